Context: an optimization exercise on an open-source flow, tuned for small area. The choices shown serve that exercise and are no tape-out recipe. RTL that was checked went through simulation tests only; none was proved equivalent to the original. The runs stand in the order in which they began. Some may have run side by side, so a run need not build on the results above it, and the first need not be the original design. Not every run is shown, and edits may drop behaviour that the tests do not exercise. No functional check of the RTL was part of runs 6, 7, 10, 11, 13, 18, 21 and 22.

===== design/flow/config.mk =====
export PLATFORM = sky130hd
export DESIGN_NAME = math_sqrtf32
export DESIGN_NICKNAME = math_sqrtf32
export VERILOG_FILES = /design/flow/design.v
export SDC_FILE = /design/flow/constraint.sdc
export NUM_CORES = 4
export LEC_CHECK = 0
export CAP_MARGIN = 20
export CORE_MARGIN = 2
export CORE_UTILIZATION = 40
export SLEW_MARGIN = 20
export SYNTH_MEMORY_MAX_BITS = 65536

===== design/flow/constraint.sdc =====
create_clock -name core_clock -period 16.0 [get_ports {clk}]
set_input_delay 3.2000 -clock core_clock [delete_from_list [all_inputs] [get_ports {clk}]]
set_output_delay 3.2000 -clock core_clock [all_outputs]
set_load 0.01 [all_outputs]

===== design/flow/design.v =====
module LutZ
(
	input  logic [7:0]  index,
	output logic [24:0] lut_value
);
always_comb begin
    case (index)
		8'b00000000:	lut_value = 25'b0010110100010100001111110;
		8'b00000001:	lut_value = 25'b0010110011100111110001101;
		8'b00000010:	lut_value = 25'b0010110010111011110100001;
		8'b00000011:	lut_value = 25'b0010110010010000010110101;
		8'b00000100:	lut_value = 25'b0010110001100101011000100;
		8'b00000101:	lut_value = 25'b0010110000111010111001011;
		8'b00000110:	lut_value = 25'b0010110000010000111000100;
		8'b00000111:	lut_value = 25'b0010101111100111010101010;
		8'b00001000:	lut_value = 25'b0010101110111110001111001;
		8'b00001001:	lut_value = 25'b0010101110010101100101110;
		8'b00001010:	lut_value = 25'b0010101101101101011000100;
		8'b00001011:	lut_value = 25'b0010101101000101100110110;
		8'b00001100:	lut_value = 25'b0010101100011110010000010;
		8'b00001101:	lut_value = 25'b0010101011110111010100011;
		8'b00001110:	lut_value = 25'b0010101011010000110010101;
		8'b00001111:	lut_value = 25'b0010101010101010101010110;
		8'b00010000:	lut_value = 25'b0010101010000100111100000;
		8'b00010001:	lut_value = 25'b0010101001011111100110001;
		8'b00010010:	lut_value = 25'b0010101000111010101000110;
		8'b00010011:	lut_value = 25'b0010101000010110000011011;
		8'b00010100:	lut_value = 25'b0010100111110001110101100;
		8'b00010101:	lut_value = 25'b0010100111001101111111000;
		8'b00010110:	lut_value = 25'b0010100110101010011111010;
		8'b00010111:	lut_value = 25'b0010100110000111010101111;
		8'b00011000:	lut_value = 25'b0010100101100100100010110;
		8'b00011001:	lut_value = 25'b0010100101000010000101011;
		8'b00011010:	lut_value = 25'b0010100100011111111101010;
		8'b00011011:	lut_value = 25'b0010100011111110001010001;
		8'b00011100:	lut_value = 25'b0010100011011100101011110;
		8'b00011101:	lut_value = 25'b0010100010111011100001111;
		8'b00011110:	lut_value = 25'b0010100010011010101011111;
		8'b00011111:	lut_value = 25'b0010100001111010001001110;
		8'b00100000:	lut_value = 25'b0010100001011001111011000;
		8'b00100001:	lut_value = 25'b0010100000111001111111010;
		8'b00100010:	lut_value = 25'b0010100000011010010110100;
		8'b00100011:	lut_value = 25'b0010011111111011000000010;
		8'b00100100:	lut_value = 25'b0010011111011011111100010;
		8'b00100101:	lut_value = 25'b0010011110111101001010010;
		8'b00100110:	lut_value = 25'b0010011110011110101010000;
		8'b00100111:	lut_value = 25'b0010011110000000011011001;
		8'b00101000:	lut_value = 25'b0010011101100010011101100;
		8'b00101001:	lut_value = 25'b0010011101000100110000111;
		8'b00101010:	lut_value = 25'b0010011100100111010100111;
		8'b00101011:	lut_value = 25'b0010011100001010001001011;
		8'b00101100:	lut_value = 25'b0010011011101101001110001;
		8'b00101101:	lut_value = 25'b0010011011010000100010110;
		8'b00101110:	lut_value = 25'b0010011010110100000111001;
		8'b00101111:	lut_value = 25'b0010011010010111111011001;
		8'b00110000:	lut_value = 25'b0010011001111011111110011;
		8'b00110001:	lut_value = 25'b0010011001100000010000110;
		8'b00110010:	lut_value = 25'b0010011001000100110010000;
		8'b00110011:	lut_value = 25'b0010011000101001100001111;
		8'b00110100:	lut_value = 25'b0010011000001110100000010;
		8'b00110101:	lut_value = 25'b0010010111110011101101000;
		8'b00110110:	lut_value = 25'b0010010111011001000111110;
		8'b00110111:	lut_value = 25'b0010010110111110110000011;
		8'b00111000:	lut_value = 25'b0010010110100100100110110;
		8'b00111001:	lut_value = 25'b0010010110001010101010101;
		8'b00111010:	lut_value = 25'b0010010101110000111011110;
		8'b00111011:	lut_value = 25'b0010010101010111011010001;
		8'b00111100:	lut_value = 25'b0010010100111110000101100;
		8'b00111101:	lut_value = 25'b0010010100100100111101101;
		8'b00111110:	lut_value = 25'b0010010100001100000010011;
		8'b00111111:	lut_value = 25'b0010010011110011010011101;
		8'b01000000:	lut_value = 25'b0010010011011010110001010;
		8'b01000001:	lut_value = 25'b0010010011000010011011000;
		8'b01000010:	lut_value = 25'b0010010010101010010000110;
		8'b01000011:	lut_value = 25'b0010010010010010010010010;
		8'b01000100:	lut_value = 25'b0010010001111010011111100;
		8'b01000101:	lut_value = 25'b0010010001100010111000011;
		8'b01000110:	lut_value = 25'b0010010001001011011100101;
		8'b01000111:	lut_value = 25'b0010010000110100001100001;
		8'b01001000:	lut_value = 25'b0010010000011101000110110;
		8'b01001001:	lut_value = 25'b0010010000000110001100011;
		8'b01001010:	lut_value = 25'b0010001111101111011100111;
		8'b01001011:	lut_value = 25'b0010001111011000111000000;
		8'b01001100:	lut_value = 25'b0010001111000010011101110;
		8'b01001101:	lut_value = 25'b0010001110101100001110000;
		8'b01001110:	lut_value = 25'b0010001110010110001000100;
		8'b01001111:	lut_value = 25'b0010001110000000001101010;
		8'b01010000:	lut_value = 25'b0010001101101010011100001;
		8'b01010001:	lut_value = 25'b0010001101010100110101000;
		8'b01010010:	lut_value = 25'b0010001100111111010111101;
		8'b01010011:	lut_value = 25'b0010001100101010000100000;
		8'b01010100:	lut_value = 25'b0010001100010100111010000;
		8'b01010101:	lut_value = 25'b0010001011111111111001011;
		8'b01010110:	lut_value = 25'b0010001011101011000010010;
		8'b01010111:	lut_value = 25'b0010001011010110010100100;
		8'b01011000:	lut_value = 25'b0010001011000001101111111;
		8'b01011001:	lut_value = 25'b0010001010101101010100010;
		8'b01011010:	lut_value = 25'b0010001010011001000001101;
		8'b01011011:	lut_value = 25'b0010001010000100110111111;
		8'b01011100:	lut_value = 25'b0010001001110000110110111;
		8'b01011101:	lut_value = 25'b0010001001011100111110100;
		8'b01011110:	lut_value = 25'b0010001001001001001110110;
		8'b01011111:	lut_value = 25'b0010001000110101100111011;
		8'b01100000:	lut_value = 25'b0010001000100010001000100;
		8'b01100001:	lut_value = 25'b0010001000001110110001111;
		8'b01100010:	lut_value = 25'b0010000111111011100011100;
		8'b01100011:	lut_value = 25'b0010000111101000011101001;
		8'b01100100:	lut_value = 25'b0010000111010101011110110;
		8'b01100101:	lut_value = 25'b0010000111000010101000011;
		8'b01100110:	lut_value = 25'b0010000110101111111001111;
		8'b01100111:	lut_value = 25'b0010000110011101010011001;
		8'b01101000:	lut_value = 25'b0010000110001010110100000;
		8'b01101001:	lut_value = 25'b0010000101111000011100100;
		8'b01101010:	lut_value = 25'b0010000101100110001100100;
		8'b01101011:	lut_value = 25'b0010000101010100000011111;
		8'b01101100:	lut_value = 25'b0010000101000010000010101;
		8'b01101101:	lut_value = 25'b0010000100110000001000101;
		8'b01101110:	lut_value = 25'b0010000100011110010101111;
		8'b01101111:	lut_value = 25'b0010000100001100101010010;
		8'b01110000:	lut_value = 25'b0010000011111011000101110;
		8'b01110001:	lut_value = 25'b0010000011101001101000001;
		8'b01110010:	lut_value = 25'b0010000011011000010001011;
		8'b01110011:	lut_value = 25'b0010000011000111000001101;
		8'b01110100:	lut_value = 25'b0010000010110101111000100;
		8'b01110101:	lut_value = 25'b0010000010100100110110001;
		8'b01110110:	lut_value = 25'b0010000010010011111010011;
		8'b01110111:	lut_value = 25'b0010000010000011000101001;
		8'b01111000:	lut_value = 25'b0010000001110010010110011;
		8'b01111001:	lut_value = 25'b0010000001100001101110001;
		8'b01111010:	lut_value = 25'b0010000001010001001100010;
		8'b01111011:	lut_value = 25'b0010000001000000110000101;
		8'b01111100:	lut_value = 25'b0010000000110000011011010;
		8'b01111101:	lut_value = 25'b0010000000100000001100001;
		8'b01111110:	lut_value = 25'b0010000000010000000011000;
		8'b01111111:	lut_value = 25'b0010000000000000000000000;
		8'b10000000:	lut_value = 25'b0011111110000001011110111;
		8'b10000001:	lut_value = 25'b0011111110000001011110111;
		8'b10000010:	lut_value = 25'b0011111100000101110110011;
		8'b10000011:	lut_value = 25'b0011111100000101110110011;
		8'b10000100:	lut_value = 25'b0011111010001100111111101;
		8'b10000101:	lut_value = 25'b0011111010001100111111101;
		8'b10000110:	lut_value = 25'b0011111000010110110100001;
		8'b10000111:	lut_value = 25'b0011111000010110110100001;
		8'b10001000:	lut_value = 25'b0011110110100011001101110;
		8'b10001001:	lut_value = 25'b0011110110100011001101110;
		8'b10001010:	lut_value = 25'b0011110100110010000110011;
		8'b10001011:	lut_value = 25'b0011110100110010000110011;
		8'b10001100:	lut_value = 25'b0011110011000011011000101;
		8'b10001101:	lut_value = 25'b0011110011000011011000101;
		8'b10001110:	lut_value = 25'b0011110001010110111111000;
		8'b10001111:	lut_value = 25'b0011110001010110111111000;
		8'b10010000:	lut_value = 25'b0011101111101100110100010;
		8'b10010001:	lut_value = 25'b0011101111101100110100010;
		8'b10010010:	lut_value = 25'b0011101110000100110011111;
		8'b10010011:	lut_value = 25'b0011101110000100110011111;
		8'b10010100:	lut_value = 25'b0011101100011110111001000;
		8'b10010101:	lut_value = 25'b0011101100011110111001000;
		8'b10010110:	lut_value = 25'b0011101010111010111111011;
		8'b10010111:	lut_value = 25'b0011101010111010111111011;
		8'b10011000:	lut_value = 25'b0011101001011001000010101;
		8'b10011001:	lut_value = 25'b0011101001011001000010101;
		8'b10011010:	lut_value = 25'b0011100111111000111110111;
		8'b10011011:	lut_value = 25'b0011100111111000111110111;
		8'b10011100:	lut_value = 25'b0011100110011010110000001;
		8'b10011101:	lut_value = 25'b0011100110011010110000001;
		8'b10011110:	lut_value = 25'b0011100100111110010011000;
		8'b10011111:	lut_value = 25'b0011100100111110010011000;
		8'b10100000:	lut_value = 25'b0011100011100011100011100;
		8'b10100001:	lut_value = 25'b0011100011100011100011100;
		8'b10100010:	lut_value = 25'b0011100010001010011110110;
		8'b10100011:	lut_value = 25'b0011100010001010011110110;
		8'b10100100:	lut_value = 25'b0011100000110011000001011;
		8'b10100101:	lut_value = 25'b0011100000110011000001011;
		8'b10100110:	lut_value = 25'b0011011111011101001000010;
		8'b10100111:	lut_value = 25'b0011011111011101001000010;
		8'b10101000:	lut_value = 25'b0011011110001000110000010;
		8'b10101001:	lut_value = 25'b0011011110001000110000010;
		8'b10101010:	lut_value = 25'b0011011100110101110110111;
		8'b10101011:	lut_value = 25'b0011011100110101110110111;
		8'b10101100:	lut_value = 25'b0011011011100100011001010;
		8'b10101101:	lut_value = 25'b0011011011100100011001010;
		8'b10101110:	lut_value = 25'b0011011010010100010100101;
		8'b10101111:	lut_value = 25'b0011011010010100010100101;
		8'b10110000:	lut_value = 25'b0011011001000101100110101;
		8'b10110001:	lut_value = 25'b0011011001000101100110101;
		8'b10110010:	lut_value = 25'b0011010111111000001100111;
		8'b10110011:	lut_value = 25'b0011010111111000001100111;
		8'b10110100:	lut_value = 25'b0011010110101100000101001;
		8'b10110101:	lut_value = 25'b0011010110101100000101001;
		8'b10110110:	lut_value = 25'b0011010101100001001100111;
		8'b10110111:	lut_value = 25'b0011010101100001001100111;
		8'b10111000:	lut_value = 25'b0011010100010111100010001;
		8'b10111001:	lut_value = 25'b0011010100010111100010001;
		8'b10111010:	lut_value = 25'b0011010011001111000010111;
		8'b10111011:	lut_value = 25'b0011010011001111000010111;
		8'b10111100:	lut_value = 25'b0011010010000111101101000;
		8'b10111101:	lut_value = 25'b0011010010000111101101000;
		8'b10111110:	lut_value = 25'b0011010001000001011110110;
		8'b10111111:	lut_value = 25'b0011010001000001011110110;
		8'b11000000:	lut_value = 25'b0011001111111100010110000;
		8'b11000001:	lut_value = 25'b0011001111111100010110000;
		8'b11000010:	lut_value = 25'b0011001110111000010001011;
		8'b11000011:	lut_value = 25'b0011001110111000010001011;
		8'b11000100:	lut_value = 25'b0011001101110101001110111;
		8'b11000101:	lut_value = 25'b0011001101110101001110111;
		8'b11000110:	lut_value = 25'b0011001100110011001100110;
		8'b11000111:	lut_value = 25'b0011001100110011001100110;
		8'b11001000:	lut_value = 25'b0011001011110010001001110;
		8'b11001001:	lut_value = 25'b0011001011110010001001110;
		8'b11001010:	lut_value = 25'b0011001010110010000100000;
		8'b11001011:	lut_value = 25'b0011001010110010000100000;
		8'b11001100:	lut_value = 25'b0011001001110010111010001;
		8'b11001101:	lut_value = 25'b0011001001110010111010001;
		8'b11001110:	lut_value = 25'b0011001000110100101010101;
		8'b11001111:	lut_value = 25'b0011001000110100101010101;
		8'b11010000:	lut_value = 25'b0011000111110111010100011;
		8'b11010001:	lut_value = 25'b0011000111110111010100011;
		8'b11010010:	lut_value = 25'b0011000110111010110101101;
		8'b11010011:	lut_value = 25'b0011000110111010110101101;
		8'b11010100:	lut_value = 25'b0011000101111111001101011;
		8'b11010101:	lut_value = 25'b0011000101111111001101011;
		8'b11010110:	lut_value = 25'b0011000101000100011010001;
		8'b11010111:	lut_value = 25'b0011000101000100011010001;
		8'b11011000:	lut_value = 25'b0011000100001010011011000;
		8'b11011001:	lut_value = 25'b0011000100001010011011000;
		8'b11011010:	lut_value = 25'b0011000011010001001110011;
		8'b11011011:	lut_value = 25'b0011000011010001001110011;
		8'b11011100:	lut_value = 25'b0011000010011000110011100;
		8'b11011101:	lut_value = 25'b0011000010011000110011100;
		8'b11011110:	lut_value = 25'b0011000001100001001001000;
		8'b11011111:	lut_value = 25'b0011000001100001001001000;
		8'b11100000:	lut_value = 25'b0011000000101010001101111;
		8'b11100001:	lut_value = 25'b0011000000101010001101111;
		8'b11100010:	lut_value = 25'b0010111111110100000001001;
		8'b11100011:	lut_value = 25'b0010111111110100000001001;
		8'b11100100:	lut_value = 25'b0010111110111110100001110;
		8'b11100101:	lut_value = 25'b0010111110111110100001110;
		8'b11100110:	lut_value = 25'b0010111110001001101110101;
		8'b11100111:	lut_value = 25'b0010111110001001101110101;
		8'b11101000:	lut_value = 25'b0010111101010101100111001;
		8'b11101001:	lut_value = 25'b0010111101010101100111001;
		8'b11101010:	lut_value = 25'b0010111100100010001001111;
		8'b11101011:	lut_value = 25'b0010111100100010001001111;
		8'b11101100:	lut_value = 25'b0010111011101111010110100;
		8'b11101101:	lut_value = 25'b0010111011101111010110100;
		8'b11101110:	lut_value = 25'b0010111010111101001011101;
		8'b11101111:	lut_value = 25'b0010111010111101001011101;
		8'b11110000:	lut_value = 25'b0010111010001011101000110;
		8'b11110001:	lut_value = 25'b0010111010001011101000110;
		8'b11110010:	lut_value = 25'b0010111001011010101100111;
		8'b11110011:	lut_value = 25'b0010111001011010101100111;
		8'b11110100:	lut_value = 25'b0010111000101010010111010;
		8'b11110101:	lut_value = 25'b0010111000101010010111010;
		8'b11110110:	lut_value = 25'b0010110111111010100111010;
		8'b11110111:	lut_value = 25'b0010110111111010100111010;
		8'b11111000:	lut_value = 25'b0010110111001011011011111;
		8'b11111001:	lut_value = 25'b0010110111001011011011111;
		8'b11111010:	lut_value = 25'b0010110110011100110100101;
		8'b11111011:	lut_value = 25'b0010110110011100110100101;
		8'b11111100:	lut_value = 25'b0010110101101110110000101;
		8'b11111101:	lut_value = 25'b0010110101101110110000101;
		8'b11111110:	lut_value = 25'b0010110101000001001111001;
		8'b11111111:	lut_value = 25'b0010110101000001001111001;
	endcase
end
endmodule
module LutZ3
(
	input  logic [7:0]  index,
	output logic [24:0] lut_value
);
always_comb begin
    case (index)
		8'b00000000:	lut_value = 25'b0001011001011101011001000;
		8'b00000001:	lut_value = 25'b0001011000011011011101010;
		8'b00000010:	lut_value = 25'b0001010111011010110001110;
		8'b00000011:	lut_value = 25'b0001010110011011010100101;
		8'b00000100:	lut_value = 25'b0001010101011101000011011;
		8'b00000101:	lut_value = 25'b0001010100011111111100110;
		8'b00000110:	lut_value = 25'b0001010011100011111110011;
		8'b00000111:	lut_value = 25'b0001010010101001000110001;
		8'b00001000:	lut_value = 25'b0001010001101111010010101;
		8'b00001001:	lut_value = 25'b0001010000110110100010001;
		8'b00001010:	lut_value = 25'b0001001111111110110010111;
		8'b00001011:	lut_value = 25'b0001001111001000000010111;
		8'b00001100:	lut_value = 25'b0001001110010010010001010;
		8'b00001101:	lut_value = 25'b0001001101011101011100000;
		8'b00001110:	lut_value = 25'b0001001100101001100001110;
		8'b00001111:	lut_value = 25'b0001001011110110100001010;
		8'b00010000:	lut_value = 25'b0001001011000100011000101;
		8'b00010001:	lut_value = 25'b0001001010010011000110111;
		8'b00010010:	lut_value = 25'b0001001001100010101010111;
		8'b00010011:	lut_value = 25'b0001001000110011000011001;
		8'b00010100:	lut_value = 25'b0001001000000100001110010;
		8'b00010101:	lut_value = 25'b0001000111010110001011011;
		8'b00010110:	lut_value = 25'b0001000110101000111001010;
		8'b00010111:	lut_value = 25'b0001000101111100010110100;
		8'b00011000:	lut_value = 25'b0001000101010000100010100;
		8'b00011001:	lut_value = 25'b0001000100100101011100000;
		8'b00011010:	lut_value = 25'b0001000011111011000001101;
		8'b00011011:	lut_value = 25'b0001000011010001010010110;
		8'b00011100:	lut_value = 25'b0001000010101000001110011;
		8'b00011101:	lut_value = 25'b0001000001111111110011110;
		8'b00011110:	lut_value = 25'b0001000001011000000001100;
		8'b00011111:	lut_value = 25'b0001000000110000110111000;
		8'b00100000:	lut_value = 25'b0001000000001010010011011;
		8'b00100001:	lut_value = 25'b0000111111100100010101110;
		8'b00100010:	lut_value = 25'b0000111110111110111101011;
		8'b00100011:	lut_value = 25'b0000111110011010001001011;
		8'b00100100:	lut_value = 25'b0000111101110101111001000;
		8'b00100101:	lut_value = 25'b0000111101010010001011101;
		8'b00100110:	lut_value = 25'b0000111100101111000000011;
		8'b00100111:	lut_value = 25'b0000111100001100010110011;
		8'b00101000:	lut_value = 25'b0000111011101010001101010;
		8'b00101001:	lut_value = 25'b0000111011001000100100011;
		8'b00101010:	lut_value = 25'b0000111010100111011010110;
		8'b00101011:	lut_value = 25'b0000111010000110110000000;
		8'b00101100:	lut_value = 25'b0000111001100110100011100;
		8'b00101101:	lut_value = 25'b0000111001000110110100100;
		8'b00101110:	lut_value = 25'b0000111000100111100010010;
		8'b00101111:	lut_value = 25'b0000111000001000101100101;
		8'b00110000:	lut_value = 25'b0000110111101010010010110;
		8'b00110001:	lut_value = 25'b0000110111001100010100010;
		8'b00110010:	lut_value = 25'b0000110110101110110000100;
		8'b00110011:	lut_value = 25'b0000110110010001100110111;
		8'b00110100:	lut_value = 25'b0000110101110100110111001;
		8'b00110101:	lut_value = 25'b0000110101011000100000101;
		8'b00110110:	lut_value = 25'b0000110100111100100010110;
		8'b00110111:	lut_value = 25'b0000110100100000111101010;
		8'b00111000:	lut_value = 25'b0000110100000101101111101;
		8'b00111001:	lut_value = 25'b0000110011101010111001010;
		8'b00111010:	lut_value = 25'b0000110011010000011001111;
		8'b00111011:	lut_value = 25'b0000110010110110010001000;
		8'b00111100:	lut_value = 25'b0000110010011100011110010;
		8'b00111101:	lut_value = 25'b0000110010000011000001001;
		8'b00111110:	lut_value = 25'b0000110001101001111001011;
		8'b00111111:	lut_value = 25'b0000110001010001000110011;
		8'b01000000:	lut_value = 25'b0000110000111000101000001;
		8'b01000001:	lut_value = 25'b0000110000100000011110000;
		8'b01000010:	lut_value = 25'b0000110000001000100111100;
		8'b01000011:	lut_value = 25'b0000101111110001000100100;
		8'b01000100:	lut_value = 25'b0000101111011001110100101;
		8'b01000101:	lut_value = 25'b0000101111000010110111101;
		8'b01000110:	lut_value = 25'b0000101110101100001101000;
		8'b01000111:	lut_value = 25'b0000101110010101110100011;
		8'b01001000:	lut_value = 25'b0000101101111111101101101;
		8'b01001001:	lut_value = 25'b0000101101101001111000011;
		8'b01001010:	lut_value = 25'b0000101101010100010100011;
		8'b01001011:	lut_value = 25'b0000101100111111000001001;
		8'b01001100:	lut_value = 25'b0000101100101001111110101;
		8'b01001101:	lut_value = 25'b0000101100010101001100011;
		8'b01001110:	lut_value = 25'b0000101100000000101010000;
		8'b01001111:	lut_value = 25'b0000101011101100010111101;
		8'b01010000:	lut_value = 25'b0000101011011000010100110;
		8'b01010001:	lut_value = 25'b0000101011000100100001001;
		8'b01010010:	lut_value = 25'b0000101010110000111100100;
		8'b01010011:	lut_value = 25'b0000101010011101100110101;
		8'b01010100:	lut_value = 25'b0000101010001010011111010;
		8'b01010101:	lut_value = 25'b0000101001110111100110000;
		8'b01010110:	lut_value = 25'b0000101001100100111010111;
		8'b01010111:	lut_value = 25'b0000101001010010011101101;
		8'b01011000:	lut_value = 25'b0000101001000000001110001;
		8'b01011001:	lut_value = 25'b0000101000101110001011110;
		8'b01011010:	lut_value = 25'b0000101000011100010110101;
		8'b01011011:	lut_value = 25'b0000101000001010101110011;
		8'b01011100:	lut_value = 25'b0000100111111001010011000;
		8'b01011101:	lut_value = 25'b0000100111101000000100001;
		8'b01011110:	lut_value = 25'b0000100111010111000001100;
		8'b01011111:	lut_value = 25'b0000100111000110001011001;
		8'b01100000:	lut_value = 25'b0000100110110101100000110;
		8'b01100001:	lut_value = 25'b0000100110100101000010001;
		8'b01100010:	lut_value = 25'b0000100110010100101111001;
		8'b01100011:	lut_value = 25'b0000100110000100100111100;
		8'b01100100:	lut_value = 25'b0000100101110100101011001;
		8'b01100101:	lut_value = 25'b0000100101100100111001111;
		8'b01100110:	lut_value = 25'b0000100101010101010011100;
		8'b01100111:	lut_value = 25'b0000100101000101110111111;
		8'b01101000:	lut_value = 25'b0000100100110110100111000;
		8'b01101001:	lut_value = 25'b0000100100100111100000011;
		8'b01101010:	lut_value = 25'b0000100100011000100100000;
		8'b01101011:	lut_value = 25'b0000100100001001110001110;
		8'b01101100:	lut_value = 25'b0000100011111011001001100;
		8'b01101101:	lut_value = 25'b0000100011101100101011000;
		8'b01101110:	lut_value = 25'b0000100011011110010110011;
		8'b01101111:	lut_value = 25'b0000100011010000001011001;
		8'b01110000:	lut_value = 25'b0000100011000010001001011;
		8'b01110001:	lut_value = 25'b0000100010110100010000111;
		8'b01110010:	lut_value = 25'b0000100010100110100001011;
		8'b01110011:	lut_value = 25'b0000100010011000111011001;
		8'b01110100:	lut_value = 25'b0000100010001011011101100;
		8'b01110101:	lut_value = 25'b0000100001111110001000110;
		8'b01110110:	lut_value = 25'b0000100001110000111100101;
		8'b01110111:	lut_value = 25'b0000100001100011111000111;
		8'b01111000:	lut_value = 25'b0000100001010110111101101;
		8'b01111001:	lut_value = 25'b0000100001001010001010101;
		8'b01111010:	lut_value = 25'b0000100000111101011111111;
		8'b01111011:	lut_value = 25'b0000100000110000111101000;
		8'b01111100:	lut_value = 25'b0000100000100100100010001;
		8'b01111101:	lut_value = 25'b0000100000011000001111001;
		8'b01111110:	lut_value = 25'b0000100000001100000011110;
		8'b01111111:	lut_value = 25'b0000100000000000000000000;
		8'b10000000:	lut_value = 25'b0011111010000111010111101;
		8'b10000001:	lut_value = 25'b0011111010000111010111101;
		8'b10000010:	lut_value = 25'b0011110100011100111100101;
		8'b10000011:	lut_value = 25'b0011110100011100111100101;
		8'b10000100:	lut_value = 25'b0011101110111111111111101;
		8'b10000101:	lut_value = 25'b0011101110111111111111101;
		8'b10000110:	lut_value = 25'b0011101001101111110100110;
		8'b10000111:	lut_value = 25'b0011101001101111110100110;
		8'b10001000:	lut_value = 25'b0011100100101011110010110;
		8'b10001001:	lut_value = 25'b0011100100101011110010110;
		8'b10001010:	lut_value = 25'b0011011111110011010010011;
		8'b10001011:	lut_value = 25'b0011011111110011010010011;
		8'b10001100:	lut_value = 25'b0011011011000101110000010;
		8'b10001101:	lut_value = 25'b0011011011000101110000010;
		8'b10001110:	lut_value = 25'b0011010110100010101001110;
		8'b10001111:	lut_value = 25'b0011010110100010101001110;
		8'b10010000:	lut_value = 25'b0011010010001001011110110;
		8'b10010001:	lut_value = 25'b0011010010001001011110110;
		8'b10010010:	lut_value = 25'b0011001101111001110010000;
		8'b10010011:	lut_value = 25'b0011001101111001110010000;
		8'b10010100:	lut_value = 25'b0011001001110011000110101;
		8'b10010101:	lut_value = 25'b0011001001110011000110101;
		8'b10010110:	lut_value = 25'b0011000101110101000010110;
		8'b10010111:	lut_value = 25'b0011000101110101000010110;
		8'b10011000:	lut_value = 25'b0011000001111111001100111;
		8'b10011001:	lut_value = 25'b0011000001111111001100111;
		8'b10011010:	lut_value = 25'b0010111110010001001101111;
		8'b10011011:	lut_value = 25'b0010111110010001001101111;
		8'b10011100:	lut_value = 25'b0010111010101010101111000;
		8'b10011101:	lut_value = 25'b0010111010101010101111000;
		8'b10011110:	lut_value = 25'b0010110111001011011100001;
		8'b10011111:	lut_value = 25'b0010110111001011011100001;
		8'b10100000:	lut_value = 25'b0010110011110011000000010;
		8'b10100001:	lut_value = 25'b0010110011110011000000010;
		8'b10100010:	lut_value = 25'b0010110000100001001001110;
		8'b10100011:	lut_value = 25'b0010110000100001001001110;
		8'b10100100:	lut_value = 25'b0010101101010101100110110;
		8'b10100101:	lut_value = 25'b0010101101010101100110110;
		8'b10100110:	lut_value = 25'b0010101010010000000110010;
		8'b10100111:	lut_value = 25'b0010101010010000000110010;
		8'b10101000:	lut_value = 25'b0010100111010000011000001;
		8'b10101001:	lut_value = 25'b0010100111010000011000001;
		8'b10101010:	lut_value = 25'b0010100100010110001110000;
		8'b10101011:	lut_value = 25'b0010100100010110001110000;
		8'b10101100:	lut_value = 25'b0010100001100001011001010;
		8'b10101101:	lut_value = 25'b0010100001100001011001010;
		8'b10101110:	lut_value = 25'b0010011110110001101100000;
		8'b10101111:	lut_value = 25'b0010011110110001101100000;
		8'b10110000:	lut_value = 25'b0010011100000110111001110;
		8'b10110001:	lut_value = 25'b0010011100000110111001110;
		8'b10110010:	lut_value = 25'b0010011001100000110110100;
		8'b10110011:	lut_value = 25'b0010011001100000110110100;
		8'b10110100:	lut_value = 25'b0010010110111111010110101;
		8'b10110101:	lut_value = 25'b0010010110111111010110101;
		8'b10110110:	lut_value = 25'b0010010100100010001110011;
		8'b10110111:	lut_value = 25'b0010010100100010001110011;
		8'b10111000:	lut_value = 25'b0010010010001001010011111;
		8'b10111001:	lut_value = 25'b0010010010001001010011111;
		8'b10111010:	lut_value = 25'b0010001111110100011101000;
		8'b10111011:	lut_value = 25'b0010001111110100011101000;
		8'b10111100:	lut_value = 25'b0010001101100011100000010;
		8'b10111101:	lut_value = 25'b0010001101100011100000010;
		8'b10111110:	lut_value = 25'b0010001011010110010100011;
		8'b10111111:	lut_value = 25'b0010001011010110010100011;
		8'b11000000:	lut_value = 25'b0010001001001100110000101;
		8'b11000001:	lut_value = 25'b0010001001001100110000101;
		8'b11000010:	lut_value = 25'b0010000111000110101101001;
		8'b11000011:	lut_value = 25'b0010000111000110101101001;
		8'b11000100:	lut_value = 25'b0010000101000100000001111;
		8'b11000101:	lut_value = 25'b0010000101000100000001111;
		8'b11000110:	lut_value = 25'b0010000011000100100110110;
		8'b11000111:	lut_value = 25'b0010000011000100100110110;
		8'b11001000:	lut_value = 25'b0010000001001000010101011;
		8'b11001001:	lut_value = 25'b0010000001001000010101011;
		8'b11001010:	lut_value = 25'b0001111111001111000110001;
		8'b11001011:	lut_value = 25'b0001111111001111000110001;
		8'b11001100:	lut_value = 25'b0001111101011000110011000;
		8'b11001101:	lut_value = 25'b0001111101011000110011000;
		8'b11001110:	lut_value = 25'b0001111011100101010101001;
		8'b11001111:	lut_value = 25'b0001111011100101010101001;
		8'b11010000:	lut_value = 25'b0001111001110100100111010;
		8'b11010001:	lut_value = 25'b0001111001110100100111010;
		8'b11010010:	lut_value = 25'b0001111000000110100010101;
		8'b11010011:	lut_value = 25'b0001111000000110100010101;
		8'b11010100:	lut_value = 25'b0001110110011011000010100;
		8'b11010101:	lut_value = 25'b0001110110011011000010100;
		8'b11010110:	lut_value = 25'b0001110100110010000001001;
		8'b11010111:	lut_value = 25'b0001110100110010000001001;
		8'b11011000:	lut_value = 25'b0001110011001011011001111;
		8'b11011001:	lut_value = 25'b0001110011001011011001111;
		8'b11011010:	lut_value = 25'b0001110001100111000111001;
		8'b11011011:	lut_value = 25'b0001110001100111000111001;
		8'b11011100:	lut_value = 25'b0001110000000101000100111;
		8'b11011101:	lut_value = 25'b0001110000000101000100111;
		8'b11011110:	lut_value = 25'b0001101110100101001110010;
		8'b11011111:	lut_value = 25'b0001101110100101001110010;
		8'b11100000:	lut_value = 25'b0001101101000111011111000;
		8'b11100001:	lut_value = 25'b0001101101000111011111000;
		8'b11100010:	lut_value = 25'b0001101011101011110011000;
		8'b11100011:	lut_value = 25'b0001101011101011110011000;
		8'b11100100:	lut_value = 25'b0001101010010010000110011;
		8'b11100101:	lut_value = 25'b0001101010010010000110011;
		8'b11100110:	lut_value = 25'b0001101000111010010101001;
		8'b11100111:	lut_value = 25'b0001101000111010010101001;
		8'b11101000:	lut_value = 25'b0001100111100100011011111;
		8'b11101001:	lut_value = 25'b0001100111100100011011111;
		8'b11101010:	lut_value = 25'b0001100110010000010110100;
		8'b11101011:	lut_value = 25'b0001100110010000010110100;
		8'b11101100:	lut_value = 25'b0001100100111110000010011;
		8'b11101101:	lut_value = 25'b0001100100111110000010011;
		8'b11101110:	lut_value = 25'b0001100011101101011011100;
		8'b11101111:	lut_value = 25'b0001100011101101011011100;
		8'b11110000:	lut_value = 25'b0001100010011110011111000;
		8'b11110001:	lut_value = 25'b0001100010011110011111000;
		8'b11110010:	lut_value = 25'b0001100001010001001001111;
		8'b11110011:	lut_value = 25'b0001100001010001001001111;
		8'b11110100:	lut_value = 25'b0001100000000101011001000;
		8'b11110101:	lut_value = 25'b0001100000000101011001000;
		8'b11110110:	lut_value = 25'b0001011110111011001001111;
		8'b11110111:	lut_value = 25'b0001011110111011001001111;
		8'b11111000:	lut_value = 25'b0001011101110010011001011;
		8'b11111001:	lut_value = 25'b0001011101110010011001011;
		8'b11111010:	lut_value = 25'b0001011100101011000101010;
		8'b11111011:	lut_value = 25'b0001011100101011000101010;
		8'b11111100:	lut_value = 25'b0001011011100101001010111;
		8'b11111101:	lut_value = 25'b0001011011100101001010111;
		8'b11111110:	lut_value = 25'b0001011010100000100111011;
		8'b11111111:	lut_value = 25'b0001011010100000100111011;
	endcase
end
endmodule
module math_sqrtf32
(
	input logic 		clk,
	input logic 		rst_n,
	input logic 		sqrt_op_en,
	input logic [31:0] 	sqrt_rb,
	output logic 		sqrt_ra_en,
	output logic [31:0] sqrt_ra,
	output logic 		sqrt_lvf_flag
);
logic [4:0] shift_reg_sqrt;
always_ff @(posedge clk or negedge rst_n)
begin
	if (~rst_n)
		shift_reg_sqrt <= 5'b0;
	else
		shift_reg_sqrt <= {shift_reg_sqrt[3:0], sqrt_op_en};
end
logic [7:0] exp;
assign exp = sqrt_rb[23] ? sqrt_rb[30:24] + 8'd64 : sqrt_rb[30:24] + 8'd63;
logic [31:0] enabled_sqrt_rb;
logic [7:0] index;
logic [24:0] B;
logic [24:0] Z;
logic [24:0] Z3;
logic [55:0] BZ3;
logic [27:0] temp_x;
logic [27:0] temp_x1;
logic minus_flag;
logic inf_flag;
logic zero_flag;
assign enabled_sqrt_rb = sqrt_op_en ? sqrt_rb : 32'h00000000;
assign minus_flag 	= enabled_sqrt_rb[31];
assign inf_flag 	= (enabled_sqrt_rb[30:23] == 8'hff) ? 1'b1 : 1'b0;
assign zero_flag 	= (enabled_sqrt_rb[30:23] == 8'h00) ? 1'b1 : 1'b0;
assign index = enabled_sqrt_rb[23:16];
assign B = enabled_sqrt_rb[23] ? {2'b01, enabled_sqrt_rb[22:0]} : {1'b1, enabled_sqrt_rb[22:0], 1'b0};
LutZ u_LutZ
(
	.index		(	index		),
	.lut_value	(	Z			)
);
LutZ3 u_LutZ3
(
	.index		(	index		),
	.lut_value	(	Z3			)
);
assign BZ3 		= {B, 3'b0} * {Z3, 3'b0};
assign temp_x 	= {Z, 3'b0} + {Z[23:0], 4'b0} - BZ3[53:26];
assign temp_x1 	= {1'b0, temp_x[27:1]};
logic [27:0] reg_X1_L1;
logic [24:0] reg_B_L1;
logic [7:0] reg_exp_L1;
logic reg_minus_flag_L1; 
logic reg_inf_flag_L1;
logic reg_zero_flag_L1;
always_ff @(posedge clk or negedge rst_n)
begin
	if (~rst_n) begin
		reg_X1_L1	<=	28'h0;
		reg_B_L1	<=	25'h0;	
		reg_exp_L1	<=	8'h0;
		reg_minus_flag_L1	<=	1'h0; 
		reg_inf_flag_L1		<=	1'h0;
		reg_zero_flag_L1	<=	1'h0;
	end
	else begin
		reg_X1_L1	<=	temp_x1;
		reg_B_L1	<=	B;
		reg_exp_L1	<=	exp;
		reg_minus_flag_L1	<=	minus_flag; 
		reg_inf_flag_L1		<=	inf_flag;
		reg_zero_flag_L1	<=	zero_flag;
	end
end	
logic [55:0] temp_y1;
logic [27:0] reg_X1_L2;
logic [24:0] reg_B_L2;
logic [27:0] reg_Y1_L2;
logic [7:0] reg_exp_L2;
logic reg_minus_flag_L2; 
logic reg_inf_flag_L2;
logic reg_zero_flag_L2;
assign temp_y1 = reg_X1_L1 * {reg_B_L1, 3'b0};
always_ff @(posedge clk or negedge rst_n)
begin
	if (~rst_n) begin
		reg_X1_L2	<=	28'h0;
		reg_B_L2	<=	25'h0;
		reg_Y1_L2	<=	28'h0;
		reg_exp_L2	<=	8'h0;
		reg_minus_flag_L2	<= 1'h0; 
		reg_inf_flag_L2		<= 1'h0;
		reg_zero_flag_L2	<= 1'h0;
	end
	else begin
		reg_X1_L2	<=	reg_X1_L1;
		reg_B_L2	<=	reg_B_L1;
		reg_Y1_L2	<=	temp_y1[53:26];
		reg_exp_L2	<=	reg_exp_L1;
		reg_minus_flag_L2	<= reg_minus_flag_L1; 
		reg_inf_flag_L2		<= reg_inf_flag_L1;
		reg_zero_flag_L2	<= reg_zero_flag_L1;
	end
end	
logic [55:0] temp_xy;
logic [27:0] temp_sub;
logic [27:0] reg_T0_L3;
logic [27:0] reg_Y1_L3;
logic [24:0] reg_B_L3;
logic [7:0]  reg_exp_L3;
logic reg_minus_flag_L3; 
logic reg_inf_flag_L3;
logic reg_zero_flag_L3;
parameter THREE = 28'b1100000000000000000000000000;
assign temp_xy = reg_X1_L2 * reg_Y1_L2;
assign temp_sub = THREE - temp_xy[53:26];
always_ff @(posedge clk or negedge rst_n)
begin
	if (~rst_n) begin
		reg_T0_L3	<= 28'h0;
		reg_Y1_L3	<= 28'h0;
		reg_B_L3	<= 25'h0;
		reg_exp_L3	<= 8'h0;
		reg_minus_flag_L3	<= 1'h0; 
		reg_inf_flag_L3		<= 1'h0;
		reg_zero_flag_L3	<= 1'h0;
	end 
	else begin 
		reg_T0_L3	<= temp_sub;
		reg_Y1_L3	<= reg_Y1_L2;
		reg_B_L3	<= reg_B_L2;
		reg_exp_L3	<= reg_exp_L2;	
		reg_minus_flag_L3	<= reg_minus_flag_L2; 
		reg_inf_flag_L3		<= reg_inf_flag_L2;
		reg_zero_flag_L3	<= reg_zero_flag_L2;
	end
end
logic [55:0] temp_yt;
logic [27:0] temp_t;
logic [27:0] reg_T_L4;
logic [24:0] reg_B_L4;
logic [7:0]  reg_exp_L4;
logic reg_minus_flag_L4; 
logic reg_inf_flag_L4;
logic reg_zero_flag_L4;
logic temp_overflow_flag;
logic overflow_flag;
assign temp_yt = reg_T0_L3 * reg_Y1_L3;
assign temp_t = {1'b0, temp_yt[53:27]};
assign temp_overflow_flag = (reg_minus_flag_L3 | reg_inf_flag_L3) & ~reg_zero_flag_L3;
always_ff @(posedge clk or negedge rst_n)
begin
	if (~rst_n)
		overflow_flag <= 1'b0;
	else
		overflow_flag <= temp_overflow_flag;
end
always_ff @(posedge clk or negedge rst_n)
begin
	if (~rst_n) begin
		reg_T_L4	<= 28'h0;
		reg_B_L4	<= 25'h0;
		reg_exp_L4	<= 8'h0;
		reg_minus_flag_L4	<= 1'h0; 
		reg_inf_flag_L4		<= 1'h0;
		reg_zero_flag_L4	<= 1'h0;
	end 
	else begin 
		reg_T_L4	<= temp_t;
		reg_B_L4	<= reg_B_L3;
		reg_exp_L4	<= reg_exp_L3;	
		reg_minus_flag_L4	<= reg_minus_flag_L3; 
		reg_inf_flag_L4		<= reg_inf_flag_L3;
		reg_zero_flag_L4	<= reg_zero_flag_L3;
	end
end
logic [24:0] R;
logic [49:0] R_square;
logic [50:0] D1, D2;
logic [24:0] R_plus_1;
logic [24:0] R_minus_1;
logic bor1, bor2;
logic [24:0] R_new;
logic [7:0] ra_exp;
logic [22:0] ra_tail;
logic [31:0] output_value;
assign R 		 = reg_T_L4[27:3];
assign R_square  = R * R;
assign R_plus_1  = R + 1'b1;
assign R_minus_1 = R - 1'b1;
assign D1		 = {reg_B_L4, 23'b0} + R - R_square;
assign D2		 = R_square + R - {reg_B_L4, 23'b0};
assign bor1		 = D1[50];
assign bor2		 = D2[50];
always_comb begin
	case({bor1, bor2})
		2'b00:		R_new = R;
		2'b01:		R_new = R_plus_1;
		2'b10:		R_new = R_minus_1;
		2'b11:		R_new = R;
		default:	R_new = R;
	endcase	
end
always_comb begin
	if (reg_zero_flag_L4)
		ra_exp = 8'h00;
	else if (reg_minus_flag_L4)
		ra_exp = 8'h00;
	else if (reg_inf_flag_L4)
		ra_exp = 8'hff;
	else
		ra_exp = reg_exp_L4;
end
always_comb begin
	if (reg_zero_flag_L4)
		ra_tail = 23'h0;
	else if (reg_minus_flag_L4)
		ra_tail = 23'h0;
	else if (reg_inf_flag_L4)
		ra_tail = 23'h0;
	else
		ra_tail = R_new;
end		
always_ff @(posedge clk or negedge rst_n)
begin
	if (~rst_n)
		output_value <= 32'h0;
	else if (shift_reg_sqrt[3])
		output_value <= {1'b0, ra_exp, ra_tail};
	else
		output_value <= output_value;
end
assign sqrt_ra 		 = 	output_value;
assign sqrt_ra_en	 =	shift_reg_sqrt[4];
assign sqrt_lvf_flag =	overflow_flag;
endmodule

===== design/flow/run.sh =====
#!/bin/bash
# synth_recipe.tcl (not shown) runs the flow's synth.tcl, then flattens the netlist and writes it again
# the make line also repeats each setting of config.mk as NAME=value (left out here)
make -C /OpenROAD-flow-scripts/flow DESIGN_CONFIG=/design/flow/config.mk WORK_HOME=/design/flow/orfs CLKGATE_MAP_FILE= SYNTH_SCRIPT=/design/flow/synth_recipe.tcl finish

==> results of run 1 <==
cell type report:
type | count | share of cell area
antenna | 6 | 0.000109
clock buffer | 49 | 0.00800
timing repair buffer | 983 | 0.0588
clock inverter | 25 | 0.00252
inverter | 3290 | 0.0893
multi-input combinational | 10043 | 0.741
sequential | 343 | 0.0623
tap | 4160 | 0.0377
flip-flops by register name (all words and copies together), names as in the netlist, 5 cells and up:
| register | flops |
|---|---|
| reg_B_L4 | 25 |
| shift_reg_sqrt | 5 |
| reg_exp_L4 | 8 |
| reg_exp_L1 | 8 |
| reg_B_L1 | 25 |
| reg_B_L3 | 25 |
| reg_exp_L2 | 8 |
| reg_Y1_L3 | 28 |
| reg_X1_L2 | 27 |
| output_value | 31 |
| reg_T_L4 | 24 |
| reg_T0_L3 | 28 |
| reg_B_L2 | 25 |
| reg_X1_L1 | 27 |
| reg_Y1_L2 | 28 |
| reg_exp_L3 | 8 |
metal layers:
| metal | vias up | wire length (um) |
|---|---|---|
| li1 | 43970 | - |
| met1 | 51984 | 187000 |
| met2 | 4125 | 200000 |
| met3 | 885 | 35900 |
| met4 | 6 | 20600 |
| met5 | - | 136 |
synth_stat cells, types with 38 or more instances:
| cell type | count | area [um^2] |
|---|---|---|
| nand2_1 | 2510 | 9420 |
| and2_1 | 627 | 3920 |
| ha_1 | 1182 | 14800 |
| nor2b_1 | 56 | 350 |
| inv_1 | 3263 | 12200 |
| xor2_1 | 86 | 753 |
| o22ai_1 | 39 | 244 |
| a221oi_1 | 39 | 342 |
| xnor2_1 | 151 | 1320 |
| nor3_1 | 135 | 676 |
| o21a_1 | 44 | 330 |
| o21bai_1 | 39 | 293 |
| fa_1 | 2817 | 56400 |
| buf_1 | 110 | 413 |
| clkbuf_1 | 703 | 2640 |
| a211oi_1 | 53 | 398 |
| nand4_1 | 38 | 238 |
| a31oi_1 | 69 | 432 |
| o211ai_1 | 38 | 285 |
| a21oi_1 | 418 | 2090 |
| nor2_1 | 556 | 2090 |
| a21o_1 | 129 | 968 |
| dfrtp_1 | 343 | 8580 |
| nand3_1 | 95 | 475 |
| nand2b_1 | 66 | 413 |
| o21ai_0 | 337 | 1690 |
per-stage QoR:
step / area, um^2 / TNS [ns] / util
2_1_floorplan: 126000 / 0 / -
5_1_grt: 138000 / 0 / 0.439
3_5_place_dp: 137000 / -0.0366 / 0.434
3_3_place_gp: 137000 / -0.0977 / 0.434
6_report: 138000 / 0 / 0.439
4_1_cts: 138000 / 0 / 0.439
worst reg2reg max path: cells and delay by family, from the launching register on:
family | cells | cell delay, ns
flip-flops | 1 | 0.32
buffers and inverters | 10 | 1.28
adder cells (fa/ha/maj) | 14 | 6.01
AND/OR/NAND/NOR | 12 | 2.88
AO/OA/AOI/OAI | 18 | 4.04
XOR/XNOR | 2 | 0.26
timing repair:
item                                    in CTS  in global routing
hold buffers                                 0                  0
endpoints found under the setup margin       0                  1
resized for setup                            0                  2
final timing paths:
kind                       slack, ns               end         start
max                             0.65     reg_X1_L1[26]   sqrt_rb[17]
min                             0.33       reg_B_L3[5]   reg_B_L2[5]
max reg2reg                     1.10  output_value[22]  reg_T_L4[24]
min reg2reg                     0.33       reg_B_L3[5]   reg_B_L2[5]
max in group asynchronous      11.50      reg_Y1_L2[3]         rst_n
min in group asynchronous       2.45   output_value[1]         rst_n
cell families (layout without fill, tap and decap cells):
| family | Yosys count | count (layout) | synth area share |
|---|---|---|---|
| xor gates and xnor gates | 239 | 239 | 0.0168 |
| DFF | 343 | 343 | 0.0679 |
| other | 2 | 8 | 0.0000594 |
| buffers and inverters | 4117 | 4347 | 0.122 |
| adders and majority gates | 4003 | 4003 | 0.563 |
| and+or+nand+nor | 4245 | 4245 | 0.148 |
| AOI/OAI and AO/OA | 1520 | 1520 | 0.0782 |
| muxes | 34 | 34 | 0.00290 |
==> flow_summary.ini, run 1 <==
[setup_path]
worst_path_max_delay_cell = fa_1
crit_path_end_kind = flip-flop
crit_buf_inv = 13
r2r_cells = 56
cpLargestDelayFamily = compound AO/OA/AOI/OAI gates
crit_type = in2reg
critPathRequiredTime_ns = 16.52
cp_slowest_stage_delay_ns = 0.54
worst_setup_path_start_kind = input pin
worstPathMaxFanout = 8
cp.depth = 58
crit_arrival_ns = 15.88

[logic_synthesis]
ys_types = 102
ys_warn_count = 3
async_flop_share = 1.00
syn_avg_cell_area_um2 = 8.72
synth-seq-cells = 343
synth_edf_count = 0
synth.cell_area_mm2 = 0.126
synth-main-ff-cell = dfrtp_1
synth_cells = 14503
syn-num-nets = 18537
seq_area_frac_synth = 0.0679

[finish]
num-fill-cells = 31232
layout_commonest_cell = inv_1
register_area_mm2 = 0.00861
finalNonFillerCells = 18899
synthToLayoutAreaGrowth_pct = 9.33
fin_nets = 18736
final_cell_mix = inv_1, fa_1, nand2_1, ha_1, buf_4
multiInputGateArea_mm2 = 0.102
drive_gt1_frac = 0.0755

[sta]
fin_worst_skew_ns = 0.0646
hold_viol = 0
setup_viol = 0
holdWs_ns = 0.333
fin_crit_ns = 15.35
drv_slew = 0
fin_crit_sh = 0.960
max_slew_margin = 0.160
rsz0062_at_grt = no
fmax_mhz = 65.1
setup_ws_ns = 0.646
worst_pin_slew_ns = 1.26

[grt]
met1_usage = 0.380
busiest_layer = met2
track_usage = 0.280
grt_pass1_vias = 107238
use_met3 = 0.0499
grt_max_degree = 71
overflow = 0
grt_pass1_wl_mm = 681
antenna_found_initial = 19
grtUsageMet2 = 0.445

[place]
hpwl_mm = 349
dp_slack_ns = -0.0366
dp_cells = 18818
port_buffers = 67
place_congestion = 1.03

[detailed_routing]
first_iter_violations = 8545
vias = 100970
firstDrtPassIters = 7
drc = 0
routedWlPerCell_um = 23.5
ant_nets = 0
vias_per_cell = 5.34
routed_wl_mm = 444

[cts]
clkLatencyLatePin_ns = 0.67
h-tree-depth = 2
path_clk_slew_ns = 0.07
clock_sinks = 343
numCtsBuffers = 41
cts_tree = yes
clockBufferDepth = 3
cts_setup_buffers = 0
root_buffer = clkbuf_16

[floorplanning]
core-area_mm2 = 0.315
initial_core_util = 0.402
ioPinCount = 69
fp.dieW_um = 566
fp-row-count = 206
die_h_um = 566
die_area_mm2 = 0.321

[flow_run]
cap_violations = 0

[status]
status = no timing/DRC/antenna violations

[worst_hold_path]
holdPathStages = 0
holdCritPathClass = reg2reg
Power of run 1 is left out: the tool's default activity adds up to more than one toggle a clock period on the data nets, which glitch-free logic cannot reach.
==> run 2, diff against run 1 <==
==> design/flow/design.v (replaced) <==
module math_sqrtf32
(
	input logic 		clk,
	input logic 		rst_n,
	input logic 		sqrt_op_en,
	input logic [31:0] 	sqrt_rb,
	output logic 		sqrt_ra_en,
	output logic [31:0] sqrt_ra,
	output logic 		sqrt_lvf_flag
);
logic [4:0] vld;
always_ff @(posedge clk or negedge rst_n)
begin
	if (~rst_n)
		vld <= 5'b0;
	else
		vld <= {vld[3:0], sqrt_op_en};
end
logic [1:0] rem24;
assign rem24 = sqrt_rb[23] ? 2'b00 : {sqrt_rb[22], ~sqrt_rb[22]};
logic [3:0] T23, S23, D23;
logic ge23;
assign T23 = {rem24, (sqrt_rb[23] ? sqrt_rb[22] : sqrt_rb[21]), (sqrt_rb[23] ? sqrt_rb[21] : sqrt_rb[20])};
assign S23 = {1'b0, 1'b1, 1'b0, 1'b1};
assign {ge23, D23} = {1'b1, T23} - {1'b0, S23};
logic [2:0] rem23;
assign rem23 = ge23 ? D23[2:0] : T23[2:0];
logic [4:0] T22, S22, D22;
logic ge22;
assign T22 = {rem23, (sqrt_rb[23] ? sqrt_rb[20] : sqrt_rb[19]), (sqrt_rb[23] ? sqrt_rb[19] : sqrt_rb[18])};
assign S22 = {1'b0, 1'b1, ge23, 1'b0, 1'b1};
assign {ge22, D22} = {1'b1, T22} - {1'b0, S22};
logic [3:0] rem22;
assign rem22 = ge22 ? D22[3:0] : T22[3:0];
logic [5:0] T21, S21, D21;
logic ge21;
assign T21 = {rem22, (sqrt_rb[23] ? sqrt_rb[18] : sqrt_rb[17]), (sqrt_rb[23] ? sqrt_rb[17] : sqrt_rb[16])};
assign S21 = {1'b0, 1'b1, ge23, ge22, 1'b0, 1'b1};
assign {ge21, D21} = {1'b1, T21} - {1'b0, S21};
logic [4:0] rem21;
assign rem21 = ge21 ? D21[4:0] : T21[4:0];
logic [6:0] T20, S20, D20;
logic ge20;
assign T20 = {rem21, (sqrt_rb[23] ? sqrt_rb[16] : sqrt_rb[15]), (sqrt_rb[23] ? sqrt_rb[15] : sqrt_rb[14])};
assign S20 = {1'b0, 1'b1, ge23, ge22, ge21, 1'b0, 1'b1};
assign {ge20, D20} = {1'b1, T20} - {1'b0, S20};
logic [5:0] rem20;
assign rem20 = ge20 ? D20[5:0] : T20[5:0];
logic [7:0] T19, S19, D19;
logic ge19;
assign T19 = {rem20, (sqrt_rb[23] ? sqrt_rb[14] : sqrt_rb[13]), (sqrt_rb[23] ? sqrt_rb[13] : sqrt_rb[12])};
assign S19 = {1'b0, 1'b1, ge23, ge22, ge21, ge20, 1'b0, 1'b1};
assign {ge19, D19} = {1'b1, T19} - {1'b0, S19};
logic [6:0] rem19;
assign rem19 = ge19 ? D19[6:0] : T19[6:0];
logic [8:0] T18, S18, D18;
logic ge18;
assign T18 = {rem19, (sqrt_rb[23] ? sqrt_rb[12] : sqrt_rb[11]), (sqrt_rb[23] ? sqrt_rb[11] : sqrt_rb[10])};
assign S18 = {1'b0, 1'b1, ge23, ge22, ge21, ge20, ge19, 1'b0, 1'b1};
assign {ge18, D18} = {1'b1, T18} - {1'b0, S18};
logic [7:0] rem18;
assign rem18 = ge18 ? D18[7:0] : T18[7:0];
logic [9:0] T17, S17, D17;
logic ge17;
assign T17 = {rem18, (sqrt_rb[23] ? sqrt_rb[10] : sqrt_rb[9]), (sqrt_rb[23] ? sqrt_rb[9] : sqrt_rb[8])};
assign S17 = {1'b0, 1'b1, ge23, ge22, ge21, ge20, ge19, ge18, 1'b0, 1'b1};
assign {ge17, D17} = {1'b1, T17} - {1'b0, S17};
logic [8:0] rem17;
assign rem17 = ge17 ? D17[8:0] : T17[8:0];
logic [10:0] T16, S16, D16;
logic ge16;
assign T16 = {rem17, (sqrt_rb[23] ? sqrt_rb[8] : sqrt_rb[7]), (sqrt_rb[23] ? sqrt_rb[7] : sqrt_rb[6])};
assign S16 = {1'b0, 1'b1, ge23, ge22, ge21, ge20, ge19, ge18, ge17, 1'b0, 1'b1};
assign {ge16, D16} = {1'b1, T16} - {1'b0, S16};
logic [9:0] rem16;
assign rem16 = ge16 ? D16[9:0] : T16[9:0];
logic [7:0] q_r1;
logic [9:0] rem_r1;
logic [31:0] n_r1;
logic [6:0] k_r1;
logic par_r1, sgn_r1;
always_ff @(posedge clk)
begin
	q_r1 <= {ge23, ge22, ge21, ge20, ge19, ge18, ge17, ge16};
	rem_r1 <= rem16;
	n_r1[25] <= (sqrt_rb[23] & sqrt_rb[0]);
	n_r1[26] <= (sqrt_rb[23] ? sqrt_rb[1] : sqrt_rb[0]);
	n_r1[27] <= (sqrt_rb[23] ? sqrt_rb[2] : sqrt_rb[1]);
	n_r1[28] <= (sqrt_rb[23] ? sqrt_rb[3] : sqrt_rb[2]);
	n_r1[29] <= (sqrt_rb[23] ? sqrt_rb[4] : sqrt_rb[3]);
	n_r1[30] <= (sqrt_rb[23] ? sqrt_rb[5] : sqrt_rb[4]);
	n_r1[31] <= (sqrt_rb[23] ? sqrt_rb[6] : sqrt_rb[5]);
	k_r1 <= sqrt_rb[30:24];
	par_r1 <= sqrt_rb[23];
	sgn_r1 <= sqrt_rb[31];
end
logic [11:0] T15, S15, D15;
logic ge15;
assign T15 = {rem_r1, n_r1[31], n_r1[30]};
assign S15 = {1'b0, 1'b1, q_r1[7], q_r1[6], q_r1[5], q_r1[4], q_r1[3], q_r1[2], q_r1[1], q_r1[0], 1'b0, 1'b1};
assign {ge15, D15} = {1'b1, T15} - {1'b0, S15};
logic [10:0] rem15;
assign rem15 = ge15 ? D15[10:0] : T15[10:0];
logic [12:0] T14, S14, D14;
logic ge14;
assign T14 = {rem15, n_r1[29], n_r1[28]};
assign S14 = {1'b0, 1'b1, q_r1[7], q_r1[6], q_r1[5], q_r1[4], q_r1[3], q_r1[2], q_r1[1], q_r1[0], ge15, 1'b0, 1'b1};
assign {ge14, D14} = {1'b1, T14} - {1'b0, S14};
logic [11:0] rem14;
assign rem14 = ge14 ? D14[11:0] : T14[11:0];
logic [13:0] T13, S13, D13;
logic ge13;
assign T13 = {rem14, n_r1[27], n_r1[26]};
assign S13 = {1'b0, 1'b1, q_r1[7], q_r1[6], q_r1[5], q_r1[4], q_r1[3], q_r1[2], q_r1[1], q_r1[0], ge15, ge14, 1'b0, 1'b1};
assign {ge13, D13} = {1'b1, T13} - {1'b0, S13};
logic [12:0] rem13;
assign rem13 = ge13 ? D13[12:0] : T13[12:0];
logic [14:0] T12, S12, D12;
logic ge12;
assign T12 = {rem13, n_r1[25], 1'b0};
assign S12 = {1'b0, 1'b1, q_r1[7], q_r1[6], q_r1[5], q_r1[4], q_r1[3], q_r1[2], q_r1[1], q_r1[0], ge15, ge14, ge13, 1'b0, 1'b1};
assign {ge12, D12} = {1'b1, T12} - {1'b0, S12};
logic [13:0] rem12;
assign rem12 = ge12 ? D12[13:0] : T12[13:0];
logic [15:0] T11, S11, D11;
logic ge11;
assign T11 = {rem12, 1'b0, 1'b0};
assign S11 = {1'b0, 1'b1, q_r1[7], q_r1[6], q_r1[5], q_r1[4], q_r1[3], q_r1[2], q_r1[1], q_r1[0], ge15, ge14, ge13, ge12, 1'b0, 1'b1};
assign {ge11, D11} = {1'b1, T11} - {1'b0, S11};
logic [14:0] rem11;
assign rem11 = ge11 ? D11[14:0] : T11[14:0];
logic [12:0] q_r2;
logic [14:0] rem_r2;
logic [6:0] k_r2;
logic par_r2, sgn_r2;
always_ff @(posedge clk)
begin
	q_r2 <= {q_r1[7], q_r1[6], q_r1[5], q_r1[4], q_r1[3], q_r1[2], q_r1[1], q_r1[0], ge15, ge14, ge13, ge12, ge11};
	rem_r2 <= rem11;
	k_r2 <= k_r1;
	par_r2 <= par_r1;
	sgn_r2 <= sgn_r1;
end
logic [16:0] T10, S10, D10;
logic ge10;
assign T10 = {rem_r2, 1'b0, 1'b0};
assign S10 = {1'b0, 1'b1, q_r2[12], q_r2[11], q_r2[10], q_r2[9], q_r2[8], q_r2[7], q_r2[6], q_r2[5], q_r2[4], q_r2[3], q_r2[2], q_r2[1], q_r2[0], 1'b0, 1'b1};
assign {ge10, D10} = {1'b1, T10} - {1'b0, S10};
logic [15:0] rem10;
assign rem10 = ge10 ? D10[15:0] : T10[15:0];
logic [17:0] T9, S9, D9;
logic ge9;
assign T9 = {rem10, 1'b0, 1'b0};
assign S9 = {1'b0, 1'b1, q_r2[12], q_r2[11], q_r2[10], q_r2[9], q_r2[8], q_r2[7], q_r2[6], q_r2[5], q_r2[4], q_r2[3], q_r2[2], q_r2[1], q_r2[0], ge10, 1'b0, 1'b1};
assign {ge9, D9} = {1'b1, T9} - {1'b0, S9};
logic [16:0] rem9;
assign rem9 = ge9 ? D9[16:0] : T9[16:0];
logic [18:0] T8, S8, D8;
logic ge8;
assign T8 = {rem9, 1'b0, 1'b0};
assign S8 = {1'b0, 1'b1, q_r2[12], q_r2[11], q_r2[10], q_r2[9], q_r2[8], q_r2[7], q_r2[6], q_r2[5], q_r2[4], q_r2[3], q_r2[2], q_r2[1], q_r2[0], ge10, ge9, 1'b0, 1'b1};
assign {ge8, D8} = {1'b1, T8} - {1'b0, S8};
logic [17:0] rem8;
assign rem8 = ge8 ? D8[17:0] : T8[17:0];
logic [19:0] T7, S7, D7;
logic ge7;
assign T7 = {rem8, 1'b0, 1'b0};
assign S7 = {1'b0, 1'b1, q_r2[12], q_r2[11], q_r2[10], q_r2[9], q_r2[8], q_r2[7], q_r2[6], q_r2[5], q_r2[4], q_r2[3], q_r2[2], q_r2[1], q_r2[0], ge10, ge9, ge8, 1'b0, 1'b1};
assign {ge7, D7} = {1'b1, T7} - {1'b0, S7};
logic [18:0] rem7;
assign rem7 = ge7 ? D7[18:0] : T7[18:0];
logic [16:0] q_r3;
logic [18:0] rem_r3;
logic [6:0] k_r3;
logic par_r3, sgn_r3;
always_ff @(posedge clk)
begin
	q_r3 <= {q_r2[12], q_r2[11], q_r2[10], q_r2[9], q_r2[8], q_r2[7], q_r2[6], q_r2[5], q_r2[4], q_r2[3], q_r2[2], q_r2[1], q_r2[0], ge10, ge9, ge8, ge7};
	rem_r3 <= rem7;
	k_r3 <= k_r2;
	par_r3 <= par_r2;
	sgn_r3 <= sgn_r2;
end
logic [20:0] T6, S6, D6;
logic ge6;
assign T6 = {rem_r3, 1'b0, 1'b0};
assign S6 = {1'b0, 1'b1, q_r3[16], q_r3[15], q_r3[14], q_r3[13], q_r3[12], q_r3[11], q_r3[10], q_r3[9], q_r3[8], q_r3[7], q_r3[6], q_r3[5], q_r3[4], q_r3[3], q_r3[2], q_r3[1], q_r3[0], 1'b0, 1'b1};
assign {ge6, D6} = {1'b1, T6} - {1'b0, S6};
logic [19:0] rem6;
assign rem6 = ge6 ? D6[19:0] : T6[19:0];
logic [21:0] T5, S5, D5;
logic ge5;
assign T5 = {rem6, 1'b0, 1'b0};
assign S5 = {1'b0, 1'b1, q_r3[16], q_r3[15], q_r3[14], q_r3[13], q_r3[12], q_r3[11], q_r3[10], q_r3[9], q_r3[8], q_r3[7], q_r3[6], q_r3[5], q_r3[4], q_r3[3], q_r3[2], q_r3[1], q_r3[0], ge6, 1'b0, 1'b1};
assign {ge5, D5} = {1'b1, T5} - {1'b0, S5};
logic [20:0] rem5;
assign rem5 = ge5 ? D5[20:0] : T5[20:0];
logic [22:0] T4, S4, D4;
logic ge4;
assign T4 = {rem5, 1'b0, 1'b0};
assign S4 = {1'b0, 1'b1, q_r3[16], q_r3[15], q_r3[14], q_r3[13], q_r3[12], q_r3[11], q_r3[10], q_r3[9], q_r3[8], q_r3[7], q_r3[6], q_r3[5], q_r3[4], q_r3[3], q_r3[2], q_r3[1], q_r3[0], ge6, ge5, 1'b0, 1'b1};
assign {ge4, D4} = {1'b1, T4} - {1'b0, S4};
logic [21:0] rem4;
assign rem4 = ge4 ? D4[21:0] : T4[21:0];
logic [23:0] T3, S3, D3;
logic ge3;
assign T3 = {rem4, 1'b0, 1'b0};
assign S3 = {1'b0, 1'b1, q_r3[16], q_r3[15], q_r3[14], q_r3[13], q_r3[12], q_r3[11], q_r3[10], q_r3[9], q_r3[8], q_r3[7], q_r3[6], q_r3[5], q_r3[4], q_r3[3], q_r3[2], q_r3[1], q_r3[0], ge6, ge5, ge4, 1'b0, 1'b1};
assign {ge3, D3} = {1'b1, T3} - {1'b0, S3};
logic [22:0] rem3;
assign rem3 = ge3 ? D3[22:0] : T3[22:0];
logic [20:0] q_r4;
logic [22:0] rem_r4;
logic [6:0] k_r4;
logic par_r4, sgn_r4;
always_ff @(posedge clk)
begin
	q_r4 <= {q_r3[16], q_r3[15], q_r3[14], q_r3[13], q_r3[12], q_r3[11], q_r3[10], q_r3[9], q_r3[8], q_r3[7], q_r3[6], q_r3[5], q_r3[4], q_r3[3], q_r3[2], q_r3[1], q_r3[0], ge6, ge5, ge4, ge3};
	rem_r4 <= rem3;
	k_r4 <= k_r3;
	par_r4 <= par_r3;
	sgn_r4 <= sgn_r3;
end
logic [24:0] T2, S2, D2;
logic ge2;
assign T2 = {rem_r4, 1'b0, 1'b0};
assign S2 = {1'b0, 1'b1, q_r4[20], q_r4[19], q_r4[18], q_r4[17], q_r4[16], q_r4[15], q_r4[14], q_r4[13], q_r4[12], q_r4[11], q_r4[10], q_r4[9], q_r4[8], q_r4[7], q_r4[6], q_r4[5], q_r4[4], q_r4[3], q_r4[2], q_r4[1], q_r4[0], 1'b0, 1'b1};
assign {ge2, D2} = {1'b1, T2} - {1'b0, S2};
logic [23:0] rem2;
assign rem2 = ge2 ? D2[23:0] : T2[23:0];
logic [25:0] T1, S1, D1;
logic ge1;
assign T1 = {rem2, 1'b0, 1'b0};
assign S1 = {1'b0, 1'b1, q_r4[20], q_r4[19], q_r4[18], q_r4[17], q_r4[16], q_r4[15], q_r4[14], q_r4[13], q_r4[12], q_r4[11], q_r4[10], q_r4[9], q_r4[8], q_r4[7], q_r4[6], q_r4[5], q_r4[4], q_r4[3], q_r4[2], q_r4[1], q_r4[0], ge2, 1'b0, 1'b1};
assign {ge1, D1} = {1'b1, T1} - {1'b0, S1};
logic [24:0] rem1;
assign rem1 = ge1 ? D1[24:0] : T1[24:0];
logic [26:0] T0, S0, D0;
logic ge0;
assign T0 = {rem1, 1'b0, 1'b0};
assign S0 = {1'b0, 1'b1, q_r4[20], q_r4[19], q_r4[18], q_r4[17], q_r4[16], q_r4[15], q_r4[14], q_r4[13], q_r4[12], q_r4[11], q_r4[10], q_r4[9], q_r4[8], q_r4[7], q_r4[6], q_r4[5], q_r4[4], q_r4[3], q_r4[2], q_r4[1], q_r4[0], ge2, ge1, 1'b0, 1'b1};
assign {ge0, D0} = {1'b1, T0} - {1'b0, S0};
logic [23:0] q_r5;
logic [6:0] k_r5;
logic par_r5, sgn_r5;
always_ff @(posedge clk)
begin
	q_r5 <= {q_r4[20], q_r4[19], q_r4[18], q_r4[17], q_r4[16], q_r4[15], q_r4[14], q_r4[13], q_r4[12], q_r4[11], q_r4[10], q_r4[9], q_r4[8], q_r4[7], q_r4[6], q_r4[5], q_r4[4], q_r4[3], q_r4[2], q_r4[1], q_r4[0], ge2, ge1, ge0};
	k_r5 <= k_r4;
	par_r5 <= par_r4;
	sgn_r5 <= sgn_r4;
end
logic zero4, inf4;
assign zero4 = (k_r4 == 7'd0) & ~par_r4;
assign inf4  = (k_r4 == 7'h7f) & par_r4;
assign sqrt_lvf_flag = vld[3] & ~zero4 & (sgn_r4 | inf4);
logic zero5, inf5;
logic [22:0] mant;
logic [7:0] expo;
assign zero5 = (k_r5 == 7'd0) & ~par_r5;
assign inf5  = (k_r5 == 7'h7f) & par_r5;
assign mant = q_r5[23:1] + q_r5[0];
assign expo = {1'b0, k_r5} + 8'd63 + par_r5;
assign sqrt_ra = (zero5 | sgn_r5) ? 32'h0 : inf5 ? 32'h7f800000 : {1'b0, expo, mant};
assign sqrt_ra_en = vld[4];
endmodule
==> run 2 against run 1 <==
  * Still clean on timing, DRC and antenna
  * Sequential share of layout area grew 12 points
  * Sequential cell count shrank 139
  * Routed wire length shrank 88%
  * Maximum frequency grew 3.1%
  * Synthesized cell count shrank 83%
  * First-iteration DRC count shrank 87%
  * Register-to-register slack gained 0.35 ns
  * Worst hold slack lost 0.014 ns
  * Design area shrank 84%
  * Global-route usage shrank 7.9 points
  * Synthesized area shrank 84%
  * Setup slack gained 0.46 ns
  * Highest routed layer is now met4
==> flow_summary.ini, run 2 <==
[place]
placed_cell_area_mm2 = 0.0218
hpwl_mm = 43.7
port_buffers = 67
place_congestion = 0.856

[logic_synthesis]
yosysMostFrequentCell = ha_1
synth_edf_count = 0
synth-main-ff-cell = dfxtp_1
synth_area_leader_cell = dfxtp_1
ys_warn_count = 1
seq_area_frac_synth = 0.202
ys_types = 100
syn_avg_cell_area_um2 = 8.11
synth.top_cell.area_share = 0.196
synth_cells = 2510
async_flop_share = 0.0245
synth.cell_area_mm2 = 0.0204
netlist_top_cells_count = ha_1, a21oi_1, nor2_1
syn-num-nets = 2833
synth-seq-cells = 204
synthTopCellsByArea = dfxtp_1, ha_1, a21oi_1

[grt]
busiest_layer = met2
overflow = 0
grt_max_degree = 37
track_usage = 0.201
grt_pass1_vias = 17433
grt_pass1_wl_mm = 88.0
antenna_found_initial = 0
use_met3 = 0.0203
met1_usage = 0.269
grtUsageMet2 = 0.342

[detailed_routing]
vias = 18030
drc = 0
firstDrtPassIters = 6
routedWlPerCell_um = 16.5
routed_wl_mm = 54.0
first_iter_violations = 1123
ant_nets = 0
vias_per_cell = 5.52

[sta]
worst_pin_slew_ns = 1.01
rsz0062_at_grt = no
drv_slew = 0
fin_crit_sh = 0.931
setup_viol = 0
fin_crit_ns = 14.90
max_slew_margin = 0.330
fin_worst_skew_ns = 0.0369
hold_viol = 0
fmax_mhz = 67.1

[status]
status = no timing/DRC/antenna violations

[finish]
drive_gt1_frac = 0.0924
final_area_mm2 = 0.0226
reg_top3 = q_r5: 24 flops, rem_r4: 22 flops, q_r4: 21 flops
num-fill-cells = 4953
antennaDiodeCount = 0
synthToLayoutAreaGrowth_pct = 11.2
largest_register = q_r5
layout_commonest_cell = ha_1
largest_reg_flops = 24
fin_nets = 2903
final_cell_mix = ha_1, a21oi_1, nor2_1, dfxtp_1, inv_1

[floorplanning]
fp.dieW_um = 230
initial_core_util = 0.406
fp-row-count = 82
ioPinCount = 69
die_area_mm2 = 0.0527
die_h_um = 230
core-area_mm2 = 0.0502

[setup_path]
worstReg2RegStart = q_r1[3]
timing.rr.end = rem_r2[10]
worst_setup_path_start_kind = input pin
r2r_slack_ns = 1.45
worstPathMaxFanout = 12
critPathRequiredTime_ns = 16.44
cp_slowest_stage_delay_ns = 0.52
worst_path_max_delay_cell = clkdlybuf4s50_1
r2r_cells = 57
crit_top_cell = ha_1
crit_arrival_ns = 15.33
crit_path_end_kind = flip-flop
crit_type = in2reg

[worst_hold_path]
min_from = sgn_r3
timing.hold.worst_endpoint = sgn_r4
holdCritPathClass = reg2reg
holdPathStages = 0

[flow_run]
cap_violations = 0

[cts]
cts_tree = yes
numCtsBuffers = 23
clock_sinks = 204
path_clk_slew_ns = 0.07
clkLatencyLatePin_ns = 0.57
h-tree-depth = 1
clockBufferDepth = 3
cts-hold-fix-buffers = 0
root_buffer = clkbuf_16
==> run 2: per-stage QoR <==
stage | util | TNS (ns) | worst slack [ns] | instances | hold WS [ns]
after floorplan | - | 0 | 1.03 | 2510 | 0.310
after global placement | 0.435 | 0 | 0.272 | 3226 | 0.312
after detailed placement | 0.435 | -1.21 | -0.214 | 3226 | 0.312
after CTS | 0.450 | 0 | 0.319 | 3267 | 0.321
after global routing | 0.451 | 0 | 0.0764 | 3268 | 0.330
final | 0.451 | 0 | 1.10 | 3268 | 0.319
==> run 2: cells by family (layout without fill, tap and decap cells) <==
kind of cell | after synthesis | after routing | synth area share
buf+inv | 237 | 323 | 0.0460
simple gates | 671 | 671 | 0.158
flops | 204 | 204 | 0.202
compound gates | 731 | 731 | 0.233
other cells | 1 | 1 | 0.000184
mux | 158 | 158 | 0.0869
xor+xnor | 219 | 219 | 0.0943
fa+ha+maj | 289 | 289 | 0.179
==> run 2: worst max path at each step <==
| stage | end | startpoint | cells after the start |
|---|---|---|---|
| floorplan | rem_r1[3] | sqrt_rb[23] | 65 |
| global placement | rem_r1[3] | sqrt_rb[23] | 59 |
| detailed placement | rem_r1[5] | sqrt_rb[23] | 62 |
| CTS | rem_r1[5] | sqrt_rb[23] | 62 |
| global route | rem_r1[8] | sqrt_rb[23] | 64 |
| finish | rem_r1[5] | sqrt_rb[23] | 61 |
==> run 2: layout make-up <==
class	count	area (um^2)	area share
clock buffer	29	618	0.0273
sequential	204	4110	0.182
tap	672	841	0.0371
inverter	189	712	0.0314
clock inverter	12	133	0.00586
timing repair buffer	93	878	0.0388
multi-input combinational	2069	15300	0.678
==> run 2: worst max-delay path, delay by kind of cell <==
kind | cells | cell delay (ns)
buf+inv | 9 | 1.54
fa+ha+maj | 8 | 2.27
compound gates | 26 | 4.85
mux | 8 | 2.18
simple gates | 10 | 1.29
==> run 2: what timing repair did <==
item	4_1_cts	5_1_grt
setup endpoints to repair	0	11
buffers inserted	0	1
gates resized for setup	0	6
==> run 2: per-layer routing <==
layer  vias up  share of wire
li1       9179              -
met2       352           0.46
met4         0          0.026
met3        74          0.036
met1      8425           0.48
met5         -              0
Power of run 2 is left out for the same reason.
==> run 3, diff against run 2 <==
==> design/flow/design.v (replaced) <==
module math_sqrtf32
(
	input logic 		clk,
	input logic 		rst_n,
	input logic 		sqrt_op_en,
	input logic [31:0] 	sqrt_rb,
	output logic 		sqrt_ra_en,
	output logic [31:0] sqrt_ra,
	output logic 		sqrt_lvf_flag
);
logic [4:0] vld;
always_ff @(posedge clk or negedge rst_n)
begin
	if (~rst_n)
		vld <= 5'b0;
	else
		vld <= {vld[3:0], sqrt_op_en};
end
logic       in_zero, in_inf;
logic [7:0] in_exp, code_r0;
assign in_zero = (sqrt_rb[30:23] == 8'h00);
assign in_inf  = (sqrt_rb[30:23] == 8'hff);
assign in_exp  = {1'b0, sqrt_rb[30:24]} + 8'd63 + {7'd0, sqrt_rb[23]};
assign code_r0 = in_zero ? 8'd0 : sqrt_rb[31] ? 8'd1 : in_inf ? 8'd255 : in_exp;
logic [2:0] R24;
assign R24 = sqrt_rb[23] ? 3'b000 : {1'b0, sqrt_rb[22], ~sqrt_rb[22]};
logic [3:0] A23, B23, R23;
logic s23;
assign s23 = 1'b1;
assign A23 = {R24[1:0], (sqrt_rb[23] ? sqrt_rb[22] : sqrt_rb[21]), (sqrt_rb[23] ? sqrt_rb[21] : sqrt_rb[20])};
assign B23 = {s23, 1'b0, 1'b1, 1'b1};
logic [3:0] c23;
assign c23[0] = 1'b0;
assign R23[0] = A23[0] ^ B23[0] ^ c23[0];
assign c23[1] = (A23[0] & B23[0]) | (A23[0] & c23[0]) | (B23[0] & c23[0]);
assign R23[1] = A23[1] ^ B23[1] ^ c23[1];
assign c23[2] = (A23[1] & B23[1]) | (A23[1] & c23[1]) | (B23[1] & c23[1]);
assign R23[2] = A23[2] ^ B23[2] ^ c23[2];
assign c23[3] = (A23[2] & B23[2]) | (A23[2] & c23[2]) | (B23[2] & c23[2]);
assign R23[3] = A23[3] ^ B23[3] ^ c23[3];
logic [4:0] A22, B22, R22;
logic s22;
assign s22 = ~R23[3];
assign A22 = {R23[2:0], (sqrt_rb[23] ? sqrt_rb[20] : sqrt_rb[19]), (sqrt_rb[23] ? sqrt_rb[19] : sqrt_rb[18])};
assign B22 = {s22, (1'b1 ^ s22), 1'b0, 1'b1, 1'b1};
logic [4:0] c22;
assign c22[0] = 1'b0;
assign R22[0] = A22[0] ^ B22[0] ^ c22[0];
assign c22[1] = (A22[0] & B22[0]) | (A22[0] & c22[0]) | (B22[0] & c22[0]);
assign R22[1] = A22[1] ^ B22[1] ^ c22[1];
assign c22[2] = (A22[1] & B22[1]) | (A22[1] & c22[1]) | (B22[1] & c22[1]);
assign R22[2] = A22[2] ^ B22[2] ^ c22[2];
assign c22[3] = (A22[2] & B22[2]) | (A22[2] & c22[2]) | (B22[2] & c22[2]);
assign R22[3] = A22[3] ^ B22[3] ^ c22[3];
assign c22[4] = (A22[3] & B22[3]) | (A22[3] & c22[3]) | (B22[3] & c22[3]);
assign R22[4] = A22[4] ^ B22[4] ^ c22[4];
logic [5:0] A21, B21, R21;
logic s21;
assign s21 = ~R22[4];
assign A21 = {R22[3:0], (sqrt_rb[23] ? sqrt_rb[18] : sqrt_rb[17]), (sqrt_rb[23] ? sqrt_rb[17] : sqrt_rb[16])};
assign B21 = {s21, (1'b1 ^ s21), (~R23[3] ^ s21), 1'b0, 1'b1, 1'b1};
logic [5:0] c21;
assign c21[0] = 1'b0;
assign R21[0] = A21[0] ^ B21[0] ^ c21[0];
assign c21[1] = (A21[0] & B21[0]) | (A21[0] & c21[0]) | (B21[0] & c21[0]);
assign R21[1] = A21[1] ^ B21[1] ^ c21[1];
assign c21[2] = (A21[1] & B21[1]) | (A21[1] & c21[1]) | (B21[1] & c21[1]);
assign R21[2] = A21[2] ^ B21[2] ^ c21[2];
assign c21[3] = (A21[2] & B21[2]) | (A21[2] & c21[2]) | (B21[2] & c21[2]);
assign R21[3] = A21[3] ^ B21[3] ^ c21[3];
assign c21[4] = (A21[3] & B21[3]) | (A21[3] & c21[3]) | (B21[3] & c21[3]);
assign R21[4] = A21[4] ^ B21[4] ^ c21[4];
assign c21[5] = (A21[4] & B21[4]) | (A21[4] & c21[4]) | (B21[4] & c21[4]);
assign R21[5] = A21[5] ^ B21[5] ^ c21[5];
logic [6:0] A20, B20, R20;
logic s20;
assign s20 = ~R21[5];
assign A20 = {R21[4:0], (sqrt_rb[23] ? sqrt_rb[16] : sqrt_rb[15]), (sqrt_rb[23] ? sqrt_rb[15] : sqrt_rb[14])};
assign B20 = {s20, (1'b1 ^ s20), (~R23[3] ^ s20), (~R22[4] ^ s20), 1'b0, 1'b1, 1'b1};
logic [6:0] c20;
assign c20[0] = 1'b0;
assign R20[0] = A20[0] ^ B20[0] ^ c20[0];
assign c20[1] = (A20[0] & B20[0]) | (A20[0] & c20[0]) | (B20[0] & c20[0]);
assign R20[1] = A20[1] ^ B20[1] ^ c20[1];
assign c20[2] = (A20[1] & B20[1]) | (A20[1] & c20[1]) | (B20[1] & c20[1]);
assign R20[2] = A20[2] ^ B20[2] ^ c20[2];
assign c20[3] = (A20[2] & B20[2]) | (A20[2] & c20[2]) | (B20[2] & c20[2]);
assign R20[3] = A20[3] ^ B20[3] ^ c20[3];
assign c20[4] = (A20[3] & B20[3]) | (A20[3] & c20[3]) | (B20[3] & c20[3]);
assign R20[4] = A20[4] ^ B20[4] ^ c20[4];
assign c20[5] = (A20[4] & B20[4]) | (A20[4] & c20[4]) | (B20[4] & c20[4]);
assign R20[5] = A20[5] ^ B20[5] ^ c20[5];
assign c20[6] = (A20[5] & B20[5]) | (A20[5] & c20[5]) | (B20[5] & c20[5]);
assign R20[6] = A20[6] ^ B20[6] ^ c20[6];
logic [7:0] A19, B19, R19;
logic s19;
assign s19 = ~R20[6];
assign A19 = {R20[5:0], (sqrt_rb[23] ? sqrt_rb[14] : sqrt_rb[13]), (sqrt_rb[23] ? sqrt_rb[13] : sqrt_rb[12])};
assign B19 = {s19, (1'b1 ^ s19), (~R23[3] ^ s19), (~R22[4] ^ s19), (~R21[5] ^ s19), 1'b0, 1'b1, 1'b1};
logic [7:0] c19;
assign c19[0] = 1'b0;
assign R19[0] = A19[0] ^ B19[0] ^ c19[0];
assign c19[1] = (A19[0] & B19[0]) | (A19[0] & c19[0]) | (B19[0] & c19[0]);
assign R19[1] = A19[1] ^ B19[1] ^ c19[1];
assign c19[2] = (A19[1] & B19[1]) | (A19[1] & c19[1]) | (B19[1] & c19[1]);
assign R19[2] = A19[2] ^ B19[2] ^ c19[2];
assign c19[3] = (A19[2] & B19[2]) | (A19[2] & c19[2]) | (B19[2] & c19[2]);
assign R19[3] = A19[3] ^ B19[3] ^ c19[3];
assign c19[4] = (A19[3] & B19[3]) | (A19[3] & c19[3]) | (B19[3] & c19[3]);
assign R19[4] = A19[4] ^ B19[4] ^ c19[4];
assign c19[5] = (A19[4] & B19[4]) | (A19[4] & c19[4]) | (B19[4] & c19[4]);
assign R19[5] = A19[5] ^ B19[5] ^ c19[5];
assign c19[6] = (A19[5] & B19[5]) | (A19[5] & c19[5]) | (B19[5] & c19[5]);
assign R19[6] = A19[6] ^ B19[6] ^ c19[6];
assign c19[7] = (A19[6] & B19[6]) | (A19[6] & c19[6]) | (B19[6] & c19[6]);
assign R19[7] = A19[7] ^ B19[7] ^ c19[7];
logic [8:0] A18, B18, R18;
logic s18;
assign s18 = ~R19[7];
assign A18 = {R19[6:0], (sqrt_rb[23] ? sqrt_rb[12] : sqrt_rb[11]), (sqrt_rb[23] ? sqrt_rb[11] : sqrt_rb[10])};
assign B18 = {s18, (1'b1 ^ s18), (~R23[3] ^ s18), (~R22[4] ^ s18), (~R21[5] ^ s18), (~R20[6] ^ s18), 1'b0, 1'b1, 1'b1};
logic [8:0] c18;
assign c18[0] = 1'b0;
assign R18[0] = A18[0] ^ B18[0] ^ c18[0];
assign c18[1] = (A18[0] & B18[0]) | (A18[0] & c18[0]) | (B18[0] & c18[0]);
assign R18[1] = A18[1] ^ B18[1] ^ c18[1];
assign c18[2] = (A18[1] & B18[1]) | (A18[1] & c18[1]) | (B18[1] & c18[1]);
assign R18[2] = A18[2] ^ B18[2] ^ c18[2];
assign c18[3] = (A18[2] & B18[2]) | (A18[2] & c18[2]) | (B18[2] & c18[2]);
assign R18[3] = A18[3] ^ B18[3] ^ c18[3];
assign c18[4] = (A18[3] & B18[3]) | (A18[3] & c18[3]) | (B18[3] & c18[3]);
assign R18[4] = A18[4] ^ B18[4] ^ c18[4];
assign c18[5] = (A18[4] & B18[4]) | (A18[4] & c18[4]) | (B18[4] & c18[4]);
assign R18[5] = A18[5] ^ B18[5] ^ c18[5];
assign c18[6] = (A18[5] & B18[5]) | (A18[5] & c18[5]) | (B18[5] & c18[5]);
assign R18[6] = A18[6] ^ B18[6] ^ c18[6];
assign c18[7] = (A18[6] & B18[6]) | (A18[6] & c18[6]) | (B18[6] & c18[6]);
assign R18[7] = A18[7] ^ B18[7] ^ c18[7];
assign c18[8] = (A18[7] & B18[7]) | (A18[7] & c18[7]) | (B18[7] & c18[7]);
assign R18[8] = A18[8] ^ B18[8] ^ c18[8];
logic [9:0] A17, B17, R17;
logic s17;
assign s17 = ~R18[8];
assign A17 = {R18[7:0], (sqrt_rb[23] ? sqrt_rb[10] : sqrt_rb[9]), (sqrt_rb[23] ? sqrt_rb[9] : sqrt_rb[8])};
assign B17 = {s17, (1'b1 ^ s17), (~R23[3] ^ s17), (~R22[4] ^ s17), (~R21[5] ^ s17), (~R20[6] ^ s17), (~R19[7] ^ s17), 1'b0, 1'b1, 1'b1};
logic [9:0] c17;
assign c17[0] = 1'b0;
assign R17[0] = A17[0] ^ B17[0] ^ c17[0];
assign c17[1] = (A17[0] & B17[0]) | (A17[0] & c17[0]) | (B17[0] & c17[0]);
assign R17[1] = A17[1] ^ B17[1] ^ c17[1];
assign c17[2] = (A17[1] & B17[1]) | (A17[1] & c17[1]) | (B17[1] & c17[1]);
assign R17[2] = A17[2] ^ B17[2] ^ c17[2];
assign c17[3] = (A17[2] & B17[2]) | (A17[2] & c17[2]) | (B17[2] & c17[2]);
assign R17[3] = A17[3] ^ B17[3] ^ c17[3];
assign c17[4] = (A17[3] & B17[3]) | (A17[3] & c17[3]) | (B17[3] & c17[3]);
assign R17[4] = A17[4] ^ B17[4] ^ c17[4];
assign c17[5] = (A17[4] & B17[4]) | (A17[4] & c17[4]) | (B17[4] & c17[4]);
assign R17[5] = A17[5] ^ B17[5] ^ c17[5];
assign c17[6] = (A17[5] & B17[5]) | (A17[5] & c17[5]) | (B17[5] & c17[5]);
assign R17[6] = A17[6] ^ B17[6] ^ c17[6];
assign c17[7] = (A17[6] & B17[6]) | (A17[6] & c17[6]) | (B17[6] & c17[6]);
assign R17[7] = A17[7] ^ B17[7] ^ c17[7];
assign c17[8] = (A17[7] & B17[7]) | (A17[7] & c17[7]) | (B17[7] & c17[7]);
assign R17[8] = A17[8] ^ B17[8] ^ c17[8];
assign c17[9] = (A17[8] & B17[8]) | (A17[8] & c17[8]) | (B17[8] & c17[8]);
assign R17[9] = A17[9] ^ B17[9] ^ c17[9];
logic [6:0] q_r1;
logic [9:0] rm_r1;
logic [33:25] n_r1;
logic [7:0] code_r1;
always_ff @(posedge clk)
begin
	q_r1 <= {~R23[3], ~R22[4], ~R21[5], ~R20[6], ~R19[7], ~R18[8], ~R17[9]};
	rm_r1 <= R17;
	n_r1[25] <= (sqrt_rb[23] & sqrt_rb[0]);
	n_r1[26] <= (sqrt_rb[23] ? sqrt_rb[1] : sqrt_rb[0]);
	n_r1[27] <= (sqrt_rb[23] ? sqrt_rb[2] : sqrt_rb[1]);
	n_r1[28] <= (sqrt_rb[23] ? sqrt_rb[3] : sqrt_rb[2]);
	n_r1[29] <= (sqrt_rb[23] ? sqrt_rb[4] : sqrt_rb[3]);
	n_r1[30] <= (sqrt_rb[23] ? sqrt_rb[5] : sqrt_rb[4]);
	n_r1[31] <= (sqrt_rb[23] ? sqrt_rb[6] : sqrt_rb[5]);
	n_r1[32] <= (sqrt_rb[23] ? sqrt_rb[7] : sqrt_rb[6]);
	n_r1[33] <= (sqrt_rb[23] ? sqrt_rb[8] : sqrt_rb[7]);
	code_r1 <= code_r0;
end
logic [10:0] A16, B16, R16;
logic s16;
assign s16 = q_r1[0];
assign A16 = {rm_r1[8:0], n_r1[33], n_r1[32]};
assign B16 = {s16, (1'b1 ^ s16), (q_r1[6] ^ s16), (q_r1[5] ^ s16), (q_r1[4] ^ s16), (q_r1[3] ^ s16), (q_r1[2] ^ s16), (q_r1[1] ^ s16), 1'b0, 1'b1, 1'b1};
logic [10:0] c16;
assign c16[0] = 1'b0;
assign R16[0] = A16[0] ^ B16[0] ^ c16[0];
assign c16[1] = (A16[0] & B16[0]) | (A16[0] & c16[0]) | (B16[0] & c16[0]);
assign R16[1] = A16[1] ^ B16[1] ^ c16[1];
assign c16[2] = (A16[1] & B16[1]) | (A16[1] & c16[1]) | (B16[1] & c16[1]);
assign R16[2] = A16[2] ^ B16[2] ^ c16[2];
assign c16[3] = (A16[2] & B16[2]) | (A16[2] & c16[2]) | (B16[2] & c16[2]);
assign R16[3] = A16[3] ^ B16[3] ^ c16[3];
assign c16[4] = (A16[3] & B16[3]) | (A16[3] & c16[3]) | (B16[3] & c16[3]);
assign R16[4] = A16[4] ^ B16[4] ^ c16[4];
assign c16[5] = (A16[4] & B16[4]) | (A16[4] & c16[4]) | (B16[4] & c16[4]);
assign R16[5] = A16[5] ^ B16[5] ^ c16[5];
assign c16[6] = (A16[5] & B16[5]) | (A16[5] & c16[5]) | (B16[5] & c16[5]);
assign R16[6] = A16[6] ^ B16[6] ^ c16[6];
assign c16[7] = (A16[6] & B16[6]) | (A16[6] & c16[6]) | (B16[6] & c16[6]);
assign R16[7] = A16[7] ^ B16[7] ^ c16[7];
assign c16[8] = (A16[7] & B16[7]) | (A16[7] & c16[7]) | (B16[7] & c16[7]);
assign R16[8] = A16[8] ^ B16[8] ^ c16[8];
assign c16[9] = (A16[8] & B16[8]) | (A16[8] & c16[8]) | (B16[8] & c16[8]);
assign R16[9] = A16[9] ^ B16[9] ^ c16[9];
assign c16[10] = (A16[9] & B16[9]) | (A16[9] & c16[9]) | (B16[9] & c16[9]);
assign R16[10] = A16[10] ^ B16[10] ^ c16[10];
logic [11:0] A15, B15, R15;
logic s15;
assign s15 = ~R16[10];
assign A15 = {R16[9:0], n_r1[31], n_r1[30]};
assign B15 = {s15, (1'b1 ^ s15), (q_r1[6] ^ s15), (q_r1[5] ^ s15), (q_r1[4] ^ s15), (q_r1[3] ^ s15), (q_r1[2] ^ s15), (q_r1[1] ^ s15), (q_r1[0] ^ s15), 1'b0, 1'b1, 1'b1};
logic [11:0] c15;
assign c15[0] = 1'b0;
assign R15[0] = A15[0] ^ B15[0] ^ c15[0];
assign c15[1] = (A15[0] & B15[0]) | (A15[0] & c15[0]) | (B15[0] & c15[0]);
assign R15[1] = A15[1] ^ B15[1] ^ c15[1];
assign c15[2] = (A15[1] & B15[1]) | (A15[1] & c15[1]) | (B15[1] & c15[1]);
assign R15[2] = A15[2] ^ B15[2] ^ c15[2];
assign c15[3] = (A15[2] & B15[2]) | (A15[2] & c15[2]) | (B15[2] & c15[2]);
assign R15[3] = A15[3] ^ B15[3] ^ c15[3];
assign c15[4] = (A15[3] & B15[3]) | (A15[3] & c15[3]) | (B15[3] & c15[3]);
assign R15[4] = A15[4] ^ B15[4] ^ c15[4];
assign c15[5] = (A15[4] & B15[4]) | (A15[4] & c15[4]) | (B15[4] & c15[4]);
assign R15[5] = A15[5] ^ B15[5] ^ c15[5];
assign c15[6] = (A15[5] & B15[5]) | (A15[5] & c15[5]) | (B15[5] & c15[5]);
assign R15[6] = A15[6] ^ B15[6] ^ c15[6];
assign c15[7] = (A15[6] & B15[6]) | (A15[6] & c15[6]) | (B15[6] & c15[6]);
assign R15[7] = A15[7] ^ B15[7] ^ c15[7];
assign c15[8] = (A15[7] & B15[7]) | (A15[7] & c15[7]) | (B15[7] & c15[7]);
assign R15[8] = A15[8] ^ B15[8] ^ c15[8];
assign c15[9] = (A15[8] & B15[8]) | (A15[8] & c15[8]) | (B15[8] & c15[8]);
assign R15[9] = A15[9] ^ B15[9] ^ c15[9];
assign c15[10] = (A15[9] & B15[9]) | (A15[9] & c15[9]) | (B15[9] & c15[9]);
assign R15[10] = A15[10] ^ B15[10] ^ c15[10];
assign c15[11] = (A15[10] & B15[10]) | (A15[10] & c15[10]) | (B15[10] & c15[10]);
assign R15[11] = A15[11] ^ B15[11] ^ c15[11];
logic [12:0] A14, B14, R14;
logic s14;
assign s14 = ~R15[11];
assign A14 = {R15[10:0], n_r1[29], n_r1[28]};
assign B14 = {s14, (1'b1 ^ s14), (q_r1[6] ^ s14), (q_r1[5] ^ s14), (q_r1[4] ^ s14), (q_r1[3] ^ s14), (q_r1[2] ^ s14), (q_r1[1] ^ s14), (q_r1[0] ^ s14), (~R16[10] ^ s14), 1'b0, 1'b1, 1'b1};
logic [12:0] c14;
assign c14[0] = 1'b0;
assign R14[0] = A14[0] ^ B14[0] ^ c14[0];
assign c14[1] = (A14[0] & B14[0]) | (A14[0] & c14[0]) | (B14[0] & c14[0]);
assign R14[1] = A14[1] ^ B14[1] ^ c14[1];
assign c14[2] = (A14[1] & B14[1]) | (A14[1] & c14[1]) | (B14[1] & c14[1]);
assign R14[2] = A14[2] ^ B14[2] ^ c14[2];
assign c14[3] = (A14[2] & B14[2]) | (A14[2] & c14[2]) | (B14[2] & c14[2]);
assign R14[3] = A14[3] ^ B14[3] ^ c14[3];
assign c14[4] = (A14[3] & B14[3]) | (A14[3] & c14[3]) | (B14[3] & c14[3]);
assign R14[4] = A14[4] ^ B14[4] ^ c14[4];
assign c14[5] = (A14[4] & B14[4]) | (A14[4] & c14[4]) | (B14[4] & c14[4]);
assign R14[5] = A14[5] ^ B14[5] ^ c14[5];
assign c14[6] = (A14[5] & B14[5]) | (A14[5] & c14[5]) | (B14[5] & c14[5]);
assign R14[6] = A14[6] ^ B14[6] ^ c14[6];
assign c14[7] = (A14[6] & B14[6]) | (A14[6] & c14[6]) | (B14[6] & c14[6]);
assign R14[7] = A14[7] ^ B14[7] ^ c14[7];
assign c14[8] = (A14[7] & B14[7]) | (A14[7] & c14[7]) | (B14[7] & c14[7]);
assign R14[8] = A14[8] ^ B14[8] ^ c14[8];
assign c14[9] = (A14[8] & B14[8]) | (A14[8] & c14[8]) | (B14[8] & c14[8]);
assign R14[9] = A14[9] ^ B14[9] ^ c14[9];
assign c14[10] = (A14[9] & B14[9]) | (A14[9] & c14[9]) | (B14[9] & c14[9]);
assign R14[10] = A14[10] ^ B14[10] ^ c14[10];
assign c14[11] = (A14[10] & B14[10]) | (A14[10] & c14[10]) | (B14[10] & c14[10]);
assign R14[11] = A14[11] ^ B14[11] ^ c14[11];
assign c14[12] = (A14[11] & B14[11]) | (A14[11] & c14[11]) | (B14[11] & c14[11]);
assign R14[12] = A14[12] ^ B14[12] ^ c14[12];
logic [13:0] A13, B13, R13;
logic s13;
assign s13 = ~R14[12];
assign A13 = {R14[11:0], n_r1[27], n_r1[26]};
assign B13 = {s13, (1'b1 ^ s13), (q_r1[6] ^ s13), (q_r1[5] ^ s13), (q_r1[4] ^ s13), (q_r1[3] ^ s13), (q_r1[2] ^ s13), (q_r1[1] ^ s13), (q_r1[0] ^ s13), (~R16[10] ^ s13), (~R15[11] ^ s13), 1'b0, 1'b1, 1'b1};
logic [13:0] c13;
assign c13[0] = 1'b0;
assign R13[0] = A13[0] ^ B13[0] ^ c13[0];
assign c13[1] = (A13[0] & B13[0]) | (A13[0] & c13[0]) | (B13[0] & c13[0]);
assign R13[1] = A13[1] ^ B13[1] ^ c13[1];
assign c13[2] = (A13[1] & B13[1]) | (A13[1] & c13[1]) | (B13[1] & c13[1]);
assign R13[2] = A13[2] ^ B13[2] ^ c13[2];
assign c13[3] = (A13[2] & B13[2]) | (A13[2] & c13[2]) | (B13[2] & c13[2]);
assign R13[3] = A13[3] ^ B13[3] ^ c13[3];
assign c13[4] = (A13[3] & B13[3]) | (A13[3] & c13[3]) | (B13[3] & c13[3]);
assign R13[4] = A13[4] ^ B13[4] ^ c13[4];
assign c13[5] = (A13[4] & B13[4]) | (A13[4] & c13[4]) | (B13[4] & c13[4]);
assign R13[5] = A13[5] ^ B13[5] ^ c13[5];
assign c13[6] = (A13[5] & B13[5]) | (A13[5] & c13[5]) | (B13[5] & c13[5]);
assign R13[6] = A13[6] ^ B13[6] ^ c13[6];
assign c13[7] = (A13[6] & B13[6]) | (A13[6] & c13[6]) | (B13[6] & c13[6]);
assign R13[7] = A13[7] ^ B13[7] ^ c13[7];
assign c13[8] = (A13[7] & B13[7]) | (A13[7] & c13[7]) | (B13[7] & c13[7]);
assign R13[8] = A13[8] ^ B13[8] ^ c13[8];
assign c13[9] = (A13[8] & B13[8]) | (A13[8] & c13[8]) | (B13[8] & c13[8]);
assign R13[9] = A13[9] ^ B13[9] ^ c13[9];
assign c13[10] = (A13[9] & B13[9]) | (A13[9] & c13[9]) | (B13[9] & c13[9]);
assign R13[10] = A13[10] ^ B13[10] ^ c13[10];
assign c13[11] = (A13[10] & B13[10]) | (A13[10] & c13[10]) | (B13[10] & c13[10]);
assign R13[11] = A13[11] ^ B13[11] ^ c13[11];
assign c13[12] = (A13[11] & B13[11]) | (A13[11] & c13[11]) | (B13[11] & c13[11]);
assign R13[12] = A13[12] ^ B13[12] ^ c13[12];
assign c13[13] = (A13[12] & B13[12]) | (A13[12] & c13[12]) | (B13[12] & c13[12]);
assign R13[13] = A13[13] ^ B13[13] ^ c13[13];
logic [10:0] q_r2;
logic [13:0] rm_r2;
logic [25:25] n_r2;
logic [7:0] code_r2;
always_ff @(posedge clk)
begin
	q_r2 <= {q_r1[6], q_r1[5], q_r1[4], q_r1[3], q_r1[2], q_r1[1], q_r1[0], ~R16[10], ~R15[11], ~R14[12], ~R13[13]};
	rm_r2 <= R13;
	n_r2[25] <= n_r1[25];
	code_r2 <= code_r1;
end
logic [14:0] A12, B12, R12;
logic s12;
assign s12 = q_r2[0];
assign A12 = {rm_r2[12:0], n_r2[25], 1'b0};
assign B12 = {s12, (1'b1 ^ s12), (q_r2[10] ^ s12), (q_r2[9] ^ s12), (q_r2[8] ^ s12), (q_r2[7] ^ s12), (q_r2[6] ^ s12), (q_r2[5] ^ s12), (q_r2[4] ^ s12), (q_r2[3] ^ s12), (q_r2[2] ^ s12), (q_r2[1] ^ s12), 1'b0, 1'b1, 1'b1};
logic [14:0] c12;
assign c12[0] = 1'b0;
assign R12[0] = A12[0] ^ B12[0] ^ c12[0];
assign c12[1] = (A12[0] & B12[0]) | (A12[0] & c12[0]) | (B12[0] & c12[0]);
assign R12[1] = A12[1] ^ B12[1] ^ c12[1];
assign c12[2] = (A12[1] & B12[1]) | (A12[1] & c12[1]) | (B12[1] & c12[1]);
assign R12[2] = A12[2] ^ B12[2] ^ c12[2];
assign c12[3] = (A12[2] & B12[2]) | (A12[2] & c12[2]) | (B12[2] & c12[2]);
assign R12[3] = A12[3] ^ B12[3] ^ c12[3];
assign c12[4] = (A12[3] & B12[3]) | (A12[3] & c12[3]) | (B12[3] & c12[3]);
assign R12[4] = A12[4] ^ B12[4] ^ c12[4];
assign c12[5] = (A12[4] & B12[4]) | (A12[4] & c12[4]) | (B12[4] & c12[4]);
assign R12[5] = A12[5] ^ B12[5] ^ c12[5];
assign c12[6] = (A12[5] & B12[5]) | (A12[5] & c12[5]) | (B12[5] & c12[5]);
assign R12[6] = A12[6] ^ B12[6] ^ c12[6];
assign c12[7] = (A12[6] & B12[6]) | (A12[6] & c12[6]) | (B12[6] & c12[6]);
assign R12[7] = A12[7] ^ B12[7] ^ c12[7];
assign c12[8] = (A12[7] & B12[7]) | (A12[7] & c12[7]) | (B12[7] & c12[7]);
assign R12[8] = A12[8] ^ B12[8] ^ c12[8];
assign c12[9] = (A12[8] & B12[8]) | (A12[8] & c12[8]) | (B12[8] & c12[8]);
assign R12[9] = A12[9] ^ B12[9] ^ c12[9];
assign c12[10] = (A12[9] & B12[9]) | (A12[9] & c12[9]) | (B12[9] & c12[9]);
assign R12[10] = A12[10] ^ B12[10] ^ c12[10];
assign c12[11] = (A12[10] & B12[10]) | (A12[10] & c12[10]) | (B12[10] & c12[10]);
assign R12[11] = A12[11] ^ B12[11] ^ c12[11];
assign c12[12] = (A12[11] & B12[11]) | (A12[11] & c12[11]) | (B12[11] & c12[11]);
assign R12[12] = A12[12] ^ B12[12] ^ c12[12];
assign c12[13] = (A12[12] & B12[12]) | (A12[12] & c12[12]) | (B12[12] & c12[12]);
assign R12[13] = A12[13] ^ B12[13] ^ c12[13];
assign c12[14] = (A12[13] & B12[13]) | (A12[13] & c12[13]) | (B12[13] & c12[13]);
assign R12[14] = A12[14] ^ B12[14] ^ c12[14];
logic [15:0] A11, B11, R11;
logic s11;
assign s11 = ~R12[14];
assign A11 = {R12[13:0], 1'b0, 1'b0};
assign B11 = {s11, (1'b1 ^ s11), (q_r2[10] ^ s11), (q_r2[9] ^ s11), (q_r2[8] ^ s11), (q_r2[7] ^ s11), (q_r2[6] ^ s11), (q_r2[5] ^ s11), (q_r2[4] ^ s11), (q_r2[3] ^ s11), (q_r2[2] ^ s11), (q_r2[1] ^ s11), (q_r2[0] ^ s11), 1'b0, 1'b1, 1'b1};
logic [15:0] c11;
assign c11[0] = 1'b0;
assign R11[0] = A11[0] ^ B11[0] ^ c11[0];
assign c11[1] = (A11[0] & B11[0]) | (A11[0] & c11[0]) | (B11[0] & c11[0]);
assign R11[1] = A11[1] ^ B11[1] ^ c11[1];
assign c11[2] = (A11[1] & B11[1]) | (A11[1] & c11[1]) | (B11[1] & c11[1]);
assign R11[2] = A11[2] ^ B11[2] ^ c11[2];
assign c11[3] = (A11[2] & B11[2]) | (A11[2] & c11[2]) | (B11[2] & c11[2]);
assign R11[3] = A11[3] ^ B11[3] ^ c11[3];
assign c11[4] = (A11[3] & B11[3]) | (A11[3] & c11[3]) | (B11[3] & c11[3]);
assign R11[4] = A11[4] ^ B11[4] ^ c11[4];
assign c11[5] = (A11[4] & B11[4]) | (A11[4] & c11[4]) | (B11[4] & c11[4]);
assign R11[5] = A11[5] ^ B11[5] ^ c11[5];
assign c11[6] = (A11[5] & B11[5]) | (A11[5] & c11[5]) | (B11[5] & c11[5]);
assign R11[6] = A11[6] ^ B11[6] ^ c11[6];
assign c11[7] = (A11[6] & B11[6]) | (A11[6] & c11[6]) | (B11[6] & c11[6]);
assign R11[7] = A11[7] ^ B11[7] ^ c11[7];
assign c11[8] = (A11[7] & B11[7]) | (A11[7] & c11[7]) | (B11[7] & c11[7]);
assign R11[8] = A11[8] ^ B11[8] ^ c11[8];
assign c11[9] = (A11[8] & B11[8]) | (A11[8] & c11[8]) | (B11[8] & c11[8]);
assign R11[9] = A11[9] ^ B11[9] ^ c11[9];
assign c11[10] = (A11[9] & B11[9]) | (A11[9] & c11[9]) | (B11[9] & c11[9]);
assign R11[10] = A11[10] ^ B11[10] ^ c11[10];
assign c11[11] = (A11[10] & B11[10]) | (A11[10] & c11[10]) | (B11[10] & c11[10]);
assign R11[11] = A11[11] ^ B11[11] ^ c11[11];
assign c11[12] = (A11[11] & B11[11]) | (A11[11] & c11[11]) | (B11[11] & c11[11]);
assign R11[12] = A11[12] ^ B11[12] ^ c11[12];
assign c11[13] = (A11[12] & B11[12]) | (A11[12] & c11[12]) | (B11[12] & c11[12]);
assign R11[13] = A11[13] ^ B11[13] ^ c11[13];
assign c11[14] = (A11[13] & B11[13]) | (A11[13] & c11[13]) | (B11[13] & c11[13]);
assign R11[14] = A11[14] ^ B11[14] ^ c11[14];
assign c11[15] = (A11[14] & B11[14]) | (A11[14] & c11[14]) | (B11[14] & c11[14]);
assign R11[15] = A11[15] ^ B11[15] ^ c11[15];
logic [16:0] A10, B10, R10;
logic s10;
assign s10 = ~R11[15];
assign A10 = {R11[14:0], 1'b0, 1'b0};
assign B10 = {s10, (1'b1 ^ s10), (q_r2[10] ^ s10), (q_r2[9] ^ s10), (q_r2[8] ^ s10), (q_r2[7] ^ s10), (q_r2[6] ^ s10), (q_r2[5] ^ s10), (q_r2[4] ^ s10), (q_r2[3] ^ s10), (q_r2[2] ^ s10), (q_r2[1] ^ s10), (q_r2[0] ^ s10), (~R12[14] ^ s10), 1'b0, 1'b1, 1'b1};
logic [16:0] c10;
assign c10[0] = 1'b0;
assign R10[0] = A10[0] ^ B10[0] ^ c10[0];
assign c10[1] = (A10[0] & B10[0]) | (A10[0] & c10[0]) | (B10[0] & c10[0]);
assign R10[1] = A10[1] ^ B10[1] ^ c10[1];
assign c10[2] = (A10[1] & B10[1]) | (A10[1] & c10[1]) | (B10[1] & c10[1]);
assign R10[2] = A10[2] ^ B10[2] ^ c10[2];
assign c10[3] = (A10[2] & B10[2]) | (A10[2] & c10[2]) | (B10[2] & c10[2]);
assign R10[3] = A10[3] ^ B10[3] ^ c10[3];
assign c10[4] = (A10[3] & B10[3]) | (A10[3] & c10[3]) | (B10[3] & c10[3]);
assign R10[4] = A10[4] ^ B10[4] ^ c10[4];
assign c10[5] = (A10[4] & B10[4]) | (A10[4] & c10[4]) | (B10[4] & c10[4]);
assign R10[5] = A10[5] ^ B10[5] ^ c10[5];
assign c10[6] = (A10[5] & B10[5]) | (A10[5] & c10[5]) | (B10[5] & c10[5]);
assign R10[6] = A10[6] ^ B10[6] ^ c10[6];
assign c10[7] = (A10[6] & B10[6]) | (A10[6] & c10[6]) | (B10[6] & c10[6]);
assign R10[7] = A10[7] ^ B10[7] ^ c10[7];
assign c10[8] = (A10[7] & B10[7]) | (A10[7] & c10[7]) | (B10[7] & c10[7]);
assign R10[8] = A10[8] ^ B10[8] ^ c10[8];
assign c10[9] = (A10[8] & B10[8]) | (A10[8] & c10[8]) | (B10[8] & c10[8]);
assign R10[9] = A10[9] ^ B10[9] ^ c10[9];
assign c10[10] = (A10[9] & B10[9]) | (A10[9] & c10[9]) | (B10[9] & c10[9]);
assign R10[10] = A10[10] ^ B10[10] ^ c10[10];
assign c10[11] = (A10[10] & B10[10]) | (A10[10] & c10[10]) | (B10[10] & c10[10]);
assign R10[11] = A10[11] ^ B10[11] ^ c10[11];
assign c10[12] = (A10[11] & B10[11]) | (A10[11] & c10[11]) | (B10[11] & c10[11]);
assign R10[12] = A10[12] ^ B10[12] ^ c10[12];
assign c10[13] = (A10[12] & B10[12]) | (A10[12] & c10[12]) | (B10[12] & c10[12]);
assign R10[13] = A10[13] ^ B10[13] ^ c10[13];
assign c10[14] = (A10[13] & B10[13]) | (A10[13] & c10[13]) | (B10[13] & c10[13]);
assign R10[14] = A10[14] ^ B10[14] ^ c10[14];
assign c10[15] = (A10[14] & B10[14]) | (A10[14] & c10[14]) | (B10[14] & c10[14]);
assign R10[15] = A10[15] ^ B10[15] ^ c10[15];
assign c10[16] = (A10[15] & B10[15]) | (A10[15] & c10[15]) | (B10[15] & c10[15]);
assign R10[16] = A10[16] ^ B10[16] ^ c10[16];
logic [13:0] q_r3;
logic [16:0] rm_r3;
logic [7:0] code_r3;
always_ff @(posedge clk)
begin
	q_r3 <= {q_r2[10], q_r2[9], q_r2[8], q_r2[7], q_r2[6], q_r2[5], q_r2[4], q_r2[3], q_r2[2], q_r2[1], q_r2[0], ~R12[14], ~R11[15], ~R10[16]};
	rm_r3 <= R10;
	code_r3 <= code_r2;
end
logic [17:0] A9, B9, R9;
logic s9;
assign s9 = q_r3[0];
assign A9 = {rm_r3[15:0], 1'b0, 1'b0};
assign B9 = {s9, (1'b1 ^ s9), (q_r3[13] ^ s9), (q_r3[12] ^ s9), (q_r3[11] ^ s9), (q_r3[10] ^ s9), (q_r3[9] ^ s9), (q_r3[8] ^ s9), (q_r3[7] ^ s9), (q_r3[6] ^ s9), (q_r3[5] ^ s9), (q_r3[4] ^ s9), (q_r3[3] ^ s9), (q_r3[2] ^ s9), (q_r3[1] ^ s9), 1'b0, 1'b1, 1'b1};
assign R9 = A9 + B9;
logic [18:0] A8, B8, R8;
logic s8;
assign s8 = ~R9[17];
assign A8 = {R9[16:0], 1'b0, 1'b0};
assign B8 = {s8, (1'b1 ^ s8), (q_r3[13] ^ s8), (q_r3[12] ^ s8), (q_r3[11] ^ s8), (q_r3[10] ^ s8), (q_r3[9] ^ s8), (q_r3[8] ^ s8), (q_r3[7] ^ s8), (q_r3[6] ^ s8), (q_r3[5] ^ s8), (q_r3[4] ^ s8), (q_r3[3] ^ s8), (q_r3[2] ^ s8), (q_r3[1] ^ s8), (q_r3[0] ^ s8), 1'b0, 1'b1, 1'b1};
assign R8 = A8 + B8;
logic [19:0] A7, B7, R7;
logic s7;
assign s7 = ~R8[18];
assign A7 = {R8[17:0], 1'b0, 1'b0};
assign B7 = {s7, (1'b1 ^ s7), (q_r3[13] ^ s7), (q_r3[12] ^ s7), (q_r3[11] ^ s7), (q_r3[10] ^ s7), (q_r3[9] ^ s7), (q_r3[8] ^ s7), (q_r3[7] ^ s7), (q_r3[6] ^ s7), (q_r3[5] ^ s7), (q_r3[4] ^ s7), (q_r3[3] ^ s7), (q_r3[2] ^ s7), (q_r3[1] ^ s7), (q_r3[0] ^ s7), (~R9[17] ^ s7), 1'b0, 1'b1, 1'b1};
assign R7 = A7 + B7;
logic [20:0] A6, B6, R6;
logic s6;
assign s6 = ~R7[19];
assign A6 = {R7[18:0], 1'b0, 1'b0};
assign B6 = {s6, (1'b1 ^ s6), (q_r3[13] ^ s6), (q_r3[12] ^ s6), (q_r3[11] ^ s6), (q_r3[10] ^ s6), (q_r3[9] ^ s6), (q_r3[8] ^ s6), (q_r3[7] ^ s6), (q_r3[6] ^ s6), (q_r3[5] ^ s6), (q_r3[4] ^ s6), (q_r3[3] ^ s6), (q_r3[2] ^ s6), (q_r3[1] ^ s6), (q_r3[0] ^ s6), (~R9[17] ^ s6), (~R8[18] ^ s6), 1'b0, 1'b1, 1'b1};
assign R6 = A6 + B6;
logic [21:0] A5, B5, R5;
logic s5;
assign s5 = ~R6[20];
assign A5 = {R6[19:0], 1'b0, 1'b0};
assign B5 = {s5, (1'b1 ^ s5), (q_r3[13] ^ s5), (q_r3[12] ^ s5), (q_r3[11] ^ s5), (q_r3[10] ^ s5), (q_r3[9] ^ s5), (q_r3[8] ^ s5), (q_r3[7] ^ s5), (q_r3[6] ^ s5), (q_r3[5] ^ s5), (q_r3[4] ^ s5), (q_r3[3] ^ s5), (q_r3[2] ^ s5), (q_r3[1] ^ s5), (q_r3[0] ^ s5), (~R9[17] ^ s5), (~R8[18] ^ s5), (~R7[19] ^ s5), 1'b0, 1'b1, 1'b1};
assign R5 = A5 + B5;
logic [22:0] A4, B4, R4;
logic s4;
assign s4 = ~R5[21];
assign A4 = {R5[20:0], 1'b0, 1'b0};
assign B4 = {s4, (1'b1 ^ s4), (q_r3[13] ^ s4), (q_r3[12] ^ s4), (q_r3[11] ^ s4), (q_r3[10] ^ s4), (q_r3[9] ^ s4), (q_r3[8] ^ s4), (q_r3[7] ^ s4), (q_r3[6] ^ s4), (q_r3[5] ^ s4), (q_r3[4] ^ s4), (q_r3[3] ^ s4), (q_r3[2] ^ s4), (q_r3[1] ^ s4), (q_r3[0] ^ s4), (~R9[17] ^ s4), (~R8[18] ^ s4), (~R7[19] ^ s4), (~R6[20] ^ s4), 1'b0, 1'b1, 1'b1};
assign R4 = A4 + B4;
logic [23:0] A3, B3, R3;
logic s3;
assign s3 = ~R4[22];
assign A3 = {R4[21:0], 1'b0, 1'b0};
assign B3 = {s3, (1'b1 ^ s3), (q_r3[13] ^ s3), (q_r3[12] ^ s3), (q_r3[11] ^ s3), (q_r3[10] ^ s3), (q_r3[9] ^ s3), (q_r3[8] ^ s3), (q_r3[7] ^ s3), (q_r3[6] ^ s3), (q_r3[5] ^ s3), (q_r3[4] ^ s3), (q_r3[3] ^ s3), (q_r3[2] ^ s3), (q_r3[1] ^ s3), (q_r3[0] ^ s3), (~R9[17] ^ s3), (~R8[18] ^ s3), (~R7[19] ^ s3), (~R6[20] ^ s3), (~R5[21] ^ s3), 1'b0, 1'b1, 1'b1};
assign R3 = A3 + B3;
logic [20:0] q_r4;
logic [23:0] rm_r4;
logic [7:0] code_r4;
always_ff @(posedge clk)
begin
	q_r4 <= {q_r3[13], q_r3[12], q_r3[11], q_r3[10], q_r3[9], q_r3[8], q_r3[7], q_r3[6], q_r3[5], q_r3[4], q_r3[3], q_r3[2], q_r3[1], q_r3[0], ~R9[17], ~R8[18], ~R7[19], ~R6[20], ~R5[21], ~R4[22], ~R3[23]};
	rm_r4 <= R3;
	code_r4 <= code_r3;
end
logic [24:0] A2, B2, R2;
logic s2;
assign s2 = q_r4[0];
assign A2 = {rm_r4[22:0], 1'b0, 1'b0};
assign B2 = {s2, (1'b1 ^ s2), (q_r4[20] ^ s2), (q_r4[19] ^ s2), (q_r4[18] ^ s2), (q_r4[17] ^ s2), (q_r4[16] ^ s2), (q_r4[15] ^ s2), (q_r4[14] ^ s2), (q_r4[13] ^ s2), (q_r4[12] ^ s2), (q_r4[11] ^ s2), (q_r4[10] ^ s2), (q_r4[9] ^ s2), (q_r4[8] ^ s2), (q_r4[7] ^ s2), (q_r4[6] ^ s2), (q_r4[5] ^ s2), (q_r4[4] ^ s2), (q_r4[3] ^ s2), (q_r4[2] ^ s2), (q_r4[1] ^ s2), 1'b0, 1'b1, 1'b1};
assign R2 = A2 + B2;
logic [25:0] A1, B1, R1;
logic s1;
assign s1 = ~R2[24];
assign A1 = {R2[23:0], 1'b0, 1'b0};
assign B1 = {s1, (1'b1 ^ s1), (q_r4[20] ^ s1), (q_r4[19] ^ s1), (q_r4[18] ^ s1), (q_r4[17] ^ s1), (q_r4[16] ^ s1), (q_r4[15] ^ s1), (q_r4[14] ^ s1), (q_r4[13] ^ s1), (q_r4[12] ^ s1), (q_r4[11] ^ s1), (q_r4[10] ^ s1), (q_r4[9] ^ s1), (q_r4[8] ^ s1), (q_r4[7] ^ s1), (q_r4[6] ^ s1), (q_r4[5] ^ s1), (q_r4[4] ^ s1), (q_r4[3] ^ s1), (q_r4[2] ^ s1), (q_r4[1] ^ s1), (q_r4[0] ^ s1), 1'b0, 1'b1, 1'b1};
logic [25:0] c1;
assign c1[0] = 1'b0;
assign R1[0] = A1[0] ^ B1[0] ^ c1[0];
assign c1[1] = (A1[0] & B1[0]) | (A1[0] & c1[0]) | (B1[0] & c1[0]);
assign R1[1] = A1[1] ^ B1[1] ^ c1[1];
assign c1[2] = (A1[1] & B1[1]) | (A1[1] & c1[1]) | (B1[1] & c1[1]);
assign R1[2] = A1[2] ^ B1[2] ^ c1[2];
assign c1[3] = (A1[2] & B1[2]) | (A1[2] & c1[2]) | (B1[2] & c1[2]);
assign R1[3] = A1[3] ^ B1[3] ^ c1[3];
assign c1[4] = (A1[3] & B1[3]) | (A1[3] & c1[3]) | (B1[3] & c1[3]);
assign R1[4] = A1[4] ^ B1[4] ^ c1[4];
assign c1[5] = (A1[4] & B1[4]) | (A1[4] & c1[4]) | (B1[4] & c1[4]);
assign R1[5] = A1[5] ^ B1[5] ^ c1[5];
assign c1[6] = (A1[5] & B1[5]) | (A1[5] & c1[5]) | (B1[5] & c1[5]);
assign R1[6] = A1[6] ^ B1[6] ^ c1[6];
assign c1[7] = (A1[6] & B1[6]) | (A1[6] & c1[6]) | (B1[6] & c1[6]);
assign R1[7] = A1[7] ^ B1[7] ^ c1[7];
assign c1[8] = (A1[7] & B1[7]) | (A1[7] & c1[7]) | (B1[7] & c1[7]);
assign R1[8] = A1[8] ^ B1[8] ^ c1[8];
assign c1[9] = (A1[8] & B1[8]) | (A1[8] & c1[8]) | (B1[8] & c1[8]);
assign R1[9] = A1[9] ^ B1[9] ^ c1[9];
assign c1[10] = (A1[9] & B1[9]) | (A1[9] & c1[9]) | (B1[9] & c1[9]);
assign R1[10] = A1[10] ^ B1[10] ^ c1[10];
assign c1[11] = (A1[10] & B1[10]) | (A1[10] & c1[10]) | (B1[10] & c1[10]);
assign R1[11] = A1[11] ^ B1[11] ^ c1[11];
assign c1[12] = (A1[11] & B1[11]) | (A1[11] & c1[11]) | (B1[11] & c1[11]);
assign R1[12] = A1[12] ^ B1[12] ^ c1[12];
assign c1[13] = (A1[12] & B1[12]) | (A1[12] & c1[12]) | (B1[12] & c1[12]);
assign R1[13] = A1[13] ^ B1[13] ^ c1[13];
assign c1[14] = (A1[13] & B1[13]) | (A1[13] & c1[13]) | (B1[13] & c1[13]);
assign R1[14] = A1[14] ^ B1[14] ^ c1[14];
assign c1[15] = (A1[14] & B1[14]) | (A1[14] & c1[14]) | (B1[14] & c1[14]);
assign R1[15] = A1[15] ^ B1[15] ^ c1[15];
assign c1[16] = (A1[15] & B1[15]) | (A1[15] & c1[15]) | (B1[15] & c1[15]);
assign R1[16] = A1[16] ^ B1[16] ^ c1[16];
assign c1[17] = (A1[16] & B1[16]) | (A1[16] & c1[16]) | (B1[16] & c1[16]);
assign R1[17] = A1[17] ^ B1[17] ^ c1[17];
assign c1[18] = (A1[17] & B1[17]) | (A1[17] & c1[17]) | (B1[17] & c1[17]);
assign R1[18] = A1[18] ^ B1[18] ^ c1[18];
assign c1[19] = (A1[18] & B1[18]) | (A1[18] & c1[18]) | (B1[18] & c1[18]);
assign R1[19] = A1[19] ^ B1[19] ^ c1[19];
assign c1[20] = (A1[19] & B1[19]) | (A1[19] & c1[19]) | (B1[19] & c1[19]);
assign R1[20] = A1[20] ^ B1[20] ^ c1[20];
assign c1[21] = (A1[20] & B1[20]) | (A1[20] & c1[20]) | (B1[20] & c1[20]);
assign R1[21] = A1[21] ^ B1[21] ^ c1[21];
assign c1[22] = (A1[21] & B1[21]) | (A1[21] & c1[21]) | (B1[21] & c1[21]);
assign R1[22] = A1[22] ^ B1[22] ^ c1[22];
assign c1[23] = (A1[22] & B1[22]) | (A1[22] & c1[22]) | (B1[22] & c1[22]);
assign R1[23] = A1[23] ^ B1[23] ^ c1[23];
assign c1[24] = (A1[23] & B1[23]) | (A1[23] & c1[23]) | (B1[23] & c1[23]);
assign R1[24] = A1[24] ^ B1[24] ^ c1[24];
assign c1[25] = (A1[24] & B1[24]) | (A1[24] & c1[24]) | (B1[24] & c1[24]);
assign R1[25] = A1[25] ^ B1[25] ^ c1[25];
logic [26:0] A0, B0, R0;
logic s0;
assign s0 = ~R1[25];
assign A0 = {R1[24:0], 1'b0, 1'b0};
assign B0 = {s0, (1'b1 ^ s0), (q_r4[20] ^ s0), (q_r4[19] ^ s0), (q_r4[18] ^ s0), (q_r4[17] ^ s0), (q_r4[16] ^ s0), (q_r4[15] ^ s0), (q_r4[14] ^ s0), (q_r4[13] ^ s0), (q_r4[12] ^ s0), (q_r4[11] ^ s0), (q_r4[10] ^ s0), (q_r4[9] ^ s0), (q_r4[8] ^ s0), (q_r4[7] ^ s0), (q_r4[6] ^ s0), (q_r4[5] ^ s0), (q_r4[4] ^ s0), (q_r4[3] ^ s0), (q_r4[2] ^ s0), (q_r4[1] ^ s0), (q_r4[0] ^ s0), (~R2[24] ^ s0), 1'b0, 1'b1, 1'b1};
logic [26:0] c0;
assign c0[0] = 1'b0;
assign R0[0] = A0[0] ^ B0[0] ^ c0[0];
assign c0[1] = (A0[0] & B0[0]) | (A0[0] & c0[0]) | (B0[0] & c0[0]);
assign R0[1] = A0[1] ^ B0[1] ^ c0[1];
assign c0[2] = (A0[1] & B0[1]) | (A0[1] & c0[1]) | (B0[1] & c0[1]);
assign R0[2] = A0[2] ^ B0[2] ^ c0[2];
assign c0[3] = (A0[2] & B0[2]) | (A0[2] & c0[2]) | (B0[2] & c0[2]);
assign R0[3] = A0[3] ^ B0[3] ^ c0[3];
assign c0[4] = (A0[3] & B0[3]) | (A0[3] & c0[3]) | (B0[3] & c0[3]);
assign R0[4] = A0[4] ^ B0[4] ^ c0[4];
assign c0[5] = (A0[4] & B0[4]) | (A0[4] & c0[4]) | (B0[4] & c0[4]);
assign R0[5] = A0[5] ^ B0[5] ^ c0[5];
assign c0[6] = (A0[5] & B0[5]) | (A0[5] & c0[5]) | (B0[5] & c0[5]);
assign R0[6] = A0[6] ^ B0[6] ^ c0[6];
assign c0[7] = (A0[6] & B0[6]) | (A0[6] & c0[6]) | (B0[6] & c0[6]);
assign R0[7] = A0[7] ^ B0[7] ^ c0[7];
assign c0[8] = (A0[7] & B0[7]) | (A0[7] & c0[7]) | (B0[7] & c0[7]);
assign R0[8] = A0[8] ^ B0[8] ^ c0[8];
assign c0[9] = (A0[8] & B0[8]) | (A0[8] & c0[8]) | (B0[8] & c0[8]);
assign R0[9] = A0[9] ^ B0[9] ^ c0[9];
assign c0[10] = (A0[9] & B0[9]) | (A0[9] & c0[9]) | (B0[9] & c0[9]);
assign R0[10] = A0[10] ^ B0[10] ^ c0[10];
assign c0[11] = (A0[10] & B0[10]) | (A0[10] & c0[10]) | (B0[10] & c0[10]);
assign R0[11] = A0[11] ^ B0[11] ^ c0[11];
assign c0[12] = (A0[11] & B0[11]) | (A0[11] & c0[11]) | (B0[11] & c0[11]);
assign R0[12] = A0[12] ^ B0[12] ^ c0[12];
assign c0[13] = (A0[12] & B0[12]) | (A0[12] & c0[12]) | (B0[12] & c0[12]);
assign R0[13] = A0[13] ^ B0[13] ^ c0[13];
assign c0[14] = (A0[13] & B0[13]) | (A0[13] & c0[13]) | (B0[13] & c0[13]);
assign R0[14] = A0[14] ^ B0[14] ^ c0[14];
assign c0[15] = (A0[14] & B0[14]) | (A0[14] & c0[14]) | (B0[14] & c0[14]);
assign R0[15] = A0[15] ^ B0[15] ^ c0[15];
assign c0[16] = (A0[15] & B0[15]) | (A0[15] & c0[15]) | (B0[15] & c0[15]);
assign R0[16] = A0[16] ^ B0[16] ^ c0[16];
assign c0[17] = (A0[16] & B0[16]) | (A0[16] & c0[16]) | (B0[16] & c0[16]);
assign R0[17] = A0[17] ^ B0[17] ^ c0[17];
assign c0[18] = (A0[17] & B0[17]) | (A0[17] & c0[17]) | (B0[17] & c0[17]);
assign R0[18] = A0[18] ^ B0[18] ^ c0[18];
assign c0[19] = (A0[18] & B0[18]) | (A0[18] & c0[18]) | (B0[18] & c0[18]);
assign R0[19] = A0[19] ^ B0[19] ^ c0[19];
assign c0[20] = (A0[19] & B0[19]) | (A0[19] & c0[19]) | (B0[19] & c0[19]);
assign R0[20] = A0[20] ^ B0[20] ^ c0[20];
assign c0[21] = (A0[20] & B0[20]) | (A0[20] & c0[20]) | (B0[20] & c0[20]);
assign R0[21] = A0[21] ^ B0[21] ^ c0[21];
assign c0[22] = (A0[21] & B0[21]) | (A0[21] & c0[21]) | (B0[21] & c0[21]);
assign R0[22] = A0[22] ^ B0[22] ^ c0[22];
assign c0[23] = (A0[22] & B0[22]) | (A0[22] & c0[22]) | (B0[22] & c0[22]);
assign R0[23] = A0[23] ^ B0[23] ^ c0[23];
assign c0[24] = (A0[23] & B0[23]) | (A0[23] & c0[23]) | (B0[23] & c0[23]);
assign R0[24] = A0[24] ^ B0[24] ^ c0[24];
assign c0[25] = (A0[24] & B0[24]) | (A0[24] & c0[24]) | (B0[24] & c0[24]);
assign R0[25] = A0[25] ^ B0[25] ^ c0[25];
assign c0[26] = (A0[25] & B0[25]) | (A0[25] & c0[25]) | (B0[25] & c0[25]);
assign R0[26] = A0[26] ^ B0[26] ^ c0[26];
logic [23:0] q_r5;
logic [7:0] code_r5;
always_ff @(posedge clk)
begin
	q_r5 <= {q_r4[20], q_r4[19], q_r4[18], q_r4[17], q_r4[16], q_r4[15], q_r4[14], q_r4[13], q_r4[12], q_r4[11], q_r4[10], q_r4[9], q_r4[8], q_r4[7], q_r4[6], q_r4[5], q_r4[4], q_r4[3], q_r4[2], q_r4[1], q_r4[0], ~R2[24], ~R1[25], ~R0[26]};
	code_r5 <= code_r4;
end
assign sqrt_lvf_flag = vld[3] & ((code_r4 == 8'd1) | (code_r4 == 8'd255));
logic        zero_out, special;
logic [22:0] mant;
assign zero_out = (code_r5[7:1] == 7'd0);
assign special  = zero_out | (code_r5 == 8'd255);
assign mant     = q_r5[23:1] + {22'd0, q_r5[0]};
assign sqrt_ra  = {1'b0, zero_out ? 8'd0 : code_r5, special ? 23'd0 : mant};
assign sqrt_ra_en = vld[4];
endmodule
--- a/design/flow/config.mk
+++ b/design/flow/config.mk
@@ -5,6 +5,7 @@
 export SDC_FILE = /design/flow/constraint.sdc
 export NUM_CORES = 4
 export LEC_CHECK = 0
+export ABC_AREA = 1
 export CAP_MARGIN = 20
 export CORE_MARGIN = 2
 export CORE_UTILIZATION = 40
==> run 3 against run 2 <==
  * Still clean
  * Clock skew is 0.020 ns lower
  * Core utilization is 0.19 points higher
  * First-iteration DRC count is 47% lower
  * Final cell count is 13% lower
  * Via count is 24% lower
  * Critical endpoint is now q_r2[0]
  * Largest cell class unchanged
  * Highest routed layer unchanged
==> flow_summary.ini, run 3 <==
[status]
status = no timing/DRC/antenna violations

[grt]
track_usage = 0.190
grt_pass1_wl_mm = 67.8
antenna_found_initial = 0
grt_pass1_vias = 13661
grt_max_degree = 28
overflow = 0

[sta]
fin_worst_skew_ns = 0.0165
fmax_mhz = 65.5
drv_slew = 0
rsz0062_at_grt = no
fin_crit_ns = 15.27
setup_viol = 0
max_slew_margin = 0.379
worst_pin_slew_ns = 0.931
tns_ns = 0
fin_crit_sh = 0.954
holdWs_ns = 0.319
hold_viol = 0

[logic_synthesis]
yosysMostFrequentCell = inv_1
synth.cell_area_mm2 = 0.0173
synthTopCellsByArea = dfxtp_1, xor2_1, fa_1
ys_warn_count = 1
ys_types = 58
synth-seq-cells = 187
synth_cells = 2175
netlist_top_cells_count = inv_1, nand2_1, xor2_1
syn_avg_cell_area_um2 = 7.96
synth_edf_count = 0
syn-num-nets = 2474
async_flop_share = 0.0267
synth.top_cell.area_share = 0.210
synth_area_leader_cell = dfxtp_1
seq_area_frac_synth = 0.218
synth-main-ff-cell = dfxtp_1

[finish]
antennaDiodeCount = 0
final_area_mm2 = 0.0194
layout_commonest_cell = inv_1
largest_reg_flops = 24
reg_top3 = q_r5: 24 flops, q_r4: 21 flops, rm_r4: 20 flops
final_cell_mix = inv_1, nand2_1, xor2_1, dfxtp_1, ha_1
fin_nets = 2546
drive_gt1_frac = 0.0558
synthToLayoutAreaGrowth_pct = 12.3
largest_register = q_r5

[place]
place_congestion = 0.889
port_buffers = 67
placed_cell_area_mm2 = 0.0187
hpwl_mm = 34.7

[setup_path]
worst_setup_path_start_kind = flip-flop
crit_path_end_kind = flip-flop
worstPathMaxFanout = 9
crit_top_cell = fa_1
cp_slowest_stage_delay_ns = 0.47
critPathRequiredTime_ns = 16.32
worst_path_max_delay_cell = fa_1
crit_arrival_ns = 15.59
crit_type = reg2reg

[floorplanning]
ioPinCount = 69
initial_core_util = 0.404
die_h_um = 212
fp-row-count = 76
fp.dieW_um = 212
die_area_mm2 = 0.0450
core-area_mm2 = 0.0429

[worst_hold_path]
holdCritPathClass = reg2reg

[detailed_routing]
routed-wl-met3_um = 994
drt-met1-wl_mm = 19.0
ant_nets = 0
vias = 13710
first_iter_violations = 597
wl_met2_mm = 20.8
vias_per_cell = 4.82
drc = 0
top_layer_used = met4
routedWlPerCell_um = 14.7
routed_wl_mm = 41.7
firstDrtPassIters = 5

[cts]
path_clk_slew_ns = 0.08
numCtsBuffers = 17
cts_tree = yes
root_buffer = clkbuf_16
clockBufferDepth = 2
h-tree-depth = 4
clock_sinks = 187
clkLatencyLatePin_ns = 0.44

[flow_run]
cap_violations = 0
==> run 3: cell count changes after synthesis, sizes merged, moves of 51 or more <==
| cell | change |
|---|---|
| ha | -127 |
| xor2 | +223 |
| mux2 | -123 |
| a21oi | -132 |
| a21o | -64 |
| nand2 | +211 |
| nor2 | -127 |
| nand3 | +51 |
| inv | +178 |
| fa | +103 |
| xnor2 | -66 |
| o21ai | -52 |
==> run 3: final cells by class <==
cell class / instances / area (um^2)
flip-flops and latches: 187 / 3770
clock inverters: 15 / 203
fillers: 4279 / 23500
inverters: 370 / 1390
repair buffers: 91 / 851
multi-input cells: 1580 / 12100
clock buffers: 17 / 425
well taps: 585 / 732
==> run 3: critical path, delay by kind of cell (launching register included) <==
kind                     cells  cell delay (ns)
XOR/XNOR                     7             1.67
adder cells (fa/ha/maj)     33            12.64
buffers and inverters        5             0.58
flip-flops                   1             0.30
==> run 3: metrics by stage <==
step / util / setup WS [ns] / instances
after floorplan: - / 0.752 / 2175
after global placement: 0.437 / 0.612 / 2813
after detailed placement: 0.437 / 0.293 / 2813
after CTS: 0.452 / 0.366 / 2845
after global routing: 0.453 / 0.0972 / 2845
final: 0.453 / 0.732 / 2845
==> run 3: worst paths after layout <==
path                             from  depth (start not counted)  slack [ns]          to
min reg2reg                code_r1[7]                          0        0.32  code_r2[7]
max reg2reg                   q_r1[0]                         45        0.73     q_r2[0]
min                        code_r1[7]                          0        0.32  code_r2[7]
min in group asynchronous       rst_n                          1        2.97      vld[3]
max                           q_r1[0]                         45        0.73     q_r2[0]
max in group asynchronous       rst_n                          1       12.85      vld[2]
==> run 3: kinds of logic (layout without fill, tap and decap cells) <==
logic type / after synthesis / after routing / synth area share
compound gates: 285 / 285 / 0.0933
xor+xnor: 376 / 376 / 0.191
fa+ha+maj: 264 / 264 / 0.238
buf+inv: 408 / 493 / 0.0896
flops: 187 / 187 / 0.218
mux: 5 / 5 / 0.00289
other cells: 1 / 1 / 0.000217
simple gates: 649 / 649 / 0.168
==> run 3: metal layers <==
metal / track usage / vias up
met2: 0.341 / 189
met4: 0.0469 / 0
met3: 0.0236 / 49
met1: 0.243 / 6429
li1: - / 7043
met5: 0 / -
==> run 3: timing repair <==
item                                    CTS  global route
endpoints found under the setup margin    0            22
resized for setup                         0            14
hold buffers                              0             0
buffers inserted                          0             0
Power of run 3 is left out for the same reason.
==> run 4, diff against run 3 <==
--- a/design/flow/config.mk
+++ b/design/flow/config.mk
@@ -9,5 +9,7 @@
 export CAP_MARGIN = 20
 export CORE_MARGIN = 2
 export CORE_UTILIZATION = 40
+export CTS_BUF_LIST = sky130_fd_sc_hd__clkbuf_8
+export CTS_CLUSTER_SIZE = 20
 export SLEW_MARGIN = 20
 export SYNTH_MEMORY_MAX_BITS = 65536
==> run 4 against run 3 <==
  * Still clean
  * Design area is 1.0% lower
  * Sequential cell count stayed put
  * Core utilization decreased by 0.47 points
  * Via count shrank 0.11%
  * Non-clock buffer count is the same
  * Final cell count unchanged
  * Count of clock-buffer cells in the layout unchanged
  * Maximum frequency grew 0.14%
  * Die area did not move
  * Setup slack improved by 0.021 ns
  * Register-to-register slack improved by 0.02 ns
  * Critical path type unchanged
  * Critical endpoint unchanged
==> flow_summary.ini, run 4 <==
[logic_synthesis]
ys_warn_count = 1
ys_types = 58
synth-main-ff-cell = dfxtp_1
synth_area_leader_cell = dfxtp_1
seq_area_frac_synth = 0.218
synthTopCellsByArea = dfxtp_1, xor2_1, fa_1
synth_edf_count = 0
async_flop_share = 0.0267
netlist_top_cells_count = inv_1, nand2_1, xor2_1
synth_cells = 2175
synth-seq-cells = 187
synth.cell_area_mm2 = 0.0173
yosysMostFrequentCell = inv_1
syn-num-nets = 2474
synth.top_cell.area_share = 0.210
syn_avg_cell_area_um2 = 7.96

[setup_path]
r2r_slack_ns = 0.75
crit_path_end_kind = flip-flop
worst_setup_path_start_kind = flip-flop
r2r_cells = 44
crit_arrival_ns = 15.61
cp_slowest_stage_delay_ns = 0.47
crit_type = reg2reg
crit_buf_inv = 4
worst_path_max_delay_cell = fa_1
critPathRequiredTime_ns = 16.36
timing.rr.end = q_r2[0]
worstPathMaxFanout = 9
crit_top_cell = fa_1
worstReg2RegStart = q_r1[0]
cpLargestDelayFamily = adder cells

[cts]
clkLatencyLatePin_ns = 0.48
clockBufferDepth = 2
h-tree-depth = 4
root_buffer = clkbuf_8
clock_sinks = 187
cts_tree = yes
path_clk_slew_ns = 0.11
numCtsBuffers = 17
cts-hold-fix-buffers = 0

[detailed_routing]
firstDrtPassIters = 5
vias_per_cell = 4.81
routedWlPerCell_um = 14.6
ant_nets = 0
vias = 13695
first_iter_violations = 526
drc = 0
routed_wl_mm = 41.6

[finish]
largest_reg_flops = 24
largest_register = q_r5
fin_nets = 2546
num-fill-cells = 4302
layout_commonest_cell = inv_1
synthToLayoutAreaGrowth_pct = 11.1
reg_top3 = q_r5: 24 flops, q_r4: 21 flops, rm_r4: 20 flops
final_cell_mix = inv_1, nand2_1, xor2_1, dfxtp_1, ha_1
antennaDiodeCount = 0
drive_gt1_frac = 0.0549

[worst_hold_path]
min_from = code_r1[7]
timing.hold.worst_endpoint = code_r2[7]
holdPathStages = 0
holdCritPathClass = reg2reg

[sta]
hold_viol = 0
fin_crit_sh = 0.953
drv_slew = 0
fmax_mhz = 65.6
worst_pin_slew_ns = 0.937
max_slew_margin = 0.375
fin_crit_ns = 15.25
tns_ns = 0
rsz0062_at_grt = no
fin_worst_skew_ns = 0.0181
setup_viol = 0

[floorplanning]
die_area_mm2 = 0.0450
fp-row-count = 76
fp.dieW_um = 212
ioPinCount = 69
die_h_um = 212
core-area_mm2 = 0.0429
initial_core_util = 0.404

[grt]
track_usage = 0.190
grt_pass1_vias = 13622
grt_pass1_wl_mm = 67.6
overflow = 0
grt_max_degree = 28
antenna_found_initial = 0

[place]
hpwl_mm = 34.7
port_buffers = 67
place_congestion = 0.889

[flow_run]
cap_violations = 0

[status]
status = no timing/DRC/antenna violations
run 4: cell count changes in the layout (fill, tap and decap cells not counted):
| cell | previous run | this run |
|---|---|---|
| xor2_2 | 2 | 1 |
| clkbuf_8 | 0 | 17 |
| xor2_1 | 291 | 292 |
| nand2_1 | 336 | 337 |
| clkbuf_16 | 17 | 0 |
| nand2_2 | 26 | 25 |
run 4: worst max path at each step:
stage	startpoint	endpoint	slack (ns)	depth (start not counted)
6_report	q_r1[0]	q_r2[0]	0.75	44
5_1_grt	sqrt_rb[23]	q_r1[0]	0.02	51
4_1_cts	q_r1[0]	q_r2[0]	0.37	45
3_5_place_dp	sqrt_rb[23]	q_r1[0]	0.29	51
3_3_place_gp	sqrt_rb[23]	q_r1[0]	0.61	51
2_1_floorplan	q_r1[0]	q_r2[0]	0.75	44
run 4: logic make-up (layout without fill, tap and decap cells):
logic type,count (synthesis),in the layout,synth area share
flops,187,187,0.218
xor+xnor,376,376,0.191
fa+ha+maj,264,264,0.238
mux,5,5,0.00289
compound gates,285,285,0.0933
simple gates,649,649,0.168
other cells,1,1,0.000217
buf+inv,408,493,0.0896
run 4: metrics by stage:
step	instance area, um^2	instances	hold slack [ns]	setup WS, ns	util
finish	19200	2845	0.319	0.753	0.448
detailed placement	18700	2813	0.312	0.293	0.437
floorplan	17300	2175	0.310	0.752	-
global route	19200	2845	0.322	0.0181	0.448
global placement	18700	2813	0.310	0.612	0.437
CTS	19200	2845	0.315	0.371	0.447
run 4: area by class of cell:
| class | instances | area [um^2] | share of cell area |
|---|---|---|---|
| multi-input combinational | 1580 | 12100 | 0.627 |
| sequential | 187 | 3770 | 0.196 |
| inverter | 370 | 1390 | 0.0724 |
| timing repair buffer | 91 | 851 | 0.0442 |
| tap | 585 | 732 | 0.0381 |
| clock buffer | 17 | 234 | 0.0122 |
| clock inverter | 15 | 203 | 0.0105 |
run 4: per-layer routing:
| layer | wire (um) | vias up | share of wire | GRT usage |
|---|---|---|---|---|
| met5 | 0 | - | 0 | 0 |
| met4 | 855 | 0 | 0.021 | 0.0481 |
| met3 | 910 | 41 | 0.022 | 0.0207 |
| met2 | 20700 | 186 | 0.50 | 0.341 |
| met1 | 19100 | 6420 | 0.46 | 0.241 |
| li1 | - | 7048 | - | - |
run 4: repair_timing:
item / 4_1_cts / 5_1_grt
setup buffers: 0 / 0
gates resized for setup: 0 / 12
setup endpoints to repair: 0 / 22
run 4: worst reg2reg max path: cells and delay by family (launching register included):
family	cells	cell delay (ns)
buffers and inverters	4	0.40
adder cells (fa/ha/maj)	32	12.45
flip-flops	1	0.31
XOR/XNOR	8	1.99
Power of run 4 is left out for the same reason.
==> run 5: too many edits to list; what changed since run 4 <==
design/flow/design.v: 634 -> 1922 lines; modules unchanged: 0
  math_sqrtf32: edited, 634 -> 1922 lines, shown in part
==> module math_sqrtf32 as of run 5, first 69 of 1922 lines <==
module math_sqrtf32
(
	input logic 		clk,
	input logic 		rst_n,
	input logic 		sqrt_op_en,
	input logic [31:0] 	sqrt_rb,
	output logic 		sqrt_ra_en,
	output logic [31:0] sqrt_ra,
	output logic 		sqrt_lvf_flag
);
logic [4:0] vld;
logic [6:0] q_r1;
logic [8:0] rm_r1;
logic [33:25] n_r1;
logic [7:0] code_r1;
logic [10:0] q_r2;
logic [12:0] rm_r2;
logic [25:25] n_r2;
logic [7:0] code_r2;
logic [15:0] q_r3;
logic [17:3] rm_r3;
logic [7:0] code_r3;
logic [19:0] q_r4;
logic [21:3] rm_r4;
logic [7:0] code_r4;
logic [23:0] q_r5;
logic [7:0] code_r5;
wire w39 = ~sqrt_rb[23] & ~sqrt_rb[24];
wire w40 = ~sqrt_rb[25] & ~sqrt_rb[26];
wire w41 = ~sqrt_rb[27] & ~sqrt_rb[28];
wire w42 = ~sqrt_rb[29] & ~sqrt_rb[30];
wire w43 = w39 & w40;
wire w44 = w41 & w42;
wire w45 = w43 & w44;
wire w46 = sqrt_rb[23] & sqrt_rb[24];
wire w47 = sqrt_rb[25] & sqrt_rb[26];
wire w48 = sqrt_rb[27] & sqrt_rb[28];
wire w49 = sqrt_rb[29] & sqrt_rb[30];
wire w50 = w46 & w47;
wire w51 = w48 & w49;
wire w52 = w50 & w51;
wire w53 = sqrt_rb[23] ^ sqrt_rb[24];
wire w54 = sqrt_rb[25] ^ w39;
wire w55 = ~sqrt_rb[25] & w39;
wire w56 = sqrt_rb[26] ^ w55;
wire w57 = ~sqrt_rb[26] & w55;
wire w58 = sqrt_rb[27] ^ w57;
wire w59 = ~sqrt_rb[27] & w57;
wire w60 = sqrt_rb[28] ^ w59;
wire w61 = ~sqrt_rb[28] & w59;
wire w62 = sqrt_rb[29] ^ w61;
wire w63 = ~sqrt_rb[29] & w61;
wire w64 = sqrt_rb[30] ^ w63;
wire w66 = ~w52 & w53;
wire w67 = ~sqrt_rb[31] & w66;
wire w68 = ~w45 & ~w67;
wire w69 = ~w52 & ~w54;
wire w70 = ~sqrt_rb[31] & ~w69;
wire w71 = ~w45 & w70;
wire w72 = ~w52 & ~w56;
wire w73 = ~sqrt_rb[31] & ~w72;
wire w74 = ~w45 & w73;
wire w75 = ~w52 & ~w58;
wire w76 = ~sqrt_rb[31] & ~w75;
wire w77 = ~w45 & w76;
wire w78 = ~w52 & ~w60;
wire w79 = ~sqrt_rb[31] & ~w78;
wire w80 = ~w45 & w79;
wire w81 = ~w52 & ~w62;
new, not shown: design/flow/flow/gen4.py
removed: design/flow/run.sh
==> design/flow/flow/run.sh (new file) <==
#!/bin/bash
# Own flow: the standard synthesis; then flow/gen4.py writes the same logic as a
# gate netlist (full adders and and-or carry chains mapped by hand) that keeps the
# standard synthesis's registers, names and cell types; then the standard layout.
# If the register sets do not match, the standard netlist is laid out instead.
set -uo pipefail
R=orfs/results/${FLOW_PLATFORM:-sky130hd}/math_sqrtf32/base
bash standard.sh synth > run_synth.log 2>&1 || exit 1
cp $R/1_2_yosys.v std_netlist.v
if python3 flow/gen4.py net flow/params.txt std_netlist.v gate_netlist.v > run_gen.log 2>&1; then
  cp gate_netlist.v $R/1_2_yosys.v
  rm -f $R/1_synth.odb $R/1_synth.sdc
  bash standard.sh synth > run_synth2.log 2>&1 || exit 1
fi
BUFFER_PORTS_ARGS="-buffer_cell sky130_fd_sc_hd__buf_1" bash standard.sh > run_layout.log 2>&1
==> design/flow/flow/params.txt (new file) <==
17,13,8,4
0,0,0,0,0,6,6,0,0,6,6,15,16,17,18,19,20,21,22,23,24,24,24,24
==> design/flow/standard.sh (new file) <==
#!/bin/bash
# synth_recipe.tcl (not shown) runs the flow's synth.tcl, then flattens the netlist and writes it again
# the make line also repeats each setting of config.mk as NAME=value (left out here)
make -C /OpenROAD-flow-scripts/flow DESIGN_CONFIG=/design/flow/config.mk WORK_HOME=/design/flow/orfs CLKGATE_MAP_FILE= SYNTH_SCRIPT=/design/flow/synth_recipe.tcl "${@:-finish}"
--- a/design/flow/config.mk
+++ b/design/flow/config.mk
@@ -10,6 +10,5 @@
 export CORE_MARGIN = 2
 export CORE_UTILIZATION = 40
 export CTS_BUF_LIST = sky130_fd_sc_hd__clkbuf_8
-export CTS_CLUSTER_SIZE = 20
 export SLEW_MARGIN = 20
 export SYNTH_MEMORY_MAX_BITS = 65536
==> run 5 against run 4 <==
  * Still clean
  * Critical path depth is 46 higher
  * Global-route usage is 4.6 points lower
  * Synthesized area is 12% lower
  * Critical path type unchanged
==> flow_summary.ini, run 5 <==
[grt]
antenna_found_initial = 0
track_usage = 0.144
overflow = 0
grt_max_degree = 24
grt_pass1_wl_mm = 46.7
grt_pass1_vias = 10745

[floorplanning]
core-area_mm2 = 0.0376
die_h_um = 199
fp-row-count = 71
ioPinCount = 69
die_area_mm2 = 0.0396
fp.dieW_um = 199
initial_core_util = 0.405

[detailed_routing]
routed_wl_mm = 27.3
drc = 0
first_iter_violations = 238
firstDrtPassIters = 4
ant_nets = 0
vias_per_cell = 4.50
routedWlPerCell_um = 10.9
vias = 11226

[logic_synthesis]
synth_cells = 1834
syn_avg_cell_area_um2 = 8.29
ys_warn_count = 1
syn-num-nets = 1904
synth.cell_area_mm2 = 0.0152

[setup_path]
crit_path_end_kind = flip-flop
worst_setup_path_start_kind = flip-flop
crit_top_cell = o21ai_1
worst_path_max_delay_cell = dfxtp_4
critPathRequiredTime_ns = 16.38
cp_slowest_stage_delay_ns = 0.41
crit_arrival_ns = 14.94
crit_type = reg2reg
worstPathMaxFanout = 9

[cts]
numCtsBuffers = 17
clockBufferDepth = 2
cts_tree = yes
h-tree-depth = 4
cts-hold-fix-buffers = 0
path_clk_slew_ns = 0.10
clock_sinks = 189
clkLatencyLatePin_ns = 0.49
root_buffer = clkbuf_8

[flow_run]
cap_violations = 0

[place]
placed_cell_area_mm2 = 0.0166
port_buffers = 67
hpwl_mm = 22.7
dp_cells = 2457
place_congestion = 0.780

[sta]
fin_worst_skew_ns = 0.0173
max_slew_margin = 0.363
holdWs_ns = 0.330
hold_viol = 0
worst_pin_slew_ns = 0.956
fin_crit_sh = 0.910
setup_viol = 0
drv_slew = 0
fin_crit_ns = 14.56
fmax_mhz = 68.7

[finish]
fin_nets = 2042
antennaDiodeCount = 0
largest_reg_flops = 24
synthToLayoutAreaGrowth_pct = 13.9
final_area_mm2 = 0.0173
post-route-util = 0.461
layout_commonest_cell = xor2_1
largest_register = q_r5
drive_gt1_frac = 0.0806
final_cell_mix = xor2_1, xnor2_1, nor2_1, nand2_1, dfxtp_1
finalNonFillerCells = 2496
reg_top3 = q_r5: 24 flops, q_r4: 20 flops, rm_r4: 19 flops

[status]
status = no timing/DRC/antenna violations

[worst_hold_path]
holdCritPathClass = reg2reg
==> run 5: cell types whose count changed in the layout (fill, tap and decap cells not counted), moves of 92 or more <==
cell / change
xnor2_1: +274
inv_1: -349
nand2_1: -136
xor2_1: +92
ha_1: -156
nor2_1: +153
==> run 5: what timing repair did <==
action / 4_1_cts / 5_1_grt
endpoints found under the setup margin: 1 / 13
buffers inserted: 3 / 4
pin swaps: 1 / 7
gates resized for setup: 2 / 66
==> run 5: critical path: cells and delay by family (launching register included) <==
family	cells	cell delay, ns
xor gates and xnor gates	8	1.66
and+or+nand+nor	4	0.60
AOI/OAI and AO/OA	76	11.36
DFF	1	0.41
buffers and inverters	2	0.45
==> run 5: path summary, 6_finish.rpt <==
kind	from	endpoint	slack, ns	cells past startpoint
worst min-delay path	code_r2[7]	code_r3[7]	0.33	0
worst max-delay path	q_r4[0]	q_r5[0]	1.44	90
min in group asynchronous	rst_n	vld[4]	2.54	1
worst max register to register	q_r4[0]	q_r5[0]	1.44	90
worst min register to register	code_r2[7]	code_r3[7]	0.33	0
max in group asynchronous	rst_n	vld[2]	13.27	1
==> run 5: layer usage <==
metal,up-vias,share of wire,global-route usage
met2,89,0.54,0.282
met3,21,0.020,0.0268
met1,5059,0.43,0.156
li1,6057,-,-
met4,0,0.015,0.0359
met5,-,0,0
==> run 5: layout make-up <==
type | instances | area, um^2
fillers | 3587 | 20300
multi-input cells | 1633 | 11700
flip-flops and latches | 189 | 3820
repair buffers | 119 | 658
well taps | 511 | 639
clock buffers | 18 | 248
clock inverters | 14 | 176
inverters | 12 | 45.0
==> run 5: through the flow <==
step	setup TNS [ns]	setup WS [ns]
CTS	0	0.0997
finish	0	1.44
global placement	0	0.222
detailed placement	-0.267	-0.267
floorplan	0	0.131
global route	-0.157	-0.0930
Power of run 5 is left out for the same reason.
==> run 6, diff against run 5 <==
--- a/design/flow/design.v
+++ b/design/flow/design.v
@@ -162,29 +162,31 @@
 wire w179 = ~w157 & ~w171;
 wire w180 = w157 & w171;
 wire w181 = w179 | (~w180 & w178);
-wire w182 = w157 ^ w171;
+wire w182 = ~w179 & ~w180;
 wire w183 = w178 ^ w182;
 wire w184 = w159 & ~w172;
 wire w185 = ~w159 & w172;
 wire w186 = w184 | (~w185 & w181);
-wire w187 = w159 ^ w172;
+wire w187 = ~w184 & ~w185;
 wire w188 = w181 ^ w187;
 wire w189 = w161 & w173;
 wire w190 = ~w161 & ~w173;
 wire w191 = w189 | (~w190 & w186);
-wire w192 = w161 ^ w173;
+wire w192 = ~w189 & ~w190;
 wire w193 = w186 ^ w192;
 wire w194 = w163 & w174;
 wire w195 = ~w163 & ~w174;
 wire w196 = w194 | (~w195 & w191);
-wire w197 = w163 ^ w174;
+wire w197 = ~w194 & ~w195;
 wire w198 = w191 ^ w197;
 wire w199 = ~w165 & ~w169;
 wire w200 = w165 & w169;
 wire w201 = w199 | (~w200 & w196);
-wire w202 = w165 ^ w169;
+wire w202 = ~w199 & ~w200;
 wire w203 = w196 ^ w202;
-wire w207 = w167 ^ w169;
+wire w204 = ~w167 & w169;
+wire w205 = w167 & ~w169;
+wire w207 = ~w204 & ~w205;
 wire w208 = w201 ^ w207;
 wire w209 = w169 ^ w208;
 wire w210 = w152 ^ w208;
@@ -195,34 +197,36 @@
 wire w215 = ~w99 & ~w100;
 wire w216 = w101 ^ w215;
 wire w217 = ~w101 & ~w215;
-wire w218 = ~w175 ^ w209 ^ w217;
-wire w219 = (~w175 & w209) | (~w175 & w217) | (w209 & w217);
-wire w220 = w177 & ~w210;
-wire w221 = ~w177 & w210;
-wire w222 = w220 | (~w221 & w219);
-wire w223 = w177 ^ w210;
+wire w218 = w175 ^ w209 ^ ~w217;
+wire w219 = (w175 & w209) | (w175 & ~w217) | (w209 & ~w217);
+wire w220 = w177 & w210;
+wire w221 = ~w177 & ~w210;
+wire w222 = w220 | (~w221 & ~w219);
+wire w223 = ~w220 & ~w221;
 wire w224 = w219 ^ w223;
-wire w225 = w183 & ~w211;
-wire w226 = ~w183 & w211;
+wire w225 = w183 & w211;
+wire w226 = ~w183 & ~w211;
 wire w227 = w225 | (~w226 & w222);
-wire w228 = w183 ^ w211;
+wire w228 = ~w225 & ~w226;
 wire w229 = w222 ^ w228;
-wire w230 = ~w188 & w212;
-wire w231 = w188 & ~w212;
+wire w230 = w188 & ~w212;
+wire w231 = ~w188 & w212;
 wire w232 = w230 | (~w231 & w227);
-wire w233 = w188 ^ w212;
+wire w233 = ~w230 & ~w231;
 wire w234 = w227 ^ w233;
-wire w235 = w193 & w213;
-wire w236 = ~w193 & ~w213;
+wire w235 = w193 & ~w213;
+wire w236 = ~w193 & w213;
 wire w237 = w235 | (~w236 & w232);
-wire w238 = w193 ^ w213;
+wire w238 = ~w235 & ~w236;
 wire w239 = w232 ^ w238;
-wire w240 = w198 & ~w208;
-wire w241 = ~w198 & w208;
+wire w240 = w198 & w208;
+wire w241 = ~w198 & ~w208;
 wire w242 = w240 | (~w241 & w237);
-wire w243 = w198 ^ w208;
+wire w243 = ~w240 & ~w241;
 wire w244 = w237 ^ w243;
-wire w248 = w203 ^ w208;
+wire w245 = w203 & ~w208;
+wire w246 = ~w203 & w208;
+wire w248 = ~w245 & ~w246;
 wire w249 = w242 ^ w248;
 wire w283 = q_r1[1] ^ q_r1[0];
 wire w284 = q_r1[2] ^ q_r1[0];
@@ -300,29 +304,31 @@
 wire w358 = ~w324 & ~w342;
 wire w359 = w324 & w342;
 wire w360 = w358 | (~w359 & ~w357);
-wire w361 = w324 ^ w342;
+wire w361 = ~w358 & ~w359;
 wire w362 = w357 ^ w361;
 wire w363 = ~w326 & ~w343;
 wire w364 = w326 & w343;
 wire w365 = w363 | (~w364 & w360);
-wire w366 = w326 ^ w343;
+wire w366 = ~w363 & ~w364;
 wire w367 = w360 ^ w366;
 wire w368 = ~w328 & ~w344;
 wire w369 = w328 & w344;
 wire w370 = w368 | (~w369 & w365);
-wire w371 = w328 ^ w344;
+wire w371 = ~w368 & ~w369;
 wire w372 = w365 ^ w371;
 wire w373 = ~w330 & ~w345;
 wire w374 = w330 & w345;
 wire w375 = w373 | (~w374 & w370);
-wire w376 = w330 ^ w345;
+wire w376 = ~w373 & ~w374;
 wire w377 = w370 ^ w376;
 wire w378 = ~w332 & w336;
 wire w379 = w332 & ~w336;
 wire w380 = w378 | (~w379 & w375);
-wire w381 = w332 ^ w336;
+wire w381 = ~w378 & ~w379;
 wire w382 = w375 ^ w381;
-wire w386 = w334 ^ w336;
+wire w383 = w334 & ~w336;
+wire w384 = ~w334 & w336;
+wire w386 = ~w383 & ~w384;
 wire w387 = w380 ^ w386;
 wire w388 = w336 ^ w387;
 wire w389 = w307 ^ w387;
@@ -337,42 +343,44 @@
 wire w398 = ~n_r1[26] & ~n_r1[27];
 wire w399 = n_r1[28] ^ w398;
 wire w400 = ~n_r1[28] & ~w398;
-wire w401 = w346 ^ w388 ^ ~w400;
-wire w402 = (w346 & w388) | (w346 & ~w400) | (w388 & ~w400);
-wire w403 = ~w348 ^ w389 ^ w402;
-wire w404 = (~w348 & w389) | (~w348 & w402) | (w389 & w402);
-wire w405 = w350 ^ w390 ^ ~w404;
-wire w406 = (w350 & w390) | (w350 & ~w404) | (w390 & ~w404);
-wire w407 = w352 ^ w391 ^ w406;
-wire w408 = (w352 & w391) | (w352 & w406) | (w391 & w406);
-wire w409 = ~w354 ^ w392 ^ w408;
-wire w410 = (~w354 & w392) | (~w354 & w408) | (w392 & w408);
-wire w411 = ~w356 & w393;
-wire w412 = w356 & ~w393;
-wire w413 = w411 | (~w412 & w410);
-wire w414 = w356 ^ w393;
+wire w401 = ~w346 ^ w388 ^ w400;
+wire w402 = (~w346 & w388) | (~w346 & w400) | (w388 & w400);
+wire w403 = w348 ^ w389 ^ w402;
+wire w404 = (w348 & w389) | (w348 & w402) | (w389 & w402);
+wire w405 = w350 ^ ~w390 ^ w404;
+wire w406 = (w350 & ~w390) | (w350 & w404) | (~w390 & w404);
+wire w407 = w352 ^ ~w391 ^ w406;
+wire w408 = (w352 & ~w391) | (w352 & w406) | (~w391 & w406);
+wire w409 = w354 ^ w392 ^ ~w408;
+wire w410 = (w354 & w392) | (w354 & ~w408) | (w392 & ~w408);
+wire w411 = ~w356 & ~w393;
+wire w412 = w356 & w393;
+wire w413 = w411 | (~w412 & ~w410);
+wire w414 = ~w411 & ~w412;
 wire w415 = w410 ^ w414;
-wire w416 = ~w362 & w394;
-wire w417 = w362 & ~w394;
+wire w416 = ~w362 & ~w394;
+wire w417 = w362 & w394;
 wire w418 = w416 | (~w417 & w413);
-wire w419 = w362 ^ w394;
+wire w419 = ~w416 & ~w417;
 wire w420 = w413 ^ w419;
-wire w421 = w367 & w395;
-wire w422 = ~w367 & ~w395;
+wire w421 = w367 & ~w395;
+wire w422 = ~w367 & w395;
 wire w423 = w421 | (~w422 & w418);
-wire w424 = w367 ^ w395;
+wire w424 = ~w421 & ~w422;
 wire w425 = w418 ^ w424;
-wire w426 = w372 & w396;
-wire w427 = ~w372 & ~w396;
+wire w426 = w372 & ~w396;
+wire w427 = ~w372 & w396;
 wire w428 = w426 | (~w427 & w423);
-wire w429 = w372 ^ w396;
+wire w429 = ~w426 & ~w427;
 wire w430 = w423 ^ w429;
-wire w431 = w377 & ~w387;
-wire w432 = ~w377 & w387;
+wire w431 = w377 & w387;
+wire w432 = ~w377 & ~w387;
 wire w433 = w431 | (~w432 & w428);
-wire w434 = w377 ^ w387;
+wire w434 = ~w431 & ~w432;
 wire w435 = w428 ^ w434;
-wire w439 = w382 ^ w387;
+wire w436 = w382 & ~w387;
+wire w437 = ~w382 & w387;
+wire w439 = ~w436 & ~w437;
 wire w440 = w433 ^ w439;
 wire w474 = q_r2[1] ^ q_r2[0];
 wire w475 = q_r2[2] ^ q_r2[0];
@@ -389,59 +397,61 @@
 wire w486 = rm_r2[1] & w474;
 wire w487 = ~rm_r2[1] & ~w474;
 wire w488 = w486 | (~w487 & w485);
-wire w489 = rm_r2[1] ^ w474;
+wire w489 = ~w486 & ~w487;
 wire w490 = w485 ^ w489;
 wire w491 = rm_r2[2] & w475;
 wire w492 = ~rm_r2[2] & ~w475;
 wire w493 = w491 | (~w492 & w488);
-wire w494 = rm_r2[2] ^ w475;
+wire w494 = ~w491 & ~w492;
 wire w495 = w488 ^ w494;
 wire w496 = rm_r2[3] & w476;
 wire w497 = ~rm_r2[3] & ~w476;
 wire w498 = w496 | (~w497 & w493);
-wire w499 = rm_r2[3] ^ w476;
+wire w499 = ~w496 & ~w497;
 wire w500 = w493 ^ w499;
 wire w501 = rm_r2[4] & w477;
 wire w502 = ~rm_r2[4] & ~w477;
 wire w503 = w501 | (~w502 & w498);
-wire w504 = rm_r2[4] ^ w477;
+wire w504 = ~w501 & ~w502;
 wire w505 = w498 ^ w504;
 wire w506 = rm_r2[5] & w478;
 wire w507 = ~rm_r2[5] & ~w478;
 wire w508 = w506 | (~w507 & w503);
-wire w509 = rm_r2[5] ^ w478;
+wire w509 = ~w506 & ~w507;
 wire w510 = w503 ^ w509;
 wire w511 = rm_r2[6] & w479;
 wire w512 = ~rm_r2[6] & ~w479;
 wire w513 = w511 | (~w512 & w508);
-wire w514 = rm_r2[6] ^ w479;
+wire w514 = ~w511 & ~w512;
 wire w515 = w508 ^ w514;
 wire w516 = rm_r2[7] & w480;
 wire w517 = ~rm_r2[7] & ~w480;
 wire w518 = w516 | (~w517 & w513);
-wire w519 = rm_r2[7] ^ w480;
+wire w519 = ~w516 & ~w517;
 wire w520 = w513 ^ w519;
 wire w521 = rm_r2[8] & w481;
 wire w522 = ~rm_r2[8] & ~w481;
 wire w523 = w521 | (~w522 & w518);
-wire w524 = rm_r2[8] ^ w481;
+wire w524 = ~w521 & ~w522;
 wire w525 = w518 ^ w524;
 wire w526 = rm_r2[9] & w482;
 wire w527 = ~rm_r2[9] & ~w482;
 wire w528 = w526 | (~w527 & w523);
-wire w529 = rm_r2[9] ^ w482;
+wire w529 = ~w526 & ~w527;
 wire w530 = w523 ^ w529;
 wire w531 = rm_r2[10] & w483;
 wire w532 = ~rm_r2[10] & ~w483;
 wire w533 = w531 | (~w532 & w528);
-wire w534 = rm_r2[10] ^ w483;
+wire w534 = ~w531 & ~w532;
 wire w535 = w528 ^ w534;
 wire w536 = ~q_r2[0] & rm_r2[11];
 wire w537 = q_r2[0] & ~rm_r2[11];
 wire w538 = w536 | (~w537 & w533);
-wire w539 = q_r2[0] ^ rm_r2[11];
+wire w539 = ~w536 & ~w537;
 wire w540 = w533 ^ w539;
-wire w544 = q_r2[0] ^ rm_r2[12];
+wire w541 = q_r2[0] & rm_r2[12];
+wire w542 = ~q_r2[0] & ~rm_r2[12];
+wire w544 = ~w541 & ~w542;
 wire w545 = w538 ^ w544;
 wire w546 = q_r2[0] ^ w545;
 wire w547 = q_r2[1] ^ w545;
@@ -459,59 +469,61 @@
 wire w559 = w484 & ~w547;
 wire w560 = ~w484 & w547;
 wire w561 = w559 | (~w560 & w558);
-wire w562 = w484 ^ w547;
+wire w562 = ~w559 & ~w560;
 wire w563 = w558 ^ w562;
 wire w564 = w490 & ~w548;
 wire w565 = ~w490 & w548;
 wire w566 = w564 | (~w565 & w561);
-wire w567 = w490 ^ w548;
+wire w567 = ~w564 & ~w565;
 wire w568 = w561 ^ w567;
 wire w569 = w495 & ~w549;
 wire w570 = ~w495 & w549;
 wire w571 = w569 | (~w570 & w566);
-wire w572 = w495 ^ w549;
+wire w572 = ~w569 & ~w570;
 wire w573 = w566 ^ w572;
 wire w574 = w500 & ~w550;
 wire w575 = ~w500 & w550;
 wire w576 = w574 | (~w575 & w571);
-wire w577 = w500 ^ w550;
+wire w577 = ~w574 & ~w575;
 wire w578 = w571 ^ w577;
 wire w579 = w505 & ~w551;
 wire w580 = ~w505 & w551;
 wire w581 = w579 | (~w580 & w576);
-wire w582 = w505 ^ w551;
+wire w582 = ~w579 & ~w580;
 wire w583 = w576 ^ w582;
 wire w584 = w510 & ~w552;
 wire w585 = ~w510 & w552;
 wire w586 = w584 | (~w585 & w581);
-wire w587 = w510 ^ w552;
+wire w587 = ~w584 & ~w585;
 wire w588 = w581 ^ w587;
 wire w589 = w515 & ~w553;
 wire w590 = ~w515 & w553;
 wire w591 = w589 | (~w590 & w586);
-wire w592 = w515 ^ w553;
+wire w592 = ~w589 & ~w590;
 wire w593 = w586 ^ w592;
 wire w594 = w520 & ~w554;
 wire w595 = ~w520 & w554;
 wire w596 = w594 | (~w595 & w591);
-wire w597 = w520 ^ w554;
+wire w597 = ~w594 & ~w595;
 wire w598 = w591 ^ w597;
 wire w599 = w525 & ~w555;
 wire w600 = ~w525 & w555;
 wire w601 = w599 | (~w600 & w596);
-wire w602 = w525 ^ w555;
+wire w602 = ~w599 & ~w600;
 wire w603 = w596 ^ w602;
 wire w604 = w530 & ~w556;
 wire w605 = ~w530 & w556;
 wire w606 = w604 | (~w605 & w601);
-wire w607 = w530 ^ w556;
+wire w607 = ~w604 & ~w605;
 wire w608 = w601 ^ w607;
 wire w609 = w535 & w545;
 wire w610 = ~w535 & ~w545;
 wire w611 = w609 | (~w610 & w606);
-wire w612 = w535 ^ w545;
+wire w612 = ~w609 & ~w610;
 wire w613 = w606 ^ w612;
-wire w617 = w540 ^ w545;
+wire w614 = w540 & ~w545;
+wire w615 = ~w540 & w545;
+wire w617 = ~w614 & ~w615;
 wire w618 = w611 ^ w617;
 wire w619 = w545 ^ w618;
 wire w620 = q_r2[0] ^ w618;
@@ -530,59 +542,61 @@
 wire w633 = w557 & ~w621;
 wire w634 = ~w557 & w621;
 wire w635 = w633 | (~w634 & ~w632);
-wire w636 = w557 ^ w621;
+wire w636 = ~w633 & ~w634;
 wire w637 = w632 ^ w636;
-wire w638 = ~w563 & ~w622;
-wire w639 = w563 & w622;
+wire w638 = w563 & ~w622;
+wire w639 = ~w563 & w622;
 wire w640 = w638 | (~w639 & w635);
-wire w641 = w563 ^ w622;
+wire w641 = ~w638 & ~w639;
 wire w642 = w635 ^ w641;
-wire w643 = ~w568 & ~w623;
-wire w644 = w568 & w623;
+wire w643 = w568 & ~w623;
+wire w644 = ~w568 & w623;
 wire w645 = w643 | (~w644 & w640);
-wire w646 = w568 ^ w623;
+wire w646 = ~w643 & ~w644;
 wire w647 = w640 ^ w646;
-wire w648 = ~w573 & ~w624;
-wire w649 = w573 & w624;
+wire w648 = w573 & ~w624;
+wire w649 = ~w573 & w624;
 wire w650 = w648 | (~w649 & w645);
-wire w651 = w573 ^ w624;
+wire w651 = ~w648 & ~w649;
 wire w652 = w645 ^ w651;
-wire w653 = ~w578 & ~w625;
-wire w654 = w578 & w625;
+wire w653 = w578 & ~w625;
+wire w654 = ~w578 & w625;
 wire w655 = w653 | (~w654 & w650);
-wire w656 = w578 ^ w625;
+wire w656 = ~w653 & ~w654;
 wire w657 = w650 ^ w656;
-wire w658 = ~w583 & ~w626;
-wire w659 = w583 & w626;
+wire w658 = w583 & ~w626;
+wire w659 = ~w583 & w626;
 wire w660 = w658 | (~w659 & w655);
-wire w661 = w583 ^ w626;
+wire w661 = ~w658 & ~w659;
 wire w662 = w655 ^ w661;
-wire w663 = ~w588 & ~w627;
-wire w664 = w588 & w627;
+wire w663 = w588 & ~w627;
+wire w664 = ~w588 & w627;
 wire w665 = w663 | (~w664 & w660);
-wire w666 = w588 ^ w627;
+wire w666 = ~w663 & ~w664;
 wire w667 = w660 ^ w666;
-wire w668 = ~w593 & ~w628;
-wire w669 = w593 & w628;
+wire w668 = w593 & ~w628;
+wire w669 = ~w593 & w628;
 wire w670 = w668 | (~w669 & w665);
-wire w671 = w593 ^ w628;
+wire w671 = ~w668 & ~w669;
 wire w672 = w665 ^ w671;
-wire w673 = ~w598 & ~w629;
-wire w674 = w598 & w629;
+wire w673 = w598 & ~w629;
+wire w674 = ~w598 & w629;
 wire w675 = w673 | (~w674 & w670);
-wire w676 = w598 ^ w629;
+wire w676 = ~w673 & ~w674;
 wire w677 = w670 ^ w676;
-wire w678 = ~w603 & ~w630;
-wire w679 = w603 & w630;
+wire w678 = w603 & ~w630;
+wire w679 = ~w603 & w630;
 wire w680 = w678 | (~w679 & w675);
-wire w681 = w603 ^ w630;
+wire w681 = ~w678 & ~w679;
 wire w682 = w675 ^ w681;
-wire w683 = ~w608 & w618;
-wire w684 = w608 & ~w618;
+wire w683 = w608 & w618;
+wire w684 = ~w608 & ~w618;
 wire w685 = w683 | (~w684 & w680);
-wire w686 = w608 ^ w618;
+wire w686 = ~w683 & ~w684;
 wire w687 = w680 ^ w686;
-wire w691 = w613 ^ w618;
+wire w688 = w613 & ~w618;
+wire w689 = ~w613 & w618;
+wire w691 = ~w688 & ~w689;
 wire w692 = w685 ^ w691;
 wire w693 = w618 ^ w692;
 wire w694 = w545 ^ w692;
@@ -598,68 +612,70 @@
 wire w704 = q_r2[9] ^ w692;
 wire w705 = q_r2[10] ^ w692;
 wire w706 = w693 ^ w694;
-wire w707 = w693 & w694;
-wire w708 = ~w619 & w695;
-wire w709 = w619 & ~w695;
+wire w707 = ~w693 & ~w694;
+wire w708 = ~w619 & ~w695;
+wire w709 = w619 & w695;
 wire w710 = w708 | (~w709 & ~w707);
-wire w711 = w619 ^ w695;
+wire w711 = ~w708 & ~w709;
 wire w712 = w707 ^ w711;
-wire w713 = w631 & w696;
-wire w714 = ~w631 & ~w696;
+wire w713 = w631 & ~w696;
+wire w714 = ~w631 & w696;
 wire w715 = w713 | (~w714 & w710);
-wire w716 = w631 ^ w696;
+wire w716 = ~w713 & ~w714;
 wire w717 = w710 ^ w716;
-wire w718 = w637 & w697;
-wire w719 = ~w637 & ~w697;
+wire w718 = ~w637 & ~w697;
+wire w719 = w637 & w697;
 wire w720 = w718 | (~w719 & w715);
-wire w721 = w637 ^ w697;
+wire w721 = ~w718 & ~w719;
 wire w722 = w715 ^ w721;
-wire w723 = w642 & w698;
-wire w724 = ~w642 & ~w698;
+wire w723 = w642 & ~w698;
+wire w724 = ~w642 & w698;
 wire w725 = w723 | (~w724 & w720);
-wire w726 = w642 ^ w698;
+wire w726 = ~w723 & ~w724;
 wire w727 = w720 ^ w726;
-wire w728 = w647 & w699;
-wire w729 = ~w647 & ~w699;
+wire w728 = w647 & ~w699;
+wire w729 = ~w647 & w699;
 wire w730 = w728 | (~w729 & w725);
-wire w731 = w647 ^ w699;
+wire w731 = ~w728 & ~w729;
 wire w732 = w725 ^ w731;
-wire w733 = w652 & w700;
-wire w734 = ~w652 & ~w700;
+wire w733 = w652 & ~w700;
+wire w734 = ~w652 & w700;
 wire w735 = w733 | (~w734 & w730);
-wire w736 = w652 ^ w700;
+wire w736 = ~w733 & ~w734;
 wire w737 = w730 ^ w736;
-wire w738 = w657 & w701;
-wire w739 = ~w657 & ~w701;
+wire w738 = w657 & ~w701;
+wire w739 = ~w657 & w701;
 wire w740 = w738 | (~w739 & w735);
-wire w741 = w657 ^ w701;
+wire w741 = ~w738 & ~w739;
 wire w742 = w735 ^ w741;
-wire w743 = w662 & w702;
-wire w744 = ~w662 & ~w702;
+wire w743 = w662 & ~w702;
+wire w744 = ~w662 & w702;
 wire w745 = w743 | (~w744 & w740);
-wire w746 = w662 ^ w702;
+wire w746 = ~w743 & ~w744;
 wire w747 = w740 ^ w746;
-wire w748 = w667 & w703;
-wire w749 = ~w667 & ~w703;
+wire w748 = w667 & ~w703;
+wire w749 = ~w667 & w703;
 wire w750 = w748 | (~w749 & w745);
-wire w751 = w667 ^ w703;
+wire w751 = ~w748 & ~w749;
 wire w752 = w745 ^ w751;
-wire w753 = w672 & w704;
-wire w754 = ~w672 & ~w704;
+wire w753 = w672 & ~w704;
+wire w754 = ~w672 & w704;
 wire w755 = w753 | (~w754 & w750);
-wire w756 = w672 ^ w704;
+wire w756 = ~w753 & ~w754;
 wire w757 = w750 ^ w756;
-wire w758 = w677 & w705;
-wire w759 = ~w677 & ~w705;
+wire w758 = w677 & ~w705;
+wire w759 = ~w677 & w705;
 wire w760 = w758 | (~w759 & w755);
-wire w761 = w677 ^ w705;
+wire w761 = ~w758 & ~w759;
 wire w762 = w755 ^ w761;
-wire w763 = w682 & ~w692;
-wire w764 = ~w682 & w692;
+wire w763 = w682 & w692;
+wire w764 = ~w682 & ~w692;
 wire w765 = w763 | (~w764 & w760);
-wire w766 = w682 ^ w692;
+wire w766 = ~w763 & ~w764;
 wire w767 = w760 ^ w766;
-wire w771 = w687 ^ w692;
+wire w768 = w687 & ~w692;
+wire w769 = ~w687 & w692;
+wire w771 = ~w768 & ~w769;
 wire w772 = w765 ^ w771;
 wire w773 = w692 ^ w772;
 wire w774 = w618 ^ w772;
@@ -676,73 +692,75 @@
 wire w785 = q_r2[9] ^ w772;
 wire w786 = q_r2[10] ^ w772;
 wire w787 = w773 ^ w774;
-wire w788 = ~w773 & w774;
-wire w789 = w693 & ~w775;
-wire w790 = ~w693 & w775;
+wire w788 = ~w773 & ~w774;
+wire w789 = ~w693 & w775;
+wire w790 = w693 & ~w775;
 wire w791 = w789 | (~w790 & ~w788);
-wire w792 = w693 ^ w775;
+wire w792 = ~w789 & ~w790;
 wire w793 = w788 ^ w792;
-wire w794 = ~w706 & w776;
-wire w795 = w706 & ~w776;
+wire w794 = ~w706 & ~w776;
+wire w795 = w706 & w776;
 wire w796 = w794 | (~w795 & w791);
-wire w797 = w706 ^ w776;
+wire w797 = ~w794 & ~w795;
 wire w798 = w791 ^ w797;
-wire w799 = w712 & w777;
-wire w800 = ~w712 & ~w777;
+wire w799 = ~w712 & ~w777;
+wire w800 = w712 & w777;
 wire w801 = w799 | (~w800 & w796);
-wire w802 = w712 ^ w777;
+wire w802 = ~w799 & ~w800;
 wire w803 = w796 ^ w802;
-wire w804 = w717 & w778;
-wire w805 = ~w717 & ~w778;
+wire w804 = w717 & ~w778;
+wire w805 = ~w717 & w778;
 wire w806 = w804 | (~w805 & w801);
-wire w807 = w717 ^ w778;
+wire w807 = ~w804 & ~w805;
 wire w808 = w801 ^ w807;
-wire w809 = w722 & w779;
-wire w810 = ~w722 & ~w779;
+wire w809 = w722 & ~w779;
+wire w810 = ~w722 & w779;
 wire w811 = w809 | (~w810 & w806);
-wire w812 = w722 ^ w779;
+wire w812 = ~w809 & ~w810;
 wire w813 = w806 ^ w812;
-wire w814 = w727 & w780;
-wire w815 = ~w727 & ~w780;
+wire w814 = w727 & ~w780;
+wire w815 = ~w727 & w780;
 wire w816 = w814 | (~w815 & w811);
-wire w817 = w727 ^ w780;
+wire w817 = ~w814 & ~w815;
 wire w818 = w811 ^ w817;
-wire w819 = w732 & w781;
-wire w820 = ~w732 & ~w781;
+wire w819 = w732 & ~w781;
+wire w820 = ~w732 & w781;
 wire w821 = w819 | (~w820 & w816);
-wire w822 = w732 ^ w781;
+wire w822 = ~w819 & ~w820;
 wire w823 = w816 ^ w822;
-wire w824 = w737 & w782;
-wire w825 = ~w737 & ~w782;
+wire w824 = w737 & ~w782;
+wire w825 = ~w737 & w782;
 wire w826 = w824 | (~w825 & w821);
-wire w827 = w737 ^ w782;
+wire w827 = ~w824 & ~w825;
 wire w828 = w821 ^ w827;
-wire w829 = w742 & w783;
-wire w830 = ~w742 & ~w783;
+wire w829 = w742 & ~w783;
+wire w830 = ~w742 & w783;
 wire w831 = w829 | (~w830 & w826);
-wire w832 = w742 ^ w783;
+wire w832 = ~w829 & ~w830;
 wire w833 = w826 ^ w832;
-wire w834 = w747 & w784;
-wire w835 = ~w747 & ~w784;
+wire w834 = w747 & ~w784;
+wire w835 = ~w747 & w784;
 wire w836 = w834 | (~w835 & w831);
-wire w837 = w747 ^ w784;
+wire w837 = ~w834 & ~w835;
 wire w838 = w831 ^ w837;
-wire w839 = w752 & w785;
-wire w840 = ~w752 & ~w785;
+wire w839 = w752 & ~w785;
+wire w840 = ~w752 & w785;
 wire w841 = w839 | (~w840 & w836);
-wire w842 = w752 ^ w785;
+wire w842 = ~w839 & ~w840;
 wire w843 = w836 ^ w842;
-wire w844 = w757 & w786;
-wire w845 = ~w757 & ~w786;
+wire w844 = w757 & ~w786;
+wire w845 = ~w757 & w786;
 wire w846 = w844 | (~w845 & w841);
-wire w847 = w757 ^ w786;
+wire w847 = ~w844 & ~w845;
 wire w848 = w841 ^ w847;
-wire w849 = w762 & ~w772;
-wire w850 = ~w762 & w772;
+wire w849 = w762 & w772;
+wire w850 = ~w762 & ~w772;
 wire w851 = w849 | (~w850 & w846);
-wire w852 = w762 ^ w772;
+wire w852 = ~w849 & ~w850;
 wire w853 = w846 ^ w852;
-wire w857 = w767 ^ w772;
+wire w854 = w767 & ~w772;
+wire w855 = ~w767 & w772;
+wire w857 = ~w854 & ~w855;
 wire w858 = w851 ^ w857;
 wire w898 = q_r3[1] ^ q_r3[0];
 wire w899 = q_r3[2] ^ q_r3[0];
@@ -764,74 +782,76 @@
 wire w915 = rm_r3[3] & w900;
 wire w916 = ~rm_r3[3] & ~w900;
 wire w917 = w915 | (~w916 & ~w914);
-wire w918 = rm_r3[3] ^ w900;
+wire w918 = ~w915 & ~w916;
 wire w919 = w914 ^ w918;
 wire w920 = rm_r3[4] & w901;
 wire w921 = ~rm_r3[4] & ~w901;
 wire w922 = w920 | (~w921 & w917);
-wire w923 = rm_r3[4] ^ w901;
+wire w923 = ~w920 & ~w921;
 wire w924 = w917 ^ w923;
 wire w925 = rm_r3[5] & w902;
 wire w926 = ~rm_r3[5] & ~w902;
 wire w927 = w925 | (~w926 & w922);
-wire w928 = rm_r3[5] ^ w902;
+wire w928 = ~w925 & ~w926;
 wire w929 = w922 ^ w928;
 wire w930 = rm_r3[6] & w903;
 wire w931 = ~rm_r3[6] & ~w903;
 wire w932 = w930 | (~w931 & w927);
-wire w933 = rm_r3[6] ^ w903;
+wire w933 = ~w930 & ~w931;
 wire w934 = w927 ^ w933;
 wire w935 = rm_r3[7] & w904;
 wire w936 = ~rm_r3[7] & ~w904;
 wire w937 = w935 | (~w936 & w932);
-wire w938 = rm_r3[7] ^ w904;
+wire w938 = ~w935 & ~w936;
 wire w939 = w932 ^ w938;
 wire w940 = rm_r3[8] & w905;
 wire w941 = ~rm_r3[8] & ~w905;
 wire w942 = w940 | (~w941 & w937);
-wire w943 = rm_r3[8] ^ w905;
+wire w943 = ~w940 & ~w941;
 wire w944 = w937 ^ w943;
 wire w945 = rm_r3[9] & w906;
 wire w946 = ~rm_r3[9] & ~w906;
 wire w947 = w945 | (~w946 & w942);
-wire w948 = rm_r3[9] ^ w906;
+wire w948 = ~w945 & ~w946;
 wire w949 = w942 ^ w948;
 wire w950 = rm_r3[10] & w907;
 wire w951 = ~rm_r3[10] & ~w907;
 wire w952 = w950 | (~w951 & w947);
-wire w953 = rm_r3[10] ^ w907;
+wire w953 = ~w950 & ~w951;
 wire w954 = w947 ^ w953;
 wire w955 = rm_r3[11] & w908;
 wire w956 = ~rm_r3[11] & ~w908;
 wire w957 = w955 | (~w956 & w952);
-wire w958 = rm_r3[11] ^ w908;
+wire w958 = ~w955 & ~w956;
 wire w959 = w952 ^ w958;
 wire w960 = rm_r3[12] & w909;
 wire w961 = ~rm_r3[12] & ~w909;
 wire w962 = w960 | (~w961 & w957);
-wire w963 = rm_r3[12] ^ w909;
+wire w963 = ~w960 & ~w961;
 wire w964 = w957 ^ w963;
 wire w965 = rm_r3[13] & w910;
 wire w966 = ~rm_r3[13] & ~w910;
 wire w967 = w965 | (~w966 & w962);
-wire w968 = rm_r3[13] ^ w910;
+wire w968 = ~w965 & ~w966;
 wire w969 = w962 ^ w968;
 wire w970 = rm_r3[14] & w911;
 wire w971 = ~rm_r3[14] & ~w911;
 wire w972 = w970 | (~w971 & w967);
-wire w973 = rm_r3[14] ^ w911;
+wire w973 = ~w970 & ~w971;
 wire w974 = w967 ^ w973;
 wire w975 = rm_r3[15] & w912;
 wire w976 = ~rm_r3[15] & ~w912;
 wire w977 = w975 | (~w976 & w972);
-wire w978 = rm_r3[15] ^ w912;
+wire w978 = ~w975 & ~w976;
 wire w979 = w972 ^ w978;
 wire w980 = ~q_r3[0] & rm_r3[16];
 wire w981 = q_r3[0] & ~rm_r3[16];
 wire w982 = w980 | (~w981 & w977);
-wire w983 = q_r3[0] ^ rm_r3[16];
+wire w983 = ~w980 & ~w981;
 wire w984 = w977 ^ w983;
-wire w988 = q_r3[0] ^ rm_r3[17];
+wire w985 = q_r3[0] & rm_r3[17];
+wire w986 = ~q_r3[0] & ~rm_r3[17];
+wire w988 = ~w985 & ~w986;
 wire w989 = w982 ^ w988;
 wire w990 = q_r3[0] ^ w989;
 wire w991 = q_r3[1] ^ w989;
@@ -854,79 +874,81 @@
 wire w1008 = ~w898 & ~w992;
 wire w1009 = w898 & w992;
 wire w1010 = w1008 | (~w1009 & ~w1007);
-wire w1011 = w898 ^ w992;
+wire w1011 = ~w1008 & ~w1009;
 wire w1012 = w1007 ^ w1011;
 wire w1013 = ~w913 & ~w993;
 wire w1014 = w913 & w993;
 wire w1015 = w1013 | (~w1014 & w1010);
-wire w1016 = w913 ^ w993;
+wire w1016 = ~w1013 & ~w1014;
 wire w1017 = w1010 ^ w1016;
 wire w1018 = ~w919 & ~w994;
 wire w1019 = w919 & w994;
 wire w1020 = w1018 | (~w1019 & w1015);
-wire w1021 = w919 ^ w994;
+wire w1021 = ~w1018 & ~w1019;
 wire w1022 = w1015 ^ w1021;
 wire w1023 = w924 & ~w995;
 wire w1024 = ~w924 & w995;
 wire w1025 = w1023 | (~w1024 & w1020);
-wire w1026 = w924 ^ w995;
+wire w1026 = ~w1023 & ~w1024;
 wire w1027 = w1020 ^ w1026;
 wire w1028 = w929 & ~w996;
 wire w1029 = ~w929 & w996;
 wire w1030 = w1028 | (~w1029 & w1025);
-wire w1031 = w929 ^ w996;
+wire w1031 = ~w1028 & ~w1029;
 wire w1032 = w1025 ^ w1031;
 wire w1033 = w934 & ~w997;
 wire w1034 = ~w934 & w997;
 wire w1035 = w1033 | (~w1034 & w1030);
-wire w1036 = w934 ^ w997;
+wire w1036 = ~w1033 & ~w1034;
 wire w1037 = w1030 ^ w1036;
 wire w1038 = w939 & ~w998;
 wire w1039 = ~w939 & w998;
 wire w1040 = w1038 | (~w1039 & w1035);
-wire w1041 = w939 ^ w998;
+wire w1041 = ~w1038 & ~w1039;
 wire w1042 = w1035 ^ w1041;
 wire w1043 = w944 & ~w999;
 wire w1044 = ~w944 & w999;
 wire w1045 = w1043 | (~w1044 & w1040);
-wire w1046 = w944 ^ w999;
+wire w1046 = ~w1043 & ~w1044;
 wire w1047 = w1040 ^ w1046;
 wire w1048 = w949 & ~w1000;
 wire w1049 = ~w949 & w1000;
 wire w1050 = w1048 | (~w1049 & w1045);
-wire w1051 = w949 ^ w1000;
+wire w1051 = ~w1048 & ~w1049;
 wire w1052 = w1045 ^ w1051;
 wire w1053 = w954 & ~w1001;
 wire w1054 = ~w954 & w1001;
 wire w1055 = w1053 | (~w1054 & w1050);
-wire w1056 = w954 ^ w1001;
+wire w1056 = ~w1053 & ~w1054;
 wire w1057 = w1050 ^ w1056;
 wire w1058 = w959 & ~w1002;
 wire w1059 = ~w959 & w1002;
 wire w1060 = w1058 | (~w1059 & w1055);
-wire w1061 = w959 ^ w1002;
+wire w1061 = ~w1058 & ~w1059;
 wire w1062 = w1055 ^ w1061;
 wire w1063 = w964 & ~w1003;
 wire w1064 = ~w964 & w1003;
 wire w1065 = w1063 | (~w1064 & w1060);
-wire w1066 = w964 ^ w1003;
+wire w1066 = ~w1063 & ~w1064;
 wire w1067 = w1060 ^ w1066;
 wire w1068 = w969 & ~w1004;
 wire w1069 = ~w969 & w1004;
 wire w1070 = w1068 | (~w1069 & w1065);
-wire w1071 = w969 ^ w1004;
+wire w1071 = ~w1068 & ~w1069;
 wire w1072 = w1065 ^ w1071;
 wire w1073 = w974 & ~w1005;
 wire w1074 = ~w974 & w1005;
 wire w1075 = w1073 | (~w1074 & w1070);
-wire w1076 = w974 ^ w1005;
+wire w1076 = ~w1073 & ~w1074;
 wire w1077 = w1070 ^ w1076;
 wire w1078 = w979 & w989;
 wire w1079 = ~w979 & ~w989;
 wire w1080 = w1078 | (~w1079 & w1075);
-wire w1081 = w979 ^ w989;
+wire w1081 = ~w1078 & ~w1079;
 wire w1082 = w1075 ^ w1081;
-wire w1086 = w984 ^ w989;
+wire w1083 = w984 & ~w989;
+wire w1084 = ~w984 & w989;
+wire w1086 = ~w1083 & ~w1084;
 wire w1087 = w1080 ^ w1086;
 wire w1088 = w989 ^ w1087;
 wire w1089 = q_r3[0] ^ w1087;
@@ -950,84 +972,86 @@
 wire w1107 = w990 & ~w1090;
 wire w1108 = ~w990 & w1090;
 wire w1109 = w1107 | (~w1108 & ~w1106);
-wire w1110 = w990 ^ w1090;
+wire w1110 = ~w1107 & ~w1108;
 wire w1111 = w1106 ^ w1110;
 wire w1112 = ~w1006 & ~w1091;
 wire w1113 = w1006 & w1091;
 wire w1114 = w1112 | (~w1113 & w1109);
-wire w1115 = w1006 ^ w1091;
+wire w1115 = ~w1112 & ~w1113;
 wire w1116 = w1109 ^ w1115;
 wire w1117 = ~w1012 & ~w1092;
 wire w1118 = w1012 & w1092;
 wire w1119 = w1117 | (~w1118 & w1114);
-wire w1120 = w1012 ^ w1092;
+wire w1120 = ~w1117 & ~w1118;
 wire w1121 = w1114 ^ w1120;
 wire w1122 = w1017 & ~w1093;
 wire w1123 = ~w1017 & w1093;
 wire w1124 = w1122 | (~w1123 & w1119);
-wire w1125 = w1017 ^ w1093;
+wire w1125 = ~w1122 & ~w1123;
 wire w1126 = w1119 ^ w1125;
 wire w1127 = w1022 & ~w1094;
 wire w1128 = ~w1022 & w1094;
 wire w1129 = w1127 | (~w1128 & w1124);
-wire w1130 = w1022 ^ w1094;
+wire w1130 = ~w1127 & ~w1128;
 wire w1131 = w1124 ^ w1130;
-wire w1132 = ~w1027 & ~w1095;
-wire w1133 = w1027 & w1095;
+wire w1132 = w1027 & ~w1095;
+wire w1133 = ~w1027 & w1095;
 wire w1134 = w1132 | (~w1133 & w1129);
-wire w1135 = w1027 ^ w1095;
+wire w1135 = ~w1132 & ~w1133;
 wire w1136 = w1129 ^ w1135;
-wire w1137 = ~w1032 & ~w1096;
-wire w1138 = w1032 & w1096;
+wire w1137 = w1032 & ~w1096;
+wire w1138 = ~w1032 & w1096;
 wire w1139 = w1137 | (~w1138 & w1134);
-wire w1140 = w1032 ^ w1096;
+wire w1140 = ~w1137 & ~w1138;
 wire w1141 = w1134 ^ w1140;
-wire w1142 = ~w1037 & ~w1097;
-wire w1143 = w1037 & w1097;
+wire w1142 = w1037 & ~w1097;
+wire w1143 = ~w1037 & w1097;
 wire w1144 = w1142 | (~w1143 & w1139);
-wire w1145 = w1037 ^ w1097;
+wire w1145 = ~w1142 & ~w1143;
 wire w1146 = w1139 ^ w1145;
-wire w1147 = ~w1042 & ~w1098;
-wire w1148 = w1042 & w1098;
+wire w1147 = w1042 & ~w1098;
+wire w1148 = ~w1042 & w1098;
 wire w1149 = w1147 | (~w1148 & w1144);
-wire w1150 = w1042 ^ w1098;
+wire w1150 = ~w1147 & ~w1148;
 wire w1151 = w1144 ^ w1150;
-wire w1152 = ~w1047 & ~w1099;
-wire w1153 = w1047 & w1099;
+wire w1152 = w1047 & ~w1099;
+wire w1153 = ~w1047 & w1099;
 wire w1154 = w1152 | (~w1153 & w1149);
-wire w1155 = w1047 ^ w1099;
+wire w1155 = ~w1152 & ~w1153;
 wire w1156 = w1149 ^ w1155;
-wire w1157 = ~w1052 & ~w1100;
-wire w1158 = w1052 & w1100;
+wire w1157 = w1052 & ~w1100;
+wire w1158 = ~w1052 & w1100;
 wire w1159 = w1157 | (~w1158 & w1154);
-wire w1160 = w1052 ^ w1100;
+wire w1160 = ~w1157 & ~w1158;
 wire w1161 = w1154 ^ w1160;
-wire w1162 = ~w1057 & ~w1101;
-wire w1163 = w1057 & w1101;
+wire w1162 = w1057 & ~w1101;
+wire w1163 = ~w1057 & w1101;
 wire w1164 = w1162 | (~w1163 & w1159);
-wire w1165 = w1057 ^ w1101;
+wire w1165 = ~w1162 & ~w1163;
 wire w1166 = w1159 ^ w1165;
-wire w1167 = ~w1062 & ~w1102;
-wire w1168 = w1062 & w1102;
+wire w1167 = w1062 & ~w1102;
+wire w1168 = ~w1062 & w1102;
 wire w1169 = w1167 | (~w1168 & w1164);
-wire w1170 = w1062 ^ w1102;
+wire w1170 = ~w1167 & ~w1168;
 wire w1171 = w1164 ^ w1170;
-wire w1172 = ~w1067 & ~w1103;
-wire w1173 = w1067 & w1103;
+wire w1172 = w1067 & ~w1103;
+wire w1173 = ~w1067 & w1103;
 wire w1174 = w1172 | (~w1173 & w1169);
-wire w1175 = w1067 ^ w1103;
+wire w1175 = ~w1172 & ~w1173;
 wire w1176 = w1169 ^ w1175;
-wire w1177 = ~w1072 & ~w1104;
-wire w1178 = w1072 & w1104;
+wire w1177 = w1072 & ~w1104;
+wire w1178 = ~w1072 & w1104;
 wire w1179 = w1177 | (~w1178 & w1174);
-wire w1180 = w1072 ^ w1104;
+wire w1180 = ~w1177 & ~w1178;
 wire w1181 = w1174 ^ w1180;
-wire w1182 = ~w1077 & w1087;
-wire w1183 = w1077 & ~w1087;
+wire w1182 = w1077 & w1087;
+wire w1183 = ~w1077 & ~w1087;
 wire w1184 = w1182 | (~w1183 & w1179);
-wire w1185 = w1077 ^ w1087;
+wire w1185 = ~w1182 & ~w1183;
 wire w1186 = w1179 ^ w1185;
-wire w1190 = w1082 ^ w1087;
+wire w1187 = w1082 & ~w1087;
+wire w1188 = ~w1082 & w1087;
+wire w1190 = ~w1187 & ~w1188;
 wire w1191 = w1184 ^ w1190;
 wire w1192 = w1087 ^ w1191;
 wire w1193 = w989 ^ w1191;
@@ -1048,93 +1072,95 @@
 wire w1208 = q_r3[14] ^ w1191;
 wire w1209 = q_r3[15] ^ w1191;
 wire w1210 = w1192 ^ w1193;
-wire w1211 = w1192 & w1193;
-wire w1212 = ~w1088 & w1194;
-wire w1213 = w1088 & ~w1194;
+wire w1211 = ~w1192 & ~w1193;
+wire w1212 = ~w1088 & ~w1194;
+wire w1213 = w1088 & w1194;
 wire w1214 = w1212 | (~w1213 & ~w1211);
-wire w1215 = w1088 ^ w1194;
+wire w1215 = ~w1212 & ~w1213;
 wire w1216 = w1211 ^ w1215;
-wire w1217 = w1105 & w1195;
-wire w1218 = ~w1105 & ~w1195;
+wire w1217 = w1105 & ~w1195;
+wire w1218 = ~w1105 & w1195;
 wire w1219 = w1217 | (~w1218 & w1214);
-wire w1220 = w1105 ^ w1195;
+wire w1220 = ~w1217 & ~w1218;
 wire w1221 = w1214 ^ w1220;
-wire w1222 = w1111 & w1196;
-wire w1223 = ~w1111 & ~w1196;
+wire w1222 = ~w1111 & ~w1196;
+wire w1223 = w1111 & w1196;
 wire w1224 = w1222 | (~w1223 & w1219);
-wire w1225 = w1111 ^ w1196;
+wire w1225 = ~w1222 & ~w1223;
 wire w1226 = w1219 ^ w1225;
-wire w1227 = w1116 & w1197;
-wire w1228 = ~w1116 & ~w1197;
+wire w1227 = w1116 & ~w1197;
+wire w1228 = ~w1116 & w1197;
 wire w1229 = w1227 | (~w1228 & w1224);
-wire w1230 = w1116 ^ w1197;
+wire w1230 = ~w1227 & ~w1228;
 wire w1231 = w1224 ^ w1230;
-wire w1232 = w1121 & w1198;
-wire w1233 = ~w1121 & ~w1198;
+wire w1232 = w1121 & ~w1198;
+wire w1233 = ~w1121 & w1198;
 wire w1234 = w1232 | (~w1233 & w1229);
-wire w1235 = w1121 ^ w1198;
+wire w1235 = ~w1232 & ~w1233;
 wire w1236 = w1229 ^ w1235;
-wire w1237 = ~w1126 & w1199;
-wire w1238 = w1126 & ~w1199;
+wire w1237 = w1126 & ~w1199;
+wire w1238 = ~w1126 & w1199;
 wire w1239 = w1237 | (~w1238 & w1234);
-wire w1240 = w1126 ^ w1199;
+wire w1240 = ~w1237 & ~w1238;
 wire w1241 = w1234 ^ w1240;
-wire w1242 = ~w1131 & w1200;
-wire w1243 = w1131 & ~w1200;
+wire w1242 = w1131 & ~w1200;
+wire w1243 = ~w1131 & w1200;
 wire w1244 = w1242 | (~w1243 & w1239);
-wire w1245 = w1131 ^ w1200;
+wire w1245 = ~w1242 & ~w1243;
 wire w1246 = w1239 ^ w1245;
-wire w1247 = w1136 & w1201;
-wire w1248 = ~w1136 & ~w1201;
+wire w1247 = w1136 & ~w1201;
+wire w1248 = ~w1136 & w1201;
 wire w1249 = w1247 | (~w1248 & w1244);
-wire w1250 = w1136 ^ w1201;
+wire w1250 = ~w1247 & ~w1248;
 wire w1251 = w1244 ^ w1250;
-wire w1252 = w1141 & w1202;
-wire w1253 = ~w1141 & ~w1202;
+wire w1252 = w1141 & ~w1202;
+wire w1253 = ~w1141 & w1202;
 wire w1254 = w1252 | (~w1253 & w1249);
-wire w1255 = w1141 ^ w1202;
+wire w1255 = ~w1252 & ~w1253;
 wire w1256 = w1249 ^ w1255;
-wire w1257 = w1146 & w1203;
-wire w1258 = ~w1146 & ~w1203;
+wire w1257 = w1146 & ~w1203;
+wire w1258 = ~w1146 & w1203;
 wire w1259 = w1257 | (~w1258 & w1254);
-wire w1260 = w1146 ^ w1203;
+wire w1260 = ~w1257 & ~w1258;
 wire w1261 = w1254 ^ w1260;
-wire w1262 = w1151 & w1204;
-wire w1263 = ~w1151 & ~w1204;
+wire w1262 = w1151 & ~w1204;
+wire w1263 = ~w1151 & w1204;
 wire w1264 = w1262 | (~w1263 & w1259);
-wire w1265 = w1151 ^ w1204;
+wire w1265 = ~w1262 & ~w1263;
 wire w1266 = w1259 ^ w1265;
-wire w1267 = w1156 & w1205;
-wire w1268 = ~w1156 & ~w1205;
+wire w1267 = w1156 & ~w1205;
+wire w1268 = ~w1156 & w1205;
 wire w1269 = w1267 | (~w1268 & w1264);
-wire w1270 = w1156 ^ w1205;
+wire w1270 = ~w1267 & ~w1268;
 wire w1271 = w1264 ^ w1270;
-wire w1272 = w1161 & w1206;
-wire w1273 = ~w1161 & ~w1206;
+wire w1272 = w1161 & ~w1206;
+wire w1273 = ~w1161 & w1206;
 wire w1274 = w1272 | (~w1273 & w1269);
-wire w1275 = w1161 ^ w1206;
+wire w1275 = ~w1272 & ~w1273;
 wire w1276 = w1269 ^ w1275;
-wire w1277 = w1166 & w1207;
-wire w1278 = ~w1166 & ~w1207;
+wire w1277 = w1166 & ~w1207;
+wire w1278 = ~w1166 & w1207;
 wire w1279 = w1277 | (~w1278 & w1274);
-wire w1280 = w1166 ^ w1207;
+wire w1280 = ~w1277 & ~w1278;
 wire w1281 = w1274 ^ w1280;
-wire w1282 = w1171 & w1208;
-wire w1283 = ~w1171 & ~w1208;
+wire w1282 = w1171 & ~w1208;
+wire w1283 = ~w1171 & w1208;
 wire w1284 = w1282 | (~w1283 & w1279);
-wire w1285 = w1171 ^ w1208;
+wire w1285 = ~w1282 & ~w1283;
 wire w1286 = w1279 ^ w1285;
-wire w1287 = w1176 & w1209;
-wire w1288 = ~w1176 & ~w1209;
+wire w1287 = w1176 & ~w1209;
+wire w1288 = ~w1176 & w1209;
 wire w1289 = w1287 | (~w1288 & w1284);
-wire w1290 = w1176 ^ w1209;
+wire w1290 = ~w1287 & ~w1288;
 wire w1291 = w1284 ^ w1290;
-wire w1292 = w1181 & ~w1191;
-wire w1293 = ~w1181 & w1191;
+wire w1292 = w1181 & w1191;
+wire w1293 = ~w1181 & ~w1191;
 wire w1294 = w1292 | (~w1293 & w1289);
-wire w1295 = w1181 ^ w1191;
+wire w1295 = ~w1292 & ~w1293;
 wire w1296 = w1289 ^ w1295;
-wire w1300 = w1186 ^ w1191;
+wire w1297 = w1186 & ~w1191;
+wire w1298 = ~w1186 & w1191;
+wire w1300 = ~w1297 & ~w1298;
 wire w1301 = w1294 ^ w1300;
 wire w1349 = q_r4[1] ^ q_r4[0];
 wire w1350 = q_r4[2] ^ q_r4[0];
@@ -1160,94 +1186,96 @@
 wire w1370 = rm_r4[3] & w1351;
 wire w1371 = ~rm_r4[3] & ~w1351;
 wire w1372 = w1370 | (~w1371 & ~w1369);
-wire w1373 = rm_r4[3] ^ w1351;
+wire w1373 = ~w1370 & ~w1371;
 wire w1374 = w1369 ^ w1373;
 wire w1375 = rm_r4[4] & w1352;
 wire w1376 = ~rm_r4[4] & ~w1352;
 wire w1377 = w1375 | (~w1376 & w1372);
-wire w1378 = rm_r4[4] ^ w1352;
+wire w1378 = ~w1375 & ~w1376;
 wire w1379 = w1372 ^ w1378;
 wire w1380 = rm_r4[5] & w1353;
 wire w1381 = ~rm_r4[5] & ~w1353;
 wire w1382 = w1380 | (~w1381 & w1377);
-wire w1383 = rm_r4[5] ^ w1353;
+wire w1383 = ~w1380 & ~w1381;
 wire w1384 = w1377 ^ w1383;
 wire w1385 = rm_r4[6] & w1354;
 wire w1386 = ~rm_r4[6] & ~w1354;
 wire w1387 = w1385 | (~w1386 & w1382);
-wire w1388 = rm_r4[6] ^ w1354;
+wire w1388 = ~w1385 & ~w1386;
 wire w1389 = w1382 ^ w1388;
 wire w1390 = rm_r4[7] & w1355;
 wire w1391 = ~rm_r4[7] & ~w1355;
 wire w1392 = w1390 | (~w1391 & w1387);
-wire w1393 = rm_r4[7] ^ w1355;
+wire w1393 = ~w1390 & ~w1391;
 wire w1394 = w1387 ^ w1393;
 wire w1395 = rm_r4[8] & w1356;
 wire w1396 = ~rm_r4[8] & ~w1356;
 wire w1397 = w1395 | (~w1396 & w1392);
-wire w1398 = rm_r4[8] ^ w1356;
+wire w1398 = ~w1395 & ~w1396;
 wire w1399 = w1392 ^ w1398;
 wire w1400 = rm_r4[9] & w1357;
 wire w1401 = ~rm_r4[9] & ~w1357;
 wire w1402 = w1400 | (~w1401 & w1397);
-wire w1403 = rm_r4[9] ^ w1357;
+wire w1403 = ~w1400 & ~w1401;
 wire w1404 = w1397 ^ w1403;
 wire w1405 = rm_r4[10] & w1358;
 wire w1406 = ~rm_r4[10] & ~w1358;
 wire w1407 = w1405 | (~w1406 & w1402);
-wire w1408 = rm_r4[10] ^ w1358;
+wire w1408 = ~w1405 & ~w1406;
 wire w1409 = w1402 ^ w1408;
 wire w1410 = rm_r4[11] & w1359;
 wire w1411 = ~rm_r4[11] & ~w1359;
 wire w1412 = w1410 | (~w1411 & w1407);
-wire w1413 = rm_r4[11] ^ w1359;
+wire w1413 = ~w1410 & ~w1411;
 wire w1414 = w1407 ^ w1413;
 wire w1415 = rm_r4[12] & w1360;
 wire w1416 = ~rm_r4[12] & ~w1360;
 wire w1417 = w1415 | (~w1416 & w1412);
-wire w1418 = rm_r4[12] ^ w1360;
+wire w1418 = ~w1415 & ~w1416;
 wire w1419 = w1412 ^ w1418;
 wire w1420 = rm_r4[13] & w1361;
 wire w1421 = ~rm_r4[13] & ~w1361;
 wire w1422 = w1420 | (~w1421 & w1417);
-wire w1423 = rm_r4[13] ^ w1361;
+wire w1423 = ~w1420 & ~w1421;
 wire w1424 = w1417 ^ w1423;
 wire w1425 = rm_r4[14] & w1362;
 wire w1426 = ~rm_r4[14] & ~w1362;
 wire w1427 = w1425 | (~w1426 & w1422);
-wire w1428 = rm_r4[14] ^ w1362;
+wire w1428 = ~w1425 & ~w1426;
 wire w1429 = w1422 ^ w1428;
 wire w1430 = rm_r4[15] & w1363;
 wire w1431 = ~rm_r4[15] & ~w1363;
 wire w1432 = w1430 | (~w1431 & w1427);
-wire w1433 = rm_r4[15] ^ w1363;
+wire w1433 = ~w1430 & ~w1431;
 wire w1434 = w1427 ^ w1433;
 wire w1435 = rm_r4[16] & w1364;
 wire w1436 = ~rm_r4[16] & ~w1364;
 wire w1437 = w1435 | (~w1436 & w1432);
-wire w1438 = rm_r4[16] ^ w1364;
+wire w1438 = ~w1435 & ~w1436;
 wire w1439 = w1432 ^ w1438;
 wire w1440 = rm_r4[17] & w1365;
 wire w1441 = ~rm_r4[17] & ~w1365;
 wire w1442 = w1440 | (~w1441 & w1437);
-wire w1443 = rm_r4[17] ^ w1365;
+wire w1443 = ~w1440 & ~w1441;
 wire w1444 = w1437 ^ w1443;
 wire w1445 = rm_r4[18] & w1366;
 wire w1446 = ~rm_r4[18] & ~w1366;
 wire w1447 = w1445 | (~w1446 & w1442);
-wire w1448 = rm_r4[18] ^ w1366;
+wire w1448 = ~w1445 & ~w1446;
 wire w1449 = w1442 ^ w1448;
 wire w1450 = rm_r4[19] & w1367;
 wire w1451 = ~rm_r4[19] & ~w1367;
 wire w1452 = w1450 | (~w1451 & w1447);
-wire w1453 = rm_r4[19] ^ w1367;
+wire w1453 = ~w1450 & ~w1451;
 wire w1454 = w1447 ^ w1453;
 wire w1455 = ~q_r4[0] & rm_r4[20];
 wire w1456 = q_r4[0] & ~rm_r4[20];
 wire w1457 = w1455 | (~w1456 & w1452);
-wire w1458 = q_r4[0] ^ rm_r4[20];
+wire w1458 = ~w1455 & ~w1456;
 wire w1459 = w1452 ^ w1458;
-wire w1463 = q_r4[0] ^ rm_r4[21];
+wire w1460 = q_r4[0] & rm_r4[21];
+wire w1461 = ~q_r4[0] & ~rm_r4[21];
+wire w1463 = ~w1460 & ~w1461;
 wire w1464 = w1457 ^ w1463;
 wire w1465 = q_r4[0] ^ w1464;
 wire w1466 = q_r4[1] ^ w1464;
@@ -1274,99 +1302,101 @@
 wire w1487 = ~w1349 & ~w1467;
 wire w1488 = w1349 & w1467;
 wire w1489 = w1487 | (~w1488 & ~w1486);
-wire w1490 = w1349 ^ w1467;
+wire w1490 = ~w1487 & ~w1488;
 wire w1491 = w1486 ^ w1490;
 wire w1492 = ~w1368 & ~w1468;
 wire w1493 = w1368 & w1468;
 wire w1494 = w1492 | (~w1493 & w1489);
-wire w1495 = w1368 ^ w1468;
+wire w1495 = ~w1492 & ~w1493;
 wire w1496 = w1489 ^ w1495;
 wire w1497 = ~w1374 & ~w1469;
 wire w1498 = w1374 & w1469;
 wire w1499 = w1497 | (~w1498 & w1494);
-wire w1500 = w1374 ^ w1469;
+wire w1500 = ~w1497 & ~w1498;
 wire w1501 = w1494 ^ w1500;
 wire w1502 = w1379 & ~w1470;
 wire w1503 = ~w1379 & w1470;
 wire w1504 = w1502 | (~w1503 & w1499);
-wire w1505 = w1379 ^ w1470;
+wire w1505 = ~w1502 & ~w1503;
 wire w1506 = w1499 ^ w1505;
 wire w1507 = w1384 & ~w1471;
 wire w1508 = ~w1384 & w1471;
 wire w1509 = w1507 | (~w1508 & w1504);
-wire w1510 = w1384 ^ w1471;
+wire w1510 = ~w1507 & ~w1508;
 wire w1511 = w1504 ^ w1510;
 wire w1512 = w1389 & ~w1472;
 wire w1513 = ~w1389 & w1472;
 wire w1514 = w1512 | (~w1513 & w1509);
-wire w1515 = w1389 ^ w1472;
+wire w1515 = ~w1512 & ~w1513;
 wire w1516 = w1509 ^ w1515;
 wire w1517 = w1394 & ~w1473;
 wire w1518 = ~w1394 & w1473;
 wire w1519 = w1517 | (~w1518 & w1514);
-wire w1520 = w1394 ^ w1473;
+wire w1520 = ~w1517 & ~w1518;
 wire w1521 = w1514 ^ w1520;
 wire w1522 = w1399 & ~w1474;
 wire w1523 = ~w1399 & w1474;
 wire w1524 = w1522 | (~w1523 & w1519);
-wire w1525 = w1399 ^ w1474;
+wire w1525 = ~w1522 & ~w1523;
 wire w1526 = w1519 ^ w1525;
 wire w1527 = w1404 & ~w1475;
 wire w1528 = ~w1404 & w1475;
 wire w1529 = w1527 | (~w1528 & w1524);
-wire w1530 = w1404 ^ w1475;
+wire w1530 = ~w1527 & ~w1528;
 wire w1531 = w1524 ^ w1530;
 wire w1532 = w1409 & ~w1476;
 wire w1533 = ~w1409 & w1476;
 wire w1534 = w1532 | (~w1533 & w1529);
-wire w1535 = w1409 ^ w1476;
+wire w1535 = ~w1532 & ~w1533;
 wire w1536 = w1529 ^ w1535;
 wire w1537 = w1414 & ~w1477;
 wire w1538 = ~w1414 & w1477;
 wire w1539 = w1537 | (~w1538 & w1534);
-wire w1540 = w1414 ^ w1477;
+wire w1540 = ~w1537 & ~w1538;
 wire w1541 = w1534 ^ w1540;
 wire w1542 = w1419 & ~w1478;
 wire w1543 = ~w1419 & w1478;
 wire w1544 = w1542 | (~w1543 & w1539);
-wire w1545 = w1419 ^ w1478;
+wire w1545 = ~w1542 & ~w1543;
 wire w1546 = w1539 ^ w1545;
 wire w1547 = w1424 & ~w1479;
 wire w1548 = ~w1424 & w1479;
 wire w1549 = w1547 | (~w1548 & w1544);
-wire w1550 = w1424 ^ w1479;
+wire w1550 = ~w1547 & ~w1548;
 wire w1551 = w1544 ^ w1550;
 wire w1552 = w1429 & ~w1480;
 wire w1553 = ~w1429 & w1480;
 wire w1554 = w1552 | (~w1553 & w1549);
-wire w1555 = w1429 ^ w1480;
+wire w1555 = ~w1552 & ~w1553;
 wire w1556 = w1549 ^ w1555;
 wire w1557 = w1434 & ~w1481;
 wire w1558 = ~w1434 & w1481;
 wire w1559 = w1557 | (~w1558 & w1554);
-wire w1560 = w1434 ^ w1481;
+wire w1560 = ~w1557 & ~w1558;
 wire w1561 = w1554 ^ w1560;
 wire w1562 = w1439 & ~w1482;
 wire w1563 = ~w1439 & w1482;
 wire w1564 = w1562 | (~w1563 & w1559);
-wire w1565 = w1439 ^ w1482;
+wire w1565 = ~w1562 & ~w1563;
 wire w1566 = w1559 ^ w1565;
 wire w1567 = w1444 & ~w1483;
 wire w1568 = ~w1444 & w1483;
 wire w1569 = w1567 | (~w1568 & w1564);
-wire w1570 = w1444 ^ w1483;
+wire w1570 = ~w1567 & ~w1568;
 wire w1571 = w1564 ^ w1570;
 wire w1572 = w1449 & ~w1484;
 wire w1573 = ~w1449 & w1484;
 wire w1574 = w1572 | (~w1573 & w1569);
-wire w1575 = w1449 ^ w1484;
+wire w1575 = ~w1572 & ~w1573;
 wire w1576 = w1569 ^ w1575;
 wire w1577 = w1454 & w1464;
 wire w1578 = ~w1454 & ~w1464;
 wire w1579 = w1577 | (~w1578 & w1574);
-wire w1580 = w1454 ^ w1464;
+wire w1580 = ~w1577 & ~w1578;
 wire w1581 = w1574 ^ w1580;
-wire w1585 = w1459 ^ w1464;
+wire w1582 = w1459 & ~w1464;
+wire w1583 = ~w1459 & w1464;
+wire w1585 = ~w1582 & ~w1583;
 wire w1586 = w1579 ^ w1585;
 wire w1587 = w1464 ^ w1586;
 wire w1588 = q_r4[0] ^ w1586;
@@ -1394,104 +1424,106 @@
 wire w1610 = w1465 & ~w1589;
 wire w1611 = ~w1465 & w1589;
 wire w1612 = w1610 | (~w1611 & ~w1609);
-wire w1613 = w1465 ^ w1589;
+wire w1613 = ~w1610 & ~w1611;
 wire w1614 = w1609 ^ w1613;
 wire w1615 = ~w1485 & ~w1590;
 wire w1616 = w1485 & w1590;
 wire w1617 = w1615 | (~w1616 & w1612);
-wire w1618 = w1485 ^ w1590;
+wire w1618 = ~w1615 & ~w1616;
 wire w1619 = w1612 ^ w1618;
 wire w1620 = ~w1491 & ~w1591;
 wire w1621 = w1491 & w1591;
 wire w1622 = w1620 | (~w1621 & w1617);
-wire w1623 = w1491 ^ w1591;
+wire w1623 = ~w1620 & ~w1621;
 wire w1624 = w1617 ^ w1623;
 wire w1625 = w1496 & ~w1592;
 wire w1626 = ~w1496 & w1592;
 wire w1627 = w1625 | (~w1626 & w1622);
-wire w1628 = w1496 ^ w1592;
+wire w1628 = ~w1625 & ~w1626;
 wire w1629 = w1622 ^ w1628;
 wire w1630 = w1501 & ~w1593;
 wire w1631 = ~w1501 & w1593;
 wire w1632 = w1630 | (~w1631 & w1627);
-wire w1633 = w1501 ^ w1593;
+wire w1633 = ~w1630 & ~w1631;
 wire w1634 = w1627 ^ w1633;
-wire w1635 = ~w1506 & ~w1594;
-wire w1636 = w1506 & w1594;
+wire w1635 = w1506 & ~w1594;
+wire w1636 = ~w1506 & w1594;
 wire w1637 = w1635 | (~w1636 & w1632);
-wire w1638 = w1506 ^ w1594;
+wire w1638 = ~w1635 & ~w1636;
 wire w1639 = w1632 ^ w1638;
-wire w1640 = ~w1511 & ~w1595;
-wire w1641 = w1511 & w1595;
+wire w1640 = w1511 & ~w1595;
+wire w1641 = ~w1511 & w1595;
 wire w1642 = w1640 | (~w1641 & w1637);
-wire w1643 = w1511 ^ w1595;
+wire w1643 = ~w1640 & ~w1641;
 wire w1644 = w1637 ^ w1643;
-wire w1645 = ~w1516 & ~w1596;
-wire w1646 = w1516 & w1596;
+wire w1645 = w1516 & ~w1596;
+wire w1646 = ~w1516 & w1596;
 wire w1647 = w1645 | (~w1646 & w1642);
-wire w1648 = w1516 ^ w1596;
+wire w1648 = ~w1645 & ~w1646;
 wire w1649 = w1642 ^ w1648;
-wire w1650 = ~w1521 & ~w1597;
-wire w1651 = w1521 & w1597;
+wire w1650 = w1521 & ~w1597;
+wire w1651 = ~w1521 & w1597;
 wire w1652 = w1650 | (~w1651 & w1647);
-wire w1653 = w1521 ^ w1597;
+wire w1653 = ~w1650 & ~w1651;
 wire w1654 = w1647 ^ w1653;
-wire w1655 = ~w1526 & ~w1598;
-wire w1656 = w1526 & w1598;
+wire w1655 = w1526 & ~w1598;
+wire w1656 = ~w1526 & w1598;
 wire w1657 = w1655 | (~w1656 & w1652);
-wire w1658 = w1526 ^ w1598;
+wire w1658 = ~w1655 & ~w1656;
 wire w1659 = w1652 ^ w1658;
-wire w1660 = ~w1531 & ~w1599;
-wire w1661 = w1531 & w1599;
+wire w1660 = w1531 & ~w1599;
+wire w1661 = ~w1531 & w1599;
 wire w1662 = w1660 | (~w1661 & w1657);
-wire w1663 = w1531 ^ w1599;
+wire w1663 = ~w1660 & ~w1661;
 wire w1664 = w1657 ^ w1663;
-wire w1665 = ~w1536 & ~w1600;
-wire w1666 = w1536 & w1600;
+wire w1665 = w1536 & ~w1600;
+wire w1666 = ~w1536 & w1600;
 wire w1667 = w1665 | (~w1666 & w1662);
-wire w1668 = w1536 ^ w1600;
+wire w1668 = ~w1665 & ~w1666;
 wire w1669 = w1662 ^ w1668;
-wire w1670 = ~w1541 & ~w1601;
-wire w1671 = w1541 & w1601;
+wire w1670 = w1541 & ~w1601;
+wire w1671 = ~w1541 & w1601;
 wire w1672 = w1670 | (~w1671 & w1667);
-wire w1673 = w1541 ^ w1601;
+wire w1673 = ~w1670 & ~w1671;
 wire w1674 = w1667 ^ w1673;
-wire w1675 = ~w1546 & ~w1602;
-wire w1676 = w1546 & w1602;
+wire w1675 = w1546 & ~w1602;
+wire w1676 = ~w1546 & w1602;
 wire w1677 = w1675 | (~w1676 & w1672);
-wire w1678 = w1546 ^ w1602;
+wire w1678 = ~w1675 & ~w1676;
 wire w1679 = w1672 ^ w1678;
-wire w1680 = ~w1551 & ~w1603;
-wire w1681 = w1551 & w1603;
+wire w1680 = w1551 & ~w1603;
+wire w1681 = ~w1551 & w1603;
 wire w1682 = w1680 | (~w1681 & w1677);
-wire w1683 = w1551 ^ w1603;
+wire w1683 = ~w1680 & ~w1681;
 wire w1684 = w1677 ^ w1683;
-wire w1685 = ~w1556 & ~w1604;
-wire w1686 = w1556 & w1604;
+wire w1685 = w1556 & ~w1604;
+wire w1686 = ~w1556 & w1604;
 wire w1687 = w1685 | (~w1686 & w1682);
-wire w1688 = w1556 ^ w1604;
+wire w1688 = ~w1685 & ~w1686;
 wire w1689 = w1682 ^ w1688;
-wire w1690 = ~w1561 & ~w1605;
-wire w1691 = w1561 & w1605;
+wire w1690 = w1561 & ~w1605;
+wire w1691 = ~w1561 & w1605;
 wire w1692 = w1690 | (~w1691 & w1687);
-wire w1693 = w1561 ^ w1605;
+wire w1693 = ~w1690 & ~w1691;
 wire w1694 = w1687 ^ w1693;
-wire w1695 = ~w1566 & ~w1606;
-wire w1696 = w1566 & w1606;
+wire w1695 = w1566 & ~w1606;
+wire w1696 = ~w1566 & w1606;
 wire w1697 = w1695 | (~w1696 & w1692);
-wire w1698 = w1566 ^ w1606;
+wire w1698 = ~w1695 & ~w1696;
 wire w1699 = w1692 ^ w1698;
-wire w1700 = ~w1571 & ~w1607;
-wire w1701 = w1571 & w1607;
+wire w1700 = w1571 & ~w1607;
+wire w1701 = ~w1571 & w1607;
 wire w1702 = w1700 | (~w1701 & w1697);
-wire w1703 = w1571 ^ w1607;
+wire w1703 = ~w1700 & ~w1701;
 wire w1704 = w1697 ^ w1703;
-wire w1705 = ~w1576 & w1586;
-wire w1706 = w1576 & ~w1586;
+wire w1705 = w1576 & w1586;
+wire w1706 = ~w1576 & ~w1586;
 wire w1707 = w1705 | (~w1706 & w1702);
-wire w1708 = w1576 ^ w1586;
+wire w1708 = ~w1705 & ~w1706;
 wire w1709 = w1702 ^ w1708;
-wire w1713 = w1581 ^ w1586;
+wire w1710 = w1581 & ~w1586;
+wire w1711 = ~w1581 & w1586;
+wire w1713 = ~w1710 & ~w1711;
 wire w1714 = w1707 ^ w1713;
 wire w1715 = w1586 ^ w1714;
 wire w1716 = w1464 ^ w1714;
@@ -1515,71 +1547,73 @@
 wire w1734 = q_r4[17] ^ w1714;
 wire w1735 = q_r4[18] ^ w1714;
 wire w1736 = q_r4[19] ^ w1714;
-wire w1738 = w1715 & w1716;
-wire w1739 = ~w1587 & w1717;
-wire w1740 = w1587 & ~w1717;
+wire w1738 = ~w1715 & ~w1716;
+wire w1739 = ~w1587 & ~w1717;
+wire w1740 = w1587 & w1717;
 wire w1741 = w1739 | (~w1740 & ~w1738);
-wire w1744 = w1608 & w1718;
-wire w1745 = ~w1608 & ~w1718;
+wire w1744 = w1608 & ~w1718;
+wire w1745 = ~w1608 & w1718;
 wire w1746 = w1744 | (~w1745 & w1741);
-wire w1749 = w1614 & w1719;
-wire w1750 = ~w1614 & ~w1719;
+wire w1749 = ~w1614 & ~w1719;
+wire w1750 = w1614 & w1719;
 wire w1751 = w1749 | (~w1750 & w1746);
-wire w1754 = w1619 & w1720;
-wire w1755 = ~w1619 & ~w1720;
+wire w1754 = w1619 & ~w1720;
+wire w1755 = ~w1619 & w1720;
 wire w1756 = w1754 | (~w1755 & w1751);
-wire w1759 = w1624 & w1721;
-wire w1760 = ~w1624 & ~w1721;
+wire w1759 = w1624 & ~w1721;
+wire w1760 = ~w1624 & w1721;
 wire w1761 = w1759 | (~w1760 & w1756);
-wire w1764 = ~w1629 & w1722;
-wire w1765 = w1629 & ~w1722;
+wire w1764 = w1629 & ~w1722;
+wire w1765 = ~w1629 & w1722;
 wire w1766 = w1764 | (~w1765 & w1761);
-wire w1769 = ~w1634 & w1723;
-wire w1770 = w1634 & ~w1723;
+wire w1769 = w1634 & ~w1723;
+wire w1770 = ~w1634 & w1723;
 wire w1771 = w1769 | (~w1770 & w1766);
-wire w1774 = w1639 & w1724;
-wire w1775 = ~w1639 & ~w1724;
+wire w1774 = w1639 & ~w1724;
+wire w1775 = ~w1639 & w1724;
 wire w1776 = w1774 | (~w1775 & w1771);
-wire w1779 = w1644 & w1725;
-wire w1780 = ~w1644 & ~w1725;
+wire w1779 = w1644 & ~w1725;
+wire w1780 = ~w1644 & w1725;
 wire w1781 = w1779 | (~w1780 & w1776);
-wire w1784 = w1649 & w1726;
-wire w1785 = ~w1649 & ~w1726;
+wire w1784 = w1649 & ~w1726;
+wire w1785 = ~w1649 & w1726;
 wire w1786 = w1784 | (~w1785 & w1781);
-wire w1789 = w1654 & w1727;
-wire w1790 = ~w1654 & ~w1727;
+wire w1789 = w1654 & ~w1727;
+wire w1790 = ~w1654 & w1727;
 wire w1791 = w1789 | (~w1790 & w1786);
-wire w1794 = w1659 & w1728;
-wire w1795 = ~w1659 & ~w1728;
+wire w1794 = w1659 & ~w1728;
+wire w1795 = ~w1659 & w1728;
 wire w1796 = w1794 | (~w1795 & w1791);
-wire w1799 = w1664 & w1729;
-wire w1800 = ~w1664 & ~w1729;
+wire w1799 = w1664 & ~w1729;
+wire w1800 = ~w1664 & w1729;
 wire w1801 = w1799 | (~w1800 & w1796);
-wire w1804 = w1669 & w1730;
-wire w1805 = ~w1669 & ~w1730;
+wire w1804 = w1669 & ~w1730;
+wire w1805 = ~w1669 & w1730;
 wire w1806 = w1804 | (~w1805 & w1801);
-wire w1809 = w1674 & w1731;
-wire w1810 = ~w1674 & ~w1731;
+wire w1809 = w1674 & ~w1731;
+wire w1810 = ~w1674 & w1731;
 wire w1811 = w1809 | (~w1810 & w1806);
-wire w1814 = w1679 & w1732;
-wire w1815 = ~w1679 & ~w1732;
+wire w1814 = w1679 & ~w1732;
+wire w1815 = ~w1679 & w1732;
 wire w1816 = w1814 | (~w1815 & w1811);
-wire w1819 = w1684 & w1733;
-wire w1820 = ~w1684 & ~w1733;
+wire w1819 = w1684 & ~w1733;
+wire w1820 = ~w1684 & w1733;
 wire w1821 = w1819 | (~w1820 & w1816);
-wire w1824 = w1689 & w1734;
-wire w1825 = ~w1689 & ~w1734;
+wire w1824 = w1689 & ~w1734;
+wire w1825 = ~w1689 & w1734;
 wire w1826 = w1824 | (~w1825 & w1821);
-wire w1829 = w1694 & w1735;
-wire w1830 = ~w1694 & ~w1735;
+wire w1829 = w1694 & ~w1735;
+wire w1830 = ~w1694 & w1735;
 wire w1831 = w1829 | (~w1830 & w1826);
-wire w1834 = w1699 & w1736;
-wire w1835 = ~w1699 & ~w1736;
+wire w1834 = w1699 & ~w1736;
+wire w1835 = ~w1699 & w1736;
 wire w1836 = w1834 | (~w1835 & w1831);
-wire w1839 = w1704 & ~w1714;
-wire w1840 = ~w1704 & w1714;
+wire w1839 = w1704 & w1714;
+wire w1840 = ~w1704 & ~w1714;
 wire w1841 = w1839 | (~w1840 & w1836);
-wire w1847 = w1709 ^ w1714;
+wire w1844 = w1709 & ~w1714;
+wire w1845 = ~w1709 & w1714;
+wire w1847 = ~w1844 & ~w1845;
 wire w1848 = w1841 ^ w1847;
 wire w1881 = ~code_r4[1] & ~code_r4[2];
 wire w1882 = ~code_r4[3] & ~code_r4[4];
@@ -1705,17 +1739,17 @@
 	q_r1[4] <= ~w138;
 	q_r1[3] <= ~w152;
 	q_r1[2] <= w169;
-	q_r1[1] <= w208;
+	q_r1[1] <= ~w208;
 	q_r1[0] <= ~w249;
 	rm_r1[0] <= ~w99;
 	rm_r1[1] <= ~w214;
 	rm_r1[2] <= w216;
-	rm_r1[3] <= w218;
+	rm_r1[3] <= ~w218;
 	rm_r1[4] <= ~w224;
-	rm_r1[5] <= ~w229;
-	rm_r1[6] <= ~w234;
+	rm_r1[5] <= w229;
+	rm_r1[6] <= w234;
 	rm_r1[7] <= w239;
-	rm_r1[8] <= ~w244;
+	rm_r1[8] <= w244;
 	n_r1[25] <= w90;
 	n_r1[26] <= w91;
 	n_r1[27] <= w92;
@@ -1742,21 +1776,21 @@
 	q_r2[4] <= q_r1[0];
 	q_r2[3] <= ~w307;
 	q_r2[2] <= ~w336;
-	q_r2[1] <= w387;
-	q_r2[0] <= w440;
+	q_r2[1] <= ~w387;
+	q_r2[0] <= ~w440;
 	rm_r2[0] <= ~n_r1[26];
 	rm_r2[1] <= ~w397;
 	rm_r2[2] <= w399;
-	rm_r2[3] <= ~w401;
-	rm_r2[4] <= ~w403;
+	rm_r2[3] <= w401;
+	rm_r2[4] <= w403;
 	rm_r2[5] <= w405;
 	rm_r2[6] <= w407;
-	rm_r2[7] <= w409;
+	rm_r2[7] <= ~w409;
 	rm_r2[8] <= ~w415;
-	rm_r2[9] <= ~w420;
+	rm_r2[9] <= w420;
 	rm_r2[10] <= w425;
 	rm_r2[11] <= w430;
-	rm_r2[12] <= ~w435;
+	rm_r2[12] <= w435;
 	n_r2[25] <= n_r1[25];
 	code_r2[0] <= code_r1[0];
 	code_r2[1] <= code_r1[1];
@@ -1779,13 +1813,13 @@
 	q_r3[5] <= q_r2[0];
 	q_r3[4] <= ~w545;
 	q_r3[3] <= ~w618;
-	q_r3[2] <= w692;
-	q_r3[1] <= w772;
-	q_r3[0] <= w858;
+	q_r3[2] <= ~w692;
+	q_r3[1] <= ~w772;
+	q_r3[0] <= ~w858;
 	rm_r3[3] <= ~w773;
-	rm_r3[4] <= w787;
-	rm_r3[5] <= w793;
-	rm_r3[6] <= ~w798;
+	rm_r3[4] <= ~w787;
+	rm_r3[5] <= ~w793;
+	rm_r3[6] <= w798;
 	rm_r3[7] <= w803;
 	rm_r3[8] <= w808;
 	rm_r3[9] <= w813;
@@ -1796,7 +1830,7 @@
 	rm_r3[14] <= w838;
 	rm_r3[15] <= w843;
 	rm_r3[16] <= w848;
-	rm_r3[17] <= ~w853;
+	rm_r3[17] <= w853;
 	code_r3[0] <= code_r2[0];
 	code_r3[1] <= code_r2[1];
 	code_r3[2] <= code_r2[2];
@@ -1823,17 +1857,17 @@
 	q_r4[4] <= q_r3[0];
 	q_r4[3] <= ~w989;
 	q_r4[2] <= ~w1087;
-	q_r4[1] <= w1191;
-	q_r4[0] <= w1301;
-	rm_r4[3] <= w1192;
+	q_r4[1] <= ~w1191;
+	q_r4[0] <= ~w1301;
+	rm_r4[3] <= ~w1192;
 	rm_r4[4] <= ~w1210;
-	rm_r4[5] <= w1216;
+	rm_r4[5] <= ~w1216;
 	rm_r4[6] <= w1221;
 	rm_r4[7] <= w1226;
 	rm_r4[8] <= w1231;
 	rm_r4[9] <= w1236;
-	rm_r4[10] <= ~w1241;
-	rm_r4[11] <= ~w1246;
+	rm_r4[10] <= w1241;
+	rm_r4[11] <= w1246;
 	rm_r4[12] <= w1251;
 	rm_r4[13] <= w1256;
 	rm_r4[14] <= w1261;
@@ -1843,7 +1877,7 @@
 	rm_r4[18] <= w1281;
 	rm_r4[19] <= w1286;
 	rm_r4[20] <= w1291;
-	rm_r4[21] <= ~w1296;
+	rm_r4[21] <= w1296;
 	code_r4[0] <= code_r3[0];
 	code_r4[1] <= code_r3[1];
 	code_r4[2] <= code_r3[2];
@@ -1874,8 +1908,8 @@
 	q_r5[4] <= q_r4[0];
 	q_r5[3] <= ~w1464;
 	q_r5[2] <= ~w1586;
-	q_r5[1] <= w1714;
-	q_r5[0] <= w1848;
+	q_r5[1] <= ~w1714;
+	q_r5[0] <= ~w1848;
 	code_r5[0] <= code_r4[0];
 	code_r5[1] <= code_r4[1];
 	code_r5[2] <= code_r4[2];
--- a/design/flow/flow/gen4.py
+++ b/design/flow/flow/gen4.py
@@ -128,7 +128,7 @@
             g = self.AND(a, b)
             t = self.OR(a, b)
             cy = self.node("cf", g, t, c)
-            return self.XOR(self.XOR(a, b), c), cy
+            return self.XOR(self.AND(t, inv(g)), c), cy
         # full adder; self-dual, so keep at most one inverted input
         p = 0
         if a[1] + b[1] + c[1] >= 2:
@@ -542,7 +542,7 @@
                 if want:
                     self.cell("nand2b_1", A_N=na, B=nb, Y=o)
                 else:
-                    self.cell("and2b_1", A_N=na, B=nb, X=o)
+                    self.cell("nor2b_1", A=na, B_N=nb, Y=o)
             self.real[n] = (o, want)
         elif k == "mux":
             s, a0, a1 = a
==> run 6 against run 5 <==
  * Worst hold slack improved by 0.0016 ns
  * Non-clock buffer count rose by 14
  * Sequential share of layout area rose by 0.53 points
  * Critical path depth fell by 48
  * Count of clock-buffer cells in the layout fell by 1
  * Via count rose by 2.1%
  * Setup slack got worse by 0.12 ns
  * Synthesized cell count rose by 1.9%
  * Sequential cell count did not move
  * Die area fell by 2.9%
  * Critical path type is now in2reg
  * Critical endpoint is now q_r1[0]
==> flow_summary.ini, run 6 <==
[floorplanning]
fp.dieW_um = 196
core-area_mm2 = 0.0365
die_area_mm2 = 0.0385
ioPinCount = 69
initial_core_util = 0.404
fp-row-count = 70
die_h_um = 196

[worst_hold_path]
holdCritPathClass = reg2reg

[setup_path]
critPathRequiredTime_ns = 16.44
worst_path_max_delay_cell = xor2_1
cpLargestDelayFamily = adder cells
worstPathMaxFanout = 10
crit_path_end_kind = flip-flop
crit_type = in2reg
worst_setup_path_start_kind = input pin
crit_arrival_ns = 15.11
crit_top_cell = fa_1
crit_buf_inv = 5
cp_slowest_stage_delay_ns = 0.81

[place]
place_congestion = 0.785
hpwl_mm = 22.3
port_buffers = 67

[sta]
fmax_mhz = 68.2
fin_crit_sh = 0.917
holdWs_ns = 0.331
worst_pin_slew_ns = 1.01
fin_crit_ns = 14.67
drv_slew = 0
fin_worst_skew_ns = 0.0217
hold_viol = 0
setup_viol = 0
max_slew_margin = 0.324

[flow_run]
cap_violations = 0

[grt]
grt_max_degree = 24
grt_pass1_wl_mm = 47.4
overflow = 0
track_usage = 0.148
antenna_found_initial = 0
grt_pass1_vias = 11109

[finish]
synthToLayoutAreaGrowth_pct = 14.5
num-fill-cells = 3558
drive_gt1_frac = 0.0748
register_area_mm2 = 0.00382
largest_register = q_r5
multiInputGateArea_mm2 = 0.0112
reg_top3 = q_r5: 24 flops, q_r4: 20 flops, rm_r4: 19 flops
largest_reg_flops = 24
final_cell_mix = xnor2_1, nor2b_1, nor2_1, xor2_1, nand2_1
layout_commonest_cell = xnor2_1
post-route-util = 0.463
fin_nets = 2090
antennaDiodeCount = 0

[detailed_routing]
first_iter_violations = 308
firstDrtPassIters = 4
ant_nets = 0
drc = 0
vias_per_cell = 4.58
routed_wl_mm = 26.8
routedWlPerCell_um = 10.7
vias = 11466

[cts]
cts-hold-fix-buffers = 0
cts_tree = yes
path_clk_slew_ns = 0.11
h-tree-depth = 4
root_buffer = clkbuf_8
clockBufferDepth = 2
clock_sinks = 189
numCtsBuffers = 17
clkLatencyLatePin_ns = 0.49

[logic_synthesis]
syn-num-nets = 1938
synth_cells = 1868
syn_avg_cell_area_um2 = 7.91
ys_warn_count = 1
synth.cell_area_mm2 = 0.0148

[status]
status = no timing/DRC/antenna violations
[run 6: final cells by class]
cell class / count / share of cell area
clock buffers: 17 / 0.0138
repair buffers: 133 / 0.0481
clock inverters: 15 / 0.0101
well taps: 468 / 0.0346
multi-input cells: 1667 / 0.665
flip-flops and latches: 189 / 0.226
inverters: 12 / 0.00266
[run 6: worst paths after layout]
kind | from | cells past startpoint | slack [ns] | endpoint
setup reg to reg | q_r4[0] | 94 | 1.36 | q_r5[0]
max in group asynchronous | rst_n | 1 | 13.26 | vld[3]
min in group asynchronous | rst_n | 1 | 2.54 | vld[2]
setup / recovery | sqrt_rb[23] | 42 | 1.33 | q_r1[0]
hold reg to reg | code_r3[5] | 0 | 0.33 | code_r4[5]
hold / removal | code_r3[5] | 0 | 0.33 | code_r4[5]
[run 6: per-stage QoR]
step / setup slack (ns) / cells / setup TNS, ns / cell area, um^2
4_1_cts: 0.0242 / 2493 / 0 / 16600
2_1_floorplan: -0.267 / 1868 / -0.267 / 14900
3_3_place_gp: 0.229 / 2459 / 0 / 16200
5_1_grt: -0.136 / 2501 / -0.136 / 16900
6_report: 1.33 / 2501 / 0 / 16900
3_5_place_dp: -0.245 / 2459 / -0.245 / 16200
[run 6: layer usage]
layer,vias up,track usage,share of wire
met4,0,0.0407,0.020
met3,21,0.0263,0.021
met5,-,0,0
met2,87,0.289,0.52
li1,6224,-,-
met1,5134,0.162,0.44
[run 6: worst register-to-register path: cells and delay by family, from the launching register on]
kind	cells	cell delay [ns]
AOI/OAI and AO/OA	78	11.42
xor gates and xnor gates	8	1.35
buffers and inverters	4	0.75
and+or+nand+nor	4	0.61
DFF	1	0.43
[run 6: what timing repair did]
action / in CTS / in global routing
gates resized for setup: 0 / 52
endpoints found under the setup margin: 1 / 15
pin swaps: 1 / 6
setup buffers: 2 / 8
Power of run 6 is left out for the same reason.
==> run 7, diff against run 6 <==
--- a/design/flow/config.mk
+++ b/design/flow/config.mk
@@ -9,6 +9,6 @@
 export CAP_MARGIN = 20
 export CORE_MARGIN = 2
 export CORE_UTILIZATION = 40
-export CTS_BUF_LIST = sky130_fd_sc_hd__clkbuf_8
+export CTS_BUF_LIST = sky130_fd_sc_hd__clkbuf_4 sky130_fd_sc_hd__clkbuf_8
 export SLEW_MARGIN = 20
 export SYNTH_MEMORY_MAX_BITS = 65536
==> run 7 against run 6 <==
  * Design area unchanged
  * Die area unchanged
  * Sequential share of layout area unchanged
  * Synthesized area unchanged
  * Routed wire length unchanged
  * Count of clock-buffer cells in the layout unchanged
  * Via count unchanged
  * Register-to-register slack about the same
  * Setup slack unchanged
  * Critical path depth unchanged
  * Core utilization unchanged
  * Non-clock buffer count unchanged
  * Largest cell class unchanged
==> flow_summary.ini, run 7 <==
[sta]
fin_worst_skew_ns = 0.0217
hold_viol = 0
setup_ws_ns = 1.33
fin_crit_sh = 0.917
max_slew_margin = 0.324
worst_pin_slew_ns = 1.01
fmax_mhz = 68.2
drv_slew = 0
setup_viol = 0
fin_crit_ns = 14.67

[finish]
antennaDiodeCount = 0
multiInputGateArea_mm2 = 0.0112
final_area_mm2 = 0.0169
final_cell_mix = xnor2_1, nor2b_1, nor2_1, xor2_1, nand2_1
drive_gt1_frac = 0.0748
fin_nets = 2090
largest_register = q_r5
num-fill-cells = 3558
reg_top3 = q_r5: 24 flops, q_r4: 20 flops, rm_r4: 19 flops
register_area_mm2 = 0.00382
largest_reg_flops = 24
layout_commonest_cell = xnor2_1
synthToLayoutAreaGrowth_pct = 14.5

[logic_synthesis]
synth_cells = 1868
ys_warn_count = 1
synth.cell_area_mm2 = 0.0148
syn_avg_cell_area_um2 = 7.91
syn-num-nets = 1938

[floorplanning]
die_h_um = 196
initial_core_util = 0.404
ioPinCount = 69
die_area_mm2 = 0.0385
core-area_mm2 = 0.0365
fp.dieW_um = 196
fp-row-count = 70

[cts]
clkLatencyLatePin_ns = 0.49
clockBufferDepth = 2
clock_sinks = 189
cts_tree = yes
h-tree-depth = 4
path_clk_slew_ns = 0.11
numCtsBuffers = 17
root_buffer = clkbuf_8

[setup_path]
worstReg2RegStart = q_r4[0]
critPathRequiredTime_ns = 16.44
crit_top_cell = fa_1
worst_path_max_delay_cell = xor2_1
crit_arrival_ns = 15.11
cp_slowest_stage_delay_ns = 0.81
worstPathMaxFanout = 10
crit_type = in2reg
worst_setup_path_start_kind = input pin
cpLargestDelayFamily = adder cells
r2r_cells = 94
crit_path_end_kind = flip-flop
crit_buf_inv = 5
timing.rr.end = q_r5[0]
r2r_slack_ns = 1.36

[flow_run]
cap_violations = 0

[detailed_routing]
firstDrtPassIters = 4
ant_nets = 0
vias_per_cell = 4.58
routed_wl_mm = 26.8
drc = 0
routedWlPerCell_um = 10.7
vias = 11466
first_iter_violations = 308

[place]
port_buffers = 67
dp_slack_ns = -0.245
hpwl_mm = 22.3
placed_cell_area_mm2 = 0.0162
place_congestion = 0.785

[grt]
grt_pass1_vias = 11109
overflow = 0
grt_max_degree = 24
track_usage = 0.148
grt_pass1_wl_mm = 47.4
antenna_found_initial = 0

[worst_hold_path]
timing.hold.worst_endpoint = code_r4[5]
min_from = code_r3[5]
holdPathStages = 0
holdCritPathClass = reg2reg

[status]
status = no timing/DRC/antenna violations
## run 7: through the flow
step	cells	util	hold slack [ns]	TNS, ns
2_1_floorplan	1868	-	0.310	-0.267
3_3_place_gp	2459	0.442	0.314	0
3_5_place_dp	2459	0.442	0.312	-0.245
4_1_cts	2493	0.454	0.330	0
5_1_grt	2501	0.463	0.336	-0.136
6_report	2501	0.463	0.331	0
## run 7: repair_timing
item / 4_1_cts / 5_1_grt
hold buffers: 0 / 0
setup endpoints to repair: 1 / 15
pin swaps: 1 / 6
buffers inserted: 2 / 8
gates resized for setup: 0 / 52
## run 7: worst max-delay path by stage
stage / depth (start not counted) / end / slack, ns / from
after floorplan: 90 / q_r5[0] / -0.27 / q_r4[0]
after global placement: 73 / q_r3[0] / 0.23 / q_r2[1]
after detailed placement: 93 / q_r5[0] / -0.25 / q_r4[0]
after CTS: 74 / q_r3[0] / 0.02 / q_r2[1]
after global routing: 94 / q_r5[0] / -0.14 / q_r4[0]
final: 42 / q_r1[0] / 1.33 / sqrt_rb[23]
## run 7: worst reg2reg max path: cells and delay by family (launching register included)
family	cells	cell delay, ns
compound gates	78	11.42
xor+xnor	8	1.35
buf+inv	4	0.75
simple gates	4	0.61
flops	1	0.43
## run 7: layer usage
| layer | global-route usage | part of all wire | wire length [um] | up-vias |
|---|---|---|---|---|
| met5 | 0 | 0 | 0 | - |
| met4 | 0.0407 | 0.020 | 525 | 0 |
| met3 | 0.0263 | 0.021 | 552 | 21 |
| met2 | 0.289 | 0.52 | 13800 | 87 |
| met1 | 0.162 | 0.44 | 11900 | 5134 |
| li1 | - | - | - | 6224 |
## run 7: cell type report
class	count	share of cell area
multi-input cells	1667	0.665
clock inverters	15	0.0101
flip-flops and latches	189	0.226
repair buffers	133	0.0481
clock buffers	17	0.0138
well taps	468	0.0346
inverters	12	0.00266
Power of run 7 is left out for the same reason.
## Run 8: large edit since run 7, in outline
design/flow/design.v: 1956 -> 1881 lines; modules unchanged: 0
  math_sqrtf32: edited, 1956 -> 1881 lines, shown in part
==> module math_sqrtf32 as of run 8, first 69 of 1881 lines <==
module math_sqrtf32
(
	input logic 		clk,
	input logic 		rst_n,
	input logic 		sqrt_op_en,
	input logic [31:0] 	sqrt_rb,
	output logic 		sqrt_ra_en,
	output logic [31:0] sqrt_ra,
	output logic 		sqrt_lvf_flag
);
logic [4:0] vld;
logic [6:0] q_r1;
logic [8:0] rm_r1;
logic [33:25] n_r1;
logic [7:0] code_r1;
logic [10:0] q_r2;
logic [12:0] rm_r2;
logic [25:25] n_r2;
logic [7:0] code_r2;
logic [15:0] q_r3;
logic [17:3] rm_r3;
logic [7:0] code_r3;
logic [19:0] q_r4;
logic [21:3] rm_r4;
logic [7:0] code_r4;
logic [23:0] q_r5;
logic [7:0] code_r5;
wire w39 = ~sqrt_rb[23] & ~sqrt_rb[24];
wire w40 = ~sqrt_rb[25] & ~sqrt_rb[26];
wire w41 = ~sqrt_rb[27] & ~sqrt_rb[28];
wire w42 = ~sqrt_rb[29] & ~sqrt_rb[30];
wire w43 = w39 & w40;
wire w44 = w41 & w42;
wire w45 = w43 & w44;
wire w46 = sqrt_rb[23] & sqrt_rb[24];
wire w47 = sqrt_rb[25] & sqrt_rb[26];
wire w48 = sqrt_rb[27] & sqrt_rb[28];
wire w49 = sqrt_rb[29] & sqrt_rb[30];
wire w50 = w46 & w47;
wire w51 = w48 & w49;
wire w52 = w50 & w51;
wire w53 = sqrt_rb[23] ^ sqrt_rb[24];
wire w54 = sqrt_rb[25] ^ w39;
wire w55 = ~sqrt_rb[25] & w39;
wire w56 = sqrt_rb[26] ^ w55;
wire w57 = ~sqrt_rb[26] & w55;
wire w58 = sqrt_rb[27] ^ w57;
wire w59 = ~sqrt_rb[27] & w57;
wire w60 = sqrt_rb[28] ^ w59;
wire w61 = ~sqrt_rb[28] & w59;
wire w62 = sqrt_rb[29] ^ w61;
wire w63 = ~sqrt_rb[29] & w61;
wire w64 = sqrt_rb[30] ^ w63;
wire w66 = ~w52 & w53;
wire w67 = ~sqrt_rb[31] & w66;
wire w68 = ~w45 & ~w67;
wire w69 = ~w52 & ~w54;
wire w70 = ~sqrt_rb[31] & ~w69;
wire w71 = ~w45 & w70;
wire w72 = ~w52 & ~w56;
wire w73 = ~sqrt_rb[31] & ~w72;
wire w74 = ~w45 & w73;
wire w75 = ~w52 & ~w58;
wire w76 = ~sqrt_rb[31] & ~w75;
wire w77 = ~w45 & w76;
wire w78 = ~w52 & ~w60;
wire w79 = ~sqrt_rb[31] & ~w78;
wire w80 = ~w45 & w79;
wire w81 = ~w52 & ~w62;
==> design/flow/flow/params.txt (replaced) <==
17,13,8,4
0,0,0,0,0,0,6,0,0,0,2,8,16,17,18,19,11,21,22,23,18,24,24,24
==> design/flow/config.mk (replaced) <==
export PLATFORM = sky130hd
export DESIGN_NAME = math_sqrtf32
export DESIGN_NICKNAME = math_sqrtf32
export VERILOG_FILES = /design/flow/design.v
export SDC_FILE = /design/flow/constraint.sdc
export NUM_CORES = 4
export LEC_CHECK = 0
export ABC_AREA = 1
export CAP_MARGIN = 5
export CORE_MARGIN = 2
export CORE_UTILIZATION = 40
export CTS_BUF_LIST = sky130_fd_sc_hd__clkbuf_8
export SLEW_MARGIN = 5
export SYNTH_MEMORY_MAX_BITS = 65536
==> run 8 against run 7 <==
  * Still clean
  * Critical path depth stayed put
  * Worst hold slack got worse by 0.0014 ns
  * Non-clock buffer count stayed put
  * Routed wire length is 1.0% lower
  * Highest routed layer unchanged
==> flow_summary.ini, run 8 <==
[sta]
worst_pin_slew_ns = 0.919
setup_ws_ns = 0.596
hold_viol = 0
fin_crit_ns = 15.40
max_slew_margin = 0.387
fin_worst_skew_ns = 0.0200
fin_crit_sh = 0.963
drv_slew = 0
fmax_mhz = 64.9
setup_viol = 0

[finish]
largest_reg_flops = 24
final_cell_mix = xnor2_1, nor2b_1, nor2_1, xor2_1, nand2_1
fin_nets = 2024
reg_top3 = q_r5: 24 flops, q_r4: 20 flops, rm_r4: 19 flops
num-fill-cells = 3540
post-route-util = 0.470
antennaDiodeCount = 0
largest_register = q_r5
layout_commonest_cell = xnor2_1
drive_gt1_frac = 0.0936
synthToLayoutAreaGrowth_pct = 15.1

[grt]
overflow = 0
track_usage = 0.145
antenna_found_initial = 0
grt_pass1_vias = 10256
grt_pass1_wl_mm = 45.7
grt_max_degree = 24

[worst_hold_path]
holdCritPathClass = reg2reg

[cts]
numCtsBuffers = 17
clock_sinks = 189
clkLatencyLatePin_ns = 0.50
clockBufferDepth = 2
cts-hold-fix-buffers = 0
path_clk_slew_ns = 0.12
cts_tree = yes
root_buffer = clkbuf_8
h-tree-depth = 4

[setup_path]
crit_type = reg2reg
crit_top_cell = fa_1
critPathRequiredTime_ns = 16.42
worst_path_max_delay_cell = dfxtp_1
worstPathMaxFanout = 5
worst_setup_path_start_kind = flip-flop
cp_slowest_stage_delay_ns = 0.52
crit_path_end_kind = flip-flop
crit_arrival_ns = 15.83

[detailed_routing]
vias = 10958
vias_per_cell = 4.56
drc = 0
routed_wl_mm = 26.6
firstDrtPassIters = 4
first_iter_violations = 213
routedWlPerCell_um = 11.0
ant_nets = 0

[floorplanning]
fp.dieW_um = 195
ioPinCount = 69
fp-row-count = 69
die_area_mm2 = 0.0380
die_h_um = 195
core-area_mm2 = 0.0357
initial_core_util = 0.408

[logic_synthesis]
syn-num-nets = 1872
synth.cell_area_mm2 = 0.0146
synth_cells = 1779
ys_warn_count = 1
syn_avg_cell_area_um2 = 8.20

[place]
place_congestion = 0.846
hpwl_mm = 21.5
dp_slack_ns = -0.0290
port_buffers = 67

[flow_run]
cap_violations = 0

[status]
status = no timing/DRC/antenna violations
run 8: cell count changes in the layout (fill, tap and decap cells not counted), moves of 21 or more:
cell and change:
xnor2_1 -21, nor2_1 -24, o21ai_1 -21, a21oi_1 -26, fa_1 +23, nand2_1 -21
nor2b_1 -29
run 8: metal layers:
metal | GRT usage | share of wire | vias up | routed length (um)
met4 | 0.0297 | 0.0090 | 0 | 240
met3 | 0.0297 | 0.027 | 16 | 719
met2 | 0.273 | 0.52 | 87 | 13800
li1 | - | - | 5910 | -
met5 | 0 | 0 | - | 0
met1 | 0.168 | 0.44 | 4945 | 11800
run 8: worst paths after layout:
| kind | startpoint | end | slack [ns] | depth (start not counted) |
|---|---|---|---|---|
| setup / recovery | q_r1[1] | q_r2[0] | 0.60 | 42 |
| hold / removal | code_r1[7] | code_r2[7] | 0.33 | 0 |
| setup reg to reg | q_r1[1] | q_r2[0] | 0.60 | 42 |
| hold reg to reg | code_r1[7] | code_r2[7] | 0.33 | 0 |
| max in group asynchronous | rst_n | vld[3] | 13.26 | 1 |
| min in group asynchronous | rst_n | vld[4] | 2.54 | 1 |
run 8: layout make-up:
| type | count | area, um^2 | share of cell area |
|---|---|---|---|
| Multi-Input combinational cell | 1571 | 11100 | 0.663 |
| Sequential cell | 189 | 3810 | 0.227 |
| Timing Repair Buffer | 133 | 808 | 0.0481 |
| Tap cell | 461 | 577 | 0.0343 |
| Clock buffer | 17 | 234 | 0.0139 |
| Clock inverter | 15 | 150 | 0.00894 |
| Inverter | 19 | 71.3 | 0.00424 |
run 8: what timing repair did:
action | in CTS | in global routing
resized for setup | 1 | 76
setup endpoints to repair | 1 | 17
pin swaps | 0 | 7
buffers inserted | 0 | 9
run 8: critical path, delay by kind of cell, from the launching register on:
kind / cells / cell delay [ns]
AOI/OAI and AO/OA: 1 / 0.19
xor gates and xnor gates: 8 / 1.40
adders and majority gates: 33 / 13.21
DFF: 1 / 0.52
run 8: metrics by stage:
stage / std cells / setup TNS, ns / area [um^2] / hold WS [ns]
floorplan: 1779 / -0.0907 / 14700 / 0.310
global placement: 2365 / 0 / 16100 / 0.313
detailed placement: 2365 / -0.0290 / 16100 / 0.313
CTS: 2397 / 0 / 16400 / 0.331
global route: 2405 / -0.259 / 16800 / 0.333
finish: 2405 / 0 / 16800 / 0.330
Power of run 8 is left out for the same reason.
==> run 9, diff against run 8 <==
--- a/design/flow/config.mk
+++ b/design/flow/config.mk
@@ -6,9 +6,9 @@
 export NUM_CORES = 4
 export LEC_CHECK = 0
 export ABC_AREA = 1
-export CAP_MARGIN = 5
+export CAP_MARGIN = 20
 export CORE_MARGIN = 2
-export CORE_UTILIZATION = 40
+export CORE_UTILIZATION = 60
 export CTS_BUF_LIST = sky130_fd_sc_hd__clkbuf_8
-export SLEW_MARGIN = 5
+export SLEW_MARGIN = 20
 export SYNTH_MEMORY_MAX_BITS = 65536
==> run 9 against run 8 <==
  * Global-route usage is 7.2 points higher
  * Setup slack worse by 0.031 ns
  * Via count up 2.7%
  * Non-clock buffer count is 12 higher
  * Sequential cell count is the same
  * Die area decreased by 33%
  * Maximum frequency is 0.20% lower
==> flow_summary.ini, run 9 <==
[status]
status = no timing/DRC/antenna violations

[place]
port_buffers = 67
dp_slack_ns = 0.168
place_congestion = 0.844
hpwl_mm = 22.1

[setup_path]
critPathLaunch = q_r1[1]
worstReg2RegStart = q_r1[1]
crit_path_end_kind = flip-flop
worst_setup_path_start_kind = flip-flop
critPathRequiredTime_ns = 16.41
r2r_slack_ns = 0.57
crit_type = reg2reg
worstPathMaxFanout = 14
crit_top_cell = fa_1
crit_arrival_ns = 15.85
worst_path_max_delay_cell = fa_1
cp_slowest_stage_delay_ns = 0.43

[floorplanning]
die_area_mm2 = 0.0256
core-area_mm2 = 0.0241
die_h_um = 160
fp.dieW_um = 160
ioPinCount = 69
fp-row-count = 57
initial_core_util = 0.605

[logic_synthesis]
synth.cell_area_mm2 = 0.0146
synth_cells = 1779
syn_avg_cell_area_um2 = 8.20
syn-num-nets = 1872
ys_warn_count = 1

[cts]
clock_sinks = 189
clockBufferDepth = 2
root_buffer = clkbuf_8
numCtsBuffers = 17
path_clk_slew_ns = 0.11
h-tree-depth = 4
cts_tree = yes
clkLatencyLatePin_ns = 0.47

[detailed_routing]
first_iter_violations = 250
routedWlPerCell_um = 11.9
routed_wl_mm = 27.1
vias = 11251
ant_nets = 0
firstDrtPassIters = 5
vias_per_cell = 4.93
drc = 0

[flow_run]
cap_violations = 0

[grt]
antenna_found_initial = 0
grt_pass1_wl_mm = 45.9
grt_max_degree = 24
overflow = 0
grt_pass1_vias = 10441
track_usage = 0.217

[sta]
fin_crit_ns = 15.43
setup_viol = 0
setup_ws_ns = 0.566
fmax_mhz = 64.8
max_slew_margin = 0.414
hold_viol = 0
tns_ns = 0
drv_slew = 0
fin_worst_skew_ns = 0.0158
worst_pin_slew_ns = 0.878
fin_crit_sh = 0.965

[finish]
antennaDiodeCount = 0
synthToLayoutAreaGrowth_pct = 14.1
num-fill-cells = 2044
largest_reg_flops = 24
drive_gt1_frac = 0.0941
layout_commonest_cell = xnor2_1
reg_top3 = q_r5: 24 flops, q_r4: 20 flops, rm_r4: 19 flops
final_cell_mix = xnor2_1, nor2b_1, nor2_1, xor2_1, nand2_1
fin_nets = 2036
largest_register = q_r5

[worst_hold_path]
min_from = code_r1[1]
holdCritPathClass = reg2reg
## run 9: per-stage QoR
stage	hold WS (ns)	instances	cell area (um^2)	util
floorplan	0.310	1779	14700	-
global route	0.336	2280	16700	0.691
global placement	0.310	2237	15900	0.661
CTS	0.334	2269	16300	0.678
finish	0.334	2280	16700	0.691
detailed placement	0.312	2237	15900	0.661
## run 9: worst paths after layout
kind | endpoint | cells after the start
max in group asynchronous | vld[2] | 1
worst min register to register | code_r2[1] | 0
min in group asynchronous | vld[0] | 1
worst max-delay path | q_r2[0] | 43
worst min-delay path | code_r2[1] | 0
worst max register to register | q_r2[0] | 43
## run 9: area by class of cell
| class | instances | area (um^2) | area share |
|---|---|---|---|
| multi-input combinational | 1571 | 11100 | 0.664 |
| sequential | 189 | 3810 | 0.229 |
| timing repair buffer | 145 | 873 | 0.0524 |
| inverter | 19 | 71.3 | 0.00428 |
| clock buffer | 19 | 262 | 0.0157 |
| tap | 324 | 405 | 0.0243 |
| clock inverter | 13 | 164 | 0.00984 |
## run 9: what timing repair did
action / CTS / global route
setup buffers: 0 / 11
endpoints found under the setup margin: 0 / 16
resized for setup: 0 / 64
hold buffers: 0 / 0
## run 9: critical path: cells and delay by family, from the launching register on
| kind | cells | cell delay, ns |
|---|---|---|
| flip-flops | 1 | 0.38 |
| adder cells (fa/ha/maj) | 33 | 13.24 |
| XOR/XNOR | 8 | 1.36 |
| AO/OA/AOI/OAI | 1 | 0.18 |
| buffers and inverters | 1 | 0.21 |
## run 9: routing by layer
| metal | wire length (um) | vias to the layer above | track usage |
|---|---|---|---|
| met5 | 0 | - | 0 |
| met4 | 314 | 0 | 0.0483 |
| met3 | 551 | 22 | 0.0361 |
| met2 | 14500 | 111 | 0.422 |
| met1 | 11700 | 5169 | 0.246 |
| li1 | - | 5949 | - |
Power of run 9 is left out for the same reason.
==> run 10, diff against run 9 <==
==> design/flow/design.v (replaced) <==
module math_sqrtf32
(
	input logic 		clk,
	input logic 		rst_n,
	input logic 		sqrt_op_en,
	input logic [31:0] 	sqrt_rb,
	output logic 		sqrt_ra_en,
	output logic [31:0] sqrt_ra,
	output logic 		sqrt_lvf_flag
);
logic [4:0] vld;
logic [6:0] q_r1;
logic [8:0] rm_r1;
logic [33:25] n_r1;
logic [7:0] code_r1;
logic [10:0] q_r2;
logic [12:0] rm_r2;
logic [25:25] n_r2;
logic [7:0] code_r2;
logic [15:0] q_r3;
logic [17:3] rm_r3;
logic [7:0] code_r3;
logic [19:0] q_r4;
logic [21:3] rm_r4;
logic [7:0] code_r4;
logic [23:0] q_r5;
logic [7:0] code_r5;
wire w39 = ~sqrt_rb[23] & ~sqrt_rb[24];
wire w40 = ~sqrt_rb[25] & ~sqrt_rb[26];
wire w41 = ~sqrt_rb[27] & ~sqrt_rb[28];
wire w42 = ~sqrt_rb[29] & ~sqrt_rb[30];
wire w43 = w39 & w40;
wire w44 = w41 & w42;
wire w45 = w43 & w44;
wire w46 = sqrt_rb[23] & sqrt_rb[24];
wire w47 = sqrt_rb[25] & sqrt_rb[26];
wire w48 = sqrt_rb[27] & sqrt_rb[28];
wire w49 = sqrt_rb[29] & sqrt_rb[30];
wire w50 = w46 & w47;
wire w51 = w48 & w49;
wire w52 = w50 & w51;
wire w53 = sqrt_rb[23] ^ sqrt_rb[24];
wire w54 = sqrt_rb[25] ^ w39;
wire w55 = ~sqrt_rb[25] & w39;
wire w56 = sqrt_rb[26] ^ w55;
wire w57 = ~sqrt_rb[26] & w55;
wire w58 = sqrt_rb[27] ^ w57;
wire w59 = ~sqrt_rb[27] & w57;
wire w60 = sqrt_rb[28] ^ w59;
wire w61 = ~sqrt_rb[28] & w59;
wire w62 = sqrt_rb[29] ^ w61;
wire w63 = ~sqrt_rb[29] & w61;
wire w64 = sqrt_rb[30] ^ w63;
wire w66 = ~w52 & w53;
wire w67 = ~sqrt_rb[31] & w66;
wire w68 = ~w45 & ~w67;
wire w69 = ~w52 & ~w54;
wire w70 = ~sqrt_rb[31] & ~w69;
wire w71 = ~w45 & w70;
wire w72 = ~w52 & ~w56;
wire w73 = ~sqrt_rb[31] & ~w72;
wire w74 = ~w45 & w73;
wire w75 = ~w52 & ~w58;
wire w76 = ~sqrt_rb[31] & ~w75;
wire w77 = ~w45 & w76;
wire w78 = ~w52 & ~w60;
wire w79 = ~sqrt_rb[31] & ~w78;
wire w80 = ~w45 & w79;
wire w81 = ~w52 & ~w62;
wire w82 = ~sqrt_rb[31] & ~w81;
wire w83 = ~w45 & w82;
wire w84 = ~w52 & w64;
wire w85 = ~sqrt_rb[31] & ~w84;
wire w86 = ~w45 & w85;
wire w87 = ~w52 & ~w64;
wire w88 = ~sqrt_rb[31] & ~w87;
wire w89 = ~w45 & w88;
wire w90 = sqrt_rb[0] & sqrt_rb[23];
wire w91 = sqrt_rb[23] ? sqrt_rb[1] : sqrt_rb[0];
wire w92 = sqrt_rb[23] ? sqrt_rb[2] : sqrt_rb[1];
wire w93 = sqrt_rb[23] ? sqrt_rb[3] : sqrt_rb[2];
wire w94 = sqrt_rb[23] ? sqrt_rb[4] : sqrt_rb[3];
wire w95 = sqrt_rb[23] ? sqrt_rb[5] : sqrt_rb[4];
wire w96 = sqrt_rb[23] ? sqrt_rb[6] : sqrt_rb[5];
wire w97 = sqrt_rb[23] ? sqrt_rb[7] : sqrt_rb[6];
wire w98 = sqrt_rb[23] ? sqrt_rb[8] : sqrt_rb[7];
wire w99 = sqrt_rb[23] ? sqrt_rb[9] : sqrt_rb[8];
wire w100 = sqrt_rb[23] ? sqrt_rb[10] : sqrt_rb[9];
wire w101 = sqrt_rb[23] ? sqrt_rb[11] : sqrt_rb[10];
wire w102 = sqrt_rb[23] ? sqrt_rb[12] : sqrt_rb[11];
wire w103 = sqrt_rb[23] ? sqrt_rb[13] : sqrt_rb[12];
wire w104 = sqrt_rb[23] ? sqrt_rb[14] : sqrt_rb[13];
wire w105 = sqrt_rb[23] ? sqrt_rb[15] : sqrt_rb[14];
wire w106 = sqrt_rb[23] ? sqrt_rb[16] : sqrt_rb[15];
wire w107 = sqrt_rb[23] ? sqrt_rb[17] : sqrt_rb[16];
wire w108 = sqrt_rb[23] ? sqrt_rb[18] : sqrt_rb[17];
wire w109 = sqrt_rb[23] ? sqrt_rb[19] : sqrt_rb[18];
wire w110 = sqrt_rb[23] ? sqrt_rb[20] : sqrt_rb[19];
wire w111 = sqrt_rb[23] ? sqrt_rb[21] : sqrt_rb[20];
wire w112 = sqrt_rb[23] ? sqrt_rb[22] : sqrt_rb[21];
wire w113 = ~sqrt_rb[22] & ~sqrt_rb[23];
wire w114 = sqrt_rb[22] & ~sqrt_rb[23];
wire w115 = w111 ^ w112;
wire w116 = ~w111 & ~w112;
wire w117 = w113 ^ w116;
wire w118 = w113 & ~w116;
wire w119 = w114 ^ w118;
wire w121 = w109 ^ w110;
wire w122 = ~w109 & ~w110;
wire w123 = w111 ^ w122;
wire w124 = ~w111 & ~w122;
wire w125 = w115 ^ w119 ^ ~w124;
wire w126 = (w115 & w119) | (w115 & ~w124) | (w119 & ~w124);
wire w127 = w117 ^ ~w119 ^ w126;
wire w129 = w119 ^ w127;
wire w130 = w107 ^ w108;
wire w131 = ~w107 & ~w108;
wire w132 = w109 ^ w131;
wire w133 = ~w109 & ~w131;
wire w134 = ~w121 ^ w129 ^ w133;
wire w135 = (~w121 & w129) | (~w121 & w133) | (w129 & w133);
wire w136 = w123 ^ ~w127 ^ w135;
wire w137 = (w123 & ~w127) | (w123 & w135) | (~w127 & w135);
wire w138 = ~w125 ^ w127 ^ w137;
wire w140 = w127 ^ w138;
wire w141 = w119 ^ w138;
wire w142 = w105 ^ w106;
wire w143 = ~w105 & ~w106;
wire w144 = w107 ^ w143;
wire w145 = ~w107 & ~w143;
wire w146 = w130 ^ w140 ^ ~w145;
wire w147 = (w130 & w140) | (w130 & ~w145) | (w140 & ~w145);
wire w148 = ~w132 ^ w141 ^ w147;
wire w149 = (~w132 & w141) | (~w132 & w147) | (w141 & w147);
wire w150 = w134 ^ w138 ^ ~w149;
wire w151 = (w134 & w138) | (w134 & ~w149) | (w138 & ~w149);
wire w152 = w136 ^ ~w138 ^ w151;
wire w154 = w138 ^ w152;
wire w155 = w127 ^ w152;
wire w156 = w119 ^ w152;
wire w157 = w103 ^ w104;
wire w158 = ~w103 & ~w104;
wire w159 = w105 ^ w158;
wire w160 = ~w105 & ~w158;
wire w161 = ~w142 ^ w154 ^ w160;
wire w162 = (~w142 & w154) | (~w142 & w160) | (w154 & w160);
wire w163 = w144 ^ ~w155 ^ w162;
wire w164 = (w144 & ~w155) | (w144 & w162) | (~w155 & w162);
wire w165 = w146 ^ w156 ^ ~w164;
wire w166 = (w146 & w156) | (w146 & ~w164) | (w156 & ~w164);
wire w167 = w148 ^ ~w152 ^ w166;
wire w168 = (w148 & ~w152) | (w148 & w166) | (~w152 & w166);
wire w169 = ~w150 ^ w152 ^ w168;
wire w171 = w152 ^ w169;
wire w172 = w138 ^ w169;
wire w173 = w127 ^ w169;
wire w174 = w119 ^ w169;
wire w175 = w101 ^ w102;
wire w176 = ~w101 & ~w102;
wire w177 = w103 ^ w176;
wire w178 = ~w103 & ~w176;
wire w179 = w157 ^ w171 ^ ~w178;
wire w180 = (w157 & w171) | (w157 & ~w178) | (w171 & ~w178);
wire w181 = ~w159 ^ w172 ^ w180;
wire w182 = (~w159 & w172) | (~w159 & w180) | (w172 & w180);
wire w183 = w161 ^ w173 ^ ~w182;
wire w184 = (w161 & w173) | (w161 & ~w182) | (w173 & ~w182);
wire w185 = w163 ^ w174 ^ w184;
wire w186 = (w163 & w174) | (w163 & w184) | (w174 & w184);
wire w187 = w165 ^ w169 ^ ~w186;
wire w188 = (w165 & w169) | (w165 & ~w186) | (w169 & ~w186);
wire w189 = w167 ^ ~w169 ^ w188;
wire w191 = w169 ^ w189;
wire w192 = w152 ^ w189;
wire w193 = w138 ^ w189;
wire w194 = w127 ^ w189;
wire w195 = w119 ^ w189;
wire w196 = w99 ^ w100;
wire w197 = ~w99 & ~w100;
wire w198 = w101 ^ w197;
wire w199 = ~w101 & ~w197;
wire w200 = ~w175 ^ w191 ^ w199;
wire w201 = (~w175 & w191) | (~w175 & w199) | (w191 & w199);
wire w202 = w177 & ~w192;
wire w203 = w177 ^ w192;
wire w204 = w202 | (~w203 & w201);
wire w205 = w201 ^ w203;
wire w206 = ~w179 & ~w193;
wire w207 = w179 ^ w193;
wire w208 = w206 | (w207 & w204);
wire w209 = w204 ^ w207;
wire w210 = ~w181 & w194;
wire w211 = w181 ^ w194;
wire w212 = w210 | (~w211 & w208);
wire w213 = w208 ^ w211;
wire w214 = w183 & w195;
wire w215 = w183 ^ w195;
wire w216 = w214 | (w215 & w212);
wire w217 = w212 ^ w215;
wire w218 = w185 & ~w189;
wire w219 = w185 ^ w189;
wire w220 = w218 | (~w219 & w216);
wire w221 = w216 ^ w219;
wire w223 = w187 ^ w189;
wire w225 = w220 ^ w223;
wire w259 = q_r1[1] ^ q_r1[0];
wire w260 = q_r1[2] ^ q_r1[0];
wire w261 = q_r1[3] ^ q_r1[0];
wire w262 = q_r1[4] ^ q_r1[0];
wire w263 = q_r1[5] ^ q_r1[0];
wire w264 = q_r1[6] ^ q_r1[0];
wire w265 = n_r1[32] ^ n_r1[33];
wire w266 = ~n_r1[32] & ~n_r1[33];
wire w267 = rm_r1[0] ^ w266;
wire w268 = rm_r1[0] & ~w266;
wire w269 = rm_r1[1] ^ w259 ^ w268;
wire w270 = (rm_r1[1] & w259) | (rm_r1[1] & w268) | (w259 & w268);
wire w271 = rm_r1[2] ^ w260 ^ w270;
wire w272 = (rm_r1[2] & w260) | (rm_r1[2] & w270) | (w260 & w270);
wire w273 = rm_r1[3] ^ w261 ^ w272;
wire w274 = (rm_r1[3] & w261) | (rm_r1[3] & w272) | (w261 & w272);
wire w275 = rm_r1[4] ^ w262 ^ w274;
wire w276 = (rm_r1[4] & w262) | (rm_r1[4] & w274) | (w262 & w274);
wire w277 = rm_r1[5] ^ w263 ^ w276;
wire w278 = (rm_r1[5] & w263) | (rm_r1[5] & w276) | (w263 & w276);
wire w279 = rm_r1[6] ^ w264 ^ w278;
wire w280 = (rm_r1[6] & w264) | (rm_r1[6] & w278) | (w264 & w278);
wire w281 = rm_r1[7] ^ ~q_r1[0] ^ w280;
wire w282 = (rm_r1[7] & ~q_r1[0]) | (rm_r1[7] & w280) | (~q_r1[0] & w280);
wire w283 = rm_r1[8] ^ q_r1[0] ^ w282;
wire w285 = q_r1[0] ^ w283;
wire w286 = q_r1[1] ^ w283;
wire w287 = q_r1[2] ^ w283;
wire w288 = q_r1[3] ^ w283;
wire w289 = q_r1[4] ^ w283;
wire w290 = q_r1[5] ^ w283;
wire w291 = q_r1[6] ^ w283;
wire w292 = n_r1[30] ^ n_r1[31];
wire w293 = ~n_r1[30] & ~n_r1[31];
wire w294 = n_r1[32] ^ w293;
wire w295 = ~n_r1[32] & ~w293;
wire w296 = w265 ^ w285 ^ ~w295;
wire w297 = (w265 & w285) | (w265 & ~w295) | (w285 & ~w295);
wire w298 = w267 ^ w286 ^ w297;
wire w299 = (w267 & w286) | (w267 & w297) | (w286 & w297);
wire w300 = ~w269 ^ w287 ^ w299;
wire w301 = (~w269 & w287) | (~w269 & w299) | (w287 & w299);
wire w302 = ~w271 ^ w288 ^ w301;
wire w303 = (~w271 & w288) | (~w271 & w301) | (w288 & w301);
wire w304 = ~w273 ^ w289 ^ w303;
wire w305 = (~w273 & w289) | (~w273 & w303) | (w289 & w303);
wire w306 = ~w275 ^ w290 ^ w305;
wire w307 = (~w275 & w290) | (~w275 & w305) | (w290 & w305);
wire w308 = ~w277 ^ w291 ^ w307;
wire w309 = (~w277 & w291) | (~w277 & w307) | (w291 & w307);
wire w310 = w279 ^ w283 ^ ~w309;
wire w311 = (w279 & w283) | (w279 & ~w309) | (w283 & ~w309);
wire w312 = w281 ^ ~w283 ^ w311;
wire w314 = w283 ^ w312;
wire w315 = q_r1[0] ^ w312;
wire w316 = q_r1[1] ^ w312;
wire w317 = q_r1[2] ^ w312;
wire w318 = q_r1[3] ^ w312;
wire w319 = q_r1[4] ^ w312;
wire w320 = q_r1[5] ^ w312;
wire w321 = q_r1[6] ^ w312;
wire w322 = n_r1[28] ^ n_r1[29];
wire w323 = ~n_r1[28] & ~n_r1[29];
wire w324 = n_r1[30] ^ w323;
wire w325 = ~n_r1[30] & ~w323;
wire w326 = ~w292 ^ w314 ^ w325;
wire w327 = (~w292 & w314) | (~w292 & w325) | (w314 & w325);
wire w328 = w294 ^ ~w315 ^ w327;
wire w329 = (w294 & ~w315) | (w294 & w327) | (~w315 & w327);
wire w330 = w296 ^ w316 ^ ~w329;
wire w331 = (w296 & w316) | (w296 & ~w329) | (w316 & ~w329);
wire w332 = w298 ^ w317 ^ w331;
wire w333 = (w298 & w317) | (w298 & w331) | (w317 & w331);
wire w334 = w300 ^ w318 ^ w333;
wire w335 = (w300 & w318) | (w300 & w333) | (w318 & w333);
wire w336 = w302 ^ w319 ^ w335;
wire w337 = (w302 & w319) | (w302 & w335) | (w319 & w335);
wire w338 = w304 ^ w320 ^ w337;
wire w339 = (w304 & w320) | (w304 & w337) | (w320 & w337);
wire w340 = w306 ^ w321 ^ w339;
wire w341 = (w306 & w321) | (w306 & w339) | (w321 & w339);
wire w342 = w308 ^ ~w312 ^ w341;
wire w343 = (w308 & ~w312) | (w308 & w341) | (~w312 & w341);
wire w344 = ~w310 ^ w312 ^ w343;
wire w346 = w312 ^ w344;
wire w347 = w283 ^ w344;
wire w348 = q_r1[0] ^ w344;
wire w349 = q_r1[1] ^ w344;
wire w350 = q_r1[2] ^ w344;
wire w351 = q_r1[3] ^ w344;
wire w352 = q_r1[4] ^ w344;
wire w353 = q_r1[5] ^ w344;
wire w354 = q_r1[6] ^ w344;
wire w355 = n_r1[26] ^ n_r1[27];
wire w356 = ~n_r1[26] & ~n_r1[27];
wire w357 = n_r1[28] ^ w356;
wire w358 = ~n_r1[28] & ~w356;
wire w359 = w322 ^ w346 ^ ~w358;
wire w360 = (w322 & w346) | (w322 & ~w358) | (w346 & ~w358);
wire w361 = ~w324 ^ w347 ^ w360;
wire w362 = (~w324 & w347) | (~w324 & w360) | (w347 & w360);
wire w363 = w326 ^ w348 ^ ~w362;
wire w364 = (w326 & w348) | (w326 & ~w362) | (w348 & ~w362);
wire w365 = w328 ^ w349 ^ w364;
wire w366 = (w328 & w349) | (w328 & w364) | (w349 & w364);
wire w367 = ~w330 ^ w350 ^ w366;
wire w368 = (~w330 & w350) | (~w330 & w366) | (w350 & w366);
wire w369 = ~w332 ^ w351 ^ w368;
wire w370 = (~w332 & w351) | (~w332 & w368) | (w351 & w368);
wire w371 = ~w334 ^ w352 ^ w370;
wire w372 = (~w334 & w352) | (~w334 & w370) | (w352 & w370);
wire w373 = ~w336 ^ w353 ^ w372;
wire w374 = (~w336 & w353) | (~w336 & w372) | (w353 & w372);
wire w375 = ~w338 ^ w354 ^ w374;
wire w376 = (~w338 & w354) | (~w338 & w374) | (w354 & w374);
wire w377 = ~w340 & ~w344;
wire w378 = w340 ^ w344;
wire w379 = w377 | (w378 & w376);
wire w380 = w376 ^ w378;
wire w382 = w342 ^ w344;
wire w384 = w379 ^ w382;
wire w418 = q_r2[1] ^ q_r2[0];
wire w419 = q_r2[2] ^ q_r2[0];
wire w420 = q_r2[3] ^ q_r2[0];
wire w421 = q_r2[4] ^ q_r2[0];
wire w422 = q_r2[5] ^ q_r2[0];
wire w423 = q_r2[6] ^ q_r2[0];
wire w424 = q_r2[7] ^ q_r2[0];
wire w425 = q_r2[8] ^ q_r2[0];
wire w426 = q_r2[9] ^ q_r2[0];
wire w427 = q_r2[10] ^ q_r2[0];
wire w428 = rm_r2[0] ^ n_r2[25];
wire w429 = rm_r2[0] & n_r2[25];
wire w430 = rm_r2[1] ^ w418 ^ w429;
wire w431 = (rm_r2[1] & w418) | (rm_r2[1] & w429) | (w418 & w429);
wire w432 = rm_r2[2] ^ w419 ^ w431;
wire w433 = (rm_r2[2] & w419) | (rm_r2[2] & w431) | (w419 & w431);
wire w434 = rm_r2[3] ^ w420 ^ w433;
wire w435 = (rm_r2[3] & w420) | (rm_r2[3] & w433) | (w420 & w433);
wire w436 = rm_r2[4] ^ w421 ^ w435;
wire w437 = (rm_r2[4] & w421) | (rm_r2[4] & w435) | (w421 & w435);
wire w438 = rm_r2[5] & w422;
wire w439 = rm_r2[5] ^ w422;
wire w440 = w438 | (w439 & w437);
wire w441 = w437 ^ w439;
wire w442 = rm_r2[6] & w423;
wire w443 = rm_r2[6] ^ w423;
wire w444 = w442 | (w443 & w440);
wire w445 = w440 ^ w443;
wire w446 = rm_r2[7] & w424;
wire w447 = rm_r2[7] ^ w424;
wire w448 = w446 | (w447 & w444);
wire w449 = w444 ^ w447;
wire w450 = rm_r2[8] & w425;
wire w451 = rm_r2[8] ^ w425;
wire w452 = w450 | (w451 & w448);
wire w453 = w448 ^ w451;
wire w454 = rm_r2[9] & w426;
wire w455 = rm_r2[9] ^ w426;
wire w456 = w454 | (w455 & w452);
wire w457 = w452 ^ w455;
wire w458 = rm_r2[10] & w427;
wire w459 = rm_r2[10] ^ w427;
wire w460 = w458 | (w459 & w456);
wire w461 = w456 ^ w459;
wire w462 = ~q_r2[0] & rm_r2[11];
wire w463 = q_r2[0] ^ rm_r2[11];
wire w464 = w462 | (~w463 & w460);
wire w465 = w460 ^ w463;
wire w467 = q_r2[0] ^ rm_r2[12];
wire w469 = w464 ^ w467;
wire w470 = q_r2[0] ^ w469;
wire w471 = q_r2[1] ^ w469;
wire w472 = q_r2[2] ^ w469;
wire w473 = q_r2[3] ^ w469;
wire w474 = q_r2[4] ^ w469;
wire w475 = q_r2[5] ^ w469;
wire w476 = q_r2[6] ^ w469;
wire w477 = q_r2[7] ^ w469;
wire w478 = q_r2[8] ^ w469;
wire w479 = q_r2[9] ^ w469;
wire w480 = q_r2[10] ^ w469;
wire w481 = n_r2[25] ^ w470;
wire w482 = ~n_r2[25] & ~w470;
wire w483 = w428 & ~w471;
wire w484 = w428 ^ w471;
wire w485 = w483 | (~w484 & w482);
wire w486 = w482 ^ w484;
wire w487 = w430 & ~w472;
wire w488 = w430 ^ w472;
wire w489 = w487 | (~w488 & w485);
wire w490 = w485 ^ w488;
wire w491 = w432 & ~w473;
wire w492 = w432 ^ w473;
wire w493 = w491 | (~w492 & w489);
wire w494 = w489 ^ w492;
wire w495 = w434 & ~w474;
wire w496 = w434 ^ w474;
wire w497 = w495 | (~w496 & w493);
wire w498 = w493 ^ w496;
wire w499 = w436 & ~w475;
wire w500 = w436 ^ w475;
wire w501 = w499 | (~w500 & w497);
wire w502 = w497 ^ w500;
wire w503 = w441 & ~w476;
wire w504 = w441 ^ w476;
wire w505 = w503 | (~w504 & w501);
wire w506 = w501 ^ w504;
wire w507 = w445 & ~w477;
wire w508 = w445 ^ w477;
wire w509 = w507 | (~w508 & w505);
wire w510 = w505 ^ w508;
wire w511 = w449 & ~w478;
wire w512 = w449 ^ w478;
wire w513 = w511 | (~w512 & w509);
wire w514 = w509 ^ w512;
wire w515 = w453 & ~w479;
wire w516 = w453 ^ w479;
wire w517 = w515 | (~w516 & w513);
wire w518 = w513 ^ w516;
wire w519 = w457 & ~w480;
wire w520 = w457 ^ w480;
wire w521 = w519 | (~w520 & w517);
wire w522 = w517 ^ w520;
wire w523 = w461 & w469;
wire w524 = w461 ^ w469;
wire w525 = w523 | (w524 & w521);
wire w526 = w521 ^ w524;
wire w528 = w465 ^ w469;
wire w530 = w525 ^ w528;
wire w531 = w469 ^ w530;
wire w532 = q_r2[0] ^ w530;
wire w533 = q_r2[1] ^ w530;
wire w534 = q_r2[2] ^ w530;
wire w535 = q_r2[3] ^ w530;
wire w536 = q_r2[4] ^ w530;
wire w537 = q_r2[5] ^ w530;
wire w538 = q_r2[6] ^ w530;
wire w539 = q_r2[7] ^ w530;
wire w540 = q_r2[8] ^ w530;
wire w541 = q_r2[9] ^ w530;
wire w542 = q_r2[10] ^ w530;
wire w543 = w531 ^ w532;
wire w544 = ~w531 & w532;
wire w545 = w481 & ~w533;
wire w546 = w481 ^ w533;
wire w547 = w545 | (~w546 & ~w544);
wire w548 = w544 ^ w546;
wire w549 = ~w486 & ~w534;
wire w550 = w486 ^ w534;
wire w551 = w549 | (w550 & w547);
wire w552 = w547 ^ w550;
wire w553 = ~w490 & ~w535;
wire w554 = w490 ^ w535;
wire w555 = w553 | (w554 & w551);
wire w556 = w551 ^ w554;
wire w557 = ~w494 & ~w536;
wire w558 = w494 ^ w536;
wire w559 = w557 | (w558 & w555);
wire w560 = w555 ^ w558;
wire w561 = ~w498 & ~w537;
wire w562 = w498 ^ w537;
wire w563 = w561 | (w562 & w559);
wire w564 = w559 ^ w562;
wire w565 = ~w502 & ~w538;
wire w566 = w502 ^ w538;
wire w567 = w565 | (w566 & w563);
wire w568 = w563 ^ w566;
wire w569 = ~w506 & ~w539;
wire w570 = w506 ^ w539;
wire w571 = w569 | (w570 & w567);
wire w572 = w567 ^ w570;
wire w573 = ~w510 & ~w540;
wire w574 = w510 ^ w540;
wire w575 = w573 | (w574 & w571);
wire w576 = w571 ^ w574;
wire w577 = ~w514 & ~w541;
wire w578 = w514 ^ w541;
wire w579 = w577 | (w578 & w575);
wire w580 = w575 ^ w578;
wire w581 = ~w518 & ~w542;
wire w582 = w518 ^ w542;
wire w583 = w581 | (w582 & w579);
wire w584 = w579 ^ w582;
wire w585 = ~w522 & w530;
wire w586 = w522 ^ w530;
wire w587 = w585 | (~w586 & w583);
wire w588 = w583 ^ w586;
wire w590 = w526 ^ w530;
wire w592 = w587 ^ w590;
wire w593 = w530 ^ w592;
wire w594 = w469 ^ w592;
wire w595 = q_r2[0] ^ w592;
wire w596 = q_r2[1] ^ w592;
wire w597 = q_r2[2] ^ w592;
wire w598 = q_r2[3] ^ w592;
wire w599 = q_r2[4] ^ w592;
wire w600 = q_r2[5] ^ w592;
wire w601 = q_r2[6] ^ w592;
wire w602 = q_r2[7] ^ w592;
wire w603 = q_r2[8] ^ w592;
wire w604 = q_r2[9] ^ w592;
wire w605 = q_r2[10] ^ w592;
wire w606 = w593 ^ w594;
wire w607 = w593 & w594;
wire w608 = ~w531 & w595;
wire w609 = w531 ^ w595;
wire w610 = w608 | (~w609 & ~w607);
wire w611 = w607 ^ w609;
wire w612 = w543 & w596;
wire w613 = w543 ^ w596;
wire w614 = w612 | (w613 & w610);
wire w615 = w610 ^ w613;
wire w616 = w548 & w597;
wire w617 = w548 ^ w597;
wire w618 = w616 | (w617 & w614);
wire w619 = w614 ^ w617;
wire w620 = w552 & w598;
wire w621 = w552 ^ w598;
wire w622 = w620 | (w621 & w618);
wire w623 = w618 ^ w621;
wire w624 = w556 & w599;
wire w625 = w556 ^ w599;
wire w626 = w624 | (w625 & w622);
wire w627 = w622 ^ w625;
wire w628 = w560 & w600;
wire w629 = w560 ^ w600;
wire w630 = w628 | (w629 & w626);
wire w631 = w626 ^ w629;
wire w632 = w564 & w601;
wire w633 = w564 ^ w601;
wire w634 = w632 | (w633 & w630);
wire w635 = w630 ^ w633;
wire w636 = w568 & w602;
wire w637 = w568 ^ w602;
wire w638 = w636 | (w637 & w634);
wire w639 = w634 ^ w637;
wire w640 = w572 & w603;
wire w641 = w572 ^ w603;
wire w642 = w640 | (w641 & w638);
wire w643 = w638 ^ w641;
wire w644 = w576 & w604;
wire w645 = w576 ^ w604;
wire w646 = w644 | (w645 & w642);
wire w647 = w642 ^ w645;
wire w648 = w580 & w605;
wire w649 = w580 ^ w605;
wire w650 = w648 | (w649 & w646);
wire w651 = w646 ^ w649;
wire w652 = w584 & ~w592;
wire w653 = w584 ^ w592;
wire w654 = w652 | (~w653 & w650);
wire w655 = w650 ^ w653;
wire w657 = w588 ^ w592;
wire w659 = w654 ^ w657;
wire w660 = w592 ^ w659;
wire w661 = w530 ^ w659;
wire w662 = w469 ^ w659;
wire w663 = q_r2[0] ^ w659;
wire w664 = q_r2[1] ^ w659;
wire w665 = q_r2[2] ^ w659;
wire w666 = q_r2[3] ^ w659;
wire w667 = q_r2[4] ^ w659;
wire w668 = q_r2[5] ^ w659;
wire w669 = q_r2[6] ^ w659;
wire w670 = q_r2[7] ^ w659;
wire w671 = q_r2[8] ^ w659;
wire w672 = q_r2[9] ^ w659;
wire w673 = q_r2[10] ^ w659;
wire w674 = w660 ^ w661;
wire w675 = ~w660 & w661;
wire w676 = w593 & ~w662;
wire w677 = w593 ^ w662;
wire w678 = w676 | (~w677 & ~w675);
wire w679 = w675 ^ w677;
wire w680 = ~w606 & w663;
wire w681 = w606 ^ w663;
wire w682 = w680 | (~w681 & w678);
wire w683 = w678 ^ w681;
wire w684 = w611 & w664;
wire w685 = w611 ^ w664;
wire w686 = w684 | (w685 & w682);
wire w687 = w682 ^ w685;
wire w688 = w615 & w665;
wire w689 = w615 ^ w665;
wire w690 = w688 | (w689 & w686);
wire w691 = w686 ^ w689;
wire w692 = w619 & w666;
wire w693 = w619 ^ w666;
wire w694 = w692 | (w693 & w690);
wire w695 = w690 ^ w693;
wire w696 = w623 & w667;
wire w697 = w623 ^ w667;
wire w698 = w696 | (w697 & w694);
wire w699 = w694 ^ w697;
wire w700 = w627 & w668;
wire w701 = w627 ^ w668;
wire w702 = w700 | (w701 & w698);
wire w703 = w698 ^ w701;
wire w704 = w631 & w669;
wire w705 = w631 ^ w669;
wire w706 = w704 | (w705 & w702);
wire w707 = w702 ^ w705;
wire w708 = w635 & w670;
wire w709 = w635 ^ w670;
wire w710 = w708 | (w709 & w706);
wire w711 = w706 ^ w709;
wire w712 = w639 & w671;
wire w713 = w639 ^ w671;
wire w714 = w712 | (w713 & w710);
wire w715 = w710 ^ w713;
wire w716 = w643 & w672;
wire w717 = w643 ^ w672;
wire w718 = w716 | (w717 & w714);
wire w719 = w714 ^ w717;
wire w720 = w647 & w673;
wire w721 = w647 ^ w673;
wire w722 = w720 | (w721 & w718);
wire w723 = w718 ^ w721;
wire w724 = w651 & ~w659;
wire w725 = w651 ^ w659;
wire w726 = w724 | (~w725 & w722);
wire w727 = w722 ^ w725;
wire w729 = w655 ^ w659;
wire w731 = w726 ^ w729;
wire w771 = q_r3[1] ^ q_r3[0];
wire w772 = q_r3[2] ^ q_r3[0];
wire w773 = q_r3[3] ^ q_r3[0];
wire w774 = q_r3[4] ^ q_r3[0];
wire w775 = q_r3[5] ^ q_r3[0];
wire w776 = q_r3[6] ^ q_r3[0];
wire w777 = q_r3[7] ^ q_r3[0];
wire w778 = q_r3[8] ^ q_r3[0];
wire w779 = q_r3[9] ^ q_r3[0];
wire w780 = q_r3[10] ^ q_r3[0];
wire w781 = q_r3[11] ^ q_r3[0];
wire w782 = q_r3[12] ^ q_r3[0];
wire w783 = q_r3[13] ^ q_r3[0];
wire w784 = q_r3[14] ^ q_r3[0];
wire w785 = q_r3[15] ^ q_r3[0];
wire w786 = w771 ^ w772;
wire w787 = ~w771 & ~w772;
wire w788 = rm_r3[3] ^ w773 ^ ~w787;
wire w789 = (rm_r3[3] & w773) | (rm_r3[3] & ~w787) | (w773 & ~w787);
wire w790 = rm_r3[4] ^ w774 ^ w789;
wire w791 = (rm_r3[4] & w774) | (rm_r3[4] & w789) | (w774 & w789);
wire w792 = rm_r3[5] ^ w775 ^ w791;
wire w793 = (rm_r3[5] & w775) | (rm_r3[5] & w791) | (w775 & w791);
wire w794 = rm_r3[6] ^ w776 ^ w793;
wire w795 = (rm_r3[6] & w776) | (rm_r3[6] & w793) | (w776 & w793);
wire w796 = rm_r3[7] & w777;
wire w797 = rm_r3[7] ^ w777;
wire w798 = w796 | (w797 & w795);
wire w799 = w795 ^ w797;
wire w800 = rm_r3[8] & w778;
wire w801 = rm_r3[8] ^ w778;
wire w802 = w800 | (w801 & w798);
wire w803 = w798 ^ w801;
wire w804 = rm_r3[9] & w779;
wire w805 = rm_r3[9] ^ w779;
wire w806 = w804 | (w805 & w802);
wire w807 = w802 ^ w805;
wire w808 = rm_r3[10] & w780;
wire w809 = rm_r3[10] ^ w780;
wire w810 = w808 | (w809 & w806);
wire w811 = w806 ^ w809;
wire w812 = rm_r3[11] & w781;
wire w813 = rm_r3[11] ^ w781;
wire w814 = w812 | (w813 & w810);
wire w815 = w810 ^ w813;
wire w816 = rm_r3[12] & w782;
wire w817 = rm_r3[12] ^ w782;
wire w818 = w816 | (w817 & w814);
wire w819 = w814 ^ w817;
wire w820 = rm_r3[13] & w783;
wire w821 = rm_r3[13] ^ w783;
wire w822 = w820 | (w821 & w818);
wire w823 = w818 ^ w821;
wire w824 = rm_r3[14] & w784;
wire w825 = rm_r3[14] ^ w784;
wire w826 = w824 | (w825 & w822);
wire w827 = w822 ^ w825;
wire w828 = rm_r3[15] & w785;
wire w829 = rm_r3[15] ^ w785;
wire w830 = w828 | (w829 & w826);
wire w831 = w826 ^ w829;
wire w832 = ~q_r3[0] & rm_r3[16];
wire w833 = q_r3[0] ^ rm_r3[16];
wire w834 = w832 | (~w833 & w830);
wire w835 = w830 ^ w833;
wire w837 = q_r3[0] ^ rm_r3[17];
wire w839 = w834 ^ w837;
wire w840 = q_r3[0] ^ w839;
wire w841 = q_r3[1] ^ w839;
wire w842 = q_r3[2] ^ w839;
wire w843 = q_r3[3] ^ w839;
wire w844 = q_r3[4] ^ w839;
wire w845 = q_r3[5] ^ w839;
wire w846 = q_r3[6] ^ w839;
wire w847 = q_r3[7] ^ w839;
wire w848 = q_r3[8] ^ w839;
wire w849 = q_r3[9] ^ w839;
wire w850 = q_r3[10] ^ w839;
wire w851 = q_r3[11] ^ w839;
wire w852 = q_r3[12] ^ w839;
wire w853 = q_r3[13] ^ w839;
wire w854 = q_r3[14] ^ w839;
wire w855 = q_r3[15] ^ w839;
wire w856 = w840 ^ w841;
wire w857 = w840 & w841;
wire w858 = ~w771 & ~w842;
wire w859 = w771 ^ w842;
wire w860 = w858 | (w859 & ~w857);
wire w861 = w857 ^ w859;
wire w862 = ~w786 & ~w843;
wire w863 = w786 ^ w843;
wire w864 = w862 | (w863 & w860);
wire w865 = w860 ^ w863;
wire w866 = w788 & ~w844;
wire w867 = w788 ^ w844;
wire w868 = w866 | (~w867 & w864);
wire w869 = w864 ^ w867;
wire w870 = w790 & ~w845;
wire w871 = w790 ^ w845;
wire w872 = w870 | (~w871 & w868);
wire w873 = w868 ^ w871;
wire w874 = w792 & ~w846;
wire w875 = w792 ^ w846;
wire w876 = w874 | (~w875 & w872);
wire w877 = w872 ^ w875;
wire w878 = w794 & ~w847;
wire w879 = w794 ^ w847;
wire w880 = w878 | (~w879 & w876);
wire w881 = w876 ^ w879;
wire w882 = w799 & ~w848;
wire w883 = w799 ^ w848;
wire w884 = w882 | (~w883 & w880);
wire w885 = w880 ^ w883;
wire w886 = w803 & ~w849;
wire w887 = w803 ^ w849;
wire w888 = w886 | (~w887 & w884);
wire w889 = w884 ^ w887;
wire w890 = w807 & ~w850;
wire w891 = w807 ^ w850;
wire w892 = w890 | (~w891 & w888);
wire w893 = w888 ^ w891;
wire w894 = w811 & ~w851;
wire w895 = w811 ^ w851;
wire w896 = w894 | (~w895 & w892);
wire w897 = w892 ^ w895;
wire w898 = w815 & ~w852;
wire w899 = w815 ^ w852;
wire w900 = w898 | (~w899 & w896);
wire w901 = w896 ^ w899;
wire w902 = w819 & ~w853;
wire w903 = w819 ^ w853;
wire w904 = w902 | (~w903 & w900);
wire w905 = w900 ^ w903;
wire w906 = w823 & ~w854;
wire w907 = w823 ^ w854;
wire w908 = w906 | (~w907 & w904);
wire w909 = w904 ^ w907;
wire w910 = w827 & ~w855;
wire w911 = w827 ^ w855;
wire w912 = w910 | (~w911 & w908);
wire w913 = w908 ^ w911;
wire w914 = w831 & w839;
wire w915 = w831 ^ w839;
wire w916 = w914 | (w915 & w912);
wire w917 = w912 ^ w915;
wire w919 = w835 ^ w839;
wire w921 = w916 ^ w919;
wire w922 = w839 ^ w921;
wire w923 = q_r3[0] ^ w921;
wire w924 = q_r3[1] ^ w921;
wire w925 = q_r3[2] ^ w921;
wire w926 = q_r3[3] ^ w921;
wire w927 = q_r3[4] ^ w921;
wire w928 = q_r3[5] ^ w921;
wire w929 = q_r3[6] ^ w921;
wire w930 = q_r3[7] ^ w921;
wire w931 = q_r3[8] ^ w921;
wire w932 = q_r3[9] ^ w921;
wire w933 = q_r3[10] ^ w921;
wire w934 = q_r3[11] ^ w921;
wire w935 = q_r3[12] ^ w921;
wire w936 = q_r3[13] ^ w921;
wire w937 = q_r3[14] ^ w921;
wire w938 = q_r3[15] ^ w921;
wire w939 = w922 ^ w923;
wire w940 = ~w922 & w923;
wire w941 = w840 & ~w924;
wire w942 = w840 ^ w924;
wire w943 = w941 | (~w942 & ~w940);
wire w944 = w940 ^ w942;
wire w945 = ~w856 & ~w925;
wire w946 = w856 ^ w925;
wire w947 = w945 | (w946 & w943);
wire w948 = w943 ^ w946;
wire w949 = ~w861 & ~w926;
wire w950 = w861 ^ w926;
wire w951 = w949 | (w950 & w947);
wire w952 = w947 ^ w950;
wire w953 = w865 & ~w927;
wire w954 = w865 ^ w927;
wire w955 = w953 | (~w954 & w951);
wire w956 = w951 ^ w954;
wire w957 = ~w869 & ~w928;
wire w958 = w869 ^ w928;
wire w959 = w957 | (w958 & w955);
wire w960 = w955 ^ w958;
wire w961 = ~w873 & ~w929;
wire w962 = w873 ^ w929;
wire w963 = w961 | (w962 & w959);
wire w964 = w959 ^ w962;
wire w965 = ~w877 & ~w930;
wire w966 = w877 ^ w930;
wire w967 = w965 | (w966 & w963);
wire w968 = w963 ^ w966;
wire w969 = ~w881 & ~w931;
wire w970 = w881 ^ w931;
wire w971 = w969 | (w970 & w967);
wire w972 = w967 ^ w970;
wire w973 = ~w885 & ~w932;
wire w974 = w885 ^ w932;
wire w975 = w973 | (w974 & w971);
wire w976 = w971 ^ w974;
wire w977 = ~w889 & ~w933;
wire w978 = w889 ^ w933;
wire w979 = w977 | (w978 & w975);
wire w980 = w975 ^ w978;
wire w981 = ~w893 & ~w934;
wire w982 = w893 ^ w934;
wire w983 = w981 | (w982 & w979);
wire w984 = w979 ^ w982;
wire w985 = ~w897 & ~w935;
wire w986 = w897 ^ w935;
wire w987 = w985 | (w986 & w983);
wire w988 = w983 ^ w986;
wire w989 = ~w901 & ~w936;
wire w990 = w901 ^ w936;
wire w991 = w989 | (w990 & w987);
wire w992 = w987 ^ w990;
wire w993 = ~w905 & ~w937;
wire w994 = w905 ^ w937;
wire w995 = w993 | (w994 & w991);
wire w996 = w991 ^ w994;
wire w997 = ~w909 & ~w938;
wire w998 = w909 ^ w938;
wire w999 = w997 | (w998 & w995);
wire w1000 = w995 ^ w998;
wire w1001 = ~w913 & w921;
wire w1002 = w913 ^ w921;
wire w1003 = w1001 | (~w1002 & w999);
wire w1004 = w999 ^ w1002;
wire w1006 = w917 ^ w921;
wire w1008 = w1003 ^ w1006;
wire w1009 = w921 ^ w1008;
wire w1010 = w839 ^ w1008;
wire w1011 = q_r3[0] ^ w1008;
wire w1012 = q_r3[1] ^ w1008;
wire w1013 = q_r3[2] ^ w1008;
wire w1014 = q_r3[3] ^ w1008;
wire w1015 = q_r3[4] ^ w1008;
wire w1016 = q_r3[5] ^ w1008;
wire w1017 = q_r3[6] ^ w1008;
wire w1018 = q_r3[7] ^ w1008;
wire w1019 = q_r3[8] ^ w1008;
wire w1020 = q_r3[9] ^ w1008;
wire w1021 = q_r3[10] ^ w1008;
wire w1022 = q_r3[11] ^ w1008;
wire w1023 = q_r3[12] ^ w1008;
wire w1024 = q_r3[13] ^ w1008;
wire w1025 = q_r3[14] ^ w1008;
wire w1026 = q_r3[15] ^ w1008;
wire w1027 = w1009 ^ w1010;
wire w1028 = w1009 & w1010;
wire w1029 = ~w922 & w1011;
wire w1030 = w922 ^ w1011;
wire w1031 = w1029 | (~w1030 & ~w1028);
wire w1032 = w1028 ^ w1030;
wire w1033 = w939 & w1012;
wire w1034 = w939 ^ w1012;
wire w1035 = w1033 | (w1034 & w1031);
wire w1036 = w1031 ^ w1034;
wire w1037 = w944 & w1013;
wire w1038 = w944 ^ w1013;
wire w1039 = w1037 | (w1038 & w1035);
wire w1040 = w1035 ^ w1038;
wire w1041 = w948 & w1014;
wire w1042 = w948 ^ w1014;
wire w1043 = w1041 | (w1042 & w1039);
wire w1044 = w1039 ^ w1042;
wire w1045 = w952 & w1015;
wire w1046 = w952 ^ w1015;
wire w1047 = w1045 | (w1046 & w1043);
wire w1048 = w1043 ^ w1046;
wire w1049 = ~w956 & w1016;
wire w1050 = w956 ^ w1016;
wire w1051 = w1049 | (~w1050 & w1047);
wire w1052 = w1047 ^ w1050;
wire w1053 = w960 & w1017;
wire w1054 = w960 ^ w1017;
wire w1055 = w1053 | (w1054 & w1051);
wire w1056 = w1051 ^ w1054;
wire w1057 = w964 & w1018;
wire w1058 = w964 ^ w1018;
wire w1059 = w1057 | (w1058 & w1055);
wire w1060 = w1055 ^ w1058;
wire w1061 = w968 & w1019;
wire w1062 = w968 ^ w1019;
wire w1063 = w1061 | (w1062 & w1059);
wire w1064 = w1059 ^ w1062;
wire w1065 = w972 & w1020;
wire w1066 = w972 ^ w1020;
wire w1067 = w1065 | (w1066 & w1063);
wire w1068 = w1063 ^ w1066;
wire w1069 = w976 & w1021;
wire w1070 = w976 ^ w1021;
wire w1071 = w1069 | (w1070 & w1067);
wire w1072 = w1067 ^ w1070;
wire w1073 = w980 & w1022;
wire w1074 = w980 ^ w1022;
wire w1075 = w1073 | (w1074 & w1071);
wire w1076 = w1071 ^ w1074;
wire w1077 = w984 & w1023;
wire w1078 = w984 ^ w1023;
wire w1079 = w1077 | (w1078 & w1075);
wire w1080 = w1075 ^ w1078;
wire w1081 = w988 & w1024;
wire w1082 = w988 ^ w1024;
wire w1083 = w1081 | (w1082 & w1079);
wire w1084 = w1079 ^ w1082;
wire w1085 = w992 & w1025;
wire w1086 = w992 ^ w1025;
wire w1087 = w1085 | (w1086 & w1083);
wire w1088 = w1083 ^ w1086;
wire w1089 = w996 & w1026;
wire w1090 = w996 ^ w1026;
wire w1091 = w1089 | (w1090 & w1087);
wire w1092 = w1087 ^ w1090;
wire w1093 = w1000 & ~w1008;
wire w1094 = w1000 ^ w1008;
wire w1095 = w1093 | (~w1094 & w1091);
wire w1096 = w1091 ^ w1094;
wire w1098 = w1004 ^ w1008;
wire w1100 = w1095 ^ w1098;
wire w1148 = q_r4[1] ^ q_r4[0];
wire w1149 = q_r4[2] ^ q_r4[0];
wire w1150 = q_r4[3] ^ q_r4[0];
wire w1151 = q_r4[4] ^ q_r4[0];
wire w1152 = q_r4[5] ^ q_r4[0];
wire w1153 = q_r4[6] ^ q_r4[0];
wire w1154 = q_r4[7] ^ q_r4[0];
wire w1155 = q_r4[8] ^ q_r4[0];
wire w1156 = q_r4[9] ^ q_r4[0];
wire w1157 = q_r4[10] ^ q_r4[0];
wire w1158 = q_r4[11] ^ q_r4[0];
wire w1159 = q_r4[12] ^ q_r4[0];
wire w1160 = q_r4[13] ^ q_r4[0];
wire w1161 = q_r4[14] ^ q_r4[0];
wire w1162 = q_r4[15] ^ q_r4[0];
wire w1163 = q_r4[16] ^ q_r4[0];
wire w1164 = q_r4[17] ^ q_r4[0];
wire w1165 = q_r4[18] ^ q_r4[0];
wire w1166 = q_r4[19] ^ q_r4[0];
wire w1167 = w1148 ^ w1149;
wire w1168 = ~w1148 & ~w1149;
wire w1169 = rm_r4[3] ^ w1150 ^ ~w1168;
wire w1170 = (rm_r4[3] & w1150) | (rm_r4[3] & ~w1168) | (w1150 & ~w1168);
wire w1171 = rm_r4[4] & w1151;
wire w1172 = rm_r4[4] ^ w1151;
wire w1173 = w1171 | (w1172 & w1170);
wire w1174 = w1170 ^ w1172;
wire w1175 = rm_r4[5] & w1152;
wire w1176 = rm_r4[5] ^ w1152;
wire w1177 = w1175 | (w1176 & w1173);
wire w1178 = w1173 ^ w1176;
wire w1179 = rm_r4[6] & w1153;
wire w1180 = rm_r4[6] ^ w1153;
wire w1181 = w1179 | (w1180 & w1177);
wire w1182 = w1177 ^ w1180;
wire w1183 = rm_r4[7] & w1154;
wire w1184 = rm_r4[7] ^ w1154;
wire w1185 = w1183 | (w1184 & w1181);
wire w1186 = w1181 ^ w1184;
wire w1187 = rm_r4[8] & w1155;
wire w1188 = rm_r4[8] ^ w1155;
wire w1189 = w1187 | (w1188 & w1185);
wire w1190 = w1185 ^ w1188;
wire w1191 = rm_r4[9] & w1156;
wire w1192 = rm_r4[9] ^ w1156;
wire w1193 = w1191 | (w1192 & w1189);
wire w1194 = w1189 ^ w1192;
wire w1195 = rm_r4[10] & w1157;
wire w1196 = rm_r4[10] ^ w1157;
wire w1197 = w1195 | (w1196 & w1193);
wire w1198 = w1193 ^ w1196;
wire w1199 = rm_r4[11] & w1158;
wire w1200 = rm_r4[11] ^ w1158;
wire w1201 = w1199 | (w1200 & w1197);
wire w1202 = w1197 ^ w1200;
wire w1203 = rm_r4[12] & w1159;
wire w1204 = rm_r4[12] ^ w1159;
wire w1205 = w1203 | (w1204 & w1201);
wire w1206 = w1201 ^ w1204;
wire w1207 = rm_r4[13] & w1160;
wire w1208 = rm_r4[13] ^ w1160;
wire w1209 = w1207 | (w1208 & w1205);
wire w1210 = w1205 ^ w1208;
wire w1211 = rm_r4[14] & w1161;
wire w1212 = rm_r4[14] ^ w1161;
wire w1213 = w1211 | (w1212 & w1209);
wire w1214 = w1209 ^ w1212;
wire w1215 = rm_r4[15] & w1162;
wire w1216 = rm_r4[15] ^ w1162;
wire w1217 = w1215 | (w1216 & w1213);
wire w1218 = w1213 ^ w1216;
wire w1219 = rm_r4[16] & w1163;
wire w1220 = rm_r4[16] ^ w1163;
wire w1221 = w1219 | (w1220 & w1217);
wire w1222 = w1217 ^ w1220;
wire w1223 = rm_r4[17] & w1164;
wire w1224 = rm_r4[17] ^ w1164;
wire w1225 = w1223 | (w1224 & w1221);
wire w1226 = w1221 ^ w1224;
wire w1227 = rm_r4[18] & w1165;
wire w1228 = rm_r4[18] ^ w1165;
wire w1229 = w1227 | (w1228 & w1225);
wire w1230 = w1225 ^ w1228;
wire w1231 = rm_r4[19] & w1166;
wire w1232 = rm_r4[19] ^ w1166;
wire w1233 = w1231 | (w1232 & w1229);
wire w1234 = w1229 ^ w1232;
wire w1235 = ~q_r4[0] & rm_r4[20];
wire w1236 = q_r4[0] ^ rm_r4[20];
wire w1237 = w1235 | (~w1236 & w1233);
wire w1238 = w1233 ^ w1236;
wire w1240 = q_r4[0] ^ rm_r4[21];
wire w1242 = w1237 ^ w1240;
wire w1243 = q_r4[0] ^ w1242;
wire w1244 = q_r4[1] ^ w1242;
wire w1245 = q_r4[2] ^ w1242;
wire w1246 = q_r4[3] ^ w1242;
wire w1247 = q_r4[4] ^ w1242;
wire w1248 = q_r4[5] ^ w1242;
wire w1249 = q_r4[6] ^ w1242;
wire w1250 = q_r4[7] ^ w1242;
wire w1251 = q_r4[8] ^ w1242;
wire w1252 = q_r4[9] ^ w1242;
wire w1253 = q_r4[10] ^ w1242;
wire w1254 = q_r4[11] ^ w1242;
wire w1255 = q_r4[12] ^ w1242;
wire w1256 = q_r4[13] ^ w1242;
wire w1257 = q_r4[14] ^ w1242;
wire w1258 = q_r4[15] ^ w1242;
wire w1259 = q_r4[16] ^ w1242;
wire w1260 = q_r4[17] ^ w1242;
wire w1261 = q_r4[18] ^ w1242;
wire w1262 = q_r4[19] ^ w1242;
wire w1263 = w1243 ^ w1244;
wire w1264 = w1243 & w1244;
wire w1265 = ~w1148 & ~w1245;
wire w1266 = w1148 ^ w1245;
wire w1267 = w1265 | (w1266 & ~w1264);
wire w1268 = w1264 ^ w1266;
wire w1269 = ~w1167 & ~w1246;
wire w1270 = w1167 ^ w1246;
wire w1271 = w1269 | (w1270 & w1267);
wire w1272 = w1267 ^ w1270;
wire w1273 = w1169 & ~w1247;
wire w1274 = w1169 ^ w1247;
wire w1275 = w1273 | (~w1274 & w1271);
wire w1276 = w1271 ^ w1274;
wire w1277 = w1174 & ~w1248;
wire w1278 = w1174 ^ w1248;
wire w1279 = w1277 | (~w1278 & w1275);
wire w1280 = w1275 ^ w1278;
wire w1281 = w1178 & ~w1249;
wire w1282 = w1178 ^ w1249;
wire w1283 = w1281 | (~w1282 & w1279);
wire w1284 = w1279 ^ w1282;
wire w1285 = w1182 & ~w1250;
wire w1286 = w1182 ^ w1250;
wire w1287 = w1285 | (~w1286 & w1283);
wire w1288 = w1283 ^ w1286;
wire w1289 = w1186 & ~w1251;
wire w1290 = w1186 ^ w1251;
wire w1291 = w1289 | (~w1290 & w1287);
wire w1292 = w1287 ^ w1290;
wire w1293 = w1190 & ~w1252;
wire w1294 = w1190 ^ w1252;
wire w1295 = w1293 | (~w1294 & w1291);
wire w1296 = w1291 ^ w1294;
wire w1297 = w1194 & ~w1253;
wire w1298 = w1194 ^ w1253;
wire w1299 = w1297 | (~w1298 & w1295);
wire w1300 = w1295 ^ w1298;
wire w1301 = w1198 & ~w1254;
wire w1302 = w1198 ^ w1254;
wire w1303 = w1301 | (~w1302 & w1299);
wire w1304 = w1299 ^ w1302;
wire w1305 = w1202 & ~w1255;
wire w1306 = w1202 ^ w1255;
wire w1307 = w1305 | (~w1306 & w1303);
wire w1308 = w1303 ^ w1306;
wire w1309 = w1206 & ~w1256;
wire w1310 = w1206 ^ w1256;
wire w1311 = w1309 | (~w1310 & w1307);
wire w1312 = w1307 ^ w1310;
wire w1313 = w1210 & ~w1257;
wire w1314 = w1210 ^ w1257;
wire w1315 = w1313 | (~w1314 & w1311);
wire w1316 = w1311 ^ w1314;
wire w1317 = w1214 & ~w1258;
wire w1318 = w1214 ^ w1258;
wire w1319 = w1317 | (~w1318 & w1315);
wire w1320 = w1315 ^ w1318;
wire w1321 = w1218 & ~w1259;
wire w1322 = w1218 ^ w1259;
wire w1323 = w1321 | (~w1322 & w1319);
wire w1324 = w1319 ^ w1322;
wire w1325 = w1222 & ~w1260;
wire w1326 = w1222 ^ w1260;
wire w1327 = w1325 | (~w1326 & w1323);
wire w1328 = w1323 ^ w1326;
wire w1329 = w1226 & ~w1261;
wire w1330 = w1226 ^ w1261;
wire w1331 = w1329 | (~w1330 & w1327);
wire w1332 = w1327 ^ w1330;
wire w1333 = w1230 & ~w1262;
wire w1334 = w1230 ^ w1262;
wire w1335 = w1333 | (~w1334 & w1331);
wire w1336 = w1331 ^ w1334;
wire w1337 = w1234 & w1242;
wire w1338 = w1234 ^ w1242;
wire w1339 = w1337 | (w1338 & w1335);
wire w1340 = w1335 ^ w1338;
wire w1342 = w1238 ^ w1242;
wire w1344 = w1339 ^ w1342;
wire w1345 = w1242 ^ w1344;
wire w1346 = q_r4[0] ^ w1344;
wire w1347 = q_r4[1] ^ w1344;
wire w1348 = q_r4[2] ^ w1344;
wire w1349 = q_r4[3] ^ w1344;
wire w1350 = q_r4[4] ^ w1344;
wire w1351 = q_r4[5] ^ w1344;
wire w1352 = q_r4[6] ^ w1344;
wire w1353 = q_r4[7] ^ w1344;
wire w1354 = q_r4[8] ^ w1344;
wire w1355 = q_r4[9] ^ w1344;
wire w1356 = q_r4[10] ^ w1344;
wire w1357 = q_r4[11] ^ w1344;
wire w1358 = q_r4[12] ^ w1344;
wire w1359 = q_r4[13] ^ w1344;
wire w1360 = q_r4[14] ^ w1344;
wire w1361 = q_r4[15] ^ w1344;
wire w1362 = q_r4[16] ^ w1344;
wire w1363 = q_r4[17] ^ w1344;
wire w1364 = q_r4[18] ^ w1344;
wire w1365 = q_r4[19] ^ w1344;
wire w1366 = w1345 ^ w1346;
wire w1367 = ~w1345 & w1346;
wire w1368 = w1243 & ~w1347;
wire w1369 = w1243 ^ w1347;
wire w1370 = w1368 | (~w1369 & ~w1367);
wire w1371 = w1367 ^ w1369;
wire w1372 = ~w1263 & ~w1348;
wire w1373 = w1263 ^ w1348;
wire w1374 = w1372 | (w1373 & w1370);
wire w1375 = w1370 ^ w1373;
wire w1376 = ~w1268 & ~w1349;
wire w1377 = w1268 ^ w1349;
wire w1378 = w1376 | (w1377 & w1374);
wire w1379 = w1374 ^ w1377;
wire w1380 = w1272 & ~w1350;
wire w1381 = w1272 ^ w1350;
wire w1382 = w1380 | (~w1381 & w1378);
wire w1383 = w1378 ^ w1381;
wire w1384 = ~w1276 & ~w1351;
wire w1385 = w1276 ^ w1351;
wire w1386 = w1384 | (w1385 & w1382);
wire w1387 = w1382 ^ w1385;
wire w1388 = ~w1280 & ~w1352;
wire w1389 = w1280 ^ w1352;
wire w1390 = w1388 | (w1389 & w1386);
wire w1391 = w1386 ^ w1389;
wire w1392 = ~w1284 & ~w1353;
wire w1393 = w1284 ^ w1353;
wire w1394 = w1392 | (w1393 & w1390);
wire w1395 = w1390 ^ w1393;
wire w1396 = ~w1288 & ~w1354;
wire w1397 = w1288 ^ w1354;
wire w1398 = w1396 | (w1397 & w1394);
wire w1399 = w1394 ^ w1397;
wire w1400 = ~w1292 & ~w1355;
wire w1401 = w1292 ^ w1355;
wire w1402 = w1400 | (w1401 & w1398);
wire w1403 = w1398 ^ w1401;
wire w1404 = ~w1296 & ~w1356;
wire w1405 = w1296 ^ w1356;
wire w1406 = w1404 | (w1405 & w1402);
wire w1407 = w1402 ^ w1405;
wire w1408 = ~w1300 & ~w1357;
wire w1409 = w1300 ^ w1357;
wire w1410 = w1408 | (w1409 & w1406);
wire w1411 = w1406 ^ w1409;
wire w1412 = ~w1304 & ~w1358;
wire w1413 = w1304 ^ w1358;
wire w1414 = w1412 | (w1413 & w1410);
wire w1415 = w1410 ^ w1413;
wire w1416 = ~w1308 & ~w1359;
wire w1417 = w1308 ^ w1359;
wire w1418 = w1416 | (w1417 & w1414);
wire w1419 = w1414 ^ w1417;
wire w1420 = ~w1312 & ~w1360;
wire w1421 = w1312 ^ w1360;
wire w1422 = w1420 | (w1421 & w1418);
wire w1423 = w1418 ^ w1421;
wire w1424 = ~w1316 & ~w1361;
wire w1425 = w1316 ^ w1361;
wire w1426 = w1424 | (w1425 & w1422);
wire w1427 = w1422 ^ w1425;
wire w1428 = ~w1320 & ~w1362;
wire w1429 = w1320 ^ w1362;
wire w1430 = w1428 | (w1429 & w1426);
wire w1431 = w1426 ^ w1429;
wire w1432 = ~w1324 & ~w1363;
wire w1433 = w1324 ^ w1363;
wire w1434 = w1432 | (w1433 & w1430);
wire w1435 = w1430 ^ w1433;
wire w1436 = ~w1328 & ~w1364;
wire w1437 = w1328 ^ w1364;
wire w1438 = w1436 | (w1437 & w1434);
wire w1439 = w1434 ^ w1437;
wire w1440 = ~w1332 & ~w1365;
wire w1441 = w1332 ^ w1365;
wire w1442 = w1440 | (w1441 & w1438);
wire w1443 = w1438 ^ w1441;
wire w1444 = ~w1336 & w1344;
wire w1445 = w1336 ^ w1344;
wire w1446 = w1444 | (~w1445 & w1442);
wire w1447 = w1442 ^ w1445;
wire w1449 = w1340 ^ w1344;
wire w1451 = w1446 ^ w1449;
wire w1452 = w1344 ^ w1451;
wire w1453 = w1242 ^ w1451;
wire w1454 = q_r4[0] ^ w1451;
wire w1455 = q_r4[1] ^ w1451;
wire w1456 = q_r4[2] ^ w1451;
wire w1457 = q_r4[3] ^ w1451;
wire w1458 = q_r4[4] ^ w1451;
wire w1459 = q_r4[5] ^ w1451;
wire w1460 = q_r4[6] ^ w1451;
wire w1461 = q_r4[7] ^ w1451;
wire w1462 = q_r4[8] ^ w1451;
wire w1463 = q_r4[9] ^ w1451;
wire w1464 = q_r4[10] ^ w1451;
wire w1465 = q_r4[11] ^ w1451;
wire w1466 = q_r4[12] ^ w1451;
wire w1467 = q_r4[13] ^ w1451;
wire w1468 = q_r4[14] ^ w1451;
wire w1469 = q_r4[15] ^ w1451;
wire w1470 = q_r4[16] ^ w1451;
wire w1471 = q_r4[17] ^ w1451;
wire w1472 = q_r4[18] ^ w1451;
wire w1473 = q_r4[19] ^ w1451;
wire w1475 = w1452 & w1453;
wire w1476 = ~w1345 & w1454;
wire w1477 = w1345 ^ w1454;
wire w1478 = w1476 | (~w1477 & ~w1475);
wire w1480 = w1366 & w1455;
wire w1481 = w1366 ^ w1455;
wire w1482 = w1480 | (w1481 & w1478);
wire w1484 = w1371 & w1456;
wire w1485 = w1371 ^ w1456;
wire w1486 = w1484 | (w1485 & w1482);
wire w1488 = w1375 & w1457;
wire w1489 = w1375 ^ w1457;
wire w1490 = w1488 | (w1489 & w1486);
wire w1492 = w1379 & w1458;
wire w1493 = w1379 ^ w1458;
wire w1494 = w1492 | (w1493 & w1490);
wire w1496 = ~w1383 & w1459;
wire w1497 = w1383 ^ w1459;
wire w1498 = w1496 | (~w1497 & w1494);
wire w1500 = w1387 & w1460;
wire w1501 = w1387 ^ w1460;
wire w1502 = w1500 | (w1501 & w1498);
wire w1504 = w1391 & w1461;
wire w1505 = w1391 ^ w1461;
wire w1506 = w1504 | (w1505 & w1502);
wire w1508 = w1395 & w1462;
wire w1509 = w1395 ^ w1462;
wire w1510 = w1508 | (w1509 & w1506);
wire w1512 = w1399 & w1463;
wire w1513 = w1399 ^ w1463;
wire w1514 = w1512 | (w1513 & w1510);
wire w1516 = w1403 & w1464;
wire w1517 = w1403 ^ w1464;
wire w1518 = w1516 | (w1517 & w1514);
wire w1520 = w1407 & w1465;
wire w1521 = w1407 ^ w1465;
wire w1522 = w1520 | (w1521 & w1518);
wire w1524 = w1411 & w1466;
wire w1525 = w1411 ^ w1466;
wire w1526 = w1524 | (w1525 & w1522);
wire w1528 = w1415 & w1467;
wire w1529 = w1415 ^ w1467;
wire w1530 = w1528 | (w1529 & w1526);
wire w1532 = w1419 & w1468;
wire w1533 = w1419 ^ w1468;
wire w1534 = w1532 | (w1533 & w1530);
wire w1536 = w1423 & w1469;
wire w1537 = w1423 ^ w1469;
wire w1538 = w1536 | (w1537 & w1534);
wire w1540 = w1427 & w1470;
wire w1541 = w1427 ^ w1470;
wire w1542 = w1540 | (w1541 & w1538);
wire w1544 = w1431 & w1471;
wire w1545 = w1431 ^ w1471;
wire w1546 = w1544 | (w1545 & w1542);
wire w1548 = w1435 & w1472;
wire w1549 = w1435 ^ w1472;
wire w1550 = w1548 | (w1549 & w1546);
wire w1552 = w1439 & w1473;
wire w1553 = w1439 ^ w1473;
wire w1554 = w1552 | (w1553 & w1550);
wire w1556 = w1443 & ~w1451;
wire w1557 = w1443 ^ w1451;
wire w1558 = w1556 | (~w1557 & w1554);
wire w1561 = w1447 ^ w1451;
wire w1563 = w1558 ^ w1561;
wire w1596 = ~code_r4[1] & ~code_r4[2];
wire w1597 = ~code_r4[3] & ~code_r4[4];
wire w1598 = ~code_r4[5] & ~code_r4[6];
wire w1599 = w1596 & w1597;
wire w1600 = ~code_r4[7] & w1598;
wire w1601 = w1599 & w1600;
wire w1602 = code_r4[1] & code_r4[2];
wire w1603 = code_r4[3] & code_r4[4];
wire w1604 = code_r4[5] & code_r4[6];
wire w1605 = w1602 & w1603;
wire w1606 = code_r4[7] & w1604;
wire w1607 = w1605 & w1606;
wire w1608 = ~w1601 & ~w1607;
wire w1609 = code_r4[0] & ~w1608;
wire w1610 = vld[3] & w1609;
wire w1611 = ~code_r5[1] & ~code_r5[2];
wire w1612 = ~code_r5[3] & ~code_r5[4];
wire w1613 = ~code_r5[5] & ~code_r5[6];
wire w1614 = w1611 & w1612;
wire w1615 = ~code_r5[7] & w1613;
wire w1616 = w1614 & w1615;
wire w1617 = code_r5[1] & code_r5[2];
wire w1618 = code_r5[3] & code_r5[4];
wire w1619 = code_r5[5] & code_r5[6];
wire w1620 = w1617 & w1618;
wire w1621 = code_r5[7] & w1619;
wire w1622 = w1620 & w1621;
wire w1623 = code_r5[0] & w1622;
wire w1624 = ~w1616 & ~w1623;
wire w1625 = code_r5[0] & ~w1616;
wire w1626 = code_r5[1] & ~w1616;
wire w1627 = code_r5[2] & ~w1616;
wire w1628 = code_r5[3] & ~w1616;
wire w1629 = code_r5[4] & ~w1616;
wire w1630 = code_r5[5] & ~w1616;
wire w1631 = code_r5[6] & ~w1616;
wire w1632 = code_r5[7] & ~w1616;
wire w1633 = q_r5[1] ^ q_r5[0];
wire w1634 = q_r5[1] & q_r5[0];
wire w1635 = w1624 & w1633;
wire w1636 = q_r5[2] ^ w1634;
wire w1637 = q_r5[2] & w1634;
wire w1638 = w1624 & w1636;
wire w1639 = q_r5[3] ^ w1637;
wire w1640 = q_r5[3] & w1637;
wire w1641 = w1624 & w1639;
wire w1642 = q_r5[4] ^ w1640;
wire w1643 = q_r5[4] & w1640;
wire w1644 = w1624 & w1642;
wire w1645 = q_r5[5] ^ w1643;
wire w1646 = q_r5[5] & w1643;
wire w1647 = w1624 & w1645;
wire w1648 = q_r5[6] ^ w1646;
wire w1649 = q_r5[6] & w1646;
wire w1650 = w1624 & w1648;
wire w1651 = q_r5[7] ^ w1649;
wire w1652 = q_r5[7] & w1649;
wire w1653 = w1624 & w1651;
wire w1654 = q_r5[8] ^ w1652;
wire w1655 = q_r5[8] & w1652;
wire w1656 = w1624 & w1654;
wire w1657 = q_r5[9] ^ w1655;
wire w1658 = q_r5[9] & w1655;
wire w1659 = w1624 & w1657;
wire w1660 = q_r5[10] ^ w1658;
wire w1661 = q_r5[10] & w1658;
wire w1662 = w1624 & w1660;
wire w1663 = q_r5[11] ^ w1661;
wire w1664 = q_r5[11] & w1661;
wire w1665 = w1624 & w1663;
wire w1666 = q_r5[12] ^ w1664;
wire w1667 = q_r5[12] & w1664;
wire w1668 = w1624 & w1666;
wire w1669 = q_r5[13] ^ w1667;
wire w1670 = q_r5[13] & w1667;
wire w1671 = w1624 & w1669;
wire w1672 = q_r5[14] ^ w1670;
wire w1673 = q_r5[14] & w1670;
wire w1674 = w1624 & w1672;
wire w1675 = q_r5[15] ^ w1673;
wire w1676 = q_r5[15] & w1673;
wire w1677 = w1624 & w1675;
wire w1678 = q_r5[16] ^ w1676;
wire w1679 = q_r5[16] & w1676;
wire w1680 = w1624 & w1678;
wire w1681 = q_r5[17] ^ w1679;
wire w1682 = q_r5[17] & w1679;
wire w1683 = w1624 & w1681;
wire w1684 = q_r5[18] ^ w1682;
wire w1685 = q_r5[18] & w1682;
wire w1686 = w1624 & w1684;
wire w1687 = q_r5[19] ^ w1685;
wire w1688 = q_r5[19] & w1685;
wire w1689 = w1624 & w1687;
wire w1690 = q_r5[20] ^ w1688;
wire w1691 = q_r5[20] & w1688;
wire w1692 = w1624 & w1690;
wire w1693 = q_r5[21] ^ w1691;
wire w1694 = q_r5[21] & w1691;
wire w1695 = w1624 & w1693;
wire w1696 = q_r5[22] ^ w1694;
wire w1697 = q_r5[22] & w1694;
wire w1698 = w1624 & w1696;
wire w1699 = q_r5[23] ^ w1697;
wire w1701 = w1624 & w1699;
always_ff @(posedge clk or negedge rst_n)
begin
	if (~rst_n)
		vld <= 5'b0;
	else begin
		vld[0] <= sqrt_op_en;
		vld[1] <= vld[0];
		vld[2] <= vld[1];
		vld[3] <= vld[2];
		vld[4] <= vld[3];
	end
end
always_ff @(posedge clk)
begin
	q_r1[6] <= w119;
	q_r1[5] <= w127;
	q_r1[4] <= ~w138;
	q_r1[3] <= ~w152;
	q_r1[2] <= w169;
	q_r1[1] <= w189;
	q_r1[0] <= w225;
	rm_r1[0] <= ~w99;
	rm_r1[1] <= ~w196;
	rm_r1[2] <= w198;
	rm_r1[3] <= w200;
	rm_r1[4] <= ~w205;
	rm_r1[5] <= w209;
	rm_r1[6] <= ~w213;
	rm_r1[7] <= w217;
	rm_r1[8] <= ~w221;
	n_r1[25] <= w90;
	n_r1[26] <= w91;
	n_r1[27] <= w92;
	n_r1[28] <= w93;
	n_r1[29] <= w94;
	n_r1[30] <= w95;
	n_r1[31] <= w96;
	n_r1[32] <= w97;
	n_r1[33] <= w98;
	code_r1[0] <= w68;
	code_r1[1] <= w71;
	code_r1[2] <= w74;
	code_r1[3] <= w77;
	code_r1[4] <= w80;
	code_r1[5] <= w83;
	code_r1[6] <= w86;
	code_r1[7] <= w89;
	q_r2[10] <= q_r1[6];
	q_r2[9] <= q_r1[5];
	q_r2[8] <= q_r1[4];
	q_r2[7] <= q_r1[3];
	q_r2[6] <= q_r1[2];
	q_r2[5] <= q_r1[1];
	q_r2[4] <= q_r1[0];
	q_r2[3] <= ~w283;
	q_r2[2] <= ~w312;
	q_r2[1] <= w344;
	q_r2[0] <= w384;
	rm_r2[0] <= ~n_r1[26];
	rm_r2[1] <= ~w355;
	rm_r2[2] <= w357;
	rm_r2[3] <= ~w359;
	rm_r2[4] <= ~w361;
	rm_r2[5] <= w363;
	rm_r2[6] <= w365;
	rm_r2[7] <= w367;
	rm_r2[8] <= w369;
	rm_r2[9] <= w371;
	rm_r2[10] <= w373;
	rm_r2[11] <= w375;
	rm_r2[12] <= w380;
	n_r2[25] <= n_r1[25];
	code_r2[0] <= code_r1[0];
	code_r2[1] <= code_r1[1];
	code_r2[2] <= code_r1[2];
	code_r2[3] <= code_r1[3];
	code_r2[4] <= code_r1[4];
	code_r2[5] <= code_r1[5];
	code_r2[6] <= code_r1[6];
	code_r2[7] <= code_r1[7];
	q_r3[15] <= q_r2[10];
	q_r3[14] <= q_r2[9];
	q_r3[13] <= q_r2[8];
	q_r3[12] <= q_r2[7];
	q_r3[11] <= q_r2[6];
	q_r3[10] <= q_r2[5];
	q_r3[9] <= q_r2[4];
	q_r3[8] <= q_r2[3];
	q_r3[7] <= q_r2[2];
	q_r3[6] <= q_r2[1];
	q_r3[5] <= q_r2[0];
	q_r3[4] <= ~w469;
	q_r3[3] <= ~w530;
	q_r3[2] <= w592;
	q_r3[1] <= w659;
	q_r3[0] <= w731;
	rm_r3[3] <= ~w660;
	rm_r3[4] <= w674;
	rm_r3[5] <= w679;
	rm_r3[6] <= ~w683;
	rm_r3[7] <= w687;
	rm_r3[8] <= w691;
	rm_r3[9] <= w695;
	rm_r3[10] <= w699;
	rm_r3[11] <= w703;
	rm_r3[12] <= w707;
	rm_r3[13] <= w711;
	rm_r3[14] <= w715;
	rm_r3[15] <= w719;
	rm_r3[16] <= w723;
	rm_r3[17] <= ~w727;
	code_r3[0] <= code_r2[0];
	code_r3[1] <= code_r2[1];
	code_r3[2] <= code_r2[2];
	code_r3[3] <= code_r2[3];
	code_r3[4] <= code_r2[4];
	code_r3[5] <= code_r2[5];
	code_r3[6] <= code_r2[6];
	code_r3[7] <= code_r2[7];
	q_r4[19] <= q_r3[15];
	q_r4[18] <= q_r3[14];
	q_r4[17] <= q_r3[13];
	q_r4[16] <= q_r3[12];
	q_r4[15] <= q_r3[11];
	q_r4[14] <= q_r3[10];
	q_r4[13] <= q_r3[9];
	q_r4[12] <= q_r3[8];
	q_r4[11] <= q_r3[7];
	q_r4[10] <= q_r3[6];
	q_r4[9] <= q_r3[5];
	q_r4[8] <= q_r3[4];
	q_r4[7] <= q_r3[3];
	q_r4[6] <= q_r3[2];
	q_r4[5] <= q_r3[1];
	q_r4[4] <= q_r3[0];
	q_r4[3] <= ~w839;
	q_r4[2] <= ~w921;
	q_r4[1] <= w1008;
	q_r4[0] <= w1100;
	rm_r4[3] <= w1009;
	rm_r4[4] <= ~w1027;
	rm_r4[5] <= w1032;
	rm_r4[6] <= w1036;
	rm_r4[7] <= w1040;
	rm_r4[8] <= w1044;
	rm_r4[9] <= w1048;
	rm_r4[10] <= ~w1052;
	rm_r4[11] <= w1056;
	rm_r4[12] <= w1060;
	rm_r4[13] <= w1064;
	rm_r4[14] <= w1068;
	rm_r4[15] <= w1072;
	rm_r4[16] <= w1076;
	rm_r4[17] <= w1080;
	rm_r4[18] <= w1084;
	rm_r4[19] <= w1088;
	rm_r4[20] <= w1092;
	rm_r4[21] <= ~w1096;
	code_r4[0] <= code_r3[0];
	code_r4[1] <= code_r3[1];
	code_r4[2] <= code_r3[2];
	code_r4[3] <= code_r3[3];
	code_r4[4] <= code_r3[4];
	code_r4[5] <= code_r3[5];
	code_r4[6] <= code_r3[6];
	code_r4[7] <= code_r3[7];
	q_r5[23] <= q_r4[19];
	q_r5[22] <= q_r4[18];
	q_r5[21] <= q_r4[17];
	q_r5[20] <= q_r4[16];
	q_r5[19] <= q_r4[15];
	q_r5[18] <= q_r4[14];
	q_r5[17] <= q_r4[13];
	q_r5[16] <= q_r4[12];
	q_r5[15] <= q_r4[11];
	q_r5[14] <= q_r4[10];
	q_r5[13] <= q_r4[9];
	q_r5[12] <= q_r4[8];
	q_r5[11] <= q_r4[7];
	q_r5[10] <= q_r4[6];
	q_r5[9] <= q_r4[5];
	q_r5[8] <= q_r4[4];
	q_r5[7] <= q_r4[3];
	q_r5[6] <= q_r4[2];
	q_r5[5] <= q_r4[1];
	q_r5[4] <= q_r4[0];
	q_r5[3] <= ~w1242;
	q_r5[2] <= ~w1344;
	q_r5[1] <= w1451;
	q_r5[0] <= w1563;
	code_r5[0] <= code_r4[0];
	code_r5[1] <= code_r4[1];
	code_r5[2] <= code_r4[2];
	code_r5[3] <= code_r4[3];
	code_r5[4] <= code_r4[4];
	code_r5[5] <= code_r4[5];
	code_r5[6] <= code_r4[6];
	code_r5[7] <= code_r4[7];
end
assign sqrt_lvf_flag = w1610;
assign sqrt_ra[31] = 1'b0;
assign sqrt_ra[23] = w1625;
assign sqrt_ra[24] = w1626;
assign sqrt_ra[25] = w1627;
assign sqrt_ra[26] = w1628;
assign sqrt_ra[27] = w1629;
assign sqrt_ra[28] = w1630;
assign sqrt_ra[29] = w1631;
assign sqrt_ra[30] = w1632;
assign sqrt_ra[0] = w1635;
assign sqrt_ra[1] = w1638;
assign sqrt_ra[2] = w1641;
assign sqrt_ra[3] = w1644;
assign sqrt_ra[4] = w1647;
assign sqrt_ra[5] = w1650;
assign sqrt_ra[6] = w1653;
assign sqrt_ra[7] = w1656;
assign sqrt_ra[8] = w1659;
assign sqrt_ra[9] = w1662;
assign sqrt_ra[10] = w1665;
assign sqrt_ra[11] = w1668;
assign sqrt_ra[12] = w1671;
assign sqrt_ra[13] = w1674;
assign sqrt_ra[14] = w1677;
assign sqrt_ra[15] = w1680;
assign sqrt_ra[16] = w1683;
assign sqrt_ra[17] = w1686;
assign sqrt_ra[18] = w1689;
assign sqrt_ra[19] = w1692;
assign sqrt_ra[20] = w1695;
assign sqrt_ra[21] = w1698;
assign sqrt_ra[22] = w1701;
assign sqrt_ra_en = vld[4];
endmodule
--- a/design/flow/flow/gen4.py
+++ b/design/flow/flow/gen4.py
@@ -126,9 +126,9 @@
             return inv(self.XOR(x, y)), self.OR(x, y)
         if style == "f":
             g = self.AND(a, b)
-            t = self.OR(a, b)
-            cy = self.node("cf", g, t, c)
-            return self.XOR(self.AND(t, inv(g)), c), cy
+            p = self.XOR(a, b)
+            cy = self.node("cf", g, p, c)
+            return self.XOR(p, c), cy
         # full adder; self-dual, so keep at most one inverted input
         p = 0
         if a[1] + b[1] + c[1] >= 2:
@@ -433,7 +433,7 @@
 
 # ---------------------------------------------------------------- netlist
 class Net:
-    def __init__(self, ir):
+    def __init__(self, ir, hint=None):
         self.ir = ir
         self.cells = []   # (type, name, {pin: net})
         self.real = {}    # node -> (net, p): net carries node ^ p
@@ -455,6 +455,8 @@
             if k == "fac":
                 self.need_c.add(ir.args[n])
         self.tie = None
+        self.votes = {}
+        self.hint = hint or {}
 
     def new(self):
         self.nid += 1
@@ -476,8 +478,16 @@
         n, i = s
         if n == 0:
             return self.const(i), 0
+        if pref is not None:
+            v = self.votes.setdefault(n, [0, 0])
+            v[pref ^ i] += 1
         if n not in self.real:
-            self.realize(n, (pref ^ i) if pref is not None else 0)
+            if pref is not None:
+                want = pref ^ i
+            else:
+                h = self.hint.get(n)
+                want = 0 if h is None or h[0] >= h[1] else 1
+            self.realize(n, want)
         net, p = self.real[n]
         return net, p ^ i
 
@@ -626,16 +636,20 @@
         if ("dfrtp" in typ) != f["reset"]:
             print("register kind differs for", qn)
             return False
-    nt = Net(ir)
-    # outputs first so that they may take the driving net's name
-    outnets = {}
-    for o, s in ir.outs.items():
-        if s[0] == 0:
-            outnets[o] = ("const", s[1])
-        else:
-            outnets[o] = nt.exact(s)
-    for f in ir.flops:
-        f["dnet"] = nt.exact(f["d"])
+    hint = None
+    for rnd in range(3):
+        nt = Net(ir, hint)
+        # outputs first so that they may take the driving net's name
+        outnets = {}
+        for o, s in ir.outs.items():
+            if s[0] == 0:
+                outnets[o] = ("const", s[1])
+            else:
+                outnets[o] = nt.exact(s)
+        for f in ir.flops:
+            f["dnet"] = nt.exact(f["d"])
+        print("round %d: %d cells" % (rnd, len(nt.cells)))
+        hint = nt.votes
     # rename: a net that drives an output port takes the port's name
     ren = {}
     taken = set()
--- a/design/flow/config.mk
+++ b/design/flow/config.mk
@@ -8,7 +8,7 @@
 export ABC_AREA = 1
 export CAP_MARGIN = 20
 export CORE_MARGIN = 2
-export CORE_UTILIZATION = 60
+export CORE_UTILIZATION = 40
 export CTS_BUF_LIST = sky130_fd_sc_hd__clkbuf_8
 export SLEW_MARGIN = 20
 export SYNTH_MEMORY_MAX_BITS = 65536
==> run 10 against run 9 <==
  * Critical path depth unchanged
  * Largest cell class unchanged
  * Design area increased by 1.3%
  * Highest routed layer unchanged
  * Sequential cell count unchanged
  * Global-route usage is 7.3 points lower
  * Via count decreased by 9.0%
  * Register-to-register slack got worse by 0.11 ns
==> flow_summary.ini, run 10 <==
[status]
status = no timing/DRC/antenna violations

[cts]
numCtsBuffers = 17
clockBufferDepth = 2
path_clk_slew_ns = 0.10
clock_sinks = 189
root_buffer = clkbuf_8
cts-hold-fix-buffers = 0
cts_tree = yes
clkLatencyLatePin_ns = 0.48
h-tree-depth = 4

[finish]
num-fill-cells = 3392
largest_reg_flops = 24
post-route-util = 0.478
layout_commonest_cell = xor2_1
fin_nets = 1868
reg_top3 = q_r5: 24 flops, q_r4: 20 flops, rm_r4: 19 flops
antennaDiodeCount = 0
final_cell_mix = xor2_1, xnor2_1, dfxtp_1, nor2_1, buf_4
drive_gt1_frac = 0.127
largest_register = q_r5
synthToLayoutAreaGrowth_pct = 18.2

[setup_path]
cp_slowest_stage_delay_ns = 0.44
worst_setup_path_start_kind = flip-flop
worstPathMaxFanout = 11
critPathRequiredTime_ns = 16.42
crit_path_end_kind = flip-flop
crit_top_cell = fa_1
worst_path_max_delay_cell = fa_1
r2r_cells = 43
crit_type = reg2reg
crit_arrival_ns = 15.97

[sta]
max_slew_margin = 0.442
worst_pin_slew_ns = 0.837
setup_viol = 0
holdWs_ns = 0.325
fin_crit_sh = 0.972
hold_viol = 0
setup_ws_ns = 0.451
fin_worst_skew_ns = 0.0132
fmax_mhz = 64.3
rsz0062_at_grt = yes
fin_crit_ns = 15.55
drv_slew = 0

[place]
place_congestion = 0.867
hpwl_mm = 21.0
port_buffers = 67
dp_slack_ns = -0.304

[detailed_routing]
vias_per_cell = 4.55
routed_wl_mm = 25.7
first_iter_violations = 187
vias = 10239
drc = 0
firstDrtPassIters = 6
ant_nets = 0
routedWlPerCell_um = 11.4

[logic_synthesis]
syn_avg_cell_area_um2 = 9.06
syn-num-nets = 1668
ys_warn_count = 1
synth_cells = 1575
synth.cell_area_mm2 = 0.0143

[grt]
grt_max_degree = 24
antenna_found_initial = 0
grt_pass1_vias = 9855
grt_pass1_wl_mm = 42.9
track_usage = 0.143
overflow = 0

[floorplanning]
initial_core_util = 0.404
core-area_mm2 = 0.0353
die_area_mm2 = 0.0372
ioPinCount = 69
fp.dieW_um = 193
die_h_um = 193
fp-row-count = 69

[worst_hold_path]
holdPathStages = 0
holdCritPathClass = reg2reg

[flow_run]
cap_violations = 0
run 10: layout make-up:
| cell class | count | area (um^2) | share of cell area |
|---|---|---|---|
| multi-input cells | 1367 | 10800 | 0.643 |
| flip-flops and latches | 189 | 3820 | 0.226 |
| repair buffers | 181 | 1130 | 0.0670 |
| well taps | 461 | 577 | 0.0342 |
| clock buffers | 17 | 234 | 0.0139 |
| clock inverters | 14 | 200 | 0.0119 |
| inverters | 19 | 71.3 | 0.00423 |
run 10: repair_timing:
item / in CTS / in global routing
gates resized for setup: 5 / 70
setup buffers: 0 / 18
setup endpoints to repair: 1 / 15
pin swaps: 1 / 14
run 10: worst paths after layout:
kind                            start  slack (ns)         end
setup reg to reg              q_r1[1]        0.45     q_r2[0]
hold / removal             code_r3[6]        0.33  code_r4[6]
min in group asynchronous       rst_n        2.55      vld[0]
hold reg to reg            code_r3[6]        0.33  code_r4[6]
setup / recovery              q_r1[1]        0.45     q_r2[0]
max in group asynchronous       rst_n       13.24      vld[4]
run 10: per-stage QoR:
stage / area, um^2 / instances / TNS, ns
final: 16900 / 2248 / 0
after global routing: 16900 / 2248 / -0.275
after CTS: 16500 / 2230 / 0
after detailed placement: 16000 / 2199 / -0.304
after global placement: 16000 / 2199 / 0
after floorplan: 14500 / 1575 / 0
run 10: critical path, delay by kind of cell (launching register included):
family / cells / cell delay, ns
AO/OA/AOI/OAI: 1 / 0.21
adder cells (fa/ha/maj): 33 / 13.33
flip-flops: 1 / 0.37
buffers and inverters: 1 / 0.20
XOR/XNOR: 8 / 1.33
run 10: layer usage:
metal,global-route usage,routed length (um),vias to the layer above
met5,0,0,-
met4,0.0472,523,0
met1,0.154,10600,4746
met3,0.0269,564,28
li1,-,-,5383
met2,0.278,14000,82
Power of run 10 is left out for the same reason.
==> run 11, diff against run 10 <==
--- a/design/flow/config.mk
+++ b/design/flow/config.mk
@@ -10,5 +10,6 @@
 export CORE_MARGIN = 2
 export CORE_UTILIZATION = 40
 export CTS_BUF_LIST = sky130_fd_sc_hd__clkbuf_8
+export GPL_TIMING_DRIVEN = 0
 export SLEW_MARGIN = 20
 export SYNTH_MEMORY_MAX_BITS = 65536
==> run 11 against run 10 <==
  * Register-to-register slack improved by 0.11 ns
  * Critical path type unchanged
  * Synthesized area unchanged
  * First-iteration DRC count decreased by 22%
  * Clock skew increased by 0.0012 ns
  * Design area increased by 0.37%
  * Critical endpoint unchanged
==> flow_summary.ini, run 11 <==
[sta]
fin_crit_ns = 15.44
worst_pin_slew_ns = 0.956
fin_crit_sh = 0.965
drv_slew = 0
setup_ws_ns = 0.564
max_slew_margin = 0.360
hold_viol = 0
fmax_mhz = 64.8
fin_worst_skew_ns = 0.0144
setup_viol = 0

[cts]
numCtsBuffers = 17
clkLatencyLatePin_ns = 0.48
root_buffer = clkbuf_8
clock_sinks = 189
path_clk_slew_ns = 0.09
cts-hold-fix-buffers = 0
clockBufferDepth = 2
cts_tree = yes
h-tree-depth = 4

[grt]
antenna_found_initial = 0
grt_pass1_wl_mm = 41.8
track_usage = 0.140
grt_pass1_vias = 9675
grt_max_degree = 29
overflow = 0

[floorplanning]
die_area_mm2 = 0.0372
fp-row-count = 69
initial_core_util = 0.404
ioPinCount = 69
die_h_um = 193
fp.dieW_um = 193
core-area_mm2 = 0.0353

[logic_synthesis]
syn-num-nets = 1668
ys_warn_count = 1
synth.cell_area_mm2 = 0.0143
syn_avg_cell_area_um2 = 9.06
synth_cells = 1575

[detailed_routing]
routed_wl_mm = 24.5
vias_per_cell = 4.51
firstDrtPassIters = 4
first_iter_violations = 146
routedWlPerCell_um = 11.1
ant_nets = 0
drc = 0
vias = 9936

[flow_run]
cap_violations = 0

[setup_path]
crit_path_end_kind = flip-flop
worstPathMaxFanout = 9
crit_top_cell = fa_1
worst_path_max_delay_cell = fa_1
r2r_cells = 42
critPathRequiredTime_ns = 16.41
crit_type = reg2reg
crit_arrival_ns = 15.84
worst_setup_path_start_kind = flip-flop
cp_slowest_stage_delay_ns = 0.43

[place]
port_buffers = 67
placed_cell_area_mm2 = 0.0153
dp_slack_ns = -2.81
place_congestion = 0.771
hpwl_mm = 17.9
dp_cells = 2103

[finish]
reg_top3 = q_r5: 24 flops, q_r4: 20 flops, rm_r4: 19 flops
post-route-util = 0.480
final_cell_mix = xor2_1, xnor2_1, dfxtp_1, nor2_1, nand2_1
final_area_mm2 = 0.0169
largest_register = q_r5
largest_reg_flops = 24
drive_gt1_frac = 0.132
antennaDiodeCount = 0
synthToLayoutAreaGrowth_pct = 18.7
finalNonFillerCells = 2202
fin_nets = 1821
layout_commonest_cell = xor2_1

[status]
status = no timing/DRC/antenna violations

[worst_hold_path]
holdPathStages = 0
holdCritPathClass = reg2reg
## run 11: layout make-up
class	count	area, um^2
clock buffer	19	262
clock inverter	13	163
fill	3319	18400
inverter	19	71.3
multi-input combinational	1373	11200
sequential	189	3840
tap	461	577
timing repair buffer	128	783
## run 11: worst paths after layout
check / from / endpoint / slack [ns]
min: code_r2[4] / code_r3[4] / 0.33
max: q_r1[0] / q_r2[0] / 0.56
max reg2reg: q_r1[0] / q_r2[0] / 0.56
max in group asynchronous: rst_n / vld[2] / 13.25
min reg2reg: code_r2[4] / code_r3[4] / 0.33
min in group asynchronous: rst_n / vld[1] / 2.55
## run 11: repair_timing
item,CTS,global route
resized for setup,41,92
gates cloned,6,0
endpoints found under the setup margin,35,24
pin swaps,13,8
buffers inserted,35,26
## run 11: worst max-delay path: cells and delay by family (launching register included)
family / cells / cell delay [ns]
xor gates and xnor gates: 8 / 1.36
adders and majority gates: 33 / 13.39
DFF: 1 / 0.40
AOI/OAI and AO/OA: 1 / 0.23
## run 11: layer usage
| layer | up-vias | track usage | share of wire |
|---|---|---|---|
| met4 | 0 | 0.0399 | 0.013 |
| met5 | - | 0 | 0 |
| met1 | 4558 | 0.136 | 0.39 |
| li1 | 5293 | - | - |
| met2 | 65 | 0.291 | 0.58 |
| met3 | 20 | 0.0269 | 0.020 |
## run 11: metrics by stage
| stage | TNS [ns] | hold slack (ns) |
|---|---|---|
| 6_report | 0 | 0.334 |
| 3_5_place_dp | -37.89 | 0.312 |
| 3_3_place_gp | -42.08 | 0.311 |
| 5_1_grt | -0.161 | 0.340 |
| 4_1_cts | 0 | 0.335 |
| 2_1_floorplan | 0 | 0.310 |
Power of run 11 is left out for the same reason.
==> run 12, diff against run 11 <==
==> design/flow/design.v: back to that of run 8 <==
==> design/flow/flow/gen4.py: back to that of run 6 <==
--- a/design/flow/config.mk
+++ b/design/flow/config.mk
@@ -10,6 +10,5 @@
 export CORE_MARGIN = 2
 export CORE_UTILIZATION = 40
 export CTS_BUF_LIST = sky130_fd_sc_hd__clkbuf_8
-export GPL_TIMING_DRIVEN = 0
 export SLEW_MARGIN = 20
 export SYNTH_MEMORY_MAX_BITS = 65536
==> run 12 against run 11 <==
  * Highest routed layer unchanged
  * Non-clock buffer count is 5 higher
  * Die area is 2.2% higher
  * Synthesized area is 2.3% higher
  * Maximum frequency is 0.21% higher
  * Core utilization is 0.96 points lower
  * Worst hold slack worse by 0.0039 ns
==> flow_summary.ini, run 12 <==
[sta]
fin_crit_sh = 0.963
fin_worst_skew_ns = 0.0200
hold_viol = 0
setup_viol = 0
drv_slew = 0
fmax_mhz = 64.9
worst_pin_slew_ns = 0.919
fin_crit_ns = 15.40
max_slew_margin = 0.387

[flow_run]
cap_violations = 0

[setup_path]
worstPathMaxFanout = 5
cp_slowest_stage_delay_ns = 0.52
crit_path_end_kind = flip-flop
r2r_cells = 42
worst_path_max_delay_cell = dfxtp_1
crit_type = reg2reg
timing.rr.end = q_r2[0]
r2r_slack_ns = 0.60
worstReg2RegStart = q_r1[1]
endpoint = q_r2[0]
critPathRequiredTime_ns = 16.42
critPathLaunch = q_r1[1]
worst_setup_path_start_kind = flip-flop
crit_top_cell = fa_1
crit_arrival_ns = 15.83

[cts]
clock_sinks = 189
h-tree-depth = 4
path_clk_slew_ns = 0.12
clockBufferDepth = 2
numCtsBuffers = 17
root_buffer = clkbuf_8
clkLatencyLatePin_ns = 0.50
cts_tree = yes

[place]
dp_cells = 2365
port_buffers = 67
hpwl_mm = 21.5
place_congestion = 0.846

[detailed_routing]
firstDrtPassIters = 4
drc = 0
ant_nets = 0
routed_wl_mm = 26.6
first_iter_violations = 213
vias = 10958
routedWlPerCell_um = 11.0
vias_per_cell = 4.56

[grt]
grt_pass1_vias = 10256
track_usage = 0.145
overflow = 0
grt_pass1_wl_mm = 45.7
grt_max_degree = 24
antenna_found_initial = 0

[floorplanning]
die_area_mm2 = 0.0380
die_h_um = 195
ioPinCount = 69
fp-row-count = 69
fp.dieW_um = 195
initial_core_util = 0.408
core-area_mm2 = 0.0357

[logic_synthesis]
synth_cells = 1779
syn_avg_cell_area_um2 = 8.20
ys_warn_count = 1
syn-num-nets = 1872
synth.cell_area_mm2 = 0.0146

[finish]
num-fill-cells = 3540
layout_commonest_cell = xnor2_1
fin_nets = 2024
largest_register = q_r5
drive_gt1_frac = 0.0936
multiInputGateArea_mm2 = 0.0111
finalNonFillerCells = 2405
antennaDiodeCount = 0
register_area_mm2 = 0.00381
largest_reg_flops = 24
reg_top3 = q_r5: 24 flops, q_r4: 20 flops, rm_r4: 19 flops
synthToLayoutAreaGrowth_pct = 15.1
final_cell_mix = xnor2_1, nor2b_1, nor2_1, xor2_1, nand2_1

[worst_hold_path]
holdCritPathClass = reg2reg

[status]
status = no timing/DRC/antenna violations
==> run 12: worst min-delay path by stage <==
| stage | startpoint | endpoint | slack (ns) | depth (start not counted) |
|---|---|---|---|---|
| 2_1_floorplan | code_r1[0] | code_r2[0] | 0.31 | 0 |
| 3_3_place_gp | code_r2[4] | code_r3[4] | 0.31 | 0 |
| 3_5_place_dp | code_r1[3] | code_r2[3] | 0.31 | 0 |
| 4_1_cts | code_r1[7] | code_r2[7] | 0.33 | 0 |
| 5_1_grt | code_r1[7] | code_r2[7] | 0.33 | 0 |
| 6_report | code_r1[7] | code_r2[7] | 0.33 | 0 |
==> run 12: timing repair <==
item	in CTS	in global routing
buffers inserted	0	9
pin swaps	0	7
setup endpoints to repair	1	17
gates resized for setup	1	76
hold buffers	0	0
==> run 12: metal layers <==
layer / vias to the layer above / routed length (um) / GRT usage
met2: 87 / 13800 / 0.273
met4: 0 / 240 / 0.0297
li1: 5910 / - / -
met5: - / 0 / 0
met3: 16 / 719 / 0.0297
met1: 4945 / 11800 / 0.168
==> run 12: area by class of cell <==
cell class	count	area share
flip-flops and latches	189	0.227
inverters	19	0.00424
multi-input cells	1571	0.663
clock inverters	15	0.00894
repair buffers	133	0.0481
well taps	461	0.0343
clock buffers	17	0.0139
==> run 12: stage by stage <==
step | setup WS, ns | hold WS [ns] | setup TNS (ns) | util | instance area, um^2
after floorplan | -0.0907 | 0.310 | -0.0907 | - | 14700
after global routing | -0.117 | 0.333 | -0.259 | 0.470 | 16800
after CTS | 0.00524 | 0.331 | 0 | 0.460 | 16400
after global placement | 0.249 | 0.313 | 0 | 0.449 | 16100
final | 0.596 | 0.330 | 0 | 0.470 | 16800
after detailed placement | -0.0290 | 0.313 | -0.0290 | 0.449 | 16100
==> run 12: worst max-delay path, delay by kind of cell (launching register included) <==
family | cells | cell delay [ns]
AO/OA/AOI/OAI | 1 | 0.19
XOR/XNOR | 8 | 1.40
adder cells (fa/ha/maj) | 33 | 13.21
flip-flops | 1 | 0.52
Power of run 12 is left out for the same reason.
--- run 13: outline of the changes from run 12 ---
design/flow/design.v: 1881 -> 1714 lines; modules unchanged: 0
  math_sqrtf32: edited, 1881 -> 1714 lines, shown in part
==> module math_sqrtf32 as of run 13, first 69 of 1714 lines <==
module math_sqrtf32
(
	input logic 		clk,
	input logic 		rst_n,
	input logic 		sqrt_op_en,
	input logic [31:0] 	sqrt_rb,
	output logic 		sqrt_ra_en,
	output logic [31:0] sqrt_ra,
	output logic 		sqrt_lvf_flag
);
logic [4:0] vld;
logic [6:0] q_r1;
logic [8:0] rm_r1;
logic [33:25] n_r1;
logic [7:0] code_r1;
logic [10:0] q_r2;
logic [12:0] rm_r2;
logic [25:25] n_r2;
logic [7:0] code_r2;
logic [15:0] q_r3;
logic [17:3] rm_r3;
logic [7:0] code_r3;
logic [19:0] q_r4;
logic [21:3] rm_r4;
logic [7:0] code_r4;
logic [23:0] q_r5;
logic [7:0] code_r5;
wire w39 = ~sqrt_rb[23] & ~sqrt_rb[24];
wire w40 = ~sqrt_rb[25] & ~sqrt_rb[26];
wire w41 = ~sqrt_rb[27] & ~sqrt_rb[28];
wire w42 = ~sqrt_rb[29] & ~sqrt_rb[30];
wire w43 = w39 & w40;
wire w44 = w41 & w42;
wire w45 = w43 & w44;
wire w46 = sqrt_rb[23] & sqrt_rb[24];
wire w47 = sqrt_rb[25] & sqrt_rb[26];
wire w48 = sqrt_rb[27] & sqrt_rb[28];
wire w49 = sqrt_rb[29] & sqrt_rb[30];
wire w50 = w46 & w47;
wire w51 = w48 & w49;
wire w52 = w50 & w51;
wire w53 = sqrt_rb[23] ^ sqrt_rb[24];
wire w54 = sqrt_rb[25] ^ w39;
wire w55 = ~sqrt_rb[25] & w39;
wire w56 = sqrt_rb[26] ^ w55;
wire w57 = ~sqrt_rb[26] & w55;
wire w58 = sqrt_rb[27] ^ w57;
wire w59 = ~sqrt_rb[27] & w57;
wire w60 = sqrt_rb[28] ^ w59;
wire w61 = ~sqrt_rb[28] & w59;
wire w62 = sqrt_rb[29] ^ w61;
wire w63 = ~sqrt_rb[29] & w61;
wire w64 = sqrt_rb[30] ^ w63;
wire w66 = ~w52 & w53;
wire w67 = ~sqrt_rb[31] & w66;
wire w68 = ~w45 & ~w67;
wire w69 = ~w52 & ~w54;
wire w70 = ~sqrt_rb[31] & ~w69;
wire w71 = ~w45 & w70;
wire w72 = ~w52 & ~w56;
wire w73 = ~sqrt_rb[31] & ~w72;
wire w74 = ~w45 & w73;
wire w75 = ~w52 & ~w58;
wire w76 = ~sqrt_rb[31] & ~w75;
wire w77 = ~w45 & w76;
wire w78 = ~w52 & ~w60;
wire w79 = ~sqrt_rb[31] & ~w78;
wire w80 = ~w45 & w79;
wire w81 = ~w52 & ~w62;
--- a/design/flow/flow/gen4.py
+++ b/design/flow/flow/gen4.py
@@ -433,7 +433,7 @@
 
 # ---------------------------------------------------------------- netlist
 class Net:
-    def __init__(self, ir):
+    def __init__(self, ir, hint=None):
         self.ir = ir
         self.cells = []   # (type, name, {pin: net})
         self.real = {}    # node -> (net, p): net carries node ^ p
@@ -455,6 +455,8 @@
             if k == "fac":
                 self.need_c.add(ir.args[n])
         self.tie = None
+        self.votes = {}
+        self.hint = hint or {}
 
     def new(self):
         self.nid += 1
@@ -476,8 +478,16 @@
         n, i = s
         if n == 0:
             return self.const(i), 0
+        if pref is not None:
+            v = self.votes.setdefault(n, [0, 0])
+            v[pref ^ i] += 1
         if n not in self.real:
-            self.realize(n, (pref ^ i) if pref is not None else 0)
+            if pref is not None:
+                want = pref ^ i
+            else:
+                h = self.hint.get(n)
+                want = 0 if h is None or h[0] >= h[1] else 1
+            self.realize(n, want)
         net, p = self.real[n]
         return net, p ^ i
 
@@ -626,16 +636,20 @@
         if ("dfrtp" in typ) != f["reset"]:
             print("register kind differs for", qn)
             return False
-    nt = Net(ir)
-    # outputs first so that they may take the driving net's name
-    outnets = {}
-    for o, s in ir.outs.items():
-        if s[0] == 0:
-            outnets[o] = ("const", s[1])
-        else:
-            outnets[o] = nt.exact(s)
-    for f in ir.flops:
-        f["dnet"] = nt.exact(f["d"])
+    hint = None
+    for rnd in range(3):
+        nt = Net(ir, hint)
+        # outputs first so that they may take the driving net's name
+        outnets = {}
+        for o, s in ir.outs.items():
+            if s[0] == 0:
+                outnets[o] = ("const", s[1])
+            else:
+                outnets[o] = nt.exact(s)
+        for f in ir.flops:
+            f["dnet"] = nt.exact(f["d"])
+        print("round %d: %d cells" % (rnd, len(nt.cells)))
+        hint = nt.votes
     # rename: a net that drives an output port takes the port's name
     ren = {}
     taken = set()
==> design/flow/flow/params.txt (replaced) <==
17,13,8,4
0,0,0,0,0,0,0,0,0,0,0,6,9,9,9,9,9,12,12,12,15,15,18,18
==> run 13 against run 12 <==
  * Global-route usage grew 1.7 points
  * Routed wire length grew 5.6%
  * Clock skew shrank 0.0049 ns
  * Critical path type unchanged
  * Sequential cell count is the same
  * Synthesized cell count shrank 11%
  * Critical endpoint is now q_r4[0]
==> flow_summary.ini, run 13 <==
[status]
status = no timing/DRC/antenna violations

[floorplanning]
initial_core_util = 0.403
core-area_mm2 = 0.0353
die_area_mm2 = 0.0371
die_h_um = 193
fp.dieW_um = 193
ioPinCount = 69
fp-row-count = 69

[cts]
clockBufferDepth = 2
cts-hold-fix-buffers = 0
clock_sinks = 189
root_buffer = clkbuf_8
cts_tree = yes
clkLatencyLatePin_ns = 0.47
h-tree-depth = 4
numCtsBuffers = 17
path_clk_slew_ns = 0.10

[sta]
fin_crit_sh = 0.984
max_slew_margin = 0.420
fin_worst_skew_ns = 0.0152
drv_slew = 0
fmax_mhz = 63.5
fin_crit_ns = 15.75
hold_viol = 0
worst_pin_slew_ns = 0.870
tns_ns = 0
setup_viol = 0
rsz0062_at_grt = yes

[setup_path]
crit_buf_inv = 1
worstPathMaxFanout = 5
crit_top_cell = o21ai_2
crit_arrival_ns = 16.10
critPathRequiredTime_ns = 16.35
crit_path_end_kind = flip-flop
worst_path_max_delay_cell = dfxtp_4
cp_slowest_stage_delay_ns = 0.46
worst_setup_path_start_kind = flip-flop
crit_type = reg2reg
cpLargestDelayFamily = adder cells

[detailed_routing]
routed_wl_mm = 28.0
routedWlPerCell_um = 11.9
vias_per_cell = 4.43
drc = 0
first_iter_violations = 242
firstDrtPassIters = 4
vias = 10464
ant_nets = 0

[place]
hpwl_mm = 23.3
place_congestion = 0.808
port_buffers = 67

[logic_synthesis]
synth.cell_area_mm2 = 0.0142
syn-num-nets = 1727
synth_cells = 1583
ys_warn_count = 1
syn_avg_cell_area_um2 = 8.98

[grt]
overflow = 0
grt_pass1_vias = 10473
grt_max_degree = 24
antenna_found_initial = 0
grt_pass1_wl_mm = 47.9
track_usage = 0.162

[worst_hold_path]
holdCritPathClass = reg2reg

[finish]
fin_nets = 2031
reg_top3 = q_r5: 24 flops, q_r4: 20 flops, rm_r4: 19 flops
synthToLayoutAreaGrowth_pct = 28.8
layout_commonest_cell = xnor2_1
antennaDiodeCount = 0
final_cell_mix = xnor2_1, buf_4, xor2_1, nor2_1, nor2b_1
largest_register = q_r5
largest_reg_flops = 24
drive_gt1_frac = 0.258

[flow_run]
cap_violations = 0
-- run 13: area by class of cell --
class | count | area [um^2]
inverters | 39 | 146
multi-input cells | 1355 | 11400
fillers | 3269 | 17000
flip-flops and latches | 189 | 3830
well taps | 461 | 577
clock inverters | 14 | 135
repair buffers | 285 | 1950
clock buffers | 18 | 248
-- run 13: metal layers --
layer,vias to the layer above,routed length (um),GRT usage
met4,0,343,0.0367
met3,12,514,0.0267
li1,5514,-,-
met5,-,0,0
met2,76,14700,0.304
met1,4862,12500,0.192
-- run 13: worst reg2reg max path: cells and delay by family (launching register included) --
kind	cells	cell delay, ns
simple gates	4	0.27
xor+xnor	8	1.61
compound gates	41	5.65
buf+inv	1	0.16
fa+ha+maj	21	7.48
flops	1	0.46
-- run 13: repair_timing --
action | in CTS | in global routing
pin swaps | 29 | 112
endpoints found under the setup margin | 6 | 16
setup buffers | 10 | 37
resized for setup | 6 | 39
-- run 13: metrics by stage --
stage          hold slack, ns  utilization  area [um^2]  setup WS, ns  instances
3_3_place_gp            0.310        0.492        17400        -0.400       2284
4_1_cts                 0.323        0.505        17800       0.00213       2326
2_1_floorplan           0.310            -        15200         -1.13       1583
6_report                0.324        0.518        18300         0.252       2361
5_1_grt                 0.334        0.518        18300        -0.637       2361
3_5_place_dp            0.312        0.492        17400        -0.476       2284
-- run 13: final timing paths --
| kind | from | to | slack (ns) | cells past startpoint |
|---|---|---|---|---|
| min reg2reg | code_r2[7] | code_r3[7] | 0.32 | 0 |
| max | q_r3[0] | q_r4[0] | 0.25 | 75 |
| min | code_r2[7] | code_r3[7] | 0.32 | 0 |
| min in group asynchronous | rst_n | vld[2] | 2.58 | 1 |
| max in group asynchronous | rst_n | vld[4] | 13.19 | 1 |
| max reg2reg | q_r3[0] | q_r4[0] | 0.25 | 75 |
Power of run 13 is left out for the same reason.
==> run 14, diff against run 13 <==
==> design/flow/design.v: back to that of run 8 <==
--- a/design/flow/flow/gen4.py
+++ b/design/flow/flow/gen4.py
@@ -433,7 +433,7 @@
 
 # ---------------------------------------------------------------- netlist
 class Net:
-    def __init__(self, ir, hint=None):
+    def __init__(self, ir):
         self.ir = ir
         self.cells = []   # (type, name, {pin: net})
         self.real = {}    # node -> (net, p): net carries node ^ p
@@ -455,8 +455,6 @@
             if k == "fac":
                 self.need_c.add(ir.args[n])
         self.tie = None
-        self.votes = {}
-        self.hint = hint or {}
 
     def new(self):
         self.nid += 1
@@ -478,16 +476,8 @@
         n, i = s
         if n == 0:
             return self.const(i), 0
-        if pref is not None:
-            v = self.votes.setdefault(n, [0, 0])
-            v[pref ^ i] += 1
         if n not in self.real:
-            if pref is not None:
-                want = pref ^ i
-            else:
-                h = self.hint.get(n)
-                want = 0 if h is None or h[0] >= h[1] else 1
-            self.realize(n, want)
+            self.realize(n, (pref ^ i) if pref is not None else 0)
         net, p = self.real[n]
         return net, p ^ i
 
@@ -636,20 +626,16 @@
         if ("dfrtp" in typ) != f["reset"]:
             print("register kind differs for", qn)
             return False
-    hint = None
-    for rnd in range(3):
-        nt = Net(ir, hint)
-        # outputs first so that they may take the driving net's name
-        outnets = {}
-        for o, s in ir.outs.items():
-            if s[0] == 0:
-                outnets[o] = ("const", s[1])
-            else:
-                outnets[o] = nt.exact(s)
-        for f in ir.flops:
-            f["dnet"] = nt.exact(f["d"])
-        print("round %d: %d cells" % (rnd, len(nt.cells)))
-        hint = nt.votes
+    nt = Net(ir)
+    # outputs first so that they may take the driving net's name
+    outnets = {}
+    for o, s in ir.outs.items():
+        if s[0] == 0:
+            outnets[o] = ("const", s[1])
+        else:
+            outnets[o] = nt.exact(s)
+    for f in ir.flops:
+        f["dnet"] = nt.exact(f["d"])
     # rename: a net that drives an output port takes the port's name
     ren = {}
     taken = set()
==> design/flow/flow/params.txt (replaced) <==
17,13,8,4
0,0,0,0,0,0,6,0,0,0,2,8,16,17,18,19,11,21,22,23,18,24,24,24
--- a/design/flow/config.mk
+++ b/design/flow/config.mk
@@ -10,5 +10,7 @@
 export CORE_MARGIN = 2
 export CORE_UTILIZATION = 40
 export CTS_BUF_LIST = sky130_fd_sc_hd__clkbuf_8
+export CTS_CLUSTER_DIAMETER = 120
+export CTS_CLUSTER_SIZE = 40
 export SLEW_MARGIN = 20
 export SYNTH_MEMORY_MAX_BITS = 65536
==> run 14 against run 13 <==
  * Worst hold slack improved by 0.0062 ns
  * Core utilization down 4.8 points
  * Clock skew is 0.0049 ns higher
  * Synthesized area rose by 2.7%
  * Synthesized cell count grew 12%
  * Sequential share of layout area rose by 1.8 points
  * Sequential cell count did not move
  * Maximum frequency up 2.2%
  * Critical path type unchanged
  * Still clean on timing, DRC and antenna
==> flow_summary.ini, run 14 <==
[finish]
layout_commonest_cell = xnor2_1
fin_nets = 2024
largest_register = q_r5
drive_gt1_frac = 0.0936
final_area_mm2 = 0.0168
largest_reg_flops = 24
final_cell_mix = xnor2_1, nor2b_1, nor2_1, xor2_1, nand2_1
reg_top3 = q_r5: 24 flops, q_r4: 20 flops, rm_r4: 19 flops
antennaDiodeCount = 0
synthToLayoutAreaGrowth_pct = 15.1

[setup_path]
crit_top_cell = fa_1
cp_slowest_stage_delay_ns = 0.52
worstReg2RegStart = q_r1[1]
worst_setup_path_start_kind = flip-flop
r2r_slack_ns = 0.60
crit_path_end_kind = flip-flop
r2r_cells = 42
worst_path_max_delay_cell = dfxtp_1
critPathLaunch = q_r1[1]
critPathRequiredTime_ns = 16.42
timing.rr.end = q_r2[0]
worstPathMaxFanout = 5
crit_type = reg2reg
crit_arrival_ns = 15.83

[grt]
antenna_found_initial = 0
track_usage = 0.145
grt_pass1_vias = 10256
grt_max_degree = 24
overflow = 0
grt_pass1_wl_mm = 45.7

[sta]
fin_crit_ns = 15.40
fin_worst_skew_ns = 0.0200
setup_ws_ns = 0.596
tns_ns = 0
worst_pin_slew_ns = 0.919
hold_viol = 0
fmax_mhz = 64.9
setup_viol = 0
max_slew_margin = 0.387
drv_slew = 0
fin_crit_sh = 0.963

[detailed_routing]
firstDrtPassIters = 4
drc = 0
routedWlPerCell_um = 11.0
first_iter_violations = 213
vias_per_cell = 4.56
routed_wl_mm = 26.6
vias = 10958
ant_nets = 0

[logic_synthesis]
syn-num-nets = 1872
synth_cells = 1779
ys_warn_count = 1
syn_avg_cell_area_um2 = 8.20
synth.cell_area_mm2 = 0.0146

[floorplanning]
die_area_mm2 = 0.0380
fp-row-count = 69
core-area_mm2 = 0.0357
die_h_um = 195
fp.dieW_um = 195
initial_core_util = 0.408
ioPinCount = 69

[cts]
cts-hold-fix-buffers = 0
clockBufferDepth = 2
clkLatencyLatePin_ns = 0.50
numCtsBuffers = 17
h-tree-depth = 4
path_clk_slew_ns = 0.12
root_buffer = clkbuf_8
clock_sinks = 189
cts_tree = yes

[place]
hpwl_mm = 21.5
dp_slack_ns = -0.0290
port_buffers = 67
placed_cell_area_mm2 = 0.0161
place_congestion = 0.846

[worst_hold_path]
holdPathStages = 0
min_from = code_r1[7]
timing.hold.worst_endpoint = code_r2[7]
holdCritPathClass = reg2reg

[status]
status = no timing/DRC/antenna violations

[flow_run]
cap_violations = 0
==> run 14: worst max-delay path by stage <==
stage / endpoint / slack, ns
3_5_place_dp: q_r5[0] / -0.03
5_1_grt: q_r5[0] / -0.12
6_report: q_r2[0] / 0.60
3_3_place_gp: q_r2[0] / 0.25
2_1_floorplan: q_r5[0] / -0.09
4_1_cts: q_r5[0] / 0.005
==> run 14: timing repair <==
| action | CTS | global route |
|---|---|---|
| setup buffers | 0 | 9 |
| pin swaps | 0 | 7 |
| endpoints found under the setup margin | 1 | 17 |
| resized for setup | 1 | 76 |
| gates cloned | 0 | 0 |
==> run 14: worst max-delay path: cells and delay by family, from the launching register on <==
family | cells | cell delay [ns]
adder cells (fa/ha/maj) | 33 | 13.21
XOR/XNOR | 8 | 1.40
flip-flops | 1 | 0.52
AO/OA/AOI/OAI | 1 | 0.19
==> run 14: final cells by class <==
cell class | instances | area [um^2]
repair buffers | 133 | 808
fillers | 3540 | 18900
multi-input cells | 1571 | 11100
flip-flops and latches | 189 | 3810
well taps | 461 | 577
clock inverters | 15 | 150
clock buffers | 17 | 234
inverters | 19 | 71.3
==> run 14: through the flow <==
| stage | std cells | hold WS, ns | util |
|---|---|---|---|
| finish | 2405 | 0.330 | 0.470 |
| detailed placement | 2365 | 0.313 | 0.449 |
| floorplan | 1779 | 0.310 | - |
| global placement | 2365 | 0.313 | 0.449 |
| CTS | 2397 | 0.331 | 0.460 |
| global route | 2405 | 0.333 | 0.470 |
==> run 14: layer usage <==
layer | up-vias | part of all wire | GRT usage
li1 | 5910 | - | -
met1 | 4945 | 0.44 | 0.168
met2 | 87 | 0.52 | 0.273
met3 | 16 | 0.027 | 0.0297
met4 | 0 | 0.0090 | 0.0297
met5 | - | 0 | 0
Power of run 14 is left out for the same reason.
==> run 15, diff against run 14 <==
--- a/design/flow/config.mk
+++ b/design/flow/config.mk
@@ -9,8 +9,8 @@
 export CAP_MARGIN = 20
 export CORE_MARGIN = 2
 export CORE_UTILIZATION = 40
-export CTS_BUF_LIST = sky130_fd_sc_hd__clkbuf_8
-export CTS_CLUSTER_DIAMETER = 120
-export CTS_CLUSTER_SIZE = 40
+export CTS_BUF_LIST = sky130_fd_sc_hd__clkbuf_16
+export CTS_CLUSTER_DIAMETER = 150
+export CTS_CLUSTER_SIZE = 50
 export SLEW_MARGIN = 20
 export SYNTH_MEMORY_MAX_BITS = 65536
==> run 15 against run 14 <==
  * Via count is the same
  * Design area grew 1.2%
  * Critical path depth is the same
  * Setup slack lost 0.020 ns
==> flow_summary.ini, run 15 <==
[status]
status = no timing/DRC/antenna violations

[worst_hold_path]
holdPathStages = 0
holdCritPathClass = reg2reg
timing.hold.worst_endpoint = code_r2[7]
min_from = code_r1[7]

[detailed_routing]
drc = 0
ant_nets = 0
first_iter_violations = 276
routed_wl_mm = 26.5
vias = 10958
firstDrtPassIters = 4
routedWlPerCell_um = 11.0
vias_per_cell = 4.55

[cts]
path_clk_slew_ns = 0.08
root_buffer = clkbuf_16
numCtsBuffers = 17
cts_tree = yes
cts-hold-fix-buffers = 0
h-tree-depth = 4
clkLatencyLatePin_ns = 0.44
clockBufferDepth = 2
clock_sinks = 189

[place]
hpwl_mm = 21.5
dp_cells = 2365
place_congestion = 0.846
port_buffers = 67

[finish]
drive_gt1_frac = 0.0946
finalNonFillerCells = 2406
largest_register = q_r5
num-fill-cells = 3509
layout_commonest_cell = xnor2_1
fin_nets = 2025
largest_reg_flops = 24
register_area_mm2 = 0.00381
synthToLayoutAreaGrowth_pct = 16.5
antennaDiodeCount = 0
multiInputGateArea_mm2 = 0.0111
final_cell_mix = xnor2_1, nor2b_1, nor2_1, xor2_1, nand2_1
reg_top3 = q_r5: 24 flops, q_r4: 20 flops, rm_r4: 19 flops

[setup_path]
crit_top_cell = fa_1
worst_path_max_delay_cell = dfxtp_1
worstPathMaxFanout = 5
critPathRequiredTime_ns = 16.36
cp_slowest_stage_delay_ns = 0.51
crit_type = reg2reg
worstReg2RegStart = q_r1[1]
r2r_cells = 42
crit_path_end_kind = flip-flop
timing.rr.end = q_r2[0]
crit_arrival_ns = 15.79
worst_setup_path_start_kind = flip-flop
r2r_slack_ns = 0.58

[logic_synthesis]
synth.cell_area_mm2 = 0.0146
synth_cells = 1779
ys_warn_count = 1
syn-num-nets = 1872
syn_avg_cell_area_um2 = 8.20

[sta]
setup_viol = 0
drv_slew = 0
worst_pin_slew_ns = 0.954
rsz0062_at_grt = yes
fin_crit_ns = 15.42
fin_worst_skew_ns = 0.0101
hold_viol = 0
max_slew_margin = 0.364
fmax_mhz = 64.8
fin_crit_sh = 0.964

[grt]
antenna_found_initial = 0
grt_max_degree = 24
grtUsageMet2 = 0.273
busiest_layer = met2
use_met3 = 0.0271
grt_pass1_vias = 10245
grt_pass1_wl_mm = 45.7
overflow = 0
track_usage = 0.145
met1_usage = 0.168

[floorplanning]
core-area_mm2 = 0.0357
initial_core_util = 0.408
ioPinCount = 69
die_h_um = 195
fp-row-count = 69
die_area_mm2 = 0.0380
fp.dieW_um = 195

[flow_run]
cap_violations = 0
-- run 15: cell types whose count changed in the layout (fill, tap and decap cells not counted), sizes merged --
cell,previous run,this run
buf,133,134
-- run 15: critical path: cells and delay by family, from the launching register on --
family | cells | cell delay (ns)
adder cells (fa/ha/maj) | 33 | 13.22
flip-flops | 1 | 0.51
XOR/XNOR | 8 | 1.41
AO/OA/AOI/OAI | 1 | 0.19
-- run 15: worst max path at each step --
stage,start,endpoint,slack [ns],cells after the start
after detailed placement,q_r4[0],q_r5[0],-0.03,90
after global routing,q_r4[0],q_r5[0],-0.18,90
final,q_r1[1],q_r2[0],0.58,42
after floorplan,q_r4[0],q_r5[0],-0.09,90
after CTS,q_r4[0],q_r5[0],0.07,90
after global placement,q_r1[1],q_r2[0],0.25,42
-- run 15: cell type report --
class / instances / area share
tap: 461 / 0.0339
multi-input combinational: 1571 / 0.656
timing repair buffer: 134 / 0.0480
clock buffer: 17 / 0.0250
clock inverter: 15 / 0.00883
inverter: 19 / 0.00419
sequential: 189 / 0.224
-- run 15: what timing repair did --
action / 4_1_cts / 5_1_grt
buffers inserted: 0 / 9
gates resized for setup: 2 / 76
setup endpoints to repair: 1 / 17
pin swaps: 0 / 7
-- run 15: per-layer routing --
layer  wire [um]  share of wire  up-vias
met5           0              0        -
met4         289          0.011        0
met3         633          0.024       17
met2       13700           0.52      100
met1       11900           0.45     4926
li1            -              -     5915
-- run 15: through the flow --
stage	util	TNS, ns	setup slack [ns]	hold WS (ns)	area (um^2)
floorplan	-	-0.0907	-0.0907	0.310	14700
global placement	0.449	0	0.249	0.313	16100
detailed placement	0.449	-0.0290	-0.0290	0.313	16100
CTS	0.465	0	0.0719	0.329	16600
global route	0.476	-0.312	-0.184	0.332	17000
finish	0.476	0	0.576	0.327	17000
Power of run 15 is left out for the same reason.
==> run 16, diff against run 15 <==
--- a/design/flow/config.mk
+++ b/design/flow/config.mk
@@ -9,8 +9,7 @@
 export CAP_MARGIN = 20
 export CORE_MARGIN = 2
 export CORE_UTILIZATION = 40
-export CTS_BUF_LIST = sky130_fd_sc_hd__clkbuf_16
-export CTS_CLUSTER_DIAMETER = 150
-export CTS_CLUSTER_SIZE = 50
+export CTS_BUF_LIST = sky130_fd_sc_hd__clkbuf_8
+export PLACE_DENSITY = 0.95
 export SLEW_MARGIN = 20
 export SYNTH_MEMORY_MAX_BITS = 65536
==> run 16 against run 15 <==
  * Still clean
  * Maximum frequency shrank 1.0%
  * Largest cell class unchanged
  * First-iteration DRC count grew 68%
  * Register-to-register slack lost 0.16 ns
  * Critical path depth grew 2
  * Sequential share of layout area grew 0.42 points
  * Non-clock buffer count shrank 16
  * Die area is the same
  * Clock skew grew 0.0044 ns
  * Global-route usage grew 1.2 points
  * Critical path type unchanged
==> flow_summary.ini, run 16 <==
[cts]
h-tree-depth = 4
path_clk_slew_ns = 0.10
clock_sinks = 189
cts-hold-fix-buffers = 0
clkLatencyLatePin_ns = 0.48
cts_tree = yes
clockBufferDepth = 2
root_buffer = clkbuf_8
numCtsBuffers = 17

[finish]
final_cell_mix = xnor2_1, nor2b_1, nor2_1, xor2_1
final_area_mm2 = 0.0167
drive_gt1_frac = 0.0918
layout_commonest_cell = xnor2_1
multiInputGateArea_mm2 = 0.0112
reg_top3 = q_r5: 24 flops, q_r4: 20 flops, rm_r4: 19 flops
antennaDiodeCount = 0
largest_reg_flops = 24
register_area_mm2 = 0.00382
largest_register = q_r5
num-fill-cells = 3156
fin_nets = 2009
synthToLayoutAreaGrowth_pct = 14.4

[detailed_routing]
ant_nets = 0
firstDrtPassIters = 5
first_iter_violations = 463
routed-wl-met3_mm = 1.03
vias = 11844
routed_wl_mm = 30.6
wl_met2_mm = 17.1
drt-met1-wl_mm = 11.4
routedWlPerCell_um = 12.8
top_layer_used = met4
vias_per_cell = 4.96
drc = 0

[flow_run]
cap_violations = 0

[sta]
holdWs_ns = 0.326
fin_crit_sh = 0.974
drv_slew = 0
hold_viol = 0
fmax_mhz = 64.2
max_slew_margin = 0.384
fin_worst_skew_ns = 0.0145
worst_pin_slew_ns = 0.924
setup_viol = 0
fin_crit_ns = 15.59

[floorplanning]
ioPinCount = 69
initial_core_util = 0.408
die_area_mm2 = 0.0380
fp-row-count = 69
fp.dieW_um = 195
core-area_mm2 = 0.0357
die_h_um = 195

[status]
status = no timing/DRC/antenna violations

[worst_hold_path]
min_from = code_r2[0]
holdCritPathClass = reg2reg

[place]
hpwl_mm = 23.4
port_buffers = 67
placed_cell_area_mm2 = 0.0158
place_congestion = 0.877

[setup_path]
cp_slowest_stage_delay_ns = 0.44
crit_arrival_ns = 15.99
worst_setup_path_start_kind = flip-flop
worst_path_max_delay_cell = fa_1
critPathRequiredTime_ns = 16.40
crit_path_end_kind = flip-flop
critPathLaunch = q_r1[0]
crit_top_cell = fa_1
worstReg2RegStart = q_r1[0]
crit_type = reg2reg
worstPathMaxFanout = 14

[grt]
track_usage = 0.156
grt_pass1_wl_mm = 50.4
overflow = 0
grt_pass1_vias = 12054
antenna_found_initial = 0
grt_max_degree = 24

[logic_synthesis]
synth.cell_area_mm2 = 0.0146
syn_avg_cell_area_um2 = 8.20
synth_cells = 1779
ys_warn_count = 1
syn-num-nets = 1872
run 16: cell count changes in the layout (fill, tap and decap cells not counted), moves of 7 or more:
| cell | change |
|---|---|
| xor2_2 | +8 |
| clkbuf_8 | +17 |
| xor2_1 | -7 |
| buf_4 | -15 |
| clkbuf_16 | -17 |
run 16: worst paths after layout:
| path | to | slack (ns) | cells past startpoint |
|---|---|---|---|
| min | code_r3[0] | 0.33 | 0 |
| max reg2reg | q_r2[0] | 0.41 | 44 |
| max | q_r2[0] | 0.41 | 44 |
| min in group asynchronous | vld[0] | 2.55 | 1 |
| max in group asynchronous | vld[3] | 13.26 | 1 |
| min reg2reg | code_r3[0] | 0.33 | 0 |
run 16: critical path: cells and delay by family, from the launching register on:
kind	cells	cell delay, ns
adder cells (fa/ha/maj)	33	13.30
AO/OA/AOI/OAI	1	0.16
flip-flops	1	0.31
buffers and inverters	2	0.38
XOR/XNOR	8	1.33
run 16: final cells by class:
cell class	instances	area share
inverters	19	0.00427
multi-input cells	1571	0.670
well taps	461	0.0345
clock inverters	15	0.00854
clock buffers	17	0.0140
repair buffers	118	0.0401
flip-flops and latches	189	0.229
run 16: through the flow:
stage | worst slack, ns | TNS, ns | std cells | utilization
6_report | 0.413 | 0 | 2390 | 0.467
5_1_grt | -0.468 | -0.584 | 2390 | 0.467
4_1_cts | 0.0247 | 0 | 2379 | 0.455
3_5_place_dp | -0.673 | -1.29 | 2339 | 0.442
3_3_place_gp | 0.103 | 0 | 2339 | 0.442
2_1_floorplan | -0.0907 | -0.0907 | 1779 | -
run 16: repair_timing:
action	4_1_cts	5_1_grt
buffers inserted	8	11
setup endpoints to repair	4	19
endpoints found under the hold margin	0	0
resized for setup	8	80
pin swaps	4	7
run 16: layer usage:
layer,GRT usage,vias up
met3,0.0282,91
met2,0.318,269
met1,0.151,5604
li1,-,5880
met5,0,-
met4,0.0676,0
Power of run 16 is left out for the same reason.
==> run 17, diff against run 16 <==
--- a/design/flow/config.mk
+++ b/design/flow/config.mk
@@ -10,6 +10,6 @@
 export CORE_MARGIN = 2
 export CORE_UTILIZATION = 40
 export CTS_BUF_LIST = sky130_fd_sc_hd__clkbuf_8
-export PLACE_DENSITY = 0.95
+export PLACE_DENSITY = 0.9
 export SLEW_MARGIN = 20
 export SYNTH_MEMORY_MAX_BITS = 65536
==> run 17 against run 16 <==
  * Design area hardly changed
  * Synthesized area unchanged
  * Highest routed layer unchanged
  * Still clean on timing, DRC and antenna
  * Largest cell class unchanged
  * Sequential share of layout area about the same
  * Critical path depth stayed put
  * Via count decreased by 3.7%
  * Core utilization about the same
  * Global-route usage down 0.81 points
==> flow_summary.ini, run 17 <==
[setup_path]
cp_slowest_stage_delay_ns = 0.44
worstPathMaxFanout = 14
crit_type = reg2reg
crit_path_end_kind = flip-flop
cpLargestDelayFamily = adder cells
critPathRequiredTime_ns = 16.41
crit_arrival_ns = 15.95
worst_setup_path_start_kind = flip-flop
crit_top_cell = fa_1
crit_buf_inv = 2
worst_path_max_delay_cell = fa_1

[detailed_routing]
firstDrtPassIters = 8
drc = 0
first_iter_violations = 457
routedWlPerCell_um = 11.9
routed_wl_mm = 28.4
vias = 11401
ant_nets = 0
vias_per_cell = 4.77

[sta]
max_slew_margin = 0.417
worst_pin_slew_ns = 0.875
fin_crit_sh = 0.971
fin_worst_skew_ns = 0.0142
hold_viol = 0
drv_slew = 0
fin_crit_ns = 15.54
setup_viol = 0
fmax_mhz = 64.4

[logic_synthesis]
synth.cell_area_mm2 = 0.0146
syn_avg_cell_area_um2 = 8.20
syn-num-nets = 1872
synth_cells = 1779
ys_warn_count = 1

[floorplanning]
initial_core_util = 0.408
die_area_mm2 = 0.0380
core-area_mm2 = 0.0357
ioPinCount = 69
fp.dieW_um = 195
fp-row-count = 69
die_h_um = 195

[grt]
track_usage = 0.148
grt_max_degree = 29
grt_pass1_wl_mm = 47.8
met1_usage = 0.149
grt_pass1_vias = 11530
antenna_found_initial = 0
overflow = 0
use_met3 = 0.0257
busiest_layer = met2
grtUsageMet2 = 0.299

[finish]
synthToLayoutAreaGrowth_pct = 14.5
largest_register = q_r5
layout_commonest_cell = xnor2_1
final_area_mm2 = 0.0167
largest_reg_flops = 24
antennaDiodeCount = 0
reg_top3 = q_r5: 24 flops, q_r4: 20 flops, rm_r4: 19 flops
fin_nets = 2011
final_cell_mix = xnor2_1, nor2b_1, nor2_1, xor2_1, dfxtp_1
drive_gt1_frac = 0.0854

[cts]
cts_tree = yes
root_buffer = clkbuf_8
h-tree-depth = 4
cts-hold-fix-buffers = 0
clock_sinks = 189
clockBufferDepth = 2
clkLatencyLatePin_ns = 0.48
path_clk_slew_ns = 0.10
numCtsBuffers = 17

[place]
hpwl_mm = 22.1
port_buffers = 67
placed_cell_area_mm2 = 0.0159
place_congestion = 0.868

[worst_hold_path]
holdCritPathClass = reg2reg

[flow_run]
cap_violations = 0

[status]
status = no timing/DRC/antenna violations
-- run 17: worst paths after layout --
check / start / endpoint / slack [ns] / depth (start not counted)
worst max-delay path: q_r1[0] / q_r2[0] / 0.46 / 44
worst min register to register: code_r3[1] / code_r4[1] / 0.33 / 0
min in group asynchronous: rst_n / vld[4] / 2.54 / 1
max in group asynchronous: rst_n / vld[0] / 13.25 / 1
worst min-delay path: code_r3[1] / code_r4[1] / 0.33 / 0
worst max register to register: q_r1[0] / q_r2[0] / 0.46 / 44
-- run 17: layout make-up --
type | instances | area, um^2
repair buffers | 120 | 698
inverters | 19 | 71.3
clock inverters | 15 | 199
well taps | 461 | 577
flip-flops and latches | 189 | 3810
multi-input cells | 1571 | 11100
clock buffers | 17 | 234
fillers | 3215 | 19000
-- run 17: stage by stage --
stage	worst slack [ns]	hold slack (ns)	instances	setup TNS [ns]	utilization
floorplan	-0.0907	0.310	1779	-0.0907	-
global placement	-0.0303	0.315	2347	-0.0303	0.445
detailed placement	-0.574	0.313	2347	-0.725	0.445
CTS	0.00280	0.335	2383	0	0.458
global route	-0.188	0.341	2392	-0.439	0.468
finish	0.462	0.332	2392	0	0.468
-- run 17: repair_timing --
item | in CTS | in global routing
pin swaps | 2 | 7
gates resized for setup | 3 | 69
endpoints found under the setup margin | 3 | 17
endpoints found under the hold margin | 0 | 0
buffers inserted | 4 | 9
-- run 17: metal layers --
| layer | routed length [um] | share of wire |
|---|---|---|
| met5 | 0 | 0 |
| met4 | 737 | 0.026 |
| met3 | 704 | 0.025 |
| met2 | 15700 | 0.55 |
| met1 | 11300 | 0.40 |
Power of run 17 is left out for the same reason.
--- run 18: outline of the changes from run 17 ---
design/flow/design.v: 1881 -> 1845 lines; modules unchanged: 0
  math_sqrtf32: edited, 1881 -> 1845 lines, shown in part
==> module math_sqrtf32 as of run 18, first 69 of 1845 lines <==
module math_sqrtf32
(
	input logic 		clk,
	input logic 		rst_n,
	input logic 		sqrt_op_en,
	input logic [31:0] 	sqrt_rb,
	output logic 		sqrt_ra_en,
	output logic [31:0] sqrt_ra,
	output logic 		sqrt_lvf_flag
);
logic [4:0] vld;
logic [6:0] q_r1;
logic [8:0] rm_r1;
logic [33:25] n_r1;
logic [7:0] code_r1;
logic [10:0] q_r2;
logic [12:0] rm_r2;
logic [25:25] n_r2;
logic [7:0] code_r2;
logic [15:0] q_r3;
logic [17:3] rm_r3;
logic [7:0] code_r3;
logic [19:0] q_r4;
logic [21:3] rm_r4;
logic [7:0] code_r4;
logic [23:0] q_r5;
logic [7:0] code_r5;
wire w39 = ~sqrt_rb[23] & ~sqrt_rb[24];
wire w40 = ~sqrt_rb[25] & ~sqrt_rb[26];
wire w41 = ~sqrt_rb[27] & ~sqrt_rb[28];
wire w42 = ~sqrt_rb[29] & ~sqrt_rb[30];
wire w43 = w39 & w40;
wire w44 = w41 & w42;
wire w45 = w43 & w44;
wire w46 = sqrt_rb[23] & sqrt_rb[24];
wire w47 = sqrt_rb[25] & sqrt_rb[26];
wire w48 = sqrt_rb[27] & sqrt_rb[28];
wire w49 = sqrt_rb[29] & sqrt_rb[30];
wire w50 = w46 & w47;
wire w51 = w48 & w49;
wire w52 = w50 & w51;
wire w53 = sqrt_rb[23] ^ sqrt_rb[24];
wire w54 = sqrt_rb[25] ^ w39;
wire w55 = ~sqrt_rb[25] & w39;
wire w56 = sqrt_rb[26] ^ w55;
wire w57 = ~sqrt_rb[26] & w55;
wire w58 = sqrt_rb[27] ^ w57;
wire w59 = ~sqrt_rb[27] & w57;
wire w60 = sqrt_rb[28] ^ w59;
wire w61 = ~sqrt_rb[28] & w59;
wire w62 = sqrt_rb[29] ^ w61;
wire w63 = ~sqrt_rb[29] & w61;
wire w64 = sqrt_rb[30] ^ w63;
wire w66 = ~w52 & w53;
wire w67 = ~sqrt_rb[31] & w66;
wire w68 = ~w45 & ~w67;
wire w69 = ~w52 & ~w54;
wire w70 = ~sqrt_rb[31] & ~w69;
wire w71 = ~w45 & w70;
wire w72 = ~w52 & ~w56;
wire w73 = ~sqrt_rb[31] & ~w72;
wire w74 = ~w45 & w73;
wire w75 = ~w52 & ~w58;
wire w76 = ~sqrt_rb[31] & ~w75;
wire w77 = ~w45 & w76;
wire w78 = ~w52 & ~w60;
wire w79 = ~sqrt_rb[31] & ~w78;
wire w80 = ~w45 & w79;
wire w81 = ~w52 & ~w62;
--- a/design/flow/flow/gen4.py
+++ b/design/flow/flow/gen4.py
@@ -433,7 +433,7 @@
 
 # ---------------------------------------------------------------- netlist
 class Net:
-    def __init__(self, ir):
+    def __init__(self, ir, hint=None):
         self.ir = ir
         self.cells = []   # (type, name, {pin: net})
         self.real = {}    # node -> (net, p): net carries node ^ p
@@ -455,6 +455,8 @@
             if k == "fac":
                 self.need_c.add(ir.args[n])
         self.tie = None
+        self.votes = {}
+        self.hint = hint or {}
 
     def new(self):
         self.nid += 1
@@ -476,8 +478,16 @@
         n, i = s
         if n == 0:
             return self.const(i), 0
+        if pref is not None:
+            v = self.votes.setdefault(n, [0, 0])
+            v[pref ^ i] += 1
         if n not in self.real:
-            self.realize(n, (pref ^ i) if pref is not None else 0)
+            if pref is not None:
+                want = pref ^ i
+            else:
+                h = self.hint.get(n)
+                want = 0 if h is None or h[0] >= h[1] else 1
+            self.realize(n, want)
         net, p = self.real[n]
         return net, p ^ i
 
@@ -626,16 +636,20 @@
         if ("dfrtp" in typ) != f["reset"]:
             print("register kind differs for", qn)
             return False
-    nt = Net(ir)
-    # outputs first so that they may take the driving net's name
-    outnets = {}
-    for o, s in ir.outs.items():
-        if s[0] == 0:
-            outnets[o] = ("const", s[1])
-        else:
-            outnets[o] = nt.exact(s)
-    for f in ir.flops:
-        f["dnet"] = nt.exact(f["d"])
+    hint = None
+    for rnd in range(3):
+        nt = Net(ir, hint)
+        # outputs first so that they may take the driving net's name
+        outnets = {}
+        for o, s in ir.outs.items():
+            if s[0] == 0:
+                outnets[o] = ("const", s[1])
+            else:
+                outnets[o] = nt.exact(s)
+        for f in ir.flops:
+            f["dnet"] = nt.exact(f["d"])
+        print("round %d: %d cells" % (rnd, len(nt.cells)))
+        hint = nt.votes
     # rename: a net that drives an output port takes the port's name
     ren = {}
     taken = set()
==> design/flow/flow/params.txt (replaced) <==
17,13,8,4
0,0,0,0,0,0,6,0,0,0,2,4,12,13,14,15,8,17,18,19,14,20,20,24
--- a/design/flow/config.mk
+++ b/design/flow/config.mk
@@ -10,6 +10,6 @@
 export CORE_MARGIN = 2
 export CORE_UTILIZATION = 40
 export CTS_BUF_LIST = sky130_fd_sc_hd__clkbuf_8
-export PLACE_DENSITY = 0.9
+export PLACE_DENSITY = 0.85
 export SLEW_MARGIN = 20
 export SYNTH_MEMORY_MAX_BITS = 65536
==> run 18 against run 17 <==
  * Highest routed layer unchanged
  * Setup slack improved by 0.068 ns
  * Register-to-register slack gained 0.07 ns
  * Routed wire length is 0.21% lower
==> flow_summary.ini, run 18 <==
[setup_path]
worst_setup_path_start_kind = flip-flop
worstReg2RegStart = q_r1[0]
r2r_slack_ns = 0.53
crit_buf_inv = 2
cpLargestDelayFamily = adder cells
r2r_cells = 44
crit_top_cell = fa_1
cp_slowest_stage_delay_ns = 0.43
worst_path_max_delay_cell = fa_1
crit_path_end_kind = flip-flop
critPathRequiredTime_ns = 16.42
crit_type = reg2reg
timing.rr.end = q_r2[0]
crit_arrival_ns = 15.89
worstPathMaxFanout = 14

[finish]
synthToLayoutAreaGrowth_pct = 16.7
fin_nets = 2002
drive_gt1_frac = 0.118
final_cell_mix = xnor2_1, xor2_1, nor2b_1, nor2_1, dfxtp_1
antennaDiodeCount = 0
largest_reg_flops = 24
reg_top3 = q_r5: 24 flops, q_r4: 20 flops, rm_r4: 19 flops
largest_register = q_r5
num-fill-cells = 3172
multiInputGateArea_mm2 = 0.0112
layout_commonest_cell = xnor2_1
register_area_mm2 = 0.00382

[floorplanning]
die_area_mm2 = 0.0379
fp-row-count = 69
die_h_um = 195
initial_core_util = 0.408
core-area_mm2 = 0.0357
fp.dieW_um = 195
ioPinCount = 69

[worst_hold_path]
holdCritPathClass = reg2reg
min_from = code_r2[3]
holdPathStages = 0
timing.hold.worst_endpoint = code_r3[3]

[grt]
grt_pass1_wl_mm = 48.2
overflow = 0
grt_pass1_vias = 11435
grt_max_degree = 24
antenna_found_initial = 0
track_usage = 0.150

[detailed_routing]
drc = 0
first_iter_violations = 306
routed_wl_mm = 28.3
ant_nets = 0
vias_per_cell = 4.75
vias = 11259
routedWlPerCell_um = 12.0
firstDrtPassIters = 4

[logic_synthesis]
ys_warn_count = 1
synth_cells = 1738
syn_avg_cell_area_um2 = 8.36
syn-num-nets = 1843
synth.cell_area_mm2 = 0.0145

[sta]
worst_pin_slew_ns = 0.938
fin_crit_sh = 0.967
drv_slew = 0
rsz0062_at_grt = yes
fin_crit_ns = 15.47
hold_viol = 0
setup_ws_ns = 0.529
max_slew_margin = 0.375
fmax_mhz = 64.6
fin_worst_skew_ns = 0.0259
setup_viol = 0
tns_ns = 0

[place]
place_congestion = 0.833
dp_slack_ns = -0.657
hpwl_mm = 22.3
port_buffers = 67

[cts]
cts_tree = yes
numCtsBuffers = 17
h-tree-depth = 4
root_buffer = clkbuf_8
clkLatencyLatePin_ns = 0.49
clock_sinks = 189
path_clk_slew_ns = 0.12
cts-hold-fix-buffers = 0
clockBufferDepth = 2

[flow_run]
cap_violations = 0

[status]
status = no timing/DRC/antenna violations
[run 18: timing repair]
| action | in CTS | in global routing |
|---|---|---|
| setup buffers | 2 | 11 |
| endpoints found under the setup margin | 3 | 17 |
| gates resized for setup | 22 | 90 |
| pin swaps | 3 | 9 |
[run 18: stage by stage]
step           area [um^2]   util  hold WS (ns)  instances
2_1_floorplan        14700      -         0.310       1738
4_1_cts              16500  0.464         0.306       2360
3_5_place_dp         16000  0.449         0.312       2326
3_3_place_gp         16000  0.449         0.315       2326
5_1_grt              17000  0.476         0.314       2371
6_report             17000  0.476         0.315       2371
[run 18: how the worst max path moves through the flow]
stage | from | end | slack [ns] | cells after the start
after detailed placement | q_r4[1] | q_r5[0] | -0.66 | 88
after global placement | q_r4[1] | q_r5[0] | 0.03 | 88
final | q_r1[0] | q_r2[0] | 0.53 | 44
after floorplan | q_r2[0] | q_r3[0] | -0.20 | 72
after CTS | q_r4[0] | q_r5[0] | 0.01 | 90
after global routing | q_r4[0] | q_r5[0] | -0.19 | 91
[run 18: worst reg2reg max path: cells and delay by family, from the launching register on]
| kind | cells | cell delay [ns] |
|---|---|---|
| xor+xnor | 8 | 1.30 |
| compound gates | 1 | 0.18 |
| fa+ha+maj | 33 | 13.21 |
| buf+inv | 2 | 0.39 |
| flops | 1 | 0.32 |
[run 18: routing by layer]
metal  wire, um  track usage  vias up  share of wire
met5          0            0        -              0
met4        769       0.0607        0          0.027
met3        771       0.0255       52          0.027
met2      15400        0.295      174           0.55
met1      11400        0.157     5246           0.40
li1           -            -     5787              -
[run 18: cell type report]
cell class	instances	share of cell area
inverter	26	0.00575
multi-input combinational	1523	0.662
tap	461	0.0340
clock buffer	17	0.0138
sequential	189	0.225
timing repair buffer	140	0.0476
clock inverter	15	0.0114
Power of run 18 is left out for the same reason.
==> run 19, diff against run 18 <==
==> design/flow/design.v: back to that of run 8 <==
==> design/flow/flow/params.txt (replaced) <==
17,13,8,4
0,0,0,0,0,0,6,0,0,0,2,8,16,17,18,19,11,21,22,23,18,24,24,24
==> run 19 against run 18 <==
  * Synthesized cell count is 2.4% higher
  * Critical path depth unchanged
  * Non-clock buffer count down 22
  * Worst hold slack improved by 0.020 ns
  * Core utilization fell by 0.78 points
  * Global-route usage fell by 0.41 points
  * Routed wire length shrank 1.6%
  * Via count increased by 0.85%
  * Maximum frequency down 0.42%
  * Die area rose by 0.36%
  * First-iteration DRC count rose by 7.8%
  * Critical endpoint unchanged
  * Highest routed layer unchanged
==> flow_summary.ini, run 19 <==
[finish]
final_cell_mix = xnor2_1, nor2b_1, nor2_1, xor2_1, nand2_1
largest_register = q_r5
drive_gt1_frac = 0.101
antennaDiodeCount = 0
fin_nets = 2009
reg_top3 = q_r5: 24 flops, q_r4: 20 flops, rm_r4: 19 flops
largest_reg_flops = 24
layout_commonest_cell = xnor2_1
synthToLayoutAreaGrowth_pct = 14.6

[cts]
cts-hold-fix-buffers = 0
path_clk_slew_ns = 0.10
root_buffer = clkbuf_8
clkLatencyLatePin_ns = 0.48
clockBufferDepth = 2
cts_tree = yes
numCtsBuffers = 17
clock_sinks = 189
h-tree-depth = 4

[setup_path]
critPathRequiredTime_ns = 16.41
crit_type = reg2reg
worst_path_max_delay_cell = fa_1
crit_top_cell = fa_1
crit_arrival_ns = 15.95
cp_slowest_stage_delay_ns = 0.43
worstPathMaxFanout = 14
crit_path_end_kind = flip-flop
worst_setup_path_start_kind = flip-flop

[grt]
grt_pass1_wl_mm = 47.1
grt_max_degree = 24
track_usage = 0.146
grt_pass1_vias = 11218
use_met3 = 0.0268
busiest_layer = met2
antenna_found_initial = 0
met1_usage = 0.150
overflow = 0
grtUsageMet2 = 0.289

[floorplanning]
fp.dieW_um = 195
die_area_mm2 = 0.0380
fp-row-count = 69
initial_core_util = 0.408
ioPinCount = 69
core-area_mm2 = 0.0357
die_h_um = 195

[sta]
fmax_mhz = 64.4
worst_pin_slew_ns = 0.951
fin_crit_sh = 0.971
setup_viol = 0
hold_viol = 0
drv_slew = 0
fin_crit_ns = 15.54
tns_ns = 0
fin_worst_skew_ns = 0.0131
holdWs_ns = 0.335
max_slew_margin = 0.366

[logic_synthesis]
syn-num-nets = 1872
ys_warn_count = 1
synth_cells = 1779
synth.cell_area_mm2 = 0.0146
syn_avg_cell_area_um2 = 8.20

[detailed_routing]
routedWlPerCell_um = 11.7
vias = 11355
drc = 0
ant_nets = 0
routed_wl_mm = 27.9
firstDrtPassIters = 5
vias_per_cell = 4.75
first_iter_violations = 330

[place]
hpwl_mm = 21.8
port_buffers = 67
place_congestion = 0.847

[worst_hold_path]
holdCritPathClass = reg2reg

[flow_run]
cap_violations = 0

[status]
status = no timing/DRC/antenna violations
-- run 19: layout make-up --
cell class / instances / area (um^2)
clock buffer: 17 / 234
multi-input combinational: 1571 / 11200
sequential: 189 / 3820
timing repair buffer: 118 / 649
clock inverter: 15 / 171
fill: 3255 / 19000
inverter: 19 / 71.3
tap: 461 / 577
-- run 19: critical path, delay by kind of cell, from the launching register on --
| kind | cells | cell delay (ns) |
|---|---|---|
| fa+ha+maj | 33 | 13.16 |
| xor+xnor | 8 | 1.28 |
| buf+inv | 2 | 0.41 |
| flops | 1 | 0.38 |
| compound gates | 1 | 0.17 |
-- run 19: path summary, 6_finish.rpt --
| path | slack (ns) | start | endpoint | cells past startpoint |
|---|---|---|---|---|
| worst max register to register | 0.46 | q_r1[1] | q_r2[0] | 44 |
| min in group asynchronous | 2.54 | rst_n | vld[0] | 1 |
| worst min-delay path | 0.34 | code_r3[4] | code_r4[4] | 0 |
| worst min register to register | 0.34 | code_r3[4] | code_r4[4] | 0 |
| max in group asynchronous | 13.26 | rst_n | vld[1] | 1 |
| worst max-delay path | 0.46 | q_r1[1] | q_r2[0] | 44 |
-- run 19: repair_timing --
item | in CTS | in global routing
pin swaps | 2 | 11
setup buffers | 6 | 10
gates resized for setup | 4 | 98
setup endpoints to repair | 2 | 20
-- run 19: metrics by stage --
stage	instance area, um^2	utilization	setup slack [ns]	std cells
final	16700	0.468	0.464	2390
after global routing	16700	0.468	-0.208	2390
after CTS	16300	0.456	0.00595	2380
after detailed placement	15800	0.443	-0.239	2342
after global placement	15800	0.443	0.384	2342
after floorplan	14700	-	-0.0907	1779
-- run 19: per-layer routing --
metal	vias up	routed length, um
met5	-	0
met4	0	754
met3	61	781
met2	181	15100
met1	5233	11200
li1	5880	-
Power of run 19 is left out for the same reason.
==> run 20, diff against run 19 <==
--- a/design/flow/flow/gen4.py
+++ b/design/flow/flow/gen4.py
@@ -433,7 +433,7 @@
 
 # ---------------------------------------------------------------- netlist
 class Net:
-    def __init__(self, ir, hint=None):
+    def __init__(self, ir):
         self.ir = ir
         self.cells = []   # (type, name, {pin: net})
         self.real = {}    # node -> (net, p): net carries node ^ p
@@ -455,8 +455,6 @@
             if k == "fac":
                 self.need_c.add(ir.args[n])
         self.tie = None
-        self.votes = {}
-        self.hint = hint or {}
 
     def new(self):
         self.nid += 1
@@ -478,16 +476,8 @@
         n, i = s
         if n == 0:
             return self.const(i), 0
-        if pref is not None:
-            v = self.votes.setdefault(n, [0, 0])
-            v[pref ^ i] += 1
         if n not in self.real:
-            if pref is not None:
-                want = pref ^ i
-            else:
-                h = self.hint.get(n)
-                want = 0 if h is None or h[0] >= h[1] else 1
-            self.realize(n, want)
+            self.realize(n, (pref ^ i) if pref is not None else 0)
         net, p = self.real[n]
         return net, p ^ i
 
@@ -636,20 +626,16 @@
         if ("dfrtp" in typ) != f["reset"]:
             print("register kind differs for", qn)
             return False
-    hint = None
-    for rnd in range(3):
-        nt = Net(ir, hint)
-        # outputs first so that they may take the driving net's name
-        outnets = {}
-        for o, s in ir.outs.items():
-            if s[0] == 0:
-                outnets[o] = ("const", s[1])
-            else:
-                outnets[o] = nt.exact(s)
-        for f in ir.flops:
-            f["dnet"] = nt.exact(f["d"])
-        print("round %d: %d cells" % (rnd, len(nt.cells)))
-        hint = nt.votes
+    nt = Net(ir)
+    # outputs first so that they may take the driving net's name
+    outnets = {}
+    for o, s in ir.outs.items():
+        if s[0] == 0:
+            outnets[o] = ("const", s[1])
+        else:
+            outnets[o] = nt.exact(s)
+    for f in ir.flops:
+        f["dnet"] = nt.exact(f["d"])
     # rename: a net that drives an output port takes the port's name
     ren = {}
     taken = set()
==> run 20 against run 19 <==
  * Still clean on timing, DRC and antenna
  * Global-route usage is 0.25 points lower
  * Synthesized area hardly changed
  * Routed wire length is 0.38% higher
  * Clock skew is 0.0052 ns higher
  * Via count is 0.65% higher
  * Synthesized cell count stayed put
  * Register-to-register slack better by 0.02 ns
  * Final cell count is 0.21% lower
  * Largest cell class unchanged
  * Highest routed layer unchanged
==> flow_summary.ini, run 20 <==
[finish]
final_area_mm2 = 0.0167
reg_top3 = q_r5: 24 flops, q_r4: 20 flops, rm_r4: 19 flops
layout_commonest_cell = xnor2_1
drive_gt1_frac = 0.0904
num-fill-cells = 3256
final_cell_mix = xnor2_1, nor2b_1, nor2_1, xor2_1, nand2_1
synthToLayoutAreaGrowth_pct = 14.3
register_area_mm2 = 0.00382
antennaDiodeCount = 0
fin_nets = 2004
multiInputGateArea_mm2 = 0.0112
largest_register = q_r5
largest_reg_flops = 24

[floorplanning]
fp-row-count = 69
initial_core_util = 0.408
core-area_mm2 = 0.0357
ioPinCount = 69
die_h_um = 195
die_area_mm2 = 0.0380
fp.dieW_um = 195

[sta]
worst_pin_slew_ns = 0.933
fin_crit_sh = 0.969
drv_slew = 0
max_slew_margin = 0.378
setup_viol = 0
rsz0062_at_grt = yes
fmax_mhz = 64.5
hold_viol = 0
fin_crit_ns = 15.51
fin_worst_skew_ns = 0.0183

[setup_path]
critPathRequiredTime_ns = 16.41
crit_top_cell = fa_1
crit_path_end_kind = flip-flop
cp.depth = 44
cpLargestDelayFamily = adder cells
cp_slowest_stage_delay_ns = 0.43
crit_buf_inv = 1
crit_arrival_ns = 15.92
worstPathMaxFanout = 14
worst_path_max_delay_cell = fa_1
worst_setup_path_start_kind = flip-flop
crit_type = reg2reg
r2r_cells = 44

[place]
placed_cell_area_mm2 = 0.0158
port_buffers = 67
hpwl_mm = 21.9
place_congestion = 0.870

[detailed_routing]
routedWlPerCell_um = 11.7
drc = 0
ant_nets = 0
firstDrtPassIters = 5
vias = 11429
routed_wl_mm = 28.0
vias_per_cell = 4.79
first_iter_violations = 354

[cts]
numCtsBuffers = 17
h-tree-depth = 4
clock_sinks = 189
clkLatencyLatePin_ns = 0.48
root_buffer = clkbuf_8
cts-hold-fix-buffers = 0
clockBufferDepth = 2
path_clk_slew_ns = 0.11
cts_tree = yes

[status]
status = no timing/DRC/antenna violations

[logic_synthesis]
synth_cells = 1779
syn-num-nets = 1872
synth.cell_area_mm2 = 0.0146
ys_warn_count = 1
syn_avg_cell_area_um2 = 8.20

[grt]
grt_pass1_wl_mm = 46.1
use_met3 = 0.0261
track_usage = 0.144
grt_max_degree = 24
busiest_layer = met2
antenna_found_initial = 0
met1_usage = 0.145
grt_pass1_vias = 11151
grtUsageMet2 = 0.285
overflow = 0

[worst_hold_path]
holdCritPathClass = reg2reg
holdPathStages = 0

[flow_run]
cap_violations = 0
-- run 20: what timing repair did --
action / in CTS / in global routing
pin swaps: 1 / 7
resized for setup: 5 / 82
setup endpoints to repair: 3 / 18
buffers inserted: 0 / 16
-- run 20: per-layer routing --
metal  part of all wire  routed length (um)
met5                  0                   0
met4              0.036                 999
met3              0.023                 647
met2               0.54               15200
met1               0.40               11100
-- run 20: metrics by stage --
stage | hold WS, ns | utilization | setup TNS [ns] | setup slack, ns | std cells
6_report | 0.334 | 0.467 | 0 | 0.489 | 2385
5_1_grt | 0.339 | 0.467 | -0.536 | -0.210 | 2385
4_1_cts | 0.335 | 0.455 | 0 | 0.00112 | 2369
3_5_place_dp | 0.313 | 0.443 | -0.0692 | -0.0622 | 2337
3_3_place_gp | 0.316 | 0.443 | 0 | 0.437 | 2337
2_1_floorplan | 0.310 | - | -0.0907 | -0.0907 | 1779
-- run 20: final timing paths --
| check | startpoint | end | slack [ns] |
|---|---|---|---|
| min reg2reg | code_r3[4] | code_r4[4] | 0.33 |
| max reg2reg | n_r1[32] | q_r2[0] | 0.49 |
| min in group asynchronous | rst_n | vld[0] | 2.54 |
| max | n_r1[32] | q_r2[0] | 0.49 |
| min | code_r3[4] | code_r4[4] | 0.33 |
| max in group asynchronous | rst_n | vld[1] | 13.27 |
-- run 20: final cells by class --
type                            count  area share
Multi-Input combinational cell   1571       0.670
Clock buffer                       18      0.0148
Tap cell                          461      0.0346
Sequential cell                   189       0.229
Inverter                           19     0.00427
Timing Repair Buffer              113      0.0387
Clock inverter                     14     0.00915
-- run 20: worst register-to-register path, delay by kind of cell, from the launching register on --
kind	cells	cell delay, ns
buf+inv	1	0.20
compound gates	1	0.19
fa+ha+maj	33	13.25
xor+xnor	7	1.14
simple gates	2	0.27
flops	1	0.39
Power of run 20 is left out for the same reason.
## Run 21: large edit since run 20, in outline
design/flow/design.v: 1881 -> 1905 lines; modules unchanged: 0
  math_sqrtf32: edited, 1881 -> 1905 lines, shown in part
==> module math_sqrtf32 as of run 21, first 69 of 1905 lines <==
module math_sqrtf32
(
	input logic 		clk,
	input logic 		rst_n,
	input logic 		sqrt_op_en,
	input logic [31:0] 	sqrt_rb,
	output logic 		sqrt_ra_en,
	output logic [31:0] sqrt_ra,
	output logic 		sqrt_lvf_flag
);
logic [4:0] vld;
logic [6:0] q_r1;
logic [8:0] rm_r1;
logic [33:25] n_r1;
logic [7:0] code_r1;
logic [10:0] q_r2;
logic [12:0] rm_r2;
logic [25:25] n_r2;
logic [7:0] code_r2;
logic [15:0] q_r3;
logic [17:3] rm_r3;
logic [7:0] code_r3;
logic [19:0] q_r4;
logic [21:3] rm_r4;
logic [7:0] code_r4;
logic [23:0] q_r5;
logic [7:0] code_r5;
wire w39 = ~sqrt_rb[23] & ~sqrt_rb[24];
wire w40 = ~sqrt_rb[25] & ~sqrt_rb[26];
wire w41 = ~sqrt_rb[27] & ~sqrt_rb[28];
wire w42 = ~sqrt_rb[29] & ~sqrt_rb[30];
wire w43 = w39 & w40;
wire w44 = w41 & w42;
wire w45 = w43 & w44;
wire w46 = sqrt_rb[23] & sqrt_rb[24];
wire w47 = sqrt_rb[25] & sqrt_rb[26];
wire w48 = sqrt_rb[27] & sqrt_rb[28];
wire w49 = sqrt_rb[29] & sqrt_rb[30];
wire w50 = w46 & w47;
wire w51 = w48 & w49;
wire w52 = w50 & w51;
wire w53 = sqrt_rb[23] ^ sqrt_rb[24];
wire w54 = sqrt_rb[25] ^ w39;
wire w55 = ~sqrt_rb[25] & w39;
wire w56 = sqrt_rb[26] ^ w55;
wire w57 = ~sqrt_rb[26] & w55;
wire w58 = sqrt_rb[27] ^ w57;
wire w59 = ~sqrt_rb[27] & w57;
wire w60 = sqrt_rb[28] ^ w59;
wire w61 = ~sqrt_rb[28] & w59;
wire w62 = sqrt_rb[29] ^ w61;
wire w63 = ~sqrt_rb[29] & w61;
wire w64 = sqrt_rb[30] ^ w63;
wire w66 = ~w52 & w53;
wire w67 = ~sqrt_rb[31] & w66;
wire w68 = ~w45 & ~w67;
wire w69 = ~w52 & ~w54;
wire w70 = ~sqrt_rb[31] & ~w69;
wire w71 = ~w45 & w70;
wire w72 = ~w52 & ~w56;
wire w73 = ~sqrt_rb[31] & ~w72;
wire w74 = ~w45 & w73;
wire w75 = ~w52 & ~w58;
wire w76 = ~sqrt_rb[31] & ~w75;
wire w77 = ~w45 & w76;
wire w78 = ~w52 & ~w60;
wire w79 = ~sqrt_rb[31] & ~w78;
wire w80 = ~w45 & w79;
wire w81 = ~w52 & ~w62;
==> design/flow/flow/params.txt (replaced) <==
17,13,8,4
0,0,0,0,0,0,6,0,0,4,6,8,16,17,18,19,11,21,22,23,18,24,24,24
==> run 21 against run 20 <==
  * Routed wire length barely moved
  * Sequential cell count did not move
  * Maximum frequency rose by 3.7%
  * Register-to-register slack gained 0.63 ns
  * Clock skew rose by 0.0025 ns
  * Setup slack better by 0.56 ns
  * Synthesized area is 0.49% higher
  * Die area increased by 0.48%
  * Via count grew 1.5%
  * Largest cell class unchanged
==> flow_summary.ini, run 21 <==
[setup_path]
crit_arrival_ns = 15.37
crit_path_end_kind = flip-flop
crit_top_cell = fa_1
worst_path_max_delay_cell = xor2_1
crit_type = in2reg
critPathRequiredTime_ns = 16.41
cp_slowest_stage_delay_ns = 0.65
worstPathMaxFanout = 15
worst_setup_path_start_kind = input pin

[sta]
setup_viol = 0
rsz0062_at_grt = yes
fin_crit_ns = 14.95
drv_slew = 0
holdWs_ns = 0.331
max_slew_margin = 0.400
worst_pin_slew_ns = 0.899
hold_viol = 0
fin_worst_skew_ns = 0.0208
fin_crit_sh = 0.935
fmax_mhz = 66.9

[finish]
largest_reg_flops = 24
reg_top3 = q_r5: 24 flops, q_r4: 20 flops, rm_r4: 19 flops
drive_gt1_frac = 0.0795
final_cell_mix = xnor2_1, nor2b_1, nor2_1, xor2_1, nand2_1
register_area_mm2 = 0.00382
layout_commonest_cell = xnor2_1
largest_register = q_r5
fin_nets = 2035
num-fill-cells = 3297
synthToLayoutAreaGrowth_pct = 14.2
multiInputGateArea_mm2 = 0.0112
antennaDiodeCount = 0

[cts]
path_clk_slew_ns = 0.10
numCtsBuffers = 17
clkLatencyLatePin_ns = 0.48
cts_tree = yes
root_buffer = clkbuf_8
clockBufferDepth = 2
h-tree-depth = 4
clock_sinks = 189

[detailed_routing]
firstDrtPassIters = 5
ant_nets = 0
routed_wl_mm = 28.0
drc = 0
vias = 11596
first_iter_violations = 314
routedWlPerCell_um = 11.5
vias_per_cell = 4.77

[grt]
antenna_found_initial = 0
track_usage = 0.144
grt_max_degree = 24
grt_pass1_wl_mm = 46.7
overflow = 0
grt_pass1_vias = 11442

[floorplanning]
die_area_mm2 = 0.0382
initial_core_util = 0.404
die_h_um = 195
fp-row-count = 70
core-area_mm2 = 0.0363
ioPinCount = 69
fp.dieW_um = 195

[logic_synthesis]
ys_warn_count = 1
syn_avg_cell_area_um2 = 8.11
syn-num-nets = 1894
synth.cell_area_mm2 = 0.0147
synth_cells = 1808

[place]
hpwl_mm = 22.1
port_buffers = 67
place_congestion = 0.805

[status]
status = no timing/DRC/antenna violations

[worst_hold_path]
holdCritPathClass = reg2reg

[flow_run]
cap_violations = 0
[run 21: through the flow]
stage / setup TNS (ns) / area (um^2) / utilization / std cells / setup WS [ns]
floorplan: -0.0907 / 14800 / - / 1808 / -0.0907
global placement: 0 / 15900 / 0.438 / 2379 / 0.406
detailed placement: -0.273 / 15900 / 0.438 / 2379 / -0.273
CTS: 0 / 16300 / 0.450 / 2413 / 0.0158
global route: -0.292 / 16700 / 0.461 / 2430 / -0.161
finish: 0 / 16700 / 0.461 / 2430 / 1.05
[run 21: final timing paths]
| kind | start | end | slack [ns] | cells past startpoint |
|---|---|---|---|---|
| min reg2reg | code_r2[2] | code_r3[2] | 0.33 | 0 |
| min | code_r2[2] | code_r3[2] | 0.33 | 0 |
| min in group asynchronous | rst_n | vld[0] | 2.55 | 1 |
| max | sqrt_rb[23] | q_r1[0] | 1.05 | 43 |
| max reg2reg | q_r2[1] | q_r3[0] | 1.12 | 74 |
| max in group asynchronous | rst_n | vld[1] | 13.25 | 1 |
[run 21: final cells by class]
type | count | area share
flip-flops and latches | 189 | 0.228
repair buffers | 122 | 0.0433
inverters | 18 | 0.00403
clock buffers | 18 | 0.0148
multi-input cells | 1601 | 0.666
clock inverters | 14 | 0.00904
well taps | 468 | 0.0350
[run 21: critical path, delay by kind of cell]
family                   cells  cell delay [ns]
AND/OR/NAND/NOR              2             0.28
buffers and inverters        7             1.54
XOR/XNOR                    12             2.37
adder cells (fa/ha/maj)     16             6.57
multiplexers                 1             0.47
AO/OA/AOI/OAI                5             0.92
[run 21: per-layer routing]
layer  routed length [um]  vias up  GRT usage
li1                     -     5973          -
met1                11100     5398      0.142
met2                15300      174      0.292
met3                  782       51     0.0266
met4                  810        0     0.0554
met5                    0        -          0
[run 21: timing repair]
item	4_1_cts	5_1_grt
pin swaps	4	5
resized for setup	3	65
endpoints found under the setup margin	2	14
buffers inserted	2	17
hold buffers	0	0
Power of run 21 is left out for the same reason.
--- run 22: outline of the changes from run 21 ---
design/flow/design.v: 1905 -> 2079 lines; modules unchanged: 0
  math_sqrtf32: edited, 1905 -> 2079 lines, shown in part
==> module math_sqrtf32 as of run 22, first 69 of 2079 lines <==
module math_sqrtf32
(
	input logic 		clk,
	input logic 		rst_n,
	input logic 		sqrt_op_en,
	input logic [31:0] 	sqrt_rb,
	output logic 		sqrt_ra_en,
	output logic [31:0] sqrt_ra,
	output logic 		sqrt_lvf_flag
);
logic [4:0] vld;
logic [6:0] q_r1;
logic [8:0] rm_r1;
logic [33:25] n_r1;
logic [7:0] code_r1;
logic [10:0] q_r2;
logic [12:0] rm_r2;
logic [25:25] n_r2;
logic [7:0] code_r2;
logic [15:0] q_r3;
logic [17:3] rm_r3;
logic [7:0] code_r3;
logic [19:0] q_r4;
logic [21:3] rm_r4;
logic [7:0] code_r4;
logic [23:0] q_r5;
logic [7:0] code_r5;
wire w39 = ~sqrt_rb[23] & ~sqrt_rb[24];
wire w40 = ~sqrt_rb[25] & ~sqrt_rb[26];
wire w41 = ~sqrt_rb[27] & ~sqrt_rb[28];
wire w42 = ~sqrt_rb[29] & ~sqrt_rb[30];
wire w43 = w39 & w40;
wire w44 = w41 & w42;
wire w45 = w43 & w44;
wire w46 = sqrt_rb[23] & sqrt_rb[24];
wire w47 = sqrt_rb[25] & sqrt_rb[26];
wire w48 = sqrt_rb[27] & sqrt_rb[28];
wire w49 = sqrt_rb[29] & sqrt_rb[30];
wire w50 = w46 & w47;
wire w51 = w48 & w49;
wire w52 = w50 & w51;
wire w53 = sqrt_rb[23] ^ sqrt_rb[24];
wire w54 = sqrt_rb[25] ^ w39;
wire w55 = ~sqrt_rb[25] & w39;
wire w56 = sqrt_rb[26] ^ w55;
wire w57 = ~sqrt_rb[26] & w55;
wire w58 = sqrt_rb[27] ^ w57;
wire w59 = ~sqrt_rb[27] & w57;
wire w60 = sqrt_rb[28] ^ w59;
wire w61 = ~sqrt_rb[28] & w59;
wire w62 = sqrt_rb[29] ^ w61;
wire w63 = ~sqrt_rb[29] & w61;
wire w64 = sqrt_rb[30] ^ w63;
wire w66 = ~w52 & w53;
wire w67 = ~sqrt_rb[31] & w66;
wire w68 = ~w45 & ~w67;
wire w69 = ~w52 & ~w54;
wire w70 = ~sqrt_rb[31] & ~w69;
wire w71 = ~w45 & w70;
wire w72 = ~w52 & ~w56;
wire w73 = ~sqrt_rb[31] & ~w72;
wire w74 = ~w45 & w73;
wire w75 = ~w52 & ~w58;
wire w76 = ~sqrt_rb[31] & ~w75;
wire w77 = ~w45 & w76;
wire w78 = ~w52 & ~w60;
wire w79 = ~sqrt_rb[31] & ~w78;
wire w80 = ~w45 & w79;
wire w81 = ~w52 & ~w62;
==> design/flow/flow/params.txt (replaced) <==
17,13,8,4
4,5,6,7,8,9,10,11,12,13,14,15,16,17,18,19,20,21,22,23,24,25,26,27
==> run 22 against run 21 <==
  * Critical path type is now reg2reg
  * Design area rose by 2.2%
  * Synthesized cell count is 11% higher
  * Routed wire length increased by 1.3%
  * Worst hold slack worse by 0.00058 ns
  * Via count increased by 9.1%
  * Critical path depth rose by 48
  * Highest routed layer unchanged
  * Final cell count up 9.7%
  * Core utilization down 0.31 points
  * Count of clock-buffer cells in the layout decreased by 1
  * Sequential share of layout area fell by 0.50 points
  * Non-clock buffer count is 11 lower
  * Global-route usage barely moved
==> flow_summary.ini, run 22 <==
[sta]
drv_slew = 0
fin_worst_skew_ns = 0.0228
fin_crit_sh = 0.924
setup_viol = 0
max_slew_margin = 0.293
fmax_mhz = 67.6
hold_viol = 0
fin_crit_ns = 14.79
worst_pin_slew_ns = 1.06
rsz0062_at_grt = yes

[finish]
num-fill-cells = 3485
multiInputGateArea_mm2 = 0.0116
fin_nets = 2177
post-route-util = 0.458
final_area_mm2 = 0.0171
reg_top3 = q_r5: 24 flops, q_r4: 20 flops, rm_r4: 19 flops
antennaDiodeCount = 0
largest_reg_flops = 24
register_area_mm2 = 0.00382
drive_gt1_frac = 0.0645
synthToLayoutAreaGrowth_pct = 13.7
final_cell_mix = xnor2_1, nor2b_1, nor2_1, nand2_1, xor2_1
layout_commonest_cell = xnor2_1
largest_register = q_r5

[setup_path]
cp_slowest_stage_delay_ns = 0.51
worstReg2RegStart = q_r4[3]
worst_path_max_delay_cell = dfxtp_1
crit_arrival_ns = 15.17
crit_path_end_kind = flip-flop
worst_setup_path_start_kind = flip-flop
crit_type = reg2reg
timing.rr.end = q_r5[0]
r2r_slack_ns = 1.21
crit_top_cell = o21ai_1
r2r_cells = 91
critPathRequiredTime_ns = 16.38
worstPathMaxFanout = 8

[cts]
cts_tree = yes
clkLatencyLatePin_ns = 0.49
clock_sinks = 189
cts-hold-fix-buffers = 0
numCtsBuffers = 17
clockBufferDepth = 2
root_buffer = clkbuf_8
h-tree-depth = 4
path_clk_slew_ns = 0.11

[logic_synthesis]
ys_warn_count = 1
synth.cell_area_mm2 = 0.0151
syn_avg_cell_area_um2 = 7.48
synth_cells = 2012
syn-num-nets = 2047

[floorplanning]
initial_core_util = 0.403
die_h_um = 198
fp-row-count = 71
ioPinCount = 69
core-area_mm2 = 0.0374
fp.dieW_um = 198
die_area_mm2 = 0.0392

[grt]
track_usage = 0.144
grt_pass1_wl_mm = 48.1
grt_max_degree = 29
overflow = 0
grt_pass1_vias = 12160
antenna_found_initial = 0

[detailed_routing]
firstDrtPassIters = 6
ant_nets = 0
first_iter_violations = 325
routed_wl_mm = 28.3
routedWlPerCell_um = 10.6
drc = 0
vias_per_cell = 4.75
vias = 12653

[worst_hold_path]
holdPathStages = 0
holdCritPathClass = reg2reg
timing.hold.worst_endpoint = code_r3[7]
min_from = code_r2[7]

[status]
status = no timing/DRC/antenna violations

[place]
placed_cell_area_mm2 = 0.0162
place_congestion = 0.828
port_buffers = 67
hpwl_mm = 22.1

[flow_run]
cap_violations = 0
## run 22: worst max path at each step
stage	slack, ns	startpoint	endpoint
detailed placement	-0.50	q_r4[0]	q_r5[0]
floorplan	-0.27	q_r4[0]	q_r5[0]
CTS	0.09	q_r4[0]	q_r5[0]
finish	1.21	q_r4[3]	q_r5[0]
global route	-0.24	q_r2[1]	q_r3[0]
global placement	0.36	q_r4[0]	q_r5[0]
## run 22: area by class of cell
type                            count  area share
Inverter                            4    0.000877
Clock inverter                     15      0.0110
Sequential cell                   189       0.223
Tap cell                          511      0.0374
Clock buffer                       17      0.0137
Multi-Input combinational cell   1819       0.677
Timing Repair Buffer              111      0.0373
## run 22: layer usage
metal	track usage	part of all wire
met1	0.146	0.41
met2	0.290	0.54
met3	0.0232	0.025
met4	0.0537	0.025
met5	0	0
## run 22: worst max-delay path, delay by kind of cell, from the launching register on
kind | cells | cell delay, ns
buffers and inverters | 3 | 0.44
AO/OA/AOI/OAI | 76 | 11.71
flip-flops | 1 | 0.51
AND/OR/NAND/NOR | 4 | 0.40
XOR/XNOR | 8 | 1.62
## run 22: stage by stage
stage               std cells  setup slack [ns]  TNS [ns]  hold slack [ns]
detailed placement       2610            -0.504    -0.504            0.312
finish                   2666              1.21         0            0.331
global route             2666            -0.243    -0.670            0.340
floorplan                2012            -0.267    -0.267            0.310
CTS                      2647            0.0859         0            0.330
global placement         2610             0.361         0            0.317
## run 22: repair_timing
item                       CTS  global route
setup endpoints to repair    1            14
hold endpoints to repair     0             0
buffers inserted             5            19
gates resized for setup      2            62
pin swaps                    2             8
Power of run 22 is left out for the same reason.
==> run 23, diff against run 22 <==
==> design/flow/design.v: back to that of run 8 <==
==> design/flow/flow/params.txt (replaced) <==
17,13,8,4
0,0,0,0,0,0,6,0,0,0,2,8,16,17,18,19,11,21,22,23,18,24,24,24
--- a/design/flow/config.mk
+++ b/design/flow/config.mk
@@ -10,6 +10,7 @@
 export CORE_MARGIN = 2
 export CORE_UTILIZATION = 40
 export CTS_BUF_LIST = sky130_fd_sc_hd__clkbuf_8
+export GPL_ROUTABILITY_DRIVEN = 0
 export PLACE_DENSITY = 0.85
 export SLEW_MARGIN = 20
 export SYNTH_MEMORY_MAX_BITS = 65536
==> run 23 against run 22 <==
  * Routed wire length is 1.3% lower
  * Count of clock-buffer cells in the layout is 1 higher
  * Synthesized area is 3.1% lower
  * Critical path type unchanged
  * Critical endpoint is now q_r2[0]
  * Highest routed layer unchanged
==> flow_summary.ini, run 23 <==
[setup_path]
crit_arrival_ns = 15.92
cpLargestDelayFamily = adder cells
crit_type = reg2reg
critPathRequiredTime_ns = 16.41
crit_path_end_kind = flip-flop
crit_buf_inv = 1
worst_path_max_delay_cell = fa_1
worst_setup_path_start_kind = flip-flop
worstPathMaxFanout = 14
cp_slowest_stage_delay_ns = 0.43
crit_top_cell = fa_1

[detailed_routing]
vias = 11429
wl_met2_mm = 15.2
drc = 0
vias_per_cell = 4.79
drt-met1-wl_mm = 11.1
firstDrtPassIters = 5
routed-wl-met3_um = 647
first_iter_violations = 354
routed_wl_mm = 28.0
ant_nets = 0
top_layer_used = met4
routedWlPerCell_um = 11.7

[place]
placed_cell_area_mm2 = 0.0158
dp_cells = 2337
port_buffers = 67
hpwl_mm = 21.9

[floorplanning]
die_area_mm2 = 0.0380
initial_core_util = 0.408
core-area_mm2 = 0.0357
fp-row-count = 69
ioPinCount = 69
fp.dieW_um = 195
die_h_um = 195

[grt]
grt_max_degree = 24
overflow = 0
track_usage = 0.144
grt_pass1_wl_mm = 46.1
antenna_found_initial = 0
grt_pass1_vias = 11151

[cts]
h-tree-depth = 4
clockBufferDepth = 2
clkLatencyLatePin_ns = 0.48
root_buffer = clkbuf_8
clock_sinks = 189
cts-hold-fix-buffers = 0
numCtsBuffers = 17
cts_tree = yes
path_clk_slew_ns = 0.11

[sta]
fin_worst_skew_ns = 0.0183
drv_slew = 0
fin_crit_ns = 15.51
hold_viol = 0
holdWs_ns = 0.334
setup_viol = 0
rsz0062_at_grt = yes
fmax_mhz = 64.5
max_slew_margin = 0.378
worst_pin_slew_ns = 0.933
fin_crit_sh = 0.969

[logic_synthesis]
ys_warn_count = 1
synth_cells = 1779
syn-num-nets = 1872
syn_avg_cell_area_um2 = 8.20
synth.cell_area_mm2 = 0.0146

[finish]
synthToLayoutAreaGrowth_pct = 14.3
final_cell_mix = xnor2_1, nor2b_1, nor2_1, xor2_1, nand2_1
final_area_mm2 = 0.0167
largest_reg_flops = 24
layout_commonest_cell = xnor2_1
register_area_mm2 = 0.00382
largest_register = q_r5
fin_nets = 2004
finalNonFillerCells = 2385
drive_gt1_frac = 0.0904
multiInputGateArea_mm2 = 0.0112
num-fill-cells = 3256
reg_top3 = q_r5: 24 flops, q_r4: 20 flops, rm_r4: 19 flops
antennaDiodeCount = 0

[status]
status = no timing/DRC/antenna violations

[worst_hold_path]
holdCritPathClass = reg2reg

[flow_run]
cap_violations = 0
run 23: changes by cell type in the layout (fill, tap and decap cells not counted), moves of 15 or more:
| cell | delta |
|---|---|
| nor2_1 | -63 |
| nand2_1 | -53 |
| a21oi_1 | -40 |
| nor2b_1 | -79 |
| inv_1 | +15 |
| xnor2_1 | -56 |
| fa_1 | +56 |
| o21ai_1 | -40 |
run 23: what timing repair did:
item / in CTS / in global routing
pin swaps: 1 / 7
endpoints found under the setup margin: 3 / 18
setup buffers: 0 / 16
gates resized for setup: 5 / 82
endpoints found under the hold margin: 0 / 0
run 23: area by class of cell:
cell class | count | share of cell area
Timing Repair Buffer | 113 | 0.0387
Multi-Input combinational cell | 1571 | 0.670
Inverter | 19 | 0.00427
Sequential cell | 189 | 0.229
Tap cell | 461 | 0.0346
Clock inverter | 14 | 0.00915
Clock buffer | 18 | 0.0148
run 23: path summary, 6_finish.rpt:
kind | from | end | slack, ns | depth (start not counted)
setup / recovery | n_r1[32] | q_r2[0] | 0.49 | 44
hold / removal | code_r3[4] | code_r4[4] | 0.33 | 0
setup reg to reg | n_r1[32] | q_r2[0] | 0.49 | 44
hold reg to reg | code_r3[4] | code_r4[4] | 0.33 | 0
max in group asynchronous | rst_n | vld[1] | 13.27 | 1
min in group asynchronous | rst_n | vld[0] | 2.54 | 1
run 23: through the flow:
step / setup TNS [ns] / setup slack [ns] / utilization
finish: 0 / 0.489 / 0.467
global route: -0.536 / -0.210 / 0.467
CTS: 0 / 0.00112 / 0.455
detailed placement: -0.0692 / -0.0622 / 0.443
global placement: 0 / 0.437 / 0.443
floorplan: -0.0907 / -0.0907 / -
run 23: per-layer routing:
layer	up-vias	GRT usage
met5	-	0
met4	0	0.0625
met3	64	0.0261
met2	167	0.285
met1	5341	0.145
li1	5857	-
Power of run 23 is left out for the same reason.
==> run 24, diff against run 23 <==
--- a/design/flow/config.mk
+++ b/design/flow/config.mk
@@ -10,7 +10,6 @@
 export CORE_MARGIN = 2
 export CORE_UTILIZATION = 40
 export CTS_BUF_LIST = sky130_fd_sc_hd__clkbuf_8
-export GPL_ROUTABILITY_DRIVEN = 0
-export PLACE_DENSITY = 0.85
+export PLACE_DENSITY = 0.8
 export SLEW_MARGIN = 20
 export SYNTH_MEMORY_MAX_BITS = 65536
==> run 24 against run 23 <==
  * Maximum frequency is 0.24% lower
  * Largest cell class unchanged
  * First-iteration DRC count is 8.8% higher
  * Routed wire length is 2.6% lower
==> flow_summary.ini, run 24 <==
[status]
status = no timing/DRC/antenna violations

[floorplanning]
initial_core_util = 0.408
fp.dieW_um = 195
die_area_mm2 = 0.0380
ioPinCount = 69
fp-row-count = 69
die_h_um = 195
core-area_mm2 = 0.0357

[detailed_routing]
vias = 11242
ant_nets = 0
firstDrtPassIters = 6
drc = 0
routed_wl_mm = 27.2
routedWlPerCell_um = 11.4
vias_per_cell = 4.72
first_iter_violations = 385

[sta]
worst_pin_slew_ns = 0.887
fmax_mhz = 64.3
holdWs_ns = 0.334
fin_crit_sh = 0.972
fin_crit_ns = 15.55
max_slew_margin = 0.409
hold_viol = 0
setup_ws_ns = 0.452
drv_slew = 0
setup_viol = 0
fin_worst_skew_ns = 0.0289

[setup_path]
cp_slowest_stage_delay_ns = 0.43
critPathRequiredTime_ns = 16.40
worstPathMaxFanout = 14
crit_arrival_ns = 15.95
crit_path_end_kind = flip-flop
worst_path_max_delay_cell = fa_1
crit_type = reg2reg
r2r_slack_ns = 0.45
crit_top_cell = fa_1
worst_setup_path_start_kind = flip-flop

[place]
dp_slack_ns = -0.0687
hpwl_mm = 21.5
place_congestion = 0.827
port_buffers = 67

[cts]
clock_sinks = 189
cts-hold-fix-buffers = 0
numCtsBuffers = 17
path_clk_slew_ns = 0.11
h-tree-depth = 4
clkLatencyLatePin_ns = 0.49
cts_tree = yes
clockBufferDepth = 2
root_buffer = clkbuf_8

[logic_synthesis]
syn-num-nets = 1872
synth.cell_area_mm2 = 0.0146
ys_warn_count = 1
synth_cells = 1779
syn_avg_cell_area_um2 = 8.20

[grt]
track_usage = 0.141
overflow = 0
grt_pass1_vias = 10891
antenna_found_initial = 0
grt_max_degree = 24
grt_pass1_wl_mm = 45.4

[finish]
synthToLayoutAreaGrowth_pct = 14.4
post-route-util = 0.467
final_cell_mix = xnor2_1, nor2b_1, nor2_1, xor2_1, nand2_1
antennaDiodeCount = 0
drive_gt1_frac = 0.0900
reg_top3 = q_r5: 24 flops, q_r4: 20 flops, rm_r4: 19 flops
fin_nets = 2002
largest_register = q_r5
largest_reg_flops = 24
layout_commonest_cell = xnor2_1

[flow_run]
cap_violations = 0

[worst_hold_path]
holdCritPathClass = reg2reg
run 24: critical path, delay by kind of cell, from the launching register on:
family / cells / cell delay, ns
AO/OA/AOI/OAI: 1 / 0.21
adder cells (fa/ha/maj): 33 / 13.25
XOR/XNOR: 7 / 1.16
AND/OR/NAND/NOR: 2 / 0.28
buffers and inverters: 1 / 0.20
flip-flops: 1 / 0.38
run 24: final cells by class:
cell class | count | area [um^2]
Inverter | 19 | 71.3
Tap cell | 461 | 577
Sequential cell | 189 | 3820
Clock inverter | 14 | 175
Clock buffer | 18 | 248
Multi-Input combinational cell | 1571 | 11200
Fill cell | 3286 | 19000
Timing Repair Buffer | 111 | 627
run 24: worst paths after layout:
check,end,startpoint,cells after the start
max in group asynchronous,vld[3],rst_n,1
min in group asynchronous,vld[0],rst_n,1
max,q_r2[0],n_r1[32],44
min reg2reg,code_r4[4],code_r3[4],0
min,code_r4[4],code_r3[4],0
max reg2reg,q_r2[0],n_r1[32],44
run 24: metal layers:
metal	wire, um	GRT usage	vias up
li1	-	-	5857
met1	11200	0.149	5189
met2	14800	0.282	153
met3	664	0.0244	43
met4	548	0.0444	0
met5	0	0	-
run 24: what timing repair did:
action | CTS | global route
setup buffers | 0 | 11
cloned | 0 | 0
resized for setup | 4 | 83
pin swaps | 0 | 8
endpoints found under the setup margin | 2 | 18
hold endpoints to repair | 0 | 0
run 24: metrics by stage:
step           instance area, um^2  cells  setup TNS, ns
6_report                     16700   2383              0
2_1_floorplan                14700   1779        -0.0907
3_5_place_dp                 15800   2340         -0.100
4_1_cts                      16300   2372              0
3_3_place_gp                 15800   2340              0
5_1_grt                      16700   2383         -0.294
Power of run 24 is left out for the same reason.

afterwards: timing with drivers on the ports:
No port has a modelled driver above. Below, the same layouts with a new extraction and two added sets of constraints. Step 1 sets driving cells, clkbuf_16 on the clock port and buf_2 on the other inputs (assumed; they add their load-dependent delay and slew). Step 2 also shifts input and output timing later by t, the mid clock arrival at the registers, as if the neighbouring blocks saw the same clock. Slacks: ideal / step 1 / step 2; pairs: ideal / step 1.
| run | t, ns | setup slack, ns | hold WS [ns] | worst setup path at the end | pins driven straight from the clock port |
|---|---|---|---|---|---|
| run 1 | 0.715 | 0.646 / 0.684 / -0.031 | 0.333 / 0.333 / 0.333 | input to register | 1 |
| run 2 | 0.608 | 1.103 / 1.138 / 0.530 | 0.319 / 0.319 / 0.319 | input to register | 1 |
| run 3 | 0.481 | 0.732 / 0.732 / 0.446 | 0.319 / 0.319 / 0.319 | input to register | 1 |
| run 4 | 0.508 | 0.753 / 0.753 / 0.356 | 0.319 / 0.319 / 0.319 | input to register | 1 |
| run 5 | 0.531 | 1.442 / 1.442 / 1.056 | 0.330 / 0.330 / 0.330 | input to register | 1 |
| run 6 | 0.526 | 1.327 / 1.334 / 0.808 | 0.331 / 0.331 / 0.331 | input to register | 1 |
| run 7 | 0.526 | 1.327 / 1.334 / 0.808 | 0.331 / 0.331 / 0.331 | input to register | 1 |
| run 8 | 0.531 | 0.596 / 0.596 / 0.596 | 0.330 / 0.330 / 0.330 | register to register | 1 |
| run 9 | 0.506 | 0.566 / 0.566 / 0.564 | 0.334 / 0.334 / 0.334 | input to register | 1 |
| run 10 | 0.527 | 0.451 / 0.451 / 0.451 | 0.325 / 0.325 / 0.325 | register to register | 1 |
| run 11 | 0.524 | 0.564 / 0.564 / 0.365 | 0.334 / 0.334 / 0.334 | input to register | 1 |
| run 12 | 0.531 | 0.596 / 0.596 / 0.596 | 0.330 / 0.330 / 0.330 | register to register | 1 |
| run 13 | 0.514 | 0.252 / 0.252 / 0.173 | 0.324 / 0.324 / 0.324 | input to register | 1 |
| run 14 | 0.531 | 0.596 / 0.596 / 0.596 | 0.330 / 0.330 / 0.330 | register to register | 1 |
| run 15 | 0.489 | 0.576 / 0.576 / 0.576 | 0.327 / 0.327 / 0.327 | register to register | 1 |
| run 16 | 0.512 | 0.413 / 0.413 / 0.405 | 0.326 / 0.326 / 0.326 | input to register | 1 |
| run 17 | 0.518 | 0.462 / 0.462 / 0.462 | 0.332 / 0.332 / 0.332 | register to register | 1 |
| run 18 | 0.524 | 0.529 / 0.529 / 0.293 | 0.315 / 0.315 / 0.315 | input to register | 1 |
| run 19 | 0.520 | 0.464 / 0.464 / 0.464 | 0.335 / 0.335 / 0.335 | register to register | 1 |
| run 20 | 0.518 | 0.489 / 0.489 / 0.489 | 0.334 / 0.334 / 0.334 | register to register | 1 |
| run 21 | 0.514 | 1.045 / 1.064 / 0.550 | 0.331 / 0.331 / 0.331 | input to register | 1 |
| run 22 | 0.526 | 1.210 / 1.210 / 1.210 | 0.331 / 0.331 / 0.331 | register to register | 1 |
| run 23 | 0.518 | 0.489 / 0.489 / 0.489 | 0.334 / 0.334 / 0.334 | register to register | 1 |
| run 24 | 0.520 | 0.452 / 0.452 / 0.452 | 0.334 / 0.334 / 0.334 | register to register | 1 |
With both steps, setup timing fails in run 1, where it was met with ideal ports. The setup slack of run 1, which loses most, moves by +0.038 ns with the drivers and by -0.677 ns with both steps.
